Source: an optimization exercise on an open RTL-to-GDS flow (aim: small area). Production flows keep margins and buffers that such runs may drop.
RTL that was checked went through simulation tests only; none was proved equivalent to the original.
Runs are listed by start time; runs that overlapped did not see each other's results, and the first one shown may already differ from the original design.
Not every run is shown, and edits may drop behaviour that the tests do not exercise.
For runs 8, 12, 14 to 16, 18 and 26, only the layout was checked, not whether the RTL still works.

==> design.v <==
module rgb_to_ycrcb_converter
#(
	parameter DATAIN_WIDTH 	= 32,
	parameter DATAOUT_WIDTH = 32
)
(
	input		clk		,
	input		rst		,
	input      	[DATAIN_WIDTH-1:0]	datain	,
	input             		datain_valid	,
	output	reg		datain_ready			,
	output  reg    	[DATAOUT_WIDTH-1:0]	dataout			,
	output  reg           		dataout_valid ,
	input				dataout_ready						
);
	localparam	YOFFSET	= 16'b0000000000000000;  
	localparam	COFFSET = 16'b0000000010000000;
	localparam	CA = 16'b0100110010001011;
	localparam	CB = 16'b0001110100101111;
	localparam	CC = 16'b1110000010010101;
	localparam	CD = 16'b0111110111111010;
	reg  [7:0]	Y;
	reg  [7:0]	Cr;
	reg  [7:0]	Cb;
	reg	[23:0]	result1;
	reg	[23:0]	result2;
	reg	[23:0]	result3;
	reg	[23:0]	result4;
	reg	[DATAIN_WIDTH-1:0]    datain_reg1;
	reg	[DATAIN_WIDTH-1:0]	 datain_reg2;
	reg	[7:0]	Y_reg1;
	reg	[7:0]	Y_reg2;
	reg	valid_reg1;
	reg	valid_reg2;
	reg	valid_reg3;
	reg	valid_reg4;
always @(posedge clk)
begin
	if(rst)
	begin
		datain_ready <= 1'b0;
		dataout_valid <= 1'b0;
		valid_reg1 <= 1'b0;
		valid_reg2 <= 1'b0;
		valid_reg3 <= 1'b0;
		valid_reg4 <= 1'b0;
	end
	else
	begin
		datain_ready <= dataout_ready;
		valid_reg1 <= datain_valid;
		valid_reg2 <= valid_reg1;
		valid_reg3 <= valid_reg2;
		valid_reg4 <= valid_reg3;
		dataout_valid <= valid_reg4;
		result1 <= CA * (datain[15:8] - datain[23:16]);
 		result2 <= CB * (datain[31:24] - datain[23:16]);
		datain_reg1 <= datain;
 		Y <= result1[23:16] + datain_reg1[23:16] + result2[23:16] + YOFFSET[7:0];
		datain_reg2 <= datain_reg1;
		Y_reg1 <= Y;
 		result3 <= CC * (datain_reg2[15:8] - Y) ;
		result4 <= CD *(datain_reg2[31:24] - Y);
 		Cr <= result3[23:16] + COFFSET[7:0];
	 	Cb <= result4[23:16] + COFFSET[7:0];
		Y_reg2 <= Y_reg1;
		dataout <= {Y_reg2, Cr, Cb, 8'b0};
	end
end
endmodule
==> run.sh <==
#!/bin/bash
# synth_recipe.tcl (not shown) runs the flow's synth.tcl, then flattens the netlist and writes it again
# the make line also repeats each setting of config.mk as NAME=value (left out here)
make -C /OpenROAD-flow-scripts/flow DESIGN_CONFIG=/design/flow/config.mk WORK_HOME=/design/flow/orfs CLKGATE_MAP_FILE= SYNTH_SCRIPT=/design/flow/synth_recipe.tcl finish
==> config.mk <==
export PLATFORM = sky130hd
export DESIGN_NAME = rgb_to_ycrcb_converter
export DESIGN_NICKNAME = rgb_to_ycrcb_converter
export VERILOG_FILES = /design/flow/design.v
export SDC_FILE = /design/flow/constraint.sdc
export NUM_CORES = 4
export LEC_CHECK = 0
export CAP_MARGIN = 20
export CORE_MARGIN = 2
export CORE_UTILIZATION = 40
export SLEW_MARGIN = 20
==> constraint.sdc <==
create_clock -name core_clock -period 10.0 [get_ports {clk}]
set_input_delay 2.0000 -clock core_clock [delete_from_list [all_inputs] [get_ports {clk}]]
set_output_delay 2.0000 -clock core_clock [all_outputs]
set_load 0.01 [all_outputs]
==> results.yml, run 1 <==
detailed_routing:
  via_count: 10020
  wl_um: 28990
  drt-initial-drc-count: 317
  antenna_left: 0
  detail_route.wl_per_cell_um: 13.52
  drc: 0
  first_pass_iters: 4
  vias_per_cell: 4.675
floorplan:
  row_count: 74
  die_area_mm2: 0.04307
  initial_core_util_pct: 40.59
  die_h_um: 207.5
  num_io_pins: 70
  core_area_mm2: 0.04083
  die_w_um: 207.5
sta:
  setup_tns_ns: 0
  finalSetupViolCount: 0
  timing.final.crit_share_pct: 91.18
  slew_violations: 0
  grt_setup_unrepaired: "no"
  fin_skew_ns: 0.01049
  min_period_ns: 9.118
  fmax_mhz: 109.7
  worst_slew_margin_rel_pct: 37.48
  hold_violations: 0
  worst_pin_slew_ns: 0.9368
yosys:
  syn_area_per_cell_um2: 10.89
  synth_cell_types: 66
  synth_top_area_share_pct: 24.64
  syn_inst: 1522
  synth_top_area_cell: "edfxtp_1"
  synth.cell_area_mm2: 0.01657
  synth_most_common_cell: "inv_1"
  ys.warnings.count: 1
  ys_ff_latch: 142
  ys_seq_area_share_pct: 25.37
  async_flop_share_pct: 0
  synth_top_flop_cell: "edfxtp_1"
  synth_edf_count: 136
  synthTopCellsByCount: "inv_1 (422), ha_1 (308), fa_1 (193)"
  synthTopCellsByArea: "edfxtp_1 (25%), fa_1 (23%), ha_1 (23%), inv_1 (9.6%), xnor2_1 (3.6%)"
place:
  portBuffers: 53
  hpwl_um: 24670
  gp_congestion: 0.8255
  dp_cells: 2112
global_route:
  grt_antenna_before_repair: 0
  track_usage_pct: 14.64
  grt_pass1_wl_um: 51470
  overflow: 0
  grt_pass1_vias: 10730
  grt_max_degree: 72
critical_path:
  critPathRequiredTime_ns: 10.17
  critical_path_class: "in -> reg"
  critPathBufInv: 5
  path_delay_family: "adder cells"
  end_kind: "flip-flop"
  crit_top_cell: "fa_1"
  worst-path-max-fanout: 6
  slowest_stage: "a2111oi_0"
  crit_path_start_kind: "input pin"
  arrival_ns: 9.29
  cp_slowest_stage_delay_ns: 0.63
clocking:
  cts_hold_buffers: 0
  clockRootBuffer: "clkbuf_16"
  cts_buffers: 17
  clock-sinks: 142
  post_cts_buffers: 0
  htreeDepth: 4
  cts_tree: "built"
  clock_latency_ns: 0.42
  clk_path_buf_depth: 2
  path_clk_slew_ns: 0.07
  ctsResizeCount: 0
hold_path:
  hp-class: "reg -> reg"
job:
  maxCapViolations: 0
layout:
  nNetsFinal: 2136
  n_antenna_cell: 0
  fin_cells: 2144
  syn2layout_area_growth_pct: 10.83
  reg_top3: "datain_reg1 (24), dataout (24), datain_reg2 (16)"
  drive_gt1_share_pct: 3.846
  fin_util_pct: 44.98
status:
  outcome: "complete, no violations"
## cells in the final DEF (no fill, tap or decap), drive strengths merged, types with 6 or more instances in the layout
cell type      instances
nor2                  44
nor3                  10
nand2b                 7
clkdlybuf4s50         53
inv                  432
xor2                  26
clkbuf                18
fa                   193
buf                    9
o21bai                 6
nand3                  9
conb                  11
nand2                 38
nor2b                 20
nand4                  7
ha                   308
xnor2                 68
mux2i                  9
dfxtp                  6
edfxtp               136
a21o                  39
a21boi                 6
a21oi                 48
o21ai                 34
## final timing paths
kind,depth (start not counted),slack [ns],endpoint,startpoint
max reg2reg,31,1.81,result4[21],Y[0]
min reg2reg,0,0.41,dataout[22],Cr[6]
min,0,0.41,dataout[22],Cr[6]
max,27,0.88,result2[23],datain[17]
## stage by stage
| step | setup WS, ns | hold slack (ns) | cell area (um2) |
|---|---|---|---|
| CTS | 0.7915 | 0.4067 | 18370 |
| global route | 0.3145 | 0.4056 | 18370 |
| finish | 0.8820 | 0.4068 | 18370 |
| floorplan | 0.8077 | 0.4003 | 16610 |
| global placement | 0.3926 | 0.4002 | 17790 |
| detailed placement | 0.3710 | 0.4045 | 17790 |
## kinds of logic after synthesis
logic type,count (synthesis),synth area share [%]
DFF,142,25.37
adders and majority gates,501,46.57
and+or+nand+nor,156,4.643
AOI/OAI and AO/OA,177,7.399
buffers and inverters,437,10.12
xor gates and xnor gates,95,5.104
other,2,0.04532
muxes,12,0.7475
## per-layer routing
layer,vias up,wire (um),GRT usage (%)
met5,-,0,0
met4,0,409,3.325
met3,23,518,1.634
met2,89,14570,26.14
met1,4867,13490,19.06
li1,5044,-,-
## cell type report
| cell class | count | area (um2) |
|---|---|---|
| Clock inverter | 14 | 146.4 |
| Multi-Input combinational cell | 952 | 10730 |
| Inverter | 424 | 1597 |
| Tap cell | 532 | 665.6 |
| Fill cell | 3820 | 22460 |
| Clock buffer | 18 | 429.2 |
| Timing Repair Buffer | 62 | 598.1 |
| Sequential cell | 142 | 4204 |
## worst reg2reg max path: cells and delay by family (launching register included)
kind,cells,cell delay [ns]
DFF,1,0.48
and+or+nand+nor,2,0.29
xor gates and xnor gates,1,0.26
AOI/OAI and AO/OA,13,2.45
buffers and inverters,6,0.76
adders and majority gates,9,3.71
Power of run 1 is left out: the tool's default activity adds up to more than one toggle a clock period on the data nets, which glitch-free logic cannot reach.
==> run 2: changes to the inputs <==
==> design.v (replaced) <==
module rgb_to_ycrcb_converter
#(
	parameter DATAIN_WIDTH 	= 32,
	parameter DATAOUT_WIDTH = 32
)
(
	input		clk		,
	input		rst		,
	input      	[DATAIN_WIDTH-1:0]	datain	,
	input             		datain_valid	,
	output	reg		datain_ready			,
	output      	[DATAOUT_WIDTH-1:0]	dataout			,
	output  reg           		dataout_valid ,
	input				dataout_ready
);
	wire [7:0] R0 = datain[15:8], G0 = datain[23:16], B0 = datain[31:24];
	reg [7:0] Y1, R1, B1;
	reg [7:0] Yo, Cr, Cb;
	reg v1;
	wire s0 = R0[0] ^ ~G0[0];
	wire c1 = R0[0] & ~G0[0];
	wire s2 = R0[1] ^ ~G0[1] ^ c1;
	wire c3 = (R0[1] & ~G0[1]) | (R0[1] & c1) | (~G0[1] & c1);
	wire s4 = s0 ^ s2;
	wire c5 = s0 & s2;
	wire s6 = R0[2] ^ ~G0[2] ^ c3;
	wire c7 = (R0[2] & ~G0[2]) | (R0[2] & c3) | (~G0[2] & c3);
	wire s8 = c5 ^ s6;
	wire c9 = c5 & s6;
	wire s10 = R0[3] ^ ~G0[3] ^ c7;
	wire c11 = (R0[3] & ~G0[3]) | (R0[3] & c7) | (~G0[3] & c7);
	wire s12 = c9 ^ s10;
	wire c13 = c9 & s10;
	wire s14 = R0[4] ^ ~G0[4] ^ c11;
	wire c15 = (R0[4] & ~G0[4]) | (R0[4] & c11) | (~G0[4] & c11);
	wire s16 = c13 ^ s14;
	wire c17 = c13 & s14;
	wire s18 = R0[5] ^ ~G0[5] ^ c15;
	wire c19 = (R0[5] & ~G0[5]) | (R0[5] & c15) | (~G0[5] & c15);
	wire s20 = c17 ^ s18;
	wire c21 = c17 & s18;
	wire s22 = R0[6] ^ ~G0[6] ^ c19;
	wire c23 = (R0[6] & ~G0[6]) | (R0[6] & c19) | (~G0[6] & c19);
	wire s24 = c21 ^ s22;
	wire c25 = c21 & s22;
	wire s26 = R0[7] ^ ~G0[7] ^ c23;
	wire c27 = (R0[7] & ~G0[7]) | (R0[7] & c23) | (~G0[7] & c23);
	wire s28 = c25 ^ s26;
	wire c29 = c25 & s26;
	wire s30 = c27 ^ c29;
	wire [8:0] d1 = {~s30, s28, s24, s20, s16, s12, s8, s4, ~s0};
	wire s31 = B0[0] ^ ~G0[0];
	wire c32 = B0[0] & ~G0[0];
	wire s33 = B0[1] ^ ~G0[1] ^ c32;
	wire c34 = (B0[1] & ~G0[1]) | (B0[1] & c32) | (~G0[1] & c32);
	wire s35 = B0[2] ^ ~G0[2] ^ c34;
	wire c36 = (B0[2] & ~G0[2]) | (B0[2] & c34) | (~G0[2] & c34);
	wire s37 = B0[3] ^ ~G0[3] ^ c36;
	wire c38 = (B0[3] & ~G0[3]) | (B0[3] & c36) | (~G0[3] & c36);
	wire s39 = B0[4] ^ ~G0[4] ^ c38;
	wire c40 = (B0[4] & ~G0[4]) | (B0[4] & c38) | (~G0[4] & c38);
	wire s41 = B0[5] ^ ~G0[5] ^ c40;
	wire c42 = (B0[5] & ~G0[5]) | (B0[5] & c40) | (~G0[5] & c40);
	wire s43 = B0[6] ^ ~G0[6] ^ c42;
	wire c44 = (B0[6] & ~G0[6]) | (B0[6] & c42) | (~G0[6] & c42);
	wire s45 = B0[7] ^ ~G0[7] ^ c44;
	wire c46 = (B0[7] & ~G0[7]) | (B0[7] & c44) | (~G0[7] & c44);
	wire [8:0] d2 = {~c46, s45, s43, s41, s39, s37, s35, s33, s31};
	wire s47 = ~d1[0] ^ d1[7];
	wire c48 = ~d1[0] & d1[7];
	wire s49 = ~d1[1] ^ d1[4] ^ c48;
	wire c50 = (~d1[1] & d1[4]) | (~d1[1] & c48) | (d1[4] & c48);
	wire s51 = ~d1[8] ^ s49;
	wire c52 = ~d1[8] & s49;
	wire s53 = d1[0] ^ ~d1[2] ^ d1[5];
	wire c54 = (d1[0] & ~d1[2]) | (d1[0] & d1[5]) | (~d1[2] & d1[5]);
	wire s55 = s53 ^ c50 ^ c52;
	wire c56 = (s53 & c50) | (s53 & c52) | (c50 & c52);
	wire s57 = d1[1] ^ ~d1[3] ^ c54;
	wire c58 = (d1[1] & ~d1[3]) | (d1[1] & c54) | (~d1[3] & c54);
	wire s59 = d1[6] ^ s57 ^ c56;
	wire c60 = (d1[6] & s57) | (d1[6] & c56) | (s57 & c56);
	wire s61 = d1[0] ^ d1[2] ^ ~d1[4];
	wire c62 = (d1[0] & d1[2]) | (d1[0] & ~d1[4]) | (d1[2] & ~d1[4]);
	wire s63 = s61 ^ c58 ^ d1[7];
	wire c64 = (s61 & c58) | (s61 & d1[7]) | (c58 & d1[7]);
	wire s65 = s63 ^ c60;
	wire c66 = s63 & c60;
	wire s67 = d1[1] ^ d1[3] ^ c62;
	wire c68 = (d1[1] & d1[3]) | (d1[1] & c62) | (d1[3] & c62);
	wire s69 = ~d1[5] ^ s67 ^ ~d1[8];
	wire c70 = (~d1[5] & s67) | (~d1[5] & ~d1[8]) | (s67 & ~d1[8]);
	wire s71 = c64 ^ s69 ^ c66;
	wire c72 = (c64 & s69) | (c64 & c66) | (s69 & c66);
	wire s73 = d2[0] ^ d2[7];
	wire c74 = d2[0] & d2[7];
	wire s75 = d2[1] ^ d2[3] ^ ~d2[5];
	wire c76 = (d2[1] & d2[3]) | (d2[1] & ~d2[5]) | (d2[3] & ~d2[5]);
	wire s77 = s75 ^ c74;
	wire c78 = s75 & c74;
	wire s79 = ~d2[0] ^ d2[2] ^ d2[4];
	wire c80 = (~d2[0] & d2[2]) | (~d2[0] & d2[4]) | (d2[2] & d2[4]);
	wire s81 = s79 ^ c76 ^ ~d2[6];
	wire c82 = (s79 & c76) | (s79 & ~d2[6]) | (c76 & ~d2[6]);
	wire s83 = s81 ^ c78 ^ s77;
	wire c84 = (s81 & c78) | (s81 & s77) | (c78 & s77);
	wire s85 = ~d2[1] ^ d2[3] ^ c80;
	wire c86 = (~d2[1] & d2[3]) | (~d2[1] & c80) | (d2[3] & c80);
	wire s87 = d2[5] ^ s85 ^ c82;
	wire c88 = (d2[5] & s85) | (d2[5] & c82) | (s85 & c82);
	wire s89 = ~d2[7] ^ s87 ^ c84;
	wire c90 = (~d2[7] & s87) | (~d2[7] & c84) | (s87 & c84);
	wire s91 = ~d2[2] ^ d2[4] ^ c86;
	wire c92 = (~d2[2] & d2[4]) | (~d2[2] & c86) | (d2[4] & c86);
	wire s93 = d2[6] ^ d2[8] ^ s91;
	wire c94 = (d2[6] & d2[8]) | (d2[6] & s91) | (d2[8] & s91);
	wire s95 = c88 ^ s93 ^ c90;
	wire c96 = (c88 & s93) | (c88 & c90) | (s93 & c90);
	wire s97 = d2[0] ^ ~d2[3] ^ d2[5];
	wire c98 = (d2[0] & ~d2[3]) | (d2[0] & d2[5]) | (~d2[3] & d2[5]);
	wire s99 = s97 ^ c92 ^ d2[7];
	wire c100 = (s97 & c92) | (s97 & d2[7]) | (c92 & d2[7]);
	wire s101 = c94 ^ s99 ^ c96;
	wire c102 = (c94 & s99) | (c94 & c96) | (s99 & c96);
	wire s103 = s95 ^ s101;
	wire c104 = s95 & s101;
	wire s105 = d2[1] ^ ~d2[4] ^ c98;
	wire c106 = (d2[1] & ~d2[4]) | (d2[1] & c98) | (~d2[4] & c98);
	wire s107 = d2[6] ^ ~d2[8] ^ s105;
	wire c108 = (d2[6] & ~d2[8]) | (d2[6] & s105) | (~d2[8] & s105);
	wire s109 = c100 ^ s107 ^ c102;
	wire c110 = (c100 & s107) | (c100 & c102) | (s107 & c102);
	wire s111 = c104 ^ s109;
	wire c112 = c104 & s109;
	wire s113 = d2[2] ^ ~d2[5] ^ c106;
	wire c114 = (d2[2] & ~d2[5]) | (d2[2] & c106) | (~d2[5] & c106);
	wire s115 = d2[7] ^ c108 ^ s113;
	wire c116 = (d2[7] & c108) | (d2[7] & s113) | (c108 & s113);
	wire s117 = s115 ^ c110 ^ c112;
	wire c118 = (s115 & c110) | (s115 & c112) | (c110 & c112);
	wire s119 = s111 ^ s117;
	wire c120 = s111 & s117;
	wire s121 = G0[0] ^ d1[2] ^ d2[3];
	wire c122 = (G0[0] & d1[2]) | (G0[0] & d2[3]) | (d1[2] & d2[3]);
	wire s123 = s121 ^ d1[4] ^ ~d2[6];
	wire c124 = (s121 & d1[4]) | (s121 & ~d2[6]) | (d1[4] & ~d2[6]);
	wire s125 = ~d2[8] ^ c68 ^ ~d1[6];
	wire c126 = (~d2[8] & c68) | (~d2[8] & ~d1[6]) | (c68 & ~d1[6]);
	wire s127 = s123 ^ c114 ^ s125;
	wire c128 = (s123 & c114) | (s123 & s125) | (c114 & s125);
	wire s129 = c116 ^ c70 ^ s127;
	wire c130 = (c116 & c70) | (c116 & s127) | (c70 & s127);
	wire s131 = s129 ^ c72 ^ s71;
	wire c132 = (s129 & c72) | (s129 & s71) | (c72 & s71);
	wire s133 = c118 ^ s131 ^ c120;
	wire c134 = (c118 & s131) | (c118 & c120) | (s131 & c120);
	wire s135 = s119 ^ s133;
	wire c136 = s119 & s133;
	wire s137 = G0[1] ^ d1[3] ^ c122;
	wire c138 = (G0[1] & d1[3]) | (G0[1] & c122) | (d1[3] & c122);
	wire s139 = d2[4] ^ s137 ^ d1[5];
	wire c140 = (d2[4] & s137) | (d2[4] & d1[5]) | (s137 & d1[5]);
	wire s141 = c124 ^ ~d2[7] ^ s139;
	wire c142 = (c124 & ~d2[7]) | (c124 & s139) | (~d2[7] & s139);
	wire s143 = c126 ^ ~d1[7] ^ s141;
	wire c144 = (c126 & ~d1[7]) | (c126 & s141) | (~d1[7] & s141);
	wire s145 = c128 ^ s143 ^ c130;
	wire c146 = (c128 & s143) | (c128 & c130) | (s143 & c130);
	wire s147 = s145 ^ c132 ^ c134;
	wire c148 = (s145 & c132) | (s145 & c134) | (c132 & c134);
	wire s149 = c136 ^ s135 ^ s147;
	wire c150 = (c136 & s135) | (c136 & s147) | (s135 & s147);
	wire s151 = G0[2] ^ d1[4] ^ c138;
	wire c152 = (G0[2] & d1[4]) | (G0[2] & c138) | (d1[4] & c138);
	wire s153 = d2[5] ^ s151 ^ d2[8];
	wire c154 = (d2[5] & s151) | (d2[5] & d2[8]) | (s151 & d2[8]);
	wire s155 = c140 ^ d1[6] ^ s153;
	wire c156 = (c140 & d1[6]) | (c140 & s153) | (d1[6] & s153);
	wire s157 = c142 ^ d1[8] ^ s155;
	wire c158 = (c142 & d1[8]) | (c142 & s155) | (d1[8] & s155);
	wire s159 = c144 ^ s157 ^ c146;
	wire c160 = (c144 & s157) | (c144 & c146) | (s157 & c146);
	wire s161 = s159 ^ c148 ^ c150;
	wire c162 = (s159 & c148) | (s159 & c150) | (c148 & c150);
	wire s163 = G0[3] ^ d1[5] ^ c152;
	wire c164 = (G0[3] & d1[5]) | (G0[3] & c152) | (d1[5] & c152);
	wire s165 = d2[6] ^ s163 ^ c154;
	wire c166 = (d2[6] & s163) | (d2[6] & c154) | (s163 & c154);
	wire s167 = d1[7] ^ c156 ^ s165;
	wire c168 = (d1[7] & c156) | (d1[7] & s165) | (c156 & s165);
	wire s169 = c158 ^ s167 ^ c160;
	wire c170 = (c158 & s167) | (c158 & c160) | (s167 & c160);
	wire s171 = s169 ^ c162 ^ s161;
	wire c172 = (s169 & c162) | (s169 & s161) | (c162 & s161);
	wire s173 = G0[4] ^ d1[6] ^ c164;
	wire c174 = (G0[4] & d1[6]) | (G0[4] & c164) | (d1[6] & c164);
	wire s175 = d2[7] ^ s173 ^ ~d1[8];
	wire c176 = (d2[7] & s173) | (d2[7] & ~d1[8]) | (s173 & ~d1[8]);
	wire s177 = c166 ^ s175 ^ c168;
	wire c178 = (c166 & s175) | (c166 & c168) | (s175 & c168);
	wire s179 = s177 ^ c170 ^ c172;
	wire c180 = (s177 & c170) | (s177 & c172) | (c170 & c172);
	wire s181 = G0[5] ^ ~d2[8] ^ d1[7];
	wire c182 = (G0[5] & ~d2[8]) | (G0[5] & d1[7]) | (~d2[8] & d1[7]);
	wire s183 = c174 ^ s181 ^ c176;
	wire c184 = (c174 & s181) | (c174 & c176) | (s181 & c176);
	wire s185 = s183 ^ c178 ^ c180;
	wire c186 = (s183 & c178) | (s183 & c180) | (c178 & c180);
	wire s187 = G0[6] ^ ~d1[8] ^ c182;
	wire c188 = (G0[6] & ~d1[8]) | (G0[6] & c182) | (~d1[8] & c182);
	wire s189 = s187 ^ c184 ^ c186;
	wire c190 = (s187 & c184) | (s187 & c186) | (c184 & c186);
	wire s191 = G0[7] ^ c188 ^ c190;
	wire [7:0] y = {~s191, s189, s185, s179, s171, ~s161, s149, ~s135};
	wire s192 = R1[0] ^ ~Y1[0];
	wire c193 = R1[0] & ~Y1[0];
	wire s194 = R1[1] ^ ~Y1[1] ^ c193;
	wire c195 = (R1[1] & ~Y1[1]) | (R1[1] & c193) | (~Y1[1] & c193);
	wire s196 = s192 ^ s194;
	wire c197 = s192 & s194;
	wire s198 = R1[2] ^ ~Y1[2] ^ c195;
	wire c199 = (R1[2] & ~Y1[2]) | (R1[2] & c195) | (~Y1[2] & c195);
	wire s200 = c197 ^ s198;
	wire c201 = c197 & s198;
	wire s202 = R1[3] ^ ~Y1[3] ^ c199;
	wire c203 = (R1[3] & ~Y1[3]) | (R1[3] & c199) | (~Y1[3] & c199);
	wire s204 = c201 ^ s202;
	wire c205 = c201 & s202;
	wire s206 = R1[4] ^ ~Y1[4] ^ c203;
	wire c207 = (R1[4] & ~Y1[4]) | (R1[4] & c203) | (~Y1[4] & c203);
	wire s208 = c205 ^ s206;
	wire c209 = c205 & s206;
	wire s210 = R1[5] ^ ~Y1[5] ^ c207;
	wire c211 = (R1[5] & ~Y1[5]) | (R1[5] & c207) | (~Y1[5] & c207);
	wire s212 = c209 ^ s210;
	wire c213 = c209 & s210;
	wire s214 = R1[6] ^ ~Y1[6] ^ c211;
	wire c215 = (R1[6] & ~Y1[6]) | (R1[6] & c211) | (~Y1[6] & c211);
	wire s216 = c213 ^ s214;
	wire c217 = c213 & s214;
	wire s218 = R1[7] ^ ~Y1[7] ^ c215;
	wire c219 = (R1[7] & ~Y1[7]) | (R1[7] & c215) | (~Y1[7] & c215);
	wire s220 = c217 ^ s218;
	wire c221 = c217 & s218;
	wire s222 = c219 ^ c221;
	wire [8:0] d3 = {~s222, s220, s216, s212, s208, s204, s200, s196, ~s192};
	wire s223 = B1[0] ^ ~Y1[0];
	wire c224 = B1[0] & ~Y1[0];
	wire s225 = B1[1] ^ ~Y1[1] ^ c224;
	wire c226 = (B1[1] & ~Y1[1]) | (B1[1] & c224) | (~Y1[1] & c224);
	wire s227 = B1[2] ^ ~Y1[2] ^ c226;
	wire c228 = (B1[2] & ~Y1[2]) | (B1[2] & c226) | (~Y1[2] & c226);
	wire s229 = B1[3] ^ ~Y1[3] ^ c228;
	wire c230 = (B1[3] & ~Y1[3]) | (B1[3] & c228) | (~Y1[3] & c228);
	wire s231 = B1[4] ^ ~Y1[4] ^ c230;
	wire c232 = (B1[4] & ~Y1[4]) | (B1[4] & c230) | (~Y1[4] & c230);
	wire s233 = B1[5] ^ ~Y1[5] ^ c232;
	wire c234 = (B1[5] & ~Y1[5]) | (B1[5] & c232) | (~Y1[5] & c232);
	wire s235 = B1[6] ^ ~Y1[6] ^ c234;
	wire c236 = (B1[6] & ~Y1[6]) | (B1[6] & c234) | (~Y1[6] & c234);
	wire s237 = B1[7] ^ ~Y1[7] ^ c236;
	wire c238 = (B1[7] & ~Y1[7]) | (B1[7] & c236) | (~Y1[7] & c236);
	wire [8:0] d4 = {~c238, s237, s235, s233, s231, s229, s227, s225, s223};
	wire s239 = d3[6] ^ d3[7] ^ ~d3[8];
	wire c240 = (d3[6] & d3[7]) | (d3[6] & ~d3[8]) | (d3[7] & ~d3[8]);
	wire s241 = d3[3] ^ d3[6] ^ ~d3[8];
	wire c242 = (d3[3] & d3[6]) | (d3[3] & ~d3[8]) | (d3[6] & ~d3[8]);
	wire s243 = c240 ^ s239 ^ s241;
	wire c244 = (c240 & s239) | (c240 & s241) | (s239 & s241);
	wire s245 = d3[4] ^ d3[7] ^ c242;
	wire c246 = (d3[4] & d3[7]) | (d3[4] & c242) | (d3[7] & c242);
	wire s247 = c244 ^ s245 ^ s243;
	wire c248 = (c244 & s245) | (c244 & s243) | (s245 & s243);
	wire s249 = d3[5] ^ ~d3[8] ^ c246;
	wire c250 = (d3[5] & ~d3[8]) | (d3[5] & c246) | (~d3[8] & c246);
	wire s251 = s249 ^ c248 ^ s247;
	wire c252 = (s249 & c248) | (s249 & s247) | (c248 & s247);
	wire s253 = d3[0] ^ d3[6] ^ c250;
	wire c254 = (d3[0] & d3[6]) | (d3[0] & c250) | (d3[6] & c250);
	wire s255 = s253 ^ c252;
	wire c256 = s253 & c252;
	wire s257 = d3[0] ^ d3[1] ^ d3[7];
	wire c258 = (d3[0] & d3[1]) | (d3[0] & d3[7]) | (d3[1] & d3[7]);
	wire s259 = s257 ^ c254 ^ c256;
	wire c260 = (s257 & c254) | (s257 & c256) | (c254 & c256);
	wire s261 = s255 ^ s259;
	wire c262 = s255 & s259;
	wire s263 = d3[0] ^ d3[1] ^ d3[2];
	wire c264 = (d3[0] & d3[1]) | (d3[0] & d3[2]) | (d3[1] & d3[2]);
	wire s265 = s263 ^ ~d3[8] ^ c258;
	wire c266 = (s263 & ~d3[8]) | (s263 & c258) | (~d3[8] & c258);
	wire s267 = s265 ^ c260 ^ c262;
	wire c268 = (s265 & c260) | (s265 & c262) | (c260 & c262);
	wire s269 = s261 ^ s267;
	wire c270 = s261 & s267;
	wire s271 = d3[1] ^ d3[2] ^ c264;
	wire c272 = (d3[1] & d3[2]) | (d3[1] & c264) | (d3[2] & c264);
	wire s273 = d3[3] ^ s271 ^ c266;
	wire c274 = (d3[3] & s271) | (d3[3] & c266) | (s271 & c266);
	wire s275 = s273 ^ c268 ^ c270;
	wire c276 = (s273 & c268) | (s273 & c270) | (c268 & c270);
	wire s277 = d3[2] ^ d3[3] ^ c272;
	wire c278 = (d3[2] & d3[3]) | (d3[2] & c272) | (d3[3] & c272);
	wire s279 = d3[4] ^ s277 ^ c274;
	wire c280 = (d3[4] & s277) | (d3[4] & c274) | (s277 & c274);
	wire s281 = s279 ^ c276 ^ s275;
	wire c282 = (s279 & c276) | (s279 & s275) | (c276 & s275);
	wire s283 = d3[3] ^ d3[4] ^ c278;
	wire c284 = (d3[3] & d3[4]) | (d3[3] & c278) | (d3[4] & c278);
	wire s285 = d3[5] ^ s283 ^ c280;
	wire c286 = (d3[5] & s283) | (d3[5] & c280) | (s283 & c280);
	wire s287 = s285 ^ c282 ^ s281;
	wire c288 = (s285 & c282) | (s285 & s281) | (c282 & s281);
	wire s289 = d3[4] ^ d3[5] ^ c284;
	wire c290 = (d3[4] & d3[5]) | (d3[4] & c284) | (d3[5] & c284);
	wire s291 = d3[6] ^ s289 ^ c286;
	wire c292 = (d3[6] & s289) | (d3[6] & c286) | (s289 & c286);
	wire s293 = s291 ^ c288 ^ s287;
	wire c294 = (s291 & c288) | (s291 & s287) | (c288 & s287);
	wire s295 = d3[5] ^ d3[6] ^ c290;
	wire c296 = (d3[5] & d3[6]) | (d3[5] & c290) | (d3[6] & c290);
	wire s297 = d3[7] ^ s295 ^ c292;
	wire c298 = (d3[7] & s295) | (d3[7] & c292) | (s295 & c292);
	wire s299 = s297 ^ c294 ^ s293;
	wire c300 = (s297 & c294) | (s297 & s293) | (c294 & s293);
	wire s301 = d3[6] ^ d3[7] ^ ~d3[8];
	wire c302 = (d3[6] & d3[7]) | (d3[6] & ~d3[8]) | (d3[7] & ~d3[8]);
	wire s303 = c296 ^ s301 ^ c298;
	wire c304 = (c296 & s301) | (c296 & c298) | (s301 & c298);
	wire s305 = s303 ^ c300 ^ s299;
	wire c306 = (s303 & c300) | (s303 & s299) | (c300 & s299);
	wire s307 = d3[7] ^ ~d3[8] ^ c302;
	wire c308 = (d3[7] & ~d3[8]) | (d3[7] & c302) | (~d3[8] & c302);
	wire s309 = s307 ^ c304 ^ c306;
	wire c310 = (s307 & c304) | (s307 & c306) | (c304 & c306);
	wire s311 = ~d3[8] ^ c308 ^ c310;
	wire [7:0] cr = {~s311, s309, s305, ~s299, ~s293, ~s287, ~s281, ~s275};
	wire s312 = ~d4[6] ^ ~d4[8];
	wire c313 = ~d4[6] & ~d4[8];
	wire s314 = ~d4[1] ^ ~d4[7] ^ c313;
	wire c315 = (~d4[1] & ~d4[7]) | (~d4[1] & c313) | (~d4[7] & c313);
	wire s316 = ~d4[2] ^ d4[8] ^ c315;
	wire c317 = (~d4[2] & d4[8]) | (~d4[2] & c315) | (d4[8] & c315);
	wire s318 = ~d4[3] ^ c317 ^ s316;
	wire c319 = (~d4[3] & c317) | (~d4[3] & s316) | (c317 & s316);
	wire s320 = ~d4[4] ^ c319 ^ s318;
	wire c321 = (~d4[4] & c319) | (~d4[4] & s318) | (c319 & s318);
	wire s322 = ~d4[5] ^ c321 ^ s320;
	wire c323 = (~d4[5] & c321) | (~d4[5] & s320) | (c321 & s320);
	wire s324 = d4[0] ^ ~d4[6] ^ c323;
	wire c325 = (d4[0] & ~d4[6]) | (d4[0] & c323) | (~d4[6] & c323);
	wire s326 = s322 ^ s324;
	wire c327 = s322 & s324;
	wire s328 = d4[1] ^ ~d4[7] ^ c325;
	wire c329 = (d4[1] & ~d4[7]) | (d4[1] & c325) | (~d4[7] & c325);
	wire s330 = c327 ^ s328;
	wire c331 = c327 & s328;
	wire s332 = d4[2] ^ d4[8] ^ c329;
	wire c333 = (d4[2] & d4[8]) | (d4[2] & c329) | (d4[8] & c329);
	wire s334 = c331 ^ s332;
	wire c335 = c331 & s332;
	wire s336 = d4[3] ^ c333 ^ c335;
	wire c337 = (d4[3] & c333) | (d4[3] & c335) | (c333 & c335);
	wire s338 = s334 ^ s336;
	wire c339 = s334 & s336;
	wire s340 = d4[4] ^ c337 ^ c339;
	wire c341 = (d4[4] & c337) | (d4[4] & c339) | (c337 & c339);
	wire s342 = s338 ^ s340;
	wire c343 = s338 & s340;
	wire s344 = d4[5] ^ c341 ^ c343;
	wire c345 = (d4[5] & c341) | (d4[5] & c343) | (c341 & c343);
	wire s346 = s342 ^ s344;
	wire c347 = s342 & s344;
	wire s348 = d4[6] ^ c345 ^ c347;
	wire c349 = (d4[6] & c345) | (d4[6] & c347) | (c345 & c347);
	wire s350 = s346 ^ s348;
	wire c351 = s346 & s348;
	wire s352 = d4[7] ^ c349 ^ c351;
	wire c353 = (d4[7] & c349) | (d4[7] & c351) | (c349 & c351);
	wire s354 = s350 ^ s352;
	wire c355 = s350 & s352;
	wire s356 = ~d4[8] ^ c353 ^ c355;
	wire s357 = s354 ^ s356;
	wire [7:0] cb = {~s357, ~s354, ~s350, ~s346, ~s342, ~s338, ~s334, s330};
	always @(posedge clk) begin
		Y1 <= y; R1 <= R0; B1 <= B0;
		Yo <= Y1; Cr <= cr; Cb <= cb;
		if (rst) begin
			datain_ready <= 1'b0; v1 <= 1'b0; dataout_valid <= 1'b0;
		end else begin
			datain_ready <= dataout_ready; v1 <= datain_valid; dataout_valid <= v1;
		end
	end
	assign dataout = {Yo, Cr, Cb, 8'h00};
endmodule
==> run 2 against run 1 <==
Against the previous run: non-clock buffer count increased by 70; first-iteration DRC count down 78%; die area fell by 70%; setup slack got worse by 1.9 ns; cell count is 68% lower; final area fell by 64%; flip-flop and latch count fell by 91; utilization up 10 points; synthesized cell count fell by 74%; via count decreased by 71%; highest routed layer unchanged; register-to-register slack worse by 2.3 ns; the layout now fails its checks (setup timing); fmax shrank 17%.
==> results.yml, run 2 <==
status:
  outcome: "finished with violations"
  checkFailReasons: "setup timing"
floorplan:
  die_h_um: 113.9
  die_w_um: 113.9
  core_area_mm2: 0.01191
  initial_core_util_pct: 40.56
  num_io_pins: 70
  row_count: 40
  die_area_mm2: 0.01297
detailed_routing:
  detail_route.wl_per_cell_um: 13.44
  wl_um: 9230
  first_pass_iters: 4
  via_count: 2923
  drc: 0
  drt-initial-drc-count: 70
  antenna_left: 0
  vias_per_cell: 4.255
sta:
  worst_slack_ns: -1.020
  finalSetupViolCount: 8
  min_period_ns: 11.02
  grt_setup_unrepaired: "yes"
  fmax_mhz: 90.75
  slew_violations: 0
  timing.final.crit_share_pct: 110.2
  fin_skew_ns: 0.006266
  hold_violations: 0
yosys:
  synth_compound_area_share_pct: 0.9842
  ys.warnings.count: 1
  synth_top_family_by_area: "adder cells"
  synthTopCellsByArea: "fa_1 (52%), dfxtp_1 (21%), inv_1 (11%), ha_1 (8.5%), xnor2_1 (2.0%)"
  ys_seq_area_share_pct: 21.13
  synth_most_common_cell: "inv_1"
  synth.cell_area_mm2: 0.004831
  async_flop_share_pct: 0
  synthMuxAreaShare_pct: 0.4144
  synth_simple_gate_area_share_pct: 1.502
  synth_edf_count: 0
  synth_xor_area_share_pct: 2.357
  syn_inst: 401
  synth_top_flop_cell: "dfxtp_1"
  syn_area_per_cell_um2: 12.05
  synth-adder-area-share_pct: 61.18
  synth_cell_types: 21
  synth_top_area_share_pct: 52.21
  synth_top_area_cell: "fa_1"
  ys_ff_latch: 51
  synthTopCellsByCount: "inv_1 (143), fa_1 (126), dfxtp_1 (51)"
global_route:
  track_usage_pct: 15.87
  grt_pass1_wl_um: 15700
  grt_max_degree: 18
  grt_pass1_vias: 3292
  overflow: 0
  grt_antenna_before_repair: 0
critical_path:
  arrival_ns: 11.22
  end_kind: "flip-flop"
  critPathLaunch: "datain[8]"
  critPathRequiredTime_ns: 10.20
  worst-path-max-fanout: 2
  reg2reg_from: "Y1[0]"
  r2r_cells: 34
  crit_path_start_kind: "input pin"
  critical_path_class: "in -> reg"
  crit_end: "Y1[6]"
  rrSetupSlack_ns: -0.44
  r2r_end: "Cr[7]"
place:
  hpwl_um: 8401
  dp_cells: 666
  gp_congestion: 0.8363
  portBuffers: 53
clocking:
  htreeDepth: 2
  cts_hold_buffers: 0
  cts_buffers: 5
  clock_latency_ns: 0.30
  path_clk_slew_ns: 0.07
  cts_tree: "built"
  clock-sinks: 51
  clk_path_buf_depth: 2
  clockRootBuffer: "clkbuf_16"
layout:
  nNetsFinal: 734
  final_cell_mix: "inv_1 (116), fa_1 (87), buf_4 (77), dfxtp_1 (50), clkdlybuf4s50_1 (49)"
  layout_commonest_cell: "inv_1"
  n_antenna_cell: 0
  drive_gt1_share_pct: 33.89
  nFillCells: 1024
  fin_cells: 687
  regArea_mm2: 0.001022
  syn2layout_area_growth_pct: 36.52
  multi_input_area_mm2: 0.003528
job:
  maxCapViolations: 0
hold_path:
  hp-class: "reg -> reg"
run 2: changes by cell type in the layout (fill, tap and decap cells not counted), moves of 45 or more:
cell      change
a21oi_1      -45
buf_4        +68
edfxtp_1    -136
fa_1        -106
ha_1        -292
inv_1       -305
xnor2_1      -60
run 2: layer usage:
layer | part of all wire (%) | up-vias | global-route usage, % | wire [um]
met3 | 2.7 | 17 | 1.860 | 246
li1 | - | 1373 | - | -
met5 | 0 | - | 0 | 0
met4 | 2.1 | 0 | 5.041 | 195
met2 | 54 | 49 | 29.22 | 5003
met1 | 41 | 1484 | 19.49 | 3786
run 2: area by class of cell:
class	count	share of cell area, %
multi-input cells	206	53.50
repair buffers	132	17.23
flip-flops and latches	51	15.50
inverters	143	8.367
well taps	147	2.789
clock buffers	5	1.897
clock inverters	3	0.7209
run 2: logic make-up (layout without fill, tap and decap cells):
group	after synthesis	in the layout
xor+xnor	13	13
other cells	1	8
compound gates	7	7
buf+inv	151	283
mux	2	2
flops	51	51
fa+ha+maj	161	161
simple gates	15	15
run 2: worst min path at each step:
stage               start    end  slack, ns  depth (start not counted)
CTS                 Y1[5]  Yo[5]       0.38                          0
detailed placement  Y1[5]  Yo[5]       0.37                          0
finish              Y1[5]  Yo[5]       0.37                          0
global route        Y1[5]  Yo[5]       0.38                          0
global placement    Y1[5]  Yo[5]       0.36                          0
floorplan           Y1[0]  Yo[0]       0.33                          0
run 2: per-stage QoR:
| stage | utilization [%] | instance area, um2 | TNS (ns) | setup slack, ns | hold WS, ns |
|---|---|---|---|---|---|
| final | 55.37 | 6595 | -4.322 | -1.020 | 0.3669 |
| after CTS | 54.43 | 6484 | -5.184 | -1.192 | 0.3761 |
| after floorplan | - | 4995 | -3.461 | -1.077 | 0.3308 |
| after global placement | 51.59 | 6145 | -8.896 | -1.883 | 0.3636 |
| after detailed placement | 51.59 | 6145 | -10.04 | -2.015 | 0.3657 |
| after global routing | 55.37 | 6595 | -7.212 | -1.282 | 0.3820 |
run 2: critical path, cell delays in order:
cell and delay [ns]:
clkdlybuf4s50_1 0.43, ha_1 0.21, inv_1 0.07, fa_1 0.15
inv_1 0.05, fa_2 0.36, fa_1 0.40, fa_2 0.35
fa_1 0.39, fa_2 0.36, fa_1 0.54, ha_4 0.30
nand2_1 0.07, fa_2 0.37, or3_2 0.52, a31oi_4 0.21
fa_1 0.47, fa_1 0.54, fa_2 0.40, fa_1 0.49
maj3_2 0.32, fa_1 0.50, inv_2 0.05, fa_2 0.36
fa_2 0.38, fa_2 0.37, fa_2 0.54, inv_2 0.03
run 2: timing repair:
action	4_1_cts	5_1_grt
setup buffers	8	5
resized for setup	52	23
setup endpoints to repair	11	11
endpoints found under the hold margin	0	0
pin swaps	26	19
Power of run 2 is left out for the same reason.
==> run 3: changes to the inputs <==
==> design.v (replaced) <==
module rgb_to_ycrcb_converter
#(
	parameter DATAIN_WIDTH 	= 32,
	parameter DATAOUT_WIDTH = 32
)
(
	input		clk		,
	input		rst		,
	input      	[DATAIN_WIDTH-1:0]	datain	,
	input             		datain_valid	,
	output	reg		datain_ready			,
	output      	[DATAOUT_WIDTH-1:0]	dataout			,
	output  reg           		dataout_valid ,
	input				dataout_ready
);
	reg [7:0] R0, G0, B0;
	reg [7:0] Y2;
	reg [8:0] D3, D4;
	reg v1;
	wire s0 = G0[0] ^ R0[0];
	wire c1 = ~G0[0] | R0[0];
	wire s2, c3;
	rgb_fa u4 (.a(~G0[1]), .b(R0[1]), .c(c1), .s(s2), .co(c3));
	wire s5, c6;
	rgb_fa u7 (.a(~G0[2]), .b(R0[2]), .c(c3), .s(s5), .co(c6));
	wire s8, c9;
	rgb_fa u10 (.a(~G0[3]), .b(R0[3]), .c(c6), .s(s8), .co(c9));
	wire s11, c12;
	rgb_fa u13 (.a(~G0[4]), .b(R0[4]), .c(c9), .s(s11), .co(c12));
	wire s14, c15;
	rgb_fa u16 (.a(~G0[5]), .b(R0[5]), .c(c12), .s(s14), .co(c15));
	wire s17, c18;
	rgb_fa u19 (.a(~G0[6]), .b(R0[6]), .c(c15), .s(s17), .co(c18));
	wire s20, c21;
	rgb_fa u22 (.a(~G0[7]), .b(R0[7]), .c(c18), .s(s20), .co(c21));
	wire s23 = B0[0] ^ G0[0];
	wire c24 = B0[0] & ~G0[0];
	wire s25, c26;
	rgb_fa u27 (.a(B0[1]), .b(~G0[1]), .c(c24), .s(s25), .co(c26));
	wire s28, c29;
	rgb_fa u30 (.a(B0[2]), .b(~G0[2]), .c(c26), .s(s28), .co(c29));
	wire s31, c32;
	rgb_fa u33 (.a(B0[3]), .b(~G0[3]), .c(c29), .s(s31), .co(c32));
	wire s34, c35;
	rgb_fa u36 (.a(B0[4]), .b(~G0[4]), .c(c32), .s(s34), .co(c35));
	wire s37, c38;
	rgb_fa u39 (.a(B0[5]), .b(~G0[5]), .c(c35), .s(s37), .co(c38));
	wire s40, c41;
	rgb_fa u42 (.a(B0[6]), .b(~G0[6]), .c(c38), .s(s40), .co(c41));
	wire s43, c44;
	rgb_fa u45 (.a(B0[7]), .b(~G0[7]), .c(c41), .s(s43), .co(c44));
	wire s46 = s0 ^ s20;
	wire c47 = ~s0 & s20;
	wire s48, c49;
	rgb_fa u50 (.a(~s2), .b(s11), .c(c21), .s(s48), .co(c49));
	wire s51, c52;
	assign c52 = c47 & s48;
	wire s54, c55;
	rgb_fa u56 (.a(s0), .b(~s5), .c(s14), .s(s54), .co(c55));
	wire s57, c58;
	assign c58 = (s54 & c49) | (s54 & c52) | (c49 & c52);
	wire s60, c61;
	rgb_fa u62 (.a(s2), .b(c55), .c(s17), .s(s60), .co(c61));
	wire s63, c64;
	assign c64 = (~s8 & s60) | (~s8 & c58) | (s60 & c58);
	wire s66, c67;
	rgb_fa u68 (.a(s0), .b(s5), .c(~s11), .s(s66), .co(c67));
	wire s69, c70;
	rgb_fa u71 (.a(s66), .b(c61), .c(s20), .s(s69), .co(c70));
	wire s72, c73;
	assign c73 = s69 & c64;
	wire s75, c76;
	rgb_fa u77 (.a(s2), .b(s8), .c(c67), .s(s75), .co(c76));
	wire s78, c79;
	rgb_fa u80 (.a(~s14), .b(s75), .c(c21), .s(s78), .co(c79));
	wire s81, c82;
	rgb_fa u83 (.a(c70), .b(s78), .c(c73), .s(s81), .co(c82));
	wire s84 = s23 ^ s28;
	wire c85 = ~s23 & s28;
	wire s86, c87;
	rgb_fa u88 (.a(s25), .b(c85), .c(s31), .s(s86), .co(c87));
	wire s89 = s86 ^ s37;
	wire c90 = s86 | ~s37;
	wire s91, c92;
	rgb_fa u93 (.a(s23), .b(s28), .c(c87), .s(s91), .co(c92));
	wire s94, c95;
	rgb_fa u96 (.a(s34), .b(s91), .c(c90), .s(s94), .co(c95));
	wire s97 = s40 ^ s94;
	wire c98 = ~s40 & s94;
	wire s99, c100;
	rgb_fa u101 (.a(~s25), .b(s31), .c(c92), .s(s99), .co(c100));
	wire s102, c103;
	rgb_fa u104 (.a(s37), .b(s99), .c(c95), .s(s102), .co(c103));
	wire s105, c106;
	assign c106 = (~s43 & c98) | (~s43 & s102) | (c98 & s102);
	wire s108, c109;
	rgb_fa u110 (.a(~s28), .b(s34), .c(c100), .s(s108), .co(c109));
	wire s111, c112;
	rgb_fa u113 (.a(s40), .b(s108), .c(c103), .s(s111), .co(c112));
	wire s114, c115;
	rgb_fa u116 (.a(~c44), .b(c106), .c(s111), .s(s114), .co(c115));
	wire s117, c118;
	rgb_fa u119 (.a(s23), .b(s31), .c(~s37), .s(s117), .co(c118));
	wire s120, c121;
	rgb_fa u122 (.a(~s117), .b(c109), .c(s43), .s(s120), .co(c121));
	wire s123, c124;
	rgb_fa u125 (.a(s120), .b(c112), .c(c115), .s(s123), .co(c124));
	wire s126, c127;
	assign c127 = s114 & s123;
	wire s129, c130;
	rgb_fa u131 (.a(s25), .b(~s34), .c(s40), .s(s129), .co(c130));
	wire s132, c133;
	rgb_fa u134 (.a(~c118), .b(c44), .c(s129), .s(s132), .co(c133));
	wire s135, c136;
	rgb_fa u137 (.a(c121), .b(s132), .c(c124), .s(s135), .co(c136));
	wire s138 = c127 ^ s135;
	wire c139 = c127 | s135;
	wire s140, c141;
	rgb_fa u142 (.a(s28), .b(c130), .c(s43), .s(s140), .co(c141));
	wire s143, c144;
	rgb_fa u145 (.a(~s37), .b(c133), .c(s140), .s(s143), .co(c144));
	wire s146, c147;
	rgb_fa u148 (.a(s143), .b(c136), .c(c139), .s(s146), .co(c147));
	wire s149, c150;
	rgb_fa u151 (.a(G0[0]), .b(s5), .c(s31), .s(s149), .co(c150));
	wire s152, c153;
	rgb_fa u154 (.a(s11), .b(s149), .c(c76), .s(s152), .co(c153));
	wire s155, c156;
	rgb_fa u157 (.a(s17), .b(s40), .c(~c44), .s(s155), .co(c156));
	wire s158, c159;
	rgb_fa u160 (.a(s152), .b(c79), .c(c141), .s(s158), .co(c159));
	wire s161, c162;
	rgb_fa u163 (.a(~s155), .b(c144), .c(s158), .s(s161), .co(c162));
	wire s164, c165;
	rgb_fa u166 (.a(s161), .b(c82), .c(s81), .s(s164), .co(c165));
	wire s167, c168;
	rgb_fa u169 (.a(c147), .b(s164), .c(s146), .s(s167), .co(c168));
	wire s170, c171;
	rgb_fa u172 (.a(G0[1]), .b(s8), .c(c150), .s(s170), .co(c171));
	wire s173, c174;
	rgb_fa u175 (.a(s34), .b(s14), .c(s170), .s(s173), .co(c174));
	wire s176, c177;
	rgb_fa u178 (.a(~s173), .b(s20), .c(s43), .s(s176), .co(c177));
	wire s179, c180;
	rgb_fa u181 (.a(~c153), .b(c156), .c(s176), .s(s179), .co(c180));
	wire s182, c183;
	rgb_fa u184 (.a(c159), .b(~s179), .c(c162), .s(s182), .co(c183));
	wire s185, c186;
	rgb_fa u187 (.a(s182), .b(c165), .c(c168), .s(s185), .co(c186));
	wire s188, c189;
	rgb_ha u190 (.a(s167), .b(s185), .s(s188), .co(c189));
	wire s191, c192;
	rgb_fa u193 (.a(G0[2]), .b(s11), .c(c171), .s(s191), .co(c192));
	wire s194, c195;
	rgb_fa u196 (.a(s37), .b(s17), .c(c174), .s(s194), .co(c195));
	wire s197, c198;
	rgb_fa u199 (.a(~s191), .b(c21), .c(c44), .s(s197), .co(c198));
	wire s200, c201;
	rgb_fa u202 (.a(~s194), .b(c177), .c(s197), .s(s200), .co(c201));
	wire s203, c204;
	rgb_fa u205 (.a(c180), .b(s200), .c(~c183), .s(s203), .co(c204));
	wire s206, c207;
	rgb_fa u208 (.a(~s203), .b(c186), .c(c189), .s(s206), .co(c207));
	wire s209, c210;
	rgb_fa u211 (.a(G0[3]), .b(s14), .c(c192), .s(s209), .co(c210));
	wire s212, c213;
	rgb_fa u214 (.a(s40), .b(s20), .c(c195), .s(s212), .co(c213));
	wire s215, c216;
	rgb_fa u217 (.a(s209), .b(~c198), .c(s212), .s(s215), .co(c216));
	wire s218, c219;
	rgb_fa u220 (.a(c201), .b(~s215), .c(c204), .s(s218), .co(c219));
	wire s221, c222;
	rgb_fa u223 (.a(~s218), .b(c207), .c(s206), .s(s221), .co(c222));
	wire s224, c225;
	rgb_fa u226 (.a(G0[4]), .b(s17), .c(c21), .s(s224), .co(c225));
	wire s227, c228;
	rgb_fa u229 (.a(c210), .b(s43), .c(s224), .s(s227), .co(c228));
	wire s230, c231;
	rgb_fa u232 (.a(c213), .b(s227), .c(c216), .s(s230), .co(c231));
	wire s233, c234;
	rgb_fa u235 (.a(s230), .b(~c219), .c(c222), .s(s233), .co(c234));
	wire s236, c237;
	rgb_fa u238 (.a(G0[5]), .b(c44), .c(s20), .s(s236), .co(c237));
	wire s239, c240;
	rgb_fa u241 (.a(c225), .b(s236), .c(c228), .s(s239), .co(c240));
	wire s242, c243;
	rgb_fa u244 (.a(s239), .b(c231), .c(c234), .s(s242), .co(c243));
	wire s245, c246;
	rgb_fa u247 (.a(G0[6]), .b(c21), .c(c237), .s(s245), .co(c246));
	wire s248, c249;
	rgb_fa u250 (.a(s245), .b(c240), .c(c243), .s(s248), .co(c249));
	wire s251 = G0[7] ^ c246 ^ c249;
	wire s252 = R0[0] ^ s167;
	wire c253 = R0[0] | s167;
	wire s254, c255;
	rgb_fa u256 (.a(R0[1]), .b(c253), .c(~s188), .s(s254), .co(c255));
	wire s257, c258;
	rgb_fa u259 (.a(R0[2]), .b(s206), .c(c255), .s(s257), .co(c258));
	wire s260, c261;
	rgb_fa u262 (.a(R0[3]), .b(~s221), .c(c258), .s(s260), .co(c261));
	wire s263, c264;
	rgb_fa u265 (.a(R0[4]), .b(~s233), .c(c261), .s(s263), .co(c264));
	wire s266, c267;
	rgb_fa u268 (.a(R0[5]), .b(~s242), .c(c264), .s(s266), .co(c267));
	wire s269, c270;
	rgb_fa u271 (.a(R0[6]), .b(~s248), .c(c267), .s(s269), .co(c270));
	wire s272, c273;
	rgb_fa u274 (.a(R0[7]), .b(s251), .c(c270), .s(s272), .co(c273));
	wire s275, c276;
	rgb_ha u277 (.a(B0[0]), .b(s167), .s(s275), .co(c276));
	wire s278, c279;
	rgb_fa u280 (.a(B0[1]), .b(c276), .c(~s188), .s(s278), .co(c279));
	wire s281, c282;
	rgb_fa u283 (.a(B0[2]), .b(s206), .c(c279), .s(s281), .co(c282));
	wire s284, c285;
	rgb_fa u286 (.a(B0[3]), .b(~s221), .c(c282), .s(s284), .co(c285));
	wire s287, c288;
	rgb_fa u289 (.a(B0[4]), .b(~s233), .c(c285), .s(s287), .co(c288));
	wire s290, c291;
	rgb_fa u292 (.a(B0[5]), .b(~s242), .c(c288), .s(s290), .co(c291));
	wire s293, c294;
	rgb_fa u295 (.a(B0[6]), .b(~s248), .c(c291), .s(s293), .co(c294));
	wire s296, c297;
	rgb_fa u298 (.a(B0[7]), .b(s251), .c(c294), .s(s296), .co(c297));
	wire s299, c300;
	rgb_fa u301 (.a(D3[6]), .b(D3[7]), .c(D3[8]), .s(s299), .co(c300));
	wire s302, c303;
	rgb_fa u304 (.a(D3[3]), .b(D3[6]), .c(D3[8]), .s(s302), .co(c303));
	wire s305, c306;
	rgb_fa u307 (.a(c300), .b(s299), .c(s302), .s(s305), .co(c306));
	wire s308, c309;
	rgb_fa u310 (.a(D3[4]), .b(D3[7]), .c(c303), .s(s308), .co(c309));
	wire s311, c312;
	rgb_fa u313 (.a(s308), .b(c306), .c(s305), .s(s311), .co(c312));
	wire s314, c315;
	rgb_fa u316 (.a(D3[5]), .b(D3[8]), .c(c309), .s(s314), .co(c315));
	wire s317, c318;
	assign c318 = (s314 & c312) | (s314 & s311) | (c312 & s311);
	wire s320, c321;
	rgb_fa u322 (.a(~D3[0]), .b(D3[6]), .c(c315), .s(s320), .co(c321));
	wire s323 = s320 ^ c318;
	wire c324 = s320 | c318;
	wire s325, c326;
	rgb_fa u327 (.a(~D3[0]), .b(D3[1]), .c(D3[7]), .s(s325), .co(c326));
	wire s328, c329;
	rgb_fa u330 (.a(s325), .b(c321), .c(c324), .s(s328), .co(c329));
	wire s331, c332;
	rgb_fa u333 (.a(~D3[0]), .b(D3[1]), .c(D3[2]), .s(s331), .co(c332));
	wire s334, c335;
	rgb_fa u336 (.a(D3[8]), .b(c326), .c(s331), .s(s334), .co(c335));
	wire s337, c338;
	assign c338 = (s334 & c329) | (s334 & s328) | (c329 & s328);
	wire s340, c341;
	rgb_fa u342 (.a(D3[1]), .b(D3[2]), .c(D3[3]), .s(s340), .co(c341));
	wire s343, c344;
	rgb_fa u345 (.a(s340), .b(c332), .c(c335), .s(s343), .co(c344));
	wire s346 = s343 ^ c338;
	wire c347 = s343 | c338;
	wire s348, c349;
	rgb_fa u350 (.a(D3[2]), .b(D3[3]), .c(D3[4]), .s(s348), .co(c349));
	wire s351, c352;
	rgb_fa u353 (.a(c341), .b(s348), .c(c344), .s(s351), .co(c352));
	wire s354 = s351 ^ c347;
	wire c355 = s351 | c347;
	wire s356, c357;
	rgb_fa u358 (.a(D3[3]), .b(D3[4]), .c(D3[5]), .s(s356), .co(c357));
	wire s359, c360;
	rgb_fa u361 (.a(c349), .b(s356), .c(c352), .s(s359), .co(c360));
	wire s362 = s359 ^ c355;
	wire c363 = s359 | c355;
	wire s364, c365;
	rgb_fa u366 (.a(D3[4]), .b(D3[5]), .c(D3[6]), .s(s364), .co(c365));
	wire s367, c368;
	rgb_fa u369 (.a(c357), .b(s364), .c(c360), .s(s367), .co(c368));
	wire s370 = s367 ^ c363;
	wire c371 = s367 | c363;
	wire s372, c373;
	rgb_fa u374 (.a(D3[5]), .b(D3[6]), .c(D3[7]), .s(s372), .co(c373));
	wire s375, c376;
	rgb_fa u377 (.a(c365), .b(s372), .c(c368), .s(s375), .co(c376));
	wire s378 = s375 ^ c371;
	wire c379 = s375 | c371;
	wire s380, c381;
	rgb_fa u382 (.a(D3[6]), .b(D3[7]), .c(D3[8]), .s(s380), .co(c381));
	wire s383, c384;
	rgb_fa u385 (.a(c373), .b(s380), .c(c376), .s(s383), .co(c384));
	wire s386, c387;
	rgb_ha u388 (.a(s383), .b(c379), .s(s386), .co(c387));
	wire s389, c390;
	rgb_fa u391 (.a(D3[7]), .b(D3[8]), .c(c381), .s(s389), .co(c390));
	wire s392, c393;
	rgb_fa u394 (.a(s389), .b(c384), .c(c387), .s(s392), .co(c393));
	wire s395 = D3[8] ^ c390 ^ c393;
	wire s396 = D4[6] ^ D4[8];
	wire c397 = ~D4[6] & D4[8];
	wire s398, c399;
	assign c399 = (D4[1] & D4[7]) | (D4[1] & ~c397) | (D4[7] & ~c397);
	wire s401, c402;
	rgb_fa u403 (.a(D4[2]), .b(D4[8]), .c(c399), .s(s401), .co(c402));
	wire s404, c405;
	rgb_fa u406 (.a(D4[3]), .b(c402), .c(s401), .s(s404), .co(c405));
	wire s407, c408;
	rgb_fa u409 (.a(D4[4]), .b(c405), .c(s404), .s(s407), .co(c408));
	wire s410, c411;
	rgb_fa u412 (.a(D4[5]), .b(c408), .c(s407), .s(s410), .co(c411));
	wire s413, c414;
	rgb_fa u415 (.a(~D4[0]), .b(D4[6]), .c(c411), .s(s413), .co(c414));
	wire s416 = s410 ^ s413;
	wire c417 = ~s410 & ~s413;
	wire s418, c419;
	rgb_fa u420 (.a(~D4[1]), .b(D4[7]), .c(c414), .s(s418), .co(c419));
	wire s421 = c417 ^ s418;
	wire c422 = c417 & ~s418;
	wire s423, c424;
	rgb_fa u425 (.a(~D4[2]), .b(D4[8]), .c(c419), .s(s423), .co(c424));
	wire s426 = c422 ^ s423;
	wire c427 = c422 | ~s423;
	wire s428, c429;
	rgb_fa u430 (.a(D4[3]), .b(~c424), .c(c427), .s(s428), .co(c429));
	wire s431, c432;
	rgb_fa u433 (.a(D4[4]), .b(c429), .c(s428), .s(s431), .co(c432));
	wire s434, c435;
	rgb_fa u436 (.a(D4[5]), .b(c432), .c(s431), .s(s434), .co(c435));
	wire s437, c438;
	rgb_fa u439 (.a(D4[6]), .b(c435), .c(s434), .s(s437), .co(c438));
	wire s440, c441;
	rgb_fa u442 (.a(D4[7]), .b(c438), .c(s437), .s(s440), .co(c441));
	wire s443 = D4[8] ^ c441 ^ s440;
	always @(posedge clk) begin
		R0 <= datain[15:8]; G0 <= datain[23:16]; B0 <= datain[31:24];
		Y2 <= {s251, s248, s242, s233, s221, s206, s188, s167};
		D3 <= {c273, s272, s269, s266, s263, s260, s257, s254, s252};
		D4 <= {c297, s296, s293, s290, s287, s284, s281, s278, s275};
		if (rst) begin
			datain_ready <= 1'b0; v1 <= 1'b0; dataout_valid <= 1'b0;
		end else begin
			datain_ready <= dataout_ready; v1 <= datain_valid; dataout_valid <= v1;
		end
	end
	assign dataout = {Y2 ^ 8'b10000101, {s395, s392, s386, s378, s370, s362, s354, s346} ^ 8'b10011111, {s443, s440, s437, s434, s431, s428, s426, s421} ^ 8'b11111101, 8'h00};
endmodule
module rgb_fa (input a, input b, input c, output s, output co);
	assign s = a ^ b ^ c;
	assign co = (a & b) | (a & c) | (b & c);
endmodule
module rgb_ha (input a, input b, output s, output co);
	assign s = a ^ b;
	assign co = a & b;
endmodule
--- a/config.mk
+++ b/config.mk
@@ -11 +11,2 @@
 export SLEW_MARGIN = 20
+export SYNTH_HIERARCHICAL = 1
==> run 3 against run 2 <==
Against the previous run: the run now finishes clean; critical path depth is 1 lower; critical endpoint is now D3[7]; wire length fell by 21%; cell count decreased by 24%; global-route usage is 1.5 points lower; clock skew about the same; register-to-register slack improved by 0.69 ns; synthesized area fell by 11%; synthesized cell count shrank 24%; setup slack improved by 1.3 ns; die area shrank 11%; non-clock buffer count is 52 lower.
==> results.yml, run 3 <==
yosys:
  synth.cell_area_mm2: 0.004284
  synth_edf_count: 0
  syn_area_per_cell_um2: 14.05
  syn_inst: 305
  synth_most_common_cell: "fa_1"
  ys.warnings.count: 7
  synthTopCellsByArea: "fa_1 (57%), dfxtp_1 (25%), inv_1 (6.2%), ha_1 (3.8%), buf_4 (2.8%)"
  async_flop_share_pct: 0
  ys_seq_area_share_pct: 24.77
  synth_top_area_share_pct: 57.48
  ys_ff_latch: 53
  synthTopCellsByCount: "fa_1 (123), inv_1 (71), dfxtp_1 (53)"
  synth_top_flop_cell: "dfxtp_1"
  synth_cell_types: 21
  synth_top_area_cell: "fa_1"
sta:
  hold_violations: 0
  timing.final.crit_share_pct: 97.52
  fmax_mhz: 102.5
  slew_violations: 0
  grt_setup_unrepaired: "no"
  finalSetupViolCount: 0
  hold_slack_ns: 0.4645
  fin_skew_ns: 0.005839
  min_period_ns: 9.752
layout:
  fin_util_pct: 50.75
  final_cell_mix: "fa_1 (99), inv_1 (68), clkdlybuf4s50_1 (53), dfxtp_1 (51), buf_4 (27)"
  nFillCells: 936
  n_antenna_cell: 0
  layout_commonest_cell: "fa_1"
  reg_top3: "D3 (9), D4 (9)"
  drive_gt1_share_pct: 17.75
  syn2layout_area_growth_pct: 22.84
  fin_cells: 519
  nNetsFinal: 555
critical_path:
  critPathBufInv: 3
  arrival_ns: 9.94
  slowest_stage: "fa_2"
  path_delay_family: "adder cells"
  critPathRequiredTime_ns: 10.19
  critical_path_class: "reg -> reg"
  rrSetupSlack_ns: 0.25
  cp_slowest_stage_delay_ns: 0.55
  worst-path-max-fanout: 3
  crit_top_cell: "fa_2"
  end_kind: "flip-flop"
  crit_path_start_kind: "flip-flop"
global_route:
  grt_pass1_wl_um: 12480
  grt_max_degree: 16
  grt_pass1_vias: 2558
  grt_antenna_before_repair: 0
  overflow: 0
  track_usage_pct: 14.42
hold_path:
  hp-class: "reg -> reg"
status:
  outcome: "complete, no violations"
floorplan:
  row_count: 37
  num_io_pins: 70
  die_w_um: 107.5
  initial_core_util_pct: 41.31
  die_h_um: 107.5
  die_area_mm2: 0.01155
  core_area_mm2: 0.01037
place:
  dp_cells: 510
  gp_congestion: 0.7961
  portBuffers: 53
  hpwl_um: 6731
detailed_routing:
  wl_um: 7322
  drc: 0
  via_count: 2180
  first_pass_iters: 4
  vias_per_cell: 4.200
  detail_route.wl_per_cell_um: 14.11
  antenna_left: 0
  drt-initial-drc-count: 51
clocking:
  cts_buffers: 5
  path_clk_slew_ns: 0.09
  htreeDepth: 2
  clockRootBuffer: "clkbuf_8"
  cts_hold_buffers: 0
  cts_tree: "built"
  clock-sinks: 53
  clk_path_buf_depth: 2
  clock_latency_ns: 0.31
job:
  maxCapViolations: 0
## run 3: changes by cell type in the layout (fill, tap and decap cells not counted), sizes merged, moves of 2 or more
cell           previous run  this run
buf                      81        27
clkdlybuf4s50            49        53
dfxtp                    51        53
fa                      126       123
ha                       33        13
inv                     144        71
mux2i                     2         0
nand2                     5         0
nand2b                    1         3
o21ai                     3         1
xnor2                    11         5
## run 3: logic make-up (layout without fill, tap and decap cells)
group | count (synthesis) | after routing | synth area share, %
AOI/OAI and AO/OA | 6 | 6 | 1.109
adders and majority gates | 138 | 138 | 61.80
xor gates and xnor gates | 6 | 6 | 1.227
DFF | 53 | 53 | 24.77
and+or+nand+nor | 14 | 14 | 1.986
buffers and inverters | 87 | 158 | 9.025
other | 1 | 8 | 0.08753
## run 3: routing by layer
layer | global-route usage [%] | up-vias | share of wire [%]
met3 | 3.208 | 5 | 4.9
met4 | 1.923 | 0 | 0.44
met2 | 23.41 | 57 | 48
met5 | 0 | - | 0
li1 | - | 1003 | -
met1 | 20.56 | 1115 | 47
## run 3: final timing paths
check | startpoint | end | cells past startpoint
worst max-delay path | G0[0] | D3[7] | 27
worst min-delay path | v1 | dataout_valid | 1
worst max register to register | G0[0] | D3[7] | 27
worst min register to register | v1 | dataout_valid | 1
## run 3: modules after synthesis (local to each module, per instance)
module                  flip-flops and latches  area, um2
rgb_to_ycrcb_converter                      53       1784
rgb_ha                                       0      12.51
rgb_fa                                       0      20.02
## run 3: layout make-up
type	count	area (um2)	area share, %
clock buffers	5	68.82	1.308
clock inverters	2	35.03	0.6657
inverters	71	266.5	5.064
multi-input cells	172	2925	55.59
flip-flops and latches	53	1064	20.21
well taps	136	170.2	3.233
repair buffers	80	733.2	13.93
## run 3: worst register-to-register path, stage by stage, from the launching register on
cell and delay [ns]:
dfxtp_2 0.36, inv_1 0.05, ha_1 0.20, fa_2 0.34, fa_2 0.35, fa_2 0.50
fa_2 0.36, fa_2 0.35, fa_2 0.55, fa_2 0.43, maj3_2 0.32, fa_2 0.37
fa_2 0.35, fa_1 0.48, a21o_1 0.11, fa_2 0.44, fa_2 0.35, fa_1 0.49
ha_2 0.18, fa_2 0.46, buf_4 0.15, buf_4 0.15, fa_2 0.37, fa_1 0.38
fa_1 0.39, fa_2 0.35, fa_2 0.34, fa_1 0.45
## run 3: what timing repair did
action / CTS / global route
pin swaps: 8 / 7
setup buffers: 2 / 0
cloned: 0 / 0
resized for setup: 23 / 6
setup endpoints to repair: 4 / 5
## run 3: through the flow
step                worst slack [ns]  TNS, ns  instance area, um2
floorplan                    0.02699        0                4313
global placement             -0.2979   -1.017                5081
detailed placement           -0.3443   -1.120                5081
CTS                          0.03429        0                5251
global route                 0.01196        0                5263
finish                        0.2482        0                5263
Power of run 3 is left out for the same reason.
==> run 4: changes to the inputs <==
==> flow/run.sh (new file) <==
#!/bin/bash
set -euo pipefail
export BUFFER_PORTS_ARGS="-buffer_cell sky130_fd_sc_hd__buf_1"
bash standard.sh finish > standard_flow.log 2>&1
==> standard.sh (new file) <==
#!/bin/bash
# synth_recipe.tcl (not shown) runs the flow's synth.tcl, then flattens the netlist and writes it again
# the make line also repeats each setting of config.mk as NAME=value (left out here)
make -C /OpenROAD-flow-scripts/flow DESIGN_CONFIG=/design/flow/config.mk WORK_HOME=/design/flow/orfs CLKGATE_MAP_FILE= SYNTH_SCRIPT=/design/flow/synth_recipe.tcl "${@:-finish}"
removed: run.sh
==> run 4 against run 3 <==
Against the previous run: non-clock buffer count up 3; wire length decreased by 0.46%; global-route usage is 0.71 points higher; still clean; critical path type unchanged.
==> results.yml, run 4 <==
critical_path:
  cp_slowest_stage_delay_ns: 0.56
  end_kind: "flip-flop"
  critical_path_class: "reg -> reg"
  slowest_stage: "fa_2"
  crit_top_cell: "fa_2"
  arrival_ns: 9.90
  worst-path-max-fanout: 2
  critPathRequiredTime_ns: 10.18
  crit_path_start_kind: "flip-flop"
layout:
  syn2layout_area_growth_pct: 15.80
  nNetsFinal: 558
  regArea_mm2: 0.001062
  multi_input_area_mm2: 0.002938
  layout_commonest_cell: "fa_1"
  n_antenna_cell: 0
  final_cell_mix: "fa_1 (98), inv_1 (70), buf_1 (53), dfxtp_1 (52), buf_4 (30)"
  reg_top3: "D3 (9), D4 (9)"
  nFillCells: 957
  finish.instance_area_mm2: 0.004961
  fin_util_pct: 47.84
  drive_gt1_share_pct: 18.60
sta:
  hold_slack_ns: 0.4614
  fmax_mhz: 102.9
  finalSetupViolCount: 0
  timing.final.crit_share_pct: 97.21
  slew_violations: 0
  setup_tns_ns: 0
  min_period_ns: 9.721
  fin_skew_ns: 0.01125
  grt_setup_unrepaired: "no"
  hold_violations: 0
detailed_routing:
  detail_route.wl_per_cell_um: 13.93
  drc: 0
  wl_um: 7288
  antenna_left: 0
  vias_per_cell: 4.247
  via_count: 2221
  drt-initial-drc-count: 62
  first_pass_iters: 4
place:
  gp_congestion: 0.7688
  portBuffers: 53
  hpwl_um: 6855
  dpl-instance-area_mm2: 0.004750
clocking:
  clockRootBuffer: "clkbuf_8"
  clock_latency_ns: 0.31
  cts_tree: "built"
  htreeDepth: 2
  path_clk_slew_ns: 0.09
  cts_buffers: 5
  cts_hold_buffers: 0
  clk_path_buf_depth: 2
  clock-sinks: 53
yosys:
  synthMuxAreaShare_pct: 0
  synth_top_area_share_pct: 57.48
  ys_ff_latch: 53
  synth_most_common_cell: "fa_1"
  synth_top_family_by_area: "adder cells"
  synth_compound_area_share_pct: 1.110
  synth.cell_area_mm2: 0.004284
  syn_area_per_cell_um2: 14.05
  synth_top_area_cell: "fa_1"
  synth_edf_count: 0
  synth-adder-area-share_pct: 61.80
  synthTopCellsByCount: "fa_1 (123), inv_1 (71), dfxtp_1 (53)"
  synth_xor_area_share_pct: 1.227
  synth_simple_gate_area_share_pct: 1.986
  synth_cell_types: 21
  ys_seq_area_share_pct: 24.77
  ys.warnings.count: 7
  async_flop_share_pct: 0
  syn_inst: 305
  synthTopCellsByArea: "fa_1 (57%), dfxtp_1 (25%), inv_1 (6.2%), ha_1 (3.8%), buf_4 (2.8%)"
  synth_top_flop_cell: "dfxtp_1"
global_route:
  grt_pass1_vias: 2757
  grt_pass1_wl_um: 13120
  grt_max_degree: 18
  overflow: 0
  grt_antenna_before_repair: 0
  track_usage_pct: 15.13
status:
  outcome: "complete, no violations"
hold_path:
  hp-class: "reg -> reg"
floorplan:
  die_h_um: 107.5
  die_area_mm2: 0.01155
  row_count: 37
  core_area_mm2: 0.01037
  num_io_pins: 70
  die_w_um: 107.5
  initial_core_util_pct: 41.31
job:
  maxCapViolations: 0
-- run 4: changes by cell type in the layout (fill, tap and decap cells not counted), moves of 2 or more --
cell	change
buf_1	+53
clkdlybuf4s50_1	-53
buf_4	+3
inv_1	+2
inv_2	-2
-- run 4: area by class of cell --
cell class,instances,area share [%]
multi-input cells,172,59.22
inverters,71,5.372
repair buffers,83,8.550
well taps,136,3.430
flip-flops and latches,53,21.41
clock buffers,6,1.665
clock inverters,2,0.3531
-- run 4: final timing paths --
| path | startpoint | to | slack (ns) | cells after the start |
|---|---|---|---|---|
| setup / recovery | G0[0] | D3[7] | 0.28 | 26 |
| hold / removal | v1 | dataout_valid | 0.46 | 1 |
| setup reg to reg | G0[0] | D3[7] | 0.28 | 26 |
| hold reg to reg | v1 | dataout_valid | 0.46 | 1 |
-- run 4: metrics by stage --
stage               instances  setup WS [ns]
finish                    523         0.2791
global route              523        0.01090
CTS                       523       0.008669
detailed placement        510        -0.3354
global placement          510        -0.2899
floorplan                 312        0.02699
-- run 4: cell families (layout without fill, tap and decap cells) --
kind of cell | after synthesis | in the layout
adders and majority gates | 138 | 138
buffers and inverters | 87 | 162
DFF | 53 | 53
and+or+nand+nor | 14 | 14
AOI/OAI and AO/OA | 6 | 6
xor gates and xnor gates | 6 | 6
other | 1 | 8
-- run 4: per-layer routing --
metal / vias up / share of wire (%) / GRT usage, %
li1: 1010 / - / -
met1: 1145 / 43 / 20.57
met2: 64 / 50 / 25.34
met3: 2 / 6.4 / 4.177
met4: 0 / 0.16 / 1.557
met5: - / 0 / 0
-- run 4: critical path: cells and delay by family, from the launching register on --
family / cells / cell delay (ns)
compound gates: 1 / 0.18
flops: 1 / 0.36
buf+inv: 2 / 0.14
fa+ha+maj: 23 / 8.94
-- run 4: timing repair --
action / CTS / global route
pin swaps: 10 / 10
gates resized for setup: 26 / 3
endpoints found under the setup margin: 5 / 4
buffers inserted: 5 / 0
-- run 4: modules after synthesis (local to each module, per instance) --
| module | cells inside | area (um2) | flip-flops and latches | copies in the design |
|---|---|---|---|---|
| rgb_fa | 1 | 20.02 | 0 | 123 |
| rgb_ha | 1 | 12.51 | 0 | 3 |
| rgb_to_ycrcb_converter | 179 | 1784 | 53 | 1 |
Power of run 4 is left out for the same reason.
==> run 5: changes to the inputs <==
==> run.sh (new file) <==
#!/bin/bash
# synth_recipe.tcl (not shown) runs the flow's synth.tcl, then flattens the netlist and writes it again
# the make line also repeats each setting of config.mk as NAME=value (left out here)
make -C /OpenROAD-flow-scripts/flow DESIGN_CONFIG=/design/flow/config.mk WORK_HOME=/design/flow/orfs CLKGATE_MAP_FILE= SYNTH_SCRIPT=/design/flow/synth_recipe.tcl finish
--- a/config.mk
+++ b/config.mk
@@ -9,3 +9,3 @@
 export CORE_MARGIN = 2
-export CORE_UTILIZATION = 40
+export CORE_UTILIZATION = 65
 export SLEW_MARGIN = 20
removed: flow/run.sh
removed: standard.sh
==> run 5 against run 4 <==
Against the previous run: count of clock-buffer cells in the layout is the same; setup slack worse by 0.086 ns; flip-flop and latch count is the same; cell count decreased by 12%; non-clock buffer count decreased by 5; critical path depth decreased by 7; final area grew 4.6%; wire length shrank 1.3%; fmax down 0.88%; highest routed layer unchanged; critical path type is now reg -> out; synthesized cell count stayed put; global-route usage increased by 8.6 points; via count increased by 1.3%.
==> results.yml, run 5 <==
detailed_routing:
  detail_route.wl_per_cell_um: 15.67
  first_pass_iters: 6
  drt-initial-drc-count: 48
  wl_um: 7191
  drc: 0
  antenna_left: 0
  via_count: 2250
  vias_per_cell: 4.902
yosys:
  ys_seq_area_share_pct: 24.77
  async_flop_share_pct: 0
  synth_edf_count: 0
  synth_top_flop_cell: "dfxtp_1"
  synth_top_area_cell: "fa_1"
  ys_ff_latch: 53
  synth_cell_types: 21
  synth.cell_area_mm2: 0.004284
  syn_area_per_cell_um2: 14.05
  ys.warnings.count: 7
  synth_top_area_share_pct: 57.48
  synthTopCellsByCount: "fa_1 (123), inv_1 (71), dfxtp_1 (53)"
  synthTopCellsByArea: "fa_1 (57%), dfxtp_1 (25%), inv_1 (6.2%), ha_1 (3.8%), buf_4 (2.8%)"
  synth_most_common_cell: "fa_1"
  syn_inst: 305
layout:
  reg_top3: "D3 (9), D4 (9)"
  final_cell_mix: "fa_1 (98), inv_1 (68), clkdlybuf4s50_1 (53), dfxtp_1 (51)"
  drive_gt1_share_pct: 18.32
  fin_cells: 459
  layout_commonest_cell: "fa_1"
  nNetsFinal: 553
  n_antenna_cell: 0
  nFillCells: 366
  syn2layout_area_growth_pct: 21.09
critical_path:
  crit_path_start_kind: "flip-flop"
  reg2reg_from: "G0[0]"
  cp_slowest_stage_delay_ns: 0.59
  r2r_end: "D3[7]"
  path_delay_family: "adder cells"
  crit_end: "dataout[15]"
  crit_top_cell: "fa_1"
  end_kind: "primary output"
  slowest_stage: "fa_2"
  critPathRequiredTime_ns: 8.00
  cp_cell_sequence: "nand2b_1 > maj3_2 > fa_1 > fa_1 > fa_1 > fa_1 > fa_1 > fa_1 > fa_1 > ha_1 > inv_1 > fa_1 > fa_1 > fa_2 > fa_1 > fa_2 > inv_1 > xnor2_1 > clkdlybuf4s50_1"
  rrSetupSlack_ns: 0.29
  critPathLaunch: "D4[6]"
  critical_path_cell_count: 19
  arrival_ns: 7.81
  worst-path-max-fanout: 3
  critical_path_class: "reg -> out"
  r2r_cells: 27
  critPathBufInv: 3
global_route:
  overflow: 0
  track_usage_pct: 23.69
  grt_max_degree: 18
  grt_antenna_before_repair: 0
  grt_pass1_vias: 2734
  grt_pass1_wl_um: 12840
sta:
  hold_violations: 0
  fmax_mhz: 102.0
  slew_violations: 0
  setup_tns_ns: 0
  finalSetupViolCount: 0
  fin_skew_ns: 0.01512
  min_period_ns: 9.807
  timing.final.crit_share_pct: 98.07
status:
  outcome: "complete, no violations"
floorplan:
  die_h_um: 85.19
  die_w_um: 85.19
  initial_core_util_pct: 67.47
  num_io_pins: 70
  row_count: 29
  core_area_mm2: 0.006350
  die_area_mm2: 0.007256
clocking:
  htreeDepth: 2
  clock-sinks: 53
  clock_latency_ns: 0.30
  cts_hold_buffers: 0
  path_clk_slew_ns: 0.10
  clk_path_buf_depth: 2
  clockRootBuffer: "clkbuf_8"
  cts_buffers: 5
  cts_tree: "built"
place:
  dp_cells: 448
  gp_congestion: 0.9742
  hpwl_um: 6614
  portBuffers: 53
hold_path:
  hp-class: "reg -> reg"
job:
  maxCapViolations: 0
run 5: final cells by class:
| class | count | area [um2] | share of cell area (%) |
|---|---|---|---|
| flip-flops and latches | 53 | 1064 | 20.50 |
| multi-input cells | 172 | 2943 | 56.73 |
| repair buffers | 78 | 718.2 | 13.84 |
| clock buffers | 6 | 82.58 | 1.592 |
| clock inverters | 2 | 17.52 | 0.3377 |
| well taps | 77 | 96.34 | 1.857 |
| inverters | 71 | 266.5 | 5.137 |
run 5: worst reg2reg max path, delay by kind of cell (launching register included):
family                   cells  cell delay (ns)
adder cells (fa/ha/maj)     23             8.87
flip-flops                   1             0.34
AO/OA/AOI/OAI                1             0.17
buffers and inverters        2             0.11
AND/OR/NAND/NOR              1             0.09
run 5: cell families after synthesis:
family | count (synthesis) | share of synthesized area [%]
XOR/XNOR | 6 | 1.227
AO/OA/AOI/OAI | 6 | 1.109
buffers and inverters | 87 | 9.025
flip-flops | 53 | 24.77
adder cells (fa/ha/maj) | 138 | 61.80
other | 1 | 0.08753
AND/OR/NAND/NOR | 14 | 1.986
run 5: how the worst min path moves through the flow:
stage               startpoint       endpoint  slack [ns]  cells past startpoint
CTS                         v1  dataout_valid        0.46                      1
finish                      v1  dataout_valid        0.45                      1
detailed placement          v1  dataout_valid        0.45                      1
floorplan                   v1  dataout_valid        0.41                      1
global route                v1  dataout_valid        0.48                      1
global placement            v1  dataout_valid        0.42                      1
run 5: what timing repair did:
item	in CTS	in global routing
hold endpoints to repair	0	0
buffers inserted	3	0
setup endpoints to repair	4	5
gates resized for setup	22	10
gates cloned	0	0
pin swaps	8	6
run 5: per-stage QoR:
step / setup WS, ns / hold slack (ns) / util, % / cell area, um2
2_1_floorplan: 0.02699 / 0.4138 / - / 4313
3_3_place_gp: -0.1502 / 0.4234 / 78.50 / 4985
3_5_place_dp: -0.2132 / 0.4458 / 78.50 / 4985
4_1_cts: 0.002778 / 0.4570 / 81.24 / 5159
5_1_grt: -0.05295 / 0.4804 / 81.69 / 5187
6_report: 0.1929 / 0.4484 / 81.69 / 5187
run 5: per-layer routing:
layer | up-vias | track usage [%] | share of wire, %
met1 | 1177 | 32.30 | 41
met2 | 66 | 40.48 | 52
li1 | 1001 | - | -
met4 | 0 | 4.329 | 1.3
met3 | 6 | 5.156 | 5.7
met5 | - | 0 | 0
run 5: modules after synthesis, one instance, submodules excluded:
module | times used | cells | flip-flops and latches
rgb_fa | 123 | 1 | 0
rgb_to_ycrcb_converter | 1 | 179 | 53
rgb_ha | 3 | 1 | 0
Power of run 5 is left out for the same reason.
==> run 6: changes to the inputs <==
--- a/design.v
+++ b/design.v
@@ -17,3 +17,4 @@
 	reg [7:0] Y2;
-	reg [8:0] D3, D4;
+	reg [8:0] Q3;
+	reg [8:0] Q4;
 	reg v1;
@@ -225,105 +226,91 @@
 	wire s299, c300;
-	rgb_fa u301 (.a(D3[6]), .b(D3[7]), .c(D3[8]), .s(s299), .co(c300));
+	rgb_fa u301 (.a(Q3[4]), .b(Q3[6]), .c(Q3[8]), .s(s299), .co(c300));
 	wire s302, c303;
-	rgb_fa u304 (.a(D3[3]), .b(D3[6]), .c(D3[8]), .s(s302), .co(c303));
+	rgb_fa u304 (.a(Q3[7]), .b(c300), .c(s299), .s(s302), .co(c303));
 	wire s305, c306;
-	rgb_fa u307 (.a(c300), .b(s299), .c(s302), .s(s305), .co(c306));
+	rgb_fa u307 (.a(Q3[3]), .b(Q3[6]), .c(Q3[8]), .s(s305), .co(c306));
 	wire s308, c309;
-	rgb_fa u310 (.a(D3[4]), .b(D3[7]), .c(c303), .s(s308), .co(c309));
+	rgb_fa u310 (.a(s305), .b(c303), .c(s302), .s(s308), .co(c309));
 	wire s311, c312;
-	rgb_fa u313 (.a(s308), .b(c306), .c(s305), .s(s311), .co(c312));
+	rgb_fa u313 (.a(Q3[4]), .b(Q3[7]), .c(c306), .s(s311), .co(c312));
 	wire s314, c315;
-	rgb_fa u316 (.a(D3[5]), .b(D3[8]), .c(c309), .s(s314), .co(c315));
+	rgb_fa u316 (.a(s311), .b(c309), .c(s308), .s(s314), .co(c315));
 	wire s317, c318;
-	assign c318 = (s314 & c312) | (s314 & s311) | (c312 & s311);
+	rgb_fa u319 (.a(Q3[5]), .b(Q3[8]), .c(c312), .s(s317), .co(c318));
 	wire s320, c321;
-	rgb_fa u322 (.a(~D3[0]), .b(D3[6]), .c(c315), .s(s320), .co(c321));
-	wire s323 = s320 ^ c318;
-	wire c324 = s320 | c318;
-	wire s325, c326;
-	rgb_fa u327 (.a(~D3[0]), .b(D3[1]), .c(D3[7]), .s(s325), .co(c326));
-	wire s328, c329;
-	rgb_fa u330 (.a(s325), .b(c321), .c(c324), .s(s328), .co(c329));
-	wire s331, c332;
-	rgb_fa u333 (.a(~D3[0]), .b(D3[1]), .c(D3[2]), .s(s331), .co(c332));
-	wire s334, c335;
-	rgb_fa u336 (.a(D3[8]), .b(c326), .c(s331), .s(s334), .co(c335));
-	wire s337, c338;
-	assign c338 = (s334 & c329) | (s334 & s328) | (c329 & s328);
+	assign c321 = (s317 & c315) | (s317 & s314) | (c315 & s314);
+	wire s323, c324;
+	rgb_fa u325 (.a(Q3[0]), .b(Q3[6]), .c(c318), .s(s323), .co(c324));
+	wire s326, c327;
+	assign c327 = s323 & c321;
+	wire s329, c330;
+	rgb_fa u331 (.a(~Q3[1]), .b(Q3[7]), .c(c324), .s(s329), .co(c330));
+	wire s332, c333;
+	assign c333 = s329 & c327;
+	wire s335, c336;
+	rgb_fa u337 (.a(~Q3[2]), .b(Q3[8]), .c(c330), .s(s335), .co(c336));
+	wire s338 = s335 ^ c333;
+	wire c339 = s335 | c333;
 	wire s340, c341;
-	rgb_fa u342 (.a(D3[1]), .b(D3[2]), .c(D3[3]), .s(s340), .co(c341));
-	wire s343, c344;
-	rgb_fa u345 (.a(s340), .b(c332), .c(c335), .s(s343), .co(c344));
-	wire s346 = s343 ^ c338;
-	wire c347 = s343 | c338;
-	wire s348, c349;
-	rgb_fa u350 (.a(D3[2]), .b(D3[3]), .c(D3[4]), .s(s348), .co(c349));
-	wire s351, c352;
-	rgb_fa u353 (.a(c341), .b(s348), .c(c344), .s(s351), .co(c352));
-	wire s354 = s351 ^ c347;
-	wire c355 = s351 | c347;
-	wire s356, c357;
-	rgb_fa u358 (.a(D3[3]), .b(D3[4]), .c(D3[5]), .s(s356), .co(c357));
-	wire s359, c360;
-	rgb_fa u361 (.a(c349), .b(s356), .c(c352), .s(s359), .co(c360));
-	wire s362 = s359 ^ c355;
-	wire c363 = s359 | c355;
-	wire s364, c365;
-	rgb_fa u366 (.a(D3[4]), .b(D3[5]), .c(D3[6]), .s(s364), .co(c365));
-	wire s367, c368;
-	rgb_fa u369 (.a(c357), .b(s364), .c(c360), .s(s367), .co(c368));
-	wire s370 = s367 ^ c363;
-	wire c371 = s367 | c363;
-	wire s372, c373;
-	rgb_fa u374 (.a(D3[5]), .b(D3[6]), .c(D3[7]), .s(s372), .co(c373));
-	wire s375, c376;
-	rgb_fa u377 (.a(c365), .b(s372), .c(c368), .s(s375), .co(c376));
-	wire s378 = s375 ^ c371;
-	wire c379 = s375 | c371;
-	wire s380, c381;
-	rgb_fa u382 (.a(D3[6]), .b(D3[7]), .c(D3[8]), .s(s380), .co(c381));
-	wire s383, c384;
-	rgb_fa u385 (.a(c373), .b(s380), .c(c376), .s(s383), .co(c384));
-	wire s386, c387;
-	rgb_ha u388 (.a(s383), .b(c379), .s(s386), .co(c387));
-	wire s389, c390;
-	rgb_fa u391 (.a(D3[7]), .b(D3[8]), .c(c381), .s(s389), .co(c390));
-	wire s392, c393;
-	rgb_fa u394 (.a(s389), .b(c384), .c(c387), .s(s392), .co(c393));
-	wire s395 = D3[8] ^ c390 ^ c393;
-	wire s396 = D4[6] ^ D4[8];
-	wire c397 = ~D4[6] & D4[8];
-	wire s398, c399;
-	assign c399 = (D4[1] & D4[7]) | (D4[1] & ~c397) | (D4[7] & ~c397);
+	rgb_fa u342 (.a(Q3[0]), .b(Q3[3]), .c(~c336), .s(s340), .co(c341));
+	wire s343 = c339 ^ s340;
+	wire c344 = c339 | ~s340;
+	wire s345, c346;
+	rgb_fa u347 (.a(~Q3[1]), .b(Q3[4]), .c(c341), .s(s345), .co(c346));
+	wire s348 = c344 ^ s345;
+	wire c349 = c344 | ~s345;
+	wire s350, c351;
+	rgb_fa u352 (.a(~Q3[2]), .b(Q3[5]), .c(c346), .s(s350), .co(c351));
+	wire s353 = c349 ^ s350;
+	wire c354 = c349 | ~s350;
+	wire s355, c356;
+	rgb_fa u357 (.a(~Q3[3]), .b(Q3[6]), .c(c351), .s(s355), .co(c356));
+	wire s358 = c354 ^ s355;
+	wire c359 = c354 | ~s355;
+	wire s360, c361;
+	rgb_fa u362 (.a(~Q3[4]), .b(Q3[7]), .c(c356), .s(s360), .co(c361));
+	wire s363 = c359 ^ s360;
+	wire c364 = c359 | ~s360;
+	wire s365, c366;
+	rgb_fa u367 (.a(~Q3[5]), .b(Q3[8]), .c(c361), .s(s365), .co(c366));
+	wire s368 = c364 ^ s365;
+	wire c369 = c364 & ~s365;
+	wire s370, c371;
+	rgb_fa u372 (.a(Q3[6]), .b(~c366), .c(c369), .s(s370), .co(c371));
+	wire s373 = Q3[7] ^ c371 ^ s370;
+	wire s374 = Q4[6] ^ Q4[8];
+	wire c375 = ~Q4[6] & Q4[8];
+	wire s376, c377;
+	assign c377 = (Q4[1] & Q4[7]) | (Q4[1] & ~c375) | (Q4[7] & ~c375);
+	wire s379, c380;
+	rgb_fa u381 (.a(Q4[2]), .b(Q4[8]), .c(c377), .s(s379), .co(c380));
+	wire s382, c383;
+	rgb_fa u384 (.a(Q4[3]), .b(c380), .c(s379), .s(s382), .co(c383));
+	wire s385, c386;
+	rgb_fa u387 (.a(Q4[4]), .b(c383), .c(s382), .s(s385), .co(c386));
+	wire s388, c389;
+	rgb_fa u390 (.a(Q4[5]), .b(c386), .c(s385), .s(s388), .co(c389));
+	wire s391, c392;
+	rgb_fa u393 (.a(~Q4[0]), .b(Q4[6]), .c(c389), .s(s391), .co(c392));
+	wire s394 = s388 ^ s391;
+	wire c395 = ~s388 & ~s391;
+	wire s396, c397;
+	rgb_fa u398 (.a(~Q4[1]), .b(Q4[7]), .c(c392), .s(s396), .co(c397));
+	wire s399 = c395 ^ s396;
+	wire c400 = c395 & ~s396;
 	wire s401, c402;
-	rgb_fa u403 (.a(D4[2]), .b(D4[8]), .c(c399), .s(s401), .co(c402));
-	wire s404, c405;
-	rgb_fa u406 (.a(D4[3]), .b(c402), .c(s401), .s(s404), .co(c405));
-	wire s407, c408;
-	rgb_fa u409 (.a(D4[4]), .b(c405), .c(s404), .s(s407), .co(c408));
-	wire s410, c411;
-	rgb_fa u412 (.a(D4[5]), .b(c408), .c(s407), .s(s410), .co(c411));
-	wire s413, c414;
-	rgb_fa u415 (.a(~D4[0]), .b(D4[6]), .c(c411), .s(s413), .co(c414));
-	wire s416 = s410 ^ s413;
-	wire c417 = ~s410 & ~s413;
+	rgb_fa u403 (.a(~Q4[2]), .b(Q4[8]), .c(c397), .s(s401), .co(c402));
+	wire s404 = c400 ^ s401;
+	wire c405 = c400 | ~s401;
+	wire s406, c407;
+	rgb_fa u408 (.a(Q4[3]), .b(~c402), .c(c405), .s(s406), .co(c407));
+	wire s409, c410;
+	rgb_fa u411 (.a(Q4[4]), .b(c407), .c(s406), .s(s409), .co(c410));
+	wire s412, c413;
+	rgb_fa u414 (.a(Q4[5]), .b(c410), .c(s409), .s(s412), .co(c413));
+	wire s415, c416;
+	rgb_fa u417 (.a(Q4[6]), .b(c413), .c(s412), .s(s415), .co(c416));
 	wire s418, c419;
-	rgb_fa u420 (.a(~D4[1]), .b(D4[7]), .c(c414), .s(s418), .co(c419));
-	wire s421 = c417 ^ s418;
-	wire c422 = c417 & ~s418;
-	wire s423, c424;
-	rgb_fa u425 (.a(~D4[2]), .b(D4[8]), .c(c419), .s(s423), .co(c424));
-	wire s426 = c422 ^ s423;
-	wire c427 = c422 | ~s423;
-	wire s428, c429;
-	rgb_fa u430 (.a(D4[3]), .b(~c424), .c(c427), .s(s428), .co(c429));
-	wire s431, c432;
-	rgb_fa u433 (.a(D4[4]), .b(c429), .c(s428), .s(s431), .co(c432));
-	wire s434, c435;
-	rgb_fa u436 (.a(D4[5]), .b(c432), .c(s431), .s(s434), .co(c435));
-	wire s437, c438;
-	rgb_fa u439 (.a(D4[6]), .b(c435), .c(s434), .s(s437), .co(c438));
-	wire s440, c441;
-	rgb_fa u442 (.a(D4[7]), .b(c438), .c(s437), .s(s440), .co(c441));
-	wire s443 = D4[8] ^ c441 ^ s440;
+	rgb_fa u420 (.a(Q4[7]), .b(c416), .c(s415), .s(s418), .co(c419));
+	wire s421 = Q4[8] ^ c419 ^ s418;
 	always @(posedge clk) begin
@@ -331,4 +318,4 @@
 		Y2 <= {s251, s248, s242, s233, s221, s206, s188, s167};
-		D3 <= {c273, s272, s269, s266, s263, s260, s257, s254, s252};
-		D4 <= {c297, s296, s293, s290, s287, s284, s281, s278, s275};
+		Q3 <= {c273, s272, s269, s266, s263, s260, s257, s254, s252};
+		Q4 <= {c297, s296, s293, s290, s287, s284, s281, s278, s275};
 		if (rst) begin
@@ -339,3 +326,3 @@
 	end
-	assign dataout = {Y2 ^ 8'b10000101, {s395, s392, s386, s378, s370, s362, s354, s346} ^ 8'b10011111, {s443, s440, s437, s434, s431, s428, s426, s421} ^ 8'b11111101, 8'h00};
+	assign dataout = {Y2 ^ 8'b10000101, {s373, s370, s368, s363, s358, s353, s348, s343} ^ 8'b01100000, {s421, s418, s415, s412, s409, s406, s404, s399} ^ 8'b11111101, 8'h00};
 endmodule
==> flow/run.sh (new file) <==
#!/bin/bash
set -euo pipefail
export BUFFER_PORTS_ARGS="-buffer_cell sky130_fd_sc_hd__buf_1"
bash standard.sh finish > standard_flow.log 2>&1
==> standard.sh (new file) <==
#!/bin/bash
# synth_recipe.tcl (not shown) runs the flow's synth.tcl, then flattens the netlist and writes it again
# the make line also repeats each setting of config.mk as NAME=value (left out here)
make -C /OpenROAD-flow-scripts/flow DESIGN_CONFIG=/design/flow/config.mk WORK_HOME=/design/flow/orfs CLKGATE_MAP_FILE= SYNTH_SCRIPT=/design/flow/synth_recipe.tcl "${@:-finish}"
--- a/config.mk
+++ b/config.mk
@@ -9,3 +9,3 @@
 export CORE_MARGIN = 2
-export CORE_UTILIZATION = 65
+export CORE_UTILIZATION = 40
 export SLEW_MARGIN = 20
removed: run.sh
==> run 6 against run 5 <==
Against the previous run: cell count increased by 12%; first-iteration DRC count increased by 40%; non-clock buffer count increased by 4; synthesized area decreased by 3.4%; register-to-register slack about the same; via count decreased by 2.6%; fmax increased by 0.90%; sequential share of layout area increased by 1.8 points; final area decreased by 8.2%; flip-flop and latch count unchanged; synthesized cell count decreased by 1.3%.
==> results.yml, run 6 <==
clocking:
  clock_latency_ns: 0.31
  cts_tree: "built"
  cts_hold_buffers: 0
  path_clk_slew_ns: 0.10
  clock-sinks: 53
  htreeDepth: 2
  cts_buffers: 5
  clk_path_buf_depth: 2
  clockRootBuffer: "clkbuf_8"
hold_path:
  worstHoldPathCells: 1
  hp-class: "reg -> reg"
  holdPathEnd: "dataout_valid"
  hp-start: "v1"
yosys:
  synth.cell_area_mm2: 0.004140
  synthTopCellsByCount: "fa_1 (115), inv_1 (74), dfxtp_1 (53)"
  synth_most_common_cell: "fa_1"
  synth_top_flop_cell: "dfxtp_1"
  synth_top_area_cell: "fa_1"
  synthTopCellsByArea: "fa_1 (56%), dfxtp_1 (26%), inv_1 (6.7%), ha_1 (3.9%), buf_4 (3.6%)"
  ys_seq_area_share_pct: 25.63
  synth_top_area_share_pct: 55.61
  async_flop_share_pct: 0
  syn_area_per_cell_um2: 13.75
  ys.warnings.count: 7
  ys_ff_latch: 53
  synth_edf_count: 0
  synth_cell_types: 19
  syn_inst: 301
sta:
  fin_skew_ns: 0.01714
  slew_violations: 0
  min_period_ns: 9.719
  finalSetupViolCount: 0
  grt_setup_unrepaired: "no"
  timing.final.crit_share_pct: 97.19
  hold_slack_ns: 0.4602
  fmax_mhz: 102.9
  hold_violations: 0
status:
  outcome: "complete, no violations"
global_route:
  overflow: 0
  track_usage_pct: 14.92
  grt_pass1_vias: 2607
  grt_pass1_wl_um: 12680
  grt_max_degree: 20
  grt_antenna_before_repair: 0
place:
  portBuffers: 53
  gp_congestion: 0.8559
  hpwl_um: 6672
critical_path:
  crit_top_cell: "fa_2"
  r2r_cells: 26
  end_kind: "flip-flop"
  critPathRequiredTime_ns: 10.17
  cp_slowest_stage_delay_ns: 0.57
  critical_path_class: "reg -> reg"
  arrival_ns: 9.89
  slowest_stage: "fa_2"
  critPathBufInv: 2
  reg2reg_from: "G0[0]"
  worst-path-max-fanout: 2
  crit_path_start_kind: "flip-flop"
  path_delay_family: "adder cells"
  rrSetupSlack_ns: 0.28
  r2r_end: "Q4[7]"
layout:
  syn2layout_area_growth_pct: 15.02
  layout_commonest_cell: "fa_1"
  drive_gt1_share_pct: 17.20
  multi_input_area_mm2: 0.002738
  reg_top3: "Q3 (9), Q4 (9)"
  n_antenna_cell: 0
  nNetsFinal: 541
  regArea_mm2: 0.001062
  final_cell_mix: "fa_1 (95), inv_1 (70), buf_1 (53), dfxtp_1 (52), buf_4 (29)"
  nFillCells: 940
job:
  maxCapViolations: 0
floorplan:
  core_area_mm2: 0.01018
  die_h_um: 105.7
  initial_core_util_pct: 40.65
  row_count: 37
  die_area_mm2: 0.01118
  die_w_um: 105.7
  num_io_pins: 70
detailed_routing:
  detail_route.wl_per_cell_um: 14.24
  drc: 0
  wl_um: 7319
  antenna_left: 0
  vias_per_cell: 4.265
  via_count: 2192
  first_pass_iters: 4
  drt-initial-drc-count: 67
## run 6: final cells by class
type / instances / area share (%)
timing repair buffer: 82 / 8.749
sequential: 53 / 22.31
multi-input combinational: 161 / 57.49
clock inverter: 3 / 0.6043
clock buffer: 5 / 1.445
inverter: 74 / 5.833
tap: 136 / 3.573
## run 6: worst max-delay path by stage
stage | endpoint | startpoint | cells after the start | slack, ns
finish | Q4[7] | G0[0] | 26 | 0.28
global route | Q3[7] | G0[0] | 27 | 0.003
CTS | Q4[7] | G0[0] | 27 | 0.004
detailed placement | Q4[7] | G0[0] | 26 | -0.32
global placement | Q4[7] | G0[0] | 27 | -0.25
floorplan | Q3[7] | G0[0] | 27 | 0.03
## run 6: what timing repair did
action	4_1_cts	5_1_grt
setup buffers	2	1
pin swaps	5	4
resized for setup	20	6
gates cloned	0	0
endpoints found under the setup margin	4	4
endpoints found under the hold margin	0	0
## run 6: modules after synthesis, one instance, submodules excluded
module / flops+latches / area, um2
rgb_to_ycrcb_converter: 53 / 1813
rgb_fa: 0 / 20.02
rgb_ha: 0 / 12.51
## run 6: per-layer routing
metal | vias up | global-route usage, % | wire [um]
li1 | 983 | - | -
met1 | 1144 | 20.74 | 3321
met2 | 61 | 25.44 | 3647
met3 | 4 | 2.659 | 318
met4 | 0 | 1.786 | 31
met5 | - | 0 | 0
## run 6: cell families (layout without fill, tap and decap cells)
logic type	Yosys count	count (layout)	synth area share, %
AOI/OAI and AO/OA	3	3	0.5442
xor gates and xnor gates	6	6	1.269
adders and majority gates	131	131	60.29
buffers and inverters	94	164	10.34
DFF	53	53	25.63
other	1	8	0.09057
and+or+nand+nor	13	13	1.844
## run 6: metrics by stage
step	instance area (um2)	worst slack [ns]	util, %	cells	TNS, ns
finish	4762	0.2807	46.76	514	0
global route	4762	0.003111	46.76	514	0
CTS	4737	0.004153	46.51	513	0
detailed placement	4583	-0.3248	45.00	503	-1.004
global placement	4583	-0.2524	45.00	503	-0.7407
floorplan	4169	0.02699	-	308	0
Power of run 6 is left out for the same reason.
==> run 7: changes to the inputs <==
--- a/config.mk
+++ b/config.mk
@@ -10,2 +10,3 @@
 export CORE_UTILIZATION = 40
+export GPL_TIMING_DRIVEN = 0
 export SLEW_MARGIN = 20
==> run 7 against run 6 <==
Against the previous run: synthesized area unchanged; register-to-register slack worse by 0.04 ns; utilization rose by 0.23 points; non-clock buffer count grew 1; sequential share of layout area about the same; wire length shrank 2.6%; clock skew is 0.0021 ns lower; worst hold slack gained 0.0029 ns; critical path depth increased by 1; global-route usage shrank 0.22 points; cell count grew 0.19%; largest cell class unchanged.
==> results.yml, run 7 <==
hold_path:
  hp-class: "reg -> reg"
  holdPathEnd: "dataout_valid"
  hp-start: "v1"
  worstHoldPathCells: 1
layout:
  n_antenna_cell: 0
  nFillCells: 947
  layout_commonest_cell: "fa_1"
  finish.instance_area_mm2: 0.004786
  drive_gt1_share_pct: 18.21
  syn2layout_area_growth_pct: 15.59
  nNetsFinal: 542
  reg_top3: "Q3 (9), Q4 (9)"
  fin_util_pct: 46.99
  final_cell_mix: "fa_1 (91), inv_1 (73), buf_1 (53), dfxtp_1 (51), buf_4 (30)"
yosys:
  synth.cell_area_mm2: 0.004140
  synth_edf_count: 0
  synth_most_common_cell: "fa_1"
  synth_top_area_share_pct: 55.61
  ys_ff_latch: 53
  synth_top_flop_cell: "dfxtp_1"
  async_flop_share_pct: 0
  ys.warnings.count: 7
  synth_cell_types: 19
  syn_area_per_cell_um2: 13.75
  syn_inst: 301
  ys_seq_area_share_pct: 25.63
  synthTopCellsByArea: "fa_1 (56%), dfxtp_1 (26%), inv_1 (6.7%), ha_1 (3.9%), buf_4 (3.6%)"
  synth_top_area_cell: "fa_1"
  synthTopCellsByCount: "fa_1 (115), inv_1 (74), dfxtp_1 (53)"
global_route:
  track_usage_pct: 14.70
  grt_max_degree: 20
  overflow: 0
  grt_antenna_before_repair: 0
  grt_pass1_wl_um: 12410
  grt_pass1_vias: 2586
clocking:
  cts_buffers: 5
  cts_tree: "built"
  htreeDepth: 2
  cts_hold_buffers: 0
  clk_path_buf_depth: 2
  clock-sinks: 53
  clock_latency_ns: 0.31
  clockRootBuffer: "clkbuf_8"
  path_clk_slew_ns: 0.10
detailed_routing:
  drt-initial-drc-count: 31
  detail_route.wl_per_cell_um: 13.84
  wl_met1_um: 3099
  vias_per_cell: 4.188
  drc: 0
  wl_um: 7126
  via_count: 2157
  antenna_left: 0
  dr_wl_met3_um: 353
  top_layer: "met4"
  first_pass_iters: 4
  wl_met2_um: 3631
sta:
  slew_violations: 0
  timing.final.crit_share_pct: 97.56
  fin_skew_ns: 0.01506
  hold_violations: 0
  worst_slack_ns: 0.2435
  setup_tns_ns: 0
  finalSetupViolCount: 0
  min_period_ns: 9.756
  fmax_mhz: 102.5
place:
  dpl-instance-area_mm2: 0.004538
  place_ws_ns: -0.7389
  portBuffers: 53
  gp_congestion: 0.8281
  hpwl_um: 6419
critical_path:
  cp_slowest_stage_delay_ns: 0.58
  crit_path_start_kind: "flip-flop"
  r2r_end: "Q4[7]"
  critical_path_cell_count: 27
  crit_top_cell: "fa_2"
  slowest_stage: "fa_2"
  critPathBufInv: 2
  reg2reg_from: "G0[0]"
  rrSetupSlack_ns: 0.24
  worst-path-max-fanout: 2
  arrival_ns: 9.93
  end_kind: "flip-flop"
  r2r_cells: 27
  critical_path_class: "reg -> reg"
  path_delay_family: "adder cells"
  critPathRequiredTime_ns: 10.17
status:
  outcome: "complete, no violations"
job:
  maxCapViolations: 0
floorplan:
  num_io_pins: 70
  die_h_um: 105.7
  die_area_mm2: 0.01118
  row_count: 37
  core_area_mm2: 0.01018
  initial_core_util_pct: 40.65
  die_w_um: 105.7
-- run 7: cell counts after synthesis --
Identical to the previous run, type by type.
-- run 7: repair_timing --
item                       CTS  global route
pin swaps                   11            10
setup endpoints to repair    7             4
gates resized for setup     25             5
setup buffers                6             4
hold endpoints to repair     0             0
-- run 7: cell families after synthesis --
family | Yosys count | synth area share (%)
AND/OR/NAND/NOR | 13 | 1.844
flip-flops | 53 | 25.63
other | 1 | 0.09057
AO/OA/AOI/OAI | 3 | 0.5442
buffers and inverters | 94 | 10.34
adder cells (fa/ha/maj) | 131 | 60.29
XOR/XNOR | 6 | 1.269
-- run 7: worst reg2reg max path, stage by stage (launching register included) --
cell and delay [ns]:
dfxtp_4 0.36, inv_1 0.04, ha_2 0.18, fa_2 0.34, fa_2 0.35, fa_2 0.34
fa_2 0.34, fa_2 0.58, nand2b_1 0.09, fa_2 0.35, fa_2 0.38, fa_1 0.46
fa_2 0.35, fa_2 0.34, fa_1 0.43, a21o_1 0.18, fa_1 0.46, fa_2 0.35
fa_1 0.44, ha_2 0.20, fa_2 0.49, fa_2 0.58, inv_1 0.09, fa_1 0.41
fa_2 0.35, fa_2 0.34, fa_2 0.34, fa_1 0.49
-- run 7: layout make-up --
| type | count | area [um2] | area share, % |
|---|---|---|---|
| Multi-Input combinational cell | 161 | 2750 | 57.46 |
| Clock inverter | 3 | 28.78 | 0.6013 |
| Timing Repair Buffer | 63 | 274.0 | 5.725 |
| Tap cell | 136 | 170.2 | 3.556 |
| Inverter | 74 | 277.8 | 5.804 |
| Clock buffer | 5 | 68.82 | 1.438 |
| Buffer | 20 | 150.1 | 3.137 |
| Sequential cell | 53 | 1066 | 22.27 |
-- run 7: how the worst max path moves through the flow --
stage,from,endpoint
after CTS,G0[1],Q4[7]
after global routing,G0[0],Q3[7]
after floorplan,G0[0],Q3[7]
after global placement,G0[0],Q4[7]
final,G0[0],Q4[7]
after detailed placement,G0[0],Q4[7]
-- run 7: stage by stage --
step	std cells	hold WS, ns
after global routing	515	0.4738
after CTS	511	0.4632
after detailed placement	497	0.4217
after global placement	497	0.4315
after floorplan	308	0.4138
final	515	0.4632
-- run 7: layer usage --
metal  up-vias  global-route usage [%]
met2        57                   25.35
met5         -                       0
met4         0                   2.350
met1      1112                   19.65
met3         5                   3.030
li1        983                       -
-- run 7: Yosys stat by module, one instance, submodules excluded --
module	cells	area (um2)	copies in the design
rgb_ha	1	12.51	2
rgb_fa	1	20.02	115
rgb_to_ycrcb_converter	184	1813	1
Power of run 7 is left out for the same reason.
==> run 8: changes to the inputs <==
--- a/design.v
+++ b/design.v
@@ -208,3 +208,3 @@
 	wire s272, c273;
-	rgb_fa u274 (.a(R0[7]), .b(s251), .c(c270), .s(s272), .co(c273));
+	rgb_fa u274 (.a(Q3[7]), .b(Q3[8]), .c(Y2[7]), .s(s272), .co(c273));
 	wire s275, c276;
@@ -224,9 +224,9 @@
 	wire s296, c297;
-	rgb_fa u298 (.a(B0[7]), .b(s251), .c(c294), .s(s296), .co(c297));
+	rgb_fa u298 (.a(Q4[7]), .b(Q4[8]), .c(Y2[7]), .s(s296), .co(c297));
 	wire s299, c300;
-	rgb_fa u301 (.a(Q3[4]), .b(Q3[6]), .c(Q3[8]), .s(s299), .co(c300));
+	rgb_fa u301 (.a(Q3[4]), .b(Q3[6]), .c(c273), .s(s299), .co(c300));
 	wire s302, c303;
-	rgb_fa u304 (.a(Q3[7]), .b(c300), .c(s299), .s(s302), .co(c303));
+	rgb_fa u304 (.a(s272), .b(c300), .c(s299), .s(s302), .co(c303));
 	wire s305, c306;
-	rgb_fa u307 (.a(Q3[3]), .b(Q3[6]), .c(Q3[8]), .s(s305), .co(c306));
+	rgb_fa u307 (.a(Q3[3]), .b(Q3[6]), .c(c273), .s(s305), .co(c306));
 	wire s308, c309;
@@ -234,3 +234,3 @@
 	wire s311, c312;
-	rgb_fa u313 (.a(Q3[4]), .b(Q3[7]), .c(c306), .s(s311), .co(c312));
+	rgb_fa u313 (.a(Q3[4]), .b(s272), .c(c306), .s(s311), .co(c312));
 	wire s314, c315;
@@ -238,3 +238,3 @@
 	wire s317, c318;
-	rgb_fa u319 (.a(Q3[5]), .b(Q3[8]), .c(c312), .s(s317), .co(c318));
+	rgb_fa u319 (.a(Q3[5]), .b(c273), .c(c312), .s(s317), .co(c318));
 	wire s320, c321;
@@ -246,3 +246,3 @@
 	wire s329, c330;
-	rgb_fa u331 (.a(~Q3[1]), .b(Q3[7]), .c(c324), .s(s329), .co(c330));
+	rgb_fa u331 (.a(~Q3[1]), .b(s272), .c(c324), .s(s329), .co(c330));
 	wire s332, c333;
@@ -250,3 +250,3 @@
 	wire s335, c336;
-	rgb_fa u337 (.a(~Q3[2]), .b(Q3[8]), .c(c330), .s(s335), .co(c336));
+	rgb_fa u337 (.a(~Q3[2]), .b(c273), .c(c330), .s(s335), .co(c336));
 	wire s338 = s335 ^ c333;
@@ -270,3 +270,3 @@
 	wire s360, c361;
-	rgb_fa u362 (.a(~Q3[4]), .b(Q3[7]), .c(c356), .s(s360), .co(c361));
+	rgb_fa u362 (.a(~Q3[4]), .b(s272), .c(c356), .s(s360), .co(c361));
 	wire s363 = c359 ^ s360;
@@ -274,3 +274,3 @@
 	wire s365, c366;
-	rgb_fa u367 (.a(~Q3[5]), .b(Q3[8]), .c(c361), .s(s365), .co(c366));
+	rgb_fa u367 (.a(~Q3[5]), .b(c273), .c(c361), .s(s365), .co(c366));
 	wire s368 = c364 ^ s365;
@@ -279,9 +279,9 @@
 	rgb_fa u372 (.a(Q3[6]), .b(~c366), .c(c369), .s(s370), .co(c371));
-	wire s373 = Q3[7] ^ c371 ^ s370;
-	wire s374 = Q4[6] ^ Q4[8];
-	wire c375 = ~Q4[6] & Q4[8];
+	wire s373 = s272 ^ c371 ^ s370;
+	wire s374 = Q4[0] ^ Q4[6];
+	wire c375 = ~Q4[0] & ~Q4[6];
 	wire s376, c377;
-	assign c377 = (Q4[1] & Q4[7]) | (Q4[1] & ~c375) | (Q4[7] & ~c375);
+	assign c377 = (Q4[1] & ~c375) | (Q4[1] & s296) | (~c375 & s296);
 	wire s379, c380;
-	rgb_fa u381 (.a(Q4[2]), .b(Q4[8]), .c(c377), .s(s379), .co(c380));
+	rgb_fa u381 (.a(Q4[2]), .b(c297), .c(c377), .s(s379), .co(c380));
 	wire s382, c383;
@@ -297,3 +297,3 @@
 	wire s396, c397;
-	rgb_fa u398 (.a(~Q4[1]), .b(Q4[7]), .c(c392), .s(s396), .co(c397));
+	rgb_fa u398 (.a(~Q4[1]), .b(s296), .c(c392), .s(s396), .co(c397));
 	wire s399 = c395 ^ s396;
@@ -301,3 +301,3 @@
 	wire s401, c402;
-	rgb_fa u403 (.a(~Q4[2]), .b(Q4[8]), .c(c397), .s(s401), .co(c402));
+	rgb_fa u403 (.a(~Q4[2]), .b(c297), .c(c397), .s(s401), .co(c402));
 	wire s404 = c400 ^ s401;
@@ -313,4 +313,4 @@
 	wire s418, c419;
-	rgb_fa u420 (.a(Q4[7]), .b(c416), .c(s415), .s(s418), .co(c419));
-	wire s421 = Q4[8] ^ c419 ^ s418;
+	rgb_fa u420 (.a(s296), .b(c416), .c(s415), .s(s418), .co(c419));
+	wire s421 = c297 ^ c419 ^ s418;
 	always @(posedge clk) begin
@@ -318,4 +318,4 @@
 		Y2 <= {s251, s248, s242, s233, s221, s206, s188, s167};
-		Q3 <= {c273, s272, s269, s266, s263, s260, s257, s254, s252};
-		Q4 <= {c297, s296, s293, s290, s287, s284, s281, s278, s275};
+		Q3 <= {R0[7], c270, s269, s266, s263, s260, s257, s254, s252};
+		Q4 <= {B0[7], c294, s293, s290, s287, s284, s281, s278, s275};
 		if (rst) begin
--- a/config.mk
+++ b/config.mk
@@ -10,3 +10,2 @@
 export CORE_UTILIZATION = 40
-export GPL_TIMING_DRIVEN = 0
 export SLEW_MARGIN = 20
==> run 8 against run 7 <==
Against the previous run: final area shrank 3.5%; fmax grew 0.98%; count of clock-buffer cells in the layout is the same; highest routed layer unchanged.
==> results.yml, run 8 <==
detailed_routing:
  via_count: 2094
  first_pass_iters: 4
  antenna_left: 0
  detail_route.wl_per_cell_um: 13.66
  drt-initial-drc-count: 69
  drc: 0
  vias_per_cell: 4.205
  wl_um: 6804
yosys:
  syn_inst: 302
  synth_edf_count: 0
  async_flop_share_pct: 0
  syn_area_per_cell_um2: 13.70
  ys_seq_area_share_pct: 25.64
  synth_top_area_share_pct: 55.64
  synth_top_flop_cell: "dfxtp_1"
  synthTopCellsByCount: "fa_1 (115), inv_1 (74), dfxtp_1 (53)"
  synth.cell_area_mm2: 0.004138
  synth_most_common_cell: "fa_1"
  ys_ff_latch: 53
  synthTopCellsByArea: "fa_1 (56%), dfxtp_1 (26%), inv_1 (6.7%), ha_1 (3.9%), buf_4 (3.6%)"
  synth_top_area_cell: "fa_1"
  synth_cell_types: 21
  ys.warnings.count: 7
critical_path:
  arrival_ns: 9.84
  crit_path_start_kind: "flip-flop"
  critical_path_class: "reg -> reg"
  worst-path-max-fanout: 2
  end_kind: "flip-flop"
  critPathRequiredTime_ns: 10.18
  reg2reg_from: "G0[0]"
  critPathLaunch: "G0[0]"
floorplan:
  num_io_pins: 70
  row_count: 37
  core_area_mm2: 0.01018
  die_area_mm2: 0.01117
  initial_core_util_pct: 40.63
  die_h_um: 105.7
  die_w_um: 105.7
layout:
  reg_top3: "Q3 (9), Q4 (9)"
  drive_gt1_share_pct: 9.392
  syn2layout_area_growth_pct: 11.64
  final_cell_mix: "fa_1 (104), inv_1 (74), buf_1 (53), dfxtp_1 (51), ha_1 (13)"
  nFillCells: 960
  layout_commonest_cell: "fa_1"
  n_antenna_cell: 0
  nNetsFinal: 525
hold_path:
  hp-class: "reg -> reg"
  hp-start: "R0[7]"
sta:
  fmax_mhz: 103.5
  worst_slack_ns: 0.3385
  slew_violations: 0
  min_period_ns: 9.662
  timing.final.crit_share_pct: 96.62
  hold_violations: 0
  fin_skew_ns: 0.009904
  finalSetupViolCount: 0
  grt_setup_unrepaired: "no"
  setup_tns_ns: 0
place:
  hpwl_um: 6303
  portBuffers: 53
  place_ws_ns: 0.07822
  gp_congestion: 0.8298
clocking:
  htreeDepth: 2
  cts_hold_buffers: 0
  clockRootBuffer: "clkbuf_8"
  path_clk_slew_ns: 0.10
  clock_latency_ns: 0.31
  clock-sinks: 53
  cts_buffers: 5
  cts_tree: "built"
  clk_path_buf_depth: 2
global_route:
  grt_pass1_wl_um: 11670
  grt_antenna_before_repair: 0
  grt_max_degree: 19
  grt_pass1_vias: 2408
  overflow: 0
  track_usage_pct: 13.87
job:
  maxCapViolations: 0
status:
  outcome: "complete, no violations"
[run 8: cell count changes in the layout (fill, tap and decap cells not counted), sizes merged]
cell,change
buf,-18
bufinv,+1
clkinv,-1
maj3,-1
nand2,+2
nand2b,-1
o22ai,+1
[run 8: kinds of logic after synthesis]
logic type | Yosys count | share of synthesized area (%)
buf+inv | 94 | 10.34
fa+ha+maj | 130 | 60.08
simple gates | 14 | 1.875
flops | 53 | 25.64
compound gates | 4 | 0.6958
xor+xnor | 6 | 1.270
other cells | 1 | 0.09063
[run 8: final cells by class]
class                      instances  area [um2]  area share, %
multi-input combinational        162        2703          58.50
sequential                        53        1064          23.02
timing repair buffer              65       289.0          6.257
inverter                          74       277.8          6.013
tap                              136       170.2          3.684
clock buffer                       5       68.82          1.490
clock inverter                     3       47.55          1.029
[run 8: through the flow]
stage                     util, %  cell area [um2]  instances  hold slack (ns)
after global routing        45.36             4619        498           0.4052
after detailed placement    43.92             4473        490           0.3916
after global placement      43.92             4473        490           0.3913
after floorplan                 -             4164        309           0.3593
final                       45.36             4619        498           0.3989
after CTS                   45.06             4589        498           0.4066
[run 8: final timing paths]
kind	to	slack, ns	cells past startpoint
max	Q4[6]	0.34	25
min	Q3[8]	0.40	0
max reg2reg	Q4[6]	0.34	25
min reg2reg	Q3[8]	0.40	0
[run 8: routing by layer]
layer  vias up  share of wire (%)  GRT usage [%]
met5         -                  0              0
met4         0               0.25          1.974
met3         2                6.9          3.587
met2        69                 49          22.49
met1      1070                 44          19.42
li1        953                  -              -
[run 8: critical path: stages (launching register included)]
cell and delay, ns:
dfxtp_2 0.34, inv_1 0.04, ha_1 0.20, fa_2 0.35, fa_2 0.36, fa_2 0.46, fa_1 0.41, fa_1 0.40
fa_1 0.47, fa_1 0.42, fa_1 0.46, fa_2 0.35, fa_1 0.38, fa_1 0.48, a21o_1 0.10, fa_2 0.44
fa_1 0.38, fa_1 0.44, ha_1 0.21, fa_1 0.52, fa_2 0.63, inv_1 0.09, fa_1 0.41, fa_2 0.35
fa_1 0.38, fa_1 0.47
[run 8: per-module statistics from Yosys (local to each module, per instance)]
module / times used / flip-flops and latches / area, um2
rgb_ha: 2 / 0 / 12.51
rgb_to_ycrcb_converter: 1 / 53 / 1810
rgb_fa: 115 / 0 / 20.02
[run 8: timing repair]
item | CTS | global route
gates resized for setup | 0 | 13
setup buffers | 0 | 0
endpoints found under the setup margin | 0 | 5
endpoints found under the hold margin | 0 | 0
Power of run 8 is left out for the same reason.
==> run 9: changes to the inputs <==
--- a/design.v
+++ b/design.v
@@ -206,5 +206,5 @@
 	wire s269, c270;
-	rgb_fa u271 (.a(R0[6]), .b(~s248), .c(c267), .s(s269), .co(c270));
+	rgb_fa u271 (.a(Q3[6]), .b(Q3[7]), .c(~Y2[6]), .s(s269), .co(c270));
 	wire s272, c273;
-	rgb_fa u274 (.a(Q3[7]), .b(Q3[8]), .c(Y2[7]), .s(s272), .co(c273));
+	rgb_fa u274 (.a(Q3[8]), .b(Y2[7]), .c(c270), .s(s272), .co(c273));
 	wire s275, c276;
@@ -222,7 +222,7 @@
 	wire s293, c294;
-	rgb_fa u295 (.a(B0[6]), .b(~s248), .c(c291), .s(s293), .co(c294));
+	rgb_fa u295 (.a(Q4[6]), .b(Q4[7]), .c(~Y2[6]), .s(s293), .co(c294));
 	wire s296, c297;
-	rgb_fa u298 (.a(Q4[7]), .b(Q4[8]), .c(Y2[7]), .s(s296), .co(c297));
+	rgb_fa u298 (.a(Q4[8]), .b(Y2[7]), .c(c294), .s(s296), .co(c297));
 	wire s299, c300;
-	rgb_fa u301 (.a(Q3[4]), .b(Q3[6]), .c(c273), .s(s299), .co(c300));
+	rgb_fa u301 (.a(Q3[4]), .b(s269), .c(c273), .s(s299), .co(c300));
 	wire s302, c303;
@@ -230,3 +230,3 @@
 	wire s305, c306;
-	rgb_fa u307 (.a(Q3[3]), .b(Q3[6]), .c(c273), .s(s305), .co(c306));
+	rgb_fa u307 (.a(Q3[3]), .b(s269), .c(c273), .s(s305), .co(c306));
 	wire s308, c309;
@@ -242,3 +242,3 @@
 	wire s323, c324;
-	rgb_fa u325 (.a(Q3[0]), .b(Q3[6]), .c(c318), .s(s323), .co(c324));
+	rgb_fa u325 (.a(Q3[0]), .b(s269), .c(c318), .s(s323), .co(c324));
 	wire s326, c327;
@@ -266,3 +266,3 @@
 	wire s355, c356;
-	rgb_fa u357 (.a(~Q3[3]), .b(Q3[6]), .c(c351), .s(s355), .co(c356));
+	rgb_fa u357 (.a(~Q3[3]), .b(s269), .c(c351), .s(s355), .co(c356));
 	wire s358 = c354 ^ s355;
@@ -278,6 +278,6 @@
 	wire s370, c371;
-	rgb_fa u372 (.a(Q3[6]), .b(~c366), .c(c369), .s(s370), .co(c371));
+	rgb_fa u372 (.a(s269), .b(~c366), .c(c369), .s(s370), .co(c371));
 	wire s373 = s272 ^ c371 ^ s370;
-	wire s374 = Q4[0] ^ Q4[6];
-	wire c375 = ~Q4[0] & ~Q4[6];
+	wire s374 = Q4[0] ^ s293;
+	wire c375 = ~Q4[0] & ~s293;
 	wire s376, c377;
@@ -293,3 +293,3 @@
 	wire s391, c392;
-	rgb_fa u393 (.a(~Q4[0]), .b(Q4[6]), .c(c389), .s(s391), .co(c392));
+	rgb_fa u393 (.a(~Q4[0]), .b(s293), .c(c389), .s(s391), .co(c392));
 	wire s394 = s388 ^ s391;
@@ -311,3 +311,3 @@
 	wire s415, c416;
-	rgb_fa u417 (.a(Q4[6]), .b(c413), .c(s412), .s(s415), .co(c416));
+	rgb_fa u417 (.a(s293), .b(c413), .c(s412), .s(s415), .co(c416));
 	wire s418, c419;
@@ -318,4 +318,4 @@
 		Y2 <= {s251, s248, s242, s233, s221, s206, s188, s167};
-		Q3 <= {R0[7], c270, s269, s266, s263, s260, s257, s254, s252};
-		Q4 <= {B0[7], c294, s293, s290, s287, s284, s281, s278, s275};
+		Q3 <= {R0[7], R0[6], c267, s266, s263, s260, s257, s254, s252};
+		Q4 <= {B0[7], B0[6], c291, s290, s287, s284, s281, s278, s275};
 		if (rst) begin
==> run 9 against run 8 <==
Against the previous run: global-route usage shrank 0.17 points; utilization shrank 0.26 points; die area is the same; critical path depth shrank 3; flip-flop and latch count is the same; non-clock buffer count shrank 3; count of clock-buffer cells in the layout is the same; wire length grew 1.6%; critical endpoint is now dataout[15]; highest routed layer unchanged.
==> results.yml, run 9 <==
sta:
  fin_skew_ns: 0.01149
  finalSetupViolCount: 0
  timing.final.crit_share_pct: 99.07
  min_period_ns: 9.907
  fmax_mhz: 100.9
  slew_violations: 0
  grt_setup_unrepaired: "yes"
  setup_tns_ns: 0
  hold_violations: 0
  hold_slack_ns: 0.3970
layout:
  fin_util_pct: 45.10
  n_antenna_cell: 0
  syn2layout_area_growth_pct: 11.01
  finish.instance_area_mm2: 0.004593
  nNetsFinal: 522
  layout_commonest_cell: "fa_1"
  drive_gt1_share_pct: 9.749
  reg_top3: "Q3 (9), Q4 (9)"
  final_cell_mix: "fa_1 (109), inv_1 (71), dfxtp_1 (52), buf_1 (51), ha_1 (12)"
hold_path:
  worstHoldPathCells: 0
  holdPathEnd: "Q3[8]"
  hp-class: "reg -> reg"
  hp-start: "R0[7]"
detailed_routing:
  first_pass_iters: 4
  vias_per_cell: 4.263
  drc: 0
  via_count: 2110
  wl_um: 6915
  detail_route.wl_per_cell_um: 13.97
  antenna_left: 0
  drt-initial-drc-count: 59
yosys:
  synth_top_area_share_pct: 55.64
  ys.warnings.count: 7
  synth_most_common_cell: "fa_1"
  synth.cell_area_mm2: 0.004138
  synth_cell_types: 21
  ys_seq_area_share_pct: 25.64
  synth_top_flop_cell: "dfxtp_1"
  synth_edf_count: 0
  synthTopCellsByArea: "fa_1 (56%), dfxtp_1 (26%), inv_1 (6.7%), ha_1 (3.9%), buf_4 (3.6%)"
  synthTopCellsByCount: "fa_1 (115), inv_1 (74), dfxtp_1 (53)"
  ys_ff_latch: 53
  syn_inst: 302
  synth_top_area_cell: "fa_1"
  syn_area_per_cell_um2: 13.70
  async_flop_share_pct: 0
clocking:
  clockRootBuffer: "clkbuf_8"
  clk_path_buf_depth: 2
  clock_latency_ns: 0.31
  htreeDepth: 2
  cts_tree: "built"
  cts_buffers: 5
  path_clk_slew_ns: 0.11
  clock-sinks: 53
global_route:
  track_usage_pct: 13.69
  grt_max_degree: 20
  grt_pass1_wl_um: 11610
  grt_antenna_before_repair: 0
  overflow: 0
  grt_pass1_vias: 2490
critical_path:
  arrival_ns: 7.91
  critPathLaunch: "Y2[6]"
  crit_path_start_kind: "flip-flop"
  critical_path_class: "reg -> out"
  reg2reg_from: "G0[0]"
  end_kind: "primary output"
  worst-path-max-fanout: 4
  r2r_cells: 24
  rrSetupSlack_ns: 0.38
  critPathRequiredTime_ns: 8.00
  r2r_end: "Q4[5]"
floorplan:
  row_count: 37
  initial_core_util_pct: 40.63
  core_area_mm2: 0.01018
  die_w_um: 105.7
  die_h_um: 105.7
  num_io_pins: 70
  die_area_mm2: 0.01117
place:
  dpl-instance-area_mm2: 0.004413
  gp_congestion: 0.8292
  portBuffers: 53
  hpwl_um: 6433
status:
  outcome: "complete, no violations"
job:
  maxCapViolations: 0
run 9: area by class of cell:
cell class	instances	area, um2
sequential	53	1062
timing repair buffer	62	269.0
clock inverter	3	28.78
inverter	74	277.8
clock buffer	5	68.82
multi-input combinational	162	2716
fill	963	5592
tap	136	170.2
run 9: cell families (layout without fill, tap and decap cells):
kind of cell | after synthesis | after routing | synth area share (%)
adder cells (fa/ha/maj) | 130 | 130 | 60.08
buffers and inverters | 94 | 144 | 10.34
flip-flops | 53 | 53 | 25.64
AND/OR/NAND/NOR | 14 | 14 | 1.875
XOR/XNOR | 6 | 6 | 1.270
AO/OA/AOI/OAI | 4 | 4 | 0.6958
other | 1 | 8 | 0.09063
run 9: metrics by stage:
step / cells / setup slack [ns]
global route: 495 / -0.1776
global placement: 482 / 0.2873
finish: 495 / 0.09270
CTS: 492 / 0.001092
detailed placement: 482 / 0.1576
floorplan: 309 / 0.6210
run 9: timing repair:
action                     CTS  global route
gates resized for setup      3            15
hold buffers                 0             0
pin swaps                    2            11
setup endpoints to repair    1             2
setup buffers                2             3
run 9: layer usage:
| layer | vias up | global-route usage, % | wire, um |
|---|---|---|---|
| met4 | 0 | 2.350 | 42 |
| met3 | 6 | 2.845 | 315 |
| met5 | - | 0 | 0 |
| met2 | 56 | 23.69 | 3508 |
| li1 | 947 | - | - |
| met1 | 1101 | 18.14 | 3048 |
run 9: worst max-delay path by stage:
stage	to	slack, ns
after floorplan	dataout[15]	0.62
after global placement	dataout[15]	0.29
after detailed placement	dataout[15]	0.16
after CTS	dataout[15]	0.001
after global routing	dataout[15]	-0.18
final	dataout[15]	0.09
run 9: worst max-delay path, cell delays in order, from the launching register on:
cell	delay, ns
dfxtp_2	0.35
inv_2	0.05
fa_2	0.33
fa_2	0.49
o22ai_2	0.13
nand2_2	0.08
fa_1	0.56
fa_1	0.44
fa_1	0.51
fa_2	0.39
fa_2	0.35
fa_2	0.34
fa_1	0.50
ha_2	0.17
inv_2	0.04
fa_1	0.54
fa_1	0.47
fa_1	0.57
fa_1	0.46
fa_2	0.54
inv_2	0.05
xnor2_2	0.11
buf_2	0.14
run 9: per-module statistics from Yosys, one instance, submodules excluded:
module,flip-flops and latches,times used
rgb_ha,0,2
rgb_to_ycrcb_converter,53,1
rgb_fa,0,115
Power of run 9 is left out for the same reason.
==> run 10: changes to the inputs <==
--- a/design.v
+++ b/design.v
@@ -143,7 +143,7 @@
 	wire s176, c177;
-	rgb_fa u178 (.a(~s173), .b(s20), .c(s43), .s(s176), .co(c177));
+	rgb_fa u178 (.a(s173), .b(~s20), .c(~s43), .s(s176), .co(c177));
 	wire s179, c180;
-	rgb_fa u181 (.a(~c153), .b(c156), .c(s176), .s(s179), .co(c180));
+	rgb_fa u181 (.a(c153), .b(~c156), .c(s176), .s(s179), .co(c180));
 	wire s182, c183;
-	rgb_fa u184 (.a(c159), .b(~s179), .c(c162), .s(s182), .co(c183));
+	rgb_fa u184 (.a(c159), .b(s179), .c(c162), .s(s182), .co(c183));
 	wire s185, c186;
@@ -157,9 +157,9 @@
 	wire s197, c198;
-	rgb_fa u199 (.a(~s191), .b(c21), .c(c44), .s(s197), .co(c198));
+	rgb_fa u199 (.a(s191), .b(~c21), .c(~c44), .s(s197), .co(c198));
 	wire s200, c201;
-	rgb_fa u202 (.a(~s194), .b(c177), .c(s197), .s(s200), .co(c201));
+	rgb_fa u202 (.a(s194), .b(c177), .c(s197), .s(s200), .co(c201));
 	wire s203, c204;
-	rgb_fa u205 (.a(c180), .b(s200), .c(~c183), .s(s203), .co(c204));
+	rgb_fa u205 (.a(c180), .b(s200), .c(c183), .s(s203), .co(c204));
 	wire s206, c207;
-	rgb_fa u208 (.a(~s203), .b(c186), .c(c189), .s(s206), .co(c207));
+	rgb_fa u208 (.a(s203), .b(c186), .c(c189), .s(s206), .co(c207));
 	wire s209, c210;
@@ -169,7 +169,7 @@
 	wire s215, c216;
-	rgb_fa u217 (.a(s209), .b(~c198), .c(s212), .s(s215), .co(c216));
+	rgb_fa u217 (.a(s209), .b(c198), .c(s212), .s(s215), .co(c216));
 	wire s218, c219;
-	rgb_fa u220 (.a(c201), .b(~s215), .c(c204), .s(s218), .co(c219));
+	rgb_fa u220 (.a(c201), .b(s215), .c(c204), .s(s218), .co(c219));
 	wire s221, c222;
-	rgb_fa u223 (.a(~s218), .b(c207), .c(s206), .s(s221), .co(c222));
+	rgb_fa u223 (.a(s218), .b(c207), .c(s206), .s(s221), .co(c222));
 	wire s224, c225;
@@ -181,3 +181,3 @@
 	wire s233, c234;
-	rgb_fa u235 (.a(s230), .b(~c219), .c(c222), .s(s233), .co(c234));
+	rgb_fa u235 (.a(s230), .b(c219), .c(c222), .s(s233), .co(c234));
 	wire s236, c237;
--- a/config.mk
+++ b/config.mk
@@ -9,3 +9,4 @@
 export CORE_MARGIN = 2
-export CORE_UTILIZATION = 40
+export CORE_UTILIZATION = 60
+export PLACE_DENSITY = 0.75
 export SLEW_MARGIN = 20
==> run 10 against run 9 <==
Against the previous run: first-iteration DRC count is 130% higher; critical path type unchanged; flip-flop and latch count unchanged; sequential share of layout area up 0.70 points; die area is 33% lower.
==> results.yml, run 10 <==
place:
  gp_congestion: 0.8495
  hpwl_um: 5974
  portBuffers: 53
layout:
  reg_top3: "Q3 (9), Q4 (9)"
  drive_gt1_share_pct: 7.163
  final_cell_mix: "fa_1 (109), inv_1 (66), dfxtp_1 (52), buf_1 (52), ha_1 (13)"
  n_antenna_cell: 0
  nNetsFinal: 512
  syn2layout_area_growth_pct: 8.529
  nFillCells: 512
  layout_commonest_cell: "fa_1"
sta:
  hold_violations: 0
  finalSetupViolCount: 0
  min_period_ns: 9.777
  timing.final.crit_share_pct: 97.77
  hold_slack_ns: 0.3878
  slew_violations: 0
  fin_skew_ns: 0.01946
  fmax_mhz: 102.3
critical_path:
  critical_path_class: "reg -> out"
  arrival_ns: 7.78
  end_kind: "primary output"
  crit_top_cell: "fa_1"
  critPathBufInv: 4
  cp_slowest_stage_delay_ns: 0.58
  crit_path_start_kind: "flip-flop"
  critPathRequiredTime_ns: 8.00
  cp_cell_sequence: "inv_1 > fa_2 > fa_2 > o22ai_1 > nand2_1 > fa_1 > fa_1 > fa_1 > fa_2 > fa_2 > fa_2 > fa_1 > ha_1 > inv_1 > fa_1 > fa_1 > fa_1 > fa_1 > fa_2 > inv_1 > xnor2_1 > buf_2"
  slowest_stage: "fa_2"
  path_delay_family: "adder cells"
  worst-path-max-fanout: 3
yosys:
  ys.warnings.count: 7
  synth_top_area_cell: "fa_1"
  syn_inst: 294
  synth.cell_area_mm2: 0.004108
  synth_most_common_cell: "fa_1"
  synth_top_area_share_pct: 56.05
  synth_top_flop_cell: "dfxtp_1"
  ys_ff_latch: 53
  synth_cell_types: 21
  syn_area_per_cell_um2: 13.97
  ys_seq_area_share_pct: 25.83
  async_flop_share_pct: 0
  synthTopCellsByArea: "fa_1 (56%), dfxtp_1 (26%), inv_1 (6.0%), ha_1 (4.0%), buf_4 (3.7%)"
  synth_edf_count: 0
  synthTopCellsByCount: "fa_1 (115), inv_1 (66), dfxtp_1 (53)"
detailed_routing:
  drc: 0
  first_pass_iters: 4
  via_count: 2048
  vias_per_cell: 4.774
  antenna_left: 0
  detail_route.wl_per_cell_um: 15.15
  wl_um: 6501
  drt-initial-drc-count: 138
job:
  maxCapViolations: 0
floorplan:
  die_area_mm2: 0.007524
  core_area_mm2: 0.006719
  initial_core_util_pct: 61.14
  die_w_um: 86.74
  die_h_um: 86.74
  num_io_pins: 70
  row_count: 30
clocking:
  clk_path_buf_depth: 2
  clock-sinks: 53
  clockRootBuffer: "clkbuf_8"
  cts_tree: "built"
  cts_hold_buffers: 0
  cts_buffers: 5
  htreeDepth: 2
  path_clk_slew_ns: 0.10
  clock_latency_ns: 0.31
global_route:
  grt_pass1_wl_um: 11200
  track_usage_pct: 20.32
  grt_antenna_before_repair: 0
  grt_pass1_vias: 2351
  grt_max_degree: 20
  overflow: 0
hold_path:
  hp-class: "reg -> reg"
status:
  outcome: "complete, no violations"
## run 10: cell count changes after synthesis, sizes merged
cell	before	now
inv	74	66
## run 10: routing by layer
| layer | wire [um] | up-vias | share of wire (%) | track usage (%) |
|---|---|---|---|---|
| met5 | 0 | - | 0 | 0 |
| met4 | 55 | 0 | 0.85 | 3.977 |
| met2 | 3474 | 50 | 53 | 35.38 |
| li1 | - | 927 | - | - |
| met1 | 2782 | 1065 | 43 | 28.02 |
| met3 | 188 | 6 | 2.9 | 2.667 |
## run 10: worst paths after layout
check / startpoint / slack, ns / to / depth (start not counted)
worst min-delay path: R0[6] / 0.39 / Q3[7] / 0
worst max-delay path: Y2[6] / 0.22 / dataout[15] / 22
worst max register to register: G0[0] / 0.36 / Q4[5] / 24
worst min register to register: R0[6] / 0.39 / Q3[7] / 0
## run 10: area by class of cell
type | count | area (um2) | area share [%]
clock buffer | 5 | 68.82 | 1.544
timing repair buffer | 60 | 252.7 | 5.669
tap | 80 | 100.1 | 2.245
inverter | 66 | 247.7 | 5.557
multi-input combinational | 162 | 2698 | 60.51
sequential | 53 | 1062 | 23.83
clock inverter | 3 | 28.78 | 0.6455
## run 10: Yosys stat by module, one instance, submodules excluded
| module | copies in the design | cells | area [um2] |
|---|---|---|---|
| rgb_fa | 115 | 1 | 20.02 |
| rgb_to_ycrcb_converter | 1 | 177 | 1780 |
| rgb_ha | 2 | 1 | 12.51 |
## run 10: cell families (layout without fill, tap and decap cells)
logic type,after synthesis,after routing,synth area share [%]
buffers and inverters,86,134,9.686
adder cells (fa/ha/maj),130,130,60.52
other,1,8,0.09129
flip-flops,53,53,25.83
AO/OA/AOI/OAI,4,4,0.7009
XOR/XNOR,6,6,1.279
AND/OR/NAND/NOR,14,14,1.889
## run 10: repair_timing
item | CTS | global route
pin swaps | 5 | 4
gates cloned | 0 | 0
gates resized for setup | 5 | 4
setup buffers | 3 | 0
setup endpoints to repair | 1 | 2
## run 10: metrics by stage
stage / setup WS [ns] / cells / setup TNS (ns) / instance area (um2) / utilization [%]
2_1_floorplan: 0.6210 / 301 / 0 / 4134 / -
4_1_cts: 0.01640 / 429 / 0 / 4444 / 66.15
3_5_place_dp: 0.1814 / 418 / 0 / 4313 / 64.19
3_3_place_gp: 0.3157 / 418 / 0 / 4313 / 64.19
5_1_grt: -0.02507 / 429 / -0.02507 / 4458 / 66.35
6_report: 0.2230 / 429 / 0 / 4458 / 66.35
Power of run 10 is left out for the same reason.
==> run 11: changes to the inputs <==
--- a/config.mk
+++ b/config.mk
@@ -9,4 +9,3 @@
 export CORE_MARGIN = 2
-export CORE_UTILIZATION = 60
-export PLACE_DENSITY = 0.75
+export CORE_UTILIZATION = 40
 export SLEW_MARGIN = 20
==> run 11 against run 10 <==
Against the previous run: global-route usage shrank 6.4 points; fmax down 0.13%; critical path depth is the same; clock skew down 0.012 ns; synthesized area is the same; flip-flop and latch count stayed put; worst hold slack worse by 0.0075 ns; sequential share of layout area decreased by 0.27 points; register-to-register slack hardly changed; largest cell class unchanged; highest routed layer unchanged.
==> results.yml, run 11 <==
status:
  outcome: "complete, no violations"
layout:
  nNetsFinal: 511
  layout_commonest_cell: "fa_1"
  syn2layout_area_growth_pct: 9.778
  fin_util_pct: 45.71
  reg_top3: "Q3 (9), Q4 (9)"
  nFillCells: 894
  regArea_mm2: 0.001062
  final_cell_mix: "fa_1 (109), inv_1 (65), dfxtp_1 (52), buf_1 (52), ha_1 (13)"
  multi_input_area_mm2: 0.002690
  n_antenna_cell: 0
  drive_gt1_share_pct: 6.897
detailed_routing:
  drt-initial-drc-count: 56
  wl_um: 6692
  detail_route.wl_per_cell_um: 13.91
  first_pass_iters: 4
  antenna_left: 0
  drc: 0
  via_count: 2044
  vias_per_cell: 4.249
clocking:
  cts_tree: "built"
  clock_latency_ns: 0.31
  cts_hold_buffers: 0
  path_clk_slew_ns: 0.10
  cts_buffers: 5
  htreeDepth: 2
  clockRootBuffer: "clkbuf_8"
  clock-sinks: 53
  clk_path_buf_depth: 2
critical_path:
  end_kind: "primary output"
  crit_path_start_kind: "flip-flop"
  worst-path-max-fanout: 3
  r2r_cells: 24
  arrival_ns: 7.79
  rrSetupSlack_ns: 0.36
  critical_path_class: "reg -> out"
  critPathRequiredTime_ns: 8.00
global_route:
  grt_max_degree: 20
  overflow: 0
  grt_pass1_vias: 2456
  grt_pass1_wl_um: 11970
  track_usage_pct: 13.92
  grt_antenna_before_repair: 0
floorplan:
  die_h_um: 105.3
  num_io_pins: 70
  core_area_mm2: 0.009864
  initial_core_util_pct: 41.64
  die_w_um: 105.3
  row_count: 36
  die_area_mm2: 0.01110
hold_path:
  hp-class: "reg -> reg"
  worstHoldPathCells: 0
yosys:
  async_flop_share_pct: 0
  synthTopCellsByCount: "fa_1 (115), inv_1 (66), dfxtp_1 (53)"
  ys_seq_area_share_pct: 25.83
  synth_top_area_cell: "fa_1"
  synth_top_area_share_pct: 56.05
  synth_most_common_cell: "fa_1"
  ys_ff_latch: 53
  synth_edf_count: 0
  ys.warnings.count: 7
  syn_inst: 294
  synth_top_flop_cell: "dfxtp_1"
  syn_area_per_cell_um2: 13.97
  synth.cell_area_mm2: 0.004108
  synth_cell_types: 21
  synthTopCellsByArea: "fa_1 (56%), dfxtp_1 (26%), inv_1 (6.0%), ha_1 (4.0%), buf_4 (3.7%)"
sta:
  grt_setup_unrepaired: "yes"
  min_period_ns: 9.790
  fin_skew_ns: 0.007801
  slew_violations: 0
  fmax_mhz: 102.1
  timing.final.crit_share_pct: 97.90
  hold_violations: 0
  finalSetupViolCount: 0
place:
  portBuffers: 53
  hpwl_um: 6351
  gp_congestion: 0.8285
job:
  maxCapViolations: 0
==> run 11: cell counts after synthesis <==
Identical to the previous run, type by type.
==> run 11: cell type report <==
class | instances | share of cell area (%)
sequential | 53 | 23.56
clock inverter | 3 | 0.6382
clock buffer | 5 | 1.526
timing repair buffer | 59 | 5.438
tap | 133 | 3.690
multi-input combinational | 162 | 59.66
inverter | 66 | 5.494
==> run 11: path summary, 6_finish.rpt <==
path | from | to
setup / recovery | Y2[6] | dataout[15]
hold / removal | B0[6] | Q4[7]
setup reg to reg | G0[0] | Q4[5]
hold reg to reg | B0[6] | Q4[7]
==> run 11: per-module statistics from Yosys (local to each module, per instance) <==
module | times used | flops+latches | cell area, um2
rgb_fa | 115 | 0 | 20.02
rgb_to_ycrcb_converter | 1 | 53 | 1780
rgb_ha | 2 | 0 | 12.51
==> run 11: kinds of logic (layout without fill, tap and decap cells) <==
kind of cell	count (synthesis)	in the layout	share of synthesized area, %
adders and majority gates	130	130	60.52
buffers and inverters	86	133	9.686
DFF	53	53	25.83
and+or+nand+nor	14	14	1.889
xor gates and xnor gates	6	6	1.279
AOI/OAI and AO/OA	4	4	0.7009
other	1	8	0.09129
==> run 11: per-stage QoR <==
step / cells / setup slack (ns) / TNS [ns] / area [um2] / hold WS, ns
final: 481 / 0.2104 / 0 / 4509 / 0.3803
after global routing: 481 / -0.09271 / -0.09271 / 4509 / 0.3961
after CTS: 480 / 0.02145 / 0 / 4502 / 0.3815
after detailed placement: 471 / 0.1662 / 0 / 4379 / 0.3673
after global placement: 471 / 0.3023 / 0 / 4379 / 0.3762
after floorplan: 301 / 0.6210 / 0 / 4134 / 0.3593
==> run 11: timing repair <==
item,in CTS,in global routing
gates resized for setup,9,0
pin swaps,6,5
endpoints found under the hold margin,0,0
setup buffers,1,1
setup endpoints to repair,2,2
==> run 11: layer usage <==
metal	global-route usage, %	part of all wire (%)	wire, um
met5	0	0	0
met4	2.095	0.63	42
met3	3.216	5.0	337
met2	22.90	50	3334
met1	19.34	45	2978
==> run 11: worst max-delay path, stage by stage (launching register included) <==
cell and delay, ns:
dfxtp_2 0.35, inv_2 0.05, fa_2 0.33, fa_2 0.58
o22ai_1 0.09, nand2_1 0.08, fa_1 0.42, fa_1 0.50
fa_1 0.44, fa_2 0.37, fa_2 0.35, fa_2 0.34
fa_1 0.50, ha_1 0.15, inv_1 0.05, fa_1 0.52
fa_1 0.45, fa_1 0.54, fa_1 0.45, fa_2 0.53
inv_1 0.06, xnor2_1 0.15, buf_2 0.15
Power of run 11 is left out for the same reason.
==> run 12: changes to the inputs <==
==> design.v (replaced) <==
module rgb_to_ycrcb_converter
#(
	parameter DATAIN_WIDTH 	= 32,
	parameter DATAOUT_WIDTH = 32
)
(
	input		clk		,
	input		rst		,
	input      	[DATAIN_WIDTH-1:0]	datain	,
	input             		datain_valid	,
	output	reg		datain_ready			,
	output      	[DATAOUT_WIDTH-1:0]	dataout			,
	output  reg           		dataout_valid ,
	input				dataout_ready
);
	reg [7:0] R0, G0, B0;
	reg [7:0] Y2;
	reg [8:0] Q3;
	reg [8:0] Q4;
	reg v1;
	wire s0 = G0[0] ^ R0[0];
	wire c1 = ~G0[0] | R0[0];
	wire s2, c3;
	rgb_fa u4 (.a(~G0[1]), .b(R0[1]), .c(c1), .s(s2), .co(c3));
	wire s5, c6;
	rgb_fa u7 (.a(~G0[2]), .b(R0[2]), .c(c3), .s(s5), .co(c6));
	wire s8, c9;
	rgb_fa u10 (.a(~G0[3]), .b(R0[3]), .c(c6), .s(s8), .co(c9));
	wire s11, c12;
	rgb_fa u13 (.a(~G0[4]), .b(R0[4]), .c(c9), .s(s11), .co(c12));
	wire s14, c15;
	rgb_fa u16 (.a(~G0[5]), .b(R0[5]), .c(c12), .s(s14), .co(c15));
	wire s17, c18;
	rgb_fa u19 (.a(~G0[6]), .b(R0[6]), .c(c15), .s(s17), .co(c18));
	wire s20, c21;
	rgb_fa u22 (.a(~G0[7]), .b(R0[7]), .c(c18), .s(s20), .co(c21));
	wire s23 = B0[0] ^ G0[0];
	wire c24 = B0[0] | ~G0[0];
	wire s25, c26;
	rgb_fa u27 (.a(B0[1]), .b(~G0[1]), .c(c24), .s(s25), .co(c26));
	wire s28, c29;
	rgb_fa u30 (.a(B0[2]), .b(~G0[2]), .c(c26), .s(s28), .co(c29));
	wire s31, c32;
	rgb_fa u33 (.a(B0[3]), .b(~G0[3]), .c(c29), .s(s31), .co(c32));
	wire s34, c35;
	rgb_fa u36 (.a(B0[4]), .b(~G0[4]), .c(c32), .s(s34), .co(c35));
	wire s37, c38;
	rgb_fa u39 (.a(B0[5]), .b(~G0[5]), .c(c35), .s(s37), .co(c38));
	wire s40, c41;
	rgb_fa u42 (.a(B0[6]), .b(~G0[6]), .c(c38), .s(s40), .co(c41));
	wire s43, c44;
	rgb_fa u45 (.a(B0[7]), .b(~G0[7]), .c(c41), .s(s43), .co(c44));
	wire s46 = s0 ^ s20;
	wire c47 = ~s0 & s20;
	wire s48, c49;
	rgb_fa u50 (.a(~s2), .b(s11), .c(c21), .s(s48), .co(c49));
	wire s51, c52;
	assign c52 = c47 & s48;
	wire s54, c55;
	rgb_fa u56 (.a(s0), .b(~s5), .c(s14), .s(s54), .co(c55));
	wire s57, c58;
	assign c58 = (s54 & c49) | (s54 & c52) | (c49 & c52);
	wire s60, c61;
	rgb_fa u62 (.a(s2), .b(c55), .c(s17), .s(s60), .co(c61));
	wire s63, c64;
	assign c64 = (~s8 & s60) | (~s8 & c58) | (s60 & c58);
	wire s66, c67;
	rgb_fa u68 (.a(s0), .b(s5), .c(~s11), .s(s66), .co(c67));
	wire s69, c70;
	rgb_fa u71 (.a(s66), .b(c61), .c(s20), .s(s69), .co(c70));
	wire s72, c73;
	assign c73 = s69 & c64;
	wire s75, c76;
	rgb_fa u77 (.a(s2), .b(s8), .c(c67), .s(s75), .co(c76));
	wire s78, c79;
	rgb_fa u80 (.a(~s14), .b(s75), .c(c21), .s(s78), .co(c79));
	wire s81, c82;
	rgb_fa u83 (.a(c70), .b(s78), .c(c73), .s(s81), .co(c82));
	wire s84, c85;
	rgb_fa u86 (.a(~s31), .b(s37), .c(s37), .s(s84), .co(c85));
	wire s87, c88;
	rgb_fa u89 (.a(~s28), .b(c85), .c(s40), .s(s87), .co(c88));
	wire s90 = s84 ^ s87;
	wire c91 = ~s84 & ~s87;
	wire s92, c93;
	rgb_fa u94 (.a(s25), .b(~s31), .c(~s37), .s(s92), .co(c93));
	wire s95, c96;
	rgb_fa u97 (.a(s92), .b(c88), .c(s43), .s(s95), .co(c96));
	wire s98 = c91 ^ s95;
	wire c99 = c91 | ~s95;
	wire s100, c101;
	rgb_fa u102 (.a(~s28), .b(s34), .c(~c93), .s(s100), .co(c101));
	wire s103, c104;
	rgb_fa u105 (.a(s40), .b(~c44), .c(s100), .s(s103), .co(c104));
	wire s106, c107;
	rgb_fa u108 (.a(~c96), .b(s103), .c(c99), .s(s106), .co(c107));
	wire s109, c110;
	rgb_fa u111 (.a(s23), .b(~s31), .c(s37), .s(s109), .co(c110));
	wire s112, c113;
	rgb_fa u114 (.a(s109), .b(c101), .c(s43), .s(s112), .co(c113));
	wire s115, c116;
	rgb_fa u117 (.a(c104), .b(s112), .c(c107), .s(s115), .co(c116));
	wire s118 = s106 ^ s115;
	wire c119 = s106 | s115;
	wire s120, c121;
	rgb_fa u122 (.a(s25), .b(c110), .c(s40), .s(s120), .co(c121));
	wire s123, c124;
	rgb_fa u125 (.a(~s34), .b(c44), .c(s120), .s(s123), .co(c124));
	wire s126, c127;
	rgb_fa u128 (.a(c113), .b(s123), .c(c116), .s(s126), .co(c127));
	wire s129, c130;
	assign c130 = c119 & s126;
	wire s132, c133;
	rgb_fa u134 (.a(s28), .b(c121), .c(s43), .s(s132), .co(c133));
	wire s135, c136;
	rgb_fa u137 (.a(~s37), .b(c124), .c(s132), .s(s135), .co(c136));
	wire s138, c139;
	rgb_fa u140 (.a(s135), .b(c127), .c(c130), .s(s138), .co(c139));
	wire s141, c142;
	rgb_fa u143 (.a(G0[0]), .b(s5), .c(s31), .s(s141), .co(c142));
	wire s144, c145;
	rgb_fa u146 (.a(s11), .b(s141), .c(c76), .s(s144), .co(c145));
	wire s147, c148;
	rgb_fa u149 (.a(s17), .b(s40), .c(~c44), .s(s147), .co(c148));
	wire s150, c151;
	rgb_fa u152 (.a(s144), .b(c79), .c(c133), .s(s150), .co(c151));
	wire s153, c154;
	rgb_fa u155 (.a(~s147), .b(c136), .c(s150), .s(s153), .co(c154));
	wire s156, c157;
	rgb_fa u158 (.a(s153), .b(c82), .c(s81), .s(s156), .co(c157));
	wire s159, c160;
	rgb_fa u161 (.a(c139), .b(s156), .c(s138), .s(s159), .co(c160));
	wire s162, c163;
	rgb_fa u164 (.a(G0[1]), .b(s8), .c(c142), .s(s162), .co(c163));
	wire s165, c166;
	rgb_fa u167 (.a(s34), .b(s14), .c(s162), .s(s165), .co(c166));
	wire s168, c169;
	rgb_fa u170 (.a(s165), .b(~s20), .c(~s43), .s(s168), .co(c169));
	wire s171, c172;
	rgb_fa u173 (.a(c145), .b(~c148), .c(s168), .s(s171), .co(c172));
	wire s174, c175;
	rgb_fa u176 (.a(c151), .b(s171), .c(c154), .s(s174), .co(c175));
	wire s177, c178;
	rgb_fa u179 (.a(s174), .b(c157), .c(c160), .s(s177), .co(c178));
	wire s180, c181;
	rgb_ha u182 (.a(s159), .b(s177), .s(s180), .co(c181));
	wire s183, c184;
	rgb_fa u185 (.a(G0[2]), .b(s11), .c(c163), .s(s183), .co(c184));
	wire s186, c187;
	rgb_fa u188 (.a(s37), .b(s17), .c(c166), .s(s186), .co(c187));
	wire s189, c190;
	rgb_fa u191 (.a(s183), .b(~c21), .c(~c44), .s(s189), .co(c190));
	wire s192, c193;
	rgb_fa u194 (.a(s186), .b(c169), .c(s189), .s(s192), .co(c193));
	wire s195, c196;
	rgb_fa u197 (.a(c172), .b(s192), .c(c175), .s(s195), .co(c196));
	wire s198, c199;
	rgb_fa u200 (.a(s195), .b(c178), .c(c181), .s(s198), .co(c199));
	wire s201, c202;
	rgb_fa u203 (.a(G0[3]), .b(s14), .c(c184), .s(s201), .co(c202));
	wire s204, c205;
	rgb_fa u206 (.a(s40), .b(s20), .c(c187), .s(s204), .co(c205));
	wire s207, c208;
	rgb_fa u209 (.a(s201), .b(c190), .c(s204), .s(s207), .co(c208));
	wire s210, c211;
	rgb_fa u212 (.a(c193), .b(s207), .c(c196), .s(s210), .co(c211));
	wire s213, c214;
	rgb_fa u215 (.a(s210), .b(c199), .c(s198), .s(s213), .co(c214));
	wire s216, c217;
	rgb_fa u218 (.a(G0[4]), .b(s17), .c(c21), .s(s216), .co(c217));
	wire s219, c220;
	rgb_fa u221 (.a(c202), .b(s43), .c(s216), .s(s219), .co(c220));
	wire s222, c223;
	rgb_fa u224 (.a(c205), .b(s219), .c(c208), .s(s222), .co(c223));
	wire s225, c226;
	rgb_fa u227 (.a(s222), .b(c211), .c(c214), .s(s225), .co(c226));
	wire s228, c229;
	rgb_fa u230 (.a(G0[5]), .b(c44), .c(s20), .s(s228), .co(c229));
	wire s231, c232;
	rgb_fa u233 (.a(c217), .b(s228), .c(c220), .s(s231), .co(c232));
	wire s234, c235;
	rgb_fa u236 (.a(s231), .b(c223), .c(c226), .s(s234), .co(c235));
	wire s237, c238;
	rgb_fa u239 (.a(G0[6]), .b(c21), .c(c229), .s(s237), .co(c238));
	wire s240, c241;
	rgb_fa u242 (.a(s237), .b(c232), .c(c235), .s(s240), .co(c241));
	wire s243 = G0[7] ^ c238 ^ c241;
	wire s244 = R0[0] ^ s159;
	wire c245 = R0[0] | s159;
	wire s246, c247;
	rgb_fa u248 (.a(R0[1]), .b(c245), .c(~s180), .s(s246), .co(c247));
	wire s249, c250;
	rgb_fa u251 (.a(R0[2]), .b(s198), .c(c247), .s(s249), .co(c250));
	wire s252, c253;
	rgb_fa u254 (.a(R0[3]), .b(~s213), .c(c250), .s(s252), .co(c253));
	wire s255, c256;
	rgb_fa u257 (.a(R0[4]), .b(~s225), .c(c253), .s(s255), .co(c256));
	wire s258, c259;
	rgb_fa u260 (.a(R0[5]), .b(~s234), .c(c256), .s(s258), .co(c259));
	wire s261, c262;
	rgb_fa u263 (.a(Q3[6]), .b(Q3[7]), .c(~Y2[6]), .s(s261), .co(c262));
	wire s264, c265;
	rgb_fa u266 (.a(Q3[8]), .b(Y2[7]), .c(c262), .s(s264), .co(c265));
	wire s267, c268;
	rgb_ha u269 (.a(B0[0]), .b(s159), .s(s267), .co(c268));
	wire s270, c271;
	rgb_fa u272 (.a(B0[1]), .b(c268), .c(~s180), .s(s270), .co(c271));
	wire s273, c274;
	rgb_fa u275 (.a(B0[2]), .b(s198), .c(c271), .s(s273), .co(c274));
	wire s276, c277;
	rgb_fa u278 (.a(B0[3]), .b(~s213), .c(c274), .s(s276), .co(c277));
	wire s279, c280;
	rgb_fa u281 (.a(B0[4]), .b(~s225), .c(c277), .s(s279), .co(c280));
	wire s282, c283;
	rgb_fa u284 (.a(B0[5]), .b(~s234), .c(c280), .s(s282), .co(c283));
	wire s285, c286;
	rgb_fa u287 (.a(Q4[6]), .b(Q4[7]), .c(~Y2[6]), .s(s285), .co(c286));
	wire s288, c289;
	rgb_fa u290 (.a(Q4[8]), .b(Y2[7]), .c(c286), .s(s288), .co(c289));
	wire s291, c292;
	rgb_fa u293 (.a(Q3[4]), .b(c265), .c(s264), .s(s291), .co(c292));
	wire s294, c295;
	rgb_fa u296 (.a(s264), .b(c292), .c(s291), .s(s294), .co(c295));
	wire s297, c298;
	rgb_fa u299 (.a(Q3[3]), .b(s261), .c(c265), .s(s297), .co(c298));
	wire s300, c301;
	rgb_fa u302 (.a(s297), .b(c295), .c(s294), .s(s300), .co(c301));
	wire s303, c304;
	rgb_fa u305 (.a(Q3[4]), .b(s264), .c(c298), .s(s303), .co(c304));
	wire s306, c307;
	rgb_fa u308 (.a(s303), .b(c301), .c(s300), .s(s306), .co(c307));
	wire s309, c310;
	rgb_fa u311 (.a(Q3[5]), .b(c265), .c(c304), .s(s309), .co(c310));
	wire s312, c313;
	assign c313 = (s309 & c307) | (s309 & s306) | (c307 & s306);
	wire s315, c316;
	rgb_fa u317 (.a(Q3[0]), .b(s261), .c(c310), .s(s315), .co(c316));
	wire s318, c319;
	assign c319 = s315 & c313;
	wire s321, c322;
	rgb_fa u323 (.a(~Q3[1]), .b(s264), .c(c316), .s(s321), .co(c322));
	wire s324, c325;
	assign c325 = s321 & c319;
	wire s327, c328;
	rgb_fa u329 (.a(~Q3[2]), .b(c265), .c(c322), .s(s327), .co(c328));
	wire s330 = s327 ^ c325;
	wire c331 = s327 | c325;
	wire s332, c333;
	rgb_fa u334 (.a(Q3[0]), .b(Q3[3]), .c(~c328), .s(s332), .co(c333));
	wire s335 = c331 ^ s332;
	wire c336 = c331 | ~s332;
	wire s337, c338;
	rgb_fa u339 (.a(~Q3[1]), .b(Q3[4]), .c(c333), .s(s337), .co(c338));
	wire s340 = c336 ^ s337;
	wire c341 = c336 | ~s337;
	wire s342, c343;
	rgb_fa u344 (.a(~Q3[2]), .b(Q3[5]), .c(c338), .s(s342), .co(c343));
	wire s345 = c341 ^ s342;
	wire c346 = c341 | ~s342;
	wire s347, c348;
	rgb_fa u349 (.a(~Q3[3]), .b(s261), .c(c343), .s(s347), .co(c348));
	wire s350 = c346 ^ s347;
	wire c351 = c346 | ~s347;
	wire s352, c353;
	rgb_fa u354 (.a(~Q3[4]), .b(s264), .c(c348), .s(s352), .co(c353));
	wire s355 = c351 ^ s352;
	wire c356 = c351 | ~s352;
	wire s357, c358;
	rgb_fa u359 (.a(~Q3[5]), .b(c265), .c(c353), .s(s357), .co(c358));
	wire s360 = c356 ^ s357;
	wire c361 = c356 & ~s357;
	wire s362, c363;
	rgb_fa u364 (.a(s261), .b(~c358), .c(c361), .s(s362), .co(c363));
	wire s365 = s264 ^ c363 ^ s362;
	wire s366 = Q4[0] ^ Q4[5];
	wire c367 = ~Q4[0] & Q4[5];
	wire s368, c369;
	assign c369 = (Q4[1] & ~c367) | (Q4[1] & s288) | (~c367 & s288);
	wire s371, c372;
	rgb_fa u373 (.a(Q4[2]), .b(c289), .c(c369), .s(s371), .co(c372));
	wire s374, c375;
	rgb_fa u376 (.a(Q4[3]), .b(c372), .c(s371), .s(s374), .co(c375));
	wire s377, c378;
	rgb_fa u379 (.a(Q4[4]), .b(c375), .c(s374), .s(s377), .co(c378));
	wire s380, c381;
	rgb_fa u382 (.a(Q4[5]), .b(c378), .c(s377), .s(s380), .co(c381));
	wire s383, c384;
	rgb_fa u385 (.a(~Q4[0]), .b(s285), .c(c381), .s(s383), .co(c384));
	wire s386 = s380 ^ s383;
	wire c387 = ~s380 & ~s383;
	wire s388, c389;
	rgb_fa u390 (.a(~Q4[1]), .b(s288), .c(c384), .s(s388), .co(c389));
	wire s391 = c387 ^ s388;
	wire c392 = c387 & ~s388;
	wire s393, c394;
	rgb_fa u395 (.a(~Q4[2]), .b(c289), .c(c389), .s(s393), .co(c394));
	wire s396 = c392 ^ s393;
	wire c397 = c392 | ~s393;
	wire s398, c399;
	rgb_fa u400 (.a(Q4[3]), .b(~c394), .c(c397), .s(s398), .co(c399));
	wire s401, c402;
	rgb_fa u403 (.a(Q4[4]), .b(c399), .c(s398), .s(s401), .co(c402));
	wire s404, c405;
	rgb_fa u406 (.a(Q4[5]), .b(c402), .c(s401), .s(s404), .co(c405));
	wire s407, c408;
	rgb_fa u409 (.a(s285), .b(c405), .c(s404), .s(s407), .co(c408));
	wire s410, c411;
	rgb_fa u412 (.a(s288), .b(c408), .c(s407), .s(s410), .co(c411));
	wire s413 = c289 ^ c411 ^ s410;
	always @(posedge clk) begin
		R0 <= datain[15:8]; G0 <= datain[23:16]; B0 <= datain[31:24];
		Y2 <= {s243, s240, s234, s225, s213, s198, s180, s159};
		Q3 <= {R0[7], R0[6], c259, s258, s255, s252, s249, s246, s244};
		Q4 <= {B0[7], B0[6], c283, s282, s279, s276, s273, s270, s267};
		if (rst) begin
			datain_ready <= 1'b0; v1 <= 1'b0; dataout_valid <= 1'b0;
		end else begin
			datain_ready <= dataout_ready; v1 <= datain_valid; dataout_valid <= v1;
		end
	end
	assign dataout = {Y2 ^ 8'b10000101, {s365, s362, s360, s355, s350, s345, s340, s335} ^ 8'b01100000, {s413, s410, s407, s404, s401, s398, s396, s391} ^ 8'b11111101, 8'h00};
endmodule
module rgb_fa (input a, input b, input c, output s, output co);
	assign s = a ^ b ^ c;
	assign co = (a & b) | (a & c) | (b & c);
endmodule
module rgb_ha (input a, input b, output s, output co);
	assign s = a ^ b;
	assign co = a & b;
endmodule
==> run 12 against run 11 <==
Against the previous run: flip-flop and latch count unchanged; final area increased by 1.2%; synthesized area decreased by 0.91%; sequential share of layout area decreased by 0.22 points; via count increased by 1.4%; clock skew increased by 0.0048 ns; fmax decreased by 0.56%; register-to-register slack improved by 0.03 ns; first-iteration DRC count increased by 29%; non-clock buffer count increased by 7; highest routed layer unchanged.
==> results.yml, run 12 <==
yosys:
  ys_ff_latch: 53
  ys_seq_area_share_pct: 26.07
  synth_most_common_cell: "fa_1"
  synth.cell_area_mm2: 0.004070
  synth_top_area_cell: "fa_1"
  synth_top_area_share_pct: 56.07
  synthTopCellsByArea: "fa_1 (56%), dfxtp_1 (26%), inv_1 (6.2%), ha_1 (4.0%), buf_4 (3.7%)"
  ys.warnings.count: 7
  synthTopCellsByCount: "fa_1 (114), inv_1 (67), dfxtp_1 (53)"
  syn_inst: 291
  async_flop_share_pct: 0
  syn_area_per_cell_um2: 13.99
  synth_top_flop_cell: "dfxtp_1"
  synth_edf_count: 0
  synth_cell_types: 20
global_route:
  grt_pass1_vias: 2400
  grt_pass1_wl_um: 11720
  grt_max_degree: 20
  track_usage_pct: 14.24
  overflow: 0
  grt_antenna_before_repair: 0
detailed_routing:
  drc: 0
  wl_um: 6848
  via_count: 2072
  first_pass_iters: 4
  detail_route.wl_per_cell_um: 14.12
  vias_per_cell: 4.272
  antenna_left: 0
  drt-initial-drc-count: 72
floorplan:
  row_count: 36
  core_area_mm2: 0.009819
  initial_core_util_pct: 41.45
  num_io_pins: 70
  die_area_mm2: 0.01100
  die_w_um: 104.9
  die_h_um: 104.9
clocking:
  clock_latency_ns: 0.32
  htreeDepth: 2
  cts_tree: "built"
  clockRootBuffer: "clkbuf_8"
  path_clk_slew_ns: 0.10
  cts_hold_buffers: 0
  cts_buffers: 5
  clk_path_buf_depth: 2
  clock-sinks: 53
place:
  dp_cells: 473
  dpl-instance-area_mm2: 0.004379
  portBuffers: 53
  hpwl_um: 6268
  gp_congestion: 0.8134
critical_path:
  critPathRequiredTime_ns: 8.00
  arrival_ns: 7.84
  reg2reg_from: "B0[0]"
  critical_path_class: "reg -> out"
  end_kind: "primary output"
  rrSetupSlack_ns: 0.39
  r2r_cells: 27
  crit_path_start_kind: "flip-flop"
  r2r_end: "Q4[5]"
  worst-path-max-fanout: 3
layout:
  syn2layout_area_growth_pct: 12.08
  finish.instance_area_mm2: 0.004562
  reg_top3: "Q3 (9), Q4 (9)"
  nNetsFinal: 514
  drive_gt1_share_pct: 11.36
  fin_cells: 485
  final_cell_mix: "fa_1 (104), inv_1 (66), buf_1 (52), dfxtp_1 (50)"
  layout_commonest_cell: "fa_1"
  n_antenna_cell: 0
sta:
  slew_violations: 0
  grt_setup_unrepaired: "yes"
  timing.final.crit_share_pct: 98.45
  fmax_mhz: 101.6
  fin_skew_ns: 0.01258
  finalSetupViolCount: 0
  min_period_ns: 9.845
  hold_slack_ns: 0.3931
  hold_violations: 0
  setup_tns_ns: 0
hold_path:
  hp-class: "reg -> reg"
  holdPathEnd: "Q4[8]"
  worstHoldPathCells: 0
  hp-start: "B0[7]"
status:
  outcome: "complete, no violations"
job:
  maxCapViolations: 0
-- run 12: cell count changes in the layout (fill, tap and decap cells not counted), moves of 2 or more --
cell     before  now
buf_4         6   13
fa_1        109  104
fa_2          6   10
dfxtp_1      52   50
dfxtp_2       1    3
nand2_1       2    0
-- run 12: stage by stage --
stage,setup WS [ns],utilization (%)
floorplan,0.5254,-
global placement,0.2672,44.60
detailed placement,0.1561,44.60
CTS,-0.02406,45.91
global route,-0.1087,46.46
finish,0.1554,46.46
-- run 12: critical path, cell delays in order, from the launching register on --
cell	delay, ns
dfxtp_2	0.35
inv_2	0.05
fa_2	0.33
fa_2	0.59
nor2_1	0.09
a31oi_4	0.15
fa_1	0.44
fa_1	0.51
fa_1	0.44
fa_2	0.37
fa_2	0.35
fa_2	0.35
fa_1	0.49
ha_1	0.15
inv_1	0.05
fa_1	0.52
fa_1	0.45
fa_1	0.53
fa_1	0.45
fa_2	0.53
inv_1	0.05
xnor2_1	0.13
buf_2	0.14
-- run 12: cells by family after synthesis --
kind of cell,synth area share (%)
compound gates,0.8299
xor+xnor,1.291
simple gates,1.507
buf+inv,9.868
other cells,0.09213
fa+ha+maj,60.34
flops,26.07
-- run 12: how the worst max path moves through the flow --
stage | start | endpoint | slack, ns | cells after the start
final | Y2[6] | dataout[15] | 0.16 | 22
after global routing | Y2[6] | dataout[15] | -0.11 | 22
after CTS | Y2[6] | dataout[15] | -0.02 | 22
after detailed placement | Y2[6] | dataout[15] | 0.16 | 22
after global placement | G0[1] | Q4[5] | 0.27 | 25
after floorplan | Y2[6] | dataout[15] | 0.53 | 21
-- run 12: per-module statistics from Yosys, one instance, submodules excluded --
module                  cell area (um2)  cells  flops+latches
rgb_to_ycrcb_converter             1763    175             53
rgb_fa                            20.02      1              0
rgb_ha                            12.51      1              0
-- run 12: cell type report --
cell class                      count  area [um2]
Clock buffer                        5       68.82
Clock inverter                      3       28.78
Fill cell                         934        5258
Inverter                           67       251.5
Multi-Input combinational cell    158        2684
Sequential cell                    53        1065
Tap cell                          133       166.4
Timing Repair Buffer               66       297.8
-- run 12: repair_timing --
action	CTS	global route
gates resized for setup	10	9
buffers inserted	1	3
pin swaps	8	10
endpoints found under the setup margin	2	7
-- run 12: layer usage --
layer  up-vias  routed length [um]  track usage (%)
li1        926                   -                -
met1      1077                2956            19.87
met2        65                3379            22.77
met3         4                 450            3.119
met4         0                  61            3.714
met5         -                   0                0
Power of run 12 is left out for the same reason.
==> run 13: changes to the inputs <==
==> design.v: back to that of run 10 <==
--- a/config.mk
+++ b/config.mk
@@ -10,2 +10,4 @@
 export CORE_UTILIZATION = 40
+export CTS_CLUSTER_DIAMETER = 200
+export CTS_CLUSTER_SIZE = 60
 export SLEW_MARGIN = 20
==> run 13 against run 12 <==
Against the previous run: die area rose by 0.88%; utilization shrank 0.74 points; final area down 1.2%; global-route usage decreased by 0.32 points; synthesized cell count up 1.0%; non-clock buffer count fell by 7; setup slack better by 0.055 ns; critical path depth is the same; sequential share of layout area is 0.22 points higher; clock skew is 0.0048 ns lower; worst hold slack got worse by 0.013 ns.
==> results.yml, run 13 <==
status:
  outcome: "complete, no violations"
yosys:
  ys.warnings.count: 7
  synth_most_common_cell: "fa_1"
  syn_inst: 294
  synth_cell_types: 21
  synthTopCellsByArea: "fa_1 (56%), dfxtp_1 (26%), inv_1 (6.0%), ha_1 (4.0%), buf_4 (3.7%)"
  ys_seq_area_share_pct: 25.83
  syn_area_per_cell_um2: 13.97
  synth_top_area_share_pct: 56.05
  synthTopCellsByCount: "fa_1 (115), inv_1 (66), dfxtp_1 (53)"
  synth.cell_area_mm2: 0.004108
  async_flop_share_pct: 0
  synth_edf_count: 0
  ys_ff_latch: 53
  synth_top_area_cell: "fa_1"
  synth_top_flop_cell: "dfxtp_1"
floorplan:
  row_count: 36
  die_w_um: 105.3
  die_area_mm2: 0.01110
  num_io_pins: 70
  initial_core_util_pct: 41.64
  core_area_mm2: 0.009864
  die_h_um: 105.3
critical_path:
  critical_path_class: "reg -> out"
  end_kind: "primary output"
  arrival_ns: 7.79
  crit_path_start_kind: "flip-flop"
  worst-path-max-fanout: 3
  r2r_end: "Q4[5]"
  critPathRequiredTime_ns: 8.00
  reg2reg_from: "G0[0]"
  rrSetupSlack_ns: 0.36
  cp_slowest_stage_delay_ns: 0.58
  slowest_stage: "fa_2"
  r2r_cells: 24
  cp_cell_sequence: "inv_2 > fa_2 > fa_2 > o22ai_1 > nand2_1 > fa_1 > fa_1 > fa_1 > fa_2 > fa_2 > fa_2 > fa_1 > ha_1 > inv_1 > fa_1 > fa_1 > fa_1 > fa_1 > fa_2 > inv_1 > xnor2_1 > buf_2"
  crit_top_cell: "fa_1"
layout:
  nNetsFinal: 511
  finish.instance_area_mm2: 0.004509
  final_cell_mix: "fa_1 (109), inv_1 (65), dfxtp_1 (52), buf_1 (52), ha_1 (13)"
  drive_gt1_share_pct: 6.897
  fin_cells: 481
  reg_top3: "Q3 (9), Q4 (9)"
  layout_commonest_cell: "fa_1"
  n_antenna_cell: 0
  syn2layout_area_growth_pct: 9.778
sta:
  setup_tns_ns: 0
  finalSetupViolCount: 0
  hold_violations: 0
  min_period_ns: 9.790
  slew_violations: 0
  timing.final.crit_share_pct: 97.90
  fmax_mhz: 102.1
  grt_setup_unrepaired: "yes"
  fin_skew_ns: 0.007801
detailed_routing:
  vias_per_cell: 4.249
  via_count: 2044
  drt-initial-drc-count: 56
  detail_route.wl_per_cell_um: 13.91
  first_pass_iters: 4
  antenna_left: 0
  drc: 0
  wl_um: 6692
place:
  portBuffers: 53
  hpwl_um: 6351
  dpl-instance-area_mm2: 0.004379
  gp_congestion: 0.8285
  dp_cells: 471
global_route:
  grt_max_degree: 20
  grt_pass1_wl_um: 11970
  grt_antenna_before_repair: 0
  overflow: 0
  track_usage_pct: 13.92
  grt_pass1_vias: 2456
hold_path:
  hp-start: "B0[6]"
  holdPathEnd: "Q4[7]"
  hp-class: "reg -> reg"
  worstHoldPathCells: 0
clocking:
  clock_latency_ns: 0.31
  cts_buffers: 5
  htreeDepth: 2
  clk_path_buf_depth: 2
  cts_hold_buffers: 0
  clock-sinks: 53
  cts_tree: "built"
  path_clk_slew_ns: 0.10
  clockRootBuffer: "clkbuf_8"
job:
  maxCapViolations: 0
run 13: cell count changes in the layout (fill, tap and decap cells not counted), moves of 2 or more:
| cell | delta |
|---|---|
| fa_2 | -4 |
| nand2_1 | +2 |
| buf_4 | -7 |
| fa_1 | +5 |
| dfxtp_1 | +2 |
| dfxtp_2 | -2 |
run 13: worst max path at each step:
stage	start	depth (start not counted)	end
6_report	Y2[6]	22	dataout[15]
4_1_cts	Y2[6]	22	dataout[15]
3_5_place_dp	Y2[6]	22	dataout[15]
2_1_floorplan	Y2[6]	21	dataout[15]
5_1_grt	Y2[6]	22	dataout[15]
3_3_place_gp	Y2[6]	22	dataout[15]
run 13: layout make-up:
type	count	area, um2
Clock buffer	5	68.82
Clock inverter	3	28.78
Fill cell	894	5355
Inverter	66	247.7
Multi-Input combinational cell	162	2690
Sequential cell	53	1062
Tap cell	133	166.4
Timing Repair Buffer	59	245.2
run 13: cells by family after synthesis:
kind of cell             count (synthesis)  synth area share, %
XOR/XNOR                                 6                1.279
other                                    1              0.09129
flip-flops                              53                25.83
AO/OA/AOI/OAI                            4               0.7009
AND/OR/NAND/NOR                         14                1.889
adder cells (fa/ha/maj)                130                60.52
buffers and inverters                   86                9.686
run 13: per-module statistics from Yosys, one instance, submodules excluded:
module	flops+latches	area, um2
rgb_to_ycrcb_converter	53	1780
rgb_ha	0	12.51
rgb_fa	0	20.02
run 13: layer usage:
metal | up-vias | wire (um) | global-route usage, %
met2 | 55 | 3334 | 22.90
met4 | 0 | 42 | 2.095
met5 | - | 0 | 0
li1 | 923 | - | -
met3 | 7 | 337 | 3.216
met1 | 1059 | 2978 | 19.34
run 13: stage by stage:
stage	setup WS [ns]	util [%]	hold WS, ns
3_3_place_gp	0.3023	44.39	0.3762
3_5_place_dp	0.1662	44.39	0.3673
2_1_floorplan	0.6210	-	0.3593
6_report	0.2104	45.71	0.3803
5_1_grt	-0.09271	45.71	0.3961
4_1_cts	0.02145	45.64	0.3815
run 13: repair_timing:
item / 4_1_cts / 5_1_grt
pin swaps: 6 / 5
buffers inserted: 1 / 1
endpoints found under the setup margin: 2 / 2
resized for setup: 9 / 0
run 13: critical path, delay by kind of cell (launching register included):
kind | cells | cell delay [ns]
XOR/XNOR | 1 | 0.15
buffers and inverters | 4 | 0.31
adder cells (fa/ha/maj) | 15 | 6.47
AO/OA/AOI/OAI | 1 | 0.09
flip-flops | 1 | 0.35
AND/OR/NAND/NOR | 1 | 0.08
Power of run 13 is left out for the same reason.
==> run 14: changes to the inputs <==
==> design.v (replaced) <==
module rgb_to_ycrcb_converter
#(
	parameter DATAIN_WIDTH 	= 32,
	parameter DATAOUT_WIDTH = 32
)
(
	input		clk		,
	input		rst		,
	input      	[DATAIN_WIDTH-1:0]	datain	,
	input             		datain_valid	,
	output	reg		datain_ready			,
	output      	[DATAOUT_WIDTH-1:0]	dataout			,
	output  reg           		dataout_valid ,
	input				dataout_ready
);
	reg [7:0] R0, G0, B0;
	reg [7:0] Y2;
	reg [8:0] Q3;
	reg [8:0] Q4;
	reg v1;
	wire s0 = G0[0] ^ R0[0];
	wire c1 = ~G0[0] | R0[0];
	wire s2, c3;
	rgb_fa u4 (.a(~G0[1]), .b(R0[1]), .c(c1), .s(s2), .co(c3));
	wire s5, c6;
	rgb_fa u7 (.a(~G0[2]), .b(R0[2]), .c(c3), .s(s5), .co(c6));
	wire s8, c9;
	rgb_fa u10 (.a(~G0[3]), .b(R0[3]), .c(c6), .s(s8), .co(c9));
	wire s11, c12;
	rgb_fa u13 (.a(~G0[4]), .b(R0[4]), .c(c9), .s(s11), .co(c12));
	wire s14, c15;
	rgb_fa u16 (.a(~G0[5]), .b(R0[5]), .c(c12), .s(s14), .co(c15));
	wire s17, c18;
	rgb_fa u19 (.a(~G0[6]), .b(R0[6]), .c(c15), .s(s17), .co(c18));
	wire s20, c21;
	rgb_fa u22 (.a(~G0[7]), .b(R0[7]), .c(c18), .s(s20), .co(c21));
	wire s23 = B0[0] ^ G0[0];
	wire c24 = B0[0] | ~G0[0];
	wire s25, c26;
	rgb_fa u27 (.a(B0[1]), .b(~G0[1]), .c(c24), .s(s25), .co(c26));
	wire s28, c29;
	rgb_fa u30 (.a(B0[2]), .b(~G0[2]), .c(c26), .s(s28), .co(c29));
	wire s31, c32;
	rgb_fa u33 (.a(B0[3]), .b(~G0[3]), .c(c29), .s(s31), .co(c32));
	wire s34, c35;
	rgb_fa u36 (.a(B0[4]), .b(~G0[4]), .c(c32), .s(s34), .co(c35));
	wire s37, c38;
	rgb_fa u39 (.a(B0[5]), .b(~G0[5]), .c(c35), .s(s37), .co(c38));
	wire s40, c41;
	rgb_fa u42 (.a(B0[6]), .b(~G0[6]), .c(c38), .s(s40), .co(c41));
	wire s43, c44;
	rgb_fa u45 (.a(B0[7]), .b(~G0[7]), .c(c41), .s(s43), .co(c44));
	wire s46 = s0 ^ s20;
	wire c47 = ~s0 & s20;
	wire s48, c49;
	rgb_fa u50 (.a(~s2), .b(s11), .c(c21), .s(s48), .co(c49));
	wire s51, c52;
	assign c52 = c47 & s48;
	wire s54, c55;
	rgb_fa u56 (.a(s0), .b(~s5), .c(s14), .s(s54), .co(c55));
	wire s57, c58;
	assign c58 = (s54 & c49) | (s54 & c52) | (c49 & c52);
	wire s60, c61;
	rgb_fa u62 (.a(s2), .b(c55), .c(s17), .s(s60), .co(c61));
	wire s63, c64;
	assign c64 = (~s8 & s60) | (~s8 & c58) | (s60 & c58);
	wire s66, c67;
	rgb_fa u68 (.a(s0), .b(s5), .c(~s11), .s(s66), .co(c67));
	wire s69, c70;
	rgb_fa u71 (.a(s66), .b(c61), .c(s20), .s(s69), .co(c70));
	wire s72, c73;
	assign c73 = s69 & c64;
	wire s75, c76;
	rgb_fa u77 (.a(s2), .b(s8), .c(c67), .s(s75), .co(c76));
	wire s78, c79;
	rgb_fa u80 (.a(~s14), .b(s75), .c(c21), .s(s78), .co(c79));
	wire s81, c82;
	rgb_fa u83 (.a(c70), .b(s78), .c(c73), .s(s81), .co(c82));
	wire s84, c85;
	rgb_fa u86 (.a(~s31), .b(s37), .c(s37), .s(s84), .co(c85));
	wire s87, c88;
	rgb_fa u89 (.a(~s28), .b(c85), .c(s40), .s(s87), .co(c88));
	wire s90 = s84 ^ s87;
	wire c91 = ~s84 & ~s87;
	wire s92, c93;
	rgb_fa u94 (.a(s25), .b(~s31), .c(~s37), .s(s92), .co(c93));
	wire s95, c96;
	rgb_fa u97 (.a(s92), .b(c88), .c(s43), .s(s95), .co(c96));
	wire s98 = c91 ^ s95;
	wire c99 = c91 | ~s95;
	wire s100, c101;
	rgb_fa u102 (.a(~s28), .b(s34), .c(~c93), .s(s100), .co(c101));
	wire s103, c104;
	rgb_fa u105 (.a(s40), .b(~c44), .c(s100), .s(s103), .co(c104));
	wire s106, c107;
	rgb_fa u108 (.a(~c96), .b(s103), .c(c99), .s(s106), .co(c107));
	wire s109, c110;
	rgb_fa u111 (.a(s23), .b(~s31), .c(s37), .s(s109), .co(c110));
	wire s112, c113;
	rgb_fa u114 (.a(s109), .b(c101), .c(s43), .s(s112), .co(c113));
	wire s115, c116;
	rgb_fa u117 (.a(c104), .b(s112), .c(c107), .s(s115), .co(c116));
	wire s118 = s106 ^ s115;
	wire c119 = s106 | s115;
	wire s120, c121;
	rgb_fa u122 (.a(s25), .b(c110), .c(s40), .s(s120), .co(c121));
	wire s123, c124;
	rgb_fa u125 (.a(~s34), .b(c44), .c(s120), .s(s123), .co(c124));
	wire s126, c127;
	rgb_fa u128 (.a(c113), .b(s123), .c(c116), .s(s126), .co(c127));
	wire s129, c130;
	assign c130 = c119 & s126;
	wire s132, c133;
	rgb_fa u134 (.a(s28), .b(c121), .c(s43), .s(s132), .co(c133));
	wire s135, c136;
	rgb_fa u137 (.a(~s37), .b(c124), .c(s132), .s(s135), .co(c136));
	wire s138, c139;
	rgb_fa u140 (.a(s135), .b(c127), .c(c130), .s(s138), .co(c139));
	wire s141, c142;
	rgb_fa u143 (.a(G0[0]), .b(s5), .c(s31), .s(s141), .co(c142));
	wire s144, c145;
	rgb_fa u146 (.a(s11), .b(s141), .c(c76), .s(s144), .co(c145));
	wire s147, c148;
	rgb_fa u149 (.a(s17), .b(s40), .c(~c44), .s(s147), .co(c148));
	wire s150, c151;
	rgb_fa u152 (.a(s144), .b(c79), .c(c133), .s(s150), .co(c151));
	wire s153, c154;
	rgb_fa u155 (.a(~s147), .b(c136), .c(s150), .s(s153), .co(c154));
	wire s156, c157;
	rgb_fa u158 (.a(s153), .b(c82), .c(s81), .s(s156), .co(c157));
	wire s159, c160;
	rgb_fa u161 (.a(c139), .b(s156), .c(s138), .s(s159), .co(c160));
	wire s162, c163;
	rgb_fa u164 (.a(G0[1]), .b(s8), .c(c142), .s(s162), .co(c163));
	wire s165, c166;
	rgb_fa u167 (.a(s34), .b(s14), .c(s162), .s(s165), .co(c166));
	wire s168, c169;
	rgb_fa u170 (.a(s165), .b(~s20), .c(~s43), .s(s168), .co(c169));
	wire s171, c172;
	rgb_fa u173 (.a(c145), .b(~c148), .c(s168), .s(s171), .co(c172));
	wire s174, c175;
	rgb_fa u176 (.a(c151), .b(s171), .c(c154), .s(s174), .co(c175));
	wire s177, c178;
	rgb_fa u179 (.a(s174), .b(c157), .c(c160), .s(s177), .co(c178));
	wire s180, c181;
	rgb_ha u182 (.a(s159), .b(s177), .s(s180), .co(c181));
	wire s183, c184;
	rgb_fa u185 (.a(G0[2]), .b(s11), .c(c163), .s(s183), .co(c184));
	wire s186, c187;
	rgb_fa u188 (.a(s37), .b(s17), .c(c166), .s(s186), .co(c187));
	wire s189, c190;
	rgb_fa u191 (.a(s183), .b(~c21), .c(~c44), .s(s189), .co(c190));
	wire s192, c193;
	rgb_fa u194 (.a(s186), .b(c169), .c(s189), .s(s192), .co(c193));
	wire s195, c196;
	rgb_fa u197 (.a(c172), .b(s192), .c(c175), .s(s195), .co(c196));
	wire s198, c199;
	rgb_fa u200 (.a(s195), .b(c178), .c(c181), .s(s198), .co(c199));
	wire s201, c202;
	rgb_fa u203 (.a(G0[3]), .b(s14), .c(c184), .s(s201), .co(c202));
	wire s204, c205;
	rgb_fa u206 (.a(s40), .b(s20), .c(c187), .s(s204), .co(c205));
	wire s207, c208;
	rgb_fa u209 (.a(s201), .b(c190), .c(s204), .s(s207), .co(c208));
	wire s210, c211;
	rgb_fa u212 (.a(c193), .b(s207), .c(c196), .s(s210), .co(c211));
	wire s213, c214;
	rgb_fa u215 (.a(s210), .b(c199), .c(s198), .s(s213), .co(c214));
	wire s216, c217;
	rgb_fa u218 (.a(G0[4]), .b(s17), .c(c21), .s(s216), .co(c217));
	wire s219, c220;
	rgb_fa u221 (.a(c202), .b(s43), .c(s216), .s(s219), .co(c220));
	wire s222, c223;
	rgb_fa u224 (.a(c205), .b(s219), .c(c208), .s(s222), .co(c223));
	wire s225, c226;
	rgb_fa u227 (.a(s222), .b(c211), .c(c214), .s(s225), .co(c226));
	wire s228, c229;
	rgb_fa u230 (.a(G0[5]), .b(c44), .c(s20), .s(s228), .co(c229));
	wire s231, c232;
	rgb_fa u233 (.a(c217), .b(s228), .c(c220), .s(s231), .co(c232));
	wire s234, c235;
	rgb_fa u236 (.a(s231), .b(c223), .c(c226), .s(s234), .co(c235));
	wire s237, c238;
	rgb_fa u239 (.a(G0[6]), .b(c21), .c(c229), .s(s237), .co(c238));
	wire s240, c241;
	rgb_fa u242 (.a(s237), .b(c232), .c(c235), .s(s240), .co(c241));
	wire s243 = G0[7] ^ c238 ^ c241;
	wire s244 = R0[0] ^ s159;
	wire c245 = R0[0] | s159;
	wire s246, c247;
	rgb_fa u248 (.a(R0[1]), .b(c245), .c(~s180), .s(s246), .co(c247));
	wire s249, c250;
	rgb_fa u251 (.a(R0[2]), .b(s198), .c(c247), .s(s249), .co(c250));
	wire s252, c253;
	rgb_fa u254 (.a(R0[3]), .b(~s213), .c(c250), .s(s252), .co(c253));
	wire s255, c256;
	rgb_fa u257 (.a(R0[4]), .b(~s225), .c(c253), .s(s255), .co(c256));
	wire s258, c259;
	rgb_fa u260 (.a(R0[5]), .b(~s234), .c(c256), .s(s258), .co(c259));
	wire s261, c262;
	rgb_fa u263 (.a(Q3[6]), .b(Q3[7]), .c(~Y2[6]), .s(s261), .co(c262));
	wire s264, c265;
	rgb_fa u266 (.a(Q3[8]), .b(Y2[7]), .c(c262), .s(s264), .co(c265));
	wire s267, c268;
	rgb_ha u269 (.a(B0[0]), .b(s159), .s(s267), .co(c268));
	wire s270, c271;
	rgb_fa u272 (.a(B0[1]), .b(c268), .c(~s180), .s(s270), .co(c271));
	wire s273, c274;
	rgb_fa u275 (.a(B0[2]), .b(s198), .c(c271), .s(s273), .co(c274));
	wire s276, c277;
	rgb_fa u278 (.a(B0[3]), .b(~s213), .c(c274), .s(s276), .co(c277));
	wire s279, c280;
	rgb_fa u281 (.a(B0[4]), .b(~s225), .c(c277), .s(s279), .co(c280));
	wire s282, c283;
	rgb_fa u284 (.a(B0[5]), .b(~s234), .c(c280), .s(s282), .co(c283));
	wire s285, c286;
	rgb_fa u287 (.a(B0[6]), .b(~s240), .c(c283), .s(s285), .co(c286));
	wire s288, c289;
	rgb_fa u290 (.a(Q4[7]), .b(Q4[8]), .c(Y2[7]), .s(s288), .co(c289));
	wire s291, c292;
	rgb_fa u293 (.a(Q3[4]), .b(c265), .c(s264), .s(s291), .co(c292));
	wire s294, c295;
	rgb_fa u296 (.a(s264), .b(c292), .c(s291), .s(s294), .co(c295));
	wire s297, c298;
	rgb_fa u299 (.a(Q3[3]), .b(s261), .c(c265), .s(s297), .co(c298));
	wire s300, c301;
	rgb_fa u302 (.a(s297), .b(c295), .c(s294), .s(s300), .co(c301));
	wire s303, c304;
	rgb_fa u305 (.a(Q3[4]), .b(s264), .c(c298), .s(s303), .co(c304));
	wire s306, c307;
	rgb_fa u308 (.a(s303), .b(c301), .c(s300), .s(s306), .co(c307));
	wire s309, c310;
	rgb_fa u311 (.a(Q3[5]), .b(c265), .c(c304), .s(s309), .co(c310));
	wire s312, c313;
	assign c313 = (s309 & c307) | (s309 & s306) | (c307 & s306);
	wire s315, c316;
	rgb_fa u317 (.a(Q3[0]), .b(s261), .c(c310), .s(s315), .co(c316));
	wire s318, c319;
	assign c319 = s315 & c313;
	wire s321, c322;
	rgb_fa u323 (.a(~Q3[1]), .b(s264), .c(c316), .s(s321), .co(c322));
	wire s324, c325;
	assign c325 = s321 & c319;
	wire s327, c328;
	rgb_fa u329 (.a(~Q3[2]), .b(c265), .c(c322), .s(s327), .co(c328));
	wire s330 = s327 ^ c325;
	wire c331 = s327 | c325;
	wire s332, c333;
	rgb_fa u334 (.a(Q3[0]), .b(Q3[3]), .c(~c328), .s(s332), .co(c333));
	wire s335 = c331 ^ s332;
	wire c336 = c331 | ~s332;
	wire s337, c338;
	rgb_fa u339 (.a(~Q3[1]), .b(Q3[4]), .c(c333), .s(s337), .co(c338));
	wire s340 = c336 ^ s337;
	wire c341 = c336 | ~s337;
	wire s342, c343;
	rgb_fa u344 (.a(~Q3[2]), .b(Q3[5]), .c(c338), .s(s342), .co(c343));
	wire s345 = c341 ^ s342;
	wire c346 = c341 | ~s342;
	wire s347, c348;
	rgb_fa u349 (.a(~Q3[3]), .b(s261), .c(c343), .s(s347), .co(c348));
	wire s350 = c346 ^ s347;
	wire c351 = c346 | ~s347;
	wire s352, c353;
	rgb_fa u354 (.a(~Q3[4]), .b(s264), .c(c348), .s(s352), .co(c353));
	wire s355 = c351 ^ s352;
	wire c356 = c351 | ~s352;
	wire s357, c358;
	rgb_fa u359 (.a(~Q3[5]), .b(c265), .c(c353), .s(s357), .co(c358));
	wire s360 = c356 ^ s357;
	wire c361 = c356 & ~s357;
	wire s362, c363;
	rgb_fa u364 (.a(s261), .b(~c358), .c(c361), .s(s362), .co(c363));
	wire s365 = s264 ^ c363 ^ s362;
	wire s366 = Q4[0] ^ Q4[5];
	wire c367 = ~Q4[0] & Q4[5];
	wire s368, c369;
	assign c369 = (Q4[1] & ~c367) | (Q4[1] & s288) | (~c367 & s288);
	wire s371, c372;
	rgb_fa u373 (.a(Q4[2]), .b(c289), .c(c369), .s(s371), .co(c372));
	wire s374, c375;
	rgb_fa u376 (.a(Q4[3]), .b(c372), .c(s371), .s(s374), .co(c375));
	wire s377, c378;
	rgb_fa u379 (.a(Q4[4]), .b(c375), .c(s374), .s(s377), .co(c378));
	wire s380, c381;
	rgb_fa u382 (.a(Q4[5]), .b(c378), .c(s377), .s(s380), .co(c381));
	wire s383, c384;
	rgb_fa u385 (.a(~Q4[0]), .b(Q4[6]), .c(c381), .s(s383), .co(c384));
	wire s386 = s380 ^ s383;
	wire c387 = ~s380 & ~s383;
	wire s388, c389;
	rgb_fa u390 (.a(~Q4[1]), .b(s288), .c(c384), .s(s388), .co(c389));
	wire s391 = c387 ^ s388;
	wire c392 = c387 & ~s388;
	wire s393, c394;
	rgb_fa u395 (.a(~Q4[2]), .b(c289), .c(c389), .s(s393), .co(c394));
	wire s396 = c392 ^ s393;
	wire c397 = c392 | ~s393;
	wire s398, c399;
	rgb_fa u400 (.a(Q4[3]), .b(~c394), .c(c397), .s(s398), .co(c399));
	wire s401, c402;
	rgb_fa u403 (.a(Q4[4]), .b(c399), .c(s398), .s(s401), .co(c402));
	wire s404, c405;
	rgb_fa u406 (.a(Q4[5]), .b(c402), .c(s401), .s(s404), .co(c405));
	wire s407, c408;
	rgb_fa u409 (.a(Q4[6]), .b(c405), .c(s404), .s(s407), .co(c408));
	wire s410, c411;
	rgb_fa u412 (.a(s288), .b(c408), .c(s407), .s(s410), .co(c411));
	wire s413 = c289 ^ c411 ^ s410;
	always @(posedge clk) begin
		R0 <= datain[15:8]; G0 <= datain[23:16]; B0 <= datain[31:24];
		Y2 <= {s243, s240, s234, s225, s213, s198, s180, s159};
		Q3 <= {R0[7], R0[6], c259, s258, s255, s252, s249, s246, s244};
		Q4 <= {B0[7], c286, s285, s282, s279, s276, s273, s270, s267};
		if (rst) begin
			datain_ready <= 1'b0; v1 <= 1'b0; dataout_valid <= 1'b0;
		end else begin
			datain_ready <= dataout_ready; v1 <= datain_valid; dataout_valid <= v1;
		end
	end
	assign dataout = {Y2 ^ 8'b10000101, {s365, s362, s360, s355, s350, s345, s340, s335} ^ 8'b01100000, {s413, s410, s407, s404, s401, s398, s396, s391} ^ 8'b11111101, 8'h00};
endmodule
module rgb_fa (input a, input b, input c, output s, output co);
	assign s = a ^ b ^ c;
	assign co = (a & b) | (a & c) | (b & c);
endmodule
module rgb_ha (input a, input b, output s, output co);
	assign s = a ^ b;
	assign co = a & b;
endmodule
--- a/config.mk
+++ b/config.mk
@@ -10,4 +10,2 @@
 export CORE_UTILIZATION = 40
-export CTS_CLUSTER_DIAMETER = 200
-export CTS_CLUSTER_SIZE = 60
 export SLEW_MARGIN = 20
==> run 14 against run 13 <==
Against the previous run: die area shrank 0.79%; first-iteration DRC count grew 5.4%; global-route usage grew 0.25 points; via count grew 3.0%; wire length grew 4.3%; fmax grew 0.68%; critical path type is now reg -> reg; highest routed layer unchanged.
==> results.yml, run 14 <==
sta:
  finalSetupViolCount: 0
  fin_skew_ns: 0.01194
  fmax_mhz: 102.8
  slew_violations: 0
  timing.final.crit_share_pct: 97.24
  hold_violations: 0
  grt_setup_unrepaired: "no"
  min_period_ns: 9.724
detailed_routing:
  first_pass_iters: 4
  antenna_left: 0
  via_count: 2105
  drc: 0
  drt-initial-drc-count: 59
  detail_route.wl_per_cell_um: 14.10
  vias_per_cell: 4.253
  wl_um: 6978
layout:
  reg_top3: "Q3 (9), Q4 (9)"
  regArea_mm2: 0.001065
  final_cell_mix: "fa_1 (98), inv_1 (65), buf_1 (53), dfxtp_1 (50), buf_4 (22)"
  finish.instance_area_mm2: 0.004624
  multi_input_area_mm2: 0.002676
  drive_gt1_share_pct: 14.92
  syn2layout_area_growth_pct: 13.51
  fin_util_pct: 47.09
  fin_cells: 495
  n_antenna_cell: 0
  layout_commonest_cell: "fa_1"
  nNetsFinal: 524
  nFillCells: 910
yosys:
  synth_top_area_cell: "fa_1"
  synthTopCellsByArea: "fa_1 (56%), dfxtp_1 (26%), inv_1 (6.3%), ha_1 (4.0%), buf_4 (3.7%)"
  ys_seq_area_share_pct: 26.04
  synth_top_flop_cell: "dfxtp_1"
  ys_ff_latch: 53
  synth_top_area_share_pct: 56.02
  synth_cell_types: 20
  syn_area_per_cell_um2: 13.95
  ys.warnings.count: 7
  synthTopCellsByCount: "fa_1 (114), inv_1 (68), dfxtp_1 (53)"
  async_flop_share_pct: 0
  synth_edf_count: 0
  synth_most_common_cell: "fa_1"
  syn_inst: 292
  synth.cell_area_mm2: 0.004074
place:
  dpl-instance-area_mm2: 0.004436
  hpwl_um: 6498
  dp_cells: 481
  gp_congestion: 0.8253
  portBuffers: 53
global_route:
  use_met3_pct: 2.682
  grt_pass1_vias: 2476
  overflow: 0
  track_usage_pct: 14.17
  grt_antenna_before_repair: 0
  top_usage_layer: "met2"
  use_met1_pct: 19.84
  met2_usage_pct: 23.79
  grt_pass1_wl_um: 12070
  grt_max_degree: 20
floorplan:
  core_area_mm2: 0.009819
  row_count: 36
  die_area_mm2: 0.01101
  num_io_pins: 70
  initial_core_util_pct: 41.49
  die_h_um: 104.9
  die_w_um: 104.9
critical_path:
  reg2reg_from: "B0[0]"
  critPathRequiredTime_ns: 10.18
  critPathLaunch: "B0[0]"
  critical_path_class: "reg -> reg"
  r2r_cells: 28
  r2r_end: "Q4[6]"
  worst-path-max-fanout: 5
  cp_slowest_stage_delay_ns: 0.62
  crit_end: "Q4[6]"
  end_kind: "flip-flop"
  rrSetupSlack_ns: 0.28
  arrival_ns: 9.91
  crit_path_start_kind: "flip-flop"
  slowest_stage: "fa_2"
  crit_top_cell: "fa_2"
clocking:
  path_clk_slew_ns: 0.11
  clock_latency_ns: 0.31
  htreeDepth: 2
  cts_buffers: 5
  cts_tree: "built"
  clk_path_buf_depth: 2
  clock-sinks: 53
  cts_hold_buffers: 0
  clockRootBuffer: "clkbuf_8"
status:
  outcome: "complete, no violations"
hold_path:
  hp-class: "reg -> reg"
job:
  maxCapViolations: 0
## run 14: per-module statistics from Yosys (local to each module, per instance)
module | area (um2) | cells
rgb_to_ycrcb_converter | 1767 | 176
rgb_fa | 20.02 | 1
rgb_ha | 12.51 | 1
## run 14: cell families (layout without fill, tap and decap cells)
logic type                 after synthesis  after routing  share of synthesized area (%)
AOI/OAI and AO/OA                        5              5                         0.8292
buffers and inverters                   88            151                          9.951
and+or+nand+nor                         11             11                          1.505
other                                    1              8                        0.09205
adders and majority gates              128            128                          60.29
xor gates and xnor gates                 6              6                          1.290
DFF                                     53             53                          26.04
## run 14: cell type report
| type | instances | share of cell area, % |
|---|---|---|
| repair buffers | 75 | 7.873 |
| multi-input cells | 158 | 57.87 |
| inverters | 68 | 5.519 |
| flip-flops and latches | 53 | 23.02 |
| well taps | 133 | 3.598 |
| clock inverters | 3 | 0.6223 |
| clock buffers | 5 | 1.488 |
## run 14: through the flow
step / hold WS [ns] / setup WS [ns] / TNS, ns
after floorplan: 0.3593 / 0.2352 / 0
after global placement: 0.3788 / -0.07453 / -0.07453
after detailed placement: 0.3785 / -0.1651 / -0.2021
after CTS: 0.3942 / 0.01442 / 0
after global routing: 0.4066 / 0.002613 / 0
final: 0.3904 / 0.2761 / 0
## run 14: worst min-delay path by stage
stage | from | endpoint | cells after the start
global placement | B0[7] | Q4[8] | 0
detailed placement | B0[7] | Q4[8] | 0
finish | B0[7] | Q4[8] | 0
global route | R0[7] | Q3[8] | 0
CTS | B0[7] | Q4[8] | 0
floorplan | R0[6] | Q3[7] | 0
## run 14: what timing repair did
action	4_1_cts	5_1_grt
buffers inserted	2	4
setup endpoints to repair	2	3
resized for setup	5	18
pin swaps	3	13
endpoints found under the hold margin	0	0
## run 14: worst max-delay path, delay by kind of cell, from the launching register on
family	cells	cell delay, ns
fa+ha+maj	22	8.82
flops	1	0.33
buf+inv	5	0.30
compound gates	1	0.14
## run 14: metal layers
metal,part of all wire [%],vias up,wire (um)
li1,-,951,-
met1,45,1085,3152
met2,49,63,3442
met3,4.8,6,338
met4,0.63,0,44
met5,0,-,0
Power of run 14 is left out for the same reason.
==> run 15: changes to the inputs <==
--- a/design.v
+++ b/design.v
@@ -200,5 +200,5 @@
 	wire s261, c262;
-	rgb_fa u263 (.a(Q3[6]), .b(Q3[7]), .c(~Y2[6]), .s(s261), .co(c262));
+	rgb_fa u263 (.a(R0[6]), .b(~s240), .c(c259), .s(s261), .co(c262));
 	wire s264, c265;
-	rgb_fa u266 (.a(Q3[8]), .b(Y2[7]), .c(c262), .s(s264), .co(c265));
+	rgb_fa u266 (.a(Q3[7]), .b(Q3[8]), .c(Y2[7]), .s(s264), .co(c265));
 	wire s267, c268;
@@ -224,3 +224,3 @@
 	wire s297, c298;
-	rgb_fa u299 (.a(Q3[3]), .b(s261), .c(c265), .s(s297), .co(c298));
+	rgb_fa u299 (.a(Q3[3]), .b(Q3[6]), .c(c265), .s(s297), .co(c298));
 	wire s300, c301;
@@ -236,3 +236,3 @@
 	wire s315, c316;
-	rgb_fa u317 (.a(Q3[0]), .b(s261), .c(c310), .s(s315), .co(c316));
+	rgb_fa u317 (.a(Q3[0]), .b(Q3[6]), .c(c310), .s(s315), .co(c316));
 	wire s318, c319;
@@ -260,3 +260,3 @@
 	wire s347, c348;
-	rgb_fa u349 (.a(~Q3[3]), .b(s261), .c(c343), .s(s347), .co(c348));
+	rgb_fa u349 (.a(~Q3[3]), .b(Q3[6]), .c(c343), .s(s347), .co(c348));
 	wire s350 = c346 ^ s347;
@@ -272,3 +272,3 @@
 	wire s362, c363;
-	rgb_fa u364 (.a(s261), .b(~c358), .c(c361), .s(s362), .co(c363));
+	rgb_fa u364 (.a(Q3[6]), .b(~c358), .c(c361), .s(s362), .co(c363));
 	wire s365 = s264 ^ c363 ^ s362;
@@ -312,3 +312,3 @@
 		Y2 <= {s243, s240, s234, s225, s213, s198, s180, s159};
-		Q3 <= {R0[7], R0[6], c259, s258, s255, s252, s249, s246, s244};
+		Q3 <= {R0[7], c262, s261, s258, s255, s252, s249, s246, s244};
 		Q4 <= {B0[7], c286, s285, s282, s279, s276, s273, s270, s267};
==> run 15 against run 14 <==
Against the previous run: still clean on timing, DRC and antenna; worst hold slack improved by 0.011 ns; non-clock buffer count unchanged; via count decreased by 2.2%; utilization increased by 0.24 points; wire length increased by 1.1%; sequential share of layout area decreased by 0.14 points; critical path depth decreased by 8; register-to-register slack about the same; die area about the same; fmax about the same.
==> results.yml, run 15 <==
status:
  outcome: "complete, no violations"
critical_path:
  critical_path_class: "reg -> out"
  critPathLaunch: "Y2[7]"
  crit_path_start_kind: "flip-flop"
  arrival_ns: 7.72
  reg2reg_from: "B0[0]"
  end_kind: "primary output"
  worst-path-max-fanout: 4
  critPathRequiredTime_ns: 8.00
detailed_routing:
  drt-initial-drc-count: 44
  drc: 0
  via_count: 2059
  first_pass_iters: 4
  wl_um: 7054
  vias_per_cell: 4.168
  detail_route.wl_per_cell_um: 14.28
  antenna_left: 0
yosys:
  synth_top_area_share_pct: 56.07
  synth_most_common_cell: "fa_1"
  syn_inst: 291
  synthMuxAreaShare_pct: 0
  synth_top_family_by_area: "adder cells"
  ys_seq_area_share_pct: 26.07
  synth_top_area_cell: "fa_1"
  synthTopCellsByCount: "fa_1 (114), inv_1 (67), dfxtp_1 (53)"
  synth_compound_area_share_pct: 0.8300
  synth_xor_area_share_pct: 1.291
  async_flop_share_pct: 0
  syn_area_per_cell_um2: 13.99
  synth_edf_count: 0
  synth_top_flop_cell: "dfxtp_1"
  synth_cell_types: 20
  synth.cell_area_mm2: 0.004070
  synth-adder-area-share_pct: 60.34
  synthTopCellsByArea: "fa_1 (56%), dfxtp_1 (26%), inv_1 (6.2%), ha_1 (4.0%), buf_4 (3.7%)"
  ys.warnings.count: 7
  ys_ff_latch: 53
  synth_simple_gate_area_share_pct: 1.506
place:
  dp_cells: 480
  hpwl_um: 6463
  portBuffers: 53
  gp_congestion: 0.7797
  dpl-instance-area_mm2: 0.004432
layout:
  drive_gt1_share_pct: 16.07
  fin_util_pct: 47.34
  finish.instance_area_mm2: 0.004648
  reg_top3: "Q3 (9), Q4 (9)"
  nNetsFinal: 523
  syn2layout_area_growth_pct: 14.20
  final_cell_mix: "fa_1 (96), inv_1 (64), buf_1 (52), dfxtp_1 (51), buf_4 (22)"
  n_antenna_cell: 0
  layout_commonest_cell: "fa_1"
  fin_cells: 494
floorplan:
  num_io_pins: 70
  row_count: 36
  die_area_mm2: 0.01100
  core_area_mm2: 0.009819
  die_w_um: 104.9
  initial_core_util_pct: 41.45
  die_h_um: 104.9
global_route:
  grt_max_degree: 20
  grt_pass1_vias: 2413
  track_usage_pct: 14.40
  overflow: 0
  grt_pass1_wl_um: 12130
  grt_antenna_before_repair: 0
sta:
  fmax_mhz: 102.9
  setup_tns_ns: 0
  slew_violations: 0
  finalSetupViolCount: 0
  min_period_ns: 9.718
  hold_violations: 0
  fin_skew_ns: 0.01236
  timing.final.crit_share_pct: 97.18
  grt_setup_unrepaired: "no"
clocking:
  clock-sinks: 53
  clk_path_buf_depth: 2
  path_clk_slew_ns: 0.11
  cts_buffers: 5
  clock_latency_ns: 0.32
  cts_tree: "built"
  clockRootBuffer: "clkbuf_8"
  htreeDepth: 2
hold_path:
  hp-class: "reg -> reg"
  hp-start: "R0[7]"
job:
  maxCapViolations: 0
run 15: cell types whose count changed in the layout (fill, tap and decap cells not counted), sizes merged:
cell and delta:
clkbuf +1, buf -1, inv -1
run 15: final cells by class:
cell class | instances | area, um2
Tap cell | 133 | 166.4
Clock inverter | 3 | 28.78
Clock buffer | 5 | 68.82
Timing Repair Buffer | 75 | 365.4
Multi-Input combinational cell | 158 | 2704
Inverter | 67 | 251.5
Fill cell | 918 | 5171
Sequential cell | 53 | 1064
run 15: per-stage QoR:
stage | hold WS (ns) | worst slack [ns]
global route | 0.4180 | 0.01476
floorplan | 0.3593 | 0.2350
finish | 0.4016 | 0.2822
detailed placement | 0.3990 | -0.2402
CTS | 0.4156 | 0.01143
global placement | 0.3952 | -0.09938
run 15: modules after synthesis (local to each module, per instance):
module / times used / cell area (um2) / cells inside / flops+latches
rgb_ha: 2 / 12.51 / 1 / 0
rgb_to_ycrcb_converter: 1 / 1763 / 175 / 53
rgb_fa: 114 / 20.02 / 1 / 0
run 15: routing by layer:
metal	wire [um]	part of all wire (%)	GRT usage [%]
met2	3508	50	23.28
met1	3154	45	19.85
met3	333	4.7	3.244
met5	0	0	0
met4	57	0.81	3.524
run 15: cells by family (layout without fill, tap and decap cells):
logic type	after synthesis	in the layout
xor gates and xnor gates	6	6
buffers and inverters	87	150
AOI/OAI and AO/OA	5	5
DFF	53	53
adders and majority gates	128	128
and+or+nand+nor	11	11
other	1	8
run 15: path summary, 6_finish.rpt:
path,end,slack [ns],cells past startpoint
worst max-delay path,dataout[15],0.28,20
worst max register to register,Q4[6],0.29,28
worst min register to register,Q3[8],0.40,0
worst min-delay path,Q3[8],0.40,0
run 15: repair_timing:
item                       4_1_cts  5_1_grt
pin swaps                        7       12
gates resized for setup          9       19
cloned                           0        0
hold buffers                     0        0
setup buffers                    2        4
setup endpoints to repair        4        5
run 15: worst max-delay path: stages, from the launching register on:
cell and delay (ns):
dfxtp_2 0.36, fa_2 0.64, nand2_1 0.11, a31oi_4 0.21, fa_1 0.43, fa_1 0.51
fa_1 0.42, fa_1 0.40, fa_2 0.36, fa_1 0.40, fa_1 0.45, ha_1 0.20
inv_1 0.07, fa_1 0.45, fa_1 0.52, fa_1 0.57, fa_1 0.46, fa_1 0.42
xnor2_2 0.15, xnor2_1 0.13, clkbuf_2 0.15
Power of run 15 is left out for the same reason.
==> run 16: changes to the inputs <==
==> design.v (replaced) <==
module rgb_to_ycrcb_converter
#(
	parameter DATAIN_WIDTH 	= 32,
	parameter DATAOUT_WIDTH = 32
)
(
	input		clk		,
	input		rst		,
	input      	[DATAIN_WIDTH-1:0]	datain	,
	input             		datain_valid	,
	output	reg		datain_ready			,
	output      	[DATAOUT_WIDTH-1:0]	dataout			,
	output  reg           		dataout_valid ,
	input				dataout_ready
);
	reg [7:0] G0;
	reg [8:0] D1;
	reg [8:0] D2;
	reg [7:0] Y2;
	reg [8:0] Q3;
	reg [8:0] Q4;
	reg v1;
	wire s0 = datain[16] ^ datain[8];
	wire c1 = ~datain[16] | datain[8];
	wire s2, c3;
	rgb_fa u4 (.a(~datain[17]), .b(datain[9]), .c(c1), .s(s2), .co(c3));
	wire s5, c6;
	rgb_fa u7 (.a(datain[10]), .b(~datain[18]), .c(c3), .s(s5), .co(c6));
	wire s8, c9;
	rgb_fa u10 (.a(datain[11]), .b(~datain[19]), .c(c6), .s(s8), .co(c9));
	wire s11, c12;
	rgb_fa u13 (.a(datain[12]), .b(~datain[20]), .c(c9), .s(s11), .co(c12));
	wire s14, c15;
	rgb_fa u16 (.a(datain[13]), .b(~datain[21]), .c(c12), .s(s14), .co(c15));
	wire s17, c18;
	rgb_fa u19 (.a(datain[14]), .b(~datain[22]), .c(c15), .s(s17), .co(c18));
	wire s20, c21;
	rgb_fa u22 (.a(datain[15]), .b(~datain[23]), .c(c18), .s(s20), .co(c21));
	wire s23 = datain[16] ^ datain[24];
	wire c24 = ~datain[16] | datain[24];
	wire s25, c26;
	rgb_fa u27 (.a(~datain[17]), .b(datain[25]), .c(c24), .s(s25), .co(c26));
	wire s28, c29;
	rgb_fa u30 (.a(~datain[18]), .b(datain[26]), .c(c26), .s(s28), .co(c29));
	wire s31, c32;
	rgb_fa u33 (.a(~datain[19]), .b(datain[27]), .c(c29), .s(s31), .co(c32));
	wire s34, c35;
	rgb_fa u36 (.a(~datain[20]), .b(datain[28]), .c(c32), .s(s34), .co(c35));
	wire s37, c38;
	rgb_fa u39 (.a(~datain[21]), .b(datain[29]), .c(c35), .s(s37), .co(c38));
	wire s40, c41;
	rgb_fa u42 (.a(~datain[22]), .b(datain[30]), .c(c38), .s(s40), .co(c41));
	wire s43, c44;
	rgb_fa u45 (.a(~datain[23]), .b(datain[31]), .c(c41), .s(s43), .co(c44));
	wire s46 = D1[0] ^ D1[7];
	wire c47 = ~D1[0] & D1[7];
	wire s48, c49;
	rgb_fa u50 (.a(~D1[1]), .b(D1[4]), .c(D1[8]), .s(s48), .co(c49));
	wire s51, c52;
	assign c52 = c47 & s48;
	wire s54, c55;
	rgb_fa u56 (.a(D1[0]), .b(~D1[2]), .c(D1[5]), .s(s54), .co(c55));
	wire s57, c58;
	assign c58 = (c49 & s54) | (c49 & c52) | (s54 & c52);
	wire s60, c61;
	rgb_fa u62 (.a(D1[1]), .b(~D1[3]), .c(D1[6]), .s(s60), .co(c61));
	wire s63, c64;
	assign c64 = (c55 & s60) | (c55 & c58) | (s60 & c58);
	wire s66, c67;
	rgb_fa u68 (.a(D1[0]), .b(D1[2]), .c(D1[7]), .s(s66), .co(c67));
	wire s69, c70;
	rgb_fa u71 (.a(~D1[4]), .b(s66), .c(c61), .s(s69), .co(c70));
	wire s72, c73;
	assign c73 = s69 & c64;
	wire s75, c76;
	rgb_fa u77 (.a(D1[1]), .b(D1[3]), .c(D1[8]), .s(s75), .co(c76));
	wire s78, c79;
	rgb_fa u80 (.a(~D1[5]), .b(c67), .c(s75), .s(s78), .co(c79));
	wire s81, c82;
	rgb_fa u83 (.a(c70), .b(s78), .c(c73), .s(s81), .co(c82));
	wire s84, c85;
	rgb_fa u86 (.a(~D2[3]), .b(D2[5]), .c(D2[5]), .s(s84), .co(c85));
	wire s87, c88;
	rgb_fa u89 (.a(~D2[2]), .b(D2[6]), .c(c85), .s(s87), .co(c88));
	wire s90 = s84 ^ s87;
	wire c91 = ~s84 & ~s87;
	wire s92, c93;
	rgb_fa u94 (.a(D2[1]), .b(~D2[3]), .c(~D2[5]), .s(s92), .co(c93));
	wire s95, c96;
	rgb_fa u97 (.a(D2[7]), .b(s92), .c(c88), .s(s95), .co(c96));
	wire s98 = c91 ^ s95;
	wire c99 = c91 | ~s95;
	wire s100, c101;
	rgb_fa u102 (.a(~D2[2]), .b(D2[4]), .c(D2[6]), .s(s100), .co(c101));
	wire s103, c104;
	rgb_fa u105 (.a(~D2[8]), .b(~c93), .c(s100), .s(s103), .co(c104));
	wire s106, c107;
	rgb_fa u108 (.a(s103), .b(~c96), .c(c99), .s(s106), .co(c107));
	wire s109, c110;
	rgb_fa u111 (.a(D2[0]), .b(D2[5]), .c(D2[7]), .s(s109), .co(c110));
	wire s112, c113;
	rgb_fa u114 (.a(~D2[3]), .b(s109), .c(c101), .s(s112), .co(c113));
	wire s115, c116;
	rgb_fa u117 (.a(c104), .b(s112), .c(c107), .s(s115), .co(c116));
	wire s118 = s106 ^ s115;
	wire c119 = s106 | s115;
	wire s120, c121;
	rgb_fa u122 (.a(D2[1]), .b(D2[6]), .c(D2[8]), .s(s120), .co(c121));
	wire s123, c124;
	rgb_fa u125 (.a(~D2[4]), .b(c110), .c(s120), .s(s123), .co(c124));
	wire s126, c127;
	rgb_fa u128 (.a(c113), .b(s123), .c(c116), .s(s126), .co(c127));
	wire s129, c130;
	assign c130 = c119 & s126;
	wire s132, c133;
	rgb_fa u134 (.a(D2[2]), .b(~D2[5]), .c(D2[7]), .s(s132), .co(c133));
	wire s135, c136;
	rgb_fa u137 (.a(c121), .b(s132), .c(c124), .s(s135), .co(c136));
	wire s138, c139;
	rgb_fa u140 (.a(s135), .b(c127), .c(c130), .s(s138), .co(c139));
	wire s141, c142;
	rgb_fa u143 (.a(D1[2]), .b(D1[4]), .c(D2[3]), .s(s141), .co(c142));
	wire s144, c145;
	rgb_fa u146 (.a(D1[6]), .b(D2[6]), .c(~D2[8]), .s(s144), .co(c145));
	wire s147, c148;
	rgb_fa u149 (.a(c76), .b(s141), .c(c133), .s(s147), .co(c148));
	wire s150, c151;
	rgb_fa u152 (.a(~s144), .b(c79), .c(s147), .s(s150), .co(c151));
	wire s153, c154;
	rgb_fa u155 (.a(c136), .b(s150), .c(c82), .s(s153), .co(c154));
	wire s156, c157;
	rgb_fa u158 (.a(s81), .b(s153), .c(c139), .s(s156), .co(c157));
	wire s159 = s138 ^ s156;
	wire c160 = s138 | s156;
	wire s161, c162;
	rgb_fa u163 (.a(D1[3]), .b(D1[5]), .c(D2[4]), .s(s161), .co(c162));
	wire s164, c165;
	rgb_fa u166 (.a(D1[7]), .b(D2[7]), .c(c145), .s(s164), .co(c165));
	wire s167, c168;
	rgb_fa u169 (.a(c142), .b(s161), .c(c148), .s(s167), .co(c168));
	wire s170, c171;
	rgb_fa u172 (.a(~s164), .b(s167), .c(c151), .s(s170), .co(c171));
	wire s173, c174;
	rgb_fa u175 (.a(s170), .b(c154), .c(c157), .s(s173), .co(c174));
	wire s176, c177;
	rgb_ha u178 (.a(c160), .b(s173), .s(s176), .co(c177));
	wire s179, c180;
	rgb_fa u181 (.a(D1[4]), .b(D1[6]), .c(D2[5]), .s(s179), .co(c180));
	wire s182, c183;
	rgb_fa u184 (.a(~D1[8]), .b(~D2[8]), .c(c162), .s(s182), .co(c183));
	wire s185, c186;
	rgb_fa u187 (.a(s179), .b(~c165), .c(s182), .s(s185), .co(c186));
	wire s188, c189;
	rgb_fa u190 (.a(c168), .b(s185), .c(c171), .s(s188), .co(c189));
	wire s191, c192;
	rgb_fa u193 (.a(s188), .b(c174), .c(c177), .s(s191), .co(c192));
	wire s194, c195;
	rgb_fa u196 (.a(D1[5]), .b(D1[7]), .c(D2[6]), .s(s194), .co(c195));
	wire s197, c198;
	rgb_fa u199 (.a(c180), .b(s194), .c(c183), .s(s197), .co(c198));
	wire s200, c201;
	rgb_fa u202 (.a(c186), .b(s197), .c(c189), .s(s200), .co(c201));
	wire s203, c204;
	rgb_fa u205 (.a(s200), .b(c192), .c(s191), .s(s203), .co(c204));
	wire s206, c207;
	rgb_fa u208 (.a(D1[6]), .b(D1[8]), .c(D2[7]), .s(s206), .co(c207));
	wire s209, c210;
	rgb_fa u211 (.a(c195), .b(s206), .c(c198), .s(s209), .co(c210));
	wire s212, c213;
	rgb_fa u214 (.a(s209), .b(c201), .c(c204), .s(s212), .co(c213));
	wire s215, c216;
	rgb_fa u217 (.a(D1[7]), .b(D2[8]), .c(c207), .s(s215), .co(c216));
	wire s218, c219;
	rgb_fa u220 (.a(s215), .b(c210), .c(c213), .s(s218), .co(c219));
	wire s221, c222;
	rgb_fa u223 (.a(D1[8]), .b(c216), .c(c219), .s(s221), .co(c222));
	wire s224 = G0[0] ^ s159;
	wire c225 = G0[0] & ~s159;
	wire s226, c227;
	rgb_fa u228 (.a(G0[1]), .b(c225), .c(s176), .s(s226), .co(c227));
	wire s229, c230;
	rgb_fa u231 (.a(G0[2]), .b(c227), .c(~s191), .s(s229), .co(c230));
	wire s232, c233;
	rgb_fa u234 (.a(G0[3]), .b(s203), .c(c230), .s(s232), .co(c233));
	wire s235, c236;
	rgb_fa u237 (.a(G0[4]), .b(s212), .c(c233), .s(s235), .co(c236));
	wire s238, c239;
	rgb_fa u240 (.a(G0[5]), .b(s218), .c(c236), .s(s238), .co(c239));
	wire s241, c242;
	rgb_fa u243 (.a(G0[6]), .b(s221), .c(c239), .s(s241), .co(c242));
	wire s244, c245;
	rgb_fa u246 (.a(G0[7]), .b(~c222), .c(c242), .s(s244), .co(c245));
	wire s247 = c222 ^ c245;
	wire s248 = D1[0] ^ s159;
	wire c249 = D1[0] | s159;
	wire s250, c251;
	rgb_fa u252 (.a(D1[1]), .b(c249), .c(~s176), .s(s250), .co(c251));
	wire s253, c254;
	rgb_fa u255 (.a(D1[2]), .b(s191), .c(c251), .s(s253), .co(c254));
	wire s256, c257;
	rgb_fa u258 (.a(D1[3]), .b(~s203), .c(c254), .s(s256), .co(c257));
	wire s259, c260;
	rgb_fa u261 (.a(D1[4]), .b(~s212), .c(c257), .s(s259), .co(c260));
	wire s262, c263;
	rgb_fa u264 (.a(D1[5]), .b(~s218), .c(c260), .s(s262), .co(c263));
	wire s265, c266;
	rgb_fa u267 (.a(D1[6]), .b(~s221), .c(c263), .s(s265), .co(c266));
	wire s268, c269;
	rgb_fa u270 (.a(D1[7]), .b(c222), .c(c266), .s(s268), .co(c269));
	wire s271 = D1[8] ^ c222 ^ c269;
	wire s272 = ~s271 ^ ~s247;
	wire s273, c274;
	rgb_ha u275 (.a(D2[0]), .b(s159), .s(s273), .co(c274));
	wire s276, c277;
	rgb_fa u278 (.a(D2[1]), .b(c274), .c(~s176), .s(s276), .co(c277));
	wire s279, c280;
	rgb_fa u281 (.a(D2[2]), .b(s191), .c(c277), .s(s279), .co(c280));
	wire s282, c283;
	rgb_fa u284 (.a(D2[3]), .b(~s203), .c(c280), .s(s282), .co(c283));
	wire s285, c286;
	rgb_fa u287 (.a(D2[4]), .b(~s212), .c(c283), .s(s285), .co(c286));
	wire s288, c289;
	rgb_fa u290 (.a(D2[5]), .b(~s218), .c(c286), .s(s288), .co(c289));
	wire s291, c292;
	rgb_fa u293 (.a(D2[6]), .b(~s221), .c(c289), .s(s291), .co(c292));
	wire s294, c295;
	rgb_fa u296 (.a(D2[7]), .b(c222), .c(c292), .s(s294), .co(c295));
	wire s297 = D2[8] ^ c222 ^ c295;
	wire s298 = ~s297 ^ ~s247;
	wire s299, c300;
	rgb_fa u301 (.a(Q3[4]), .b(Q3[7]), .c(~Q3[8]), .s(s299), .co(c300));
	wire s302, c303;
	rgb_fa u304 (.a(Q3[7]), .b(c300), .c(s299), .s(s302), .co(c303));
	wire s305, c306;
	rgb_fa u307 (.a(Q3[3]), .b(Q3[6]), .c(~Q3[8]), .s(s305), .co(c306));
	wire s308, c309;
	rgb_fa u310 (.a(s305), .b(c303), .c(s302), .s(s308), .co(c309));
	wire s311, c312;
	rgb_fa u313 (.a(Q3[4]), .b(Q3[7]), .c(c306), .s(s311), .co(c312));
	wire s314, c315;
	rgb_fa u316 (.a(s311), .b(c309), .c(s308), .s(s314), .co(c315));
	wire s317, c318;
	rgb_fa u319 (.a(Q3[5]), .b(~Q3[8]), .c(c312), .s(s317), .co(c318));
	wire s320, c321;
	assign c321 = (s317 & c315) | (s317 & s314) | (c315 & s314);
	wire s323, c324;
	rgb_fa u325 (.a(Q3[0]), .b(Q3[6]), .c(c318), .s(s323), .co(c324));
	wire s326, c327;
	assign c327 = s323 & c321;
	wire s329, c330;
	rgb_fa u331 (.a(~Q3[1]), .b(Q3[7]), .c(c324), .s(s329), .co(c330));
	wire s332, c333;
	assign c333 = s329 & c327;
	wire s335, c336;
	rgb_fa u337 (.a(Q3[2]), .b(Q3[8]), .c(~c330), .s(s335), .co(c336));
	wire s338 = s335 ^ c333;
	wire c339 = ~s335 | c333;
	wire s340, c341;
	rgb_fa u342 (.a(Q3[0]), .b(Q3[3]), .c(c336), .s(s340), .co(c341));
	wire s343 = c339 ^ s340;
	wire c344 = c339 | ~s340;
	wire s345, c346;
	rgb_fa u347 (.a(~Q3[1]), .b(Q3[4]), .c(c341), .s(s345), .co(c346));
	wire s348 = c344 ^ s345;
	wire c349 = c344 | ~s345;
	wire s350, c351;
	rgb_fa u352 (.a(~Q3[2]), .b(Q3[5]), .c(c346), .s(s350), .co(c351));
	wire s353 = c349 ^ s350;
	wire c354 = c349 | ~s350;
	wire s355, c356;
	rgb_fa u357 (.a(~Q3[3]), .b(Q3[6]), .c(c351), .s(s355), .co(c356));
	wire s358 = c354 ^ s355;
	wire c359 = c354 | ~s355;
	wire s360, c361;
	rgb_fa u362 (.a(~Q3[4]), .b(Q3[7]), .c(c356), .s(s360), .co(c361));
	wire s363 = c359 ^ s360;
	wire c364 = c359 | ~s360;
	wire s365, c366;
	rgb_fa u367 (.a(Q3[5]), .b(Q3[8]), .c(c364), .s(s365), .co(c366));
	wire s368 = c361 ^ s365;
	wire c369 = ~c361 & s365;
	wire s370, c371;
	rgb_fa u372 (.a(Q3[6]), .b(c366), .c(c369), .s(s370), .co(c371));
	wire s373 = Q3[7] ^ c371 ^ s370;
	wire s374 = Q4[0] ^ Q4[5];
	wire c375 = ~Q4[0] & Q4[5];
	wire s376, c377;
	assign c377 = (Q4[1] & Q4[7]) | (Q4[1] & ~c375) | (Q4[7] & ~c375);
	wire s379, c380;
	rgb_fa u381 (.a(Q4[2]), .b(~Q4[8]), .c(c377), .s(s379), .co(c380));
	wire s382, c383;
	rgb_fa u384 (.a(Q4[3]), .b(c380), .c(s379), .s(s382), .co(c383));
	wire s385, c386;
	rgb_fa u387 (.a(Q4[4]), .b(c383), .c(s382), .s(s385), .co(c386));
	wire s388, c389;
	rgb_fa u390 (.a(Q4[5]), .b(c386), .c(s385), .s(s388), .co(c389));
	wire s391, c392;
	rgb_fa u393 (.a(~Q4[0]), .b(Q4[6]), .c(c389), .s(s391), .co(c392));
	wire s394 = s388 ^ s391;
	wire c395 = ~s388 & ~s391;
	wire s396, c397;
	rgb_fa u398 (.a(~Q4[1]), .b(Q4[7]), .c(c392), .s(s396), .co(c397));
	wire s399 = c395 ^ s396;
	wire c400 = c395 & ~s396;
	wire s401, c402;
	rgb_fa u403 (.a(Q4[2]), .b(Q4[8]), .c(c400), .s(s401), .co(c402));
	wire s404 = c397 ^ s401;
	wire c405 = ~c397 | s401;
	wire s406, c407;
	rgb_fa u408 (.a(Q4[3]), .b(c402), .c(c405), .s(s406), .co(c407));
	wire s409, c410;
	rgb_fa u411 (.a(Q4[4]), .b(c407), .c(s406), .s(s409), .co(c410));
	wire s412, c413;
	rgb_fa u414 (.a(Q4[5]), .b(c410), .c(s409), .s(s412), .co(c413));
	wire s415, c416;
	rgb_fa u417 (.a(Q4[6]), .b(c413), .c(s412), .s(s415), .co(c416));
	wire s418, c419;
	rgb_fa u420 (.a(Q4[7]), .b(c416), .c(s415), .s(s418), .co(c419));
	wire s421 = Q4[8] ^ c419 ^ s418;
	always @(posedge clk) begin
		G0 <= {datain[23], datain[22], datain[21], datain[20], datain[19], datain[18], datain[17], datain[16]};
		D1 <= {c21, s20, s17, s14, s11, s8, s5, s2, s0};
		D2 <= {c44, s43, s40, s37, s34, s31, s28, s25, s23};
		Y2 <= {s244, s241, s238, s235, s232, s229, s226, s224};
		Q3 <= {s272, s268, s265, s262, s259, s256, s253, s250, s248};
		Q4 <= {s298, s294, s291, s288, s285, s282, s279, s276, s273};
		if (rst) begin
			datain_ready <= 1'b0; v1 <= 1'b0; dataout_valid <= 1'b0;
		end else begin
			datain_ready <= dataout_ready; v1 <= datain_valid; dataout_valid <= v1;
		end
	end
	assign dataout = {Y2 ^ 8'b00000001, {s373, s370, s368, s363, s358, s353, s348, s343} ^ 8'b01100000, {s421, s418, s415, s412, s409, s406, s404, s399} ^ 8'b01111101, 8'h00};
endmodule
module rgb_fa (input a, input b, input c, output s, output co);
	assign s = a ^ b ^ c;
	assign co = (a & b) | (a & c) | (b & c);
endmodule
module rgb_ha (input a, input b, output s, output co);
	assign s = a ^ b;
	assign co = a & b;
endmodule
==> run 16 against run 15 <==
Against the previous run: still clean on timing, DRC and antenna; critical path depth is 2 higher; clock skew fell by 0.0040 ns; cell count shrank 1.8%; wire length shrank 13%; worst hold slack improved by 0.043 ns; die area rose by 2.8%; utilization down 3.4 points; synthesized area is 2.9% higher; fmax up 2.7%; count of clock-buffer cells in the layout rose by 2; via count decreased by 1.6%; critical endpoint unchanged.
==> results.yml, run 16 <==
status:
  outcome: "complete, no violations"
sta:
  hold_violations: 0
  timing.final.crit_share_pct: 94.65
  worst_slack_ns: 0.5354
  grt_setup_unrepaired: "no"
  fin_skew_ns: 0.008368
  slew_violations: 0
  min_period_ns: 9.465
  setup_tns_ns: 0
  fmax_mhz: 105.7
  finalSetupViolCount: 0
clocking:
  htreeDepth: 2
  clock-sinks: 55
  clock_latency_ns: 0.30
  cts_buffers: 5
  cts_tree: "built"
  clk_path_buf_depth: 2
  clockRootBuffer: "clkbuf_8"
  cts_hold_buffers: 0
  ctsResizeCount: 0
  post_cts_buffers: 0
  path_clk_slew_ns: 0.09
detailed_routing:
  wl_um: 6120
  vias_per_cell: 4.179
  drt-initial-drc-count: 40
  detail_route.wl_per_cell_um: 12.62
  first_pass_iters: 4
  drc: 0
  antenna_left: 0
  via_count: 2027
yosys:
  ys_ff_latch: 55
  synth_top_flop_cell: "dfxtp_1"
  ys_seq_area_share_pct: 26.28
  syn_inst: 304
  ys.warnings.count: 7
  synth_cell_types: 17
  async_flop_share_pct: 0
  synth_top_area_cell: "fa_1"
  synth_top_area_share_pct: 54.48
  synth.cell_area_mm2: 0.004189
  synth_most_common_cell: "fa_1"
  synth_edf_count: 0
  syn_area_per_cell_um2: 13.78
  synthTopCellsByCount: "fa_1 (114), inv_1 (72), dfxtp_1 (55)"
  synthTopCellsByArea: "fa_1 (54%), dfxtp_1 (26%), inv_1 (6.5%), ha_1 (4.5%), buf_4 (4.1%)"
critical_path:
  critical_path_class: "reg -> out"
  crit_path_start_kind: "flip-flop"
  worst-path-max-fanout: 4
  rrSetupSlack_ns: 1.36
  arrival_ns: 7.46
  r2r_end: "Q3[8]"
  critPathRequiredTime_ns: 8.00
  r2r_cells: 22
  end_kind: "primary output"
  reg2reg_from: "D2[3]"
layout:
  layout_commonest_cell: "fa_1"
  nFillCells: 964
  multi_input_area_mm2: 0.002671
  regArea_mm2: 0.001101
  syn2layout_area_growth_pct: 7.258
  final_cell_mix: "fa_1 (114), inv_1 (72), dfxtp_1 (55), buf_1 (53), ha_1 (15)"
  nNetsFinal: 513
  n_antenna_cell: 0
  drive_gt1_share_pct: 2.006
floorplan:
  initial_core_util_pct: 40.94
  row_count: 37
  die_h_um: 106.3
  num_io_pins: 70
  die_area_mm2: 0.01131
  core_area_mm2: 0.01023
  die_w_um: 106.3
global_route:
  grt_max_degree: 16
  overflow: 0
  grt_pass1_wl_um: 10960
  track_usage_pct: 12.58
  grt_pass1_vias: 2386
  grt_antenna_before_repair: 0
hold_path:
  worstHoldPathCells: 1
  hp-start: "v1"
  holdPathEnd: "dataout_valid"
  hp-class: "reg -> reg"
place:
  gp_congestion: 0.8017
  portBuffers: 53
  place_ws_ns: 0.8332
  hpwl_um: 5626
job:
  maxCapViolations: 0
[run 16: cell types whose count changed in the layout (fill, tap and decap cells not counted), moves of 4 or more]
| cell | previous run | this run |
|---|---|---|
| fa_1 | 96 | 114 |
| fa_2 | 18 | 0 |
| inv_1 | 64 | 72 |
| buf_4 | 22 | 0 |
| dfxtp_1 | 51 | 55 |
[run 16: kinds of logic (layout without fill, tap and decap cells)]
family	count (synthesis)	in the layout	synth area share (%)
AND/OR/NAND/NOR	8	8	1.016
flip-flops	55	55	26.28
XOR/XNOR	8	8	1.673
AO/OA/AOI/OAI	7	7	1.135
buffers and inverters	95	133	10.57
adder cells (fa/ha/maj)	130	130	59.23
other	1	8	0.08952
[run 16: cell type report]
class,count,area share (%)
multi-input cells,161,59.45
flip-flops and latches,55,24.51
inverters,72,6.015
repair buffers,53,4.428
well taps,136,3.787
clock buffers,7,1.699
clock inverters,1,0.1114
[run 16: per-stage QoR]
step / hold slack (ns) / util [%] / area, um2 / cells
2_1_floorplan: 0.4138 / - / 4215 / 311
3_3_place_gp: 0.4290 / 43.12 / 4412 / 477
3_5_place_dp: 0.4289 / 43.12 / 4412 / 477
4_1_cts: 0.4520 / 43.92 / 4493 / 485
5_1_grt: 0.4677 / 43.92 / 4493 / 485
6_report: 0.4447 / 43.92 / 4493 / 485
[run 16: how the worst max path moves through the flow]
stage          start     endpoint  slack, ns  depth (start not counted)
5_1_grt        Q4[7]  dataout[15]       0.23                         22
3_5_place_dp   Q4[7]  dataout[15]       0.83                         22
6_report       Q4[7]  dataout[15]       0.54                         22
3_3_place_gp   Q4[7]  dataout[15]       0.89                         22
2_1_floorplan  Q4[7]  dataout[15]       1.13                         22
4_1_cts        Q4[7]  dataout[15]       0.47                         22
[run 16: layer usage]
layer / part of all wire [%] / vias to the layer above / track usage (%)
met5: 0 / - / 0
met4: 1.1 / 0 / 3.102
met3: 3.2 / 5 / 1.962
met2: 55 / 40 / 23.21
met1: 41 / 1051 / 15.35
li1: - / 931 / -
[run 16: modules after synthesis (local to each module, per instance)]
module | times used | cells | flip-flops and latches | cell area, um2
rgb_to_ycrcb_converter | 1 | 188 | 55 | 1882
rgb_fa | 114 | 1 | 0 | 20.02
rgb_ha | 2 | 1 | 0 | 12.51
[run 16: critical path, stage by stage, from the launching register on]
cell     delay, ns
dfxtp_1       0.44
nand2_1       0.08
a31oi_1       0.20
fa_1          0.46
fa_1          0.51
fa_1          0.44
fa_1          0.40
fa_1          0.40
fa_1          0.48
inv_1         0.04
ha_1          0.19
fa_1          0.47
inv_1         0.04
ha_1          0.17
inv_1         0.06
fa_1          0.44
fa_1          0.48
fa_1          0.54
fa_1          0.46
fa_1          0.39
xnor2_1       0.18
xnor2_1       0.13
buf_1         0.16
Power of run 16 is left out for the same reason.
==> run 17: changes to the inputs <==
==> design.v: back to that of run 10 <==
==> flow/run.sh (replaced) <==
#!/bin/bash
set -euo pipefail
export BUFFER_PORTS_ARGS="-buffer_cell sky130_fd_sc_hd__buf_1"
export REMOVE_ABC_BUFFERS=1
bash standard.sh finish > standard_flow.log 2>&1
--- a/config.mk
+++ b/config.mk
@@ -10,2 +10,3 @@
 export CORE_UTILIZATION = 40
+export GPL_TIMING_DRIVEN = 0
 export SLEW_MARGIN = 20
==> run 17 against run 16 <==
Against the previous run: wire length rose by 8.3%; register-to-register slack got worse by 0.94 ns; count of clock-buffer cells in the layout down 2; setup slack worse by 0.37 ns; fmax fell by 3.8%; flip-flop and latch count decreased by 2; global-route usage increased by 1.1 points; die area shrank 1.9%; worst hold slack worse by 0.057 ns.
==> results.yml, run 17 <==
status:
  outcome: "complete, no violations"
critical_path:
  path_delay_family: "adder cells"
  crit_path_start_kind: "flip-flop"
  critical_path_class: "reg -> out"
  cp_slowest_stage_delay_ns: 0.58
  critPathRequiredTime_ns: 8.00
  cp_cell_sequence: "inv_1 > fa_2 > fa_2 > o22ai_1 > nand2_1 > fa_1 > fa_1 > fa_1 > fa_2 > fa_2 > fa_2 > fa_1 > ha_1 > inv_1 > fa_1 > fa_1 > fa_1 > fa_1 > fa_2 > inv_1 > xnor2_1 > buf_2"
  r2r_end: "Q4[5]"
  end_kind: "primary output"
  slowest_stage: "fa_2"
  rrSetupSlack_ns: 0.42
  arrival_ns: 7.84
  critPathBufInv: 4
  r2r_cells: 25
  crit_top_cell: "fa_1"
  reg2reg_from: "G0[0]"
  worst-path-max-fanout: 3
floorplan:
  die_w_um: 105.3
  num_io_pins: 70
  die_h_um: 105.3
  core_area_mm2: 0.009864
  initial_core_util_pct: 41.64
  die_area_mm2: 0.01110
  row_count: 36
yosys:
  synth_top_area_share_pct: 56.05
  synth_top_family_by_area: "adder cells"
  synth_most_common_cell: "fa_1"
  synth_xor_area_share_pct: 1.279
  syn_area_per_cell_um2: 13.97
  synthTopCellsByArea: "fa_1 (56%), dfxtp_1 (26%), inv_1 (6.0%), ha_1 (4.0%), buf_4 (3.7%)"
  ys_seq_area_share_pct: 25.83
  ys_ff_latch: 53
  synth_cell_types: 21
  synth_edf_count: 0
  ys.warnings.count: 7
  syn_inst: 294
  synth_top_area_cell: "fa_1"
  synthTopCellsByCount: "fa_1 (115), inv_1 (66), dfxtp_1 (53)"
  synthMuxAreaShare_pct: 0
  synth_compound_area_share_pct: 0.7006
  synth.cell_area_mm2: 0.004108
  async_flop_share_pct: 0
  synth_top_flop_cell: "dfxtp_1"
  synth_simple_gate_area_share_pct: 1.889
  synth-adder-area-share_pct: 60.52
hold_path:
  worstHoldPathCells: 0
  hp-class: "reg -> reg"
  holdPathEnd: "Q4[7]"
  hp-start: "B0[6]"
sta:
  finalSetupViolCount: 0
  timing.final.crit_share_pct: 98.37
  min_period_ns: 9.837
  slew_violations: 0
  fin_skew_ns: 0.008265
  setup_tns_ns: 0
  hold_violations: 0
  fmax_mhz: 101.7
  grt_setup_unrepaired: "yes"
detailed_routing:
  wl_um: 6625
  vias_per_cell: 4.242
  drt-initial-drc-count: 57
  drc: 0
  antenna_left: 0
  detail_route.wl_per_cell_um: 13.83
  via_count: 2032
  first_pass_iters: 4
global_route:
  grt_antenna_before_repair: 0
  grt_pass1_vias: 2316
  overflow: 0
  grt_pass1_wl_um: 11560
  track_usage_pct: 13.65
  grt_max_degree: 20
clocking:
  clk_path_buf_depth: 2
  cts_tree: "built"
  cts_buffers: 5
  clockRootBuffer: "clkbuf_8"
  htreeDepth: 2
  clock-sinks: 53
  clock_latency_ns: 0.30
  path_clk_slew_ns: 0.10
layout:
  nFillCells: 900
  nNetsFinal: 509
  final_cell_mix: "fa_1 (105), inv_1 (66), buf_1 (52), dfxtp_1 (51), ha_1 (13)"
  layout_commonest_cell: "fa_1"
  reg_top3: "Q3 (9), Q4 (9)"
  drive_gt1_share_pct: 7.514
  multi_input_area_mm2: 0.002700
  regArea_mm2: 0.001064
  n_antenna_cell: 0
  syn2layout_area_growth_pct: 9.686
  fin_cells: 479
place:
  dp_cells: 467
  hpwl_um: 6243
  portBuffers: 53
  gp_congestion: 0.8117
job:
  maxCapViolations: 0
[run 17: metal layers]
metal  track usage, %  wire length (um)
met5                0                 0
met4            2.381                68
met3            2.474               309
met2            22.67              3275
met1            19.10              2972
[run 17: worst reg2reg max path, delay by kind of cell (launching register included)]
kind | cells | cell delay [ns]
AO/OA/AOI/OAI | 1 | 0.18
adder cells (fa/ha/maj) | 21 | 8.66
buffers and inverters | 2 | 0.16
flip-flops | 1 | 0.38
AND/OR/NAND/NOR | 1 | 0.09
[run 17: cell type report]
type	instances	area share, %
flip-flops and latches	53	23.60
repair buffers	57	5.110
inverters	66	5.498
clock inverters	3	0.6387
well taps	133	3.693
multi-input cells	162	59.93
clock buffers	5	1.527
[run 17: kinds of logic after synthesis]
logic type | after synthesis
adders and majority gates | 130
buffers and inverters | 86
DFF | 53
and+or+nand+nor | 14
xor gates and xnor gates | 6
AOI/OAI and AO/OA | 4
other | 1
[run 17: per-stage QoR]
| step | worst slack [ns] | util [%] | hold slack (ns) | instance area (um2) |
|---|---|---|---|---|
| after global routing | -0.1079 | 45.67 | 0.4074 | 4506 |
| final | 0.1633 | 45.67 | 0.3882 | 4506 |
| after detailed placement | 0.1385 | 44.09 | 0.3747 | 4349 |
| after global placement | 0.1828 | 44.09 | 0.3826 | 4349 |
| after CTS | 0.01230 | 45.38 | 0.3957 | 4477 |
| after floorplan | 0.5454 | - | 0.3593 | 3984 |
[run 17: repair_timing]
| item | 4_1_cts | 5_1_grt |
|---|---|---|
| pin swaps | 6 | 8 |
| resized for setup | 7 | 6 |
| buffers inserted | 2 | 2 |
| setup endpoints to repair | 2 | 7 |
| hold buffers | 0 | 0 |
[run 17: how the worst max path moves through the flow]
stage	endpoint	cells past startpoint	slack, ns	startpoint
3_5_place_dp	dataout[15]	22	0.14	Y2[6]
5_1_grt	dataout[15]	22	-0.11	Y2[6]
4_1_cts	dataout[15]	22	0.01	Y2[6]
6_report	dataout[15]	22	0.16	Y2[6]
3_3_place_gp	Q4[5]	25	0.18	G0[0]
2_1_floorplan	dataout[15]	21	0.55	Y2[6]
[run 17: modules after synthesis, one instance, submodules excluded]
module	cell area, um2	times used	cells	flip-flops and latches
rgb_ha	12.51	2	1	0
rgb_fa	20.02	115	1	0
rgb_to_ycrcb_converter	1780	1	177	53
Power of run 17 is left out for the same reason.
==> run 18: changes to the inputs <==
==> design.v: back to that of run 12 <==
==> run 18 against run 17 <==
Against the previous run: clock skew increased by 0.0055 ns; global-route usage increased by 0.62 points; utilization increased by 0.31 points; synthesized cell count decreased by 1.0%; synthesized area decreased by 0.91%; highest routed layer unchanged; cell count increased by 0.42%; sequential share of layout area about the same; wire length increased by 2.8%; count of clock-buffer cells in the layout unchanged; largest cell class unchanged; setup slack got worse by 0.022 ns; register-to-register slack got worse by 0.07 ns.
==> results.yml, run 18 <==
critical_path:
  critical_path_class: "reg -> out"
  crit_top_cell: "fa_1"
  cp_cell_sequence: "inv_2 > fa_2 > fa_2 > nand2_1 > a31oi_2 > fa_1 > fa_1 > fa_1 > fa_2 > fa_2 > fa_2 > fa_1 > ha_1 > inv_1 > fa_1 > fa_1 > fa_1 > fa_1 > fa_2 > inv_1 > xnor2_1 > buf_2"
  end_kind: "primary output"
  crit_path_start_kind: "flip-flop"
  critPathBufInv: 4
  r2r_cells: 26
  worst-path-max-fanout: 3
  path_delay_family: "adder cells"
  arrival_ns: 7.86
  critical_path_cell_count: 22
  slowest_stage: "fa_2"
  critPathRequiredTime_ns: 8.00
  cp_slowest_stage_delay_ns: 0.59
sta:
  timing.final.crit_share_pct: 98.58
  hold_slack_ns: 0.3947
  hold_violations: 0
  finalSetupViolCount: 0
  fin_skew_ns: 0.01372
  slew_violations: 0
  grt_setup_unrepaired: "yes"
  fmax_mhz: 101.4
  worst_slack_ns: 0.1417
  setup_tns_ns: 0
  min_period_ns: 9.858
global_route:
  grt_pass1_wl_um: 11750
  grt_max_degree: 20
  track_usage_pct: 14.28
  overflow: 0
  grt_pass1_vias: 2355
  grt_antenna_before_repair: 0
  top_usage_layer: "met2"
  met2_usage_pct: 23.38
  use_met1_pct: 19.22
  use_met3_pct: 3.618
layout:
  final_cell_mix: "fa_1 (104), inv_1 (65), buf_1 (52), dfxtp_1 (50), ha_1 (13)"
  reg_top3: "Q3 (9), Q4 (9)"
  syn2layout_area_growth_pct: 10.94
  layout_commonest_cell: "fa_1"
  drive_gt1_share_pct: 10.06
  n_antenna_cell: 0
  finish.instance_area_mm2: 0.004516
  nNetsFinal: 510
yosys:
  ys_ff_latch: 53
  syn_area_per_cell_um2: 13.99
  synth_edf_count: 0
  async_flop_share_pct: 0
  synth_cell_types: 20
  synth_top_area_share_pct: 56.07
  synthTopCellsByCount: "fa_1 (114), inv_1 (67), dfxtp_1 (53)"
  synthTopCellsByArea: "fa_1 (56%), dfxtp_1 (26%), inv_1 (6.2%), ha_1 (4.0%), buf_4 (3.7%)"
  ys_seq_area_share_pct: 26.07
  synth_most_common_cell: "fa_1"
  synth_top_flop_cell: "dfxtp_1"
  ys.warnings.count: 7
  synth.cell_area_mm2: 0.004070
  synth_top_area_cell: "fa_1"
  syn_inst: 291
detailed_routing:
  via_count: 2030
  drt-initial-drc-count: 40
  wl_um: 6812
  vias_per_cell: 4.220
  detail_route.wl_per_cell_um: 14.16
  first_pass_iters: 4
  drc: 0
  antenna_left: 0
clocking:
  clockRootBuffer: "clkbuf_8"
  htreeDepth: 2
  clk_path_buf_depth: 2
  cts_buffers: 5
  clock_latency_ns: 0.32
  cts_tree: "built"
  clock-sinks: 53
  path_clk_slew_ns: 0.10
floorplan:
  core_area_mm2: 0.009819
  row_count: 36
  die_h_um: 104.9
  die_area_mm2: 0.01100
  die_w_um: 104.9
  num_io_pins: 70
  initial_core_util_pct: 41.45
hold_path:
  worstHoldPathCells: 0
  hp-class: "reg -> reg"
place:
  place_ws_ns: -0.1558
  portBuffers: 53
  dpl-instance-area_mm2: 0.004312
  hpwl_um: 6191
  gp_congestion: 0.8026
status:
  outcome: "complete, no violations"
job:
  maxCapViolations: 0
## run 18: through the flow
step | util, % | cells
3_5_place_dp | 43.91 | 464
3_3_place_gp | 43.91 | 464
5_1_grt | 45.99 | 481
2_1_floorplan | - | 278
6_report | 45.99 | 481
4_1_cts | 45.53 | 476
## run 18: path summary, 6_finish.rpt
check        startpoint          end  slack (ns)
min reg2reg       R0[6]        Q3[7]        0.39
min               R0[6]        Q3[7]        0.39
max               Y2[6]  dataout[15]        0.14
max reg2reg       G0[0]        Q4[5]        0.35
## run 18: timing repair
action,4_1_cts,5_1_grt
buffers inserted,4,5
pin swaps,8,9
resized for setup,13,5
setup endpoints to repair,7,7
hold buffers,0,0
gates cloned,0,0
## run 18: cell type report
cell class | instances | area, um2
Clock inverter | 3 | 28.78
Timing Repair Buffer | 62 | 267.8
Tap cell | 133 | 166.4
Clock buffer | 5 | 68.82
Multi-Input combinational cell | 158 | 2665
Fill cell | 908 | 5304
Inverter | 67 | 251.5
Sequential cell | 53 | 1067
## run 18: Yosys stat by module (local to each module, per instance)
module / cells / area, um2 / times used / flip-flops and latches
rgb_fa: 1 / 20.02 / 114 / 0
rgb_ha: 1 / 12.51 / 2 / 0
rgb_to_ycrcb_converter: 175 / 1763 / 1 / 53
## run 18: metal layers
layer	share of wire [%]	up-vias
met2	49	64
met3	6.4	7
met1	44	1037
met4	1.1	0
met5	0	-
li1	-	922
## run 18: logic make-up (layout without fill, tap and decap cells)
| logic type | count (synthesis) | in the layout | share of synthesized area, % |
|---|---|---|---|
| xor gates and xnor gates | 6 | 6 | 1.291 |
| AOI/OAI and AO/OA | 5 | 5 | 0.8299 |
| other | 1 | 8 | 0.09213 |
| buffers and inverters | 87 | 137 | 9.868 |
| DFF | 53 | 53 | 26.07 |
| adders and majority gates | 128 | 128 | 60.34 |
| and+or+nand+nor | 11 | 11 | 1.507 |
Power of run 18 is left out for the same reason.
==> run 19: changes to the inputs <==
==> design.v (replaced) <==
module rgb_to_ycrcb_converter
#(
	parameter DATAIN_WIDTH 	= 32,
	parameter DATAOUT_WIDTH = 32
)
(
	input		clk		,
	input		rst		,
	input      	[DATAIN_WIDTH-1:0]	datain	,
	input             		datain_valid	,
	output	reg		datain_ready			,
	output      	[DATAOUT_WIDTH-1:0]	dataout			,
	output  reg           		dataout_valid ,
	input				dataout_ready
);
	reg [7:0] G0;
	reg [8:0] D1;
	reg [8:0] D2;
	reg [7:0] Y2;
	reg [8:0] Q3;
	reg [8:0] Q4;
	reg v1;
	wire s0;
	rgb_x2 u1 (.a(datain[16]), .b(datain[8]), .y(s0));
	wire c2 = ~datain[16] | datain[8];
	wire s3, c4;
	rgb_fa u5 (.a(~datain[17]), .b(datain[9]), .c(c2), .s(s3), .co(c4));
	wire s6, c7;
	rgb_fa u8 (.a(datain[10]), .b(~datain[18]), .c(c4), .s(s6), .co(c7));
	wire s9, c10;
	rgb_fa u11 (.a(datain[11]), .b(~datain[19]), .c(c7), .s(s9), .co(c10));
	wire s12, c13;
	rgb_fa u14 (.a(datain[12]), .b(~datain[20]), .c(c10), .s(s12), .co(c13));
	wire s15, c16;
	rgb_fa u17 (.a(datain[13]), .b(~datain[21]), .c(c13), .s(s15), .co(c16));
	wire s18, c19;
	rgb_fa u20 (.a(datain[14]), .b(~datain[22]), .c(c16), .s(s18), .co(c19));
	wire s21, c22;
	rgb_fa u23 (.a(datain[15]), .b(~datain[23]), .c(c19), .s(s21), .co(c22));
	wire s24;
	rgb_x2 u25 (.a(datain[16]), .b(datain[24]), .y(s24));
	wire c26 = ~datain[16] | datain[24];
	wire s27, c28;
	rgb_fa u29 (.a(~datain[17]), .b(datain[25]), .c(c26), .s(s27), .co(c28));
	wire s30, c31;
	rgb_fa u32 (.a(~datain[18]), .b(datain[26]), .c(c28), .s(s30), .co(c31));
	wire s33, c34;
	rgb_fa u35 (.a(~datain[19]), .b(datain[27]), .c(c31), .s(s33), .co(c34));
	wire s36, c37;
	rgb_fa u38 (.a(~datain[20]), .b(datain[28]), .c(c34), .s(s36), .co(c37));
	wire s39, c40;
	rgb_fa u41 (.a(~datain[21]), .b(datain[29]), .c(c37), .s(s39), .co(c40));
	wire s42, c43;
	rgb_fa u44 (.a(~datain[22]), .b(datain[30]), .c(c40), .s(s42), .co(c43));
	wire s45, c46;
	rgb_fa u47 (.a(~datain[23]), .b(datain[31]), .c(c43), .s(s45), .co(c46));
	wire s48;
	rgb_x2 u49 (.a(D1[0]), .b(D1[7]), .y(s48));
	wire c50 = ~D1[0] & D1[7];
	wire s51, c52;
	rgb_fa u53 (.a(~D1[1]), .b(D1[4]), .c(D1[8]), .s(s51), .co(c52));
	wire s54, c55;
	assign c55 = c50 & s51;
	wire s57, c58;
	rgb_fa u59 (.a(D1[0]), .b(~D1[2]), .c(D1[5]), .s(s57), .co(c58));
	wire s60, c61;
	assign c61 = (c52 & s57) | (c52 & c55) | (s57 & c55);
	wire s63, c64;
	rgb_fa u65 (.a(D1[1]), .b(~D1[3]), .c(D1[6]), .s(s63), .co(c64));
	wire s66, c67;
	assign c67 = (c58 & s63) | (c58 & c61) | (s63 & c61);
	wire s69, c70;
	rgb_fa u71 (.a(D1[0]), .b(D1[2]), .c(D1[7]), .s(s69), .co(c70));
	wire s72, c73;
	rgb_fa u74 (.a(~D1[4]), .b(s69), .c(c64), .s(s72), .co(c73));
	wire s75, c76;
	assign c76 = s72 & c67;
	wire s78, c79;
	rgb_fa u80 (.a(D1[1]), .b(D1[3]), .c(D1[8]), .s(s78), .co(c79));
	wire s81, c82;
	rgb_fa u83 (.a(~D1[5]), .b(c70), .c(s78), .s(s81), .co(c82));
	wire s84, c85;
	rgb_fa u86 (.a(c73), .b(s81), .c(c76), .s(s84), .co(c85));
	wire s87, c88;
	rgb_fa u89 (.a(~D2[3]), .b(D2[5]), .c(D2[5]), .s(s87), .co(c88));
	wire s90, c91;
	rgb_fa u92 (.a(~D2[2]), .b(D2[6]), .c(c88), .s(s90), .co(c91));
	wire s93;
	rgb_x2 u94 (.a(s87), .b(s90), .y(s93));
	wire c95 = ~s87 & ~s90;
	wire s96, c97;
	rgb_fa u98 (.a(D2[1]), .b(~D2[3]), .c(~D2[5]), .s(s96), .co(c97));
	wire s99, c100;
	rgb_fa u101 (.a(D2[7]), .b(s96), .c(c91), .s(s99), .co(c100));
	wire s102;
	rgb_x2 u103 (.a(c95), .b(s99), .y(s102));
	wire c104 = c95 | ~s99;
	wire s105, c106;
	rgb_fa u107 (.a(~D2[2]), .b(D2[4]), .c(D2[6]), .s(s105), .co(c106));
	wire s108, c109;
	rgb_fa u110 (.a(~D2[8]), .b(~c97), .c(s105), .s(s108), .co(c109));
	wire s111, c112;
	rgb_fa u113 (.a(s108), .b(~c100), .c(c104), .s(s111), .co(c112));
	wire s114, c115;
	rgb_fa u116 (.a(D2[0]), .b(D2[5]), .c(D2[7]), .s(s114), .co(c115));
	wire s117, c118;
	rgb_fa u119 (.a(~D2[3]), .b(s114), .c(c106), .s(s117), .co(c118));
	wire s120, c121;
	rgb_fa u122 (.a(c109), .b(s117), .c(c112), .s(s120), .co(c121));
	wire s123;
	rgb_x2 u124 (.a(s111), .b(s120), .y(s123));
	wire c125 = s111 | s120;
	wire s126, c127;
	rgb_fa u128 (.a(D2[1]), .b(D2[6]), .c(D2[8]), .s(s126), .co(c127));
	wire s129, c130;
	rgb_fa u131 (.a(~D2[4]), .b(c115), .c(s126), .s(s129), .co(c130));
	wire s132, c133;
	rgb_fa u134 (.a(c118), .b(s129), .c(c121), .s(s132), .co(c133));
	wire s135, c136;
	assign c136 = c125 & s132;
	wire s138, c139;
	rgb_fa u140 (.a(D2[2]), .b(~D2[5]), .c(D2[7]), .s(s138), .co(c139));
	wire s141, c142;
	rgb_fa u143 (.a(c127), .b(s138), .c(c130), .s(s141), .co(c142));
	wire s144, c145;
	rgb_fa u146 (.a(s141), .b(c133), .c(c136), .s(s144), .co(c145));
	wire s147, c148;
	rgb_fa u149 (.a(D1[2]), .b(D1[4]), .c(D2[3]), .s(s147), .co(c148));
	wire s150, c151;
	rgb_fa u152 (.a(D1[6]), .b(D2[6]), .c(~D2[8]), .s(s150), .co(c151));
	wire s153, c154;
	rgb_fa u155 (.a(c79), .b(s147), .c(c139), .s(s153), .co(c154));
	wire s156, c157;
	rgb_fa u158 (.a(~s150), .b(c82), .c(s153), .s(s156), .co(c157));
	wire s159, c160;
	rgb_fa u161 (.a(c142), .b(s156), .c(c85), .s(s159), .co(c160));
	wire s162, c163;
	rgb_fa u164 (.a(s84), .b(s159), .c(c145), .s(s162), .co(c163));
	wire s165;
	rgb_x2 u166 (.a(s144), .b(s162), .y(s165));
	wire c167 = s144 | s162;
	wire s168, c169;
	rgb_fa u170 (.a(D1[3]), .b(D1[5]), .c(D2[4]), .s(s168), .co(c169));
	wire s171, c172;
	rgb_fa u173 (.a(D1[7]), .b(D2[7]), .c(c151), .s(s171), .co(c172));
	wire s174, c175;
	rgb_fa u176 (.a(c148), .b(s168), .c(c154), .s(s174), .co(c175));
	wire s177, c178;
	rgb_fa u179 (.a(~s171), .b(s174), .c(c157), .s(s177), .co(c178));
	wire s180, c181;
	rgb_fa u182 (.a(s177), .b(c160), .c(c163), .s(s180), .co(c181));
	wire s183, c184;
	rgb_ha u185 (.a(c167), .b(s180), .s(s183), .co(c184));
	wire s186, c187;
	rgb_fa u188 (.a(D1[4]), .b(D1[6]), .c(D2[5]), .s(s186), .co(c187));
	wire s189, c190;
	rgb_fa u191 (.a(~D1[8]), .b(~D2[8]), .c(c169), .s(s189), .co(c190));
	wire s192, c193;
	rgb_fa u194 (.a(s186), .b(~c172), .c(s189), .s(s192), .co(c193));
	wire s195, c196;
	rgb_fa u197 (.a(c175), .b(s192), .c(c178), .s(s195), .co(c196));
	wire s198, c199;
	rgb_fa u200 (.a(s195), .b(c181), .c(c184), .s(s198), .co(c199));
	wire s201, c202;
	rgb_fa u203 (.a(D1[5]), .b(D1[7]), .c(D2[6]), .s(s201), .co(c202));
	wire s204, c205;
	rgb_fa u206 (.a(c187), .b(s201), .c(c190), .s(s204), .co(c205));
	wire s207, c208;
	rgb_fa u209 (.a(c193), .b(s204), .c(c196), .s(s207), .co(c208));
	wire s210, c211;
	rgb_fa u212 (.a(s207), .b(c199), .c(s198), .s(s210), .co(c211));
	wire s213, c214;
	rgb_fa u215 (.a(D1[6]), .b(D1[8]), .c(D2[7]), .s(s213), .co(c214));
	wire s216, c217;
	rgb_fa u218 (.a(c202), .b(s213), .c(c205), .s(s216), .co(c217));
	wire s219, c220;
	rgb_fa u221 (.a(s216), .b(c208), .c(c211), .s(s219), .co(c220));
	wire s222, c223;
	rgb_fa u224 (.a(D1[7]), .b(D2[8]), .c(c214), .s(s222), .co(c223));
	wire s225, c226;
	rgb_fa u227 (.a(s222), .b(c217), .c(c220), .s(s225), .co(c226));
	wire s228, c229;
	rgb_fa u230 (.a(D1[8]), .b(c223), .c(c226), .s(s228), .co(c229));
	wire s231;
	rgb_x2 u232 (.a(G0[0]), .b(s165), .y(s231));
	wire c233 = G0[0] & ~s165;
	wire s234, c235;
	rgb_fa u236 (.a(G0[1]), .b(c233), .c(s183), .s(s234), .co(c235));
	wire s237, c238;
	rgb_fa u239 (.a(G0[2]), .b(c235), .c(~s198), .s(s237), .co(c238));
	wire s240, c241;
	rgb_fa u242 (.a(G0[3]), .b(s210), .c(c238), .s(s240), .co(c241));
	wire s243, c244;
	rgb_fa u245 (.a(G0[4]), .b(s219), .c(c241), .s(s243), .co(c244));
	wire s246, c247;
	rgb_fa u248 (.a(G0[5]), .b(s225), .c(c244), .s(s246), .co(c247));
	wire s249, c250;
	rgb_fa u251 (.a(G0[6]), .b(s228), .c(c247), .s(s249), .co(c250));
	wire s252, c253;
	rgb_fa u254 (.a(G0[7]), .b(~c229), .c(c250), .s(s252), .co(c253));
	wire s255 = c229 ^ c253;
	wire s256;
	rgb_x2 u257 (.a(D1[0]), .b(s165), .y(s256));
	wire c258 = D1[0] | s165;
	wire s259, c260;
	rgb_fa u261 (.a(D1[1]), .b(c258), .c(~s183), .s(s259), .co(c260));
	wire s262, c263;
	rgb_fa u264 (.a(D1[2]), .b(s198), .c(c260), .s(s262), .co(c263));
	wire s265, c266;
	rgb_fa u267 (.a(D1[3]), .b(~s210), .c(c263), .s(s265), .co(c266));
	wire s268, c269;
	rgb_fa u270 (.a(D1[4]), .b(~s219), .c(c266), .s(s268), .co(c269));
	wire s271, c272;
	rgb_fa u273 (.a(D1[5]), .b(~s225), .c(c269), .s(s271), .co(c272));
	wire s274, c275;
	rgb_fa u276 (.a(D1[6]), .b(~s228), .c(c272), .s(s274), .co(c275));
	wire s277, c278;
	rgb_fa u279 (.a(D1[7]), .b(c229), .c(c275), .s(s277), .co(c278));
	wire s280 = D1[8] ^ c229 ^ c278;
	wire s281 = ~s280 ^ ~s255;
	wire s282, c283;
	rgb_ha u284 (.a(D2[0]), .b(s165), .s(s282), .co(c283));
	wire s285, c286;
	rgb_fa u287 (.a(D2[1]), .b(c283), .c(~s183), .s(s285), .co(c286));
	wire s288, c289;
	rgb_fa u290 (.a(D2[2]), .b(s198), .c(c286), .s(s288), .co(c289));
	wire s291, c292;
	rgb_fa u293 (.a(D2[3]), .b(~s210), .c(c289), .s(s291), .co(c292));
	wire s294, c295;
	rgb_fa u296 (.a(D2[4]), .b(~s219), .c(c292), .s(s294), .co(c295));
	wire s297, c298;
	rgb_fa u299 (.a(D2[5]), .b(~s225), .c(c295), .s(s297), .co(c298));
	wire s300, c301;
	rgb_fa u302 (.a(D2[6]), .b(~s228), .c(c298), .s(s300), .co(c301));
	wire s303, c304;
	rgb_fa u305 (.a(D2[7]), .b(c229), .c(c301), .s(s303), .co(c304));
	wire s306 = D2[8] ^ c229 ^ c304;
	wire s307 = ~s306 ^ ~s255;
	wire s308, c309;
	rgb_fa u310 (.a(Q3[4]), .b(Q3[7]), .c(~Q3[8]), .s(s308), .co(c309));
	wire s311, c312;
	rgb_fa u313 (.a(Q3[7]), .b(c309), .c(s308), .s(s311), .co(c312));
	wire s314, c315;
	rgb_fa u316 (.a(Q3[3]), .b(Q3[6]), .c(~Q3[8]), .s(s314), .co(c315));
	wire s317, c318;
	rgb_fa u319 (.a(s314), .b(c312), .c(s311), .s(s317), .co(c318));
	wire s320, c321;
	rgb_fa u322 (.a(Q3[4]), .b(Q3[7]), .c(c315), .s(s320), .co(c321));
	wire s323, c324;
	rgb_fa u325 (.a(s320), .b(c318), .c(s317), .s(s323), .co(c324));
	wire s326, c327;
	rgb_fa u328 (.a(Q3[5]), .b(~Q3[8]), .c(c321), .s(s326), .co(c327));
	wire s329, c330;
	assign c330 = (s326 & c324) | (s326 & s323) | (c324 & s323);
	wire s332, c333;
	rgb_fa u334 (.a(Q3[0]), .b(Q3[6]), .c(c327), .s(s332), .co(c333));
	wire s335, c336;
	assign c336 = s332 & c330;
	wire s338, c339;
	rgb_fa u340 (.a(~Q3[1]), .b(Q3[7]), .c(c333), .s(s338), .co(c339));
	wire s341, c342;
	assign c342 = s338 & c336;
	wire s344, c345;
	rgb_fa u346 (.a(Q3[2]), .b(Q3[8]), .c(~c339), .s(s344), .co(c345));
	wire s347;
	rgb_x2 u348 (.a(s344), .b(c342), .y(s347));
	wire c349 = ~s344 | c342;
	wire s350, c351;
	rgb_fa u352 (.a(Q3[0]), .b(Q3[3]), .c(c345), .s(s350), .co(c351));
	wire s353;
	rgb_x2 u354 (.a(c349), .b(s350), .y(s353));
	wire c355 = c349 | ~s350;
	wire s356, c357;
	rgb_fa u358 (.a(~Q3[1]), .b(Q3[4]), .c(c351), .s(s356), .co(c357));
	wire s359;
	rgb_x2 u360 (.a(c355), .b(s356), .y(s359));
	wire c361 = c355 | ~s356;
	wire s362, c363;
	rgb_fa u364 (.a(~Q3[2]), .b(Q3[5]), .c(c357), .s(s362), .co(c363));
	wire s365;
	rgb_x2 u366 (.a(c361), .b(s362), .y(s365));
	wire c367 = c361 | ~s362;
	wire s368, c369;
	rgb_fa u370 (.a(~Q3[3]), .b(Q3[6]), .c(c363), .s(s368), .co(c369));
	wire s371;
	rgb_x2 u372 (.a(c367), .b(s368), .y(s371));
	wire c373 = c367 | ~s368;
	wire s374, c375;
	rgb_fa u376 (.a(~Q3[4]), .b(Q3[7]), .c(c369), .s(s374), .co(c375));
	wire s377;
	rgb_x2 u378 (.a(c373), .b(s374), .y(s377));
	wire c379 = c373 | ~s374;
	wire s380, c381;
	rgb_fa u382 (.a(Q3[5]), .b(Q3[8]), .c(c379), .s(s380), .co(c381));
	wire s383;
	rgb_x2 u384 (.a(c375), .b(s380), .y(s383));
	wire c385 = ~c375 & s380;
	wire s386, c387;
	rgb_fa u388 (.a(Q3[6]), .b(c381), .c(c385), .s(s386), .co(c387));
	wire s389 = Q3[7] ^ c387 ^ s386;
	wire s390;
	rgb_x2 u391 (.a(Q4[0]), .b(Q4[5]), .y(s390));
	wire c392 = ~Q4[0] & Q4[5];
	wire s393, c394;
	assign c394 = (Q4[1] & Q4[7]) | (Q4[1] & ~c392) | (Q4[7] & ~c392);
	wire s396, c397;
	rgb_fa u398 (.a(Q4[2]), .b(~Q4[8]), .c(c394), .s(s396), .co(c397));
	wire s399, c400;
	rgb_fa u401 (.a(Q4[3]), .b(c397), .c(s396), .s(s399), .co(c400));
	wire s402, c403;
	rgb_fa u404 (.a(Q4[4]), .b(c400), .c(s399), .s(s402), .co(c403));
	wire s405, c406;
	rgb_fa u407 (.a(Q4[5]), .b(c403), .c(s402), .s(s405), .co(c406));
	wire s408, c409;
	rgb_fa u410 (.a(~Q4[0]), .b(Q4[6]), .c(c406), .s(s408), .co(c409));
	wire s411;
	rgb_x2 u412 (.a(s405), .b(s408), .y(s411));
	wire c413 = ~s405 & ~s408;
	wire s414, c415;
	rgb_fa u416 (.a(~Q4[1]), .b(Q4[7]), .c(c409), .s(s414), .co(c415));
	wire s417;
	rgb_x2 u418 (.a(c413), .b(s414), .y(s417));
	wire c419 = c413 & ~s414;
	wire s420, c421;
	rgb_fa u422 (.a(Q4[2]), .b(Q4[8]), .c(c419), .s(s420), .co(c421));
	wire s423;
	rgb_x2 u424 (.a(c415), .b(s420), .y(s423));
	wire c425 = ~c415 | s420;
	wire s426, c427;
	rgb_fa u428 (.a(Q4[3]), .b(c421), .c(c425), .s(s426), .co(c427));
	wire s429, c430;
	rgb_fa u431 (.a(Q4[4]), .b(c427), .c(s426), .s(s429), .co(c430));
	wire s432, c433;
	rgb_fa u434 (.a(Q4[5]), .b(c430), .c(s429), .s(s432), .co(c433));
	wire s435, c436;
	rgb_fa u437 (.a(Q4[6]), .b(c433), .c(s432), .s(s435), .co(c436));
	wire s438, c439;
	rgb_fa u440 (.a(Q4[7]), .b(c436), .c(s435), .s(s438), .co(c439));
	wire s441 = Q4[8] ^ c439 ^ s438;
	always @(posedge clk) begin
		G0 <= {datain[23], datain[22], datain[21], datain[20], datain[19], datain[18], datain[17], datain[16]};
		D1 <= {c22, s21, s18, s15, s12, s9, s6, s3, s0};
		D2 <= {c46, s45, s42, s39, s36, s33, s30, s27, s24};
		Y2 <= {s252, s249, s246, s243, s240, s237, s234, s231};
		Q3 <= {s281, s277, s274, s271, s268, s265, s262, s259, s256};
		Q4 <= {s307, s303, s300, s297, s294, s291, s288, s285, s282};
		if (rst) begin
			datain_ready <= 1'b0; v1 <= 1'b0; dataout_valid <= 1'b0;
		end else begin
			datain_ready <= dataout_ready; v1 <= datain_valid; dataout_valid <= v1;
		end
	end
	assign dataout = {Y2 ^ 8'b00000001, {s389, s386, s383, s377, s371, s365, s359, s353} ^ 8'b01100000, {s441, s438, s435, s432, s429, s426, s423, s417} ^ 8'b01111101, 8'h00};
endmodule
module rgb_fa (input a, input b, input c, output s, output co);
	assign s = a ^ b ^ c;
	assign co = (a & b) | (a & c) | (b & c);
endmodule
module rgb_x2 (input a, input b, output y);
	assign y = a ^ b;
endmodule
module rgb_ha (input a, input b, output s, output co);
	assign s = a ^ b;
	assign co = a & b;
endmodule
==> flow/run.sh (replaced) <==
#!/bin/bash
set -euo pipefail
export BUFFER_PORTS_ARGS="-buffer_cell sky130_fd_sc_hd__buf_1"
bash standard.sh finish > standard_flow.log 2>&1
--- a/config.mk
+++ b/config.mk
@@ -10,3 +10,2 @@
 export CORE_UTILIZATION = 40
-export GPL_TIMING_DRIVEN = 0
 export SLEW_MARGIN = 20
==> run 19 against run 18 <==
Against the previous run: cell count shrank 0.42%; synthesized area grew 2.0%; still clean on timing, DRC and antenna; critical endpoint unchanged; clock skew shrank 0.0053 ns.
==> results.yml, run 19 <==
status:
  outcome: "complete, no violations"
yosys:
  synth_top_area_cell: "fa_1"
  synth.cell_area_mm2: 0.004151
  async_flop_share_pct: 0
  ys.warnings.count: 7
  synth_edf_count: 0
  syn_inst: 298
  synth_cell_types: 24
  syn_area_per_cell_um2: 13.93
  synth_most_common_cell: "fa_1"
  ys_seq_area_share_pct: 26.52
  ys_ff_latch: 55
  synth_top_flop_cell: "dfxtp_1"
  synth_top_area_share_pct: 54.97
  synthTopCellsByArea: "fa_1 (55%), dfxtp_1 (27%), inv_1 (4.7%), buf_4 (4.2%), xor2_1 (2.7%)"
  synthTopCellsByCount: "fa_1 (114), dfxtp_1 (55), inv_1 (52)"
floorplan:
  num_io_pins: 70
  core_area_mm2: 0.01018
  die_h_um: 105.9
  row_count: 37
  die_area_mm2: 0.01121
  die_w_um: 105.9
  initial_core_util_pct: 40.76
global_route:
  track_usage_pct: 12.70
  grt_pass1_wl_um: 11020
  grt_pass1_vias: 2357
  grt_antenna_before_repair: 0
  grt_max_degree: 17
  overflow: 0
place:
  portBuffers: 53
  gp_congestion: 0.8165
  hpwl_um: 5707
clocking:
  cts_hold_buffers: 0
  cts_buffers: 5
  clock-sinks: 55
  clock_latency_ns: 0.30
  clk_path_buf_depth: 2
  ctsResizeCount: 0
  clockRootBuffer: "clkbuf_8"
  post_cts_buffers: 0
  htreeDepth: 2
  path_clk_slew_ns: 0.10
  cts_tree: "built"
critical_path:
  slowest_stage: "fa_1"
  arrival_ns: 7.45
  critical_path_class: "reg -> out"
  cp_cell_sequence: "nand2_1 > a31oi_1 > fa_1 > fa_1 > fa_1 > fa_1 > fa_1 > fa_1 > nor3_1 > fa_1 > nand2b_1 > fa_1 > fa_1 > fa_1 > fa_1 > fa_1 > xnor2_1 > xnor2_1 > buf_1"
  path_delay_family: "adder cells"
  cp_slowest_stage_delay_ns: 0.53
  critPathBufInv: 1
  end_kind: "primary output"
  crit_path_start_kind: "flip-flop"
  crit_top_cell: "fa_1"
  critPathRequiredTime_ns: 8.00
  worst-path-max-fanout: 4
detailed_routing:
  wl_um: 6294
  detail_route.wl_per_cell_um: 13.14
  first_pass_iters: 4
  drc: 0
  vias_per_cell: 4.194
  antenna_left: 0
  via_count: 2009
  drt-initial-drc-count: 57
sta:
  min_period_ns: 9.452
  fmax_mhz: 105.8
  fin_skew_ns: 0.008464
  setup_tns_ns: 0
  finalSetupViolCount: 0
  slew_violations: 0
  hold_violations: 0
  timing.final.crit_share_pct: 94.52
  grt_setup_unrepaired: "no"
layout:
  drive_gt1_share_pct: 3.499
  nNetsFinal: 494
  final_cell_mix: "fa_1 (114), dfxtp_1 (55), buf_1 (53), inv_1 (52), xor2_1 (13)"
  n_antenna_cell: 0
  layout_commonest_cell: "fa_1"
  syn2layout_area_growth_pct: 8.198
hold_path:
  hp-class: "reg -> reg"
job:
  maxCapViolations: 0
[run 19: final timing paths]
check / startpoint / endpoint / slack [ns] / cells past startpoint
setup / recovery: Q4[7] / dataout[15] / 0.55 / 19
hold / removal: v1 / dataout_valid / 0.44 / 1
setup reg to reg: D2[3] / Q3[8] / 1.39 / 22
hold reg to reg: v1 / dataout_valid / 0.44 / 1
[run 19: area by class of cell]
class	instances	area, um2
fill	974	5693
clock inverter	2	35.03
multi-input combinational	175	2709
clock buffer	6	82.58
tap	136	170.2
sequential	55	1101
timing repair buffer	53	198.9
inverter	52	195.2
[run 19: per-layer routing]
| layer | GRT usage (%) | vias up | wire length, um | part of all wire (%) |
|---|---|---|---|---|
| li1 | - | 927 | - | - |
| met1 | 16.18 | 1031 | 2632 | 42 |
| met2 | 23.13 | 47 | 3398 | 54 |
| met3 | 1.793 | 4 | 217 | 3.4 |
| met4 | 2.538 | 0 | 45 | 0.71 |
| met5 | 0 | - | 0 | 0 |
[run 19: kinds of logic (layout without fill, tap and decap cells)]
group | count (synthesis) | in the layout | share of synthesized area [%]
other cells | 1 | 8 | 0.09033
simple gates | 21 | 21 | 2.743
fa+ha+maj | 117 | 117 | 55.85
buf+inv | 75 | 113 | 8.861
compound gates | 8 | 8 | 1.507
flops | 55 | 55 | 26.52
xor+xnor | 21 | 21 | 4.430
[run 19: Yosys stat by module (local to each module, per instance)]
module                  cells inside  flops+latches
rgb_x2                             1              0
rgb_to_ycrcb_converter           169             55
rgb_ha                             1              0
rgb_fa                             1              0
[run 19: per-stage QoR]
stage,cells,setup WS (ns),util [%],hold WS [ns],instance area (um2)
finish,479,0.5477,44.10,0.4435,4492
global route,479,0.2971,44.10,0.4595,4492
CTS,479,0.4764,44.10,0.4518,4492
detailed placement,471,0.8175,42.95,0.4283,4374
global placement,471,0.9700,42.95,0.4203,4374
floorplan,305,1.240,-,0.4138,4178
Power of run 19 is left out for the same reason.
==> run 20: changes to the inputs <==
==> flow/run.sh (replaced) <==
#!/bin/bash
set -euo pipefail
export BUFFER_PORTS_ARGS="-buffer_cell sky130_fd_sc_hd__buf_1"
export REMOVE_ABC_BUFFERS=1
export CTS_ARGS="-sink_clustering_enable -repair_clock_nets -dont_use_dummy_load"
bash standard.sh finish > standard_flow.log 2>&1
==> run 20 against run 19 <==
Against the previous run: still clean on timing, DRC and antenna; critical path depth unchanged; final area is 1.1% lower; fmax hardly changed; synthesized area unchanged; worst hold slack gained 0.0011 ns; wire length grew 0.76%; synthesized cell count unchanged; non-clock buffer count did not move; cell count down 0.63%; via count is 2.7% higher; global-route usage up 0.56 points; flip-flop and latch count stayed put; critical path type unchanged; critical endpoint unchanged.
==> results.yml, run 20 <==
status:
  outcome: "complete, no violations"
critical_path:
  crit_top_cell: "fa_1"
  critical_path_class: "reg -> out"
  slowest_stage: "fa_1"
  crit_path_start_kind: "flip-flop"
  arrival_ns: 7.46
  critPathRequiredTime_ns: 8.00
  end_kind: "primary output"
  cp_cell_sequence: "nand2_1 > a31oi_1 > fa_1 > fa_1 > fa_1 > fa_1 > fa_1 > fa_1 > nor3_1 > fa_1 > nand2b_1 > fa_1 > fa_1 > fa_1 > fa_1 > fa_1 > xnor2_1 > xnor2_1 > buf_1"
  worst-path-max-fanout: 4
  cp_slowest_stage_delay_ns: 0.54
job:
  maxCapViolations: 0
yosys:
  synth-adder-area-share_pct: 55.85
  synth_top_flop_cell: "dfxtp_1"
  synth_compound_area_share_pct: 1.507
  syn_area_per_cell_um2: 13.93
  synth_top_area_cell: "fa_1"
  syn_inst: 298
  ys_ff_latch: 55
  synth_cell_types: 24
  synth_top_area_share_pct: 54.97
  synthMuxAreaShare_pct: 0
  async_flop_share_pct: 0
  synth_most_common_cell: "fa_1"
  synthTopCellsByArea: "fa_1 (55%), dfxtp_1 (27%), inv_1 (4.7%), buf_4 (4.2%), xor2_1 (2.7%)"
  ys_seq_area_share_pct: 26.52
  synth_top_family_by_area: "adder cells"
  synth_xor_area_share_pct: 4.430
  synth_simple_gate_area_share_pct: 2.743
  synth_edf_count: 0
  ys.warnings.count: 7
  synth.cell_area_mm2: 0.004151
  synthTopCellsByCount: "fa_1 (114), dfxtp_1 (55), inv_1 (52)"
detailed_routing:
  detail_route.wl_per_cell_um: 13.32
  antenna_left: 0
  vias_per_cell: 4.334
  wl_um: 6342
  drt-initial-drc-count: 47
  drc: 0
  via_count: 2063
  first_pass_iters: 4
global_route:
  overflow: 0
  track_usage_pct: 13.25
  grt_pass1_vias: 2459
  grt_max_degree: 17
  grt_antenna_before_repair: 0
  grt_pass1_wl_um: 11410
place:
  portBuffers: 53
  place_ws_ns: 0.7728
  hpwl_um: 5771
  gp_congestion: 0.8017
sta:
  timing.final.crit_share_pct: 94.55
  hold_violations: 0
  fmax_mhz: 105.8
  min_period_ns: 9.455
  finalSetupViolCount: 0
  grt_setup_unrepaired: "no"
  setup_tns_ns: 0
  fin_skew_ns: 0.01104
  slew_violations: 0
  worst_slack_ns: 0.5447
clocking:
  path_clk_slew_ns: 0.09
  clockRootBuffer: "clkbuf_8"
  clk_path_buf_depth: 2
  cts_hold_buffers: 0
  ctsResizeCount: 0
  cts_buffers: 5
  clock_latency_ns: 0.31
  cts_tree: "built"
  post_cts_buffers: 0
  htreeDepth: 2
  clock-sinks: 55
floorplan:
  die_h_um: 105.9
  row_count: 37
  die_area_mm2: 0.01121
  initial_core_util_pct: 40.76
  die_w_um: 105.9
  core_area_mm2: 0.01018
  num_io_pins: 70
layout:
  syn2layout_area_growth_pct: 7.022
  nNetsFinal: 494
  final_cell_mix: "fa_1 (114), dfxtp_1 (55), buf_1 (53), inv_1 (52), xor2_1 (13)"
  regArea_mm2: 0.001101
  drive_gt1_share_pct: 2.647
  nFillCells: 968
  layout_commonest_cell: "fa_1"
  n_antenna_cell: 0
  multi_input_area_mm2: 0.002709
hold_path:
  hp-class: "reg -> reg"
[run 20: final cells by class]
type	instances	area share [%]
tap	136	3.830
timing repair buffer	53	4.478
inverter	52	4.393
multi-input combinational	175	60.97
clock buffer	5	1.549
sequential	55	24.78
[run 20: metal layers]
layer | routed length, um | vias up | global-route usage (%)
met5 | 0 | - | 0
met4 | 78 | 0 | 3.571
met3 | 213 | 7 | 2.165
met2 | 3446 | 47 | 24.56
met1 | 2604 | 1083 | 15.93
li1 | - | 926 | -
[run 20: final timing paths]
path / from / to / slack [ns] / cells past startpoint
min reg2reg: v1 / dataout_valid / 0.44 / 1
min: v1 / dataout_valid / 0.44 / 1
max: Q4[7] / dataout[15] / 0.54 / 19
max reg2reg: D2[3] / Q3[8] / 1.34 / 23
[run 20: stage by stage]
| stage | hold WS [ns] | utilization (%) | std cells | instance area [um2] |
|---|---|---|---|---|
| global placement | 0.4269 | 42.95 | 471 | 4374 |
| detailed placement | 0.4295 | 42.95 | 471 | 4374 |
| CTS | 0.4512 | 43.62 | 476 | 4443 |
| global route | 0.4734 | 43.62 | 476 | 4443 |
| floorplan | 0.4138 | - | 282 | 4005 |
| finish | 0.4447 | 43.62 | 476 | 4443 |
[run 20: modules after synthesis, one instance, submodules excluded]
module / times used / area (um2)
rgb_ha: 2 / 12.51
rgb_fa: 114 / 20.02
rgb_x2: 13 / 8.758
rgb_to_ycrcb_converter: 1 / 1730
[run 20: cells by family (layout without fill, tap and decap cells)]
group                    after synthesis  count (layout)
AND/OR/NAND/NOR                       21              21
buffers and inverters                 75             110
XOR/XNOR                              21              21
adder cells (fa/ha/maj)              117             117
AO/OA/AOI/OAI                          8               8
other                                  1               8
flip-flops                            55              55
[run 20: worst max-delay path, delay by kind of cell (launching register included)]
family	cells	cell delay [ns]
flip-flops	1	0.46
XOR/XNOR	2	0.31
adder cells (fa/ha/maj)	12	5.55
AND/OR/NAND/NOR	3	0.46
AO/OA/AOI/OAI	1	0.21
buffers and inverters	1	0.16
Power of run 20 is left out for the same reason.
==> run 21: changes to the inputs <==
--- a/config.mk
+++ b/config.mk
@@ -10,2 +10,3 @@
 export CORE_UTILIZATION = 40
+export GPL_TIMING_DRIVEN = 0
 export SLEW_MARGIN = 20
==> run 21 against run 20 <==
Against the previous run: highest routed layer unchanged; utilization unchanged; global-route usage shrank 0.50 points; worst hold slack got worse by 0.0021 ns; count of clock-buffer cells in the layout unchanged; register-to-register slack got worse by 0.02 ns.
==> results.yml, run 21 <==
global_route:
  grt_pass1_vias: 2407
  track_usage_pct: 12.75
  overflow: 0
  grt_pass1_wl_um: 11030
  grt_max_degree: 17
  grt_antenna_before_repair: 0
critical_path:
  worst-path-max-fanout: 4
  arrival_ns: 7.44
  crit_top_cell: "fa_1"
  crit_path_start_kind: "flip-flop"
  end_kind: "primary output"
  critPathRequiredTime_ns: 8.00
  critical_path_class: "reg -> out"
  cp_cell_sequence: "nand2_1 > a31oi_1 > fa_1 > fa_1 > fa_1 > fa_1 > fa_1 > fa_1 > nor3_1 > fa_1 > nand2b_1 > fa_1 > fa_1 > fa_1 > fa_1 > fa_1 > xnor2_1 > xnor2_1 > buf_1"
  slowest_stage: "fa_1"
  cp_slowest_stage_delay_ns: 0.54
layout:
  n_antenna_cell: 0
  final_cell_mix: "fa_1 (114), dfxtp_1 (55), buf_1 (53), inv_1 (52), xor2_1 (13)"
  nNetsFinal: 494
  finish.instance_area_mm2: 0.004443
  drive_gt1_share_pct: 2.647
  nFillCells: 978
  layout_commonest_cell: "fa_1"
  syn2layout_area_growth_pct: 7.022
sta:
  slew_violations: 0
  finalSetupViolCount: 0
  worst_slack_ns: 0.5625
  timing.final.crit_share_pct: 94.37
  fin_skew_ns: 0.02048
  fmax_mhz: 106.0
  setup_tns_ns: 0
  hold_violations: 0
  hold_slack_ns: 0.4426
  grt_setup_unrepaired: "no"
  min_period_ns: 9.437
yosys:
  syn_area_per_cell_um2: 13.93
  ys_ff_latch: 55
  ys.warnings.count: 7
  synth_top_flop_cell: "dfxtp_1"
  synth_cell_types: 24
  ys_seq_area_share_pct: 26.52
  synthTopCellsByArea: "fa_1 (55%), dfxtp_1 (27%), inv_1 (4.7%), buf_4 (4.2%), xor2_1 (2.7%)"
  synth_top_area_cell: "fa_1"
  synth_edf_count: 0
  synthTopCellsByCount: "fa_1 (114), dfxtp_1 (55), inv_1 (52)"
  synth.cell_area_mm2: 0.004151
  syn_inst: 298
  async_flop_share_pct: 0
  synth_most_common_cell: "fa_1"
  synth_top_area_share_pct: 54.97
floorplan:
  die_area_mm2: 0.01121
  num_io_pins: 70
  initial_core_util_pct: 40.76
  die_h_um: 105.9
  die_w_um: 105.9
  row_count: 37
  core_area_mm2: 0.01018
clocking:
  ctsResizeCount: 0
  clockRootBuffer: "clkbuf_8"
  clock_latency_ns: 0.31
  cts_tree: "built"
  clk_path_buf_depth: 2
  htreeDepth: 2
  path_clk_slew_ns: 0.09
  post_cts_buffers: 0
  cts_buffers: 5
  clock-sinks: 55
  cts_hold_buffers: 0
place:
  gp_congestion: 0.7949
  place_ws_ns: 0.8518
  hpwl_um: 5779
  dpl-instance-area_mm2: 0.004374
  portBuffers: 53
detailed_routing:
  detail_route.wl_per_cell_um: 13.40
  first_pass_iters: 4
  drt-initial-drc-count: 68
  drc: 0
  vias_per_cell: 4.334
  via_count: 2063
  antenna_left: 0
  wl_um: 6377
job:
  maxCapViolations: 0
status:
  outcome: "complete, no violations"
hold_path:
  hp-class: "reg -> reg"
[run 21: cell counts after synthesis]
No cell type changed its count.
[run 21: logic make-up (layout without fill, tap and decap cells)]
kind of cell               count (synthesis)  count (layout)  share of synthesized area [%]
adders and majority gates                117             117                          55.85
buffers and inverters                     75             110                          8.861
DFF                                       55              55                          26.52
xor gates and xnor gates                  21              21                          4.430
and+or+nand+nor                           21              21                          2.743
AOI/OAI and AO/OA                          8               8                          1.507
other                                      1               8                        0.09033
[run 21: cell type report]
type	instances	area (um2)	area share, %
clock buffer	5	68.82	1.549
multi-input combinational	175	2709	60.97
sequential	55	1101	24.78
timing repair buffer	53	198.9	4.478
inverter	52	195.2	4.393
tap	136	170.2	3.830
[run 21: worst paths after layout]
kind	start	to	slack (ns)	cells after the start
worst max-delay path	Q4[7]	dataout[15]	0.56	19
worst min-delay path	G0[0]	Y2[0]	0.44	1
worst max register to register	D2[3]	Q3[8]	1.32	23
worst min register to register	G0[0]	Y2[0]	0.44	1
[run 21: Yosys stat by module, one instance, submodules excluded]
module	copies in the design	cell area (um2)	cells
rgb_fa	114	20.02	1
rgb_ha	2	12.51	1
rgb_to_ycrcb_converter	1	1730	169
rgb_x2	13	8.758	1
[run 21: worst max-delay path, delay by kind of cell, from the launching register on]
kind | cells | cell delay [ns]
XOR/XNOR | 2 | 0.32
flip-flops | 1 | 0.47
buffers and inverters | 1 | 0.16
adder cells (fa/ha/maj) | 12 | 5.51
AO/OA/AOI/OAI | 1 | 0.20
AND/OR/NAND/NOR | 3 | 0.46
[run 21: through the flow]
step / cells / util, %
floorplan: 282 / -
global placement: 471 / 42.95
detailed placement: 471 / 42.95
CTS: 476 / 43.62
global route: 476 / 43.62
finish: 476 / 43.62
[run 21: layer usage]
metal  global-route usage [%]  routed length (um)
met5                        0                   0
met4                    2.820                  65
met3                    1.917                 215
met2                    24.06                3510
met1                    15.34                2585
Power of run 21 is left out for the same reason.
==> run 22: changes to the inputs <==
--- a/flow/run.sh
+++ b/flow/run.sh
@@ -4,2 +4,3 @@
 export REMOVE_ABC_BUFFERS=1
+export SKIP_REPAIR_TIE_FANOUT=1
 export CTS_ARGS="-sink_clustering_enable -repair_clock_nets -dont_use_dummy_load"
==> run 22 against run 21 <==
Against the previous run: wire length decreased by 1.4%; highest routed layer unchanged; synthesized area unchanged; still clean on timing, DRC and antenna; register-to-register slack improved by 0.10 ns.
==> results.yml, run 22 <==
status:
  outcome: "complete, no violations"
clocking:
  post_cts_buffers: 0
  cts_hold_buffers: 0
  clk_path_buf_depth: 2
  clock-sinks: 55
  htreeDepth: 2
  cts_tree: "built"
  clockRootBuffer: "clkbuf_8"
  cts_buffers: 5
  path_clk_slew_ns: 0.08
  clock_latency_ns: 0.30
  ctsResizeCount: 0
yosys:
  syn_inst: 298
  synth_top_flop_cell: "dfxtp_1"
  synth.cell_area_mm2: 0.004151
  synthTopCellsByArea: "fa_1 (55%), dfxtp_1 (27%), inv_1 (4.7%), buf_4 (4.2%), xor2_1 (2.7%)"
  synth_top_area_share_pct: 54.97
  ys_seq_area_share_pct: 26.52
  async_flop_share_pct: 0
  synth_top_area_cell: "fa_1"
  synthTopCellsByCount: "fa_1 (114), dfxtp_1 (55), inv_1 (52)"
  ys.warnings.count: 7
  syn_area_per_cell_um2: 13.93
  ys_ff_latch: 55
  synth_cell_types: 24
  synth_edf_count: 0
  synth_most_common_cell: "fa_1"
global_route:
  grt_antenna_before_repair: 0
  grt_pass1_vias: 2497
  overflow: 0
  grt_max_degree: 16
  track_usage_pct: 13.46
  grt_pass1_wl_um: 11700
sta:
  slew_violations: 0
  finalSetupViolCount: 0
  hold_slack_ns: 0.4414
  min_period_ns: 9.402
  grt_setup_unrepaired: "no"
  setup_tns_ns: 0
  hold_violations: 0
  fmax_mhz: 106.4
  fin_skew_ns: 0.01010
  timing.final.crit_share_pct: 94.02
critical_path:
  arrival_ns: 7.40
  critical_path_class: "reg -> out"
  crit_top_cell: "fa_1"
  slowest_stage: "fa_1"
  critPathBufInv: 1
  path_delay_family: "adder cells"
  critPathRequiredTime_ns: 8.00
  end_kind: "primary output"
  crit_path_start_kind: "flip-flop"
  cp_slowest_stage_delay_ns: 0.54
  worst-path-max-fanout: 4
  cp_cell_sequence: "nand2_1 > a31oi_1 > fa_1 > fa_1 > fa_1 > fa_1 > fa_1 > fa_1 > nor3_1 > fa_1 > nand2b_1 > fa_1 > fa_1 > fa_1 > fa_1 > fa_1 > xnor2_1 > xnor2_1 > buf_1"
floorplan:
  row_count: 37
  initial_core_util_pct: 40.76
  die_area_mm2: 0.01121
  core_area_mm2: 0.01018
  die_w_um: 105.9
  num_io_pins: 70
  die_h_um: 105.9
layout:
  nNetsFinal: 487
  layout_commonest_cell: "fa_1"
  drive_gt1_share_pct: 2.703
  final_cell_mix: "fa_1 (114), dfxtp_1 (55), buf_1 (53), inv_1 (52), xor2_1 (13)"
  n_antenna_cell: 0
  fin_util_pct: 43.37
  syn2layout_area_growth_pct: 6.389
place:
  portBuffers: 53
  gp_congestion: 0.7814
  hpwl_um: 5735
detailed_routing:
  vias_per_cell: 4.286
  wl_um: 6287
  antenna_left: 0
  drc: 0
  drt-initial-drc-count: 68
  first_pass_iters: 4
  via_count: 2010
  detail_route.wl_per_cell_um: 13.41
hold_path:
  hp-class: "reg -> reg"
job:
  maxCapViolations: 0
run 22: per-layer routing:
layer	part of all wire [%]	global-route usage (%)	up-vias
met5	0	0	-
met4	1.2	3.383	0
li1	-	-	916
met2	55	24.79	39
met1	40	16.63	1049
met3	3.6	1.917	6
run 22: final cells by class:
class / count / area, um2
multi-input combinational: 168 / 2683
clock buffer: 5 / 68.82
inverter: 52 / 195.2
sequential: 55 / 1101
timing repair buffer: 53 / 198.9
tap: 136 / 170.2
fill: 979 / 5768
run 22: stage by stage:
step / cell area [um2] / setup slack, ns / std cells
after detailed placement: 4348 / 0.8640 / 464
after global placement: 4348 / 0.9309 / 464
after floorplan: 3979 / 1.289 / 275
after CTS: 4417 / 0.5187 / 469
final: 4417 / 0.5975 / 469
after global routing: 4417 / 0.2541 / 469
run 22: worst paths after layout:
| check | from | to | slack (ns) | depth (start not counted) |
|---|---|---|---|---|
| worst max-delay path | Q4[7] | dataout[15] | 0.60 | 19 |
| worst min register to register | G0[0] | Y2[0] | 0.44 | 1 |
| worst max register to register | D2[3] | Q3[8] | 1.42 | 23 |
| worst min-delay path | G0[0] | Y2[0] | 0.44 | 1 |
run 22: logic make-up after synthesis:
logic type | Yosys count | share of synthesized area, %
DFF | 55 | 26.52
other | 1 | 0.09033
buffers and inverters | 75 | 8.861
adders and majority gates | 117 | 55.85
AOI/OAI and AO/OA | 8 | 1.507
and+or+nand+nor | 21 | 2.743
xor gates and xnor gates | 21 | 4.430
run 22: per-module statistics from Yosys (local to each module, per instance):
module	cells	cell area (um2)
rgb_fa	1	20.02
rgb_x2	1	8.758
rgb_ha	1	12.51
rgb_to_ycrcb_converter	169	1730
run 22: worst register-to-register path: stages, from the launching register on:
cell,delay [ns]
dfxtp_1,0.43
inv_1,0.16
fa_1,0.46
fa_1,0.39
fa_1,0.48
o21ai_0,0.11
fa_1,0.40
fa_1,0.39
fa_1,0.43
o21a_1,0.13
fa_1,0.37
fa_1,0.38
fa_1,0.44
ha_1,0.21
fa_1,0.58
fa_1,0.61
inv_1,0.12
fa_1,0.42
fa_1,0.40
fa_1,0.39
fa_1,0.40
fa_1,0.40
xnor2_1,0.20
xnor2_1,0.18
Power of run 22 is left out for the same reason.
==> run 23: changes to the inputs <==
==> design.v (replaced) <==
module rgb_to_ycrcb_converter
#(
	parameter DATAIN_WIDTH 	= 32,
	parameter DATAOUT_WIDTH = 32
)
(
	input		clk		,
	input		rst		,
	input      	[DATAIN_WIDTH-1:0]	datain	,
	input             		datain_valid	,
	output	reg		datain_ready			,
	output      	[DATAOUT_WIDTH-1:0]	dataout			,
	output  reg           		dataout_valid ,
	input				dataout_ready
);
	reg [7:0] G0;
	reg [8:0] D1;
	reg [8:0] D2;
	reg [7:0] Y2;
	reg [8:0] Q3;
	reg [8:0] Q4;
	reg v1;
	wire s0;
	rgb_x2 u1 (.a(datain[16]), .b(datain[8]), .y(s0));
	wire c2 = ~datain[16] | datain[8];
	wire s3, c4;
	rgb_fa u5 (.a(~datain[17]), .b(datain[9]), .c(c2), .s(s3), .co(c4));
	wire s6, c7;
	rgb_fa u8 (.a(datain[10]), .b(~datain[18]), .c(c4), .s(s6), .co(c7));
	wire s9, c10;
	rgb_fa u11 (.a(datain[11]), .b(~datain[19]), .c(c7), .s(s9), .co(c10));
	wire s12, c13;
	rgb_fa u14 (.a(datain[12]), .b(~datain[20]), .c(c10), .s(s12), .co(c13));
	wire s15, c16;
	rgb_fa u17 (.a(datain[13]), .b(~datain[21]), .c(c13), .s(s15), .co(c16));
	wire s18, c19;
	rgb_fa u20 (.a(datain[14]), .b(~datain[22]), .c(c16), .s(s18), .co(c19));
	wire s21, c22;
	rgb_fa u23 (.a(datain[15]), .b(~datain[23]), .c(c19), .s(s21), .co(c22));
	wire s24;
	rgb_x2 u25 (.a(datain[16]), .b(datain[24]), .y(s24));
	wire c26 = ~datain[16] | datain[24];
	wire s27, c28;
	rgb_fa u29 (.a(~datain[17]), .b(datain[25]), .c(c26), .s(s27), .co(c28));
	wire s30, c31;
	rgb_fa u32 (.a(~datain[18]), .b(datain[26]), .c(c28), .s(s30), .co(c31));
	wire s33, c34;
	rgb_fa u35 (.a(~datain[19]), .b(datain[27]), .c(c31), .s(s33), .co(c34));
	wire s36, c37;
	rgb_fa u38 (.a(~datain[20]), .b(datain[28]), .c(c34), .s(s36), .co(c37));
	wire s39, c40;
	rgb_fa u41 (.a(~datain[21]), .b(datain[29]), .c(c37), .s(s39), .co(c40));
	wire s42, c43;
	rgb_fa u44 (.a(~datain[22]), .b(datain[30]), .c(c40), .s(s42), .co(c43));
	wire s45, c46;
	rgb_fa u47 (.a(~datain[23]), .b(datain[31]), .c(c43), .s(s45), .co(c46));
	wire s48;
	rgb_x2 u49 (.a(D1[0]), .b(D1[7]), .y(s48));
	wire c50 = ~D1[0] & D1[7];
	wire s51, c52;
	rgb_fa u53 (.a(~D1[1]), .b(D1[4]), .c(D1[8]), .s(s51), .co(c52));
	wire s54, c55;
	assign c55 = c50 & s51;
	wire s57, c58;
	rgb_fa u59 (.a(D1[0]), .b(~D1[2]), .c(D1[5]), .s(s57), .co(c58));
	wire s60, c61;
	assign c61 = (c52 & s57) | (c52 & c55) | (s57 & c55);
	wire s63, c64;
	rgb_fa u65 (.a(D1[1]), .b(~D1[3]), .c(D1[6]), .s(s63), .co(c64));
	wire s66, c67;
	assign c67 = (c58 & s63) | (c58 & c61) | (s63 & c61);
	wire s69, c70;
	rgb_fa u71 (.a(D1[0]), .b(D1[2]), .c(D1[7]), .s(s69), .co(c70));
	wire s72, c73;
	rgb_fa u74 (.a(~D1[4]), .b(s69), .c(c64), .s(s72), .co(c73));
	wire s75, c76;
	assign c76 = s72 & c67;
	wire s78, c79;
	rgb_fa u80 (.a(D1[1]), .b(D1[3]), .c(D1[8]), .s(s78), .co(c79));
	wire s81, c82;
	rgb_fa u83 (.a(~D1[5]), .b(c70), .c(s78), .s(s81), .co(c82));
	wire s84, c85;
	rgb_fa u86 (.a(c73), .b(s81), .c(c76), .s(s84), .co(c85));
	wire s87;
	rgb_x2 u88 (.a(D2[0]), .b(D2[3]), .y(s87));
	wire c89 = ~D2[0] | D2[3];
	wire s90, c91;
	rgb_fa u92 (.a(~D2[1]), .b(D2[3]), .c(D2[6]), .s(s90), .co(c91));
	wire s93, c94;
	rgb_fa u95 (.a(D2[7]), .b(c89), .c(s90), .s(s93), .co(c94));
	wire s96, c97;
	rgb_fa u98 (.a(~D2[2]), .b(D2[4]), .c(D2[7]), .s(s96), .co(c97));
	wire s99, c100;
	rgb_fa u101 (.a(D2[8]), .b(c91), .c(s96), .s(s99), .co(c100));
	wire s102, c103;
	rgb_fa u104 (.a(c94), .b(s93), .c(s99), .s(s102), .co(c103));
	wire s105, c106;
	rgb_fa u107 (.a(D2[0]), .b(D2[5]), .c(D2[8]), .s(s105), .co(c106));
	wire s108, c109;
	rgb_fa u110 (.a(~D2[3]), .b(s105), .c(c97), .s(s108), .co(c109));
	wire s111, c112;
	rgb_fa u113 (.a(c100), .b(s108), .c(c103), .s(s111), .co(c112));
	wire s114, c115;
	assign c115 = s102 & s111;
	wire s117, c118;
	rgb_fa u119 (.a(D2[1]), .b(~D2[4]), .c(D2[6]), .s(s117), .co(c118));
	wire s120, c121;
	rgb_fa u122 (.a(c106), .b(s117), .c(c109), .s(s120), .co(c121));
	wire s123, c124;
	rgb_fa u125 (.a(s120), .b(c112), .c(c115), .s(s123), .co(c124));
	wire s126, c127;
	rgb_fa u128 (.a(D2[2]), .b(~D2[5]), .c(D2[7]), .s(s126), .co(c127));
	wire s129, c130;
	rgb_fa u131 (.a(c118), .b(s126), .c(c121), .s(s129), .co(c130));
	wire s132, c133;
	rgb_fa u134 (.a(s129), .b(c124), .c(s123), .s(s132), .co(c133));
	wire s135, c136;
	rgb_fa u137 (.a(D1[2]), .b(D1[4]), .c(D2[3]), .s(s135), .co(c136));
	wire s138, c139;
	rgb_fa u140 (.a(D1[6]), .b(D2[6]), .c(~D2[8]), .s(s138), .co(c139));
	wire s141, c142;
	rgb_fa u143 (.a(c79), .b(s135), .c(c127), .s(s141), .co(c142));
	wire s144, c145;
	rgb_fa u146 (.a(~s138), .b(c82), .c(s141), .s(s144), .co(c145));
	wire s147, c148;
	rgb_fa u149 (.a(s144), .b(c130), .c(c85), .s(s147), .co(c148));
	wire s150, c151;
	rgb_fa u152 (.a(s84), .b(s147), .c(c133), .s(s150), .co(c151));
	wire s153;
	rgb_x2 u154 (.a(s132), .b(s150), .y(s153));
	wire c155 = s132 | s150;
	wire s156, c157;
	rgb_fa u158 (.a(D1[3]), .b(D1[5]), .c(D2[4]), .s(s156), .co(c157));
	wire s159, c160;
	rgb_fa u161 (.a(D1[7]), .b(D2[7]), .c(c139), .s(s159), .co(c160));
	wire s162, c163;
	rgb_fa u164 (.a(c136), .b(s156), .c(c142), .s(s162), .co(c163));
	wire s165, c166;
	rgb_fa u167 (.a(~s159), .b(s162), .c(c145), .s(s165), .co(c166));
	wire s168, c169;
	rgb_fa u170 (.a(s165), .b(c148), .c(c151), .s(s168), .co(c169));
	wire s171, c172;
	rgb_ha u173 (.a(c155), .b(s168), .s(s171), .co(c172));
	wire s174, c175;
	rgb_fa u176 (.a(D1[4]), .b(D1[6]), .c(D2[5]), .s(s174), .co(c175));
	wire s177, c178;
	rgb_fa u179 (.a(~D1[8]), .b(~D2[8]), .c(c157), .s(s177), .co(c178));
	wire s180, c181;
	rgb_fa u182 (.a(s174), .b(~c160), .c(s177), .s(s180), .co(c181));
	wire s183, c184;
	rgb_fa u185 (.a(c163), .b(s180), .c(c166), .s(s183), .co(c184));
	wire s186, c187;
	rgb_fa u188 (.a(s183), .b(c169), .c(c172), .s(s186), .co(c187));
	wire s189, c190;
	rgb_fa u191 (.a(D1[5]), .b(D1[7]), .c(D2[6]), .s(s189), .co(c190));
	wire s192, c193;
	rgb_fa u194 (.a(c175), .b(s189), .c(c178), .s(s192), .co(c193));
	wire s195, c196;
	rgb_fa u197 (.a(c181), .b(s192), .c(c184), .s(s195), .co(c196));
	wire s198, c199;
	rgb_fa u200 (.a(s195), .b(c187), .c(s186), .s(s198), .co(c199));
	wire s201, c202;
	rgb_fa u203 (.a(D1[6]), .b(D1[8]), .c(D2[7]), .s(s201), .co(c202));
	wire s204, c205;
	rgb_fa u206 (.a(c190), .b(s201), .c(c193), .s(s204), .co(c205));
	wire s207, c208;
	rgb_fa u209 (.a(s204), .b(c196), .c(c199), .s(s207), .co(c208));
	wire s210, c211;
	rgb_fa u212 (.a(D1[7]), .b(D2[8]), .c(c202), .s(s210), .co(c211));
	wire s213, c214;
	rgb_fa u215 (.a(s210), .b(c205), .c(c208), .s(s213), .co(c214));
	wire s216, c217;
	rgb_fa u218 (.a(D1[8]), .b(c211), .c(c214), .s(s216), .co(c217));
	wire s219;
	rgb_x2 u220 (.a(G0[0]), .b(s153), .y(s219));
	wire c221 = G0[0] & ~s153;
	wire s222, c223;
	rgb_fa u224 (.a(G0[1]), .b(c221), .c(s171), .s(s222), .co(c223));
	wire s225, c226;
	rgb_fa u227 (.a(G0[2]), .b(c223), .c(~s186), .s(s225), .co(c226));
	wire s228, c229;
	rgb_fa u230 (.a(G0[3]), .b(s198), .c(c226), .s(s228), .co(c229));
	wire s231, c232;
	rgb_fa u233 (.a(G0[4]), .b(s207), .c(c229), .s(s231), .co(c232));
	wire s234, c235;
	rgb_fa u236 (.a(G0[5]), .b(s213), .c(c232), .s(s234), .co(c235));
	wire s237, c238;
	rgb_fa u239 (.a(G0[6]), .b(s216), .c(c235), .s(s237), .co(c238));
	wire s240, c241;
	rgb_fa u242 (.a(G0[7]), .b(~c217), .c(c238), .s(s240), .co(c241));
	wire s243 = c217 ^ c241;
	wire s244;
	rgb_x2 u245 (.a(D1[0]), .b(s153), .y(s244));
	wire c246 = D1[0] | s153;
	wire s247, c248;
	rgb_fa u249 (.a(D1[1]), .b(c246), .c(~s171), .s(s247), .co(c248));
	wire s250, c251;
	rgb_fa u252 (.a(D1[2]), .b(s186), .c(c248), .s(s250), .co(c251));
	wire s253, c254;
	rgb_fa u255 (.a(D1[3]), .b(~s198), .c(c251), .s(s253), .co(c254));
	wire s256, c257;
	rgb_fa u258 (.a(D1[4]), .b(~s207), .c(c254), .s(s256), .co(c257));
	wire s259, c260;
	rgb_fa u261 (.a(D1[5]), .b(~s213), .c(c257), .s(s259), .co(c260));
	wire s262, c263;
	rgb_fa u264 (.a(D1[6]), .b(~s216), .c(c260), .s(s262), .co(c263));
	wire s265, c266;
	rgb_fa u267 (.a(D1[7]), .b(c217), .c(c263), .s(s265), .co(c266));
	wire s268 = D1[8] ^ c217 ^ c266;
	wire s269 = ~s268 ^ ~s243;
	wire s270, c271;
	rgb_ha u272 (.a(D2[0]), .b(s153), .s(s270), .co(c271));
	wire s273, c274;
	rgb_fa u275 (.a(D2[1]), .b(c271), .c(~s171), .s(s273), .co(c274));
	wire s276, c277;
	rgb_fa u278 (.a(D2[2]), .b(s186), .c(c274), .s(s276), .co(c277));
	wire s279, c280;
	rgb_fa u281 (.a(D2[3]), .b(~s198), .c(c277), .s(s279), .co(c280));
	wire s282, c283;
	rgb_fa u284 (.a(D2[4]), .b(~s207), .c(c280), .s(s282), .co(c283));
	wire s285, c286;
	rgb_fa u287 (.a(D2[5]), .b(~s213), .c(c283), .s(s285), .co(c286));
	wire s288, c289;
	rgb_fa u290 (.a(D2[6]), .b(~s216), .c(c286), .s(s288), .co(c289));
	wire s291, c292;
	rgb_fa u293 (.a(D2[7]), .b(c217), .c(c289), .s(s291), .co(c292));
	wire s294 = D2[8] ^ c217 ^ c292;
	wire s295 = ~s294 ^ ~s243;
	wire s296, c297;
	assign c297 = (Q3[4] & Q3[6]) | (Q3[4] & Q3[8]) | (Q3[6] & Q3[8]);
	wire s299, c300;
	rgb_fa u301 (.a(Q3[3]), .b(Q3[6]), .c(c297), .s(s299), .co(c300));
	wire s302, c303;
	rgb_fa u304 (.a(Q3[4]), .b(Q3[7]), .c(~Q3[8]), .s(s302), .co(c303));
	wire s305, c306;
	rgb_fa u307 (.a(s302), .b(c300), .c(s299), .s(s305), .co(c306));
	wire s308, c309;
	rgb_fa u310 (.a(Q3[5]), .b(~Q3[8]), .c(c303), .s(s308), .co(c309));
	wire s311, c312;
	assign c312 = (s308 & c306) | (s308 & s305) | (c306 & s305);
	wire s314, c315;
	rgb_fa u316 (.a(Q3[0]), .b(Q3[6]), .c(c309), .s(s314), .co(c315));
	wire s317, c318;
	assign c318 = s314 & c312;
	wire s320, c321;
	rgb_fa u322 (.a(~Q3[1]), .b(Q3[7]), .c(c315), .s(s320), .co(c321));
	wire s323, c324;
	assign c324 = s320 & c318;
	wire s326, c327;
	rgb_fa u328 (.a(Q3[2]), .b(Q3[8]), .c(~c321), .s(s326), .co(c327));
	wire s329;
	rgb_x2 u330 (.a(c324), .b(s326), .y(s329));
	wire c331 = c324 | ~s326;
	wire s332, c333;
	rgb_fa u334 (.a(Q3[0]), .b(Q3[3]), .c(c327), .s(s332), .co(c333));
	wire s335;
	rgb_x2 u336 (.a(c331), .b(s332), .y(s335));
	wire c337 = c331 | ~s332;
	wire s338, c339;
	rgb_fa u340 (.a(~Q3[1]), .b(Q3[4]), .c(c333), .s(s338), .co(c339));
	wire s341;
	rgb_x2 u342 (.a(c337), .b(s338), .y(s341));
	wire c343 = c337 | ~s338;
	wire s344, c345;
	rgb_fa u346 (.a(~Q3[2]), .b(Q3[5]), .c(c339), .s(s344), .co(c345));
	wire s347;
	rgb_x2 u348 (.a(c343), .b(s344), .y(s347));
	wire c349 = c343 | ~s344;
	wire s350, c351;
	rgb_fa u352 (.a(~Q3[3]), .b(Q3[6]), .c(c345), .s(s350), .co(c351));
	wire s353;
	rgb_x2 u354 (.a(c349), .b(s350), .y(s353));
	wire c355 = c349 | ~s350;
	wire s356, c357;
	rgb_fa u358 (.a(~Q3[4]), .b(Q3[7]), .c(c351), .s(s356), .co(c357));
	wire s359;
	rgb_x2 u360 (.a(c355), .b(s356), .y(s359));
	wire c361 = c355 | ~s356;
	wire s362, c363;
	rgb_fa u364 (.a(Q3[5]), .b(Q3[8]), .c(c361), .s(s362), .co(c363));
	wire s365;
	rgb_x2 u366 (.a(c357), .b(s362), .y(s365));
	wire c367 = ~c357 & s362;
	wire s368, c369;
	rgb_fa u370 (.a(Q3[6]), .b(c363), .c(c367), .s(s368), .co(c369));
	wire s371 = Q3[7] ^ c369 ^ s368;
	wire s372;
	rgb_x2 u373 (.a(Q4[0]), .b(Q4[8]), .y(s372));
	wire c374 = ~Q4[0] & ~Q4[8];
	wire s375, c376;
	assign c376 = (Q4[1] & Q4[7]) | (Q4[1] & ~c374) | (Q4[7] & ~c374);
	wire s378, c379;
	rgb_fa u380 (.a(Q4[2]), .b(~Q4[8]), .c(c376), .s(s378), .co(c379));
	wire s381, c382;
	rgb_fa u383 (.a(Q4[3]), .b(c379), .c(s378), .s(s381), .co(c382));
	wire s384, c385;
	rgb_fa u386 (.a(Q4[4]), .b(c382), .c(s381), .s(s384), .co(c385));
	wire s387, c388;
	rgb_fa u389 (.a(Q4[5]), .b(c385), .c(s384), .s(s387), .co(c388));
	wire s390, c391;
	rgb_fa u392 (.a(~Q4[0]), .b(Q4[6]), .c(c388), .s(s390), .co(c391));
	wire s393;
	rgb_x2 u394 (.a(s387), .b(s390), .y(s393));
	wire c395 = ~s387 & ~s390;
	wire s396, c397;
	rgb_fa u398 (.a(~Q4[1]), .b(Q4[7]), .c(c391), .s(s396), .co(c397));
	wire s399;
	rgb_x2 u400 (.a(c395), .b(s396), .y(s399));
	wire c401 = c395 & ~s396;
	wire s402, c403;
	rgb_fa u404 (.a(Q4[2]), .b(Q4[8]), .c(c401), .s(s402), .co(c403));
	wire s405;
	rgb_x2 u406 (.a(c397), .b(s402), .y(s405));
	wire c407 = ~c397 | s402;
	wire s408, c409;
	rgb_fa u410 (.a(Q4[3]), .b(c403), .c(c407), .s(s408), .co(c409));
	wire s411, c412;
	rgb_fa u413 (.a(Q4[4]), .b(c409), .c(s408), .s(s411), .co(c412));
	wire s414, c415;
	rgb_fa u416 (.a(Q4[5]), .b(c412), .c(s411), .s(s414), .co(c415));
	wire s417, c418;
	rgb_fa u419 (.a(Q4[6]), .b(c415), .c(s414), .s(s417), .co(c418));
	wire s420, c421;
	rgb_fa u422 (.a(Q4[7]), .b(c418), .c(s417), .s(s420), .co(c421));
	wire s423 = Q4[8] ^ c421 ^ s420;
	always @(posedge clk) begin
		G0 <= {datain[23], datain[22], datain[21], datain[20], datain[19], datain[18], datain[17], datain[16]};
		D1 <= {c22, s21, s18, s15, s12, s9, s6, s3, s0};
		D2 <= {c46, s45, s42, s39, s36, s33, s30, s27, s24};
		Y2 <= {s240, s237, s234, s231, s228, s225, s222, s219};
		Q3 <= {s269, s265, s262, s259, s256, s253, s250, s247, s244};
		Q4 <= {s295, s291, s288, s285, s282, s279, s276, s273, s270};
		if (rst) begin
			datain_ready <= 1'b0; v1 <= 1'b0; dataout_valid <= 1'b0;
		end else begin
			datain_ready <= dataout_ready; v1 <= datain_valid; dataout_valid <= v1;
		end
	end
	assign dataout = {Y2 ^ 8'b00000001, {s371, s368, s365, s359, s353, s347, s341, s335} ^ 8'b01100000, {s423, s420, s417, s414, s411, s408, s405, s399} ^ 8'b01111101, 8'h00};
endmodule
module rgb_fa (input a, input b, input c, output s, output co);
	assign s = a ^ b ^ c;
	assign co = (a & b) | (a & c) | (b & c);
endmodule
module rgb_x2 (input a, input b, output y);
	assign y = a ^ b;
endmodule
module rgb_ha (input a, input b, output s, output co);
	assign s = a ^ b;
	assign co = a & b;
endmodule
--- a/flow/run.sh
+++ b/flow/run.sh
@@ -4,3 +4,2 @@
 export REMOVE_ABC_BUFFERS=1
-export SKIP_REPAIR_TIE_FANOUT=1
 export CTS_ARGS="-sink_clustering_enable -repair_clock_nets -dont_use_dummy_load"
==> run 23 against run 22 <==
Against the previous run: critical path type unchanged; final area down 1.4%; wire length down 1.9%; global-route usage down 0.57 points; largest cell class unchanged; setup slack worse by 0.025 ns; via count up 0.70%; register-to-register slack better by 0.33 ns; synthesized cell count down 1.7%.
==> results.yml, run 23 <==
detailed_routing:
  via_count: 2024
  drt-initial-drc-count: 62
  antenna_left: 0
  drc: 0
  first_pass_iters: 4
  wl_um: 6167
  vias_per_cell: 4.325
  detail_route.wl_per_cell_um: 13.18
sta:
  grt_setup_unrepaired: "no"
  slew_violations: 0
  worst_slew_margin_rel_pct: 63.85
  fmax_mhz: 106.1
  timing.final.crit_share_pct: 94.27
  hold_violations: 0
  finalSetupViolCount: 0
  min_period_ns: 9.427
  fin_skew_ns: 0.005607
  setup_tns_ns: 0
  worst_pin_slew_ns: 0.5405
critical_path:
  r2r_end: "Q3[8]"
  crit_path_start_kind: "flip-flop"
  critical_path_class: "reg -> out"
  cp_cell_sequence: "o22ai_1 > nand2_1 > fa_1 > fa_1 > fa_1 > fa_1 > fa_1 > fa_1 > nor3_1 > fa_1 > nand2b_1 > fa_1 > fa_1 > fa_1 > fa_1 > fa_1 > xnor2_1 > xnor2_1 > buf_1"
  critPathRequiredTime_ns: 8.00
  critical_path_cell_count: 19
  critPathBufInv: 1
  slowest_stage: "fa_1"
  rrSetupSlack_ns: 1.75
  crit_top_cell: "fa_1"
  cp_slowest_stage_delay_ns: 0.54
  end_kind: "primary output"
  path_delay_family: "adder cells"
  critPathLaunch: "Q4[8]"
  arrival_ns: 7.43
  reg2reg_from: "D2[1]"
  worst-path-max-fanout: 4
  r2r_cells: 21
place:
  portBuffers: 53
  hpwl_um: 5566
  gp_congestion: 0.8035
clocking:
  cts_hold_buffers: 0
  cts_buffers: 5
  clock_latency_ns: 0.30
  cts_tree: "built"
  clk_path_buf_depth: 2
  clock-sinks: 55
  htreeDepth: 2
  ctsResizeCount: 0
  clockRootBuffer: "clkbuf_8"
  path_clk_slew_ns: 0.09
  post_cts_buffers: 0
layout:
  n_antenna_cell: 0
  final_cell_mix: "fa_1 (109), dfxtp_1 (55), buf_1 (53), inv_1 (51), xor2_1 (13)"
  drive_gt1_share_pct: 2.388
  syn2layout_area_growth_pct: 7.077
  layout_commonest_cell: "fa_1"
  nNetsFinal: 484
yosys:
  synth_top_area_share_pct: 53.66
  synth_top_area_cell: "fa_1"
  synth_most_common_cell: "fa_1"
  ys_seq_area_share_pct: 27.08
  synth_cell_types: 26
  async_flop_share_pct: 0
  synth.cell_area_mm2: 0.004066
  synthTopCellsByArea: "fa_1 (54%), dfxtp_1 (27%), inv_1 (4.7%), buf_4 (4.2%), xor2_1 (2.8%)"
  synthTopCellsByCount: "fa_1 (109), dfxtp_1 (55), inv_1 (51)"
  synth_edf_count: 0
  syn_inst: 293
  syn_area_per_cell_um2: 13.88
  ys.warnings.count: 7
  ys_ff_latch: 55
  synth_top_flop_cell: "dfxtp_1"
global_route:
  grt_pass1_vias: 2337
  grt_max_degree: 16
  grt_antenna_before_repair: 0
  grt_pass1_wl_um: 11060
  track_usage_pct: 12.90
  overflow: 0
floorplan:
  row_count: 36
  core_area_mm2: 0.009819
  die_area_mm2: 0.01099
  initial_core_util_pct: 41.41
  die_h_um: 104.8
  die_w_um: 104.8
  num_io_pins: 70
hold_path:
  holdPathEnd: "Y2[0]"
  hp-start: "G0[0]"
  worstHoldPathCells: 1
  hp-class: "reg -> reg"
job:
  maxCapViolations: 0
status:
  outcome: "complete, no violations"
[run 23: cells by family (layout without fill, tap and decap cells)]
logic type / after synthesis / count (layout) / share of synthesized area (%)
flops: 55 / 55 / 27.08
fa+ha+maj: 113 / 113 / 54.80
xor+xnor: 21 / 21 / 4.523
buf+inv: 74 / 109 / 8.954
other cells: 1 / 8 / 0.09222
simple gates: 23 / 23 / 3.046
compound gates: 6 / 6 / 1.508
[run 23: worst max path at each step]
stage | to | slack [ns]
CTS | dataout[15] | 0.50
floorplan | dataout[15] | 1.29
finish | dataout[15] | 0.57
global placement | dataout[15] | 0.91
global route | dataout[15] | 0.24
detailed placement | dataout[15] | 0.86
[run 23: metal layers]
metal | routed length, um | vias up | track usage [%]
li1 | - | 904 | -
met1 | 2554 | 1065 | 15.87
met2 | 3352 | 53 | 23.93
met3 | 237 | 2 | 2.059
met4 | 22 | 0 | 2.571
met5 | 0 | - | 0
[run 23: Yosys stat by module, one instance, submodules excluded]
module,cells inside,flops+latches,cell area [um2],copies in the design
rgb_x2,1,0,8.758,13
rgb_to_ycrcb_converter,169,55,1745,1
rgb_ha,1,0,12.51,2
rgb_fa,1,0,20.02,109
[run 23: final cells by class]
class	instances	area, um2
clock buffer	5	68.82
tap	133	166.4
sequential	55	1101
fill	959	5465
timing repair buffer	53	198.9
inverter	51	191.4
multi-input combinational	171	2628
[run 23: stage by stage]
stage	cell area [um2]	worst slack, ns	util (%)	hold WS (ns)	cells
3_3_place_gp	4285	0.9078	43.64	0.4245	463
4_1_cts	4354	0.4952	44.34	0.4451	468
6_report	4354	0.5728	44.34	0.4419	468
5_1_grt	4354	0.2402	44.34	0.4663	468
3_5_place_dp	4285	0.8641	43.64	0.4291	463
2_1_floorplan	3920	1.287	-	0.4138	277
[run 23: worst reg2reg max path: stages, from the launching register on]
cell and delay, ns:
dfxtp_1 0.45, inv_1 0.10, fa_1 0.56, fa_1 0.43, fa_1 0.42, fa_1 0.48
and2_1 0.13, fa_1 0.42, fa_1 0.39, fa_1 0.39, fa_1 0.44, ha_1 0.22
fa_1 0.59, fa_1 0.44, fa_1 0.58, inv_1 0.13, fa_1 0.42, fa_1 0.39
fa_1 0.40, fa_1 0.39, xnor2_1 0.23, xnor2_1 0.17
Power of run 23 is left out for the same reason.
==> run 24: changes to the inputs <==
--- a/flow/run.sh
+++ b/flow/run.sh
@@ -4,2 +4,3 @@
 export REMOVE_ABC_BUFFERS=1
+export SKIP_REPAIR_TIE_FANOUT=1
 export CTS_ARGS="-sink_clustering_enable -repair_clock_nets -dont_use_dummy_load"
==> run 24 against run 23 <==
Against the previous run: still clean; sequential share of layout area up 0.15 points; clock skew increased by 0.0051 ns; register-to-register slack worse by 0.03 ns; count of clock-buffer cells in the layout unchanged; utilization fell by 0.27 points; first-iteration DRC count grew 34%; global-route usage up 0.17 points; worst hold slack improved by 0.0022 ns; via count about the same; critical path depth stayed put; fmax about the same; highest routed layer unchanged.
==> results.yml, run 24 <==
yosys:
  synth.cell_area_mm2: 0.004066
  synth_top_flop_cell: "dfxtp_1"
  synth_edf_count: 0
  synth_top_area_share_pct: 53.66
  synthTopCellsByArea: "fa_1 (54%), dfxtp_1 (27%), inv_1 (4.7%), buf_4 (4.2%), xor2_1 (2.8%)"
  synth_most_common_cell: "fa_1"
  syn_area_per_cell_um2: 13.88
  ys_seq_area_share_pct: 27.08
  async_flop_share_pct: 0
  syn_inst: 293
  synthTopCellsByCount: "fa_1 (109), dfxtp_1 (55), inv_1 (51)"
  synth_top_area_cell: "fa_1"
  ys.warnings.count: 7
  synth_cell_types: 26
  ys_ff_latch: 55
clocking:
  cts_tree: "built"
  cts_hold_buffers: 0
  clk_path_buf_depth: 2
  clock-sinks: 55
  ctsResizeCount: 0
  clock_latency_ns: 0.31
  htreeDepth: 2
  post_cts_buffers: 0
  path_clk_slew_ns: 0.09
  cts_buffers: 5
  clockRootBuffer: "clkbuf_8"
sta:
  worst_slew_margin_rel_pct: 64.79
  min_period_ns: 9.431
  timing.final.crit_share_pct: 94.31
  slew_violations: 0
  finalSetupViolCount: 0
  setup_tns_ns: 0
  hold_violations: 0
  fin_skew_ns: 0.01073
  worst_pin_slew_ns: 0.5263
  fmax_mhz: 106.0
  grt_setup_unrepaired: "no"
status:
  outcome: "complete, no violations"
global_route:
  top_usage_layer: "met2"
  use_met3_pct: 1.934
  use_met1_pct: 15.57
  grt_pass1_vias: 2412
  grt_pass1_wl_um: 11190
  met2_usage_pct: 24.77
  grt_max_degree: 16
  overflow: 0
  track_usage_pct: 13.06
  grt_antenna_before_repair: 0
critical_path:
  slowest_stage: "fa_1"
  critical_path_class: "reg -> out"
  arrival_ns: 7.43
  critPathBufInv: 1
  crit_path_start_kind: "flip-flop"
  worst-path-max-fanout: 4
  path_delay_family: "adder cells"
  critPathRequiredTime_ns: 8.00
  cp_slowest_stage_delay_ns: 0.55
  crit_top_cell: "fa_1"
  cp_cell_sequence: "o22ai_1 > nand2_1 > fa_1 > fa_1 > fa_1 > fa_1 > fa_1 > fa_1 > nor3_1 > fa_1 > nand2b_1 > fa_1 > fa_1 > fa_1 > fa_1 > fa_1 > xnor2_1 > xnor2_1 > buf_1"
  end_kind: "primary output"
place:
  hpwl_um: 5678
  gp_congestion: 0.7988
  portBuffers: 53
floorplan:
  die_area_mm2: 0.01099
  die_h_um: 104.8
  num_io_pins: 70
  row_count: 36
  die_w_um: 104.8
  core_area_mm2: 0.009819
  initial_core_util_pct: 41.41
job:
  maxCapViolations: 0
detailed_routing:
  first_pass_iters: 4
  drt-initial-drc-count: 83
  detail_route.wl_per_cell_um: 13.83
  antenna_left: 0
  wl_um: 6376
  drc: 0
  vias_per_cell: 4.386
  via_count: 2022
layout:
  drive_gt1_share_pct: 2.439
  final_cell_mix: "fa_1 (109), dfxtp_1 (55), buf_1 (53), inv_1 (51), xor2_1 (13)"
  multi_input_area_mm2: 0.002601
  fin_util_pct: 44.07
  nFillCells: 966
  n_antenna_cell: 0
  syn2layout_area_growth_pct: 6.431
  nNetsFinal: 477
  layout_commonest_cell: "fa_1"
  regArea_mm2: 0.001101
hold_path:
  hp-class: "reg -> reg"
## run 24: final timing paths
check	endpoint	start	depth (start not counted)	slack [ns]
setup reg to reg	Q3[8]	D2[7]	19	1.72
hold reg to reg	Y2[0]	G0[0]	1	0.44
setup / recovery	dataout[15]	Q4[7]	19	0.57
hold / removal	Y2[0]	G0[0]	1	0.44
## run 24: kinds of logic (layout without fill, tap and decap cells)
kind of cell             count (synthesis)  after routing  share of synthesized area, %
AND/OR/NAND/NOR                         23             23                         3.046
flip-flops                              55             55                         27.08
buffers and inverters                   74            109                         8.954
adder cells (fa/ha/maj)                113            113                         54.80
other                                    1              1                       0.09222
AO/OA/AOI/OAI                            6              6                         1.508
XOR/XNOR                                21             21                         4.523
## run 24: area by class of cell
type | count | share of cell area (%)
tap | 133 | 3.845
timing repair buffer | 53 | 4.597
sequential | 55 | 25.44
multi-input combinational | 164 | 60.10
clock buffer | 5 | 1.590
inverter | 51 | 4.423
## run 24: per-layer routing
metal,vias up,part of all wire [%]
met2,41,56
met4,0,0.83
met1,1074,40
met5,-,0
met3,5,3.3
li1,902,-
## run 24: per-module statistics from Yosys (local to each module, per instance)
module                  times used  flip-flops and latches  area, um2
rgb_fa                         109                       0      20.02
rgb_ha                           2                       0      12.51
rgb_to_ycrcb_converter           1                      55       1745
rgb_x2                          13                       0      8.758
## run 24: stage by stage
step | hold WS, ns | cells | setup WS, ns | area, um2
6_report | 0.4441 | 461 | 0.5691 | 4328
5_1_grt | 0.4673 | 461 | 0.2336 | 4328
4_1_cts | 0.4500 | 461 | 0.4817 | 4328
3_5_place_dp | 0.4356 | 456 | 0.8827 | 4259
3_3_place_gp | 0.4239 | 456 | 0.9132 | 4259
2_1_floorplan | 0.4138 | 270 | 1.287 | 3894
Power of run 24 is left out for the same reason.
==> run 25: changes to the inputs <==
==> flow/run.sh (replaced) <==
#!/bin/bash
set -euo pipefail
export BUFFER_PORTS_ARGS="-buffer_cell sky130_fd_sc_hd__buf_1"
export REMOVE_ABC_BUFFERS=1
export CTS_ARGS="-sink_clustering_enable -repair_clock_nets -dont_use_dummy_load -sink_clustering_size 30 -sink_clustering_max_diameter 150"
bash standard.sh finish > standard_flow.log 2>&1
==> run 25 against run 24 <==
Against the previous run: flip-flop and latch count unchanged; highest routed layer unchanged; first-iteration DRC count decreased by 25%; critical path type unchanged; setup slack improved by 0.0036 ns; count of clock-buffer cells in the layout unchanged; wire length decreased by 3.3%.
==> results.yml, run 25 <==
status:
  outcome: "complete, no violations"
sta:
  worst_slew_margin_rel_pct: 63.85
  grt_setup_unrepaired: "no"
  min_period_ns: 9.427
  setup_tns_ns: 0
  slew_violations: 0
  timing.final.crit_share_pct: 94.27
  fmax_mhz: 106.1
  worst_pin_slew_ns: 0.5405
  hold_violations: 0
  finalSetupViolCount: 0
  fin_skew_ns: 0.005607
global_route:
  track_usage_pct: 12.90
  overflow: 0
  grt_max_degree: 16
  grt_antenna_before_repair: 0
  grt_pass1_wl_um: 11060
  grt_pass1_vias: 2337
critical_path:
  critPathRequiredTime_ns: 8.00
  r2r_cells: 21
  critical_path_class: "reg -> out"
  slowest_stage: "fa_1"
  worst-path-max-fanout: 4
  crit_top_cell: "fa_1"
  r2r_end: "Q3[8]"
  end_kind: "primary output"
  cp_slowest_stage_delay_ns: 0.54
  arrival_ns: 7.43
  rrSetupSlack_ns: 1.75
  crit_path_start_kind: "flip-flop"
  critical_path_cell_count: 19
  path_delay_family: "adder cells"
  cp_cell_sequence: "o22ai_1 > nand2_1 > fa_1 > fa_1 > fa_1 > fa_1 > fa_1 > fa_1 > nor3_1 > fa_1 > nand2b_1 > fa_1 > fa_1 > fa_1 > fa_1 > fa_1 > xnor2_1 > xnor2_1 > buf_1"
  critPathBufInv: 1
  reg2reg_from: "D2[1]"
place:
  portBuffers: 53
  gp_congestion: 0.8035
  hpwl_um: 5566
  dp_cells: 463
clocking:
  post_cts_buffers: 0
  htreeDepth: 2
  clk_path_buf_depth: 2
  path_clk_slew_ns: 0.09
  cts_tree: "built"
  ctsResizeCount: 0
  cts_buffers: 5
  clock-sinks: 55
  clock_latency_ns: 0.30
  clockRootBuffer: "clkbuf_8"
  cts_hold_buffers: 0
yosys:
  synth_top_area_share_pct: 53.66
  ys_ff_latch: 55
  synth_most_common_cell: "fa_1"
  synthTopCellsByArea: "fa_1 (54%), dfxtp_1 (27%), inv_1 (4.7%), buf_4 (4.2%), xor2_1 (2.8%)"
  ys_seq_area_share_pct: 27.08
  ys.warnings.count: 7
  synth_cell_types: 26
  syn_area_per_cell_um2: 13.88
  synth_top_flop_cell: "dfxtp_1"
  synth_top_area_cell: "fa_1"
  synthTopCellsByCount: "fa_1 (109), dfxtp_1 (55), inv_1 (51)"
  synth.cell_area_mm2: 0.004066
  synth_edf_count: 0
  async_flop_share_pct: 0
  syn_inst: 293
detailed_routing:
  drt-initial-drc-count: 62
  first_pass_iters: 4
  drc: 0
  wl_um: 6167
  detail_route.wl_per_cell_um: 13.18
  vias_per_cell: 4.325
  antenna_left: 0
  via_count: 2024
layout:
  drive_gt1_share_pct: 2.388
  layout_commonest_cell: "fa_1"
  final_cell_mix: "fa_1 (109), dfxtp_1 (55), buf_1 (53), inv_1 (51), xor2_1 (13)"
  fin_cells: 468
  nNetsFinal: 484
  n_antenna_cell: 0
  syn2layout_area_growth_pct: 7.077
  nFillCells: 959
job:
  maxCapViolations: 0
floorplan:
  row_count: 36
  initial_core_util_pct: 41.41
  core_area_mm2: 0.009819
  num_io_pins: 70
  die_area_mm2: 0.01099
  die_w_um: 104.8
  die_h_um: 104.8
hold_path:
  hp-class: "reg -> reg"
  hp-start: "G0[0]"
  holdPathEnd: "Y2[0]"
  worstHoldPathCells: 1
run 25: cell counts after synthesis:
Identical to the previous run, type by type.
run 25: worst max path at each step:
stage,start,endpoint
floorplan,Q4[8],dataout[15]
global placement,Q4[8],dataout[15]
finish,Q4[8],dataout[15]
CTS,Q4[7],dataout[15]
global route,Q4[7],dataout[15]
detailed placement,Q4[7],dataout[15]
run 25: per-layer routing:
metal  vias to the layer above  GRT usage [%]  wire (um)
met5                         -              0          0
met4                         0          2.571         22
met3                         2          2.059        237
met2                        53          23.93       3352
met1                      1065          15.87       2554
li1                        904              -          -
run 25: cells by family after synthesis:
group | synth area share [%]
AND/OR/NAND/NOR | 3.046
buffers and inverters | 8.954
other | 0.09222
flip-flops | 27.08
adder cells (fa/ha/maj) | 54.80
AO/OA/AOI/OAI | 1.508
XOR/XNOR | 4.523
run 25: modules after synthesis (local to each module, per instance):
module | cells | cell area (um2) | flops+latches
rgb_fa | 1 | 20.02 | 0
rgb_to_ycrcb_converter | 169 | 1745 | 55
rgb_x2 | 1 | 8.758 | 0
rgb_ha | 1 | 12.51 | 0
run 25: cell type report:
cell class                      count  area, um2  share of cell area, %
Tap cell                          133      166.4                  3.822
Clock buffer                        5      68.82                  1.580
Sequential cell                    55       1101                  25.29
Timing Repair Buffer               53      198.9                  4.569
Inverter                           51      191.4                  4.397
Multi-Input combinational cell    171       2628                  60.34
run 25: worst reg2reg max path, delay by kind of cell, from the launching register on:
kind / cells / cell delay, ns
fa+ha+maj: 16 / 6.96
xor+xnor: 2 / 0.40
flops: 1 / 0.45
buf+inv: 2 / 0.23
simple gates: 1 / 0.13
run 25: through the flow:
stage / worst slack [ns] / area [um2] / hold slack (ns) / util, %
final: 0.5728 / 4354 / 0.4419 / 44.34
after global routing: 0.2402 / 4354 / 0.4663 / 44.34
after CTS: 0.4952 / 4354 / 0.4451 / 44.34
after detailed placement: 0.8641 / 4285 / 0.4291 / 43.64
after global placement: 0.9078 / 4285 / 0.4245 / 43.64
after floorplan: 1.287 / 3920 / 0.4138 / -
Power of run 25 is left out for the same reason.
==> run 26: changes to the inputs <==
==> design.v (replaced) <==
module rgb_to_ycrcb_converter
#(
	parameter DATAIN_WIDTH 	= 32,
	parameter DATAOUT_WIDTH = 32
)
(
	input		clk		,
	input		rst		,
	input      	[DATAIN_WIDTH-1:0]	datain	,
	input             		datain_valid	,
	output	reg		datain_ready			,
	output      	[DATAOUT_WIDTH-1:0]	dataout			,
	output  reg           		dataout_valid ,
	input				dataout_ready
);
	reg [7:0] R0, G0, B0;
	reg [7:0] Y2;
	reg [8:0] Q3;
	reg [8:0] Q4;
	reg v1;
	wire s0;
	rgb_x2 u1 (.a(G0[0]), .b(R0[0]), .y(s0));
	wire c2 = ~G0[0] | R0[0];
	wire s3, c4;
	rgb_fa u5 (.a(~G0[1]), .b(R0[1]), .c(c2), .s(s3), .co(c4));
	wire s6, c7;
	rgb_fa u8 (.a(~G0[2]), .b(R0[2]), .c(c4), .s(s6), .co(c7));
	wire s9, c10;
	rgb_fa u11 (.a(~G0[3]), .b(R0[3]), .c(c7), .s(s9), .co(c10));
	wire s12, c13;
	rgb_fa u14 (.a(~G0[4]), .b(R0[4]), .c(c10), .s(s12), .co(c13));
	wire s15, c16;
	rgb_fa u17 (.a(~G0[5]), .b(R0[5]), .c(c13), .s(s15), .co(c16));
	wire s18, c19;
	rgb_fa u20 (.a(~G0[6]), .b(R0[6]), .c(c16), .s(s18), .co(c19));
	wire s21, c22;
	rgb_fa u23 (.a(~G0[7]), .b(R0[7]), .c(c19), .s(s21), .co(c22));
	wire s24;
	rgb_x2 u25 (.a(B0[0]), .b(G0[0]), .y(s24));
	wire c26 = B0[0] | ~G0[0];
	wire s27, c28;
	rgb_fa u29 (.a(B0[1]), .b(~G0[1]), .c(c26), .s(s27), .co(c28));
	wire s30, c31;
	rgb_fa u32 (.a(B0[2]), .b(~G0[2]), .c(c28), .s(s30), .co(c31));
	wire s33, c34;
	rgb_fa u35 (.a(B0[3]), .b(~G0[3]), .c(c31), .s(s33), .co(c34));
	wire s36, c37;
	rgb_fa u38 (.a(B0[4]), .b(~G0[4]), .c(c34), .s(s36), .co(c37));
	wire s39, c40;
	rgb_fa u41 (.a(B0[5]), .b(~G0[5]), .c(c37), .s(s39), .co(c40));
	wire s42, c43;
	rgb_fa u44 (.a(B0[6]), .b(~G0[6]), .c(c40), .s(s42), .co(c43));
	wire s45, c46;
	rgb_fa u47 (.a(B0[7]), .b(~G0[7]), .c(c43), .s(s45), .co(c46));
	wire s48;
	rgb_x2 u49 (.a(s0), .b(s21), .y(s48));
	wire c50 = ~s0 & s21;
	wire s51, c52;
	rgb_fa u53 (.a(~s3), .b(s12), .c(c22), .s(s51), .co(c52));
	wire s54, c55;
	assign c55 = c50 & s51;
	wire s57, c58;
	rgb_fa u59 (.a(s0), .b(~s6), .c(s15), .s(s57), .co(c58));
	wire s60, c61;
	assign c61 = (s57 & c52) | (s57 & c55) | (c52 & c55);
	wire s63, c64;
	rgb_fa u65 (.a(s3), .b(c58), .c(s18), .s(s63), .co(c64));
	wire s66, c67;
	assign c67 = (~s9 & s63) | (~s9 & c61) | (s63 & c61);
	wire s69, c70;
	rgb_fa u71 (.a(s0), .b(s6), .c(~s12), .s(s69), .co(c70));
	wire s72, c73;
	rgb_fa u74 (.a(s69), .b(c64), .c(s21), .s(s72), .co(c73));
	wire s75, c76;
	assign c76 = s72 & c67;
	wire s78, c79;
	rgb_fa u80 (.a(s3), .b(s9), .c(c70), .s(s78), .co(c79));
	wire s81, c82;
	rgb_fa u83 (.a(~s15), .b(s78), .c(c22), .s(s81), .co(c82));
	wire s84, c85;
	rgb_fa u86 (.a(c73), .b(s81), .c(c76), .s(s84), .co(c85));
	wire s87;
	rgb_x2 u88 (.a(s24), .b(s33), .y(s87));
	wire c89 = ~s24 | s33;
	wire s90, c91;
	rgb_fa u92 (.a(~s27), .b(s33), .c(c89), .s(s90), .co(c91));
	wire s93, c94;
	rgb_fa u95 (.a(s90), .b(s42), .c(s45), .s(s93), .co(c94));
	wire s96, c97;
	rgb_fa u98 (.a(~s30), .b(s36), .c(c91), .s(s96), .co(c97));
	wire s99, c100;
	rgb_fa u101 (.a(s96), .b(c46), .c(s45), .s(s99), .co(c100));
	wire s102, c103;
	rgb_fa u104 (.a(c94), .b(s93), .c(s99), .s(s102), .co(c103));
	wire s105, c106;
	rgb_fa u107 (.a(s24), .b(s39), .c(c97), .s(s105), .co(c106));
	wire s108, c109;
	rgb_fa u110 (.a(~s33), .b(s105), .c(c46), .s(s108), .co(c109));
	wire s111, c112;
	rgb_fa u113 (.a(c100), .b(s108), .c(c103), .s(s111), .co(c112));
	wire s114, c115;
	assign c115 = s102 & s111;
	wire s117, c118;
	rgb_fa u119 (.a(s27), .b(s42), .c(c106), .s(s117), .co(c118));
	wire s120, c121;
	rgb_fa u122 (.a(~s36), .b(s117), .c(c109), .s(s120), .co(c121));
	wire s123, c124;
	rgb_fa u125 (.a(s120), .b(c112), .c(c115), .s(s123), .co(c124));
	wire s126, c127;
	rgb_fa u128 (.a(s30), .b(s45), .c(c118), .s(s126), .co(c127));
	wire s129, c130;
	rgb_fa u131 (.a(~s39), .b(s126), .c(c121), .s(s129), .co(c130));
	wire s132, c133;
	rgb_fa u134 (.a(s129), .b(c124), .c(s123), .s(s132), .co(c133));
	wire s135, c136;
	rgb_fa u137 (.a(G0[0]), .b(s6), .c(s33), .s(s135), .co(c136));
	wire s138, c139;
	rgb_fa u140 (.a(s12), .b(s135), .c(c79), .s(s138), .co(c139));
	wire s141, c142;
	rgb_fa u143 (.a(~s18), .b(~s42), .c(c46), .s(s141), .co(c142));
	wire s144, c145;
	rgb_fa u146 (.a(s138), .b(c82), .c(c127), .s(s144), .co(c145));
	wire s147, c148;
	rgb_fa u149 (.a(s141), .b(s144), .c(c130), .s(s147), .co(c148));
	wire s150, c151;
	rgb_fa u152 (.a(s147), .b(c85), .c(s84), .s(s150), .co(c151));
	wire s153, c154;
	rgb_fa u155 (.a(c133), .b(s132), .c(s150), .s(s153), .co(c154));
	wire s156, c157;
	rgb_fa u158 (.a(G0[1]), .b(s9), .c(c136), .s(s156), .co(c157));
	wire s159, c160;
	rgb_fa u161 (.a(s36), .b(s15), .c(s156), .s(s159), .co(c160));
	wire s162, c163;
	rgb_fa u164 (.a(s159), .b(~s21), .c(~s45), .s(s162), .co(c163));
	wire s165, c166;
	rgb_fa u167 (.a(c139), .b(c142), .c(s162), .s(s165), .co(c166));
	wire s168, c169;
	rgb_fa u170 (.a(s165), .b(c145), .c(c148), .s(s168), .co(c169));
	wire s171, c172;
	rgb_fa u173 (.a(s168), .b(c151), .c(c154), .s(s171), .co(c172));
	wire s174, c175;
	rgb_ha u176 (.a(s153), .b(s171), .s(s174), .co(c175));
	wire s177, c178;
	rgb_fa u179 (.a(G0[2]), .b(s12), .c(c157), .s(s177), .co(c178));
	wire s180, c181;
	rgb_fa u182 (.a(s39), .b(s18), .c(c160), .s(s180), .co(c181));
	wire s183, c184;
	rgb_fa u185 (.a(s177), .b(~c22), .c(~c46), .s(s183), .co(c184));
	wire s186, c187;
	rgb_fa u188 (.a(s180), .b(c163), .c(s183), .s(s186), .co(c187));
	wire s189, c190;
	rgb_fa u191 (.a(c166), .b(s186), .c(c169), .s(s189), .co(c190));
	wire s192, c193;
	rgb_fa u194 (.a(s189), .b(c172), .c(c175), .s(s192), .co(c193));
	wire s195, c196;
	rgb_fa u197 (.a(G0[3]), .b(s15), .c(c178), .s(s195), .co(c196));
	wire s198, c199;
	rgb_fa u200 (.a(s42), .b(s21), .c(c181), .s(s198), .co(c199));
	wire s201, c202;
	rgb_fa u203 (.a(s195), .b(c184), .c(s198), .s(s201), .co(c202));
	wire s204, c205;
	rgb_fa u206 (.a(c187), .b(s201), .c(c190), .s(s204), .co(c205));
	wire s207, c208;
	rgb_fa u209 (.a(s204), .b(c193), .c(s192), .s(s207), .co(c208));
	wire s210, c211;
	rgb_fa u212 (.a(G0[4]), .b(s18), .c(c22), .s(s210), .co(c211));
	wire s213, c214;
	rgb_fa u215 (.a(c196), .b(s45), .c(s210), .s(s213), .co(c214));
	wire s216, c217;
	rgb_fa u218 (.a(c199), .b(s213), .c(c202), .s(s216), .co(c217));
	wire s219, c220;
	rgb_fa u221 (.a(s216), .b(c205), .c(c208), .s(s219), .co(c220));
	wire s222, c223;
	rgb_fa u224 (.a(G0[5]), .b(c46), .c(s21), .s(s222), .co(c223));
	wire s225, c226;
	rgb_fa u227 (.a(c211), .b(s222), .c(c214), .s(s225), .co(c226));
	wire s228, c229;
	rgb_fa u230 (.a(s225), .b(c217), .c(c220), .s(s228), .co(c229));
	wire s231, c232;
	rgb_fa u233 (.a(G0[6]), .b(c22), .c(c223), .s(s231), .co(c232));
	wire s234, c235;
	rgb_fa u236 (.a(s231), .b(c226), .c(c229), .s(s234), .co(c235));
	wire s237 = G0[7] ^ c232 ^ c235;
	wire s238;
	rgb_x2 u239 (.a(R0[0]), .b(s153), .y(s238));
	wire c240 = R0[0] | s153;
	wire s241, c242;
	rgb_fa u243 (.a(R0[1]), .b(c240), .c(~s174), .s(s241), .co(c242));
	wire s244, c245;
	rgb_fa u246 (.a(R0[2]), .b(s192), .c(c242), .s(s244), .co(c245));
	wire s247, c248;
	rgb_fa u249 (.a(R0[3]), .b(~s207), .c(c245), .s(s247), .co(c248));
	wire s250, c251;
	rgb_fa u252 (.a(R0[4]), .b(~s219), .c(c248), .s(s250), .co(c251));
	wire s253, c254;
	rgb_fa u255 (.a(R0[5]), .b(~s228), .c(c251), .s(s253), .co(c254));
	wire s256, c257;
	rgb_fa u258 (.a(Q3[6]), .b(Q3[7]), .c(~Y2[6]), .s(s256), .co(c257));
	wire s259, c260;
	rgb_fa u261 (.a(Q3[8]), .b(Y2[7]), .c(c257), .s(s259), .co(c260));
	wire s262, c263;
	rgb_ha u264 (.a(B0[0]), .b(s153), .s(s262), .co(c263));
	wire s265, c266;
	rgb_fa u267 (.a(B0[1]), .b(c263), .c(~s174), .s(s265), .co(c266));
	wire s268, c269;
	rgb_fa u270 (.a(B0[2]), .b(s192), .c(c266), .s(s268), .co(c269));
	wire s271, c272;
	rgb_fa u273 (.a(B0[3]), .b(~s207), .c(c269), .s(s271), .co(c272));
	wire s274, c275;
	rgb_fa u276 (.a(B0[4]), .b(~s219), .c(c272), .s(s274), .co(c275));
	wire s277, c278;
	rgb_fa u279 (.a(B0[5]), .b(~s228), .c(c275), .s(s277), .co(c278));
	wire s280, c281;
	rgb_fa u282 (.a(Q4[6]), .b(Q4[7]), .c(~Y2[6]), .s(s280), .co(c281));
	wire s283, c284;
	rgb_fa u285 (.a(Q4[8]), .b(Y2[7]), .c(c281), .s(s283), .co(c284));
	wire s286, c287;
	assign c287 = (Q3[4] & s256) | (Q3[4] & ~c260) | (s256 & ~c260);
	wire s289, c290;
	rgb_fa u291 (.a(Q3[3]), .b(s256), .c(c287), .s(s289), .co(c290));
	wire s292, c293;
	rgb_fa u294 (.a(Q3[4]), .b(c260), .c(s259), .s(s292), .co(c293));
	wire s295, c296;
	rgb_fa u297 (.a(s292), .b(c290), .c(s289), .s(s295), .co(c296));
	wire s298, c299;
	rgb_fa u300 (.a(Q3[5]), .b(c260), .c(c293), .s(s298), .co(c299));
	wire s301, c302;
	assign c302 = (s298 & c296) | (s298 & s295) | (c296 & s295);
	wire s304, c305;
	rgb_fa u306 (.a(Q3[0]), .b(s256), .c(c299), .s(s304), .co(c305));
	wire s307, c308;
	assign c308 = s304 & c302;
	wire s310, c311;
	rgb_fa u312 (.a(~Q3[1]), .b(s259), .c(c305), .s(s310), .co(c311));
	wire s313, c314;
	assign c314 = s310 & c308;
	wire s316, c317;
	rgb_fa u318 (.a(~Q3[2]), .b(c260), .c(c311), .s(s316), .co(c317));
	wire s319;
	rgb_x2 u320 (.a(s316), .b(c314), .y(s319));
	wire c321 = s316 | c314;
	wire s322, c323;
	rgb_fa u324 (.a(Q3[0]), .b(Q3[3]), .c(~c317), .s(s322), .co(c323));
	wire s325;
	rgb_x2 u326 (.a(c321), .b(s322), .y(s325));
	wire c327 = c321 | ~s322;
	wire s328, c329;
	rgb_fa u330 (.a(~Q3[1]), .b(Q3[4]), .c(c323), .s(s328), .co(c329));
	wire s331;
	rgb_x2 u332 (.a(c327), .b(s328), .y(s331));
	wire c333 = c327 | ~s328;
	wire s334, c335;
	rgb_fa u336 (.a(~Q3[2]), .b(Q3[5]), .c(c329), .s(s334), .co(c335));
	wire s337;
	rgb_x2 u338 (.a(c333), .b(s334), .y(s337));
	wire c339 = c333 | ~s334;
	wire s340, c341;
	rgb_fa u342 (.a(~Q3[3]), .b(s256), .c(c335), .s(s340), .co(c341));
	wire s343;
	rgb_x2 u344 (.a(c339), .b(s340), .y(s343));
	wire c345 = c339 | ~s340;
	wire s346, c347;
	rgb_fa u348 (.a(~Q3[4]), .b(s259), .c(c341), .s(s346), .co(c347));
	wire s349;
	rgb_x2 u350 (.a(c345), .b(s346), .y(s349));
	wire c351 = c345 | ~s346;
	wire s352, c353;
	rgb_fa u354 (.a(Q3[5]), .b(~c260), .c(~c347), .s(s352), .co(c353));
	wire s355;
	rgb_x2 u356 (.a(c351), .b(s352), .y(s355));
	wire c357 = c351 & s352;
	wire s358, c359;
	rgb_fa u360 (.a(s256), .b(c353), .c(c357), .s(s358), .co(c359));
	wire s361 = s259 ^ c359 ^ s358;
	wire s362;
	rgb_x2 u363 (.a(Q4[0]), .b(Q4[5]), .y(s362));
	wire c364 = ~Q4[0] & Q4[5];
	wire s365, c366;
	assign c366 = (Q4[1] & ~c364) | (Q4[1] & s283) | (~c364 & s283);
	wire s368, c369;
	rgb_fa u370 (.a(Q4[2]), .b(c284), .c(c366), .s(s368), .co(c369));
	wire s371, c372;
	rgb_fa u373 (.a(Q4[3]), .b(c369), .c(s368), .s(s371), .co(c372));
	wire s374, c375;
	rgb_fa u376 (.a(Q4[4]), .b(c372), .c(s371), .s(s374), .co(c375));
	wire s377, c378;
	rgb_fa u379 (.a(Q4[5]), .b(c375), .c(s374), .s(s377), .co(c378));
	wire s380, c381;
	rgb_fa u382 (.a(~Q4[0]), .b(s280), .c(c378), .s(s380), .co(c381));
	wire s383;
	rgb_x2 u384 (.a(s377), .b(s380), .y(s383));
	wire c385 = ~s377 & ~s380;
	wire s386, c387;
	rgb_fa u388 (.a(~Q4[1]), .b(s283), .c(c381), .s(s386), .co(c387));
	wire s389;
	rgb_x2 u390 (.a(c385), .b(s386), .y(s389));
	wire c391 = c385 & ~s386;
	wire s392, c393;
	rgb_fa u394 (.a(~Q4[2]), .b(c284), .c(c387), .s(s392), .co(c393));
	wire s395;
	rgb_x2 u396 (.a(c391), .b(s392), .y(s395));
	wire c397 = c391 | ~s392;
	wire s398, c399;
	rgb_fa u400 (.a(Q4[3]), .b(~c393), .c(c397), .s(s398), .co(c399));
	wire s401, c402;
	rgb_fa u403 (.a(Q4[4]), .b(c399), .c(s398), .s(s401), .co(c402));
	wire s404, c405;
	rgb_fa u406 (.a(Q4[5]), .b(c402), .c(s401), .s(s404), .co(c405));
	wire s407, c408;
	rgb_fa u409 (.a(s280), .b(c405), .c(s404), .s(s407), .co(c408));
	wire s410, c411;
	rgb_fa u412 (.a(s283), .b(c408), .c(s407), .s(s410), .co(c411));
	wire s413 = c284 ^ c411 ^ s410;
	always @(posedge clk) begin
		R0 <= datain[15:8]; G0 <= datain[23:16]; B0 <= datain[31:24];
		Y2 <= {s237, s234, s228, s219, s207, s192, s174, s153};
		Q3 <= {R0[7], R0[6], c254, s253, s250, s247, s244, s241, s238};
		Q4 <= {B0[7], B0[6], c278, s277, s274, s271, s268, s265, s262};
		if (rst) begin
			datain_ready <= 1'b0; v1 <= 1'b0; dataout_valid <= 1'b0;
		end else begin
			datain_ready <= dataout_ready; v1 <= datain_valid; dataout_valid <= v1;
		end
	end
	assign dataout = {Y2 ^ 8'b10000101, {s361, s358, s355, s349, s343, s337, s331, s325} ^ 8'b01000000, {s413, s410, s407, s404, s401, s398, s395, s389} ^ 8'b11111101, 8'h00};
endmodule
module rgb_fa (input a, input b, input c, output s, output co);
	assign s = a ^ b ^ c;
	assign co = (a & b) | (a & c) | (b & c);
endmodule
module rgb_x2 (input a, input b, output y);
	assign y = a ^ b;
endmodule
module rgb_ha (input a, input b, output s, output co);
	assign s = a ^ b;
	assign co = a & b;
endmodule
==> flow/run.sh (replaced) <==
#!/bin/bash
set -euo pipefail
export BUFFER_PORTS_ARGS="-buffer_cell sky130_fd_sc_hd__buf_1"
export REMOVE_ABC_BUFFERS=1
export CTS_ARGS="-sink_clustering_enable -repair_clock_nets -dont_use_dummy_load"
bash standard.sh finish > standard_flow.log 2>&1
--- a/config.mk
+++ b/config.mk
@@ -10,3 +10,2 @@
 export CORE_UTILIZATION = 40
-export GPL_TIMING_DRIVEN = 0
 export SLEW_MARGIN = 20
==> run 26 against run 25 <==
Against the previous run: die area decreased by 2.1%; utilization increased by 0.67 points; synthesized cell count decreased by 2.4%; flip-flop and latch count decreased by 2; first-iteration DRC count increased by 16%; clock skew increased by 0.029 ns; global-route usage increased by 1.4 points; largest cell class unchanged.
==> results.yml, run 26 <==
critical_path:
  critPathRequiredTime_ns: 8.00
  crit_end: "dataout[15]"
  arrival_ns: 7.92
  crit_path_start_kind: "flip-flop"
  critical_path_class: "reg -> out"
  r2r_cells: 23
  r2r_end: "Q4[5]"
  reg2reg_from: "B0[0]"
  rrSetupSlack_ns: 0.43
  critPathLaunch: "Y2[6]"
  end_kind: "primary output"
  worst-path-max-fanout: 3
yosys:
  synth_top_flop_cell: "dfxtp_1"
  synth-adder-area-share_pct: 56.04
  synth_top_family_by_area: "adder cells"
  synthMuxAreaShare_pct: 0
  synth_edf_count: 0
  synth_top_area_share_pct: 54.88
  syn_area_per_cell_um2: 13.90
  synthTopCellsByCount: "fa_1 (109), dfxtp_1 (53), inv_1 (52)"
  synth_top_area_cell: "fa_1"
  synth_compound_area_share_pct: 1.762
  synthTopCellsByArea: "fa_1 (55%), dfxtp_1 (27%), inv_1 (4.9%), buf_4 (4.0%), xor2_1 (2.6%)"
  syn_inst: 286
  synth_xor_area_share_pct: 3.744
  synth.cell_area_mm2: 0.003976
  ys_ff_latch: 53
  ys.warnings.count: 7
  async_flop_share_pct: 0
  synth_simple_gate_area_share_pct: 2.801
  synth_cell_types: 24
  ys_seq_area_share_pct: 26.68
  synth_most_common_cell: "fa_1"
detailed_routing:
  vias_per_cell: 4.246
  wl_um: 6645
  drc: 0
  via_count: 2004
  first_pass_iters: 4
  antenna_left: 0
  detail_route.wl_per_cell_um: 14.08
  drt-initial-drc-count: 72
status:
  outcome: "complete, no violations"
floorplan:
  die_w_um: 103.7
  row_count: 36
  core_area_mm2: 0.009729
  die_h_um: 103.7
  die_area_mm2: 0.01075
  num_io_pins: 70
  initial_core_util_pct: 40.87
layout:
  syn2layout_area_growth_pct: 10.13
  reg_top3: "Q3 (9), Q4 (9)"
  nFillCells: 927
  drive_gt1_share_pct: 7.965
  final_cell_mix: "fa_1 (104), dfxtp_1 (52), inv_1 (52), buf_1 (52), xor2_1 (12)"
  n_antenna_cell: 0
  nNetsFinal: 488
  layout_commonest_cell: "fa_1"
clocking:
  clock_latency_ns: 0.32
  clk_path_buf_depth: 2
  cts_hold_buffers: 0
  cts_tree: "built"
  path_clk_slew_ns: 0.11
  clock-sinks: 53
  htreeDepth: 2
  clockRootBuffer: "clkbuf_8"
  cts_buffers: 5
sta:
  worst_slack_ns: 0.08074
  timing.final.crit_share_pct: 99.19
  fin_skew_ns: 0.03482
  hold_violations: 0
  setup_tns_ns: 0
  slew_violations: 0
  grt_setup_unrepaired: "yes"
  finalSetupViolCount: 0
  min_period_ns: 9.919
  fmax_mhz: 100.8
place:
  gp_congestion: 0.8187
  portBuffers: 53
  hpwl_um: 6112
  place_ws_ns: 0.04860
global_route:
  grt_pass1_vias: 2404
  grt_pass1_wl_um: 11790
  overflow: 0
  track_usage_pct: 14.31
  grt_antenna_before_repair: 0
  grt_max_degree: 20
job:
  maxCapViolations: 0
hold_path:
  hp-start: "B0[6]"
  hp-class: "reg -> reg"
[run 26: cell count changes after synthesis, moves of 2 or more]
cell     previous run  this run
xnor2_1             8         5
buf_4              23        21
o21ai_0             0         2
nor2b_1             5         3
a31oi_1             2         4
dfxtp_1            55        53
[run 26: how the worst min path moves through the flow]
| stage | end | slack (ns) | cells past startpoint |
|---|---|---|---|
| final | Q4[7] | 0.40 | 0 |
| after global routing | Q4[7] | 0.41 | 0 |
| after CTS | Q4[7] | 0.41 | 0 |
| after detailed placement | Q4[8] | 0.39 | 0 |
| after global placement | Q4[8] | 0.39 | 0 |
| after floorplan | Q3[7] | 0.36 | 0 |
[run 26: area by class of cell]
class,instances,area (um2),area share (%)
Multi-Input combinational cell,167,2619,59.80
Sequential cell,53,1062,24.26
Inverter,52,195.2,4.457
Clock buffer,5,68.82,1.571
Timing Repair Buffer,62,267.8,6.114
Tap cell,133,166.4,3.800
[run 26: what timing repair did]
item / 4_1_cts / 5_1_grt
resized for setup: 8 / 2
pin swaps: 9 / 6
buffers inserted: 3 / 1
gates cloned: 0 / 0
setup endpoints to repair: 2 / 2
[run 26: kinds of logic (layout without fill, tap and decap cells)]
| kind of cell | count (synthesis) | in the layout |
|---|---|---|
| xor gates and xnor gates | 17 | 17 |
| buffers and inverters | 73 | 119 |
| other | 1 | 8 |
| and+or+nand+nor | 21 | 21 |
| AOI/OAI and AO/OA | 8 | 8 |
| DFF | 53 | 53 |
| adders and majority gates | 113 | 113 |
[run 26: stage by stage]
stage	utilization, %	hold slack, ns	instances	cell area, um2
after CTS	44.82	0.4054	471	4360
after floorplan	-	0.3593	272	3845
final	45.01	0.3968	472	4379
after global placement	43.66	0.3906	463	4248
after global routing	45.01	0.4078	472	4379
after detailed placement	43.66	0.3894	463	4248
[run 26: modules after synthesis, one instance, submodules excluded]
module	flops+latches	cells inside	copies in the design	area (um2)
rgb_x2	0	1	11	8.758
rgb_to_ycrcb_converter	53	164	1	1673
rgb_fa	0	1	109	20.02
rgb_ha	0	1	2	12.51
[run 26: layer usage]
layer | part of all wire [%] | vias to the layer above | wire length [um] | GRT usage, %
li1 | - | 909 | - | -
met1 | 43 | 1037 | 2888 | 19.10
met2 | 51 | 52 | 3357 | 23.94
met3 | 5.1 | 6 | 339 | 3.524
met4 | 0.90 | 0 | 60 | 3.089
met5 | 0 | - | 0 | 0
[run 26: worst max-delay path, cell delays in order, from the launching register on]
cell	delay, ns
dfxtp_2	0.34
inv_1	0.07
fa_2	0.34
fa_2	0.59
nor2_1	0.08
a31oi_4	0.17
fa_1	0.43
fa_1	0.51
fa_1	0.43
fa_2	0.36
fa_2	0.35
fa_2	0.35
fa_1	0.56
nand2b_1	0.07
fa_1	0.52
fa_1	0.45
fa_1	0.53
fa_1	0.46
fa_1	0.54
xor2_1	0.18
xnor2_1	0.13
buf_2	0.14
Power of run 26 is left out for the same reason.
==> run 27: changes to the inputs <==
==> design.v: back to that of run 23 <==
--- a/flow/run.sh
+++ b/flow/run.sh
@@ -4,2 +4,4 @@
 export REMOVE_ABC_BUFFERS=1
+export SKIP_REPAIR_TIE_FANOUT=1
+export RECOVER_POWER=100
 export CTS_ARGS="-sink_clustering_enable -repair_clock_nets -dont_use_dummy_load"
--- a/config.mk
+++ b/config.mk
@@ -10,2 +10,3 @@
 export CORE_UTILIZATION = 40
+export GPL_TIMING_DRIVEN = 0
 export SLEW_MARGIN = 20
==> run 27 against run 26 <==
Against the previous run: critical path depth fell by 2; critical endpoint unchanged; critical path type unchanged; wire length fell by 4.1%; clock skew fell by 0.024 ns.
==> results.yml, run 27 <==
status:
  outcome: "complete, no violations"
layout:
  syn2layout_area_growth_pct: 6.000
  drive_gt1_share_pct: 2.134
  layout_commonest_cell: "fa_1"
  nNetsFinal: 477
  final_cell_mix: "fa_1 (109), dfxtp_1 (55), buf_1 (52), inv_1 (51), xor2_1 (13)"
  n_antenna_cell: 0
critical_path:
  crit_top_cell: "fa_1"
  worst-path-max-fanout: 4
  end_kind: "primary output"
  slowest_stage: "fa_1"
  crit_path_start_kind: "flip-flop"
  path_delay_family: "adder cells"
  cp_cell_sequence: "o22ai_1 > nand2_1 > fa_1 > fa_1 > fa_1 > fa_1 > fa_1 > fa_1 > nor3_1 > fa_1 > nand2b_1 > fa_1 > fa_1 > fa_1 > fa_1 > fa_1 > xnor2_1 > xnor2_1 > buf_1"
  cp_slowest_stage_delay_ns: 0.55
  critPathBufInv: 1
  arrival_ns: 7.43
  critPathRequiredTime_ns: 8.00
  critical_path_class: "reg -> out"
floorplan:
  core_area_mm2: 0.009819
  die_w_um: 104.8
  die_area_mm2: 0.01099
  initial_core_util_pct: 41.41
  row_count: 36
  die_h_um: 104.8
  num_io_pins: 70
sta:
  hold_violations: 0
  finalSetupViolCount: 0
  setup_tns_ns: 0
  min_period_ns: 9.431
  timing.final.crit_share_pct: 94.31
  worst_pin_slew_ns: 0.5263
  grt_setup_unrepaired: "no"
  slew_violations: 0
  fin_skew_ns: 0.01054
  fmax_mhz: 106.0
  worst_slew_margin_rel_pct: 64.79
yosys:
  syn_area_per_cell_um2: 13.88
  async_flop_share_pct: 0
  syn_inst: 293
  ys_ff_latch: 55
  synth_top_flop_cell: "dfxtp_1"
  synth_cell_types: 26
  synth_top_area_share_pct: 53.66
  synth.cell_area_mm2: 0.004066
  synthTopCellsByArea: "fa_1 (54%), dfxtp_1 (27%), inv_1 (4.7%), buf_4 (4.2%), xor2_1 (2.8%)"
  synth_edf_count: 0
  synth_top_area_cell: "fa_1"
  ys.warnings.count: 7
  ys_seq_area_share_pct: 27.08
  synth_most_common_cell: "fa_1"
  synthTopCellsByCount: "fa_1 (109), dfxtp_1 (55), inv_1 (51)"
place:
  gp_congestion: 0.7988
  hpwl_um: 5678
  portBuffers: 53
clocking:
  post_cts_buffers: 0
  clk_path_buf_depth: 2
  cts_hold_buffers: 0
  cts_tree: "built"
  clock-sinks: 55
  clock_latency_ns: 0.31
  clockRootBuffer: "clkbuf_8"
  path_clk_slew_ns: 0.09
  htreeDepth: 2
  ctsResizeCount: 0
  cts_buffers: 5
detailed_routing:
  detail_route.wl_per_cell_um: 13.83
  vias_per_cell: 4.380
  wl_met1_um: 2555
  first_pass_iters: 4
  drc: 0
  wl_met2_um: 3562
  dr_wl_met3_um: 202
  drt-initial-drc-count: 61
  via_count: 2019
  antenna_left: 0
  top_layer: "met4"
  wl_um: 6374
global_route:
  grt_max_degree: 16
  grt_antenna_before_repair: 0
  overflow: 0
  track_usage_pct: 13.06
  grt_pass1_vias: 2412
  grt_pass1_wl_um: 11190
job:
  maxCapViolations: 0
hold_path:
  hp-class: "reg -> reg"
[run 27: worst reg2reg max path, stage by stage, from the launching register on]
cell	delay (ns)
dfxtp_1	0.60
fa_1	0.51
fa_1	0.47
fa_1	0.40
fa_1	0.48
and2_0	0.14
fa_1	0.43
fa_1	0.39
fa_1	0.39
fa_1	0.45
ha_1	0.22
fa_1	0.69
fa_1	0.55
fa_1	0.44
fa_1	0.41
fa_1	0.39
fa_1	0.41
fa_1	0.44
xnor2_1	0.21
xnor2_1	0.18
[run 27: final timing paths]
check | from | end | slack, ns | cells after the start
max reg2reg | D2[7] | Q3[8] | 1.71 | 19
min | G0[0] | Y2[0] | 0.44 | 1
min reg2reg | G0[0] | Y2[0] | 0.44 | 1
max | Q4[7] | dataout[15] | 0.57 | 19
[run 27: kinds of logic (layout without fill, tap and decap cells)]
group           count (synthesis)  count (layout)  synth area share (%)
fa+ha+maj                     113             113                 54.80
buf+inv                        74             109                 8.954
flops                          55              55                 27.08
simple gates                   23              23                 3.046
xor+xnor                       21              21                 4.523
compound gates                  6               6                 1.508
other cells                     1               1               0.09222
[run 27: modules after synthesis (local to each module, per instance)]
module	cells	copies in the design	area, um2
rgb_to_ycrcb_converter	169	1	1745
rgb_fa	1	109	20.02
rgb_ha	1	2	12.51
rgb_x2	1	13	8.758
[run 27: layout make-up]
class | instances | area, um2
repair buffers | 53 | 198.9
well taps | 133 | 166.4
fillers | 968 | 5509
clock buffers | 5 | 68.82
flip-flops and latches | 55 | 1101
inverters | 51 | 191.4
multi-input cells | 164 | 2584
[run 27: metrics by stage]
stage	setup WS [ns]	std cells	cell area [um2]	utilization [%]	hold slack, ns
finish	0.5691	461	4310	43.90	0.4441
floorplan	1.287	270	3894	-	0.4138
global placement	0.9132	456	4259	43.37	0.4239
detailed placement	0.8827	456	4259	43.37	0.4356
CTS	0.4817	461	4328	44.07	0.4500
global route	0.2336	461	4310	43.90	0.4673
[run 27: routing by layer]
layer | vias up | GRT usage [%]
met3 | 5 | 1.934
met4 | 0 | 2.857
li1 | 902 | -
met2 | 39 | 24.77
met5 | - | 0
met1 | 1073 | 15.57
Power of run 27 is left out for the same reason.
==> run 28: changes to the inputs <==
--- a/flow/run.sh
+++ b/flow/run.sh
@@ -6,3 +6,3 @@
 export RECOVER_POWER=100
-export CTS_ARGS="-sink_clustering_enable -repair_clock_nets -dont_use_dummy_load"
+export CTS_ARGS="-sink_clustering_enable -repair_clock_nets -dont_use_dummy_load -buf_list sky130_fd_sc_hd__clkbuf_4 -root_buf sky130_fd_sc_hd__clkbuf_8 -sink_clustering_size 10"
 bash standard.sh finish > standard_flow.log 2>&1
==> run 28 against run 27 <==
Against the previous run: fmax did not move; synthesized cell count unchanged; flip-flop and latch count did not move; global-route usage unchanged; cell count unchanged; first-iteration DRC count unchanged; via count unchanged; count of clock-buffer cells in the layout did not move; synthesized area unchanged; non-clock buffer count unchanged; critical endpoint unchanged.
==> results.yml, run 28 <==
yosys:
  ys.warnings.count: 7
  synth_top_area_share_pct: 53.66
  ys_ff_latch: 55
  synth_cell_types: 26
  syn_inst: 293
  synthTopCellsByCount: "fa_1 (109), dfxtp_1 (55), inv_1 (51)"
  synthTopCellsByArea: "fa_1 (54%), dfxtp_1 (27%), inv_1 (4.7%), buf_4 (4.2%), xor2_1 (2.8%)"
  synth_edf_count: 0
  synth.cell_area_mm2: 0.004066
  synth_top_flop_cell: "dfxtp_1"
  ys_seq_area_share_pct: 27.08
  async_flop_share_pct: 0
  synth_most_common_cell: "fa_1"
  synth_top_area_cell: "fa_1"
  syn_area_per_cell_um2: 13.88
sta:
  finalSetupViolCount: 0
  hold_violations: 0
  fin_skew_ns: 0.01054
  grt_setup_unrepaired: "no"
  worst_pin_slew_ns: 0.5263
  setup_tns_ns: 0
  slew_violations: 0
  min_period_ns: 9.431
  worst_slew_margin_rel_pct: 64.79
  fmax_mhz: 106.0
  timing.final.crit_share_pct: 94.31
layout:
  drive_gt1_share_pct: 2.134
  final_cell_mix: "fa_1 (109), dfxtp_1 (55), buf_1 (52), inv_1 (51), xor2_1 (13)"
  layout_commonest_cell: "fa_1"
  nFillCells: 968
  nNetsFinal: 477
  syn2layout_area_growth_pct: 6.000
  n_antenna_cell: 0
global_route:
  grt_antenna_before_repair: 0
  top_usage_layer: "met2"
  use_met1_pct: 15.57
  met2_usage_pct: 24.77
  grt_pass1_vias: 2412
  track_usage_pct: 13.06
  grt_max_degree: 16
  overflow: 0
  grt_pass1_wl_um: 11190
  use_met3_pct: 1.934
floorplan:
  die_w_um: 104.8
  num_io_pins: 70
  die_h_um: 104.8
  initial_core_util_pct: 41.41
  die_area_mm2: 0.01099
  core_area_mm2: 0.009819
  row_count: 36
clocking:
  clock-sinks: 55
  clk_path_buf_depth: 2
  cts_buffers: 5
  path_clk_slew_ns: 0.09
  cts_tree: "built"
  ctsResizeCount: 0
  cts_hold_buffers: 0
  htreeDepth: 2
  clock_latency_ns: 0.31
  clockRootBuffer: "clkbuf_8"
  post_cts_buffers: 0
place:
  hpwl_um: 5678
  portBuffers: 53
  gp_congestion: 0.7988
critical_path:
  critPathRequiredTime_ns: 8.00
  crit_path_start_kind: "flip-flop"
  critical_path_class: "reg -> out"
  arrival_ns: 7.43
  worst-path-max-fanout: 4
  end_kind: "primary output"
detailed_routing:
  via_count: 2019
  detail_route.wl_per_cell_um: 13.83
  first_pass_iters: 4
  drt-initial-drc-count: 61
  drc: 0
  antenna_left: 0
  wl_um: 6374
  vias_per_cell: 4.380
job:
  maxCapViolations: 0
hold_path:
  hp-class: "reg -> reg"
status:
  outcome: "complete, no violations"
[run 28: worst paths after layout]
check,end,depth (start not counted),from,slack [ns]
setup reg to reg,Q3[8],19,D2[7],1.71
hold / removal,Y2[0],1,G0[0],0.44
setup / recovery,dataout[15],19,Q4[7],0.57
hold reg to reg,Y2[0],1,G0[0],0.44
[run 28: modules after synthesis, one instance, submodules excluded]
module,flip-flops and latches,copies in the design,cells inside
rgb_ha,0,2,1
rgb_x2,0,13,1
rgb_to_ycrcb_converter,55,1,169
rgb_fa,0,109,1
[run 28: layer usage]
metal | share of wire, % | vias to the layer above
met5 | 0 | -
met2 | 56 | 39
li1 | - | 902
met1 | 40 | 1073
met3 | 3.2 | 5
met4 | 0.83 | 0
[run 28: logic make-up after synthesis]
family | synth area share [%]
buf+inv | 8.954
xor+xnor | 4.523
compound gates | 1.508
other cells | 0.09222
flops | 27.08
simple gates | 3.046
fa+ha+maj | 54.80
[run 28: stage by stage]
stage	hold WS [ns]	cells	instance area (um2)	worst slack, ns	util, %
after global placement	0.4239	456	4259	0.9132	43.37
after global routing	0.4673	461	4310	0.2336	43.90
final	0.4441	461	4310	0.5691	43.90
after detailed placement	0.4356	456	4259	0.8827	43.37
after floorplan	0.4138	270	3894	1.287	-
after CTS	0.4500	461	4328	0.4817	44.07
[run 28: final cells by class]
cell class	instances	area (um2)	area share [%]
Timing Repair Buffer	53	198.9	4.615
Tap cell	133	166.4	3.861
Inverter	51	191.4	4.441
Clock buffer	5	68.82	1.597
Sequential cell	55	1101	25.54
Multi-Input combinational cell	164	2584	59.94
[run 28: worst max-delay path, cell delays in order, from the launching register on]
cell and delay [ns]:
dfxtp_1 0.46, o22ai_1 0.10, nand2_1 0.09, fa_1 0.43, fa_1 0.51, fa_1 0.43, fa_1 0.41, fa_1 0.39
fa_1 0.48, nor3_1 0.19, fa_1 0.47, nand2b_1 0.17, fa_1 0.48, fa_1 0.55, fa_1 0.45, fa_1 0.54
fa_1 0.46, xnor2_1 0.20, xnor2_1 0.14, buf_1 0.17
Power of run 28 is left out for the same reason.
==> run 29: changes to the inputs <==
==> flow/run.sh (replaced) <==
#!/bin/bash
set -euo pipefail
export BUFFER_PORTS_ARGS="-buffer_cell sky130_fd_sc_hd__buf_1"
export REMOVE_ABC_BUFFERS=1
export SKIP_REPAIR_TIE_FANOUT=1
export RECOVER_POWER=100
export CTS_ARGS="-sink_clustering_enable -repair_clock_nets -dont_use_dummy_load"
bash standard.sh finish > standard_flow.log 2>&1
--- a/config.mk
+++ b/config.mk
@@ -9,3 +9,3 @@
 export CORE_MARGIN = 2
-export CORE_UTILIZATION = 40
+export CORE_UTILIZATION = 65
 export GPL_TIMING_DRIVEN = 0
==> run 29 against run 28 <==
Against the previous run: register-to-register slack about the same; worst hold slack worse by 0.0033 ns; first-iteration DRC count down 3.3%; fmax up 0.48%; critical path type unchanged.
==> results.yml, run 29 <==
hold_path:
  holdPathEnd: "Y2[0]"
  hp-start: "G0[0]"
  worstHoldPathCells: 1
  hp-class: "reg -> reg"
yosys:
  synth_edf_count: 0
  async_flop_share_pct: 0
  synth_top_area_share_pct: 53.66
  synthTopCellsByCount: "fa_1 (109), dfxtp_1 (55), inv_1 (51)"
  syn_area_per_cell_um2: 13.88
  synth_top_flop_cell: "dfxtp_1"
  synth.cell_area_mm2: 0.004066
  synth_top_area_cell: "fa_1"
  ys.warnings.count: 7
  ys_seq_area_share_pct: 27.08
  synth_most_common_cell: "fa_1"
  synth_cell_types: 26
  ys_ff_latch: 55
  synthTopCellsByArea: "fa_1 (54%), dfxtp_1 (27%), inv_1 (4.7%), buf_4 (4.2%), xor2_1 (2.8%)"
  syn_inst: 293
critical_path:
  rrSetupSlack_ns: 1.70
  arrival_ns: 7.39
  crit_top_cell: "fa_1"
  slowest_stage: "fa_1"
  critical_path_class: "reg -> out"
  reg2reg_from: "D2[7]"
  cp_cell_sequence: "o22ai_1 > nand2_1 > fa_1 > fa_1 > fa_1 > fa_1 > fa_1 > fa_1 > nor3_1 > fa_1 > nand2b_1 > fa_1 > fa_1 > fa_1 > fa_1 > fa_1 > xnor2_1 > xnor2_1 > buf_1"
  worst-path-max-fanout: 4
  critPathRequiredTime_ns: 8.00
  cp_slowest_stage_delay_ns: 0.54
  end_kind: "primary output"
  r2r_end: "Q3[8]"
  crit_path_start_kind: "flip-flop"
  r2r_cells: 20
detailed_routing:
  vias_per_cell: 4.973
  via_count: 2004
  wl_um: 5919
  drt-initial-drc-count: 59
  detail_route.wl_per_cell_um: 14.69
  antenna_left: 0
  drc: 0
  first_pass_iters: 4
clocking:
  cts_hold_buffers: 0
  path_clk_slew_ns: 0.08
  clock_latency_ns: 0.30
  cts_tree: "built"
  htreeDepth: 2
  ctsResizeCount: 0
  post_cts_buffers: 0
  cts_buffers: 5
  clk_path_buf_depth: 2
  clock-sinks: 55
  clockRootBuffer: "clkbuf_8"
sta:
  setup_tns_ns: 0
  finalSetupViolCount: 0
  fmax_mhz: 106.5
  hold_violations: 0
  timing.final.crit_share_pct: 93.85
  fin_skew_ns: 0.01995
  grt_setup_unrepaired: "no"
  slew_violations: 0
  min_period_ns: 9.385
floorplan:
  row_count: 28
  die_h_um: 83.10
  core_area_mm2: 0.005991
  num_io_pins: 70
  die_area_mm2: 0.006905
  die_w_um: 83.10
  initial_core_util_pct: 67.88
layout:
  syn2layout_area_growth_pct: 4.646
  drive_gt1_share_pct: 2.439
  layout_commonest_cell: "fa_1"
  final_cell_mix: "fa_1 (109), dfxtp_1 (55), buf_1 (52), inv_1 (51), xor2_1 (13)"
  fin_cells: 403
  nNetsFinal: 477
  n_antenna_cell: 0
  nFillCells: 455
place:
  portBuffers: 53
  gp_congestion: 0.8596
  dp_cells: 398
  hpwl_um: 5297
status:
  outcome: "complete, no violations"
global_route:
  grt_pass1_vias: 2310
  grt_pass1_wl_um: 10670
  overflow: 0
  track_usage_pct: 19.81
  grt_antenna_before_repair: 0
  grt_max_degree: 17
job:
  maxCapViolations: 0
## run 29: cell count changes in the layout (fill, tap and decap cells not counted)
cell / before / now
a311oi_4: 0 / 1
a311oi_1: 1 / 0
## run 29: area by class of cell
| class | count | area, um2 | area share [%] |
|---|---|---|---|
| clock buffers | 5 | 68.82 | 1.617 |
| repair buffers | 53 | 198.9 | 4.675 |
| inverters | 51 | 191.4 | 4.499 |
| flip-flops and latches | 55 | 1101 | 25.87 |
| multi-input cells | 164 | 2601 | 61.13 |
| well taps | 75 | 93.84 | 2.205 |
## run 29: modules after synthesis (local to each module, per instance)
| module | copies in the design | cells inside |
|---|---|---|
| rgb_x2 | 13 | 1 |
| rgb_ha | 2 | 1 |
| rgb_fa | 109 | 1 |
| rgb_to_ycrcb_converter | 1 | 169 |
## run 29: critical path: cells and delay by family, from the launching register on
kind	cells	cell delay (ns)
AOI/OAI and AO/OA	1	0.16
buffers and inverters	1	0.16
xor gates and xnor gates	2	0.33
adders and majority gates	12	5.59
DFF	1	0.37
and+or+nand+nor	3	0.47
## run 29: worst max-delay path by stage
stage	from	to	slack, ns	cells after the start
CTS	Q4[8]	dataout[15]	0.56	19
floorplan	Q4[8]	dataout[15]	1.29	18
finish	Q4[8]	dataout[15]	0.61	19
global route	Q4[8]	dataout[15]	0.35	19
detailed placement	Q4[8]	dataout[15]	0.90	19
global placement	Q4[8]	dataout[15]	0.95	19
## run 29: cells by family (layout without fill, tap and decap cells)
family / after synthesis / after routing / share of synthesized area [%]
buffers and inverters: 74 / 109 / 8.954
other: 1 / 1 / 0.09222
adder cells (fa/ha/maj): 113 / 113 / 54.80
flip-flops: 55 / 55 / 27.08
AND/OR/NAND/NOR: 23 / 23 / 3.046
XOR/XNOR: 21 / 21 / 4.523
AO/OA/AOI/OAI: 6 / 6 / 1.508
## run 29: metal layers
| metal | track usage, % | vias up | share of wire [%] |
|---|---|---|---|
| met1 | 25.69 | 1035 | 40 |
| met4 | 3.726 | 0 | 1.1 |
| met3 | 3.280 | 7 | 3.9 |
| li1 | - | 908 | - |
| met5 | 0 | - | 0 |
| met2 | 35.78 | 54 | 55 |
## run 29: metrics by stage
stage | utilization, % | area, um2 | setup WS (ns) | hold slack (ns)
after floorplan | - | 3894 | 1.287 | 0.4138
after global placement | 69.88 | 4187 | 0.9526 | 0.4194
after detailed placement | 69.88 | 4187 | 0.9028 | 0.4303
after CTS | 71.03 | 4255 | 0.5566 | 0.4429
after global routing | 71.03 | 4255 | 0.3464 | 0.4753
final | 71.03 | 4255 | 0.6146 | 0.4408
Power of run 29 is left out for the same reason.
==> run 30: changes to the inputs <==
--- a/flow/run.sh
+++ b/flow/run.sh
@@ -6,3 +6,3 @@
 export RECOVER_POWER=100
-export CTS_ARGS="-sink_clustering_enable -repair_clock_nets -dont_use_dummy_load"
+export CTS_ARGS="-sink_clustering_enable -repair_clock_nets -dont_use_dummy_load -buf_list sky130_fd_sc_hd__clkbuf_16 -root_buf sky130_fd_sc_hd__clkbuf_16 -sink_clustering_size 60 -sink_clustering_max_diameter 500"
 bash standard.sh finish > standard_flow.log 2>&1
--- a/config.mk
+++ b/config.mk
@@ -9,3 +9,3 @@
 export CORE_MARGIN = 2
-export CORE_UTILIZATION = 65
+export CORE_UTILIZATION = 40
 export GPL_TIMING_DRIVEN = 0
==> run 30 against run 29 <==
Against the previous run: final area up 2.6%; cell count is 14% higher; flip-flop and latch count stayed put; wire length is 8.0% higher; utilization shrank 27 points; critical path depth unchanged; non-clock buffer count did not move; synthesized cell count unchanged; via count increased by 1.1%; count of clock-buffer cells in the layout did not move; fmax decreased by 0.15%; largest cell class unchanged; highest routed layer unchanged.
==> results.yml, run 30 <==
yosys:
  synth_top_area_cell: "fa_1"
  synthTopCellsByArea: "fa_1 (54%), dfxtp_1 (27%), inv_1 (4.7%), buf_4 (4.2%), xor2_1 (2.8%)"
  synth_cell_types: 26
  synth_top_area_share_pct: 53.66
  ys_seq_area_share_pct: 27.08
  synth.cell_area_mm2: 0.004066
  synth_top_flop_cell: "dfxtp_1"
  ys_ff_latch: 55
  async_flop_share_pct: 0
  synth_edf_count: 0
  syn_inst: 293
  ys.warnings.count: 7
  syn_area_per_cell_um2: 13.88
  synthTopCellsByCount: "fa_1 (109), dfxtp_1 (55), inv_1 (51)"
  synth_most_common_cell: "fa_1"
layout:
  syn2layout_area_growth_pct: 7.385
  n_antenna_cell: 0
  final_cell_mix: "fa_1 (109), dfxtp_1 (55), buf_1 (52), inv_1 (51), xor2_1 (13)"
  nNetsFinal: 477
  nFillCells: 963
  drive_gt1_share_pct: 2.134
  multi_input_area_mm2: 0.002584
  regArea_mm2: 0.001101
  layout_commonest_cell: "fa_1"
clocking:
  clk_path_buf_depth: 2
  cts_tree: "built"
  cts_hold_buffers: 0
  clock_latency_ns: 0.29
  clockRootBuffer: "clkbuf_16"
  path_clk_slew_ns: 0.06
  cts_buffers: 5
  ctsResizeCount: 0
  post_cts_buffers: 0
  clock-sinks: 55
  htreeDepth: 2
sta:
  fmax_mhz: 106.4
  setup_tns_ns: 0
  worst_slew_margin_rel_pct: 64.79
  hold_violations: 0
  finalSetupViolCount: 0
  fin_skew_ns: 0.007139
  min_period_ns: 9.399
  grt_setup_unrepaired: "no"
  timing.final.crit_share_pct: 93.99
  worst_pin_slew_ns: 0.5264
  slew_violations: 0
detailed_routing:
  vias_per_cell: 4.397
  wl_um: 6392
  via_count: 2027
  antenna_left: 0
  drt-initial-drc-count: 58
  detail_route.wl_per_cell_um: 13.87
  first_pass_iters: 4
  drc: 0
critical_path:
  critPathBufInv: 1
  critPathRequiredTime_ns: 8.00
  slowest_stage: "fa_1"
  cp_cell_sequence: "o22ai_1 > nand2_1 > fa_1 > fa_1 > fa_1 > fa_1 > fa_1 > fa_1 > nor3_1 > fa_1 > nand2b_1 > fa_1 > fa_1 > fa_1 > fa_1 > fa_1 > xnor2_1 > xnor2_1 > buf_1"
  path_delay_family: "adder cells"
  crit_path_start_kind: "flip-flop"
  rrSetupSlack_ns: 1.71
  arrival_ns: 7.40
  worst-path-max-fanout: 4
  end_kind: "primary output"
  crit_top_cell: "fa_1"
  cp_slowest_stage_delay_ns: 0.55
  critical_path_class: "reg -> out"
floorplan:
  core_area_mm2: 0.009819
  row_count: 36
  die_w_um: 104.8
  die_h_um: 104.8
  num_io_pins: 70
  initial_core_util_pct: 41.41
  die_area_mm2: 0.01099
global_route:
  grt_pass1_wl_um: 11270
  overflow: 0
  grt_pass1_vias: 2407
  track_usage_pct: 13.23
  grt_antenna_before_repair: 0
  grt_max_degree: 16
status:
  outcome: "complete, no violations"
hold_path:
  hp-class: "reg -> reg"
place:
  portBuffers: 53
  gp_congestion: 0.7988
  hpwl_um: 5678
job:
  maxCapViolations: 0
[run 30: cells by family (layout without fill, tap and decap cells)]
family	count (synthesis)	count (layout)	synth area share (%)
fa+ha+maj	113	113	54.80
buf+inv	74	109	8.954
flops	55	55	27.08
simple gates	23	23	3.046
xor+xnor	21	21	4.523
compound gates	6	6	1.508
other cells	1	1	0.09222
[run 30: cell type report]
type | count | share of cell area, %
inverters | 51 | 4.384
multi-input cells | 164 | 59.17
repair buffers | 53 | 4.556
well taps | 133 | 3.811
flip-flops and latches | 55 | 25.21
clock buffers | 5 | 2.865
[run 30: modules after synthesis (local to each module, per instance)]
module | cell area [um2] | flops+latches
rgb_fa | 20.02 | 0
rgb_x2 | 8.758 | 0
rgb_ha | 12.51 | 0
rgb_to_ycrcb_converter | 1745 | 55
[run 30: worst paths after layout]
path         startpoint          end  depth (start not counted)
max               Q4[7]  dataout[15]                         19
min               G0[0]        Y2[0]                          1
max reg2reg       D2[7]        Q3[8]                         20
min reg2reg       G0[0]        Y2[0]                          1
[run 30: stage by stage]
step / utilization [%] / setup WS [ns] / cell area [um2] / hold WS [ns] / cells
floorplan: - / 1.287 / 3894 / 0.4138 / 270
global placement: 43.37 / 0.9132 / 4259 / 0.4239 / 456
detailed placement: 43.37 / 0.8827 / 4259 / 0.4356 / 456
CTS: 44.65 / 0.5150 / 4384 / 0.4468 / 461
global route: 44.47 / 0.2706 / 4367 / 0.4637 / 461
finish: 44.47 / 0.6005 / 4367 / 0.4409 / 461
[run 30: routing by layer]
layer | global-route usage [%] | share of wire [%]
met1 | 15.69 | 40
met2 | 24.86 | 55
met3 | 1.747 | 3.4
met4 | 3.905 | 1.3
met5 | 0 | 0
Power of run 30 is left out for the same reason.

[static timing again, ports no longer ideal]
In the flow no input, the clock included, has a driving cell. The finished layouts below were timed again as built, in two steps.
Step 1 sets driving cells, clkbuf_16 on the clock port and buf_2 on the other inputs (assumed; they add their load-dependent delay and slew).
Step 2 adds t to the input delays and takes it off the output delays; t is the mean of the earliest and latest rising clock arrival at the registers after step 1. Input paths then give back, and output paths get back, about the clock's delay inside the block.
Slacks: ideal ports / drivers / drivers and shift; pairs: ideal ports / drivers.
| run | t (ns) | slack for setup (ns) | worst hold slack (ns) | worst setup path at the end | latest minus earliest clock arrival (ns) |
|---|---|---|---|---|---|
| run 1 | 0.467 | 0.882 / 0.906 / 0.439 | 0.407 / 0.407 / 0.407 | input to register | 0.010 / 0.011 |
| run 2 | 0.330 | -1.020 / -1.009 / -1.339 | 0.367 / 0.367 / 0.367 | input to register | 0.006 / 0.007 |
| run 3 | 0.330 | 0.248 / 0.248 / 0.248 | 0.465 / 0.465 / 0.465 | register to register | 0.006 / 0.006 |
| run 4 | 0.331 | 0.279 / 0.279 / 0.279 | 0.461 / 0.461 / 0.461 | register to register | 0.011 / 0.012 |
| run 5 | 0.322 | 0.193 / 0.165 / 0.287 | 0.448 / 0.448 / 0.448 | register to register | 0.015 / 0.015 |
| run 6 | 0.326 | 0.281 / 0.281 / 0.281 | 0.460 / 0.460 / 0.460 | register to register | 0.017 / 0.017 |
| run 7 | 0.331 | 0.244 / 0.244 / 0.244 | 0.463 / 0.463 / 0.463 | register to register | 0.016 / 0.015 |
| run 8 | 0.335 | 0.338 / 0.334 / 0.338 | 0.399 / 0.399 / 0.399 | register to register | 0.010 / 0.010 |
| run 9 | 0.338 | 0.093 / 0.065 / 0.378 | 0.397 / 0.397 / 0.397 | register to register | 0.012 / 0.011 |
| run 10 | 0.331 | 0.223 / 0.197 / 0.357 | 0.388 / 0.388 / 0.388 | register to register | 0.019 / 0.019 |
| run 11 | 0.330 | 0.210 / 0.184 / 0.364 | 0.380 / 0.380 / 0.380 | register to register | 0.008 / 0.008 |
| run 12 | 0.347 | 0.155 / 0.123 / 0.392 | 0.393 / 0.393 / 0.393 | register to register | 0.012 / 0.012 |
| run 13 | 0.330 | 0.210 / 0.184 / 0.364 | 0.380 / 0.380 / 0.380 | register to register | 0.008 / 0.008 |
| run 14 | 0.329 | 0.276 / 0.276 / 0.276 | 0.390 / 0.390 / 0.390 | register to register | 0.012 / 0.012 |
| run 15 | 0.341 | 0.282 / 0.250 / 0.293 | 0.402 / 0.402 / 0.402 | register to register | 0.012 / 0.013 |
| run 16 | 0.327 | 0.535 / 0.507 / 0.834 | 0.445 / 0.445 / 0.445 | register to output | 0.008 / 0.008 |
| run 17 | 0.328 | 0.163 / 0.135 / 0.418 | 0.388 / 0.388 / 0.388 | register to register | 0.008 / 0.008 |
| run 18 | 0.343 | 0.142 / 0.109 / 0.348 | 0.395 / 0.395 / 0.395 | register to register | 0.014 / 0.014 |
| run 19 | 0.328 | 0.548 / 0.518 / 0.846 | 0.444 / 0.444 / 0.444 | register to output | 0.008 / 0.008 |
| run 20 | 0.330 | 0.545 / 0.516 / 0.845 | 0.445 / 0.445 / 0.445 | register to output | 0.011 / 0.011 |
| run 21 | 0.325 | 0.563 / 0.533 / 0.858 | 0.443 / 0.443 / 0.443 | register to output | 0.020 / 0.020 |
| run 22 | 0.327 | 0.598 / 0.568 / 0.895 | 0.441 / 0.441 / 0.441 | register to output | 0.010 / 0.010 |
| run 23 | 0.324 | 0.573 / 0.547 / 0.871 | 0.442 / 0.442 / 0.442 | register to output | 0.006 / 0.006 |
| run 24 | 0.328 | 0.569 / 0.543 / 0.871 | 0.444 / 0.444 / 0.444 | register to output | 0.011 / 0.011 |
| run 25 | 0.324 | 0.573 / 0.547 / 0.871 | 0.442 / 0.442 / 0.442 | register to output | 0.006 / 0.006 |
| run 26 | 0.330 | 0.081 / 0.050 / 0.379 | 0.397 / 0.397 / 0.397 | register to output | 0.035 / 0.035 |
| run 27 | 0.328 | 0.569 / 0.543 / 0.871 | 0.444 / 0.444 / 0.444 | register to output | 0.010 / 0.011 |
| run 28 | 0.328 | 0.569 / 0.543 / 0.871 | 0.444 / 0.444 / 0.444 | register to output | 0.010 / 0.011 |
| run 29 | 0.320 | 0.615 / 0.588 / 0.908 | 0.441 / 0.441 / 0.441 | register to output | 0.020 / 0.020 |
| run 30 | 0.317 | 0.601 / 0.567 / 0.884 | 0.441 / 0.441 / 0.441 | register to output | 0.008 / 0.008 |
The setup slack of run 1, which loses most, moves by +0.024 ns with the drivers and by -0.443 ns with both steps.
